This is an optimization exercise on Yosys and OpenROAD, whose aim is small area and a short achievable clock period, not a production implementation.
At most, simulation tests tie the RTL to the original design; equivalence was not proved.
Runs are listed by start time; runs that overlapped did not see each other's results, and the first one shown may already differ from the original design.
Not every run is shown, and edits may drop behaviour that the tests do not exercise.
Only the layout flow was run in runs 2 to 14, 17, 21 to 24, 36, 38, 46 and 49; the RTL was not checked for function there.

===== flow/design.v =====
module alu (
    input               i_clk,
    input               i_rst_n,
    input               i_valid,
    input signed [11:0] i_data_a,
    input signed [11:0] i_data_b,
    input        [2:0]  i_inst,
    output              o_valid,
    output       [11:0] o_data,
    output              o_overflow
);
reg  [11:0] o_data_w, o_data_r;
reg         o_valid_w, o_valid_r;
reg         o_overflow_w, o_overflow_r;
reg  [19:0] data_old;
reg         overflow_old;
wire [12:0] data_add, data_sub, data_mean;
wire [23:0] data_mul;
wire [19:0] data_mul_round;
wire [20:0] data_mac;
wire [11:0] data_a_abs, data_b_abs;
assign o_valid = o_valid_r;
assign o_data = o_data_r;
assign o_overflow = o_overflow_r;
assign data_add = {i_data_a[11], i_data_a} + {i_data_b[11], i_data_b};
assign data_sub = {i_data_a[11], i_data_a} - {i_data_b[11], i_data_b};
assign data_mul = {{12{i_data_a[11]}}, i_data_a} * {{12{i_data_b[11]}}, i_data_b};
assign data_mul_round = {data_mul[23], data_mul[23:5]} + {19'd0, data_mul[4]};
assign data_mac = {data_mul_round[19], data_mul_round} + {data_old[19], data_old};
assign data_mean = data_add >> 1;
assign data_a_abs = i_data_a[11]? ~(i_data_a)+12'd1: i_data_a;
assign data_b_abs = i_data_b[11]? ~(i_data_b)+12'd1: i_data_b;
always@(*) begin
  o_data_w = 12'd0;
  o_valid_w = i_valid;
  o_overflow_w = 1'b0;
  case(i_inst)
    3'b000: begin  
      o_overflow_w = ^data_add[12:11];
      o_data_w = data_add[11:0];
    end
    3'b001: begin  
      o_overflow_w = ^data_sub[12:11];
      o_data_w = data_sub[11:0];
    end
    3'b010: begin  
      o_data_w = data_mul_round[11:0];
      o_overflow_w = ~(data_mul_round[19:11] == 9'b1_1111_1111 | data_mul_round[19:11] == 9'b0_0000_0000);
    end
    3'b011: begin  
      o_data_w = data_mac[11:0]; 
      o_overflow_w = ~(data_mac[20:11] == 10'b11_1111_1111 | data_mac[20:11] == 10'b00_0000_0000) | overflow_old;
    end
    3'b100: begin  
      o_data_w = ~(i_data_a ^ i_data_b);
    end
    3'b101: begin  
      o_data_w = ~i_data_a[11]? i_data_a: 12'd0;
    end
    3'b110: begin  
      o_data_w = data_mean[11:0];
    end
    3'b111: begin  
      o_data_w = (data_a_abs >= data_b_abs)? data_a_abs: data_b_abs;
    end
  endcase
end
always@(posedge i_clk or negedge i_rst_n) begin
  if(~i_rst_n) begin
    o_data_r <= 12'd0;
    o_overflow_r <= 1'b0;
    o_valid_r <= 1'b0;
  end 
  else begin
    o_data_r <= o_data_w;
    o_overflow_r <= o_overflow_w;
    o_valid_r <= o_valid_w;
  end
end
always@(posedge i_clk or negedge i_rst_n) begin
  if(~i_rst_n) begin
    data_old <= 20'd0;
    overflow_old <= 1'b0;
  end
  else if(i_valid) begin
    if(i_inst == 3'b011)begin
      data_old <= {{8{o_data_w[11]}}, o_data_w};
      overflow_old <= o_overflow_w;
    end
    else begin
      data_old <= 20'd0;
      overflow_old <= 1'b0;
    end
  end
end
endmodule

===== flow/run.sh =====
#!/bin/bash
# synth_recipe.tcl (not shown) runs the flow's synth.tcl, then flattens the netlist and writes it again
# the make line also repeats each setting of config.mk as NAME=value (left out here)
make -C /OpenROAD-flow-scripts/flow DESIGN_CONFIG=/design/flow/config.mk WORK_HOME=/design/flow/orfs CLKGATE_MAP_FILE= SYNTH_SCRIPT=/design/flow/synth_recipe.tcl finish

===== flow/config.mk =====
export PLATFORM = sky130hd
export DESIGN_NAME = alu
export DESIGN_NICKNAME = alu
export VERILOG_FILES = /design/flow/design.v
export SDC_FILE = /design/flow/constraint.sdc
export NUM_CORES = 4
export LEC_CHECK = 0
export CAP_MARGIN = 20
export CORE_MARGIN = 2
export CORE_UTILIZATION = 40
export SLEW_MARGIN = 20

===== flow/constraint.sdc =====
create_clock -name core_clock -period 10.0 [get_ports {i_clk}]
set_input_delay 2.0000 -clock core_clock [delete_from_list [all_inputs] [get_ports {i_clk}]]
set_output_delay 2.0000 -clock core_clock [all_outputs]
set_load 0.01 [all_outputs]

==> results.cfg, run 1 <==
[global_routing]
grt_max_degree = 30
grt_util_all_layers = 0.234
antenna_found_initial = 0
grt_pass1_vias = 10200
grt_overflow = 0
grt_first_pass_wirelength_mm = 52.6

[floorplan]
ioPinCount = 44
coreArea_um2 = 25900
rows = 59
dieHeight_um = 166
start_util = 0.404
design.die.area_um2 = 27500
die-width_um = 166

[finish]
diodes = 0
drive_gt1_frac = 0.169
design.final.nets = 1787
area.growth.synth_to_final_pct = 24.1
fillers = 2486

[timing]
slew_violations = 0
fin_crit_sh = 0.970
min_period_ps = 9700
finClkSkew_ps = 4.20
worst_slew_pin_slew_ps = 1030
timing.hold.ws_ps = 523
slew_headroom = 0.310
setup_viol = 0
fmax_mhz = 103
finalHoldViolations = 0

[detailed_routing]
avgViaCountPerCell = 5.33
final_antenna_net_count = 0
drt_iter0_drc = 610
routed_wl_mm = 31.3
vias = 9809
wl_per_cell_um = 17.0
drtPass1Iterations = 7
drc_errors = 0

[worst_setup_path]
crit_path_start_kind = input pin
critPathRequiredTime_ps = 10110
slowest_delay_ps = 640
ff2ff_path_depth = 15
critPathCaptureType = flip-flop
crit_type = input pin to flip-flop
crit_arrival_ps = 9810
critical_path.max_fanout = 9
worst_path_max_delay_cell = clkdlybuf4s50_1
path_common_cell = ha_1

[cts]
cts_made_buffers = 3
tritoncts = built
clk_pin_slew_ps = 70
clock_latency_ps = 260
cts-root-buf = clkbuf_16
htree_levels = 1
cts.sinks = 27
clk_path_buf_depth = 2

[logic_synthesis]
postSynthAreaPerCell_um2 = 7.98
yosysMostFrequentCell = inv_1
netlist_area_um2 = 10500
synthTopCellsByArea = fa_1, ha_1, inv_1
synthCells = 1312
synth_common_cells = inv_1, fa_1, nand2_1
synth-seq-area-share = 0.0645
ys_dominant_reg_cell = dfrtp_1
yosysUniqueCellTypes = 73
synth_seq_cells = 27
ys_async_sr_fraction = 1.00
syn-num-nets = 1591
synth.top_cell.area_share = 0.270
ys_warn_count = 1
yosysTopAreaCell = fa_1
synth_edf_count = 0

[run]
maxCapViolCount = 0

[placement]
post-dp-hpwl_mm = 26.8
portBuffers = 43
routabilityCongestion = 0.904

[status]
status = finished clean

[hold_path]
hold_depth = 1
hold_path.class = flip-flop to flip-flop
final cells by class:
class	count	area, µm²	share of cell area
multi-input combinational	1012	8930	0.687
sequential	27	676	0.0520
inverter	219	826	0.0636
tap	335	419	0.0323
clock buffer	4	78.8	0.00607
timing repair buffer	245	2060	0.159
worst max-delay path, delay by kind of cell:
family | cells | cell delay (ps)
AO/OA/AOI/OAI | 8 | 1620
XOR/XNOR | 2 | 430
adder cells (fa/ha/maj) | 7 | 2760
buffers and inverters | 5 | 1130
AND/OR/NAND/NOR | 9 | 1850
state kept, by name, summed over array words and instances, names as in the netlist:
| signal | count |
|---|---|
| o_overflow_r | 1 |
| overflow_old | 1 |
| o_valid_r | 1 |
| o_data_r | 12 |
| data_old | 12 |
cell families after synthesis:
logic type,after synthesis,synth area share
simple gates,408,0.190
mux,14,0.0145
buf+inv,273,0.0980
compound gates,255,0.162
fa+ha+maj,249,0.399
xor+xnor,86,0.0726
flops,27,0.0645
placed cells by master (no fill, tap or decap), types with 23 or more instances in the layout:
cell type and count:
nor3_1 28, inv_1 217, nor2_1 84, buf_4 192
nand2_1 135, fa_1 139, ha_1 104, o21ai_0 39
and2_1 34, a21oi_1 71, xnor2_1 55, nand3_1 28
xor2_1 23, dfrtp_1 27, clkdlybuf4s50_1 30
final timing paths:
check	slack, ps	from	to
min	520	data_old[5]	data_old[5]
max in group asynchronous	7620	i_rst_n	data_old[6]
max	300	i_data_b[1]	overflow_old
min reg2reg	520	data_old[5]	data_old[5]
max reg2reg	6470	data_old[0]	overflow_old
min in group asynchronous	2110	i_rst_n	o_data_r[3]
layer usage:
layer / wire length [µm] / global-route usage / up-vias
met2: 15500 / 0.420 / 261
met4: 1050 / 0.0692 / 0
met1: 13600 / 0.304 / 4771
li1: - / - / 4716
met3: 1150 / 0.0138 / 61
met5: 0 / 0 / -
per-stage QoR:
step                instance area (µm²)  utilization  std cells  TNS (ps)  setup slack (ps)
CTS                               12700        0.491       1834         0              49.3
finish                            13000        0.501       1842         0               302
global route                      13000        0.501       1842     -41.9             -22.8
detailed placement                12600        0.488       1830      -321              -195
floorplan                         10500            -       1312         0              13.2
global placement                  12600        0.488       1830     -56.9             -56.9
timing repair:
item / 4_1_cts / 5_1_grt
resized for setup: 0 / 46
setup buffers: 0 / 8
hold buffers: 0 / 0
endpoints found under the setup margin: 0 / 3
Power of run 1 is not shown: default switching activity piles up to over one toggle a cycle in this logic, so the estimate is an artifact.
==> run 2, diff against run 1 <==
==> flow/design.v (replaced) <==
module alu (
    input               i_clk,
    input               i_rst_n,
    input               i_valid,
    input signed [11:0] i_data_a,
    input signed [11:0] i_data_b,
    input        [2:0]  i_inst,
    output              o_valid,
    output       [11:0] o_data,
    output              o_overflow
);
reg  [11:0] o_data_r;
reg         o_valid_r, o_overflow_r, mac_r;
reg  [11:0] res;
reg         ovf;
assign o_valid    = o_valid_r;
assign o_data     = o_data_r;
assign o_overflow = o_overflow_r;
wire        is_mac = (i_inst == 3'b011);
wire        acc_en = mac_r & is_mac;
wire [11:0] acc    = o_data_r & {12{acc_en}};
wire        acc_ov = o_overflow_r & acc_en;
wire signed [23:0] prod = i_data_a * i_data_b;
wire [23:0] macc = prod + {{7{acc[11]}}, acc, 5'b10000};
wire [18:0] m    = macc[23:5];
wire        m_ov = ~(&m[18:11] | ~|m[18:11]);
wire [12:0] sum  = {i_data_a[11], i_data_a} + {i_data_b[11], i_data_b};
wire [12:0] dif  = {i_data_a[11], i_data_a} - {i_data_b[11], i_data_b};
wire        a_ge = ~(sum[12] ^ dif[12]);
wire [11:0] x    = a_ge ? i_data_a : i_data_b;
wire [11:0] xabs = x[11] ? (~x + 12'd1) : x;
always @(*) begin
  ovf = 1'b0;
  case (i_inst)
    3'b000: begin res = sum[11:0]; ovf = sum[12] ^ sum[11]; end
    3'b001: begin res = dif[11:0]; ovf = dif[12] ^ dif[11]; end
    3'b010: begin res = m[11:0];   ovf = m_ov; end
    3'b011: begin res = m[11:0];   ovf = m_ov | acc_ov; end
    3'b100: res = ~(i_data_a ^ i_data_b);
    3'b101: res = i_data_a[11] ? 12'd0 : i_data_a;
    3'b110: res = sum[12:1];
    default: res = xabs;
  endcase
end
always @(posedge i_clk or negedge i_rst_n) begin
  if (~i_rst_n) begin
    o_valid_r    <= 1'b0;
    o_data_r     <= 12'd0;
    o_overflow_r <= 1'b0;
    mac_r        <= 1'b0;
  end else begin
    o_valid_r <= i_valid;
    if (i_valid) begin
      o_data_r     <= res;
      o_overflow_r <= ovf;
      mac_r        <= is_mac;
    end
  end
end
endmodule
==> results.cfg, run 2 <==
[cts]
clock_latency_ps = 260
cts.sinks = 15
htree_levels = 1
clk_pin_slew_ps = 60
clk_path_buf_depth = 2
hold_buffers = 0
tritoncts = built
cts_setup_buffers = 0
cts-root-buf = clkbuf_16
ctsResizeCount = 0
cts_made_buffers = 3

[logic_synthesis]
ys_dominant_reg_cell = dfrtp_1
synthCells = 1013
postSynthAreaPerCell_um2 = 8.43
synth_common_cells = inv_1, fa_1, nand2_1
synth.top_cell.area_share = 0.356
synth_edf_count = 0
yosysMostFrequentCell = inv_1
synthTopCellsByArea = fa_1, ha_1, inv_1
synth_seq_cells = 15
syn-num-nets = 1274
yosysTopAreaCell = fa_1
synth-seq-area-share = 0.0440
ys_warn_count = 1
netlist_area_um2 = 8540
yosysUniqueCellTypes = 67
ys_async_sr_fraction = 1.00

[hold_path]
min_to = o_data_r[0]
min_from = o_data_r[0]
hold_path.class = flip-flop to flip-flop
hold_depth = 1

[worst_setup_path]
crit_path_start_kind = input pin
reg2reg_from = mac_r
critPathCaptureType = flip-flop
critPathRequiredTime_ps = 10110
regToRegSetupSlack_ps = 3420
crit_type = input pin to flip-flop
ff2ff_path_depth = 20
crit_arrival_ps = 9090
r2r_end = o_overflow_r
critical_path.max_fanout = 15

[global_routing]
antenna_found_initial = 0
grt_util_all_layers = 0.235
grt_max_degree = 33
grt_pass1_vias = 7648
grt_overflow = 0
grt_first_pass_wirelength_mm = 41.1

[finish]
area.growth.synth_to_final_pct = 9.93
drive_gt1_frac = 0.0444
final_common_cell = inv_1
regMostFlops = o_data_r
diodes = 0
final_cell_mix = inv_1, fa_1, nand2_1
largest_reg_flops = 12
design.final.nets = 1297

[timing]
finalHoldViolations = 0
slew_headroom = 0.411
min_period_ps = 8980
setup_viol = 0
worst_slew_pin_slew_ps = 881
fmax_mhz = 111
setup_tns_ps = 0
fin_crit_sh = 0.898
rsz0062_at_grt = no
slew_violations = 0
finClkSkew_ps = 5.84

[floorplan]
coreArea_um2 = 21000
start_util = 0.408
die-width_um = 150
dieHeight_um = 150
design.die.area_um2 = 22500
rows = 53
ioPinCount = 44

[detailed_routing]
drt_iter0_drc = 508
wl_per_cell_um = 18.8
drc_errors = 0
vias = 7219
avgViaCountPerCell = 5.51
final_antenna_net_count = 0
drtPass1Iterations = 6
routed_wl_mm = 24.7

[placement]
post-dp-hpwl_mm = 20.2
portBuffers = 43
routabilityCongestion = 0.955

[status]
status = finished clean

[run]
maxCapViolCount = 0
## run 2: cell types whose count changed after synthesis, moves of 13 or more
cell	delta
nor2_1	-31
nand3_1	-15
xor2_1	-13
inv_1	-44
a21oi_1	-34
ha_1	-29
xnor2_1	-16
## run 2: cell families after synthesis
kind of cell	synth area share
compound gates	0.137
xor+xnor	0.0574
fa+ha+maj	0.472
buf+inv	0.100
flops	0.0440
mux	0.0180
simple gates	0.171
## run 2: layout make-up
cell class / instances / area, µm²
Clock buffer: 4 / 78.8
Tap cell: 275 / 344
Sequential cell: 15 / 375
Fill cell: 2113 / 11600
Inverter: 173 / 649
Timing Repair Buffer: 67 / 611
Multi-Input combinational cell: 776 / 7330
## run 2: how the worst max path moves through the flow
| stage | from | depth (start not counted) | slack [ps] | endpoint |
|---|---|---|---|---|
| after floorplan | i_inst[0] | 23 | 1890 | o_overflow_r |
| final | i_inst[1] | 24 | 1020 | o_overflow_r |
| after detailed placement | i_inst[2] | 23 | 810 | o_overflow_r |
| after global routing | i_inst[1] | 24 | 590 | o_overflow_r |
| after global placement | i_inst[1] | 24 | 970 | o_overflow_r |
| after CTS | i_inst[2] | 23 | 1070 | o_overflow_r |
## run 2: per-stage QoR
step / std cells / setup slack (ps) / instance area (µm²) / util / hold WS (ps)
6_report: 1310 / 1020 / 9390 / 0.448 / 547
5_1_grt: 1310 / 592 / 9390 / 0.448 / 590
4_1_cts: 1310 / 1070 / 9380 / 0.448 / 550
3_5_place_dp: 1306 / 805 / 9300 / 0.444 / 538
3_3_place_gp: 1306 / 972 / 9300 / 0.444 / 550
2_1_floorplan: 1013 / 1890 / 8540 / - / 506
## run 2: per-layer routing
layer	GRT usage	wire length, µm	vias to the layer above
met5	0	0	-
met4	0.0642	737	0
met3	0.0203	1480	46
met2	0.411	12000	266
met1	0.313	10400	3603
li1	-	-	3304
## run 2: critical path, stage by stage
cell	delay, ps
clkdlybuf4s50_1	450
buf_4	200
nor2b_1	150
buf_4	200
and3_1	560
nand2_1	160
fa_1	550
inv_1	50
fa_1	500
inv_1	60
fa_1	530
inv_1	50
fa_1	360
ha_1	300
ha_1	340
and3_1	200
a211oi_1	560
a211o_1	260
nand3_1	100
xor2_1	160
or4_1	490
or4_1	400
mux2i_1	270
a41oi_1	160
Power of run 2 is not shown: the default activity estimate is doubtful for this run.
==> run 3: too many edits to list; what changed since run 2 <==
flow/design.v: 60 -> 549 lines; modules unchanged: 0
  alu: edited, 60 -> 549 lines, shown in part
==> module alu, changes in run 3, first 95 of 498 lines <==
@@ -21,6 +21,495 @@
 wire [11:0] acc    = o_data_r & {12{acc_en}};
 wire        acc_ov = o_overflow_r & acc_en;
-wire signed [23:0] prod = i_data_a * i_data_b;
-wire [23:0] macc = prod + {{7{acc[11]}}, acc, 5'b10000};
+wire one1;
+wire two2;
+wire neg3;
+wire pp4;
+wire pp5;
+wire pp6;
+wire pp7;
+wire pp8;
+wire pp9;
+wire pp10;
+wire pp11;
+wire pp12;
+wire pp13;
+wire pp14;
+wire pp15;
+wire pp16;
+wire one17;
+wire two18;
+wire neg19;
+wire pp20;
+wire pp21;
+wire pp22;
+wire pp23;
+wire pp24;
+wire pp25;
+wire pp26;
+wire pp27;
+wire pp28;
+wire pp29;
+wire pp30;
+wire pp31;
+wire pp32;
+wire one33;
+wire two34;
+wire neg35;
+wire pp36;
+wire pp37;
+wire pp38;
+wire pp39;
+wire pp40;
+wire pp41;
+wire pp42;
+wire pp43;
+wire pp44;
+wire pp45;
+wire pp46;
+wire pp47;
+wire pp48;
+wire one49;
+wire two50;
+wire neg51;
+wire pp52;
+wire pp53;
+wire pp54;
+wire pp55;
+wire pp56;
+wire pp57;
+wire pp58;
+wire pp59;
+wire pp60;
+wire pp61;
+wire pp62;
+wire pp63;
+wire pp64;
+wire one65;
+wire two66;
+wire neg67;
+wire pp68;
+wire pp69;
+wire pp70;
+wire pp71;
+wire pp72;
+wire pp73;
+wire pp74;
+wire pp75;
+wire pp76;
+wire pp77;
+wire pp78;
+wire pp79;
+wire pp80;
+wire one81;
+wire two82;
+wire neg83;
+wire pp84;
+wire pp85;
+wire pp86;
+wire pp87;
+wire pp88;
+wire pp89;
+wire pp90;
==> results.cfg, run 3 <==
[status]
status = finished clean

[detailed_routing]
drt_iter0_drc = 529
avgViaCountPerCell = 5.83
final_antenna_net_count = 0
top_layer_used = met4
wl_met1_mm = 9.68
vias = 6514
drc_errors = 0
wl_met3_mm = 1.12
routed_wl_mm = 21.0
drtPass1Iterations = 5
wl_met2_mm = 9.67
wl_per_cell_um = 18.8

[timing]
fin_crit_sh = 0.807
worst_slew_pin_slew_ps = 983
fmax_mhz = 124
setup_tns_ps = 0
timing.hold.ws_ps = 588
min_period_ps = 8070
finClkSkew_ps = 7.15
setup_viol = 0
rsz0062_at_grt = no
slew_headroom = 0.343
finalHoldViolations = 0
slew_violations = 0

[cts]
clock_latency_ps = 260
cts_made_buffers = 3
cts-root-buf = clkbuf_16
clk_pin_slew_ps = 60
cts_setup_buffers = 0
htree_levels = 1
hold_buffers = 0
cts.sinks = 15
ctsResizeCount = 0
clk_path_buf_depth = 2
tritoncts = built

[logic_synthesis]
yosysUniqueCellTypes = 73
synth.top_cell.area_share = 0.165
synth_edf_count = 0
ys_warn_count = 1
synth_seq_cells = 15
netlist_area_um2 = 6910
yosysTopAreaCell = fa_1
ys_async_sr_fraction = 1.00
ys_dominant_reg_cell = dfrtp_1
synthCells = 893
yosysMostFrequentCell = inv_1
synth-seq-area-share = 0.0543
syn-num-nets = 1043
postSynthAreaPerCell_um2 = 7.74
synthTopCellsByArea = fa_1, ha_1, xnor2_1
synth_common_cells = inv_1, nand2_1, xnor2_1

[finish]
largest_reg_flops = 12
final_cell_mix = inv_1, nand2_1, xnor2_1
diodes = 0
area.growth.synth_to_final_pct = 9.88
regMostFlops = o_data_r
drive_gt1_frac = 0.0526
design.final.nets = 1044
final_common_cell = inv_1

[global_routing]
grt_overflow = 0
grt_pass1_vias = 6294
grt_max_degree = 29
grt_first_pass_wirelength_mm = 34.3
grt_util_all_layers = 0.235
antenna_found_initial = 0

[worst_setup_path]
crit_path_start_kind = input pin
reg2reg_from = mac_r
crit_type = input pin to flip-flop
r2r_end = o_overflow_r
regToRegSetupSlack_ps = 4750
critPathCaptureType = flip-flop
ff2ff_path_depth = 18
critical_path.max_fanout = 14
crit_arrival_ps = 8210
critPathRequiredTime_ps = 10140

[floorplan]
start_util = 0.404
dieHeight_um = 135
rows = 48
ioPinCount = 44
design.die.area_um2 = 18300
coreArea_um2 = 17100
die-width_um = 135

[hold_path]
hold_depth = 1
min_to = o_data_r[0]
hold_path.class = flip-flop to flip-flop
min_from = o_data_r[0]

[placement]
routabilityCongestion = 0.914
post-dp-hpwl_mm = 16.5
portBuffers = 43

[run]
maxCapViolCount = 0
==> run 3: final cells by class <==
class	instances	area [µm²]
flip-flops and latches	15	375
repair buffers	67	611
multi-input cells	718	5910
well taps	225	282
fillers	1740	9520
inverters	89	334
clock buffers	3	75.1
clock inverters	1	5.00
==> run 3: stage by stage <==
stage | setup WS (ps) | cells | util | cell area, µm²
2_1_floorplan | 2710 | 893 | - | 6910
3_3_place_gp | 1800 | 1114 | 0.439 | 7510
3_5_place_dp | 1670 | 1114 | 0.439 | 7510
4_1_cts | 1920 | 1118 | 0.444 | 7590
5_1_grt | 1430 | 1118 | 0.444 | 7590
6_report | 1930 | 1118 | 0.444 | 7590
==> run 3: metal layers <==
layer	up-vias	track usage
met3	28	0.0232
met5	-	0
li1	3113	-
met2	208	0.390
met4	0	0.0492
met1	3165	0.334
==> run 3: kinds of logic (layout without fill, tap and decap cells) <==
| kind of cell | after synthesis | count (layout) | synth area share |
|---|---|---|---|
| and+or+nand+nor | 220 | 220 | 0.150 |
| muxes | 13 | 13 | 0.0210 |
| buffers and inverters | 160 | 160 | 0.0902 |
| AOI/OAI and AO/OA | 245 | 245 | 0.253 |
| xor gates and xnor gates | 120 | 120 | 0.152 |
| adders and majority gates | 120 | 120 | 0.279 |
| DFF | 15 | 15 | 0.0543 |
==> run 3: worst max-delay path by stage <==
stage | endpoint | start | slack, ps | cells after the start
global placement | o_overflow_r | i_data_b[3] | 1800 | 20
detailed placement | o_overflow_r | i_data_b[3] | 1670 | 20
global route | o_overflow_r | i_data_b[3] | 1430 | 20
finish | o_overflow_r | i_data_b[3] | 1930 | 20
CTS | o_overflow_r | i_data_b[3] | 1920 | 20
floorplan | o_overflow_r | i_data_b[3] | 2710 | 22
==> run 3: critical path, cell delays in order <==
cell and delay, ps:
clkdlybuf4s50_1 650, ha_1 320, nand2b_1 530, xnor2_1 410, fa_1 470, fa_1 400
fa_1 400, fa_1 510, inv_1 40, ha_1 370, a21o_1 220, nor2_1 210
a31o_2 230, a41oi_4 50, a221o_1 430, nor3_1 190, a31oi_1 60, nor4_1 270
a31oi_1 60, a311o_1 350
Power of run 3 is not shown: the default activity estimate is doubtful for this run.
==> run 4, diff against run 3 <==
--- a/flow/config.mk
+++ b/flow/config.mk
@@ -9,3 +9,4 @@
 export CORE_MARGIN = 2
 export CORE_UTILIZATION = 40
+export SETUP_SLACK_MARGIN = 4
 export SLEW_MARGIN = 20
==> results.cfg, run 4 <==
[status]
status = finished clean

[placement]
dpl_cell_area_um2 = 7640
post-dp-hpwl_mm = 16.6
portBuffers = 43
routabilityCongestion = 0.901
dp_cells = 1104

[logic_synthesis]
synthTopCellsByArea = fa_1, ha_1, xnor2_1
yosysTopAreaCell = fa_1
synth_common_cells = inv_1, nand2_1, xnor2_1
ys_dominant_reg_cell = dfrtp_1
synth-seq-area-share = 0.0543
synth_edf_count = 0
ys_warn_count = 1
ys_async_sr_fraction = 1.00
postSynthAreaPerCell_um2 = 7.74
yosysUniqueCellTypes = 73
synthCells = 893
syn-num-nets = 1043
netlist_area_um2 = 6910
yosysMostFrequentCell = inv_1
synth_seq_cells = 15
synth.top_cell.area_share = 0.165

[timing]
setup_viol = 0
worst_slew_pin_slew_ps = 1010
finalHoldViolations = 0
min_period_ps = 6870
slew_headroom = 0.326
setup_tns_ps = 0
fmax_mhz = 146
finClkSkew_ps = 2.21
rsz0062_at_grt = yes
fin_crit_sh = 0.687
slew_violations = 0

[detailed_routing]
drt_iter0_drc = 427
drc_errors = 0
avgViaCountPerCell = 5.81
routed_wl_mm = 23.3
final_antenna_net_count = 0
drtPass1Iterations = 5
vias = 6875
wl_per_cell_um = 19.7

[worst_setup_path]
crit_path_start_kind = input pin
slowest_delay_ps = 520
critPathRequiredTime_ps = 10130
crit_chain = buf_8, buf_12, ha_4, a22oi_2, xnor2_4, fa_2, fa_2, fa_2, fa_1, inv_2, ha_4, a21o_1, nor2_4, a31o_4, a41oi_4, buf_4, a21oi_2, xnor2_2, nand3b_1, nor4_1, a31oi_1, a311o_1
cp_num_buf_inv = 4
critical_path.max_fanout = 7
path_common_cell = fa_2
critPathCaptureType = flip-flop
crit_type = input pin to flip-flop
path_depth = 22
worst_path_max_delay_cell = fa_1
ff2ff_path_depth = 19
crit_family = adder cells
crit_arrival_ps = 7000

[global_routing]
grt_first_pass_wirelength_mm = 36.7
met1_usage = 0.346
grt_use_met2 = 0.437
grt.met3_usage = 0.0112
grt_util_all_layers = 0.255
grt_pass1_vias = 6641
grt.busiest_layer = met2
grt_max_degree = 30
antenna_found_initial = 0
grt_overflow = 0

[floorplan]
rows = 48
design.die.area_um2 = 18300
dieHeight_um = 135
start_util = 0.404
die-width_um = 135
ioPinCount = 44
coreArea_um2 = 17100

[hold_path]
hold_path.class = flip-flop to flip-flop
hold_depth = 1

[run]
maxCapViolCount = 0

[cts]
cts-root-buf = clkbuf_16
cts_made_buffers = 3
clk_pin_slew_ps = 50
hold_buffers = 0
htree_levels = 1
tritoncts = built
cts.sinks = 15
clk_path_buf_depth = 2
clock_latency_ps = 250

[finish]
final_cell_mix = inv_1, nand2_1, buf_4
drive_gt1_frac = 0.232
regMostFlops = o_data_r
diodes = 0
fin_area_um2 = 8880
design.final.nets = 1109
final_common_cell = inv_1
final_cells = 1183
utilization = 0.519
largest_reg_flops = 12
area.growth.synth_to_final_pct = 28.5
-- run 4: cell counts after synthesis --
Identical to the previous run, type by type.
-- run 4: worst paths after layout --
check                       startpoint      endpoint  slack, ps
hold / removal             o_data_r[0]   o_data_r[0]        560
setup reg to reg                 mac_r  o_overflow_r       4950
max in group asynchronous      i_rst_n     o_valid_r       7330
hold reg to reg            o_data_r[0]   o_data_r[0]        560
min in group asynchronous      i_rst_n   o_data_r[1]       2190
setup / recovery           i_data_b[1]  o_overflow_r       3130
-- run 4: cell type report --
type	count	area (µm²)
clock buffer	4	78.8
fill	1647	8230
inverter	89	360
multi-input combinational	718	6510
sequential	15	375
tap	225	282
timing repair buffer	132	1280
-- run 4: metal layers --
metal,part of all wire,vias up,wire length [µm]
met4,0.028,0,658
met1,0.44,3327,10300
met5,0,-,0
met3,0.050,55,1160
li1,-,3244,-
met2,0.48,249,11200
-- run 4: cell families (layout without fill, tap and decap cells) --
kind of cell               Yosys count  after routing  synth area share
adders and majority gates          120            120             0.279
buffers and inverters              160            225            0.0902
muxes                               13             13            0.0210
AOI/OAI and AO/OA                  245            245             0.253
DFF                                 15             15            0.0543
xor gates and xnor gates           120            120             0.152
and+or+nand+nor                    220            220             0.150
-- run 4: timing repair --
action	in CTS	in global routing
pin swaps	56	40
endpoints found under the setup margin	13	11
resized for setup	184	49
gates cloned	3	0
setup buffers	54	18
-- run 4: stage by stage --
step	hold slack (ps)	setup slack [ps]
3_3_place_gp	550	1950
3_5_place_dp	555	1840
4_1_cts	566	3150
6_report	559	3130
5_1_grt	581	2910
2_1_floorplan	555	3370
Power of run 4 is not shown: the default activity estimate is doubtful for this run.
==> run 5, diff against run 4 <==
--- a/flow/config.mk
+++ b/flow/config.mk
@@ -6,4 +6,5 @@
 export NUM_CORES = 4
 export LEC_CHECK = 0
+export ABC_CLOCK_PERIOD_IN_PS = 4000
 export CAP_MARGIN = 20
 export CORE_MARGIN = 2
==> results.cfg, run 5 <==
[status]
status = finished clean

[hold_path]
hold_path.class = flip-flop to flip-flop
min_to = o_data_r[0]
min_from = o_data_r[0]
hold_depth = 1

[global_routing]
grt_util_all_layers = 0.255
antenna_found_initial = 0
grt_max_degree = 30
met1_usage = 0.346
grt_use_met2 = 0.437
grt_pass1_vias = 6641
grt_first_pass_wirelength_mm = 36.7
grt_overflow = 0
grt.met3_usage = 0.0112
grt.busiest_layer = met2

[floorplan]
design.die.area_um2 = 18300
ioPinCount = 44
coreArea_um2 = 17100
rows = 48
dieHeight_um = 135
start_util = 0.404
die-width_um = 135

[finish]
regMostFlops = o_data_r
drive_gt1_frac = 0.232
largest_reg_flops = 12
fin_area_um2 = 8880
final_cells = 1183
area.growth.synth_to_final_pct = 28.5
fillers = 1647
seqCellArea_um2 = 375
design.final.nets = 1109
multi_input_area_um2 = 6510
final_cell_mix = inv_1, nand2_1, buf_4
final_common_cell = inv_1
diodes = 0

[worst_setup_path]
regToRegSetupSlack_ps = 4950
reg2reg_from = mac_r
critPathRequiredTime_ps = 10130
ff2ff_path_depth = 19
critical_path.max_fanout = 7
r2r_end = o_overflow_r
critPathCaptureType = flip-flop
crit_arrival_ps = 7000
crit_type = input pin to flip-flop
crit_path_start_kind = input pin

[detailed_routing]
drtPass1Iterations = 5
routed_wl_mm = 23.3
avgViaCountPerCell = 5.81
drt_iter0_drc = 427
vias = 6875
drc_errors = 0
final_antenna_net_count = 0
wl_per_cell_um = 19.7

[logic_synthesis]
netlist_area_um2 = 6910
synth.top_cell.area_share = 0.165
ys_dominant_reg_cell = dfrtp_1
yosysMostFrequentCell = inv_1
yosysUniqueCellTypes = 73
synthTopCellsByArea = fa_1, ha_1, xnor2_1
synth_edf_count = 0
yosysTopAreaCell = fa_1
synthCells = 893
synth_common_cells = inv_1, nand2_1, xnor2_1
syn-num-nets = 1043
synth-seq-area-share = 0.0543
synth_seq_cells = 15
ys_async_sr_fraction = 1.00
ys_warn_count = 1
postSynthAreaPerCell_um2 = 7.74

[timing]
finalHoldViolations = 0
setup_viol = 0
timing.hold.ws_ps = 559
slew_headroom = 0.326
min_period_ps = 6870
finClkSkew_ps = 2.21
rsz0062_at_grt = yes
fmax_mhz = 146
setup_tns_ps = 0
worst_slew_pin_slew_ps = 1010
slew_violations = 0
fin_crit_sh = 0.687

[run]
maxCapViolCount = 0

[placement]
post-dp-hpwl_mm = 16.6
portBuffers = 43
routabilityCongestion = 0.901
dp_cells = 1104
dpl_cell_area_um2 = 7640

[cts]
clk_path_buf_depth = 2
cts_made_buffers = 3
tritoncts = built
clock_latency_ps = 250
cts-root-buf = clkbuf_16
clk_pin_slew_ps = 50
cts.sinks = 15
htree_levels = 1
[run 5: area by class of cell]
type	count	share of cell area
multi-input combinational	718	0.733
tap	225	0.0317
inverter	89	0.0406
sequential	15	0.0423
clock buffer	4	0.00887
timing repair buffer	132	0.144
[run 5: routing by layer]
metal  routed length (µm)  part of all wire
met4                  658             0.028
met2                11200              0.48
met5                    0                 0
met3                 1160             0.050
met1                10300              0.44
[run 5: how the worst max path moves through the flow]
stage,cells after the start,startpoint,to
after global placement,19,i_data_b[3],o_overflow_r
after global routing,20,i_data_b[9],o_overflow_r
after CTS,21,i_data_b[1],o_overflow_r
after floorplan,20,i_data_a[5],o_overflow_r
after detailed placement,19,i_data_b[3],o_overflow_r
final,22,i_data_b[1],o_overflow_r
[run 5: timing repair]
action,CTS,global route
hold buffers,0,0
resized for setup,184,49
cloned,3,0
buffers inserted,54,18
pin swaps,56,40
setup endpoints to repair,13,11
[run 5: critical path: stages]
cell,delay (ps)
buf_8,100
buf_12,140
ha_4,280
a22oi_2,270
xnor2_4,160
fa_2,470
fa_2,350
fa_2,350
fa_1,520
inv_2,50
ha_4,290
a21o_1,200
nor2_4,60
a31o_4,230
a41oi_4,250
buf_4,170
a21oi_2,60
xnor2_2,150
nand3b_1,160
nor4_1,260
a31oi_1,130
a311o_1,350
[run 5: kinds of logic (layout without fill, tap and decap cells)]
group	count (synthesis)	after routing	share of synthesized area
AOI/OAI and AO/OA	245	245	0.253
DFF	15	15	0.0543
muxes	13	13	0.0210
buffers and inverters	160	225	0.0902
adders and majority gates	120	120	0.279
xor gates and xnor gates	120	120	0.152
and+or+nand+nor	220	220	0.150
[run 5: per-stage QoR]
stage,setup WS [ps],util
finish,3130,0.519
global route,2910,0.519
CTS,3150,0.505
detailed placement,1840,0.446
global placement,1950,0.446
floorplan,3370,-
Power of run 5 is not shown: the default activity estimate is doubtful for this run.
## Run 6: large edit since run 5, in outline
flow/design.v: 549 -> 572 lines; modules unchanged: 0
  alu: edited, 549 -> 572 lines, shown in part
==> module alu, changes in run 6, first 27 of 480 lines <==
@@ -10,15 +10,34 @@
     output              o_overflow
 );
-reg  [11:0] o_data_r;
-reg         o_valid_r, o_overflow_r, mac_r;
-reg  [11:0] res;
-reg         ovf;
+reg  [18:0] x_r, y_r;
+reg         o_valid_r, ovf_r, mul_r, mac_r;
+wire [18:0] z = x_r + y_r;
+wire        m_ov = ~(&z[18:11] | ~|z[18:11]);
 assign o_valid    = o_valid_r;
-assign o_data     = o_data_r;
-assign o_overflow = o_overflow_r;
+assign o_data     = z[11:0];
+assign o_overflow = (m_ov & mul_r) | ovf_r;
+wire        is_mul = (i_inst[2:1] == 2'b01);
 wire        is_mac = (i_inst == 3'b011);
-wire        acc_en = mac_r & is_mac;
-wire [11:0] acc    = o_data_r & {12{acc_en}};
-wire        acc_ov = o_overflow_r & acc_en;
+wire        mul_en = i_valid & is_mul;
+wire        acc_en = mac_r & (is_mac | ~i_valid);
+wire        oth_en = i_valid & ~is_mul;
+wire        ovf_old = mac_r & (m_ov | ovf_r);
+wire [12:0] sum  = {i_data_a[11], i_data_a} + {i_data_b[11], i_data_b};
+wire [12:0] dif  = {i_data_a[11], i_data_a} - {i_data_b[11], i_data_b};
--- a/flow/config.mk
+++ b/flow/config.mk
@@ -6,8 +6,6 @@
 export NUM_CORES = 4
 export LEC_CHECK = 0
-export ABC_CLOCK_PERIOD_IN_PS = 4000
 export CAP_MARGIN = 20
 export CORE_MARGIN = 2
 export CORE_UTILIZATION = 40
-export SETUP_SLACK_MARGIN = 4
 export SLEW_MARGIN = 20
==> results.cfg, run 6 <==
[status]
status = finished clean

[timing]
setup_tns_ps = 0
post-route-worst-setup-slack_ps = 2230
worst_slew_pin_slew_ps = 1170
fmax_mhz = 129
setup_viol = 0
min_period_ps = 7770
fin_crit_sh = 0.777
slew_headroom = 0.211
slew_violations = 0
finClkSkew_ps = 2.18
finalHoldViolations = 0
rsz0062_at_grt = no

[cts]
tritoncts = built
clk_pin_slew_ps = 60
hold_buffers = 0
cts-root-buf = clkbuf_16
clk_path_buf_depth = 2
cts.sinks = 41
cts_made_buffers = 5
ctsResizeCount = 0
clock_latency_ps = 280
htree_levels = 2
cts_setup_buffers = 0

[finish]
final_cells = 1141
largest_reg_flops = 19
design.final.nets = 1058
utilization = 0.443
regMostFlops = x_r
top_regs = x_r: 19 flops, y_r: 18 flops
final_common_cell = inv_1
fillers = 1868
seqCellArea_um2 = 1030
area.growth.synth_to_final_pct = 8.65
drive_gt1_frac = 0.0474
multi_input_area_um2 = 5900
final_cell_mix = inv_1, xnor2_1, ha_1
diodes = 0

[worst_setup_path]
crit_start = i_data_b[1]
critPathRequiredTime_ps = 10160
reg2reg_from = x_r[6]
regToRegSetupSlack_ps = 6320
ff2ff_path_depth = 11
critical_path.max_fanout = 20
r2r_end = y_r[12]
critPathCaptureType = flip-flop
crit_arrival_ps = 7930
crit_path_start_kind = input pin
crit_type = input pin to flip-flop

[global_routing]
grt_overflow = 0
grt_util_all_layers = 0.222
grt_first_pass_wirelength_mm = 35.2
grt_max_degree = 42
grt_pass1_vias = 6397
antenna_found_initial = 1

[logic_synthesis]
synthTopCellsByArea = fa_1, dfrtp_1, ha_1
ys_dominant_reg_cell = dfrtp_1
netlist_area_um2 = 7620
yosysMostFrequentCell = inv_1
synth-seq-area-share = 0.135
postSynthAreaPerCell_um2 = 8.42
synthCells = 905
yosysUniqueCellTypes = 82
ys_warn_count = 1
synth.top_cell.area_share = 0.152
synth_common_cells = inv_1, xnor2_1, ha_1
synth_edf_count = 0
syn-num-nets = 1057
ys_async_sr_fraction = 1.00
synth_seq_cells = 41
yosysTopAreaCell = fa_1

[hold_path]
hold_path.class = flip-flop to flip-flop
min_from = mac_r
min_to = mac_r
hold_depth = 2

[run]
maxCapViolCount = 0

[detailed_routing]
drt_iter0_drc = 487
final_antenna_net_count = 0
drtPass1Iterations = 6
routed_wl_mm = 22.3
vias = 6639
wl_per_cell_um = 19.5
avgViaCountPerCell = 5.82
drc_errors = 0

[floorplan]
coreArea_um2 = 18700
start_util = 0.407
ioPinCount = 44
rows = 50
die-width_um = 142
dieHeight_um = 142
design.die.area_um2 = 20200

[placement]
dp_cells = 1133
dp_slack_ps = 1880
routabilityCongestion = 0.890
post-dp-hpwl_mm = 17.3
portBuffers = 43
run 6: changes by cell type after synthesis, sizes merged, moves of 6 or more:
cell	before	now
a31oi	12	5
a32o	0	7
buf	16	10
clkbuf	55	49
dfrtp	15	41
inv	88	101
nand2	76	53
nand3	12	18
o211ai	11	4
o31ai	12	1
xor2	53	64
run 6: worst max-delay path by stage:
stage	end	slack [ps]	cells after the start
3_3_place_gp	y_r[7]	2010	17
2_1_floorplan	y_r[9]	3830	18
3_5_place_dp	y_r[7]	1880	17
6_report	y_r[7]	2230	17
4_1_cts	y_r[7]	2190	17
5_1_grt	y_r[7]	1880	17
run 6: critical path, stage by stage:
cell and delay, ps:
clkdlybuf4s50_1 1090, clkinv_1 510, fa_1 580, o21bai_1 260
a2111o_1 240, o221ai_2 120, a21oi_2 210, o41ai_4 90
xor2_2 800, mux2i_1 280, nand2_1 70, a32o_1 270
fa_1 480, inv_1 50, fa_1 360, inv_1 90
fa_1 420
run 6: area by class of cell:
class,instances,area share
Clock buffer,6,0.0168
Tap cell,234,0.0354
Multi-Input combinational cell,702,0.712
Timing Repair Buffer,53,0.0605
Inverter,103,0.0467
Sequential cell,41,0.124
Clock inverter,2,0.00453
run 6: kinds of logic (layout without fill, tap and decap cells):
logic type                 count (synthesis)  count (layout)  synth area share
buffers and inverters                    162             164            0.0934
AOI/OAI and AO/OA                        233             233             0.218
muxes                                     16              16            0.0212
other                                      1               1          0.000492
and+or+nand+nor                          201             201             0.126
adders and majority gates                122             122             0.257
DFF                                       41              41             0.135
xor gates and xnor gates                 129             129             0.149
run 6: metrics by stage:
stage               instance area (µm²)  hold slack (ps)
detailed placement                 8100              525
finish                             8280              534
global placement                   8100              512
floorplan                          7620              491
CTS                                8280              534
global route                       8280              562
run 6: per-layer routing:
metal	track usage	vias up	routed length, µm
met4	0.0726	0	504
met5	0	-	0
met1	0.316	3230	10300
li1	-	3111	-
met3	0.0273	35	1580
met2	0.352	263	9870
Power of run 6 is not shown: the default activity estimate is doubtful for this run.
--- run 7: outline of the changes from run 6 ---
flow/design.v: 572 -> 573 lines; modules unchanged: 0
  alu: edited, 572 -> 573 lines, shown in part
==> module alu, changes in run 7, first 31 of 155 lines <==
@@ -26,5 +26,6 @@
 wire [12:0] dif  = {i_data_a[11], i_data_a} - {i_data_b[11], i_data_b};
 wire        a_ge = ~(sum[12] ^ dif[12]);
-wire [11:0] x    = a_ge ? i_data_a : i_data_b;
+wire [11:0] ra   = i_data_a ^ {12{i_data_a[11]}};    
+wire [11:0] rb   = i_data_b ^ {12{i_data_b[11]}};
 reg  [11:0] oth;
 always @(*) begin
@@ -35,9 +36,9 @@
     3'b101:  oth = i_data_a[11] ? 12'd0 : i_data_a;
     3'b110:  oth = sum[12:1];
-    default: oth = x ^ {12{x[11]}};    
+    default: oth = a_ge ? ra : rb;
   endcase
 end
 wire [11:0] row   = acc_en ? o_data : (oth & {12{oth_en}});
-wire        row_c = oth_en & (i_inst == 3'b111) & x[11];
+wire        row_c = oth_en & (i_inst == 3'b111) & (a_ge ? i_data_a[11] : i_data_b[11]);
 wire one1;
 wire two2;
@@ -394,6 +395,6 @@
 assign s101 = neg19 ^ pp20 ^ pp6;
 assign c102 = (neg19 & pp20) | (pp6 & (neg19 ^ pp20));
-assign s103 = c100 ^ s101;
-assign c104 = c100 & s101;
+assign s103 = s101 ^ c100;
+assign c104 = s101 & c100;
 assign s105 = pp21 ^ pp7 ^ c102;
 assign c106 = (pp21 & pp7) | (c102 & (pp21 ^ pp7));
@@ -408,14 +409,14 @@
 assign s115 = pp23 ^ pp37 ^ pp9;
--- a/flow/config.mk
+++ b/flow/config.mk
@@ -9,3 +9,4 @@
 export CORE_MARGIN = 2
 export CORE_UTILIZATION = 40
+export SETUP_SLACK_MARGIN = 4
 export SLEW_MARGIN = 20
==> results.cfg, run 7 <==
[timing]
finalHoldViolations = 0
min_period_ps = 5870
setup_viol = 0
slew_violations = 0
finClkSkew_ps = 7.93
worst_slew_pin_slew_ps = 949
rsz0062_at_grt = yes
fin_crit_sh = 0.587
fmax_mhz = 170
slew_headroom = 0.367
post-route-worst-setup-slack_ps = 4130
setup_tns_ps = 0

[logic_synthesis]
synth_edf_count = 0
synthTopCellsByArea = fa_1, dfrtp_1, ha_1
yosysTopAreaCell = fa_1
postSynthAreaPerCell_um2 = 8.31
ys_async_sr_fraction = 1.00
ys_dominant_reg_cell = dfrtp_1
synth-seq-area-share = 0.134
synth_seq_cells = 41
netlist_area_um2 = 7680
synthCells = 925
synth_common_cells = inv_1, ha_1, a22oi_1
syn-num-nets = 1090
ys_warn_count = 1
synth.top_cell.area_share = 0.151
yosysUniqueCellTypes = 74
yosysMostFrequentCell = inv_1

[finish]
drive_gt1_frac = 0.131
final_cell_mix = inv_1, ha_1, a22oi_1
utilization = 0.469
final_common_cell = inv_1
area.growth.synth_to_final_pct = 14.5
largest_reg_flops = 19
diodes = 0
design.final.nets = 1108
top_regs = x_r: 19 flops, y_r: 18 flops
regMostFlops = x_r

[global_routing]
grt_max_degree = 42
antenna_found_initial = 1
grt_util_all_layers = 0.235
grt_overflow = 0
grt_first_pass_wirelength_mm = 37.3
grt_pass1_vias = 6456

[placement]
portBuffers = 43
post-dp-hpwl_mm = 18.0
dp_slack_ps = 1910
routabilityCongestion = 1.02

[cts]
htree_levels = 2
clk_path_buf_depth = 2
cts.sinks = 41
clk_pin_slew_ps = 60
clock_latency_ps = 290
cts-root-buf = clkbuf_16
tritoncts = built
cts_made_buffers = 5

[detailed_routing]
avgViaCountPerCell = 5.88
drc_errors = 0
drt_iter0_drc = 601
final_antenna_net_count = 0
routed_wl_mm = 23.6
drtPass1Iterations = 5
vias = 6930
wl_per_cell_um = 20.0

[floorplan]
dieHeight_um = 143
design.die.area_um2 = 20300
die-width_um = 143
start_util = 0.409
coreArea_um2 = 18800
rows = 50
ioPinCount = 44

[worst_setup_path]
reg2reg_from = x_r[0]
crit_start = i_valid
crit_type = input pin to flip-flop
crit_arrival_ps = 6030
crit_path_start_kind = input pin
critical_path.max_fanout = 19
critPathRequiredTime_ps = 10160
critPathCaptureType = flip-flop

[status]
status = finished clean

[run]
maxCapViolCount = 0

[hold_path]
hold_path.class = flip-flop to flip-flop
min_from = ovf_r
[run 7: changes by cell type in the layout (fill, tap and decap cells not counted), moves of 7 or more]
cell	before	now
clkdlybuf4s50_1	42	17
buf_4	10	27
xnor2_1	65	53
inv_1	100	89
mux2i_1	15	5
o21ai_1	2	12
nor3_1	21	13
a32o_1	7	0
buf_2	1	8
[run 7: final timing paths]
path | cells past startpoint | slack [ps] | endpoint
hold reg to reg | 2 | 540 | ovf_r
min in group asynchronous | 1 | 1830 | x_r[0]
setup / recovery | 14 | 4130 | y_r[6]
hold / removal | 2 | 540 | ovf_r
setup reg to reg | 13 | 6090 | y_r[12]
max in group asynchronous | 1 | 7620 | x_r[16]
[run 7: cells by family (layout without fill, tap and decap cells)]
| group | count (synthesis) | in the layout | synth area share |
|---|---|---|---|
| compound gates | 265 | 265 | 0.237 |
| xor+xnor | 111 | 111 | 0.127 |
| fa+ha+maj | 135 | 135 | 0.277 |
| buf+inv | 156 | 173 | 0.0800 |
| flops | 41 | 41 | 0.134 |
| mux | 11 | 13 | 0.0160 |
| other cells | 1 | 1 | 0.000488 |
| simple gates | 205 | 205 | 0.130 |
[run 7: timing repair]
action / 4_1_cts / 5_1_grt
pin swaps: 8 / 11
endpoints found under the setup margin: 33 / 21
setup buffers: 14 / 6
gates resized for setup: 109 / 48
endpoints found under the hold margin: 0 / 0
hold buffers: 0 / 0
cloned: 2 / 0
[run 7: critical path, cell delays in order]
cell           delay, ps
dlygate4sd2_1        760
nand2_4              350
nor3_4               340
clkinvlp_4           140
buf_4                170
xnor2_1              140
fa_1                 420
fa_1                 430
inv_1                100
fa_1                 400
inv_1                 70
fa_1                 400
inv_1                 70
ha_1                 220
[run 7: layer usage]
metal	routed length, µm	global-route usage
met2	10400	0.355
met5	0	0
met1	11100	0.359
met3	1740	0.0246
met4	382	0.0573
[run 7: final cells by class]
type | instances | area (µm²)
fill | 1822 | 9970
multi-input combinational | 730 | 6340
sequential | 41 | 1030
timing repair buffer | 71 | 602
inverter | 94 | 362
tap | 234 | 293
clock buffer | 5 | 125
clock inverter | 3 | 46.3
[run 7: metrics by stage]
stage	std cells	instance area, µm²	hold WS [ps]
floorplan	925	7690	468
global placement	1148	8210	521
detailed placement	1148	8210	534
CTS	1172	8700	548
global route	1178	8800	585
finish	1178	8800	537
Power of run 7 is not shown: the default activity estimate is doubtful for this run.
==> run 8, diff against run 7 <==
--- a/flow/config.mk
+++ b/flow/config.mk
@@ -9,4 +9,3 @@
 export CORE_MARGIN = 2
 export CORE_UTILIZATION = 40
-export SETUP_SLACK_MARGIN = 4
 export SLEW_MARGIN = 20
==> results.cfg, run 8 <==
[status]
status = finished clean

[timing]
min_period_ps = 7980
finClkSkew_ps = 5.65
worst_slew_pin_slew_ps = 934
rsz0062_at_grt = no
slew_violations = 0
slew_headroom = 0.378
setup_viol = 0
finalHoldViolations = 0
fin_crit_sh = 0.798
fmax_mhz = 125
setup_tns_ps = 0

[finish]
area.growth.synth_to_final_pct = 9.35
design.final.nets = 1088
final_cell_mix = inv_1, ha_1, a22oi_1
largest_reg_flops = 19
top_regs = x_r: 19 flops, y_r: 18 flops
regMostFlops = x_r
final_common_cell = inv_1
diodes = 0
fillers = 1865
drive_gt1_frac = 0.0509

[cts]
tritoncts = built
cts_made_buffers = 5
ctsResizeCount = 0
cts.sinks = 41
cts-root-buf = clkbuf_16
cts_setup_buffers = 0
clk_path_buf_depth = 2
hold_buffers = 0
htree_levels = 2
clock_latency_ps = 280
clk_pin_slew_ps = 60

[detailed_routing]
routed_wl_mm = 22.8
drt_iter0_drc = 692
vias = 6829
final_antenna_net_count = 0
avgViaCountPerCell = 5.90
wl_per_cell_um = 19.7
drc_errors = 0
drtPass1Iterations = 6

[worst_setup_path]
critical_path.max_fanout = 20
critPathRequiredTime_ps = 10160
crit_arrival_ps = 8140
crit_path_start_kind = input pin
critPathCaptureType = flip-flop
crit_type = input pin to flip-flop

[logic_synthesis]
synthTopCellsByArea = fa_1, dfrtp_1, ha_1
synthCells = 925
postSynthAreaPerCell_um2 = 8.31
syn-num-nets = 1090
synth.top_cell.area_share = 0.151
yosysUniqueCellTypes = 74
ys_warn_count = 1
ys_dominant_reg_cell = dfrtp_1
synth_common_cells = inv_1, ha_1, a22oi_1
synth_edf_count = 0
netlist_area_um2 = 7680
ys_async_sr_fraction = 1.00
synth_seq_cells = 41
yosysMostFrequentCell = inv_1
synth-seq-area-share = 0.134
yosysTopAreaCell = fa_1

[placement]
portBuffers = 43
routabilityCongestion = 1.03
post-dp-hpwl_mm = 18.1

[floorplan]
die-width_um = 143
start_util = 0.409
design.die.area_um2 = 20300
rows = 50
ioPinCount = 44
coreArea_um2 = 18800
dieHeight_um = 143

[global_routing]
grt_first_pass_wirelength_mm = 36.9
grt_overflow = 0
grt_pass1_vias = 6650
grt_util_all_layers = 0.231
antenna_found_initial = 0
grt_max_degree = 42

[hold_path]
hold_path.class = flip-flop to flip-flop

[run]
maxCapViolCount = 0
[run 8: cell counts after synthesis]
No cell type changed its count.
[run 8: kinds of logic (layout without fill, tap and decap cells)]
kind of cell             count (synthesis)  in the layout  synth area share
XOR/XNOR                               111            111             0.127
other                                    1              1          0.000488
flip-flops                              41             41             0.134
adder cells (fa/ha/maj)                135            135             0.277
AND/OR/NAND/NOR                        205            205             0.130
multiplexers                            11             11            0.0160
AO/OA/AOI/OAI                          265            265             0.237
buffers and inverters                  156            155            0.0800
[run 8: path summary, 6_finish.rpt]
kind | slack [ps] | endpoint | from | cells past startpoint
worst max-delay path | 2020 | y_r[6] | i_inst[1] | 15
worst min-delay path | 530 | ovf_r | ovf_r | 2
worst max register to register | 5890 | y_r[11] | x_r[1] | 13
worst min register to register | 530 | ovf_r | ovf_r | 2
max in group asynchronous | 7630 | y_r[16] | i_rst_n | 1
min in group asynchronous | 1830 | y_r[0] | i_rst_n | 1
[run 8: per-layer routing]
layer,up-vias,track usage,wire length (µm)
met1,3282,0.339,10400
met5,-,0,0
li1,3221,-,-
met2,305,0.356,10000
met3,21,0.0434,2020
met4,0,0.0438,280
[run 8: cell type report]
| type | count | area [µm²] | share of cell area |
|---|---|---|---|
| Inverter | 94 | 353 | 0.0420 |
| Timing Repair Buffer | 53 | 500 | 0.0596 |
| Clock buffer | 6 | 139 | 0.0165 |
| Clock inverter | 2 | 37.5 | 0.00447 |
| Sequential cell | 41 | 1030 | 0.122 |
| Multi-Input combinational cell | 728 | 6050 | 0.720 |
| Tap cell | 234 | 293 | 0.0348 |
[run 8: critical path, cell delays in order]
cell and delay, ps:
clkdlybuf4s50_1 1000, clkinv_1 500, nor2_1 660, nand2_1 560, nor3_1 620, inv_1 430
xnor2_1 260, fa_1 410, fa_1 430, inv_1 90, fa_1 420, inv_1 80
fa_1 400, inv_1 70, ha_1 220
[run 8: per-stage QoR]
stage / hold WS [ps] / utilization / area, µm² / cells / setup WS [ps]
2_1_floorplan: 468 / - / 7680 / 925 / 3920
3_3_place_gp: 520 / 0.438 / 8230 / 1150 / 2060
3_5_place_dp: 529 / 0.438 / 8230 / 1150 / 1870
4_1_cts: 542 / 0.448 / 8400 / 1158 / 2180
5_1_grt: 585 / 0.448 / 8400 / 1158 / 1680
6_report: 534 / 0.448 / 8400 / 1158 / 2020
Power of run 8 is not shown: the default activity estimate is doubtful for this run.
==> run 9, diff against run 8 <==
==> flow/flow/run.sh (new file) <==
#!/bin/bash
# The standard layout, with the port buffers made of buf_4 cells.
set -euo pipefail
export BUFFER_PORTS_ARGS="-buffer_cell sky130_fd_sc_hd__buf_4"
bash standard.sh > standard.log 2>&1
==> flow/standard.sh (new file) <==
#!/bin/bash
# synth_recipe.tcl (not shown) runs the flow's synth.tcl, then flattens the netlist and writes it again
# the make line also repeats each setting of config.mk as NAME=value (left out here)
make -C /OpenROAD-flow-scripts/flow DESIGN_CONFIG=/design/flow/config.mk WORK_HOME=/design/flow/orfs CLKGATE_MAP_FILE= SYNTH_SCRIPT=/design/flow/synth_recipe.tcl "${@:-finish}"
--- a/flow/config.mk
+++ b/flow/config.mk
@@ -9,3 +9,4 @@
 export CORE_MARGIN = 2
 export CORE_UTILIZATION = 40
+export SETUP_SLACK_MARGIN = 4
 export SLEW_MARGIN = 20
removed: flow/run.sh
==> results.cfg, run 9 <==
[status]
status = finished clean

[floorplan]
start_util = 0.409
design.die.area_um2 = 20300
rows = 50
dieHeight_um = 143
ioPinCount = 44
die-width_um = 143
coreArea_um2 = 18800

[timing]
fmax_mhz = 170
rsz0062_at_grt = yes
slew_violations = 0
fin_crit_sh = 0.587
timing.hold.ws_ps = 536
setup_viol = 0
finalHoldViolations = 0
worst_slew_pin_slew_ps = 972
min_period_ps = 5870
finClkSkew_ps = 6.32
slew_headroom = 0.352
setup_tns_ps = 0

[cts]
cts.sinks = 41
clock_latency_ps = 280
clk_pin_slew_ps = 60
htree_levels = 2
tritoncts = built
cts_made_buffers = 5
cts-root-buf = clkbuf_16
clk_path_buf_depth = 2

[hold_path]
hold_depth = 2
min_to = ovf_r
min_from = ovf_r
hold_path.class = flip-flop to flip-flop

[detailed_routing]
drtPass1Iterations = 5
drt_iter0_drc = 620
routed_wl_mm = 23.2
final_antenna_net_count = 0
avgViaCountPerCell = 5.87
vias = 6889
wl_per_cell_um = 19.7
drc_errors = 0

[placement]
dp_cells = 1147
routabilityCongestion = 0.987
post-dp-hpwl_mm = 18.0
portBuffers = 43

[logic_synthesis]
synth_common_cells = inv_1, ha_1, a22oi_1
yosysUniqueCellTypes = 74
synth_edf_count = 0
netlist_area_um2 = 7680
synth-seq-area-share = 0.134
ys_warn_count = 1
ys_async_sr_fraction = 1.00
synth.top_cell.area_share = 0.151
synth_seq_cells = 41
postSynthAreaPerCell_um2 = 8.31
ys_dominant_reg_cell = dfrtp_1
syn-num-nets = 1090
yosysMostFrequentCell = inv_1
synthCells = 925
synthTopCellsByArea = fa_1, dfrtp_1, ha_1
yosysTopAreaCell = fa_1

[global_routing]
grt_max_degree = 42
grt_util_all_layers = 0.233
grt_first_pass_wirelength_mm = 37.1
antenna_found_initial = 0
grt_pass1_vias = 6533
grt_overflow = 0

[finish]
final_common_cell = inv_1
largest_reg_flops = 19
final_cells = 1173
design.final.nets = 1103
final_cell_mix = inv_1, ha_1, buf_4
regMostFlops = x_r
drive_gt1_frac = 0.136
area.growth.synth_to_final_pct = 12.1
top_regs = x_r: 19 flops, y_r: 18 flops
diodes = 0

[worst_setup_path]
critical_path.max_fanout = 14
crit_arrival_ps = 6030
ff2ff_path_depth = 13
reg2reg_from = x_r[1]
critPathCaptureType = flip-flop
crit_path_start_kind = input pin
regToRegSetupSlack_ps = 6090
critPathRequiredTime_ps = 10160
crit_type = input pin to flip-flop
r2r_end = y_r[11]

[run]
maxCapViolCount = 0
==> run 9: cell types whose count changed in the layout (fill, tap and decap cells not counted), moves of 4 or more <==
cell,delta
clkdlybuf4s50_1,-42
ha_1,-4
buf_4,+54
a21oi_1,-4
==> run 9: layout make-up <==
cell class | count | area, µm²
sequential | 41 | 1030
multi-input combinational | 729 | 6240
inverter | 94 | 358
timing repair buffer | 67 | 518
tap | 234 | 293
clock buffer | 6 | 139
fill | 1851 | 10200
clock inverter | 2 | 37.5
==> run 9: what timing repair did <==
action,CTS,global route
hold endpoints to repair,0,0
hold buffers,0,0
pin swaps,1,10
cloned,1,0
setup buffers,6,11
setup endpoints to repair,29,14
resized for setup,25,18
==> run 9: logic make-up (layout without fill, tap and decap cells) <==
kind of cell / after synthesis / count (layout) / synth area share
fa+ha+maj: 135 / 135 / 0.277
flops: 41 / 41 / 0.134
buf+inv: 156 / 169 / 0.0800
other cells: 1 / 1 / 0.000488
simple gates: 205 / 205 / 0.130
compound gates: 265 / 265 / 0.237
mux: 11 / 12 / 0.0160
xor+xnor: 111 / 111 / 0.127
==> run 9: worst max path at each step <==
stage / from / to / cells after the start
final: i_data_a[0] / y_r[9] / 20
after global routing: i_data_b[3] / y_r[7] / 18
after CTS: i_data_b[3] / y_r[7] / 17
after detailed placement: i_inst[1] / y_r[6] / 15
after global placement: i_inst[1] / y_r[6] / 15
after floorplan: i_data_a[0] / y_r[7] / 19
==> run 9: metrics by stage <==
| stage | cell area, µm² | setup slack [ps] | utilization |
|---|---|---|---|
| 2_1_floorplan | 7690 | 4030 | - |
| 3_3_place_gp | 8100 | 2710 | 0.432 |
| 3_5_place_dp | 8100 | 2620 | 0.432 |
| 4_1_cts | 8460 | 4000 | 0.451 |
| 5_1_grt | 8610 | 3930 | 0.459 |
| 6_report | 8610 | 4130 | 0.459 |
==> run 9: metal layers <==
metal / wire length [µm] / global-route usage
met5: 0 / 0
met2: 10200 / 0.358
met4: 349 / 0.0427
met1: 10500 / 0.347
met3: 2090 / 0.0404
==> run 9: worst max-delay path: stages <==
cell,delay (ps)
buf_6,140
inv_1,60
ha_1,220
fa_2,360
nand2b_4,170
a21oi_4,190
o211ai_2,150
o31ai_4,370
a211oi_4,140
mux2i_4,240
buf_4,150
buf_4,110
nand3_1,60
o21ai_1,70
a31oi_1,130
fa_1,560
inv_1,50
fa_1,350
inv_1,80
fa_1,420
Power of run 9 is not shown: the default activity estimate is doubtful for this run.
==> run 10, diff against run 9 <==
==> flow/flow/run.sh (replaced) <==
#!/bin/bash
# The standard layout, with the port buffers made of buf_2 cells.
set -euo pipefail
export BUFFER_PORTS_ARGS="-buffer_cell sky130_fd_sc_hd__buf_2"
bash standard.sh > standard.log 2>&1
==> results.cfg, run 10 <==
[status]
status = finished clean

[global_routing]
grt_first_pass_wirelength_mm = 36.8
grt_util_all_layers = 0.232
antenna_found_initial = 1
grt_overflow = 0
grt_pass1_vias = 6541
grt_max_degree = 42

[finish]
fillers = 1840
diodes = 0
seqCellArea_um2 = 1030
regMostFlops = x_r
top_regs = x_r: 19 flops, y_r: 18 flops
drive_gt1_frac = 0.141
largest_reg_flops = 19
multi_input_area_um2 = 6290
final_cell_mix = inv_1, ha_1, a22oi_1
area.growth.synth_to_final_pct = 11.9
final_common_cell = inv_1
design.final.nets = 1101

[floorplan]
dieHeight_um = 143
coreArea_um2 = 18800
rows = 50
start_util = 0.409
ioPinCount = 44
die-width_um = 143
design.die.area_um2 = 20300

[logic_synthesis]
synthCells = 925
synth_common_cells = inv_1, ha_1, a22oi_1
netlist_area_um2 = 7680
synth_seq_cells = 41
yosysUniqueCellTypes = 74
synth-seq-area-share = 0.134
yosysMostFrequentCell = inv_1
ys_warn_count = 1
synth.top_cell.area_share = 0.151
synthTopCellsByArea = fa_1, dfrtp_1, ha_1
ys_async_sr_fraction = 1.00
postSynthAreaPerCell_um2 = 8.31
syn-num-nets = 1090
yosysTopAreaCell = fa_1
synth_edf_count = 0
ys_dominant_reg_cell = dfrtp_1

[detailed_routing]
final_antenna_net_count = 0
wl_per_cell_um = 19.8
drc_errors = 0
vias = 6851
routed_wl_mm = 23.2
drtPass1Iterations = 5
drt_iter0_drc = 699
avgViaCountPerCell = 5.85

[timing]
rsz0062_at_grt = yes
slew_headroom = 0.285
fin_crit_sh = 0.591
slew_violations = 0
finClkSkew_ps = 5.77
setup_viol = 0
setup_tns_ps = 0
fmax_mhz = 169
worst_slew_pin_slew_ps = 1070
min_period_ps = 5910
finalHoldViolations = 0

[cts]
clock_latency_ps = 280
htree_levels = 2
clk_pin_slew_ps = 60
clk_path_buf_depth = 2
hold_buffers = 0
cts-root-buf = clkbuf_16
tritoncts = built
cts.sinks = 41
cts_made_buffers = 5

[worst_setup_path]
crit_arrival_ps = 6050
critical_path.max_fanout = 15
crit_type = input pin to flip-flop
crit_path_start_kind = input pin
critPathRequiredTime_ps = 10150
ff2ff_path_depth = 13
crit_start = i_data_a[6]
critPathCaptureType = flip-flop
reg2reg_from = x_r[1]

[hold_path]
min_from = ovf_r
hold_path.class = flip-flop to flip-flop
hold_depth = 2

[run]
maxCapViolCount = 0

[placement]
portBuffers = 43
post-dp-hpwl_mm = 17.9
routabilityCongestion = 0.976
-- run 10: cell families (layout without fill, tap and decap cells) --
kind of cell | Yosys count | count (layout) | synth area share
AOI/OAI and AO/OA | 265 | 265 | 0.237
xor gates and xnor gates | 111 | 111 | 0.127
adders and majority gates | 135 | 135 | 0.277
buffers and inverters | 156 | 168 | 0.0800
DFF | 41 | 41 | 0.134
muxes | 11 | 11 | 0.0160
other | 1 | 1 | 0.000488
and+or+nand+nor | 205 | 205 | 0.130
-- run 10: area by class of cell --
class                   instances  area share
inverters                      94      0.0421
multi-input cells             728       0.732
clock inverters                 2     0.00437
well taps                     234      0.0341
repair buffers                 66      0.0523
clock buffers                   6      0.0162
flip-flops and latches         41       0.119
-- run 10: metal layers --
layer	routed length [µm]	up-vias	track usage	part of all wire
met1	10900	3308	0.346	0.47
met4	304	0	0.0433	0.013
met2	10200	275	0.356	0.44
met5	0	-	0	0
li1	-	3245	-	-
met3	1800	23	0.0397	0.078
-- run 10: path summary, 6_finish.rpt --
path / endpoint / slack (ps)
min in group asynchronous: y_r[0] / 1830
max reg2reg: y_r[11] / 6030
min: ovf_r / 540
min reg2reg: ovf_r / 540
max: y_r[7] / 4090
max in group asynchronous: x_r[11] / 7620
-- run 10: metrics by stage --
step	hold slack (ps)	cells	setup WS [ps]	area, µm²	util
floorplan	468	925	4030	7690	-
global placement	527	1146	2770	7990	0.425
detailed placement	531	1146	2630	7990	0.425
CTS	545	1163	4010	8410	0.448
global route	576	1171	3960	8590	0.458
finish	539	1171	4090	8590	0.458
-- run 10: what timing repair did --
action | CTS | global route
setup endpoints to repair | 29 | 17
resized for setup | 39 | 24
pin swaps | 5 | 14
buffers inserted | 9 | 8
-- run 10: critical path: stages --
cell and delay [ps]:
buf_2 220, ha_1 320, or3_1 410, o211ai_2 300, o31ai_4 110, a211oi_4 320
mux2i_4 370, and3_4 220, o21ai_1 70, a22o_1 260, fa_1 500, inv_1 50
fa_1 360, inv_1 100, fa_1 430
Power of run 10 is not shown: the default activity estimate is doubtful for this run.
==> run 11, diff against run 10 <==
--- a/flow/config.mk
+++ b/flow/config.mk
@@ -9,4 +9,4 @@
 export CORE_MARGIN = 2
 export CORE_UTILIZATION = 40
-export SETUP_SLACK_MARGIN = 4
+export SETUP_SLACK_MARGIN = 5
 export SLEW_MARGIN = 20
==> results.cfg, run 11 <==
[cts]
hold_buffers = 0
clk_pin_slew_ps = 60
cts_made_buffers = 5
cts.sinks = 41
cts-root-buf = clkbuf_16
clock_latency_ps = 290
clk_path_buf_depth = 2
htree_levels = 2
tritoncts = built

[finish]
area.growth.synth_to_final_pct = 30.6
design.final.nets = 1175
top_regs = x_r: 19 flops, y_r: 18 flops
largest_reg_flops = 19
regMostFlops = x_r
final_common_cell = buf_4
fillers = 1694
diodes = 0
final_cell_mix = buf_4, inv_1, nand2_1
drive_gt1_frac = 0.302

[global_routing]
grt_util_all_layers = 0.245
grt_first_pass_wirelength_mm = 38.9
grt_max_degree = 42
grt_overflow = 0
antenna_found_initial = 0
grt_pass1_vias = 6870

[worst_setup_path]
critPathCaptureType = flip-flop
worst_path_max_delay_cell = fa_2
critical_path.max_fanout = 7
ff2ff_path_depth = 14
reg2reg_from = x_r[1]
critPathRequiredTime_ps = 10160
crit_type = input pin to flip-flop
regToRegSetupSlack_ps = 6130
r2r_end = y_r[12]
crit_arrival_ps = 5700
path_common_cell = fa_2
crit_chain = buf_12, inv_4, ha_4, fa_2, nand2b_4, a21oi_4, o211ai_4, o31ai_4, a211oi_2, mux2i_1, buf_4, and3_4, o21ai_1, a22o_1, fa_2, inv_2, fa_2, inv_2, fa_1
crit_path_start_kind = input pin
slowest_delay_ps = 530

[logic_synthesis]
postSynthAreaPerCell_um2 = 8.31
synthTopCellsByArea = fa_1, dfrtp_1, ha_1
synth.top_cell.area_share = 0.151
synth_common_cells = inv_1, ha_1, a22oi_1
netlist_area_um2 = 7680
yosysMostFrequentCell = inv_1
ys_async_sr_fraction = 1.00
yosysTopAreaCell = fa_1
synth_edf_count = 0
synth-seq-area-share = 0.134
yosysUniqueCellTypes = 74
syn-num-nets = 1090
synth_seq_cells = 41
synthCells = 925
ys_dominant_reg_cell = dfrtp_1
ys_warn_count = 1

[timing]
setup_tns_ps = 0
setup_viol = 0
finClkSkew_ps = 7.14
min_period_ps = 5550
rsz0062_at_grt = yes
slew_headroom = 0.413
finalHoldViolations = 0
fin_crit_sh = 0.555
fmax_mhz = 180
slew_violations = 0
worst_slew_pin_slew_ps = 880

[floorplan]
die-width_um = 143
ioPinCount = 44
dieHeight_um = 143
start_util = 0.409
design.die.area_um2 = 20300
coreArea_um2 = 18800
rows = 50

[placement]
routabilityCongestion = 0.934
post-dp-hpwl_mm = 17.9
portBuffers = 43

[detailed_routing]
drtPass1Iterations = 5
drc_errors = 0
avgViaCountPerCell = 5.80
routed_wl_mm = 25.1
final_antenna_net_count = 0
vias = 7226
wl_per_cell_um = 20.2
drt_iter0_drc = 689

[hold_path]
hold_path.class = flip-flop to flip-flop
hold_depth = 2
min_from = ovf_r
min_to = ovf_r

[status]
status = finished clean

[run]
maxCapViolCount = 0
[run 11: routing by layer]
metal | track usage | vias to the layer above | part of all wire
li1 | - | 3402 | -
met5 | 0 | - | 0
met3 | 0.0249 | 24 | 0.072
met4 | 0.0532 | 0 | 0.016
met1 | 0.373 | 3489 | 0.48
met2 | 0.376 | 311 | 0.44
[run 11: critical path: cells and delay by family]
kind	cells	cell delay, ps
fa+ha+maj	5	1740
compound gates	6	1030
buf+inv	5	410
simple gates	2	350
mux	1	170
[run 11: cell type report]
cell class                      count  area, µm²  area share
Timing Repair Buffer              139       1320       0.132
Tap cell                          234        293      0.0292
Clock inverter                      3       22.5     0.00224
Clock buffer                        5        125      0.0125
Sequential cell                    41       1030       0.102
Multi-Input combinational cell    729       6840       0.682
Inverter                           94        402      0.0400
[run 11: through the flow]
| stage | hold slack [ps] | setup slack (ps) | instances | utilization | area (µm²) |
|---|---|---|---|---|---|
| 3_3_place_gp | 500 | 2910 | 1148 | 0.434 | 8140 |
| 6_report | 507 | 4450 | 1245 | 0.535 | 10000 |
| 2_1_floorplan | 468 | 4240 | 925 | - | 7890 |
| 5_1_grt | 552 | 4380 | 1245 | 0.535 | 10000 |
| 3_5_place_dp | 506 | 2850 | 1148 | 0.434 | 8140 |
| 4_1_cts | 516 | 4420 | 1217 | 0.507 | 9520 |
[run 11: worst max-delay path by stage]
| stage | start | to | slack [ps] | cells after the start |
|---|---|---|---|---|
| after floorplan | i_data_b[1] | y_r[5] | 4240 | 17 |
| after global placement | i_data_b[0] | y_r[7] | 2910 | 18 |
| after detailed placement | i_data_b[0] | y_r[7] | 2850 | 18 |
| after CTS | i_data_a[0] | y_r[7] | 4420 | 19 |
| after global routing | i_data_a[0] | y_r[7] | 4380 | 19 |
| final | i_data_a[0] | y_r[7] | 4450 | 19 |
[run 11: what timing repair did]
action | 4_1_cts | 5_1_grt
setup endpoints to repair | 32 | 28
endpoints found under the hold margin | 0 | 0
pin swaps | 67 | 73
buffers inserted | 57 | 28
cloned | 4 | 0
gates resized for setup | 151 | 76
[run 11: kinds of logic (layout without fill, tap and decap cells)]
logic type / count (synthesis) / in the layout / synth area share
AO/OA/AOI/OAI: 265 / 265 / 0.237
AND/OR/NAND/NOR: 205 / 206 / 0.130
adder cells (fa/ha/maj): 135 / 135 / 0.277
XOR/XNOR: 111 / 111 / 0.127
buffers and inverters: 156 / 241 / 0.0800
multiplexers: 11 / 11 / 0.0160
other: 1 / 1 / 0.000488
flip-flops: 41 / 41 / 0.134
Power of run 11 is not shown: the default activity estimate is doubtful for this run.
==> run 12, diff against run 11 <==
--- a/flow/config.mk
+++ b/flow/config.mk
@@ -9,4 +9,4 @@
 export CORE_MARGIN = 2
 export CORE_UTILIZATION = 40
-export SETUP_SLACK_MARGIN = 5
+export SETUP_SLACK_MARGIN = 4.5
 export SLEW_MARGIN = 20
==> results.cfg, run 12 <==
[floorplan]
rows = 50
die-width_um = 143
start_util = 0.409
dieHeight_um = 143
design.die.area_um2 = 20300
ioPinCount = 44
coreArea_um2 = 18800

[finish]
final_common_cell = inv_1
final_cells = 1207
fin_area_um2 = 9290
area.growth.synth_to_final_pct = 21.0
final_cell_mix = inv_1, ha_1, nand2_1
multi_input_area_um2 = 6610
top_regs = x_r: 19 flops, y_r: 18 flops
drive_gt1_frac = 0.236
seqCellArea_um2 = 1030
fillers = 1782
regMostFlops = x_r
largest_reg_flops = 19
design.final.nets = 1136

[detailed_routing]
avgViaCountPerCell = 5.89
final_antenna_net_count = 0
wl_per_cell_um = 19.9
drt_iter0_drc = 557
vias = 7114
drc_errors = 0
drtPass1Iterations = 5
routed_wl_mm = 24.1

[logic_synthesis]
ys_async_sr_fraction = 1.00
synth.top_cell.area_share = 0.151
netlist_area_um2 = 7680
synth_seq_cells = 41
syn-num-nets = 1090
synth-seq-area-share = 0.134
synth_common_cells = inv_1, ha_1, a22oi_1
postSynthAreaPerCell_um2 = 8.31
synth_edf_count = 0
ys_dominant_reg_cell = dfrtp_1
ys_warn_count = 1
yosysUniqueCellTypes = 74
yosysMostFrequentCell = inv_1
yosysTopAreaCell = fa_1
synthCells = 925
synthTopCellsByArea = fa_1, dfrtp_1, ha_1

[timing]
setup_viol = 0
min_period_ps = 5590
timing.hold.ws_ps = 518
fmax_mhz = 179
slew_headroom = 0.431
finalHoldViolations = 0
worst_slew_pin_slew_ps = 853
setup_tns_ps = 0
slew_violations = 0
finClkSkew_ps = 5.29
rsz0062_at_grt = yes
fin_crit_sh = 0.559

[global_routing]
grt_first_pass_wirelength_mm = 37.8
met1_usage = 0.356
grt_overflow = 0
grt.busiest_layer = met2
grt_pass1_vias = 6619
antenna_found_initial = 2
grt_use_met2 = 0.359
grt.met3_usage = 0.0303
grt_util_all_layers = 0.239
grt_max_degree = 42

[worst_setup_path]
crit_end = y_r[7]
worst_path_max_delay_cell = fa_2
r2r_end = y_r[11]
crit_arrival_ps = 5740
critPathCaptureType = flip-flop
regToRegSetupSlack_ps = 6140
crit_type = input pin to flip-flop
ff2ff_path_depth = 13
path_common_cell = fa_2
cp_num_buf_inv = 5
reg2reg_from = x_r[7]
crit_chain = buf_16, buf_8, fa_2, nand2b_4, a21oi_4, o211ai_4, o31ai_4, a211oi_4, mux2i_4, buf_6, a21oi_2, o21ai_2, a22o_1, fa_2, inv_2, fa_2, inv_2, fa_1
path_depth = 18
slowest_delay_ps = 530
critPathRequiredTime_ps = 10150
crit_path_start_kind = input pin
crit_family = adder cells
crit_start = i_data_b[1]
critical_path.max_fanout = 4

[placement]
routabilityCongestion = 0.899
dpl_cell_area_um2 = 8110
post-dp-hpwl_mm = 17.9
dp_cells = 1148
portBuffers = 43

[cts]
clock_latency_ps = 280
cts.sinks = 41
htree_levels = 2
tritoncts = built
cts-root-buf = clkbuf_16
hold_buffers = 0
clk_pin_slew_ps = 60
clk_path_buf_depth = 2
cts_made_buffers = 5

[hold_path]
hold_path.class = flip-flop to flip-flop
min_from = ovf_r

[status]
status = finished clean

[run]
maxCapViolCount = 0
-- run 12: cell type report --
| type | count | share of cell area |
|---|---|---|
| clock buffers | 5 | 0.0135 |
| flip-flops and latches | 41 | 0.110 |
| clock inverters | 3 | 0.00242 |
| multi-input cells | 729 | 0.711 |
| inverters | 94 | 0.0398 |
| repair buffers | 100 | 0.0913 |
| well taps | 234 | 0.0315 |
| diodes | 1 | 0.000269 |
-- run 12: per-layer routing --
layer  vias to the layer above  wire length (µm)
li1                       3326                 -
met1                      3492             11300
met2                       261             10600
met3                        35              1680
met4                         0               471
met5                         -                 0
-- run 12: how the worst min path moves through the flow --
stage          slack [ps]  endpoint  depth (start not counted)
2_1_floorplan         470     ovf_r                          2
3_3_place_gp          500     ovf_r                          2
3_5_place_dp          500     ovf_r                          2
4_1_cts               520     ovf_r                          2
5_1_grt               540     ovf_r                          2
6_report              520     ovf_r                          2
-- run 12: timing repair --
action | in CTS | in global routing
setup endpoints to repair | 29 | 21
resized for setup | 116 | 40
gates cloned | 1 | 1
setup buffers | 31 | 17
pin swaps | 31 | 33
-- run 12: cell families after synthesis --
group | Yosys count | share of synthesized area
and+or+nand+nor | 205 | 0.130
other | 1 | 0.000488
adders and majority gates | 135 | 0.277
muxes | 11 | 0.0160
DFF | 41 | 0.134
buffers and inverters | 156 | 0.0800
AOI/OAI and AO/OA | 265 | 0.237
xor gates and xnor gates | 111 | 0.127
-- run 12: worst reg2reg max path: cells and delay by family (launching register included) --
kind	cells	cell delay [ps]
AND/OR/NAND/NOR	1	100
adder cells (fa/ha/maj)	4	1450
XOR/XNOR	1	470
flip-flops	1	360
AO/OA/AOI/OAI	5	1230
buffers and inverters	2	140
-- run 12: per-stage QoR --
| step | util | worst slack (ps) |
|---|---|---|
| floorplan | - | 4240 |
| global placement | 0.432 | 3100 |
| detailed placement | 0.432 | 3060 |
| CTS | 0.480 | 4440 |
| global route | 0.495 | 4340 |
| finish | 0.495 | 4410 |
Power of run 12 is not shown: the default activity estimate is doubtful for this run.
--- run 13: outline of the changes from run 12 ---
flow/design.v: 573 -> 573 lines; modules unchanged: 0
  alu: edited, 573 -> 573 lines, shown in part
==> module alu, changes in run 13, first 27 of 172 lines <==
@@ -395,6 +395,6 @@
 assign s101 = neg19 ^ pp20 ^ pp6;
 assign c102 = (neg19 & pp20) | (pp6 & (neg19 ^ pp20));
-assign s103 = s101 ^ c100;
-assign c104 = s101 & c100;
+assign s103 = c100 ^ s101;
+assign c104 = c100 & s101;
 assign s105 = pp21 ^ pp7 ^ c102;
 assign c106 = (pp21 & pp7) | (c102 & (pp21 ^ pp7));
@@ -409,14 +409,14 @@
 assign s115 = pp23 ^ pp37 ^ pp9;
 assign c116 = (pp23 & pp37) | (pp9 & (pp23 ^ pp37));
-assign s117 = c110 ^ s115 ^ row[0];
-assign c118 = (c110 & s115) | (row[0] & (c110 ^ s115));
-assign s119 = row_c ^ c112 ^ s117;
-assign c120 = (row_c & c112) | (s117 & (row_c ^ c112));
+assign s117 = c110 ^ s115 ^ c112;
+assign c118 = (c110 & s115) | (c112 & (c110 ^ s115));
+assign s119 = row[0] ^ row_c ^ s117;
+assign c120 = (row[0] & row_c) | (s117 & (row[0] ^ row_c));
 assign s121 = neg51 ^ pp10 ^ pp24;
 assign c122 = (neg51 & pp10) | (pp24 & (neg51 ^ pp10));
 assign s123 = pp38 ^ pp52 ^ c116;
 assign c124 = (pp38 & pp52) | (c116 & (pp38 ^ pp52));
-assign s125 = s121 ^ row[1] ^ s123;
-assign c126 = (s121 & row[1]) | (s123 & (s121 ^ row[1]));
+assign s125 = s121 ^ s123 ^ row[1];
--- a/flow/config.mk
+++ b/flow/config.mk
@@ -9,4 +9,4 @@
 export CORE_MARGIN = 2
 export CORE_UTILIZATION = 40
-export SETUP_SLACK_MARGIN = 4.5
+export SETUP_SLACK_MARGIN = 4
 export SLEW_MARGIN = 20
==> results.cfg, run 13 <==
[cts]
htree_levels = 2
clock_latency_ps = 280
tritoncts = built
cts.sinks = 41
clk_pin_slew_ps = 60
cts-root-buf = clkbuf_16
cts_made_buffers = 5
clk_path_buf_depth = 2

[detailed_routing]
drc_errors = 0
routed_wl_mm = 21.9
drtPass1Iterations = 5
vias = 6574
final_antenna_net_count = 0
wl_per_cell_um = 19.0
drt_iter0_drc = 573
avgViaCountPerCell = 5.69

[finish]
top_regs = x_r: 19 flops, y_r: 18 flops
regMostFlops = x_r
area.growth.synth_to_final_pct = 11.2
final_cells = 1156
design.final.nets = 1086
diodes = 0
final_common_cell = inv_1
largest_reg_flops = 19
final_cell_mix = inv_1, ha_1, xnor2_1
drive_gt1_frac = 0.137

[worst_setup_path]
regToRegSetupSlack_ps = 6550
crit_arrival_ps = 6010
r2r_end = y_r[9]
critPathCaptureType = flip-flop
crit_path_start_kind = input pin
cp_num_buf_inv = 6
ff2ff_path_depth = 10
crit_type = input pin to flip-flop
critPathRequiredTime_ps = 10150
critical_path.max_fanout = 20
crit_chain = buf_6, clkinvlp_4, nor2_4, nand2_8, nor3_4, clkinvlp_4, xnor2_1, fa_1, fa_1, inv_1, fa_1, inv_1, fa_1, inv_1, fa_1
reg2reg_from = x_r[1]
crit_family = adder cells
worst_path_max_delay_cell = fa_1
path_common_cell = fa_1
slowest_delay_ps = 510

[timing]
setup_tns_ps = 0
timing.hold.ws_ps = 532
slew_violations = 0
rsz0062_at_grt = no
worst_slew_pin_slew_ps = 1160
fmax_mhz = 171
fin_crit_sh = 0.585
finalHoldViolations = 0
slew_headroom = 0.221
setup_viol = 0
min_period_ps = 5850
finClkSkew_ps = 6.38
post-route-worst-setup-slack_ps = 4150

[hold_path]
hold_depth = 2
min_to = mac_r
min_from = mac_r
hold_path.class = flip-flop to flip-flop

[logic_synthesis]
ys_dominant_reg_cell = dfrtp_1
synth_edf_count = 0
synth_common_cells = inv_1, ha_1, xnor2_1
ys_warn_count = 1
synth.top_cell.area_share = 0.153
synthCells = 901
synthTopCellsByArea = fa_1, dfrtp_1, ha_1
synth-seq-area-share = 0.135
yosysMostFrequentCell = inv_1
synth_seq_cells = 41
yosysUniqueCellTypes = 82
postSynthAreaPerCell_um2 = 8.44
ys_async_sr_fraction = 1.00
yosysTopAreaCell = fa_1
syn-num-nets = 1066
netlist_area_um2 = 7600

[run]
maxCapViolCount = 0

[global_routing]
grt_util_all_layers = 0.221
grt_pass1_vias = 6332
grt_overflow = 0
grt_max_degree = 42
grt_first_pass_wirelength_mm = 35.0
antenna_found_initial = 0

[floorplan]
die-width_um = 142
design.die.area_um2 = 20100
ioPinCount = 44
coreArea_um2 = 18700
rows = 50
start_util = 0.406
dieHeight_um = 142

[placement]
dp_cells = 1124
routabilityCongestion = 0.895
dp_slack_ps = 2490
portBuffers = 43
post-dp-hpwl_mm = 17.1

[status]
status = finished clean
## run 13: logic make-up (layout without fill, tap and decap cells)
group / after synthesis / in the layout / share of synthesized area
buffers and inverters: 167 / 188 / 0.0849
AO/OA/AOI/OAI: 237 / 237 / 0.222
flip-flops: 41 / 41 / 0.135
other: 1 / 1 / 0.000493
XOR/XNOR: 115 / 115 / 0.135
adder cells (fa/ha/maj): 135 / 135 / 0.280
AND/OR/NAND/NOR: 192 / 192 / 0.124
multiplexers: 13 / 13 / 0.0186
## run 13: how the worst max path moves through the flow
stage	from	end	slack, ps	depth (start not counted)
6_report	i_inst[1]	y_r[7]	4150	15
5_1_grt	i_inst[1]	y_r[7]	4000	15
4_1_cts	i_inst[1]	y_r[7]	4010	15
3_5_place_dp	i_inst[1]	y_r[7]	2490	15
3_3_place_gp	i_inst[1]	y_r[7]	2540	15
2_1_floorplan	i_data_b[1]	y_r[7]	4060	16
## run 13: cell type report
type	count	area, µm²
clock inverters	3	46.3
multi-input cells	693	6090
inverters	111	429
flip-flops and latches	41	1030
clock buffers	5	125
repair buffers	69	443
well taps	234	293
fillers	1820	10200
## run 13: worst min-delay path: cells and delay by family, from the launching register on
kind                   cells  cell delay [ps]
AO/OA/AOI/OAI              1              130
buffers and inverters      1               50
flip-flops                 1              320
## run 13: per-stage QoR
step                      utilization  instance area, µm²
after floorplan                     -                7620
after global placement          0.424                7930
after detailed placement        0.424                7930
after CTS                       0.447                8360
after global routing            0.452                8460
final                           0.452                8460
## run 13: what timing repair did
item | 4_1_cts | 5_1_grt
buffers inserted | 19 | 5
endpoints found under the setup margin | 28 | 21
hold buffers | 0 | 0
gates resized for setup | 27 | 15
pin swaps | 4 | 7
hold endpoints to repair | 0 | 0
## run 13: per-layer routing
layer | vias to the layer above | share of wire | global-route usage
li1 | 3169 | - | -
met1 | 3175 | 0.49 | 0.327
met2 | 202 | 0.43 | 0.339
met3 | 28 | 0.062 | 0.0277
met4 | 0 | 0.021 | 0.0605
met5 | - | 0 | 0
Power of run 13 is not shown: the default activity estimate is doubtful for this run.
==> run 14, diff against run 13 <==
--- a/flow/config.mk
+++ b/flow/config.mk
@@ -8,5 +8,6 @@
 export CAP_MARGIN = 20
 export CORE_MARGIN = 2
-export CORE_UTILIZATION = 40
+export CORE_UTILIZATION = 60
+export CTS_BUF_LIST = sky130_fd_sc_hd__clkbuf_4 sky130_fd_sc_hd__clkbuf_8
 export SETUP_SLACK_MARGIN = 4
 export SLEW_MARGIN = 20
==> results.cfg, run 14 <==
[status]
status = finished clean

[global_routing]
grt_overflow = 0
grt_first_pass_wirelength_mm = 35.3
antenna_found_initial = 1
grt_max_degree = 42
grt_pass1_vias = 6432
grt_util_all_layers = 0.340

[placement]
post-dp-hpwl_mm = 17.9
routabilityCongestion = 0.988
portBuffers = 43

[cts]
clock_latency_ps = 300
cts.sinks = 41
htree_levels = 2
clk_path_buf_depth = 2
cts-root-buf = clkbuf_8
clk_pin_slew_ps = 80
cts_made_buffers = 5
tritoncts = built
hold_buffers = 0

[worst_setup_path]
slowest_delay_ps = 550
crit_chain = buf_4, inv_1, ha_1, fa_1, nor2b_2, o31ai_2, a21oi_2, a311oi_2, o21a_2, xor2_4, buf_4, mux2_1, a21oi_1, a22oi_2, fa_1, inv_1, fa_1
critPathCaptureType = flip-flop
crit_family = adder cells
cp_num_buf_inv = 4
regToRegSetupSlack_ps = 6600
critical_path.max_fanout = 14
ff2ff_path_depth = 13
reg2reg_from = x_r[0]
crit_type = input pin to flip-flop
path_common_cell = fa_1
crit_arrival_ps = 6070
r2r_end = y_r[9]
critPathRequiredTime_ps = 10180
worst_path_max_delay_cell = fa_1
crit_path_start_kind = input pin

[timing]
finalHoldViolations = 0
slew_headroom = 0.316
worst_slew_pin_slew_ps = 1030
setup_viol = 0
slew_violations = 0
fmax_mhz = 170
finClkSkew_ps = 7.50
fin_crit_sh = 0.588
rsz0062_at_grt = no
min_period_ps = 5880
setup_tns_ps = 0

[finish]
final_cell_mix = inv_1, ha_1, xnor2_1
utilization = 0.671
area.growth.synth_to_final_pct = 10.6
fillers = 1100
final_common_cell = inv_1
drive_gt1_frac = 0.148
regMostFlops = x_r
top_regs = x_r: 19 flops, y_r: 18 flops
design.final.nets = 1098
largest_reg_flops = 19

[run]
maxCapViolCount = 0

[detailed_routing]
drtPass1Iterations = 6
avgViaCountPerCell = 6.22
vias = 6886
final_antenna_net_count = 0
wl_per_cell_um = 20.8
drc_errors = 0
routed_wl_mm = 23.0
drt_iter0_drc = 745

[hold_path]
min_from = mac_r
hold_depth = 2
hold_path.class = flip-flop to flip-flop
min_to = mac_r

[logic_synthesis]
synth_edf_count = 0
synth_common_cells = inv_1, ha_1, xnor2_1
ys_async_sr_fraction = 1.00
ys_warn_count = 1
synth_seq_cells = 41
yosysTopAreaCell = fa_1
netlist_area_um2 = 7600
ys_dominant_reg_cell = dfrtp_1
synthCells = 901
synth.top_cell.area_share = 0.153
postSynthAreaPerCell_um2 = 8.44
synthTopCellsByArea = fa_1, dfrtp_1, ha_1
yosysMostFrequentCell = inv_1
yosysUniqueCellTypes = 82
syn-num-nets = 1066
synth-seq-area-share = 0.135

[floorplan]
ioPinCount = 44
design.die.area_um2 = 13600
start_util = 0.607
coreArea_um2 = 12500
die-width_um = 117
dieHeight_um = 117
rows = 41
## run 14: cell counts after synthesis
Identical to the previous run, type by type.
## run 14: logic make-up (layout without fill, tap and decap cells)
| family | Yosys count | count (layout) | synth area share |
|---|---|---|---|
| xor gates and xnor gates | 115 | 115 | 0.135 |
| buffers and inverters | 167 | 200 | 0.0849 |
| muxes | 13 | 13 | 0.0186 |
| adders and majority gates | 135 | 135 | 0.280 |
| DFF | 41 | 41 | 0.135 |
| and+or+nand+nor | 192 | 192 | 0.124 |
| other | 1 | 2 | 0.000493 |
| AOI/OAI and AO/OA | 237 | 237 | 0.222 |
## run 14: worst register-to-register path, stage by stage, from the launching register on
cell	delay [ps]
dfrtp_1	340
ha_1	180
inv_1	70
fa_1	400
and2b_1	230
o2111ai_1	180
and4_4	260
a21oi_1	150
xor2_1	260
nand2_1	120
o31a_1	190
fa_1	420
inv_1	70
fa_1	400
## run 14: routing by layer
metal,share of wire,track usage,vias to the layer above
met5,0,0,-
met4,0.027,0.109,0
met3,0.092,0.0317,48
met2,0.44,0.529,350
met1,0.44,0.502,3296
li1,-,-,3192
## run 14: layout make-up
class	instances	area [µm²]	share of cell area
Tap cell	172	215	0.0256
Antenna cell	1	2.50	0.000298
Inverter	111	430	0.0512
Sequential cell	41	1030	0.122
Clock inverter	3	43.8	0.00521
Multi-Input combinational cell	693	6080	0.724
Timing Repair Buffer	81	534	0.0636
Clock buffer	5	68.8	0.00819
## run 14: worst max path at each step
| stage | start | to | depth (start not counted) |
|---|---|---|---|
| after floorplan | i_data_b[1] | y_r[7] | 16 |
| after global placement | i_inst[1] | y_r[7] | 15 |
| after detailed placement | i_inst[1] | y_r[7] | 15 |
| after CTS | i_data_b[1] | y_r[7] | 15 |
| after global routing | i_inst[1] | y_r[7] | 15 |
| final | i_data_a[0] | y_r[9] | 17 |
## run 14: what timing repair did
action,CTS,global route
pin swaps,4,9
gates resized for setup,22,16
setup buffers,17,18
gates cloned,0,0
endpoints found under the setup margin,28,16
## run 14: metrics by stage
step / std cells / worst slack (ps) / cell area [µm²] / hold WS, ps
after floorplan: 901 / 4060 / 7620 / 491
after global placement: 1063 / 2820 / 7860 / 505
after detailed placement: 1063 / 2620 / 7860 / 534
after CTS: 1088 / 4020 / 8190 / 548
after global routing: 1106 / 3980 / 8400 / 581
final: 1107 / 4120 / 8400 / 547
Power of run 14 is not shown: the default activity estimate is doubtful for this run.
==> run 15: too many edits to list; what changed since run 14 <==
flow/design.v: 573 -> 574 lines; modules unchanged: 0
  alu: edited, 573 -> 574 lines, shown in part
==> module alu as of run 15, first 27 of 574 lines <==
module alu (
    input               i_clk,
    input               i_rst_n,
    input               i_valid,
    input signed [11:0] i_data_a,
    input signed [11:0] i_data_b,
    input        [2:0]  i_inst,
    output              o_valid,
    output       [11:0] o_data,
    output              o_overflow
);
reg  [18:0] x_r, y_r;
reg         o_valid_r, ovf_r, mul_r, mac_r;
wire [18:0] z = x_r + y_r;
wire        m_ov = ~(&z[18:11] | ~|z[18:11]);
assign o_valid    = o_valid_r;
assign o_data     = z[11:0];
assign o_overflow = (m_ov & mul_r) | ovf_r;
wire        is_mul = (i_inst[2:1] == 2'b01);
wire        is_mac = (i_inst == 3'b011);
wire        mul_en = i_valid & is_mul;
wire [11:0] ag     = i_data_a & {12{mul_en}};
wire        acc_en = mac_r & (is_mac | ~i_valid);
wire        oth_en = i_valid & ~is_mul;
wire        ovf_old = mac_r & (m_ov | ovf_r);
wire [12:0] sum  = {i_data_a[11], i_data_a} + {i_data_b[11], i_data_b};
wire [12:0] dif  = {i_data_a[11], i_data_a} - {i_data_b[11], i_data_b};
--- a/flow/config.mk
+++ b/flow/config.mk
@@ -8,6 +8,5 @@
 export CAP_MARGIN = 20
 export CORE_MARGIN = 2
-export CORE_UTILIZATION = 60
-export CTS_BUF_LIST = sky130_fd_sc_hd__clkbuf_4 sky130_fd_sc_hd__clkbuf_8
+export CORE_UTILIZATION = 40
 export SETUP_SLACK_MARGIN = 4
 export SLEW_MARGIN = 20
==> results.cfg, run 15 <==
[global_routing]
grt_max_degree = 42
grt_first_pass_wirelength_mm = 35.7
grt_overflow = 0
antenna_found_initial = 0
grt_pass1_vias = 6582
grt_util_all_layers = 0.222

[worst_setup_path]
r2r_end = ovf_r
crit_end = y_r[7]
critPathCaptureType = flip-flop
reg2reg_from = x_r[0]
critical_path.max_fanout = 27
critPathRequiredTime_ps = 10160
crit_arrival_ps = 6030
crit_type = input pin to flip-flop
crit_path_start_kind = input pin
ff2ff_path_depth = 12
crit_start = i_inst[1]
regToRegSetupSlack_ps = 6480

[logic_synthesis]
ys_dominant_reg_cell = dfrtp_1
yosysUniqueCellTypes = 69
synth_common_cells = inv_1, xnor2_1, nand2_1
ys_warn_count = 1
synth_edf_count = 0
syn-num-nets = 1132
postSynthAreaPerCell_um2 = 7.96
synth_seq_cells = 41
netlist_area_um2 = 7700
synth-seq-area-share = 0.133
synthCells = 967
synth.top_cell.area_share = 0.151
ys_async_sr_fraction = 1.00
yosysTopAreaCell = fa_1
synthTopCellsByArea = fa_1, dfrtp_1, ha_1
yosysMostFrequentCell = inv_1

[finish]
top_regs = x_r: 19 flops, y_r: 18 flops
area.growth.synth_to_final_pct = 9.31
design.final.nets = 1138
final_cell_mix = inv_1, xnor2_1, nand2_1
drive_gt1_frac = 0.112
regMostFlops = x_r
final_common_cell = inv_1
diodes = 0
largest_reg_flops = 19

[detailed_routing]
drtPass1Iterations = 5
wl_per_cell_um = 18.2
final_antenna_net_count = 0
avgViaCountPerCell = 5.62
vias = 6791
routed_wl_mm = 22.0
drt_iter0_drc = 518
drc_errors = 0

[placement]
portBuffers = 43
post-dp-hpwl_mm = 17.2
routabilityCongestion = 0.940

[cts]
htree_levels = 2
cts.sinks = 41
clk_path_buf_depth = 2
clock_latency_ps = 290
tritoncts = built
clk_pin_slew_ps = 60
cts_made_buffers = 5
cts-root-buf = clkbuf_16

[floorplan]
die-width_um = 143
design.die.area_um2 = 20400
coreArea_um2 = 18800
start_util = 0.410
rows = 50
ioPinCount = 44
dieHeight_um = 143

[timing]
fin_crit_sh = 0.586
fmax_mhz = 171
finClkSkew_ps = 7.66
worst_slew_pin_slew_ps = 1070
finalHoldViolations = 0
slew_headroom = 0.284
rsz0062_at_grt = yes
min_period_ps = 5860
setup_viol = 0
slew_violations = 0
setup_tns_ps = 0

[hold_path]
hold_depth = 2
hold_path.class = flip-flop to flip-flop

[run]
maxCapViolCount = 0

[status]
status = finished clean
-- run 15: cell count changes in the layout (fill, tap and decap cells not counted), moves of 11 or more --
cell     delta
xor2_1     -44
buf_4      -25
nand3_1    -11
nand2_1    +47
o21ai_0    +43
xnor2_1    +41
a22oi_1    -39
-- run 15: critical path: stages --
cell and delay, ps:
clkbuf_4 310, nor2b_4 270, buf_12 130, and3_1 500, xnor2_1 180, a21oi_1 120, fa_1 470, fa_1 510
inv_1 50, fa_1 470, inv_1 50, fa_1 470, inv_1 50, fa_1 430
-- run 15: per-layer routing --
layer	global-route usage	up-vias	wire [µm]
li1	-	3302	-
met1	0.317	3253	10400
met2	0.365	213	10100
met3	0.0258	23	1180
met4	0.0464	0	341
met5	0	-	0
-- run 15: repair_timing --
| item | in CTS | in global routing |
|---|---|---|
| setup endpoints to repair | 25 | 20 |
| buffers inserted | 7 | 1 |
| hold buffers | 0 | 0 |
| pin swaps | 1 | 4 |
| resized for setup | 11 | 17 |
-- run 15: cell type report --
type | instances | area (µm²)
Fill cell | 1933 | 10400
Multi-Input combinational cell | 759 | 6140
Sequential cell | 41 | 1030
Inverter | 107 | 405
Timing Repair Buffer | 59 | 358
Tap cell | 234 | 293
Clock buffer | 5 | 125
Clock inverter | 3 | 68.8
-- run 15: kinds of logic (layout without fill, tap and decap cells) --
family,after synthesis,after routing,share of synthesized area
multiplexers,18,18,0.0254
other,1,1,0.000487
XOR/XNOR,112,112,0.128
adder cells (fa/ha/maj),135,135,0.276
buffers and inverters,167,174,0.0829
AND/OR/NAND/NOR,241,241,0.148
flip-flops,41,41,0.133
AO/OA/AOI/OAI,252,252,0.205
-- run 15: through the flow --
step	area, µm²	hold slack, ps	utilization	setup slack, ps	std cells
after detailed placement	8030	554	0.428	3110	1192
after global placement	8030	538	0.428	3220	1192
after global routing	8410	585	0.448	3960	1208
after CTS	8340	563	0.444	4000	1207
final	8410	559	0.448	4140	1208
after floorplan	7700	516	-	4010	967
-- run 15: how the worst min path moves through the flow --
stage          startpoint     to  slack [ps]
6_report            mac_r  mac_r         560
2_1_floorplan       mac_r  mac_r         520
4_1_cts             mac_r  mac_r         560
3_3_place_gp        mac_r  mac_r         540
3_5_place_dp        mac_r  mac_r         550
5_1_grt             mac_r  ovf_r         590
Power of run 15 is not shown: the default activity estimate is doubtful for this run.
==> run 16, diff against run 15 <==
==> flow/flow/run.sh (replaced) <==
#!/bin/bash
# The standard layout, with two changes: the port buffers are buf_2 cells, and
# after synthesis flow/fapol.py flips full-adder cells (a full adder is
# self-dual) where that removes inverters between them. Registers are untouched.
set -euo pipefail
export BUFFER_PORTS_ARGS="-buffer_cell sky130_fd_sc_hd__buf_2"
R=orfs/results/sky130hd/alu/base
bash standard.sh synth > synth.log 2>&1
python3 flow/fapol.py $R/1_2_yosys.v > fapol.log 2>&1
rm -f $R/1_synth.odb $R/1_synth.sdc
bash standard.sh > standard.log 2>&1
==> flow/flow/fapol.py (new file) <==
#!/usr/bin/env python3
"""Remove inverters around full-adder cells in a Yosys netlist.

A full adder is self-dual: FA(~a, ~b, ~c) = (~sum, ~cout).  Synthesis maps
adders with arbitrary input and output polarity and leaves inverters between
them.  This pass flips full adders (inverts all three inputs and both outputs)
when that lowers the number of inverters, and rewrites the netlist in place.
It changes no register and no function.
usage: fapol.py netlist.v"""
import re, sys, collections

path = sys.argv[1]
text = open(path).read()
cell_re = re.compile(r'^(\s*)(sky130_fd_sc_hd__\w+)\s+(\S+)\s*\((.*?)\);\n', re.S | re.M)
pin_re = re.compile(r'\.(\w+)\(([^()]*)\)')

cells = {}      # name -> [type, {pin: net}]
order = []
for m in cell_re.finditer(text):
    typ, name, body = m.group(2), m.group(3), m.group(4)
    cells[name] = [typ, {p: n.strip() for p, n in pin_re.findall(body)}]
    order.append(name)

OUT = {'X', 'Y', 'SUM', 'COUT', 'Q', 'Q_N', 'HI', 'LO'}
def is_inv(n): return re.match(r'sky130_fd_sc_hd__(clk)?inv_\d+$', cells[n][0]) is not None
def is_fa(n): return re.match(r'sky130_fd_sc_hd__fa_\d+$', cells[n][0]) is not None

hdr = text[:text.index(');') + 2]
ports = set()
for m in re.finditer(r'^\s*(input|output)\s+(\[\d+:\d+\]\s+)?(\S+);', text, re.M):
    ports.add(m.group(3))
def is_port(net):
    return net.split('[')[0].strip() in ports or net.startswith("1'")

def build():
    drv, loads = {}, collections.defaultdict(list)
    for n, (t, pins) in cells.items():
        for p, net in pins.items():
            if p in OUT: drv[net] = (n, p)
            else: loads[net].append((n, p))
    return drv, loads

newcnt = [0]
def newnet():
    newcnt[0] += 1
    return f'_fapol{newcnt[0]}_'
new_wires = []

def inv_of(net, drv, loads):
    """an existing inverter whose input is net"""
    for (n, p) in loads[net]:
        if is_inv(n) and p == 'A': return n
    return None

def cost_flip(f, drv, loads):
    t, pins = cells[f]
    d = 0
    for p in ('A', 'B', 'CIN'):
        x = pins[p]
        src = drv.get(x)
        if src and is_inv(src[0]):
            d -= 1 if len(loads[x]) == 1 else 0
        elif inv_of(x, drv, loads) is None:
            d += 1
    for p in ('SUM', 'COUT'):
        y = pins[p]
        ls = loads[y]
        invs = [n for n, q in ls if is_inv(n)]
        others = len(ls) - len(invs) + (1 if is_port(y) else 0)
        d -= len(invs)
        if others: d += 1
    return d

def flip(f, drv, loads):
    t, pins = cells[f]
    for p in ('A', 'B', 'CIN'):
        x = pins[p]
        src = drv.get(x)
        if src and is_inv(src[0]):
            pins[p] = cells[src[0]][1]['A']
        else:
            i = inv_of(x, drv, loads)
            if i is None:
                y = newnet(); new_wires.append(y)
                i = f'_fapolinv{newcnt[0]}_'
                cells[i] = ['sky130_fd_sc_hd__inv_1', {'A': x, 'Y': y}]
                order.append(i)
            pins[p] = cells[i][1]['Y']
    for p in ('SUM', 'COUT'):
        y = pins[p]
        ls = list(loads[y])
        y2 = newnet(); new_wires.append(y2)
        pins[p] = y2
        others = False
        for n, q in ls:
            if is_inv(n) and q == 'A':
                # this inverter's output equals y2: move its loads to y2
                z = cells[n][1]['Y']
                if is_port(z):
                    cells[n][1]['A'] = y2     # keep as buffer-free inverter? no: z = ~y = y2
                    # z must equal y2; drive z with a buffer-like pair is not needed:
                    # keep inverter fed by original y instead
                    cells[n][1]['A'] = y
                    others = True
                    continue
                for n2, q2 in loads[z]:
                    cells[n2][1][q2] = y2
                del cells[n]
            else:
                others = True
        if others or is_port(y):
            i = f'_fapolinv{newcnt[0]}_o{p}'
            cells[i] = ['sky130_fd_sc_hd__inv_1', {'A': y2, 'Y': y}]
            order.append(i)

changed = True
passes = 0
nflip = 0
while changed and passes < 50:
    changed = False
    passes += 1
    for f in list(order):
        if f not in cells or not is_fa(f): continue
        drv, loads = build()
        if cost_flip(f, drv, loads) < 0:
            flip(f, drv, loads)
            nflip += 1
            changed = True
    # drop inverters with no loads
    drv, loads = build()
    for n in list(cells):
        if is_inv(n):
            y = cells[n][1]['Y']
            if not loads[y] and not is_port(y):
                del cells[n]

before = sum(1 for l in cell_re.finditer(text) if re.match(r'sky130_fd_sc_hd__(clk)?inv_\d+$', l.group(2)))
after = sum(1 for n in cells if is_inv(n))
sys.stderr.write(f'fapol: {nflip} flips, inverters {before} -> {after}\n')

# rewrite
out = []
pos = 0
first = None
for m in cell_re.finditer(text):
    if first is None: first = m.start()
    last = m.end()
body = text[first:last]
lines = []
for n in order:
    if n not in cells: continue
    t, pins = cells[n]
    conn = ',\n'.join(f'    .{p}({net}' + (' )' if net.startswith('\\') else ')') for p, net in pins.items())
    lines.append(f'  {t} {n} (\n{conn}\n  );\n')
decl = ''.join(f'  wire {w};\n' for w in new_wires)
text2 = text[:first] + decl + ''.join(lines) + text[last:]
open(path, 'w').write(text2)
==> results.cfg, run 16 <==
[finish]
regMostFlops = x_r
multi_input_area_um2 = 6170
area.growth.synth_to_final_pct = 9.54
final_common_cell = xnor2_1
top_regs = x_r: 19 flops, y_r: 18 flops
seqCellArea_um2 = 1030
fillers = 1898
design.final.nets = 1109
largest_reg_flops = 19
diodes = 0
final_cell_mix = xnor2_1, nand2_1, inv_1
drive_gt1_frac = 0.116

[logic_synthesis]
postSynthAreaPerCell_um2 = 8.09
ys_warn_count = 1
netlist_area_um2 = 7590
syn-num-nets = 1104
synthCells = 939

[global_routing]
grt_first_pass_wirelength_mm = 35.5
antenna_found_initial = 0
grt_util_all_layers = 0.224
grt_pass1_vias = 6471
grt_max_degree = 42
grt_overflow = 0

[worst_setup_path]
crit_chain = clkbuf_4, ha_1, fa_1, nor2b_1, o21ai_0, a21oi_2, o211ai_1, a21oi_2, xnor2_4, buf_4, mux2_2, nand2_1, a22oi_1, fa_1, fa_1, inv_1
crit_arrival_ps = 6050
critical_path.max_fanout = 25
regToRegSetupSlack_ps = 6410
crit_path_start_kind = input pin
crit_type = input pin to flip-flop
path_common_cell = fa_1
worst_path_max_delay_cell = fa_1
critPathCaptureType = flip-flop
critPathRequiredTime_ps = 10190
slowest_delay_ps = 520
ff2ff_path_depth = 12

[timing]
min_period_ps = 5860
slew_violations = 0
finalHoldViolations = 0
rsz0062_at_grt = yes
slew_headroom = 0.300
setup_viol = 0
worst_slew_pin_slew_ps = 1050
fmax_mhz = 171
finClkSkew_ps = 9.77
setup_tns_ps = 0
fin_crit_sh = 0.586

[cts]
clock_latency_ps = 290
htree_levels = 2
tritoncts = built
clk_pin_slew_ps = 70
cts-root-buf = clkbuf_16
cts.sinks = 41
hold_buffers = 0
clk_path_buf_depth = 2
cts_made_buffers = 5

[floorplan]
die-width_um = 142
ioPinCount = 44
start_util = 0.407
design.die.area_um2 = 20100
coreArea_um2 = 18600
rows = 50
dieHeight_um = 142

[detailed_routing]
routed_wl_mm = 22.0
avgViaCountPerCell = 5.70
wl_per_cell_um = 18.6
vias = 6721
drtPass1Iterations = 5
drc_errors = 0
drt_iter0_drc = 438
final_antenna_net_count = 0

[placement]
post-dp-hpwl_mm = 17.1
portBuffers = 43
routabilityCongestion = 0.932

[run]
maxCapViolCount = 0

[hold_path]
hold_depth = 2
hold_path.class = flip-flop to flip-flop

[status]
status = finished clean
## run 16: area by class of cell
| class | instances | area share |
|---|---|---|
| clock inverter | 3 | 0.00827 |
| sequential | 41 | 0.123 |
| timing repair buffer | 58 | 0.0403 |
| inverter | 79 | 0.0361 |
| clock buffer | 5 | 0.0150 |
| tap | 234 | 0.0352 |
| multi-input combinational | 759 | 0.742 |
## run 16: critical path: cells and delay by family
kind | cells | cell delay [ps]
compound gates | 5 | 1130
xor+xnor | 1 | 190
fa+ha+maj | 4 | 1710
buf+inv | 3 | 470
mux | 1 | 330
simple gates | 2 | 190
## run 16: final timing paths
check                             from      end
max                        i_data_b[0]   y_r[7]
max in group asynchronous      i_rst_n  x_r[17]
min in group asynchronous      i_rst_n  x_r[18]
min                              mac_r    mac_r
min reg2reg                      mac_r    mac_r
max reg2reg                     x_r[0]    ovf_r
## run 16: repair_timing
item,in CTS,in global routing
setup buffers,4,4
pin swaps,2,4
gates resized for setup,13,19
endpoints found under the setup margin,25,25
## run 16: routing by layer
layer	global-route usage	up-vias	share of wire
li1	-	3234	-
met1	0.315	3221	0.45
met2	0.363	234	0.47
met3	0.0280	32	0.062
met4	0.0668	0	0.024
met5	0	-	0
## run 16: metrics by stage
step / util / hold slack, ps / worst slack, ps / std cells / instance area, µm²
2_1_floorplan: - / 516 / 4090 / 939 / 7590
3_3_place_gp: 0.425 / 546 / 3240 / 1163 / 7920
3_5_place_dp: 0.425 / 547 / 3120 / 1163 / 7920
4_1_cts: 0.440 / 557 / 3940 / 1175 / 8200
5_1_grt: 0.446 / 594 / 3950 / 1179 / 8320
6_report: 0.446 / 558 / 4140 / 1179 / 8320
Power of run 16 is not shown: the default activity estimate is doubtful for this run.
==> run 17: too many edits to list; what changed since run 16 <==
flow/design.v: 574 -> 571 lines; modules unchanged: 0
  alu: edited, 574 -> 571 lines, shown in part
==> module alu, changes in run 17, first 30 of 289 lines <==
@@ -11,35 +11,37 @@
 );
 reg  [18:0] x_r, y_r;
-reg         o_valid_r, ovf_r, mul_r, mac_r;
+reg         o_valid_r, ovf_r, abs_r, mac_r;
 wire [18:0] z = x_r + y_r;
 wire        m_ov = ~(&z[18:11] | ~|z[18:11]);
-assign o_valid    = o_valid_r;
 assign o_data     = z[11:0];
-assign o_overflow = (m_ov & mul_r) | ovf_r;
-wire        is_mul = (i_inst[2:1] == 2'b01);
-wire        is_mac = (i_inst == 3'b011);
-wire        mul_en = i_valid & is_mul;
-wire [11:0] ag     = i_data_a & {12{mul_en}};
-wire        acc_en = mac_r & (is_mac | ~i_valid);
-wire        oth_en = i_valid & ~is_mul;
-wire        ovf_old = mac_r & (m_ov | ovf_r);
-wire [12:0] sum  = {i_data_a[11], i_data_a} + {i_data_b[11], i_data_b};
-wire [12:0] dif  = {i_data_a[11], i_data_a} - {i_data_b[11], i_data_b};
-wire        a_ge = ~(sum[12] ^ dif[12]);
-wire [11:0] ra   = i_data_a ^ {12{i_data_a[11]}};    
-wire [11:0] rb   = i_data_b ^ {12{i_data_b[11]}};
+assign o_valid    = o_valid_r;
+assign o_overflow = (m_ov & ~abs_r) | ovf_r;
+wire        is_mul    = (i_inst[2:1] == 2'b01);
+wire        is_mac    = (i_inst == 3'b011);
+wire        is_abs    = (i_inst == 3'b111);
+wire        mul_en    = i_valid & is_mul;
+wire        addsub_en = i_valid & (i_inst[2:1] == 2'b00);
+wire        mean_en   = i_valid & (i_inst == 3'b110);
==> results.cfg, run 17 <==
[detailed_routing]
drtPass1Iterations = 6
final_antenna_net_count = 0
avgViaCountPerCell = 5.69
vias = 6068
drt_iter0_drc = 492
drc_errors = 0
routed_wl_mm = 19.9
wl_per_cell_um = 18.7

[finish]
diodes = 0
regMostFlops = x_r
final_cell_mix = nand2_1, ha_1, inv_1
drive_gt1_frac = 0.126
design.final.nets = 991
fillers = 1698
top_regs = x_r: 19 flops, y_r: 18 flops
final_common_cell = nand2_1
largest_reg_flops = 19
area.growth.synth_to_final_pct = 9.02
final_cells = 1066

[floorplan]
start_util = 0.407
rows = 48
ioPinCount = 44
design.die.area_um2 = 18500
die-width_um = 136
coreArea_um2 = 17200
dieHeight_um = 136

[cts]
tritoncts = built
clk_path_buf_depth = 2
cts.sinks = 41
clock_latency_ps = 290
htree_levels = 2
clk_pin_slew_ps = 70
cts-root-buf = clkbuf_16
cts_made_buffers = 5

[placement]
portBuffers = 43
dp_cells = 1043
routabilityCongestion = 0.900
post-dp-hpwl_mm = 15.2

[hold_path]
hold_path.class = flip-flop to flip-flop

[status]
status = finished clean

[timing]
slew_headroom = 0.424
finClkSkew_ps = 16.2
rsz0062_at_grt = no
finalHoldViolations = 0
setup_tns_ps = 0
min_period_ps = 5840
slew_violations = 0
worst_slew_pin_slew_ps = 864
fin_crit_sh = 0.584
setup_viol = 0
fmax_mhz = 171

[worst_setup_path]
crit_type = input pin to flip-flop
crit_path_start_kind = input pin
worst_path_max_delay_cell = fa_1
critPathRequiredTime_ps = 10180
path_common_cell = fa_1
crit_chain = buf_2, inv_1, ha_1, mux2i_1, nor2_4, a22oi_1, xor2_1, fa_1, fa_1, fa_1, fa_1, fa_1, inv_1
critPathCaptureType = flip-flop
critical_path.max_fanout = 16
slowest_delay_ps = 510
crit_arrival_ps = 6020

[global_routing]
grt_overflow = 0
grt_max_degree = 42
grt_pass1_vias = 5865
grt_util_all_layers = 0.224
antenna_found_initial = 0
grt_first_pass_wirelength_mm = 32.2

[logic_synthesis]
netlist_area_um2 = 6990
postSynthAreaPerCell_um2 = 8.43
synthCells = 829
ys_warn_count = 1
syn-num-nets = 980

[run]
maxCapViolCount = 0
run 17: worst max-delay path, delay by kind of cell:
| family | cells | cell delay, ps |
|---|---|---|
| fa+ha+maj | 6 | 2570 |
| buf+inv | 3 | 700 |
| mux | 1 | 260 |
| compound gates | 1 | 240 |
| simple gates | 1 | 120 |
| xor+xnor | 1 | 120 |
run 17: metal layers:
layer	vias up	global-route usage	part of all wire
li1	2919	-	-
met1	2930	0.319	0.46
met2	185	0.351	0.45
met3	34	0.0328	0.061
met4	0	0.0660	0.030
met5	-	0	0
run 17: final timing paths:
path	cells after the start	slack [ps]	start	to
worst max-delay path	13	4160	i_data_b[11]	y_r[7]
worst max register to register	13	6490	x_r[0]	y_r[7]
worst min-delay path	2	550	mac_r	mac_r
min in group asynchronous	1	1690	i_rst_n	y_r[2]
max in group asynchronous	1	7910	i_rst_n	abs_r
worst min register to register	2	550	mac_r	mac_r
run 17: repair_timing:
item,in CTS,in global routing
setup endpoints to repair,23,11
hold buffers,0,0
pin swaps,0,1
buffers inserted,3,12
gates resized for setup,13,5
run 17: final cells by class:
cell class	instances	area (µm²)	share of cell area
multi-input cells	663	5530	0.726
repair buffers	66	393	0.0516
well taps	225	282	0.0369
flip-flops and latches	41	1030	0.135
inverters	63	240	0.0315
clock buffers	5	125	0.0164
clock inverters	3	22.5	0.00296
run 17: per-stage QoR:
step | instance area (µm²) | worst slack (ps) | hold WS, ps | util
finish | 7620 | 4160 | 547 | 0.444
global route | 7620 | 3990 | 562 | 0.444
CTS | 7510 | 4010 | 541 | 0.437
detailed placement | 7290 | 2960 | 531 | 0.424
global placement | 7290 | 3120 | 525 | 0.424
floorplan | 6990 | 4190 | 506 | -
Power of run 17 is not shown: the default activity estimate is doubtful for this run.
==> run 18, diff against run 17 <==
--- a/flow/design.v
+++ b/flow/design.v
@@ -12,7 +12,19 @@
 reg  [18:0] x_r, y_r;
 reg         o_valid_r, ovf_r, abs_r, mac_r;
-wire [18:0] z = x_r + y_r;
-wire        m_ov = ~(&z[18:11] | ~|z[18:11]);
-assign o_data     = z[11:0];
+wire [11:0] lo   = {1'b0, x_r[10:0]} + {1'b0, y_r[10:0]};
+wire        c16  = lo[11];
+wire        p11  = x_r[11] ^ y_r[11];
+wire        g11  = x_r[11] & y_r[11];
+wire [6:0]  hx   = x_r[18:12], hy = y_r[18:12];
+wire [6:0]  hp   = hx ^ hy;
+wire [6:0]  ho   = hx | hy;
+wire [6:0]  ha   = hx & hy;
+wire        e0   = ~hp[0] & (&(hp[6:1] ~^ ho[5:0]));                    
+wire        e127 =  hp[0] & (&(hp[6:1] ~^ ~ha[5:0]));                   
+wire        e126 = ~hp[0] & (hp[1] ~^ ~ho[0]) & (&(hp[6:2] ~^ ~ha[5:1]));   
+wire        eq_c0 = g11 ? e127 : (p11 ? e127 : e0);
+wire        eq_c1 = (g11 | p11) ? (p11 ? e127 : e126) : e127;
+wire        m_ov  = ~(c16 ? eq_c1 : eq_c0);
+assign o_data     = {p11 ^ c16, lo[10:0]};
 assign o_valid    = o_valid_r;
 assign o_overflow = (m_ov & ~abs_r) | ovf_r;
==> results.cfg, run 18 <==
[detailed_routing]
wl_met3_um = 736
final_antenna_net_count = 0
vias = 5324
drt_iter0_drc = 384
drtPass1Iterations = 5
routed_wl_mm = 18.0
top_layer_used = met4
avgViaCountPerCell = 5.42
drc_errors = 0
wl_met1_mm = 8.65
wl_met2_mm = 8.33
wl_per_cell_um = 18.3

[worst_setup_path]
critPathRequiredTime_ps = 10190
crit_path_start_kind = input pin
crit_start = i_valid
crit_arrival_ps = 6000
critical_path.max_fanout = 17
crit_type = input pin to flip-flop
critPathCaptureType = flip-flop
reg2reg_from = x_r[0]

[cts]
htree_levels = 2
cts-root-buf = clkbuf_16
cts_made_buffers = 5
clk_pin_slew_ps = 70
hold_buffers = 0
clk_path_buf_depth = 2
tritoncts = built
clock_latency_ps = 290
cts.sinks = 41

[floorplan]
design.die.area_um2 = 17900
die-width_um = 134
coreArea_um2 = 16500
ioPinCount = 44
start_util = 0.408
dieHeight_um = 134
rows = 47

[timing]
rsz0062_at_grt = no
worst_slew_pin_slew_ps = 926
timing.hold.ws_ps = 521
setup_tns_ps = 0
fmax_mhz = 172
setup_viol = 0
min_period_ps = 5810
finalHoldViolations = 0
finClkSkew_ps = 10.6
slew_violations = 0
slew_headroom = 0.383
fin_crit_sh = 0.581

[logic_synthesis]
netlist_area_um2 = 6740
synthCells = 761
postSynthAreaPerCell_um2 = 8.85
ys_warn_count = 1
syn-num-nets = 919

[global_routing]
grt_first_pass_wirelength_mm = 29.3
grt_overflow = 0
antenna_found_initial = 2
grt_max_degree = 45
grt_util_all_layers = 0.210
grt_pass1_vias = 5292

[hold_path]
hold_path.class = flip-flop to flip-flop
min_from = mac_r

[finish]
largest_reg_flops = 19
drive_gt1_frac = 0.112
fillers = 1620
regMostFlops = x_r
area.growth.synth_to_final_pct = 7.84
seqCellArea_um2 = 1030
multi_input_area_um2 = 5200
final_cell_mix = xor2_1, ha_1, inv_1
top_regs = x_r: 19 flops, y_r: 18 flops
final_cells = 982
fin_area_um2 = 7260
final_common_cell = xor2_1
design.final.nets = 917

[placement]
dp_cells = 969
post-dp-hpwl_mm = 13.8
dpl_cell_area_um2 = 6990
routabilityCongestion = 0.858
portBuffers = 43

[status]
status = finished clean

[run]
maxCapViolCount = 0
-- run 18: timing repair --
action / 4_1_cts / 5_1_grt
pin swaps: 1 / 0
endpoints found under the setup margin: 17 / 6
gates resized for setup: 11 / 3
setup buffers: 3 / 0
-- run 18: critical path, stage by stage --
cell,delay [ps]
buf_2,300
nand2_2,160
nor2_4,290
and2_1,450
a22oi_1,170
xor2_1,200
fa_1,460
fa_1,510
fa_1,420
fa_1,470
fa_1,510
inv_1,40
-- run 18: path summary, 6_finish.rpt --
check                           endpoint  slack [ps]  cells past startpoint
worst min register to register     mac_r         520                      2
worst max register to register    y_r[9]        6450                     11
worst min-delay path               mac_r         520                      2
worst max-delay path              y_r[7]        4190                     12
max in group asynchronous         x_r[2]        7570                      1
min in group asynchronous        x_r[18]        1850                      1
-- run 18: area by class of cell --
type,count,area share
Multi-Input combinational cell,587,0.716
Tap cell,220,0.0379
Antenna cell,2,0.000689
Clock inverter,3,0.00947
Clock buffer,5,0.0172
Sequential cell,41,0.141
Inverter,71,0.0367
Timing Repair Buffer,53,0.0403
-- run 18: metal layers --
metal  GRT usage  vias up
met4      0.0544        0
met3      0.0164       14
li1            -     2578
met5           0        -
met2       0.334      138
met1       0.308     2594
-- run 18: metrics by stage --
stage	utilization	setup slack, ps
detailed placement	0.423	3360
finish	0.440	4190
global route	0.440	4040
floorplan	-	4170
global placement	0.423	3430
CTS	0.439	4050
Power of run 18 is not shown: the default activity estimate is doubtful for this run.
==> run 19, diff against run 18 <==
--- a/flow/config.mk
+++ b/flow/config.mk
@@ -9,4 +9,4 @@
 export CORE_MARGIN = 2
 export CORE_UTILIZATION = 40
-export SETUP_SLACK_MARGIN = 4
+export SETUP_SLACK_MARGIN = 4.3
 export SLEW_MARGIN = 20
==> results.cfg, run 19 <==
[logic_synthesis]
syn-num-nets = 919
netlist_area_um2 = 6740
synthCells = 761
postSynthAreaPerCell_um2 = 8.85
ys_warn_count = 1

[timing]
min_period_ps = 5560
finalHoldViolations = 0
slew_violations = 0
timing.hold.ws_ps = 528
worst_slew_pin_slew_ps = 922
setup_viol = 0
setup_tns_ps = 0
fin_crit_sh = 0.556
slew_headroom = 0.386
rsz0062_at_grt = no
finClkSkew_ps = 11.5
fmax_mhz = 180

[placement]
post-dp-hpwl_mm = 13.8
routabilityCongestion = 0.896
portBuffers = 43
dpl_cell_area_um2 = 6990

[global_routing]
grt_util_all_layers = 0.213
grt_max_degree = 45
antenna_found_initial = 2
grt_first_pass_wirelength_mm = 29.6
grt_pass1_vias = 5303
grt_overflow = 0

[floorplan]
design.die.area_um2 = 17900
ioPinCount = 44
coreArea_um2 = 16500
dieHeight_um = 134
start_util = 0.408
rows = 47
die-width_um = 134

[cts]
cts-root-buf = clkbuf_16
clk_path_buf_depth = 2
hold_buffers = 0
cts_made_buffers = 5
cts.sinks = 41
clk_pin_slew_ps = 70
clock_latency_ps = 300
htree_levels = 2
tritoncts = built

[detailed_routing]
vias = 5481
routed_wl_mm = 18.7
wl_per_cell_um = 18.6
final_antenna_net_count = 0
avgViaCountPerCell = 5.46
drt_iter0_drc = 515
drc_errors = 0
drtPass1Iterations = 5

[status]
status = finished clean

[worst_setup_path]
crit_family = adder cells
cp_num_buf_inv = 2
path_common_cell = fa_1
crit_chain = buf_2, or3b_2, a21oi_4, a22oi_1, xor2_1, fa_1, fa_1, fa_1, fa_1, fa_1, inv_1
crit_path_start_kind = input pin
crit_arrival_ps = 5760
crit_type = input pin to flip-flop
slowest_delay_ps = 520
critical_path.max_fanout = 10
critPathCaptureType = flip-flop
critPathRequiredTime_ps = 10200
worst_path_max_delay_cell = fa_1

[finish]
regMostFlops = x_r
top_regs = x_r: 19 flops, y_r: 18 flops
largest_reg_flops = 19
fin_area_um2 = 7510
final_common_cell = xor2_1
design.final.nets = 939
area.growth.synth_to_final_pct = 11.5
final_cell_mix = xor2_1, ha_1, inv_1
drive_gt1_frac = 0.145
fillers = 1626

[hold_path]
hold_path.class = flip-flop to flip-flop

[run]
maxCapViolCount = 0
[run 19: cell type report]
| class | count | area (µm²) | area share |
|---|---|---|---|
| Antenna cell | 2 | 5.00 | 0.000666 |
| Tap cell | 220 | 275 | 0.0367 |
| Clock buffer | 5 | 125 | 0.0167 |
| Clock inverter | 3 | 68.8 | 0.00916 |
| Timing Repair Buffer | 75 | 510 | 0.0680 |
| Multi-Input combinational cell | 587 | 5230 | 0.696 |
| Inverter | 71 | 270 | 0.0360 |
| Sequential cell | 41 | 1030 | 0.137 |
[run 19: metal layers]
metal / part of all wire / track usage / vias to the layer above / routed length, µm
met5: 0 / 0 / - / 0
met4: 0.023 / 0.0609 / 0 / 437
met3: 0.052 / 0.0320 / 28 / 976
met2: 0.46 / 0.339 / 162 / 8630
met1: 0.46 / 0.301 / 2665 / 8610
li1: - / - / 2626 / -
[run 19: path summary, 6_finish.rpt]
check	start	end	slack [ps]	depth (start not counted)
setup / recovery	i_data_b[7]	y_r[7]	4440	11
hold / removal	mac_r	mac_r	530	2
setup reg to reg	x_r[0]	y_r[9]	6420	11
hold reg to reg	mac_r	mac_r	530	2
max in group asynchronous	i_rst_n	y_r[2]	7570	1
min in group asynchronous	i_rst_n	y_r[7]	1850	1
[run 19: stage by stage]
stage | utilization | setup slack (ps) | cells
final | 0.454 | 4440 | 1004
after floorplan | - | 4310 | 761
after global placement | 0.423 | 3420 | 968
after detailed placement | 0.423 | 3320 | 968
after global routing | 0.454 | 4320 | 1004
after CTS | 0.442 | 4370 | 984
[run 19: worst min-delay path, stage by stage (launching register included)]
cell,delay [ps]
dfrtp_1,320
inv_1,50
mux2i_1,110
[run 19: timing repair]
action	CTS	global route
buffers inserted	8	18
hold endpoints to repair	0	0
setup endpoints to repair	26	10
resized for setup	21	11
pin swaps	2	5
Power of run 19 is not shown: the default activity estimate is doubtful for this run.
==> run 20, diff against run 19 <==
--- a/flow/config.mk
+++ b/flow/config.mk
@@ -9,4 +9,4 @@
 export CORE_MARGIN = 2
 export CORE_UTILIZATION = 40
-export SETUP_SLACK_MARGIN = 4.3
+export SETUP_SLACK_MARGIN = 4.6
 export SLEW_MARGIN = 20
==> results.cfg, run 20 <==
[worst_setup_path]
critical_path.max_fanout = 13
regToRegSetupSlack_ps = 6450
critPathRequiredTime_ps = 10190
crit_path_start_kind = input pin
crit_arrival_ps = 5540
r2r_end = y_r[9]
ff2ff_path_depth = 11
crit_type = input pin to flip-flop
critPathCaptureType = flip-flop
reg2reg_from = x_r[0]

[status]
status = finished clean

[cts]
cts-root-buf = clkbuf_16
tritoncts = built
htree_levels = 2
hold_buffers = 0
clock_latency_ps = 290
clk_pin_slew_ps = 70
clk_path_buf_depth = 2
cts_made_buffers = 5
cts.sinks = 41

[logic_synthesis]
netlist_area_um2 = 6740
ys_warn_count = 1
synthCells = 761
postSynthAreaPerCell_um2 = 8.85
syn-num-nets = 919

[hold_path]
hold_path.class = flip-flop to flip-flop
hold_depth = 2
min_to = mac_r
min_from = mac_r

[detailed_routing]
routed_wl_mm = 19.0
drtPass1Iterations = 5
vias = 5475
top_layer_used = met4
wl_met2_mm = 8.85
wl_met3_um = 996
wl_per_cell_um = 18.9
drc_errors = 0
final_antenna_net_count = 0
wl_met1_mm = 8.77
drt_iter0_drc = 403
avgViaCountPerCell = 5.43

[floorplan]
dieHeight_um = 134
start_util = 0.408
die-width_um = 134
coreArea_um2 = 16500
ioPinCount = 44
design.die.area_um2 = 17900
rows = 47

[global_routing]
grt_util_all_layers = 0.216
grt_pass1_vias = 5262
grt_max_degree = 45
grt_first_pass_wirelength_mm = 29.8
grt_overflow = 0
antenna_found_initial = 0

[placement]
portBuffers = 43
routabilityCongestion = 0.907
post-dp-hpwl_mm = 14.1

[finish]
final_common_cell = xor2_1
regMostFlops = x_r
drive_gt1_frac = 0.177
top_regs = x_r: 19 flops, y_r: 18 flops
design.final.nets = 944
area.growth.synth_to_final_pct = 14.5
largest_reg_flops = 19
final_cell_mix = xor2_1, ha_1, inv_1

[timing]
min_period_ps = 5340
fin_crit_sh = 0.534
fmax_mhz = 187
worst_slew_pin_slew_ps = 949
slew_headroom = 0.367
setup_viol = 0
setup_tns_ps = 0
slew_violations = 0
rsz0062_at_grt = yes
finClkSkew_ps = 9.65
finalHoldViolations = 0

[run]
maxCapViolCount = 0
==> run 20: worst max path at each step <==
| stage | start | end | cells past startpoint |
|---|---|---|---|
| after detailed placement | i_inst[1] | y_r[7] | 12 |
| after global routing | i_data_b[3] | y_r[7] | 13 |
| after CTS | i_inst[1] | y_r[7] | 12 |
| after global placement | i_inst[1] | y_r[7] | 12 |
| after floorplan | i_inst[1] | y_r[7] | 13 |
| final | i_data_b[3] | y_r[7] | 13 |
==> run 20: area by class of cell <==
type | instances | area (µm²)
Multi-Input combinational cell | 588 | 5340
Clock buffer | 5 | 125
Tap cell | 220 | 275
Sequential cell | 41 | 1030
Clock inverter | 3 | 68.8
Inverter | 71 | 270
Antenna cell | 1 | 2.50
Timing Repair Buffer | 79 | 602
Fill cell | 1585 | 8810
==> run 20: routing by layer <==
metal  global-route usage  up-vias
met4               0.0550        0
met5                    0        -
met1                0.310     2671
li1                     -     2634
met2                0.344      148
met3               0.0263       22
==> run 20: worst max-delay path, stage by stage <==
cell and delay (ps):
clkbuf_4 170, ha_1 300, o21ai_0 190, nor2_1 80, buf_6 160, a22oi_2 140, xor2_1 210, fa_1 450
fa_1 510, fa_1 430, fa_2 350, fa_1 500, inv_1 40
==> run 20: stage by stage <==
stage / hold WS, ps / instances / setup WS [ps] / instance area (µm²) / utilization
6_report: 521 / 1008 / 4660 / 7710 / 0.467
5_1_grt: 541 / 1007 / 4480 / 7710 / 0.466
4_1_cts: 527 / 996 / 4600 / 7510 / 0.454
3_5_place_dp: 511 / 969 / 3370 / 7040 / 0.426
3_3_place_gp: 500 / 969 / 3420 / 7040 / 0.426
2_1_floorplan: 486 / 761 / 4400 / 6830 / -
==> run 20: what timing repair did <==
| action | 4_1_cts | 5_1_grt |
|---|---|---|
| setup buffers | 19 | 10 |
| cloned | 0 | 1 |
| pin swaps | 6 | 4 |
| hold endpoints to repair | 0 | 0 |
| setup endpoints to repair | 27 | 16 |
| resized for setup | 32 | 30 |
Power of run 20 is not shown: the default activity estimate is doubtful for this run.
==> run 21, diff against run 20 <==
--- a/flow/design.v
+++ b/flow/design.v
@@ -11,5 +11,6 @@
 );
 reg  [18:0] x_r, y_r;
-reg         o_valid_r, ovf_r, abs_r, mac_r;
+reg         o_valid_r, ovf_r, abs_r, mac_r, run_r;
+wire [11:0] o_data_w;
 wire [11:0] lo   = {1'b0, x_r[10:0]} + {1'b0, y_r[10:0]};
 wire        c16  = lo[11];
@@ -26,7 +27,8 @@
 wire        eq_c1 = (g11 | p11) ? (p11 ? e127 : e126) : e127;
 wire        m_ov  = ~(c16 ? eq_c1 : eq_c0);
-assign o_data     = {p11 ^ c16, lo[10:0]};
+assign o_data_w   = {p11 ^ c16, lo[10:0]};
 assign o_valid    = o_valid_r;
-assign o_overflow = (m_ov & ~abs_r) | ovf_r;
+assign o_data     = o_data_w & {12{run_r}};
+assign o_overflow = (m_ov & ~abs_r & run_r) | ovf_r;
 wire        is_mul    = (i_inst[2:1] == 2'b01);
 wire        is_mac    = (i_inst == 3'b011);
@@ -53,5 +55,5 @@
   endcase
 end
-wire [11:0] row   = acc_en ? o_data : (oth & {12{i_valid & ~is_mul}});
+wire [11:0] row   = acc_en ? o_data_w : (oth & {12{i_valid & ~is_mul}});
 wire        row_c = i_valid & ((i_inst == 3'b001) | (is_abs & (a_ge ? sa : sb)));
 wire        rnd   = mean_en ? i_data_b[0] : 1'b1;
@@ -560,9 +562,12 @@
 assign s251 = 1'b1 ^ pp95;
 assign c252 = 1'b1 & pp95;
+always @(posedge i_clk) begin
+  x_r <= {1'b1, pp96, s251, c248, s247, s243, c234, c224, s223, c204, s203, c180, c168, c156, c146, c136, c128, c120, c114};
+  y_r <= {1'b0, c252, c250, s249, c244, c240, s239, s233, c214, s213, c192, s191, s179, s167, s155, s145, s135, s127, s119};
+end
 always @(posedge i_clk or negedge i_rst_n) begin
   if (~i_rst_n) begin
     o_valid_r <= 1'b0;
-    x_r       <= 19'd0;
-    y_r       <= 19'd0;
+    run_r     <= 1'b0;
     ovf_r     <= 1'b0;
     abs_r     <= 1'b0;
@@ -570,6 +575,5 @@
   end else begin
     o_valid_r <= i_valid;
-    x_r       <= {1'b1, pp96, s251, c248, s247, s243, c234, c224, s223, c204, s203, c180, c168, c156, c146, c136, c128, c120, c114};
-    y_r       <= {1'b0, c252, c250, s249, c244, c240, s239, s233, c214, s213, c192, s191, s179, s167, s155, s145, s135, s127, s119};
+    run_r     <= 1'b1;
     abs_r     <= is_abs;
     if (i_valid) begin
--- a/flow/config.mk
+++ b/flow/config.mk
@@ -9,4 +9,4 @@
 export CORE_MARGIN = 2
 export CORE_UTILIZATION = 40
-export SETUP_SLACK_MARGIN = 4.6
+export SETUP_SLACK_MARGIN = 4.3
 export SLEW_MARGIN = 20
==> results.cfg, run 21 <==
[worst_setup_path]
crit_chain = buf_4, inv_1, ha_1, mux2i_1, nor2_4, a22oi_1, xor2_1, fa_1, fa_1, fa_1, fa_1, fa_1, inv_1
critPathCaptureType = flip-flop
crit_type = input pin to flip-flop
crit_arrival_ps = 5740
critical_path.max_fanout = 17
ff2ff_path_depth = 10
crit_path_start_kind = input pin
critPathRequiredTime_ps = 10190
worst_path_max_delay_cell = fa_1
slowest_delay_ps = 510
path_common_cell = fa_1

[detailed_routing]
final_antenna_net_count = 0
avgViaCountPerCell = 5.50
drtPass1Iterations = 5
drt_iter0_drc = 403
vias = 5569
drc_errors = 0
wl_per_cell_um = 18.4
routed_wl_mm = 18.6

[timing]
rsz0062_at_grt = no
fin_crit_sh = 0.555
slew_headroom = 0.592
fmax_mhz = 180
post-route-worst-setup-slack_ps = 4450
finClkSkew_ps = 10.7
setup_viol = 0
finalHoldViolations = 0
slew_violations = 0
worst_slew_pin_slew_ps = 610
min_period_ps = 5550
setup_tns_ps = 0

[global_routing]
grt_first_pass_wirelength_mm = 29.9
grt_util_all_layers = 0.214
antenna_found_initial = 2
grt_pass1_vias = 5419
grt_max_degree = 39
grt_overflow = 0

[logic_synthesis]
synthCells = 767
ys_warn_count = 1
netlist_area_um2 = 6670
postSynthAreaPerCell_um2 = 8.70
syn-num-nets = 925

[hold_path]
hold_depth = 2
hold_path.class = flip-flop to flip-flop

[finish]
final_cell_mix = ha_1, inv_1, xor2_1
drive_gt1_frac = 0.142
design.final.nets = 948
area.growth.synth_to_final_pct = 11.6
top_regs = x_r: 18 flops, y_r: 18 flops
fin_area_um2 = 7450
final_common_cell = ha_1

[status]
status = finished clean

[floorplan]
design.die.area_um2 = 17700
coreArea_um2 = 16500
ioPinCount = 44
die-width_um = 133
start_util = 0.405
rows = 47
dieHeight_um = 133

[run]
maxCapViolCount = 0

[cts]
cts_made_buffers = 5
tritoncts = built
cts-root-buf = clkbuf_16
clk_pin_slew_ps = 60
clock_latency_ps = 290
htree_levels = 2
hold_buffers = 0
clk_path_buf_depth = 2
cts.sinks = 41

[placement]
dp_slack_ps = 3120
post-dp-hpwl_mm = 14.2
dpl_cell_area_um2 = 6870
routabilityCongestion = 0.853
portBuffers = 43
## run 21: cell count changes in the layout (fill, tap and decap cells not counted), moves of 9 or more
cell	before	now
dfrtp_1	41	5
dfxtp_1	0	36
and2_1	2	17
xor2_1	75	61
xnor2_1	46	36
nor2_1	39	30
## run 21: critical path: cells and delay by family
family | cells | cell delay [ps]
adder cells (fa/ha/maj) | 6 | 2510
multiplexers | 1 | 260
AO/OA/AOI/OAI | 1 | 230
AND/OR/NAND/NOR | 1 | 120
buffers and inverters | 3 | 480
XOR/XNOR | 1 | 110
## run 21: per-stage QoR
stage / util / instances / hold WS [ps]
finish: 0.452 / 1012 / 545
global route: 0.452 / 1012 / 587
floorplan: - / 767 / 487
global placement: 0.417 / 972 / 517
CTS: 0.446 / 1002 / 542
detailed placement: 0.417 / 972 / 528
## run 21: what timing repair did
| item | 4_1_cts | 5_1_grt |
|---|---|---|
| gates resized for setup | 17 | 12 |
| pin swaps | 5 | 1 |
| buffers inserted | 22 | 9 |
| setup endpoints to repair | 27 | 14 |
| endpoints found under the hold margin | 0 | 0 |
## run 21: final timing paths
kind                        endpoint  slack (ps)    startpoint
setup / recovery              y_r[7]        4450  i_data_b[11]
hold / removal                 ovf_r         540         ovf_r
setup reg to reg             y_r[11]        6730        x_r[1]
hold reg to reg                ovf_r         540         ovf_r
max in group asynchronous      ovf_r        8310       i_rst_n
min in group asynchronous  o_valid_r        1530       i_rst_n
## run 21: layout make-up
| class | instances | area, µm² |
|---|---|---|
| clock buffers | 6 | 150 |
| diodes | 1 | 2.50 |
| clock inverters | 2 | 38.8 |
| flip-flops and latches | 41 | 846 |
| well taps | 220 | 275 |
| multi-input cells | 596 | 5340 |
| repair buffers | 76 | 523 |
| inverters | 70 | 270 |
| fillers | 1610 | 9020 |
## run 21: layer usage
metal / global-route usage / vias to the layer above / share of wire / wire length, µm
met5: 0 / - / 0 / 0
met1: 0.312 / 2657 / 0.46 / 8550
met2: 0.341 / 195 / 0.46 / 8510
met3: 0.0236 / 21 / 0.062 / 1160
li1: - / 2696 / - / -
met4: 0.0502 / 0 / 0.019 / 361
Power of run 21 is not shown: the default activity estimate is doubtful for this run.
==> run 22, diff against run 21 <==
--- a/flow/design.v
+++ b/flow/design.v
@@ -10,22 +10,15 @@
     output              o_overflow
 );
-reg  [18:0] x_r, y_r;
+reg  [12:0] x_r, y_r;
 reg         o_valid_r, ovf_r, abs_r, mac_r, run_r;
+reg         f_0, f_m1, f_m2;
 wire [11:0] o_data_w;
-wire [11:0] lo   = {1'b0, x_r[10:0]} + {1'b0, y_r[10:0]};
-wire        c16  = lo[11];
-wire        p11  = x_r[11] ^ y_r[11];
-wire        g11  = x_r[11] & y_r[11];
-wire [6:0]  hx   = x_r[18:12], hy = y_r[18:12];
-wire [6:0]  hp   = hx ^ hy;
-wire [6:0]  ho   = hx | hy;
-wire [6:0]  ha   = hx & hy;
-wire        e0   = ~hp[0] & (&(hp[6:1] ~^ ho[5:0]));                    
-wire        e127 =  hp[0] & (&(hp[6:1] ~^ ~ha[5:0]));                   
-wire        e126 = ~hp[0] & (hp[1] ~^ ~ho[0]) & (&(hp[6:2] ~^ ~ha[5:1]));   
-wire        eq_c0 = g11 ? e127 : (p11 ? e127 : e0);
-wire        eq_c1 = (g11 | p11) ? (p11 ? e127 : e126) : e127;
-wire        m_ov  = ~(c16 ? eq_c1 : eq_c0);
-assign o_data_w   = {p11 ^ c16, lo[10:0]};
+wire [13:0] zz  = {1'b0, x_r} + {1'b0, y_r};
+wire        c_top = zz[13];
+wire [1:0]  zm   = zz[12:11];
+wire        hz   = c_top ? f_m1 : f_0;      
+wire        ho1  = c_top ? f_m2 : f_m1;     
+wire        m_ov = ~((hz & ~|zm) | (ho1 & &zm));
+assign o_data_w   = zz[11:0];
 assign o_valid    = o_valid_r;
 assign o_data     = o_data_w & {12{run_r}};
@@ -562,7 +555,16 @@
 assign s251 = 1'b1 ^ pp95;
 assign c252 = 1'b1 & pp95;
+wire [5:0] tx = {1'b1, pp96, s251, c248, s247, s243};
+wire [5:0] ty = {1'b0, c252, c250, s249, c244, c240};
+wire [5:0] tp = tx ^ ty, to = tx | ty, ta = tx & ty;
+wire        f0_d  = ~tp[0] & (&(tp[5:1] ~^ to[4:0]));
+wire        fm1_d =  tp[0] & (&(tp[5:1] ~^ ~ta[4:0]));
+wire        fm2_d = ~tp[0] & (tp[1] ~^ ~to[0]) & (&(tp[5:2] ~^ ~ta[4:1]));
 always @(posedge i_clk) begin
-  x_r <= {1'b1, pp96, s251, c248, s247, s243, c234, c224, s223, c204, s203, c180, c168, c156, c146, c136, c128, c120, c114};
-  y_r <= {1'b0, c252, c250, s249, c244, c240, s239, s233, c214, s213, c192, s191, s179, s167, s155, s145, s135, s127, s119};
+  x_r  <= {c234, c224, s223, c204, s203, c180, c168, c156, c146, c136, c128, c120, c114};
+  y_r  <= {s239, s233, c214, s213, c192, s191, s179, s167, s155, s145, s135, s127, s119};
+  f_0  <= f0_d;
+  f_m1 <= fm1_d;
+  f_m2 <= fm2_d;
 end
 always @(posedge i_clk or negedge i_rst_n) begin
--- a/flow/config.mk
+++ b/flow/config.mk
@@ -9,4 +9,4 @@
 export CORE_MARGIN = 2
 export CORE_UTILIZATION = 40
-export SETUP_SLACK_MARGIN = 4.3
+export SETUP_SLACK_MARGIN = 4.6
 export SLEW_MARGIN = 20
==> results.cfg, run 22 <==
[status]
status = finished clean

[global_routing]
grt_pass1_vias = 5812
antenna_found_initial = 0
grt_max_degree = 41
grt_overflow = 0
grt_first_pass_wirelength_mm = 31.7
grt_util_all_layers = 0.242

[timing]
fmax_mhz = 182
timing.hold.ws_ps = 510
setup_viol = 0
fin_crit_sh = 0.550
min_period_ps = 5500
finalHoldViolations = 0
finClkSkew_ps = 9.50
slew_violations = 0
setup_tns_ps = 0
rsz0062_at_grt = yes
worst_slew_pin_slew_ps = 988
slew_headroom = 0.325

[logic_synthesis]
ys_warn_count = 1
postSynthAreaPerCell_um2 = 8.51
synthCells = 747
syn-num-nets = 903
netlist_area_um2 = 6350

[hold_path]
min_to = mac_r
min_from = mac_r
hold_depth = 1
hold_path.class = flip-flop to flip-flop

[cts]
tritoncts = built
clk_path_buf_depth = 2
cts-root-buf = clkbuf_16
hold_buffers = 0
cts.sinks = 34
cts_made_buffers = 5
clock_latency_ps = 280
clk_pin_slew_ps = 60
htree_levels = 2

[floorplan]
coreArea_um2 = 15700
rows = 46
design.die.area_um2 = 16900
die-width_um = 130
start_util = 0.404
dieHeight_um = 130
ioPinCount = 44

[placement]
routabilityCongestion = 0.918
portBuffers = 43
post-dp-hpwl_mm = 14.5
dp_cells = 954

[finish]
drive_gt1_frac = 0.226
utilization = 0.493
final_cells = 1017
design.final.nets = 956
area.growth.synth_to_final_pct = 21.9
final_cell_mix = ha_1, xor2_1, inv_1
diodes = 0
top_regs = x_r: 13 flops, y_r: 13 flops
final_common_cell = ha_1

[worst_setup_path]
crit_type = input pin to flip-flop
critical_path.max_fanout = 5
r2r_end = f_m2
crit_path_start_kind = input pin
ff2ff_path_depth = 12
reg2reg_from = x_r[3]
regToRegSetupSlack_ps = 6400
critPathRequiredTime_ps = 10170
crit_arrival_ps = 5670
critPathCaptureType = flip-flop

[detailed_routing]
drt_iter0_drc = 424
final_antenna_net_count = 0
drtPass1Iterations = 5
routed_wl_mm = 20.3
avgViaCountPerCell = 5.62
vias = 5718
drc_errors = 0
wl_per_cell_um = 19.9

[run]
maxCapViolCount = 0
-- run 22: timing repair --
action | 4_1_cts | 5_1_grt
cloned | 2 | 0
resized for setup | 84 | 31
pin swaps | 26 | 19
setup buffers | 36 | 17
setup endpoints to repair | 29 | 13
-- run 22: worst max-delay path by stage --
stage,start,end,slack [ps],cells after the start
2_1_floorplan,i_inst[1],f_0,4210,19
3_3_place_gp,i_inst[1],f_0,3300,17
3_5_place_dp,i_inst[1],f_0,3070,17
4_1_cts,i_data_b[6],f_0,4440,16
5_1_grt,i_data_b[5],y_r[7],4420,13
6_report,i_data_b[5],y_r[7],4500,13
-- run 22: critical path, stage by stage --
cell,delay [ps]
buf_12,110
or3b_4,400
a21oi_4,230
buf_4,150
buf_4,120
a22oi_1,70
xor2_1,190
fa_2,390
fa_1,540
fa_1,430
fa_1,460
fa_1,520
inv_1,40
-- run 22: final cells by class --
class | count | area (µm²)
clock buffers | 6 | 139
fillers | 1441 | 7960
well taps | 216 | 270
clock inverters | 2 | 12.5
flip-flops and latches | 34 | 706
multi-input cells | 593 | 5470
repair buffers | 105 | 917
inverters | 61 | 235
-- run 22: through the flow --
stage,setup WS [ps],cell area [µm²]
finish,4500,7750
global route,4420,7750
CTS,4440,7500
detailed placement,3070,6720
global placement,3300,6720
floorplan,4210,6500
-- run 22: metal layers --
layer  track usage  part of all wire  up-vias
li1              -                 -     2678
met1         0.315              0.43     2794
met2         0.396              0.48      208
met3        0.0316             0.050       38
met4         0.124             0.036        0
met5             0                 0        -
Power of run 22 is not shown: the default activity estimate is doubtful for this run.
==> run 23, diff against run 22 <==
--- a/flow/design.v
+++ b/flow/design.v
@@ -10,15 +10,22 @@
     output              o_overflow
 );
-reg  [12:0] x_r, y_r;
+reg  [18:0] x_r, y_r;
 reg         o_valid_r, ovf_r, abs_r, mac_r, run_r;
-reg         f_0, f_m1, f_m2;
 wire [11:0] o_data_w;
-wire [13:0] zz  = {1'b0, x_r} + {1'b0, y_r};
-wire        c_top = zz[13];
-wire [1:0]  zm   = zz[12:11];
-wire        hz   = c_top ? f_m1 : f_0;      
-wire        ho1  = c_top ? f_m2 : f_m1;     
-wire        m_ov = ~((hz & ~|zm) | (ho1 & &zm));
-assign o_data_w   = zz[11:0];
+wire [11:0] lo   = {1'b0, x_r[10:0]} + {1'b0, y_r[10:0]};
+wire        c16  = lo[11];
+wire        p11  = x_r[11] ^ y_r[11];
+wire        g11  = x_r[11] & y_r[11];
+wire [6:0]  hx   = x_r[18:12], hy = y_r[18:12];
+wire [6:0]  hp   = hx ^ hy;
+wire [6:0]  ho   = hx | hy;
+wire [6:0]  ha   = hx & hy;
+wire        e0   = ~hp[0] & (&(hp[6:1] ~^ ho[5:0]));                    
+wire        e127 =  hp[0] & (&(hp[6:1] ~^ ~ha[5:0]));                   
+wire        e126 = ~hp[0] & (hp[1] ~^ ~ho[0]) & (&(hp[6:2] ~^ ~ha[5:1]));   
+wire        eq_c0 = g11 ? e127 : (p11 ? e127 : e0);
+wire        eq_c1 = (g11 | p11) ? (p11 ? e127 : e126) : e127;
+wire        m_ov  = ~(c16 ? eq_c1 : eq_c0);
+assign o_data_w   = {p11 ^ c16, lo[10:0]};
 assign o_valid    = o_valid_r;
 assign o_data     = o_data_w & {12{run_r}};
@@ -555,16 +562,7 @@
 assign s251 = 1'b1 ^ pp95;
 assign c252 = 1'b1 & pp95;
-wire [5:0] tx = {1'b1, pp96, s251, c248, s247, s243};
-wire [5:0] ty = {1'b0, c252, c250, s249, c244, c240};
-wire [5:0] tp = tx ^ ty, to = tx | ty, ta = tx & ty;
-wire        f0_d  = ~tp[0] & (&(tp[5:1] ~^ to[4:0]));
-wire        fm1_d =  tp[0] & (&(tp[5:1] ~^ ~ta[4:0]));
-wire        fm2_d = ~tp[0] & (tp[1] ~^ ~to[0]) & (&(tp[5:2] ~^ ~ta[4:1]));
 always @(posedge i_clk) begin
-  x_r  <= {c234, c224, s223, c204, s203, c180, c168, c156, c146, c136, c128, c120, c114};
-  y_r  <= {s239, s233, c214, s213, c192, s191, s179, s167, s155, s145, s135, s127, s119};
-  f_0  <= f0_d;
-  f_m1 <= fm1_d;
-  f_m2 <= fm2_d;
+  x_r <= {1'b1, pp96, s251, c248, s247, s243, c234, c224, s223, c204, s203, c180, c168, c156, c146, c136, c128, c120, c114};
+  y_r <= {1'b0, c252, c250, s249, c244, c240, s239, s233, c214, s213, c192, s191, s179, s167, s155, s145, s135, s127, s119};
 end
 always @(posedge i_clk or negedge i_rst_n) begin
--- a/flow/config.mk
+++ b/flow/config.mk
@@ -9,4 +9,5 @@
 export CORE_MARGIN = 2
 export CORE_UTILIZATION = 40
-export SETUP_SLACK_MARGIN = 4.6
+export CTS_BUF_LIST = sky130_fd_sc_hd__clkbuf_4 sky130_fd_sc_hd__clkbuf_8
+export SETUP_SLACK_MARGIN = 4.3
 export SLEW_MARGIN = 20
==> results.cfg, run 23 <==
[detailed_routing]
vias = 5551
final_antenna_net_count = 0
wl_per_cell_um = 18.3
drtPass1Iterations = 5
avgViaCountPerCell = 5.49
routed_wl_mm = 18.5
drc_errors = 0
drt_iter0_drc = 409

[finish]
drive_gt1_frac = 0.142
area.growth.synth_to_final_pct = 10.9
fin_area_um2 = 7400
top_regs = x_r: 18 flops, y_r: 18 flops
utilization = 0.449
final_cell_mix = ha_1, inv_1, xor2_1
design.final.nets = 948
final_common_cell = ha_1

[floorplan]
design.die.area_um2 = 17700
coreArea_um2 = 16500
dieHeight_um = 133
start_util = 0.405
die-width_um = 133
ioPinCount = 44
rows = 47

[placement]
routabilityCongestion = 0.853
dpl_cell_area_um2 = 6870
post-dp-hpwl_mm = 14.2
portBuffers = 43

[global_routing]
grt_pass1_vias = 5381
antenna_found_initial = 2
grt_first_pass_wirelength_mm = 29.6
grt_util_all_layers = 0.212
grt_max_degree = 39
grt_overflow = 0

[timing]
slew_violations = 0
min_period_ps = 5560
timing.hold.ws_ps = 550
worst_slew_pin_slew_ps = 605
rsz0062_at_grt = no
slew_headroom = 0.595
fin_crit_sh = 0.556
finalHoldViolations = 0
finClkSkew_ps = 19.2
fmax_mhz = 180
setup_tns_ps = 0
setup_viol = 0

[worst_setup_path]
reg2reg_from = x_r[0]
crit_end = y_r[9]
critPathRequiredTime_ps = 10200
crit_start = i_inst[2]
regToRegSetupSlack_ps = 6720
crit_arrival_ps = 5760
ff2ff_path_depth = 11
critical_path.max_fanout = 34
r2r_end = y_r[9]
crit_path_start_kind = input pin
critPathCaptureType = flip-flop
crit_type = input pin to flip-flop

[cts]
cts_made_buffers = 5
clock_latency_ps = 310
clk_pin_slew_ps = 80
clk_path_buf_depth = 2
cts-root-buf = clkbuf_8
htree_levels = 2
cts.sinks = 41
tritoncts = built

[logic_synthesis]
ys_warn_count = 1
netlist_area_um2 = 6670
synthCells = 767
postSynthAreaPerCell_um2 = 8.70
syn-num-nets = 925

[status]
status = finished clean

[hold_path]
hold_path.class = flip-flop to flip-flop
min_from = ovf_r
hold_depth = 2

[run]
maxCapViolCount = 0
-- run 23: layout make-up --
| class | instances | area (µm²) |
|---|---|---|
| fillers | 1623 | 9070 |
| repair buffers | 76 | 523 |
| inverters | 70 | 270 |
| flip-flops and latches | 41 | 846 |
| diodes | 1 | 2.50 |
| well taps | 220 | 275 |
| clock inverters | 3 | 68.8 |
| clock buffers | 5 | 68.8 |
| multi-input cells | 596 | 5340 |
-- run 23: how the worst min path moves through the flow --
stage	to	slack, ps
after global placement	ovf_r	520
after floorplan	ovf_r	490
after detailed placement	ovf_r	530
after CTS	ovf_r	550
after global routing	ovf_r	590
final	ovf_r	550
-- run 23: stage by stage --
stage,cells,setup WS [ps]
after floorplan,767,4340
after global placement,972,3250
after detailed placement,972,3120
after CTS,1002,4310
after global routing,1012,4310
final,1012,4440
-- run 23: what timing repair did --
item                                    CTS  global route
hold buffers                              0             0
endpoints found under the setup margin   27            16
setup buffers                            22             9
gates resized for setup                  16            13
pin swaps                                 4             1
-- run 23: critical path: stages --
cell and delay [ps]:
clkbuf_4 270, nor2b_4 310, nand2_8 180, nor3b_4 220
buf_6 230, xor2_1 120, fa_1 450, fa_1 580
fa_1 450, fa_1 390, fa_1 490, inv_1 40
-- run 23: routing by layer --
layer | global-route usage | up-vias | share of wire
li1 | - | 2695 | -
met1 | 0.311 | 2656 | 0.46
met2 | 0.339 | 180 | 0.46
met4 | 0.0437 | 0 | 0.017
met5 | 0 | - | 0
met3 | 0.0225 | 20 | 0.062
Power of run 23 is not shown: the default activity estimate is doubtful for this run.
==> run 24, diff against run 23 <==
--- a/flow/config.mk
+++ b/flow/config.mk
@@ -9,5 +9,4 @@
 export CORE_MARGIN = 2
 export CORE_UTILIZATION = 40
-export CTS_BUF_LIST = sky130_fd_sc_hd__clkbuf_4 sky130_fd_sc_hd__clkbuf_8
-export SETUP_SLACK_MARGIN = 4.3
+export SETUP_SLACK_MARGIN = 4.6
 export SLEW_MARGIN = 20
==> results.cfg, run 24 <==
[status]
status = finished clean

[floorplan]
die-width_um = 133
dieHeight_um = 133
rows = 47
ioPinCount = 44
coreArea_um2 = 16500
start_util = 0.405
design.die.area_um2 = 17700

[finish]
area.growth.synth_to_final_pct = 18.6
fin_area_um2 = 7910
final_cell_mix = ha_1, inv_1, xor2_1
final_common_cell = ha_1
drive_gt1_frac = 0.196
utilization = 0.480
top_regs = x_r: 18 flops, y_r: 18 flops
fillers = 1596
design.final.nets = 974

[cts]
cts-root-buf = clkbuf_16
cts_made_buffers = 5
clk_path_buf_depth = 2
cts.sinks = 41
hold_buffers = 0
tritoncts = built
clk_pin_slew_ps = 60
clock_latency_ps = 290
htree_levels = 2

[logic_synthesis]
syn-num-nets = 925
ys_warn_count = 1
synthCells = 767
postSynthAreaPerCell_um2 = 8.70
netlist_area_um2 = 6670

[detailed_routing]
final_antenna_net_count = 0
vias = 5752
routed_wl_mm = 19.8
wl_per_cell_um = 19.1
drtPass1Iterations = 5
drt_iter0_drc = 517
avgViaCountPerCell = 5.54
drc_errors = 0

[worst_setup_path]
crit_path_start_kind = input pin
worst_path_max_delay_cell = fa_1
crit_type = input pin to flip-flop
cp_num_buf_inv = 2
crit_chain = buf_2, or3b_4, a21oi_4, a22oi_2, xor2_1, fa_2, fa_1, fa_1, fa_1, fa_1, inv_1
crit_arrival_ps = 5510
crit_family = adder cells
slowest_delay_ps = 530
critPathRequiredTime_ps = 10180
critPathCaptureType = flip-flop
critical_path.max_fanout = 7
path_common_cell = fa_1

[global_routing]
grt_max_degree = 39
grt_util_all_layers = 0.222
antenna_found_initial = 2
grt_overflow = 0
grt_pass1_vias = 5562
grt_first_pass_wirelength_mm = 30.6

[timing]
finalHoldViolations = 0
worst_slew_pin_slew_ps = 587
fin_crit_sh = 0.533
slew_headroom = 0.606
setup_viol = 0
min_period_ps = 5330
fmax_mhz = 188
rsz0062_at_grt = no
slew_violations = 0
finClkSkew_ps = 12.2
setup_tns_ps = 0

[placement]
dpl_cell_area_um2 = 6920
post-dp-hpwl_mm = 14.3
portBuffers = 43
routabilityCongestion = 0.868

[run]
maxCapViolCount = 0

[hold_path]
hold_path.class = flip-flop to flip-flop
## run 24: cell count changes in the layout (fill, tap and decap cells not counted), sizes merged
cell    delta
diode      +1
nand2      +1
bufinv     -1
clkinv     +1
buf       +25
## run 24: layer usage
| metal | vias up | GRT usage | wire length, µm | share of wire |
|---|---|---|---|---|
| met5 | - | 0 | 0 | 0 |
| met4 | 0 | 0.0851 | 542 | 0.027 |
| met3 | 35 | 0.0213 | 1270 | 0.064 |
| met2 | 203 | 0.358 | 9140 | 0.46 |
| met1 | 2760 | 0.310 | 8900 | 0.45 |
| li1 | 2754 | - | - | - |
## run 24: final timing paths
path / cells past startpoint / endpoint / slack (ps) / start
max: 11 / y_r[7] / 4670 / i_data_b[6]
min: 1 / mac_r / 540 / mac_r
max reg2reg: 10 / y_r[12] / 6680 / x_r[1]
min reg2reg: 1 / mac_r / 540 / mac_r
max in group asynchronous: 1 / ovf_r / 8310 / i_rst_n
min in group asynchronous: 1 / o_valid_r / 1530 / i_rst_n
## run 24: per-stage QoR
step,instances,setup slack (ps),hold slack (ps)
after floorplan,767,4480,487
after global placement,974,3290,520
after detailed placement,974,3180,518
after CTS,1014,4610,537
after global routing,1039,4580,574
final,1039,4670,540
## run 24: area by class of cell
cell class / instances / area [µm²] / area share
antenna: 2 / 5.00 / 0.000633
clock buffer: 5 / 125 / 0.0158
clock inverter: 3 / 46.3 / 0.00585
inverter: 70 / 269 / 0.0340
multi-input combinational: 597 / 5450 / 0.689
sequential: 41 / 846 / 0.107
tap: 220 / 275 / 0.0348
timing repair buffer: 101 / 893 / 0.113
## run 24: timing repair
| item | in CTS | in global routing |
|---|---|---|
| cloned | 1 | 3 |
| setup buffers | 31 | 20 |
| setup endpoints to repair | 29 | 7 |
| resized for setup | 41 | 39 |
| pin swaps | 8 | 21 |
Power of run 24 is not shown: the default activity estimate is doubtful for this run.
==> run 25, diff against run 24 <==
--- a/flow/design.v
+++ b/flow/design.v
@@ -10,22 +10,15 @@
     output              o_overflow
 );
-reg  [18:0] x_r, y_r;
+reg  [13:0] x_r, y_r;
 reg         o_valid_r, ovf_r, abs_r, mac_r, run_r;
+reg         f_0, f_m1, f_m2;
 wire [11:0] o_data_w;
-wire [11:0] lo   = {1'b0, x_r[10:0]} + {1'b0, y_r[10:0]};
-wire        c16  = lo[11];
-wire        p11  = x_r[11] ^ y_r[11];
-wire        g11  = x_r[11] & y_r[11];
-wire [6:0]  hx   = x_r[18:12], hy = y_r[18:12];
-wire [6:0]  hp   = hx ^ hy;
-wire [6:0]  ho   = hx | hy;
-wire [6:0]  ha   = hx & hy;
-wire        e0   = ~hp[0] & (&(hp[6:1] ~^ ho[5:0]));                    
-wire        e127 =  hp[0] & (&(hp[6:1] ~^ ~ha[5:0]));                   
-wire        e126 = ~hp[0] & (hp[1] ~^ ~ho[0]) & (&(hp[6:2] ~^ ~ha[5:1]));   
-wire        eq_c0 = g11 ? e127 : (p11 ? e127 : e0);
-wire        eq_c1 = (g11 | p11) ? (p11 ? e127 : e126) : e127;
-wire        m_ov  = ~(c16 ? eq_c1 : eq_c0);
-assign o_data_w   = {p11 ^ c16, lo[10:0]};
+wire [14:0] zz  = {1'b0, x_r} + {1'b0, y_r};
+wire        c_top = zz[14];
+wire [2:0]  zm   = zz[13:11];
+wire        hz   = c_top ? f_m1 : f_0;      
+wire        ho1  = c_top ? f_m2 : f_m1;     
+wire        m_ov = ~((hz & ~|zm) | (ho1 & &zm));
+assign o_data_w   = zz[11:0];
 assign o_valid    = o_valid_r;
 assign o_data     = o_data_w & {12{run_r}};
@@ -562,7 +555,16 @@
 assign s251 = 1'b1 ^ pp95;
 assign c252 = 1'b1 & pp95;
+wire [4:0] tx = {1'b1, pp96, s251, c248, s247};
+wire [4:0] ty = {1'b0, c252, c250, s249, c244};
+wire [4:0] tp = tx ^ ty, to = tx | ty, ta = tx & ty;
+wire        f0_d  = ~tp[0] & (&(tp[4:1] ~^ to[3:0]));
+wire        fm1_d =  tp[0] & (&(tp[4:1] ~^ ~ta[3:0]));
+wire        fm2_d = ~tp[0] & (tp[1] ~^ ~to[0]) & (&(tp[4:2] ~^ ~ta[3:1]));
 always @(posedge i_clk) begin
-  x_r <= {1'b1, pp96, s251, c248, s247, s243, c234, c224, s223, c204, s203, c180, c168, c156, c146, c136, c128, c120, c114};
-  y_r <= {1'b0, c252, c250, s249, c244, c240, s239, s233, c214, s213, c192, s191, s179, s167, s155, s145, s135, s127, s119};
+  x_r  <= {s243, c234, c224, s223, c204, s203, c180, c168, c156, c146, c136, c128, c120, c114};
+  y_r  <= {c240, s239, s233, c214, s213, c192, s191, s179, s167, s155, s145, s135, s127, s119};
+  f_0  <= f0_d;
+  f_m1 <= fm1_d;
+  f_m2 <= fm2_d;
 end
 always @(posedge i_clk or negedge i_rst_n) begin
==> results.cfg, run 25 <==
[timing]
rsz0062_at_grt = yes
finClkSkew_ps = 2.18
slew_violations = 0
min_period_ps = 5350
finalHoldViolations = 0
setup_tns_ps = 0
fmax_mhz = 187
setup_viol = 0
fin_crit_sh = 0.535
worst_slew_pin_slew_ps = 886
slew_headroom = 0.409

[cts]
hold_buffers = 0
tritoncts = built
cts.sinks = 36
clk_pin_slew_ps = 50
clock_latency_ps = 270
clk_path_buf_depth = 2
htree_levels = 2
cts_made_buffers = 5
cts-root-buf = clkbuf_16

[logic_synthesis]
synthCells = 806
ys_warn_count = 1
netlist_area_um2 = 6530
postSynthAreaPerCell_um2 = 8.10
syn-num-nets = 961

[detailed_routing]
wl_per_cell_um = 18.0
drtPass1Iterations = 5
final_antenna_net_count = 0
routed_wl_mm = 19.3
drc_errors = 0
drt_iter0_drc = 766
avgViaCountPerCell = 5.66
vias = 6053

[placement]
post-dp-hpwl_mm = 14.4
portBuffers = 43
routabilityCongestion = 0.885

[finish]
multi_input_area_um2 = 5460
top_regs = x_r: 14 flops, y_r: 14 flops
drive_gt1_frac = 0.181
final_cell_mix = inv_1, ha_1, a22oi_1, o21ai_0
final_common_cell = inv_1
area.growth.synth_to_final_pct = 17.5
fillers = 1584
design.final.nets = 1008
diodes = 0
seqCellArea_um2 = 746

[floorplan]
dieHeight_um = 132
coreArea_um2 = 15900
start_util = 0.410
design.die.area_um2 = 17400
ioPinCount = 44
rows = 46
die-width_um = 132

[global_routing]
grt_max_degree = 42
antenna_found_initial = 0
grt_pass1_vias = 5573
grt_overflow = 0
grt_util_all_layers = 0.220
grt_first_pass_wirelength_mm = 30.8

[run]
maxCapViolCount = 0

[worst_setup_path]
critical_path.max_fanout = 6
critPathCaptureType = flip-flop
crit_path_start_kind = input pin
critPathRequiredTime_ps = 10170
worst_path_max_delay_cell = fa_1
slowest_delay_ps = 530
path_common_cell = fa_1
crit_type = input pin to flip-flop
crit_chain = clkbuf_4, inv_1, nor3_1, a21oi_1, a21oi_1, buf_4, buf_6, buf_4, a22oi_1, xor2_1, ha_2, fa_1, fa_1, fa_1, fa_1, inv_1
crit_arrival_ps = 5530

[hold_path]
hold_path.class = flip-flop to flip-flop

[status]
status = finished clean
## run 25: cell count changes in the layout (fill, tap and decap cells not counted), sizes merged, moves of 15 or more
cell,previous run,this run
o21ai,30,55
nand3,10,27
a21o,2,18
a21oi,35,50
## run 25: stage by stage
stage / hold slack, ps / instance area [µm²] / setup WS [ps] / instances / utilization
after floorplan: 516 / 6620 / 4460 / 806 / -
after global placement: 545 / 6850 / 3400 / 1010 / 0.430
after detailed placement: 558 / 6850 / 3310 / 1010 / 0.430
after CTS: 565 / 7380 / 4570 / 1050 / 0.463
after global routing: 599 / 7670 / 4530 / 1070 / 0.481
final: 570 / 7670 / 4650 / 1070 / 0.481
## run 25: final timing paths
path | start | to | slack [ps] | depth (start not counted)
setup / recovery | i_data_b[4] | y_r[9] | 4650 | 16
hold / removal | mac_r | mac_r | 570 | 2
setup reg to reg | x_r[0] | x_r[10] | 6590 | 13
hold reg to reg | mac_r | mac_r | 570 | 2
max in group asynchronous | i_rst_n | ovf_r | 8310 | 1
min in group asynchronous | i_rst_n | mac_r | 1540 | 1
## run 25: area by class of cell
type,instances,area share
clock buffers,6,0.0181
multi-input cells,638,0.712
inverters,73,0.0373
clock inverters,2,0.00130
repair buffers,99,0.0993
flip-flops and latches,36,0.0972
well taps,216,0.0352
## run 25: critical path: cells and delay by family
family                     cells  cell delay (ps)
buffers and inverters          6              670
adders and majority gates      5             2190
AOI/OAI and AO/OA              3              300
and+or+nand+nor                1              160
xor gates and xnor gates       1              190
## run 25: what timing repair did
action	in CTS	in global routing
endpoints found under the setup margin	30	21
gates resized for setup	34	38
buffers inserted	32	18
pin swaps	8	18
cloned	0	2
## run 25: layer usage
metal  wire length (µm)  track usage  vias up
met3               1820       0.0204       21
met5                  0            0        -
met2               8470        0.341      264
li1                   -            -     2891
met4                254       0.0386        0
met1               8750        0.336     2877
Power of run 25 is not shown: the default activity estimate is doubtful for this run.
==> run 26, diff against run 25 <==
--- a/flow/config.mk
+++ b/flow/config.mk
@@ -6,7 +6,8 @@
 export NUM_CORES = 4
 export LEC_CHECK = 0
-export CAP_MARGIN = 20
+export CAP_MARGIN = 0
 export CORE_MARGIN = 2
 export CORE_UTILIZATION = 40
+export CTS_BUF_LIST = sky130_fd_sc_hd__clkbuf_4 sky130_fd_sc_hd__clkbuf_8
 export SETUP_SLACK_MARGIN = 4.6
-export SLEW_MARGIN = 20
+export SLEW_MARGIN = 0
==> results.cfg, run 26 <==
[cts]
cts_made_buffers = 5
htree_levels = 2
clk_path_buf_depth = 2
cts-root-buf = clkbuf_8
clock_latency_ps = 280
cts.sinks = 36
hold_buffers = 0
clk_pin_slew_ps = 70
tritoncts = built

[placement]
portBuffers = 43
post-dp-hpwl_mm = 14.4
routabilityCongestion = 0.885

[worst_setup_path]
crit_chain = buf_12, nor2_4, and3_4, a22oi_1, xor2_1, fa_1, fa_1, fa_1, fa_1, fa_1, inv_1
critPathCaptureType = flip-flop
worst_path_max_delay_cell = fa_1
critical_path.max_fanout = 41
crit_type = input pin to flip-flop
critPathRequiredTime_ps = 10190
crit_path_start_kind = input pin
path_common_cell = fa_1
crit_arrival_ps = 5560
slowest_delay_ps = 510

[floorplan]
design.die.area_um2 = 17400
ioPinCount = 44
start_util = 0.410
coreArea_um2 = 15900
dieHeight_um = 132
rows = 46
die-width_um = 132

[detailed_routing]
wl_per_cell_um = 18.0
final_antenna_net_count = 0
drtPass1Iterations = 6
routed_wl_mm = 19.2
drc_errors = 0
avgViaCountPerCell = 5.63
vias = 6000
drt_iter0_drc = 526

[finish]
drive_gt1_frac = 0.172
diodes = 0
final_cell_mix = inv_1, ha_1, a22oi_1
top_regs = x_r: 14 flops, y_r: 14 flops
design.final.nets = 1003
area.growth.synth_to_final_pct = 15.6
final_common_cell = inv_1

[global_routing]
antenna_found_initial = 1
grt_use_met2 = 0.339
grt_util_all_layers = 0.220
met1_usage = 0.333
grt_max_degree = 42
grt_overflow = 0
grt.busiest_layer = met2
grt_first_pass_wirelength_mm = 30.6
grt_pass1_vias = 5574
grt.met3_usage = 0.0235

[timing]
slew_violations = 0
rsz0062_at_grt = yes
slew_headroom = 0.405
finClkSkew_ps = 4.31
setup_viol = 0
setup_tns_ps = 0
min_period_ps = 5370
worst_slew_pin_slew_ps = 893
fmax_mhz = 186
finalHoldViolations = 0
fin_crit_sh = 0.537

[logic_synthesis]
syn-num-nets = 961
synthCells = 806
postSynthAreaPerCell_um2 = 8.10
ys_warn_count = 1
netlist_area_um2 = 6530

[run]
maxCapViolCount = 0

[status]
status = finished clean

[hold_path]
hold_path.class = flip-flop to flip-flop
## run 26: path summary, 6_finish.rpt
kind                            from   endpoint  slack (ps)  cells past startpoint
hold / removal                 mac_r      mac_r         570                      2
setup / recovery           i_inst[2]     y_r[7]        4630                     11
setup reg to reg              x_r[3]     y_r[9]        6580                      9
min in group asynchronous    i_rst_n      run_r        1530                      1
hold reg to reg                mac_r      mac_r         570                      2
max in group asynchronous    i_rst_n  o_valid_r        8330                      1
## run 26: repair_timing
action / 4_1_cts / 5_1_grt
endpoints found under the setup margin: 28 / 21
gates cloned: 0 / 2
setup buffers: 32 / 13
resized for setup: 34 / 30
pin swaps: 8 / 12
## run 26: routing by layer
layer,up-vias,part of all wire
li1,2877,-
met1,2846,0.47
met3,17,0.083
met2,260,0.44
met4,0,0.0093
met5,-,0
## run 26: cell type report
type	instances	area, µm²
clock buffers	6	82.6
clock inverters	2	10.0
fillers	1596	8390
inverters	73	283
multi-input cells	638	5450
flip-flops and latches	36	746
well taps	216	270
repair buffers	94	717
## run 26: metrics by stage
stage	hold WS (ps)	std cells	worst slack (ps)	util	instance area (µm²)
3_3_place_gp	545	1010	3400	0.430	6850
6_report	574	1065	4630	0.474	7550
3_5_place_dp	558	1010	3310	0.430	6850
2_1_floorplan	516	806	4460	-	6620
5_1_grt	602	1065	4480	0.474	7550
4_1_cts	567	1050	4590	0.459	7320
## run 26: critical path, delay by kind of cell
kind	cells	cell delay [ps]
adders and majority gates	5	2370
and+or+nand+nor	2	660
AOI/OAI and AO/OA	1	130
buffers and inverters	2	180
xor gates and xnor gates	1	190
Power of run 26 is not shown: the default activity estimate is doubtful for this run.
==> run 27, diff against run 26 <==
==> flow/flow/run.sh (replaced) <==
#!/bin/bash
# The standard layout, with two changes: the port buffers are buf_1 cells, and
# after synthesis flow/fapol.py flips full-adder cells (a full adder is
# self-dual) where that removes inverters between them. Registers are untouched.
set -euo pipefail
export BUFFER_PORTS_ARGS="-buffer_cell sky130_fd_sc_hd__buf_1"
R=orfs/results/sky130hd/alu/base
bash standard.sh synth > synth.log 2>&1
python3 flow/fapol.py $R/1_2_yosys.v > fapol.log 2>&1
rm -f $R/1_synth.odb $R/1_synth.sdc
bash standard.sh > standard.log 2>&1
--- a/flow/config.mk
+++ b/flow/config.mk
@@ -6,8 +6,8 @@
 export NUM_CORES = 4
 export LEC_CHECK = 0
-export CAP_MARGIN = 0
+export CAP_MARGIN = 20
 export CORE_MARGIN = 2
 export CORE_UTILIZATION = 40
 export CTS_BUF_LIST = sky130_fd_sc_hd__clkbuf_4 sky130_fd_sc_hd__clkbuf_8
 export SETUP_SLACK_MARGIN = 4.6
-export SLEW_MARGIN = 0
+export SLEW_MARGIN = 20
==> results.cfg, run 27 <==
[placement]
dpl_cell_area_um2 = 6870
post-dp-hpwl_mm = 14.5
routabilityCongestion = 0.874
dp_cells = 1020
portBuffers = 43

[floorplan]
start_util = 0.410
rows = 46
dieHeight_um = 132
die-width_um = 132
design.die.area_um2 = 17400
coreArea_um2 = 15900
ioPinCount = 44

[status]
status = finished clean

[worst_setup_path]
critical_path.max_fanout = 15
crit_type = input pin to flip-flop
crit_chain = clkbuf_2, buf_12, ha_1, and3_4, buf_4, o21ai_0, xnor2_1, fa_1, fa_1, fa_1, fa_1, inv_1, fa_1
ff2ff_path_depth = 9
reg2reg_from = x_r[3]
cp_num_buf_inv = 4
crit_path_start_kind = input pin
regToRegSetupSlack_ps = 6520
crit_family = adder cells
critPathRequiredTime_ps = 10170
crit_arrival_ps = 5490
path_common_cell = fa_1
r2r_end = y_r[9]
slowest_delay_ps = 490
worst_path_max_delay_cell = fa_1
critPathCaptureType = flip-flop

[cts]
cts-root-buf = clkbuf_8
clock_latency_ps = 300
clk_pin_slew_ps = 80
clk_path_buf_depth = 2
hold_buffers = 0
cts_made_buffers = 5
tritoncts = built
htree_levels = 2
cts.sinks = 36

[timing]
slew_violations = 0
slew_headroom = 0.399
setup_tns_ps = 0
setup_viol = 0
rsz0062_at_grt = yes
fmax_mhz = 188
finalHoldViolations = 0
fin_crit_sh = 0.532
finClkSkew_ps = 15.0
worst_slew_pin_slew_ps = 901
timing.hold.ws_ps = 554
min_period_ps = 5320

[logic_synthesis]
syn-num-nets = 961
postSynthAreaPerCell_um2 = 8.10
ys_warn_count = 1
netlist_area_um2 = 6530
synthCells = 806

[detailed_routing]
avgViaCountPerCell = 5.63
routed_wl_mm = 19.4
wl_per_cell_um = 18.2
final_antenna_net_count = 0
drt_iter0_drc = 585
drc_errors = 0
vias = 6028
drtPass1Iterations = 5

[finish]
design.final.nets = 1008
final_cell_mix = inv_1, ha_1, o21ai_0
fin_area_um2 = 7660
final_common_cell = inv_1
top_regs = x_r: 14 flops, y_r: 14 flops
drive_gt1_frac = 0.156
final_cells = 1070
diodes = 0
area.growth.synth_to_final_pct = 17.3

[global_routing]
antenna_found_initial = 0
grt.met3_usage = 0.0392
grt_pass1_vias = 5679
grt_first_pass_wirelength_mm = 31.1
grt_overflow = 0
met1_usage = 0.327
grt_util_all_layers = 0.225
grt_max_degree = 43
grt.busiest_layer = met2
grt_use_met2 = 0.341

[run]
maxCapViolCount = 0

[hold_path]
hold_depth = 2
min_from = mac_r
min_to = mac_r
hold_path.class = flip-flop to flip-flop
-- run 27: cell count changes in the layout (fill, tap and decap cells not counted), moves of 3 or more --
| cell | previous run | this run |
|---|---|---|
| buf_1 | 0 | 22 |
| a22oi_2 | 1 | 4 |
| a22oi_1 | 56 | 53 |
| buf_4 | 46 | 41 |
| clkbuf_2 | 0 | 11 |
| fa_1 | 51 | 48 |
| buf_12 | 2 | 7 |
| buf_2 | 34 | 7 |
| fa_2 | 6 | 9 |
-- run 27: repair_timing --
| item | CTS | global route |
|---|---|---|
| pin swaps | 10 | 11 |
| buffers inserted | 31 | 6 |
| cloned | 3 | 2 |
| gates resized for setup | 54 | 41 |
| setup endpoints to repair | 30 | 19 |
-- run 27: cell type report --
| cell class | instances | area [µm²] |
|---|---|---|
| sequential | 36 | 746 |
| multi-input combinational | 639 | 5480 |
| inverter | 73 | 287 |
| tap | 216 | 270 |
| clock buffer | 8 | 97.6 |
| fill | 1562 | 8280 |
| timing repair buffer | 98 | 782 |
-- run 27: worst max-delay path by stage --
stage,from,slack (ps),cells after the start,endpoint
global placement,i_valid,3320,11,y_r[7]
finish,i_data_b[1],4680,13,y_r[12]
CTS,i_inst[1],4610,13,y_r[7]
floorplan,i_data_b[11],4460,14,y_r[7]
global route,i_data_b[3],4560,13,y_r[7]
detailed placement,i_valid,3250,11,y_r[7]
-- run 27: worst register-to-register path: stages, from the launching register on --
cell	delay (ps)
dfxtp_1	310
ha_1	350
o211ai_1	140
o211a_1	250
o41a_1	500
xnor2_1	560
a32oi_2	180
fa_1	540
fa_1	510
inv_1	30
-- run 27: layer usage --
| layer | wire (µm) | up-vias |
|---|---|---|
| met4 | 315 | 0 |
| met1 | 8720 | 2828 |
| met5 | 0 | - |
| li1 | - | 2894 |
| met3 | 1740 | 29 |
| met2 | 8650 | 277 |
-- run 27: per-stage QoR --
stage                     setup slack, ps   util
after global routing                 4560  0.480
after floorplan                      4460      -
after detailed placement             3250  0.431
after CTS                            4610  0.468
after global placement               3320  0.431
final                                4680  0.480
Power of run 27 is not shown: the default activity estimate is doubtful for this run.
==> run 28, diff against run 27 <==
--- a/flow/config.mk
+++ b/flow/config.mk
@@ -6,8 +6,8 @@
 export NUM_CORES = 4
 export LEC_CHECK = 0
-export CAP_MARGIN = 20
+export CAP_MARGIN = 0
 export CORE_MARGIN = 2
 export CORE_UTILIZATION = 40
 export CTS_BUF_LIST = sky130_fd_sc_hd__clkbuf_4 sky130_fd_sc_hd__clkbuf_8
 export SETUP_SLACK_MARGIN = 4.6
-export SLEW_MARGIN = 20
+export SLEW_MARGIN = 0
==> results.cfg, run 28 <==
[floorplan]
coreArea_um2 = 15900
die-width_um = 132
design.die.area_um2 = 17400
rows = 46
dieHeight_um = 132
start_util = 0.410
ioPinCount = 44

[cts]
clk_path_buf_depth = 2
clk_pin_slew_ps = 80
htree_levels = 2
cts-root-buf = clkbuf_8
clock_latency_ps = 300
cts.sinks = 36
tritoncts = built
cts_made_buffers = 5

[timing]
min_period_ps = 5320
setup_viol = 0
slew_headroom = 0.399
slew_violations = 0
finClkSkew_ps = 15.0
timing.hold.ws_ps = 554
fin_crit_sh = 0.532
finalHoldViolations = 0
rsz0062_at_grt = yes
setup_tns_ps = 0
worst_slew_pin_slew_ps = 901
fmax_mhz = 188

[global_routing]
grt_util_all_layers = 0.225
grt.busiest_layer = met2
grt_first_pass_wirelength_mm = 31.1
grt.met3_usage = 0.0392
grt_max_degree = 43
grt_pass1_vias = 5679
met1_usage = 0.327
grt_overflow = 0
antenna_found_initial = 0
grt_use_met2 = 0.341

[detailed_routing]
drc_errors = 0
final_antenna_net_count = 0
wl_per_cell_um = 18.2
routed_wl_mm = 19.4
drt_iter0_drc = 585
drtPass1Iterations = 5
vias = 6028
avgViaCountPerCell = 5.63

[finish]
final_cell_mix = inv_1, ha_1, o21ai_0
top_regs = x_r: 14 flops, y_r: 14 flops
design.final.nets = 1008
fillers = 1562
seqCellArea_um2 = 746
diodes = 0
drive_gt1_frac = 0.156
final_common_cell = inv_1
area.growth.synth_to_final_pct = 17.3
multi_input_area_um2 = 5480

[worst_setup_path]
critPathRequiredTime_ps = 10170
crit_type = input pin to flip-flop
ff2ff_path_depth = 9
critical_path.max_fanout = 15
critPathCaptureType = flip-flop
crit_arrival_ps = 5490
crit_path_start_kind = input pin

[hold_path]
hold_path.class = flip-flop to flip-flop
hold_depth = 2

[logic_synthesis]
ys_warn_count = 1
synthCells = 806
netlist_area_um2 = 6530
syn-num-nets = 961
postSynthAreaPerCell_um2 = 8.10

[placement]
post-dp-hpwl_mm = 14.5
routabilityCongestion = 0.874
portBuffers = 43

[run]
maxCapViolCount = 0

[status]
status = finished clean
==> run 28: cell type report <==
class | instances | area share
inverters | 73 | 0.0374
flip-flops and latches | 36 | 0.0974
multi-input cells | 639 | 0.715
well taps | 216 | 0.0353
repair buffers | 98 | 0.102
clock buffers | 8 | 0.0127
==> run 28: worst max-delay path, stage by stage <==
cell	delay, ps
clkbuf_2	130
buf_12	160
ha_1	280
and3_4	210
buf_4	140
o21ai_0	210
xnor2_1	150
fa_1	450
fa_1	410
fa_1	490
fa_1	360
inv_1	70
fa_1	390
==> run 28: layer usage <==
layer  routed length (µm)  part of all wire  vias to the layer above
met2                 8650              0.45                      277
li1                     -                 -                     2894
met4                  315             0.016                        0
met1                 8720              0.45                     2828
met3                 1740             0.090                       29
met5                    0                 0                        -
==> run 28: worst paths after layout <==
path / start / to / slack (ps)
worst min-delay path: mac_r / mac_r / 550
worst min register to register: mac_r / mac_r / 550
max in group asynchronous: i_rst_n / abs_r / 7990
worst max register to register: x_r[3] / y_r[9] / 6520
worst max-delay path: i_data_b[1] / y_r[12] / 4680
min in group asynchronous: i_rst_n / o_valid_r / 1640
==> run 28: per-stage QoR <==
| stage | instance area, µm² | std cells | worst slack [ps] | util |
|---|---|---|---|---|
| after floorplan | 6620 | 806 | 4460 | - |
| after global placement | 6870 | 1020 | 3320 | 0.431 |
| after detailed placement | 6870 | 1020 | 3250 | 0.431 |
| after CTS | 7450 | 1062 | 4610 | 0.468 |
| after global routing | 7660 | 1070 | 4560 | 0.480 |
| final | 7660 | 1070 | 4680 | 0.480 |
==> run 28: repair_timing <==
item                                    CTS  global route
gates resized for setup                  54            41
endpoints found under the setup margin   30            19
hold buffers                              0             0
pin swaps                                10            11
setup buffers                            31             6
gates cloned                              3             2
Power of run 28 is not shown: the default activity estimate is doubtful for this run.
==> run 29, diff against run 28 <==
==> flow/flow/run.sh (replaced) <==
#!/bin/bash
# The standard layout, with two changes: the port buffers are buf_2 cells, and
# after synthesis flow/fapol.py flips full-adder cells (a full adder is
# self-dual) where that removes inverters between them. Registers are untouched.
set -euo pipefail
export BUFFER_PORTS_ARGS="-buffer_cell sky130_fd_sc_hd__buf_2"
R=orfs/results/sky130hd/alu/base
bash standard.sh synth > synth.log 2>&1
python3 flow/fapol.py $R/1_2_yosys.v > fapol.log 2>&1
rm -f $R/1_synth.odb $R/1_synth.sdc
bash standard.sh > standard.log 2>&1
--- a/flow/config.mk
+++ b/flow/config.mk
@@ -8,5 +8,5 @@
 export CAP_MARGIN = 0
 export CORE_MARGIN = 2
-export CORE_UTILIZATION = 40
+export CORE_UTILIZATION = 55
 export CTS_BUF_LIST = sky130_fd_sc_hd__clkbuf_4 sky130_fd_sc_hd__clkbuf_8
 export SETUP_SLACK_MARGIN = 4.6
==> results.cfg, run 29 <==
[hold_path]
hold_path.class = flip-flop to flip-flop
min_to = mac_r
min_from = mac_r
hold_depth = 2

[worst_setup_path]
r2r_end = y_r[12]
slowest_delay_ps = 510
ff2ff_path_depth = 10
crit_chain = buf_6, ha_1, and3_4, a22oi_1, xor2_2, fa_2, fa_1, fa_1, fa_1, fa_1, inv_1
regToRegSetupSlack_ps = 6560
critical_path.max_fanout = 29
path_common_cell = fa_1
crit_path_start_kind = input pin
cp_num_buf_inv = 2
crit_arrival_ps = 5630
critPathCaptureType = flip-flop
reg2reg_from = x_r[1]
path_depth = 11
crit_type = input pin to flip-flop
critPathRequiredTime_ps = 10190
worst_path_max_delay_cell = fa_1
crit_family = adder cells

[cts]
cts.sinks = 36
htree_levels = 2
cts_made_buffers = 5
cts-root-buf = clkbuf_8
clock_latency_ps = 290
tritoncts = built
clk_pin_slew_ps = 70
clk_path_buf_depth = 2

[detailed_routing]
drt_iter0_drc = 585
routed_wl_mm = 19.5
drtPass1Iterations = 6
final_antenna_net_count = 0
drc_errors = 0
avgViaCountPerCell = 6.23
wl_per_cell_um = 19.9
vias = 6125

[timing]
min_period_ps = 5440
fmax_mhz = 184
slew_violations = 0
setup_tns_ps = 0
timing.hold.ws_ps = 565
worst_slew_pin_slew_ps = 921
slew_headroom = 0.386
finClkSkew_ps = 7.48
setup_viol = 0
finalHoldViolations = 0
fin_crit_sh = 0.544
rsz0062_at_grt = yes

[finish]
drive_gt1_frac = 0.162
design.final.nets = 994
top_regs = x_r: 14 flops, y_r: 14 flops
area.growth.synth_to_final_pct = 12.6
diodes = 0
final_cell_mix = inv_1, ha_1, a22oi_1
final_common_cell = inv_1

[placement]
portBuffers = 43
routabilityCongestion = 0.940
post-dp-hpwl_mm = 14.4

[floorplan]
start_util = 0.567
rows = 39
design.die.area_um2 = 12800
coreArea_um2 = 11500
ioPinCount = 44
dieHeight_um = 113
die-width_um = 113

[run]
maxCapViolCount = 0

[global_routing]
grt_overflow = 0
antenna_found_initial = 0
grt_util_all_layers = 0.305
grt_first_pass_wirelength_mm = 30.5
grt_pass1_vias = 5706
grt_max_degree = 43

[logic_synthesis]
ys_warn_count = 1
synthCells = 806
netlist_area_um2 = 6530
syn-num-nets = 961
postSynthAreaPerCell_um2 = 8.10

[status]
status = finished clean
run 29: worst max-delay path by stage:
stage                       startpoint      to
final                      i_data_b[1]  y_r[7]
after global routing       i_data_b[1]  y_r[7]
after CTS                    i_inst[1]  y_r[7]
after detailed placement     i_inst[1]  y_r[7]
after global placement       i_inst[1]  y_r[7]
after floorplan           i_data_b[11]  y_r[7]
run 29: final cells by class:
class / instances / area, µm²
Clock buffer: 8 / 104
Fill cell: 1022 / 4160
Inverter: 73 / 287
Multi-Input combinational cell: 639 / 5460
Sequential cell: 36 / 746
Tap cell: 143 / 179
Timing Repair Buffer: 84 / 587
run 29: per-stage QoR:
step                utilization  worst slack (ps)  cell area, µm²  instances
detailed placement        0.586              3360            6750        936
global route              0.639              4490            7360        983
finish                    0.639              4560            7360        983
floorplan                     -              4460            6620        806
CTS                       0.625              4620            7200        972
global placement          0.586              3440            6750        936
run 29: repair_timing:
item                                    4_1_cts  5_1_grt
endpoints found under the setup margin       27       14
gates cloned                                  1        1
buffers inserted                             27       10
hold buffers                                  0        0
pin swaps                                     7        2
gates resized for setup                      32       22
run 29: worst register-to-register path, cell delays in order (launching register included):
cell      delay, ps
dfxtp_1         340
ha_1            320
a211oi_1        340
o211a_1         240
o41a_1          320
nor3_1          100
a211oi_2        480
o21ai_0         270
fa_1            450
inv_1            70
fa_1            400
run 29: routing by layer:
metal  GRT usage  share of wire  wire length, µm  vias up
met2       0.481           0.45             8720      325
met5           0              0                0        -
li1            -              -                -     2873
met1       0.436           0.43             8440     2878
met3      0.0407          0.088             1730       49
met4       0.104          0.033              649        0
Power of run 29 is not shown: the default activity estimate is doubtful for this run.
==> run 30, diff against run 29 <==
--- a/flow/config.mk
+++ b/flow/config.mk
@@ -8,6 +8,7 @@
 export CAP_MARGIN = 0
 export CORE_MARGIN = 2
-export CORE_UTILIZATION = 55
+export CORE_UTILIZATION = 40
 export CTS_BUF_LIST = sky130_fd_sc_hd__clkbuf_4 sky130_fd_sc_hd__clkbuf_8
 export SETUP_SLACK_MARGIN = 4.6
 export SLEW_MARGIN = 0
+export TNS_END_PERCENT = 5
==> results.cfg, run 30 <==
[timing]
slew_violations = 0
worst_slew_pin_slew_ps = 901
slew_headroom = 0.400
setup_viol = 0
fmax_mhz = 186
fin_crit_sh = 0.539
rsz0062_at_grt = yes
min_period_ps = 5390
finClkSkew_ps = 4.87
finalHoldViolations = 0
setup_tns_ps = 0

[finish]
drive_gt1_frac = 0.158
diodes = 0
final_cell_mix = inv_1, ha_1, a22oi_1
final_common_cell = inv_1
fillers = 1600
top_regs = x_r: 14 flops, y_r: 14 flops
design.final.nets = 992
area.growth.synth_to_final_pct = 13.9

[floorplan]
die-width_um = 132
dieHeight_um = 132
coreArea_um2 = 15900
start_util = 0.410
rows = 46
design.die.area_um2 = 17400
ioPinCount = 44

[detailed_routing]
vias = 5882
drtPass1Iterations = 5
wl_per_cell_um = 17.7
avgViaCountPerCell = 5.58
routed_wl_mm = 18.7
drt_iter0_drc = 510
drc_errors = 0
final_antenna_net_count = 0

[hold_path]
hold_path.class = flip-flop to flip-flop

[cts]
cts-root-buf = clkbuf_8
htree_levels = 2
clk_path_buf_depth = 2
cts.sinks = 36
clock_latency_ps = 280
tritoncts = built
cts_made_buffers = 5
clk_pin_slew_ps = 70

[logic_synthesis]
postSynthAreaPerCell_um2 = 8.10
netlist_area_um2 = 6530
synthCells = 806
syn-num-nets = 961
ys_warn_count = 1

[worst_setup_path]
crit_arrival_ps = 5570
crit_path_start_kind = input pin
crit_chain = buf_4, clkinvlp_4, ha_1, mux2i_2, nor2_4, a22oi_1, xor2_1, fa_1, fa_1, fa_1, fa_1, fa_1, inv_1
critical_path.max_fanout = 15
critPathRequiredTime_ps = 10180
critPathCaptureType = flip-flop
worst_path_max_delay_cell = fa_1
path_common_cell = fa_1
slowest_delay_ps = 510
crit_type = input pin to flip-flop

[global_routing]
antenna_found_initial = 0
grt_max_degree = 42
grt_first_pass_wirelength_mm = 30.7
grt_util_all_layers = 0.218
grt_overflow = 0
grt_pass1_vias = 5712

[placement]
portBuffers = 43
post-dp-hpwl_mm = 14.3
routabilityCongestion = 0.860

[run]
maxCapViolCount = 0

[status]
status = finished clean
-- run 30: cell count changes in the layout (fill, tap and decap cells not counted), sizes merged --
cell | previous run | this run
nor2 | 42 | 41
clkbuf | 10 | 9
-- run 30: final cells by class --
cell class / count / area, µm² / share of cell area
inverter: 73 / 282 / 0.0378
multi-input combinational: 638 / 5460 / 0.733
tap: 216 / 270 / 0.0363
sequential: 36 / 746 / 0.100
clock buffer: 8 / 104 / 0.0140
timing repair buffer: 83 / 584 / 0.0785
-- run 30: worst paths after layout --
kind	start	endpoint	slack, ps	cells after the start
worst min register to register	mac_r	mac_r	580	2
max in group asynchronous	i_rst_n	o_valid_r	8320	1
worst max-delay path	i_data_b[11]	y_r[7]	4610	13
min in group asynchronous	i_rst_n	run_r	1530	1
worst min-delay path	mac_r	mac_r	580	2
worst max register to register	x_r[4]	y_r[9]	6540	9
-- run 30: metrics by stage --
| stage | hold slack (ps) | cell area (µm²) | worst slack [ps] | utilization | std cells |
|---|---|---|---|---|---|
| 3_3_place_gp | 543 | 6840 | 3380 | 0.429 | 1010 |
| 6_report | 578 | 7440 | 4610 | 0.467 | 1054 |
| 4_1_cts | 574 | 7380 | 4600 | 0.463 | 1053 |
| 5_1_grt | 611 | 7440 | 4490 | 0.467 | 1054 |
| 2_1_floorplan | 516 | 6600 | 4420 | - | 806 |
| 3_5_place_dp | 564 | 6840 | 3280 | 0.429 | 1010 |
-- run 30: repair_timing --
item | in CTS | in global routing
pin swaps | 10 | 5
gates cloned | 1 | 0
hold buffers | 0 | 0
setup buffers | 34 | 1
resized for setup | 39 | 13
setup endpoints to repair | 30 | 18
-- run 30: critical path: cells and delay by family --
kind | cells | cell delay, ps
buf+inv | 3 | 450
fa+ha+maj | 6 | 2510
mux | 1 | 220
xor+xnor | 1 | 140
simple gates | 1 | 70
compound gates | 1 | 170
-- run 30: per-layer routing --
layer	track usage	up-vias	part of all wire
met1	0.317	2789	0.47
met4	0.0465	0	0.015
met5	0	-	0
met3	0.0396	17	0.084
met2	0.339	218	0.43
li1	-	2858	-
Power of run 30 is not shown: the default activity estimate is doubtful for this run.
==> run 31, diff against run 30 <==
--- a/flow/config.mk
+++ b/flow/config.mk
@@ -12,3 +12,3 @@
 export SETUP_SLACK_MARGIN = 4.6
 export SLEW_MARGIN = 0
-export TNS_END_PERCENT = 5
+export TNS_END_PERCENT = 30
==> results.cfg, run 31 <==
[worst_setup_path]
crit_chain = buf_12, nor2_4, and3_4, a22oi_1, xor2_1, fa_1, fa_1, fa_1, fa_1, fa_1, inv_1
slowest_delay_ps = 520
critPathCaptureType = flip-flop
critical_path.max_fanout = 41
crit_family = adder cells
path_common_cell = fa_1
crit_arrival_ps = 5540
crit_type = input pin to flip-flop
crit_path_start_kind = input pin
worst_path_max_delay_cell = fa_1
critPathRequiredTime_ps = 10190
cp_num_buf_inv = 2

[floorplan]
dieHeight_um = 132
design.die.area_um2 = 17400
die-width_um = 132
rows = 46
start_util = 0.410
coreArea_um2 = 15900
ioPinCount = 44

[timing]
finClkSkew_ps = 4.31
rsz0062_at_grt = yes
setup_viol = 0
slew_violations = 0
fmax_mhz = 187
worst_slew_pin_slew_ps = 890
finalHoldViolations = 0
slew_headroom = 0.407
fin_crit_sh = 0.536
setup_tns_ps = 0
timing.hold.ws_ps = 574
min_period_ps = 5360

[detailed_routing]
drtPass1Iterations = 5
vias = 5988
drc_errors = 0
final_antenna_net_count = 0
avgViaCountPerCell = 5.62
wl_per_cell_um = 18.0
drt_iter0_drc = 531
routed_wl_mm = 19.1

[global_routing]
grt_overflow = 0
grt_max_degree = 42
grt.met3_usage = 0.0235
met1_usage = 0.333
grt_pass1_vias = 5574
antenna_found_initial = 1
grt_first_pass_wirelength_mm = 30.6
grt.busiest_layer = met2
grt_util_all_layers = 0.220
grt_use_met2 = 0.339

[finish]
top_regs = x_r: 14 flops, y_r: 14 flops
seqCellArea_um2 = 746
final_common_cell = inv_1
fillers = 1598
final_cells = 1065
area.growth.synth_to_final_pct = 15.6
diodes = 0
multi_input_area_um2 = 5440
design.final.nets = 1003
drive_gt1_frac = 0.171
utilization = 0.474
final_cell_mix = inv_1, ha_1, a22oi_1

[logic_synthesis]
postSynthAreaPerCell_um2 = 8.10
netlist_area_um2 = 6530
syn-num-nets = 961
ys_warn_count = 1
synthCells = 806

[run]
maxCapViolCount = 0

[placement]
dp_cells = 1010
routabilityCongestion = 0.885
portBuffers = 43
post-dp-hpwl_mm = 14.4

[cts]
cts-root-buf = clkbuf_8
htree_levels = 2
hold_buffers = 0
cts_made_buffers = 5
clk_path_buf_depth = 2
tritoncts = built
clock_latency_ps = 280
cts.sinks = 36
clk_pin_slew_ps = 70

[hold_path]
hold_path.class = flip-flop to flip-flop

[status]
status = finished clean
==> run 31: cell type report <==
class                      count  share of cell area
clock buffer                   6              0.0109
multi-input combinational    638               0.721
clock inverter                 2             0.00133
inverter                      73              0.0374
sequential                    36              0.0988
timing repair buffer          94              0.0949
tap                          216              0.0358
==> run 31: path summary, 6_finish.rpt <==
check | to | startpoint | slack, ps | cells past startpoint
max in group asynchronous | o_valid_r | i_rst_n | 8330 | 1
setup reg to reg | y_r[9] | x_r[3] | 6580 | 9
hold / removal | mac_r | mac_r | 570 | 2
hold reg to reg | mac_r | mac_r | 570 | 2
setup / recovery | y_r[7] | i_inst[2] | 4640 | 11
min in group asynchronous | run_r | i_rst_n | 1530 | 1
==> run 31: layer usage <==
layer	wire length [µm]	share of wire
met1	8900	0.47
met2	8410	0.44
met3	1630	0.085
met4	186	0.0097
met5	0	0
==> run 31: stage by stage <==
step	instance area [µm²]	setup slack, ps
finish	7550	4640
global route	7550	4480
CTS	7320	4590
detailed placement	6850	3310
global placement	6850	3400
floorplan	6620	4460
==> run 31: what timing repair did <==
action	CTS	global route
cloned	0	2
gates resized for setup	34	29
endpoints found under the setup margin	28	21
pin swaps	8	11
buffers inserted	32	13
==> run 31: worst register-to-register path, delay by kind of cell, from the launching register on <==
kind | cells | cell delay, ps
DFF | 1 | 310
adders and majority gates | 3 | 1390
buffers and inverters | 1 | 30
xor gates and xnor gates | 1 | 560
AOI/OAI and AO/OA | 4 | 1040
Power of run 31 is not shown: the default activity estimate is doubtful for this run.
==> run 32, diff against run 31 <==
==> flow/flow/run.sh (replaced) <==
#!/bin/bash
# The standard layout, with these changes: the port buffers are buf_2 cells;
# after synthesis flow/fapol.py flips full-adder cells (a full adder is
# self-dual) where that removes inverters between them, and flow/faxor.py
# then builds each full adder from two xor2 gates and a maj3 gate, whose sum
# path is faster than the fa cell's. Registers are untouched.
set -euo pipefail
export BUFFER_PORTS_ARGS="-buffer_cell sky130_fd_sc_hd__buf_2"
R=orfs/results/sky130hd/alu/base
bash standard.sh synth > synth.log 2>&1
python3 flow/fapol.py $R/1_2_yosys.v > fapol.log 2>&1
python3 flow/faxor.py $R/1_2_yosys.v > faxor.log 2>&1
rm -f $R/1_synth.odb $R/1_synth.sdc
bash standard.sh > standard.log 2>&1
==> flow/flow/faxor.py (new file) <==
#!/usr/bin/env python3
"""Replace full-adder cells by two XOR gates and a majority gate.

The sum output of sky130's fa cell is slow; two xor2 gates give the sum
faster, and a maj3 gate gives the carry.  The function is unchanged and no
register is touched.  usage: faxor.py netlist.v"""
import re, sys

path = sys.argv[1]
text = open(path).read()
cell_re = re.compile(r'^(\s*)(sky130_fd_sc_hd__fa_\d+)\s+(\S+)\s*\((.*?)\);\n', re.S | re.M)
pin_re = re.compile(r'\.(\w+)\(([^()]*)\)')
wires = []
n = [0]

def net(x):
    return x + (' ' if x.startswith('\\') else '')

def repl(m):
    ind, typ, name, body = m.groups()
    pins = {p: v.strip() for p, v in pin_re.findall(body)}
    n[0] += 1
    t = f'_faxor{n[0]}_'
    wires.append(t)
    out = ''
    if pins.get('SUM'):
        out += f'{ind}sky130_fd_sc_hd__xor2_1 _faxa{n[0]}_ (.A({net(pins["A"])}), .B({net(pins["B"])}), .X({t}));\n'
        out += f'{ind}sky130_fd_sc_hd__xor2_1 _faxb{n[0]}_ (.A({t}), .B({net(pins["CIN"])}), .X({net(pins["SUM"])}));\n'
    if pins.get('COUT'):
        out += f'{ind}sky130_fd_sc_hd__maj3_1 _faxc{n[0]}_ (.A({net(pins["A"])}), .B({net(pins["B"])}), .C({net(pins["CIN"])}), .X({net(pins["COUT"])}));\n'
    return out

text2 = cell_re.sub(repl, text)
# declare the new wires after the module header's port list
i = text2.index(');', text2.index('module ')) + 2
text2 = text2[:i] + '\n' + ''.join(f'  wire {w};\n' for w in wires) + text2[i:]
open(path, 'w').write(text2)
sys.stderr.write(f'faxor: {n[0]} full adders replaced\n')
--- a/flow/config.mk
+++ b/flow/config.mk
@@ -12,3 +12,3 @@
 export SETUP_SLACK_MARGIN = 4.6
 export SLEW_MARGIN = 0
-export TNS_END_PERCENT = 30
+export TNS_END_PERCENT = 5
==> results.cfg, run 32 <==
[hold_path]
hold_depth = 2
hold_path.class = flip-flop to flip-flop
min_from = mac_r

[floorplan]
rows = 48
start_util = 0.405
ioPinCount = 44
dieHeight_um = 136
coreArea_um2 = 17200
design.die.area_um2 = 18500
die-width_um = 136

[worst_setup_path]
critPathCaptureType = flip-flop
path_depth = 17
reg2reg_from = x_r[1]
path_common_cell = xor2_1
worst_path_max_delay_cell = ha_1
ff2ff_path_depth = 11
crit_arrival_ps = 5520
critPathRequiredTime_ps = 10200
crit_family = compound AO/OA/AOI/OAI gates
critical_path.max_fanout = 14
cp_num_buf_inv = 4
crit_type = input pin to flip-flop
crit_start = i_data_a[11]
slowest_delay_ps = 360
crit_chain = clkbuf_4, clkinvlp_4, ha_1, inv_1, ha_1, a21o_1, a21o_1, a211oi_4, or4_4, nand3_1, a21o_1, a32oi_1, xor2_1, xor2_1, xor2_1, xor2_1, inv_1
crit_path_start_kind = input pin

[detailed_routing]
final_antenna_net_count = 0
avgViaCountPerCell = 5.64
drtPass1Iterations = 5
routed_wl_mm = 20.1
drc_errors = 0
wl_per_cell_um = 17.4
drt_iter0_drc = 450
vias = 6539

[finish]
area.growth.synth_to_final_pct = 9.53
top_regs = x_r: 14 flops, y_r: 14 flops
drive_gt1_frac = 0.110
diodes = 0
final_common_cell = xor2_1
fillers = 1804
design.final.nets = 1032
final_cell_mix = xor2_1, inv_1, ha_1

[timing]
rsz0062_at_grt = yes
min_period_ps = 5320
slew_headroom = 0.473
worst_slew_pin_slew_ps = 790
fmax_mhz = 188
fin_crit_sh = 0.532
setup_viol = 0
slew_violations = 0
finClkSkew_ps = 16.8
finalHoldViolations = 0
setup_tns_ps = 0

[cts]
cts-root-buf = clkbuf_8
clk_pin_slew_ps = 70
clock_latency_ps = 310
clk_path_buf_depth = 2
cts.sinks = 36
tritoncts = built
htree_levels = 2
cts_made_buffers = 5

[run]
maxCapViolCount = 0

[global_routing]
grt_use_met2 = 0.354
grt_pass1_vias = 5978
met1_usage = 0.307
antenna_found_initial = 0
grt_first_pass_wirelength_mm = 31.8
grt.busiest_layer = met2
grt_overflow = 0
grt.met3_usage = 0.0198
grt_max_degree = 42
grt_util_all_layers = 0.219

[placement]
post-dp-hpwl_mm = 15.3
routabilityCongestion = 0.873
portBuffers = 43

[status]
status = finished clean

[logic_synthesis]
postSynthAreaPerCell_um2 = 7.57
ys_warn_count = 1
synthCells = 920
syn-num-nets = 1018
netlist_area_um2 = 6960
-- run 32: what timing repair did --
| item | in CTS | in global routing |
|---|---|---|
| hold buffers | 0 | 0 |
| gates resized for setup | 16 | 11 |
| setup endpoints to repair | 30 | 22 |
| pin swaps | 1 | 1 |
| buffers inserted | 8 | 8 |
-- run 32: layout make-up --
cell class                      instances  area (µm²)  share of cell area
Timing Repair Buffer                   67         413              0.0542
Tap cell                              225         282              0.0369
Sequential cell                        36         746              0.0978
Inverter                               73         278              0.0364
Clock buffer                            5        68.8             0.00903
Clock inverter                          3        42.5             0.00558
Multi-Input combinational cell        751        5790               0.760
-- run 32: path summary, 6_finish.rpt --
| kind | endpoint | slack, ps |
|---|---|---|
| max | y_r[9] | 4680 |
| min in group asynchronous | ovf_r | 1510 |
| max reg2reg | y_r[11] | 6840 |
| max in group asynchronous | mac_r | 8340 |
| min | mac_r | 550 |
| min reg2reg | mac_r | 550 |
-- run 32: worst min-delay path, delay by kind of cell (launching register included) --
family / cells / cell delay (ps)
flops: 1 / 380
buf+inv: 1 / 70
compound gates: 1 / 70
-- run 32: routing by layer --
layer / vias up / part of all wire
met5: - / 0
met4: 0 / 0.022
met3: 34 / 0.052
met2: 208 / 0.47
met1: 3060 / 0.46
li1: 3237 / -
-- run 32: stage by stage --
step                      area [µm²]  hold WS, ps  setup slack [ps]  cells   util
after global placement          7270          548              3700   1136  0.423
after detailed placement        7270          542              3570   1136  0.423
after global routing            7620          571              4500   1160  0.444
after CTS                       7510          555              4510   1152  0.437
after floorplan                 6960          516              4640    920      -
final                           7620          553              4680   1160  0.444
Power of run 32 is not shown: the default activity estimate is doubtful for this run.
==> run 33, diff against run 32 <==
==> flow/flow/run.sh (replaced) <==
#!/bin/bash
# The standard layout, with two changes: the port buffers are buf_2 cells, and
# after synthesis flow/fapol.py flips full-adder cells (a full adder is
# self-dual) where that removes inverters between them. Registers are untouched.
set -euo pipefail
export BUFFER_PORTS_ARGS="-buffer_cell sky130_fd_sc_hd__buf_2"
R=orfs/results/sky130hd/alu/base
bash standard.sh synth > synth.log 2>&1
python3 flow/fapol.py $R/1_2_yosys.v > fapol.log 2>&1
rm -f $R/1_synth.odb $R/1_synth.sdc
bash standard.sh > standard.log 2>&1
--- a/flow/config.mk
+++ b/flow/config.mk
@@ -10,5 +10,5 @@
 export CORE_UTILIZATION = 40
 export CTS_BUF_LIST = sky130_fd_sc_hd__clkbuf_4 sky130_fd_sc_hd__clkbuf_8
-export SETUP_SLACK_MARGIN = 4.6
+export SETUP_SLACK_MARGIN = 5.0
 export SLEW_MARGIN = 0
 export TNS_END_PERCENT = 5
removed: flow/flow/faxor.py
==> results.cfg, run 33 <==
[status]
status = finished clean

[global_routing]
grt_overflow = 0
grt_first_pass_wirelength_mm = 33.5
antenna_found_initial = 0
grt_pass1_vias = 6137
grt_max_degree = 32
grt_util_all_layers = 0.238

[finish]
drive_gt1_frac = 0.255
area.growth.synth_to_final_pct = 27.8
design.final.nets = 1041
final_common_cell = buf_4
top_regs = x_r: 14 flops, y_r: 14 flops
utilization = 0.524
final_cell_mix = buf_4, inv_1, ha_1
diodes = 0

[cts]
tritoncts = built
cts-root-buf = clkbuf_8
htree_levels = 2
clk_pin_slew_ps = 60
cts_made_buffers = 5
clock_latency_ps = 280
clk_path_buf_depth = 2
cts.sinks = 36

[worst_setup_path]
crit_chain = buf_2, clkinvlp_4, nand2_1, and3_1, o21ai_1, fa_2, fa_1, fa_1, fa_2, fa_1, inv_1
cp_num_buf_inv = 3
reg2reg_from = x_r[4]
critPathRequiredTime_ps = 10180
path_common_cell = fa_1
crit_family = adder cells
crit_start = i_data_b[0]
crit_path_start_kind = input pin
crit_arrival_ps = 5390
slowest_delay_ps = 600
crit_type = input pin to flip-flop
critPathCaptureType = flip-flop
critical_path.max_fanout = 15
worst_path_max_delay_cell = fa_2

[floorplan]
design.die.area_um2 = 17400
start_util = 0.410
die-width_um = 132
ioPinCount = 44
coreArea_um2 = 15900
dieHeight_um = 132
rows = 46

[placement]
routabilityCongestion = 0.860
post-dp-hpwl_mm = 14.3
portBuffers = 43

[logic_synthesis]
synthCells = 806
ys_warn_count = 1
postSynthAreaPerCell_um2 = 8.10
syn-num-nets = 961
netlist_area_um2 = 6530

[detailed_routing]
drc_errors = 0
vias = 6364
avgViaCountPerCell = 5.77
drt_iter0_drc = 638
final_antenna_net_count = 0
routed_wl_mm = 21.0
drtPass1Iterations = 6
wl_per_cell_um = 19.0

[timing]
rsz0062_at_grt = yes
fin_crit_sh = 0.521
setup_tns_ps = 0
worst_slew_pin_slew_ps = 954
min_period_ps = 5210
slew_headroom = 0.364
slew_violations = 0
fmax_mhz = 192
finalHoldViolations = 0
finClkSkew_ps = 4.97
timing.hold.ws_ps = 587
setup_viol = 0

[run]
maxCapViolCount = 0

[hold_path]
hold_path.class = flip-flop to flip-flop
min_from = mac_r
[run 33: cell count changes in the layout (fill, tap and decap cells not counted), sizes merged, moves of 2 or more]
cell	before	now
xor2	166	52
inv	72	69
bufbuf	0	3
clkinvlp	2	4
fa	0	57
maj3	57	0
buf	64	126
clkbuf	8	11
[run 33: layout make-up]
| cell class | instances | area, µm² |
|---|---|---|
| timing repair buffer | 132 | 1240 |
| inverter | 73 | 304 |
| tap | 216 | 270 |
| fill | 1466 | 7590 |
| sequential | 36 | 746 |
| clock buffer | 8 | 104 |
| multi-input combinational | 638 | 5690 |
[run 33: worst min-delay path, delay by kind of cell, from the launching register on]
kind	cells	cell delay (ps)
flops	1	390
buf+inv	1	70
compound gates	1	80
[run 33: timing repair]
action,in CTS,in global routing
endpoints found under the setup margin,32,30
buffers inserted,70,11
gates cloned,4,0
resized for setup,103,48
hold endpoints to repair,0,0
pin swaps,39,49
hold buffers,0,0
[run 33: stage by stage]
step	worst slack, ps	std cells	instance area, µm²
finish	4790	1103	8350
global route	4710	1103	8350
CTS	4820	1092	8050
detailed placement	3280	1010	6840
global placement	3380	1010	6840
floorplan	4420	806	6600
[run 33: path summary, 6_finish.rpt]
check / end / slack, ps / cells past startpoint
worst max-delay path: y_r[7] / 4790 / 11
worst min-delay path: mac_r / 590 / 2
worst max register to register: y_r[9] / 6590 / 9
worst min register to register: mac_r / 590 / 2
max in group asynchronous: o_valid_r / 8320 / 1
min in group asynchronous: ovf_r / 1530 / 1
[run 33: routing by layer]
metal	vias up	track usage	wire length (µm)
met5	-	0	0
met4	0	0.0670	669
met3	60	0.0365	2210
met2	367	0.375	9310
met1	2979	0.340	8770
li1	2958	-	-
Power of run 33 is not shown: the default activity estimate is doubtful for this run.
==> run 34, diff against run 33 <==
==> flow/flow/run.sh (replaced) <==
#!/bin/bash
# The standard layout, with these changes: the port buffers are buf_2 cells;
# after synthesis flow/fapol.py flips full-adder cells (a full adder is
# self-dual) where that removes inverters between them, and flow/faxor.py
# then builds each full adder from two xor2 gates and a maj3 gate, whose sum
# path is faster than the fa cell's. Registers are untouched.
set -euo pipefail
export BUFFER_PORTS_ARGS="-buffer_cell sky130_fd_sc_hd__buf_2"
R=orfs/results/sky130hd/alu/base
bash standard.sh synth > synth.log 2>&1
python3 flow/fapol.py $R/1_2_yosys.v > fapol.log 2>&1
python3 flow/faxor.py $R/1_2_yosys.v > faxor.log 2>&1
rm -f $R/1_synth.odb $R/1_synth.sdc
bash standard.sh > standard.log 2>&1
==> flow/flow/faxor.py (new file) <==
#!/usr/bin/env python3
"""Replace full-adder cells by two XOR gates and a majority gate.

The sum output of sky130's fa cell is slow; two xor2 gates give the sum
faster, and a maj3 gate gives the carry.  The function is unchanged and no
register is touched.  usage: faxor.py netlist.v"""
import re, sys

path = sys.argv[1]
text = open(path).read()
cell_re = re.compile(r'^(\s*)(sky130_fd_sc_hd__fa_\d+)\s+(\S+)\s*\((.*?)\);\n', re.S | re.M)
pin_re = re.compile(r'\.(\w+)\(([^()]*)\)')
wires = []
n = [0]

def net(x):
    return x + (' ' if x.startswith('\\') else '')

def repl(m):
    ind, typ, name, body = m.groups()
    pins = {p: v.strip() for p, v in pin_re.findall(body)}
    n[0] += 1
    t = f'_faxor{n[0]}_'
    wires.append(t)
    out = ''
    if pins.get('SUM'):
        out += f'{ind}sky130_fd_sc_hd__xor2_1 _faxa{n[0]}_ (.A({net(pins["A"])}), .B({net(pins["B"])}), .X({t}));\n'
        out += f'{ind}sky130_fd_sc_hd__xor2_1 _faxb{n[0]}_ (.A({t}), .B({net(pins["CIN"])}), .X({net(pins["SUM"])}));\n'
    if pins.get('COUT'):
        out += f'{ind}sky130_fd_sc_hd__maj3_1 _faxc{n[0]}_ (.A({net(pins["A"])}), .B({net(pins["B"])}), .C({net(pins["CIN"])}), .X({net(pins["COUT"])}));\n'
    return out

text2 = cell_re.sub(repl, text)
# declare the new wires after the module header's port list
i = text2.index(');', text2.index('module ')) + 2
text2 = text2[:i] + '\n' + ''.join(f'  wire {w};\n' for w in wires) + text2[i:]
open(path, 'w').write(text2)
sys.stderr.write(f'faxor: {n[0]} full adders replaced\n')
==> results.cfg, run 34 <==
[timing]
setup_tns_ps = 0
timing.hold.ws_ps = 550
rsz0062_at_grt = yes
finalHoldViolations = 0
worst_slew_pin_slew_ps = 812
slew_violations = 0
fmax_mhz = 200
setup_viol = 0
slew_headroom = 0.459
fin_crit_sh = 0.499
min_period_ps = 4990
finClkSkew_ps = 8.19

[detailed_routing]
drt_iter0_drc = 518
wl_per_cell_um = 16.7
drc_errors = 0
avgViaCountPerCell = 5.56
routed_wl_mm = 19.8
vias = 6573
final_antenna_net_count = 0
drtPass1Iterations = 5

[placement]
post-dp-hpwl_mm = 14.8
routabilityCongestion = 0.880
dp_cells = 1132
portBuffers = 43

[finish]
diodes = 0
final_common_cell = xor2_1
multi_input_area_um2 = 5920
utilization = 0.465
drive_gt1_frac = 0.151
final_cell_mix = xor2_1, inv_1, ha_1
area.growth.synth_to_final_pct = 14.7
seqCellArea_um2 = 746
final_cells = 1183
design.final.nets = 1055
top_regs = x_r: 14 flops, y_r: 14 flops
fillers = 1770

[floorplan]
dieHeight_um = 136
start_util = 0.405
design.die.area_um2 = 18500
rows = 48
die-width_um = 136
ioPinCount = 44
coreArea_um2 = 17200

[status]
status = finished clean

[cts]
clock_latency_ps = 290
hold_buffers = 0
htree_levels = 2
clk_path_buf_depth = 2
tritoncts = built
clk_pin_slew_ps = 70
cts.sinks = 36
cts-root-buf = clkbuf_8
cts_made_buffers = 5

[hold_path]
min_from = mac_r
hold_path.class = flip-flop to flip-flop
hold_depth = 2
min_to = mac_r

[worst_setup_path]
critPathRequiredTime_ps = 10170
ff2ff_path_depth = 11
r2r_end = y_r[11]
regToRegSetupSlack_ps = 6860
crit_path_start_kind = input pin
critPathCaptureType = flip-flop
reg2reg_from = x_r[3]
crit_arrival_ps = 5160
critical_path.max_fanout = 15
crit_type = input pin to flip-flop

[logic_synthesis]
synthCells = 920
ys_warn_count = 1
syn-num-nets = 1018
netlist_area_um2 = 6960
postSynthAreaPerCell_um2 = 7.57

[global_routing]
antenna_found_initial = 0
grt_pass1_vias = 5874
grt_overflow = 0
grt_first_pass_wirelength_mm = 31.3
grt_max_degree = 42
grt_util_all_layers = 0.211

[run]
maxCapViolCount = 0
## run 34: cell types whose count changed in the layout (fill, tap and decap cells not counted), sizes merged
| cell | delta |
|---|---|
| bufbuf | -3 |
| buf | -40 |
| maj3 | +57 |
| inv | +2 |
| fa | -57 |
| clkbuf | -3 |
| clkinv | +2 |
| clkinvlp | -1 |
| or4 | +1 |
| xor2 | +114 |
| nand2 | -1 |
## run 34: cell type report
type,instances,share of cell area
clock buffer,6,0.0103
clock inverter,2,0.00125
inverter,73,0.0359
multi-input combinational,752,0.742
sequential,36,0.0934
tap,225,0.0352
timing repair buffer,88,0.0815
timing repair inverter,1,0.000627
## run 34: stage by stage
step                cell area, µm²  worst slack (ps)
floorplan                     7060              4980
global placement              7290              3910
detailed placement            7290              3750
CTS                           7660              4930
global route                  7990              4920
finish                        7990              5010
## run 34: worst max-delay path: stages
cell       delay, ps
buf_2            210
ha_1             380
inv_1             50
ha_1             290
nand3_1          190
or4_2            800
buf_4            190
nand3_1           70
a21oi_1           80
a2bb2oi_1        180
maj3_1           410
inv_1             70
ha_1             220
## run 34: timing repair
item                                    4_1_cts  5_1_grt
endpoints found under the setup margin       32       27
setup buffers                                19       22
pin swaps                                     5       16
gates cloned                                  0        2
endpoints found under the hold margin         0        0
gates resized for setup                      26       30
## run 34: worst max path at each step
stage          endpoint  cells past startpoint    startpoint  slack (ps)
2_1_floorplan   y_r[10]                     15     i_inst[1]        4980
5_1_grt          y_r[9]                     16   i_data_a[5]        4920
6_report         y_r[4]                     13   i_data_a[9]        5010
4_1_cts             f_0                     14  i_data_b[11]        4930
3_5_place_dp    y_r[13]                     14     i_inst[1]        3750
3_3_place_gp    y_r[13]                     14     i_inst[1]        3910
## run 34: layer usage
| layer | vias up | GRT usage | part of all wire |
|---|---|---|---|
| li1 | 3277 | - | - |
| met3 | 15 | 0.0123 | 0.045 |
| met5 | - | 0 | 0 |
| met1 | 3121 | 0.310 | 0.50 |
| met2 | 160 | 0.341 | 0.45 |
| met4 | 0 | 0.0388 | 0.0083 |
Power of run 34 is not shown: the default activity estimate is doubtful for this run.
==> run 35, diff against run 34 <==
--- a/flow/flow/run.sh
+++ b/flow/flow/run.sh
@@ -6,4 +6,5 @@
 # path is faster than the fa cell's. Registers are untouched.
 set -euo pipefail
+export SETUP_SLACK_MARGIN=5.3
 export BUFFER_PORTS_ARGS="-buffer_cell sky130_fd_sc_hd__buf_2"
 R=orfs/results/sky130hd/alu/base
--- a/flow/config.mk
+++ b/flow/config.mk
@@ -10,5 +10,4 @@
 export CORE_UTILIZATION = 40
 export CTS_BUF_LIST = sky130_fd_sc_hd__clkbuf_4 sky130_fd_sc_hd__clkbuf_8
-export SETUP_SLACK_MARGIN = 5.0
 export SLEW_MARGIN = 0
 export TNS_END_PERCENT = 5
==> results.cfg, run 35 <==
[placement]
post-dp-hpwl_mm = 15.7
dpl_cell_area_um2 = 7370
dp_slack_ps = 3980
portBuffers = 43
routabilityCongestion = 0.942

[detailed_routing]
final_antenna_net_count = 0
drtPass1Iterations = 5
avgViaCountPerCell = 5.64
routed_wl_mm = 21.9
vias = 6782
drc_errors = 0
drt_iter0_drc = 649
wl_per_cell_um = 18.2

[timing]
slew_violations = 0
fin_crit_sh = 0.484
slew_headroom = 0.370
setup_tns_ps = 0
worst_slew_pin_slew_ps = 944
min_period_ps = 4840
finClkSkew_ps = 3.97
fmax_mhz = 207
post-route-worst-setup-slack_ps = 5160
rsz0062_at_grt = yes
setup_viol = 0
finalHoldViolations = 0

[finish]
top_regs = x_r: 14 flops, y_r: 14 flops
area.growth.synth_to_final_pct = 23.1
drive_gt1_frac = 0.218
fin_area_um2 = 8570
design.final.nets = 1074
final_common_cell = xor2_1
utilization = 0.499
diodes = 0
final_cell_mix = xor2_1, inv_1, buf_4
fillers = 1732

[worst_setup_path]
crit_type = input pin to flip-flop
crit_start = i_data_a[2]
crit_arrival_ps = 5010
critPathRequiredTime_ps = 10170
crit_chain = buf_2, ha_1, inv_1, ha_1, a211oi_4, buf_4, nor4_4, buf_4, o21ai_0, a21o_1, a32oi_2, xor2_1, xor2_1, inv_1, ha_1
crit_path_start_kind = input pin
reg2reg_from = y_r[3]
slowest_delay_ps = 380
worst_path_max_delay_cell = ha_1
critical_path.max_fanout = 15
path_common_cell = ha_1
critPathCaptureType = flip-flop

[cts]
cts_made_buffers = 5
clk_path_buf_depth = 2
cts.sinks = 36
hold_buffers = 0
clk_pin_slew_ps = 70
cts-root-buf = clkbuf_8
clock_latency_ps = 280
tritoncts = built
htree_levels = 2

[floorplan]
die-width_um = 136
rows = 48
start_util = 0.405
design.die.area_um2 = 18500
ioPinCount = 44
dieHeight_um = 136
coreArea_um2 = 17200

[logic_synthesis]
ys_warn_count = 1
postSynthAreaPerCell_um2 = 7.57
netlist_area_um2 = 6960
synthCells = 920
syn-num-nets = 1018

[global_routing]
antenna_found_initial = 0
grt_pass1_vias = 6459
grt_first_pass_wirelength_mm = 34.9
grt_overflow = 0
grt_util_all_layers = 0.239
grt_max_degree = 42

[hold_path]
min_from = mac_r
hold_path.class = flip-flop to flip-flop

[status]
status = finished clean

[run]
maxCapViolCount = 0
-- run 35: area by class of cell --
type                       instances  area, µm²  area share
clock inverter                     3       42.5     0.00497
tap                              225        282      0.0329
multi-input combinational        752       6240       0.728
timing repair buffer             107        887       0.104
clock buffer                       5       68.8     0.00803
timing repair inverter             1       8.76     0.00102
inverter                          73        293      0.0342
sequential                        36        746      0.0871
-- run 35: per-layer routing --
layer | track usage | part of all wire
met1 | 0.333 | 0.45
met2 | 0.387 | 0.45
met3 | 0.0291 | 0.076
met4 | 0.0683 | 0.026
met5 | 0 | 0
-- run 35: timing repair --
action,4_1_cts,5_1_grt
setup endpoints to repair,32,31
gates resized for setup,102,14
cloned,3,0
pin swaps,44,21
buffers inserted,54,5
-- run 35: critical path, delay by kind of cell --
family,cells,cell delay [ps]
fa+ha+maj,3,960
buf+inv,5,690
compound gates,4,650
xor+xnor,2,380
simple gates,1,310
-- run 35: per-stage QoR --
step	hold slack, ps	cells
final	561	1202
after global routing	631	1202
after CTS	563	1197
after detailed placement	553	1132
after global placement	540	1132
after floorplan	516	920
-- run 35: worst paths after layout --
path | endpoint | slack [ps] | cells after the start
max reg2reg | y_r[11] | 6990 | 11
min | mac_r | 560 | 2
min reg2reg | mac_r | 560 | 2
max | y_r[6] | 5160 | 15
max in group asynchronous | mac_r | 8330 | 1
min in group asynchronous | ovf_r | 1520 | 1
Power of run 35 is not shown: the default activity estimate is doubtful for this run.
==> run 36, diff against run 35 <==
--- a/flow/design.v
+++ b/flow/design.v
@@ -405,6 +405,6 @@
 assign s101 = neg19 ^ pp20 ^ pp6;
 assign c102 = (neg19 & pp20) | (pp6 & (neg19 ^ pp20));
-assign s103 = c100 ^ s101;
-assign c104 = c100 & s101;
+assign s103 = s101 ^ c100;
+assign c104 = s101 & c100;
 assign s105 = pp21 ^ pp7 ^ c102;
 assign c106 = (pp21 & pp7) | (c102 & (pp21 ^ pp7));
@@ -421,14 +421,14 @@
 assign s117 = c110 ^ s115 ^ c112;
 assign c118 = (c110 & s115) | (c112 & (c110 ^ s115));
-assign s119 = row[0] ^ row_c ^ s117;
-assign c120 = (row[0] & row_c) | (s117 & (row[0] ^ row_c));
+assign s119 = s117 ^ row[0] ^ row_c;
+assign c120 = (s117 & row[0]) | (row_c & (s117 ^ row[0]));
 assign s121 = neg51 ^ pp10 ^ pp24;
 assign c122 = (neg51 & pp10) | (pp24 & (neg51 ^ pp10));
 assign s123 = pp38 ^ pp52 ^ c116;
 assign c124 = (pp38 & pp52) | (c116 & (pp38 ^ pp52));
-assign s125 = s121 ^ s123 ^ row[1];
-assign c126 = (s121 & s123) | (row[1] & (s121 ^ s123));
-assign s127 = c118 ^ s125;
-assign c128 = c118 & s125;
+assign s125 = s121 ^ s123 ^ c118;
+assign c126 = (s121 & s123) | (c118 & (s121 ^ s123));
+assign s127 = row[1] ^ s125;
+assign c128 = row[1] & s125;
 assign s129 = pp11 ^ pp25 ^ pp39;
 assign c130 = (pp11 & pp25) | (pp39 & (pp11 ^ pp25));
@@ -453,8 +453,8 @@
 assign s149 = pp55 ^ pp69 ^ c138;
 assign c150 = (pp55 & pp69) | (c138 & (pp55 ^ pp69));
-assign s151 = c140 ^ s147 ^ s149;
-assign c152 = (c140 & s147) | (s149 & (c140 ^ s147));
-assign s153 = c142 ^ row[4] ^ s151;
-assign c154 = (c142 & row[4]) | (s151 & (c142 ^ row[4]));
+assign s151 = c140 ^ s147 ^ c142;
+assign c152 = (c140 & s147) | (c142 & (c140 ^ s147));
+assign s153 = s149 ^ s151 ^ row[4];
+assign c154 = (s149 & s151) | (row[4] & (s149 ^ s151));
 assign s155 = c144 ^ s153;
 assign c156 = c144 & s153;
@@ -467,6 +467,6 @@
 assign s163 = s159 ^ c150 ^ s161;
 assign c164 = (s159 & c150) | (s161 & (s159 ^ c150));
-assign s165 = row[5] ^ c152 ^ s163;
-assign c166 = (row[5] & c152) | (s163 & (row[5] ^ c152));
+assign s165 = c152 ^ s163 ^ row[5];
+assign c166 = (c152 & s163) | (row[5] & (c152 ^ s163));
 assign s167 = c154 ^ s165;
 assign c168 = c154 & s165;
@@ -479,6 +479,6 @@
 assign s175 = s171 ^ c162 ^ s173;
 assign c176 = (s171 & c162) | (s173 & (s171 ^ c162));
-assign s177 = row[6] ^ c164 ^ s175;
-assign c178 = (row[6] & c164) | (s175 & (row[6] ^ c164));
+assign s177 = c164 ^ s175 ^ row[6];
+assign c178 = (c164 & s175) | (row[6] & (c164 ^ s175));
 assign s179 = c166 ^ s177;
 assign c180 = c166 & s177;
@@ -489,10 +489,10 @@
 assign s185 = pp86 ^ c170 ^ c172;
 assign c186 = (pp86 & c170) | (c172 & (pp86 ^ c170));
-assign s187 = s181 ^ s183 ^ s185;
-assign c188 = (s181 & s183) | (s185 & (s181 ^ s183));
-assign s189 = c174 ^ row[7] ^ s187;
-assign c190 = (c174 & row[7]) | (s187 & (c174 ^ row[7]));
-assign s191 = c176 ^ s189 ^ c178;
-assign c192 = (c176 & s189) | (c178 & (c176 ^ s189));
+assign s187 = s181 ^ s183 ^ c174;
+assign c188 = (s181 & s183) | (c174 & (s181 ^ s183));
+assign s189 = s185 ^ c176 ^ s187;
+assign c190 = (s185 & c176) | (s187 & (s185 ^ c176));
+assign s191 = row[7] ^ s189 ^ c178;
+assign c192 = (row[7] & s189) | (c178 & (row[7] ^ s189));
 assign s193 = 1'b1 ^ pp31 ^ pp45;
 assign c194 = (1'b1 & pp31) | (pp45 & (1'b1 ^ pp31));
@@ -503,6 +503,6 @@
 assign s199 = s195 ^ c186 ^ s197;
 assign c200 = (s195 & c186) | (s197 & (s195 ^ c186));
-assign s201 = row[8] ^ c188 ^ s199;
-assign c202 = (row[8] & c188) | (s199 & (row[8] ^ c188));
+assign s201 = c188 ^ s199 ^ row[8];
+assign c202 = (c188 & s199) | (row[8] & (c188 ^ s199));
 assign s203 = c190 ^ s201;
 assign c204 = c190 & s201;
@@ -511,10 +511,10 @@
 assign s207 = pp74 ^ pp88 ^ c194;
 assign c208 = (pp74 & pp88) | (c194 & (pp74 ^ pp88));
-assign s209 = c196 ^ s205 ^ s207;
-assign c210 = (c196 & s205) | (s207 & (c196 ^ s205));
-assign s211 = c198 ^ row[9] ^ s209;
-assign c212 = (c198 & row[9]) | (s209 & (c198 ^ row[9]));
-assign s213 = c200 ^ s211 ^ c202;
-assign c214 = (c200 & s211) | (c202 & (c200 ^ s211));
+assign s209 = c196 ^ s205 ^ c198;
+assign c210 = (c196 & s205) | (c198 & (c196 ^ s205));
+assign s211 = s207 ^ c200 ^ s209;
+assign c212 = (s207 & c200) | (s209 & (s207 ^ c200));
+assign s213 = row[9] ^ s211 ^ c202;
+assign c214 = (row[9] & s211) | (c202 & (row[9] ^ s211));
 assign s215 = 1'b1 ^ pp47 ^ pp61;
 assign c216 = (1'b1 & pp47) | (pp61 & (1'b1 ^ pp47));
@@ -523,6 +523,6 @@
 assign s219 = s215 ^ c208 ^ s217;
 assign c220 = (s215 & c208) | (s217 & (s215 ^ c208));
-assign s221 = row[10] ^ c210 ^ s219;
-assign c222 = (row[10] & c210) | (s219 & (row[10] ^ c210));
+assign s221 = c210 ^ s219 ^ row[10];
+assign c222 = (c210 & s219) | (row[10] & (c210 ^ s219));
 assign s223 = c212 ^ s221;
 assign c224 = c212 & s221;
@@ -533,6 +533,6 @@
 assign s229 = s225 ^ c218 ^ s227;
 assign c230 = (s225 & c218) | (s227 & (s225 ^ c218));
-assign s231 = ~row[11] ^ c220 ^ s229;
-assign c232 = (~row[11] & c220) | (s229 & (~row[11] ^ c220));
+assign s231 = c220 ^ s229 ^ ~row[11];
+assign c232 = (c220 & s229) | (~row[11] & (c220 ^ s229));
 assign s233 = c222 ^ s231;
 assign c234 = c222 & s231;
--- a/flow/flow/run.sh
+++ b/flow/flow/run.sh
@@ -6,5 +6,4 @@
 # path is faster than the fa cell's. Registers are untouched.
 set -euo pipefail
-export SETUP_SLACK_MARGIN=5.3
 export BUFFER_PORTS_ARGS="-buffer_cell sky130_fd_sc_hd__buf_2"
 R=orfs/results/sky130hd/alu/base
--- a/flow/config.mk
+++ b/flow/config.mk
@@ -10,4 +10,5 @@
 export CORE_UTILIZATION = 40
 export CTS_BUF_LIST = sky130_fd_sc_hd__clkbuf_4 sky130_fd_sc_hd__clkbuf_8
+export SETUP_SLACK_MARGIN = 5.0
 export SLEW_MARGIN = 0
 export TNS_END_PERCENT = 5
==> results.cfg, run 36 <==
[placement]
portBuffers = 43
dp_cells = 1130
routabilityCongestion = 0.920
dpl_cell_area_um2 = 7370
post-dp-hpwl_mm = 15.4

[global_routing]
grt_overflow = 0
grt_pass1_vias = 5930
grt_util_all_layers = 0.219
grt_first_pass_wirelength_mm = 32.5
grt_max_degree = 43
antenna_found_initial = 0

[cts]
clk_path_buf_depth = 2
tritoncts = built
clk_pin_slew_ps = 70
cts_made_buffers = 5
cts-root-buf = clkbuf_8
htree_levels = 2
clock_latency_ps = 280
hold_buffers = 0
cts.sinks = 36

[logic_synthesis]
postSynthAreaPerCell_um2 = 7.62
syn-num-nets = 1027
synthCells = 929
netlist_area_um2 = 7080
ys_warn_count = 1

[timing]
slew_violations = 0
setup_tns_ps = 0
fmax_mhz = 200
rsz0062_at_grt = yes
min_period_ps = 4990
finClkSkew_ps = 1.54
fin_crit_sh = 0.499
slew_headroom = 0.636
setup_viol = 0
worst_slew_pin_slew_ps = 532
finalHoldViolations = 0

[worst_setup_path]
slowest_delay_ps = 520
critical_path.max_fanout = 15
regToRegSetupSlack_ps = 7000
worst_path_max_delay_cell = or4_4
critPathRequiredTime_ps = 10170
crit_path_start_kind = input pin
critPathCaptureType = flip-flop
crit_chain = buf_12, clkinvlp_4, buf_6, buf_4, ha_4, inv_1, ha_1, a211oi_4, buf_4, or4_4, nand3_1, a21oi_1, a2bb2oi_2, maj3_1, inv_1, ha_1
crit_type = input pin to flip-flop
crit_arrival_ps = 5160

[finish]
fillers = 1670
drive_gt1_frac = 0.230
final_common_cell = xor2_1
area.growth.synth_to_final_pct = 23.2
final_cell_mix = xor2_1, inv_1, a21oi_1
final_cells = 1203
fin_area_um2 = 8720
top_regs = x_r: 14 flops, y_r: 14 flops
design.final.nets = 1075
diodes = 0

[detailed_routing]
final_antenna_net_count = 0
drc_errors = 0
avgViaCountPerCell = 5.60
top_layer_used = met4
drt_iter0_drc = 610
wl_met3_mm = 1.53
vias = 6734
wl_per_cell_um = 18.0
wl_met1_mm = 9.84
routed_wl_mm = 21.6
wl_met2_mm = 9.81
drtPass1Iterations = 5

[run]
maxCapViolCount = 0

[floorplan]
die-width_um = 137
design.die.area_um2 = 18800
dieHeight_um = 137
start_util = 0.409
rows = 48
coreArea_um2 = 17300
ioPinCount = 44

[hold_path]
hold_path.class = flip-flop to flip-flop

[status]
status = finished clean
==> run 36: critical path: cells and delay by family <==
kind            cells  cell delay (ps)
simple gates        2              630
fa+ha+maj           4             1190
buf+inv             7              930
compound gates      3              400
==> run 36: through the flow <==
step                      utilization  worst slack [ps]  hold slack, ps
after floorplan                     -              4970             516
after global placement          0.426              3500             539
after detailed placement        0.426              3430             543
after CTS                       0.458              4970             556
after global routing            0.504              4940             594
final                           0.504              5010             555
==> run 36: area by class of cell <==
| type | count | area [µm²] | area share |
|---|---|---|---|
| multi-input combinational | 747 | 6370 | 0.730 |
| timing repair buffer | 106 | 892 | 0.102 |
| sequential | 36 | 746 | 0.0856 |
| inverter | 81 | 319 | 0.0366 |
| tap | 225 | 282 | 0.0323 |
| clock buffer | 5 | 68.8 | 0.00790 |
| clock inverter | 3 | 42.5 | 0.00488 |
==> run 36: repair_timing <==
| item | in CTS | in global routing |
|---|---|---|
| gates resized for setup | 41 | 94 |
| pin swaps | 9 | 31 |
| endpoints found under the setup margin | 31 | 29 |
| setup buffers | 31 | 30 |
| cloned | 1 | 3 |
==> run 36: path summary, 6_finish.rpt <==
check	startpoint	endpoint	depth (start not counted)
worst max register to register	x_r[0]	y_r[11]	13
worst max-delay path	i_data_a[11]	y_r[3]	16
min in group asynchronous	i_rst_n	run_r	1
worst min register to register	mac_r	mac_r	2
max in group asynchronous	i_rst_n	mac_r	1
worst min-delay path	mac_r	mac_r	2
==> run 36: routing by layer <==
metal	GRT usage	up-vias
li1	-	3310
met1	0.310	3123
met2	0.350	268
met3	0.0311	33
met4	0.0487	0
met5	0	-
Power of run 36 is not shown: the default activity estimate is doubtful for this run.
==> run 37, diff against run 36 <==
==> flow/design.v: back to that of run 25 <==
==> flow/flow/run.sh (replaced) <==
#!/bin/bash
# The standard layout, with these changes: the port buffers are buf_2 cells;
# after synthesis flow/fapol.py flips full-adder cells (a full adder is
# self-dual) where that removes inverters between them, and flow/faxor.py
# then builds each full adder from two xor2 gates and a maj3 gate (and each
# half adder from an xor2 and an and2 gate), whose sum
# path is faster than the fa cell's. Registers are untouched.
set -euo pipefail
export BUFFER_PORTS_ARGS="-buffer_cell sky130_fd_sc_hd__buf_2"
R=orfs/results/sky130hd/alu/base
bash standard.sh synth > synth.log 2>&1
python3 flow/fapol.py $R/1_2_yosys.v > fapol.log 2>&1
python3 flow/faxor.py $R/1_2_yosys.v --ha > faxor.log 2>&1
rm -f $R/1_synth.odb $R/1_synth.sdc
bash standard.sh > standard.log 2>&1
--- a/flow/flow/faxor.py
+++ b/flow/flow/faxor.py
@@ -1,4 +1,5 @@
 #!/usr/bin/env python3
-"""Replace full-adder cells by two XOR gates and a majority gate.
+"""Replace full-adder cells by two XOR gates and a majority gate (and, with
+--ha, half-adder cells by an XOR and an AND gate).
 
 The sum output of sky130's fa cell is slow; two xor2 gates give the sum
@@ -7,5 +8,7 @@
 import re, sys
 
-path = sys.argv[1]
+args = [a for a in sys.argv[1:] if not a.startswith('--')]
+path = args[0]
+do_ha = '--ha' in sys.argv
 text = open(path).read()
 cell_re = re.compile(r'^(\s*)(sky130_fd_sc_hd__fa_\d+)\s+(\S+)\s*\((.*?)\);\n', re.S | re.M)
@@ -32,7 +35,21 @@
 
 text2 = cell_re.sub(repl, text)
+nh = [0]
+def repl_ha(m):
+    ind, typ, name, body = m.groups()
+    pins = {p: v.strip() for p, v in pin_re.findall(body)}
+    nh[0] += 1
+    out = ''
+    if pins.get('SUM'):
+        out += f'{ind}sky130_fd_sc_hd__xor2_1 _haxa{nh[0]}_ (.A({net(pins["A"])}), .B({net(pins["B"])}), .X({net(pins["SUM"])}));\n'
+    if pins.get('COUT'):
+        out += f'{ind}sky130_fd_sc_hd__and2_1 _haxc{nh[0]}_ (.A({net(pins["A"])}), .B({net(pins["B"])}), .X({net(pins["COUT"])}));\n'
+    return out
+if do_ha:
+    ha_re = re.compile(r'^(\s*)(sky130_fd_sc_hd__ha_\d+)\s+(\S+)\s*\((.*?)\);\n', re.S | re.M)
+    text2 = ha_re.sub(repl_ha, text2)
 # declare the new wires after the module header's port list
 i = text2.index(');', text2.index('module ')) + 2
 text2 = text2[:i] + '\n' + ''.join(f'  wire {w};\n' for w in wires) + text2[i:]
 open(path, 'w').write(text2)
-sys.stderr.write(f'faxor: {n[0]} full adders replaced\n')
+sys.stderr.write(f'faxor: {n[0]} full adders replaced' + (f', {nh[0]} half adders' if do_ha else '') + '\n')
==> results.cfg, run 37 <==
[placement]
dp_cells = 1198
dpl_cell_area_um2 = 7450
routabilityCongestion = 0.837
post-dp-hpwl_mm = 15.1
portBuffers = 43

[global_routing]
grt_overflow = 0
antenna_found_initial = 0
grt.busiest_layer = met2
met1_usage = 0.310
grt_max_degree = 42
grt.met3_usage = 0.0211
grt_pass1_vias = 6120
grt_first_pass_wirelength_mm = 32.4
grt_util_all_layers = 0.218
grt_use_met2 = 0.348

[logic_synthesis]
ys_warn_count = 1
postSynthAreaPerCell_um2 = 7.21
syn-num-nets = 1013
synthCells = 983
netlist_area_um2 = 7090

[timing]
slew_violations = 0
finClkSkew_ps = 10.7
fin_crit_sh = 0.489
finalHoldViolations = 0
rsz0062_at_grt = yes
setup_viol = 0
slew_headroom = 0.452
min_period_ps = 4890
fmax_mhz = 204
setup_tns_ps = 0
worst_slew_pin_slew_ps = 822

[floorplan]
start_util = 0.410
dieHeight_um = 137
ioPinCount = 44
die-width_um = 137
coreArea_um2 = 17300
design.die.area_um2 = 18800
rows = 48

[finish]
area.growth.synth_to_final_pct = 15.0
top_regs = x_r: 14 flops, y_r: 14 flops
fin_area_um2 = 8150
design.final.nets = 1053
final_cells = 1249
utilization = 0.471
final_common_cell = xor2_1
drive_gt1_frac = 0.153
diodes = 0
final_cell_mix = xor2_1, and2_1, inv_1

[worst_setup_path]
crit_arrival_ps = 5130
critical_path.max_fanout = 28
critPathCaptureType = flip-flop
crit_path_start_kind = input pin
crit_type = input pin to flip-flop
critPathRequiredTime_ps = 10240

[cts]
clock_latency_ps = 290
clk_pin_slew_ps = 70
clk_path_buf_depth = 2
htree_levels = 2
cts.sinks = 36
cts-root-buf = clkbuf_8
cts_made_buffers = 5
tritoncts = built
hold_buffers = 0

[detailed_routing]
drtPass1Iterations = 7
routed_wl_mm = 20.9
final_antenna_net_count = 0
drt_iter0_drc = 356
avgViaCountPerCell = 5.43
drc_errors = 0
vias = 6784
wl_per_cell_um = 16.7

[run]
maxCapViolCount = 0

[status]
status = finished clean

[hold_path]
hold_path.class = flip-flop to flip-flop
[run 37: metrics by stage]
stage,setup slack [ps],hold slack (ps)
after CTS,4950,569
after global routing,4980,611
after global placement,3860,553
after detailed placement,3800,560
final,5110,572
after floorplan,4970,516
[run 37: final timing paths]
kind / from / depth (start not counted) / slack [ps] / endpoint
min in group asynchronous: i_rst_n / 1 / 1520 / ovf_r
worst max-delay path: i_inst[1] / 16 / 5110 / y_r[10]
worst min register to register: mac_r / 2 / 570 / mac_r
worst min-delay path: mac_r / 2 / 570 / mac_r
max in group asynchronous: i_rst_n / 1 / 8330 / mac_r
worst max register to register: y_r[2] / 10 / 6900 / y_r[13]
[run 37: layer usage]
layer	share of wire	vias up	wire (µm)
met2	0.45	218	9500
met5	0	-	0
met4	0.020	0	423
met1	0.47	3127	9830
li1	-	3399	-
met3	0.055	40	1150
[run 37: layout make-up]
cell class                      count  area (µm²)
Fill cell                        1762        9150
Tap cell                          225         282
Clock buffer                        5        68.8
Inverter                           73         285
Multi-Input combinational cell    815        6070
Sequential cell                    36         746
Timing Repair Buffer               91         672
Clock inverter                      3        18.8
Timing Repair inverter              1        5.00
[run 37: critical path, cell delays in order]
cell and delay (ps):
buf_12 150, inv_2 90, nor2_4 250, nand2_8 120, buf_12 160, nor3_4 220, buf_4 220, xor2_1 120
maj3_1 410, xor2_1 170, xor2_1 160, buf_4 160, xor2_1 160, maj3_2 340, maj3_1 350, inv_1 50
[run 37: repair_timing]
action / 4_1_cts / 5_1_grt
cloned: 1 / 2
buffers inserted: 19 / 21
setup endpoints to repair: 32 / 31
gates resized for setup: 18 / 45
pin swaps: 7 / 19
endpoints found under the hold margin: 0 / 0
Power of run 37 is not shown: the default activity estimate is doubtful for this run.
==> run 38, diff against run 37 <==
--- a/flow/design.v
+++ b/flow/design.v
@@ -35,6 +35,37 @@
 wire [11:0] ra   = i_data_a ^ {12{sa}};
 wire [11:0] rb   = i_data_b ^ {12{sb}};
-wire [12:0] cmp  = {1'b0, ra} + {1'b0, ~rb} + {12'd0, sa & ~sb};
-wire        a_ge = cmp[12];
+wire [11:0] cg = ra & ~rb;
+wire [11:0] ct = ra | ~rb;
+wire        cg0 = cg[0] | (ct[0] & sa & ~sb);
+wire        pg1 = cg[1] | (ct[1] & cg0);
+wire        pg2 = cg[3] | (ct[3] & cg[2]);
+wire        pt2 = ct[3] & ct[2];
+wire        pg3 = cg[5] | (ct[5] & cg[4]);
+wire        pt3 = ct[5] & ct[4];
+wire        pg4 = cg[7] | (ct[7] & cg[6]);
+wire        pt4 = ct[7] & ct[6];
+wire        pg5 = cg[9] | (ct[9] & cg[8]);
+wire        pt5 = ct[9] & ct[8];
+wire        pg6 = cg[11] | (ct[11] & cg[10]);
+wire        pt6 = ct[11] & ct[10];
+wire        pg7 = cg[2] | (ct[2] & pg1);
+wire        pg8 = pg2 | (pt2 & pg1);
+wire        pg9 = cg[6] | (ct[6] & pg3);
+wire        pt9 = ct[6] & pt3;
+wire        pg10 = pg4 | (pt4 & pg3);
+wire        pt10 = pt4 & pt3;
+wire        pg11 = cg[10] | (ct[10] & pg5);
+wire        pt11 = ct[10] & pt5;
+wire        pg12 = pg6 | (pt6 & pg5);
+wire        pt12 = pt6 & pt5;
+wire        pg13 = cg[4] | (ct[4] & pg8);
+wire        pg14 = pg3 | (pt3 & pg8);
+wire        pg15 = pg9 | (pt9 & pg8);
+wire        pg16 = pg10 | (pt10 & pg8);
+wire        pg17 = cg[8] | (ct[8] & pg16);
+wire        pg18 = pg5 | (pt5 & pg16);
+wire        pg19 = pg11 | (pt11 & pg16);
+wire        pg20 = pg12 | (pt12 & pg16);
+wire        a_ge = pg20;
 reg  [11:0] oth;
 always @(*) begin
==> flow/flow/run.sh (replaced) <==
#!/bin/bash
# The standard layout, with these changes: the port buffers are buf_2 cells;
# after synthesis flow/fapol.py flips full-adder cells (a full adder is
# self-dual) where that removes inverters between them, and flow/faxor.py
# then builds each full adder from two xor2 gates and a maj3 gate, whose sum
# path is faster than the fa cell's. Registers are untouched.
set -euo pipefail
export BUFFER_PORTS_ARGS="-buffer_cell sky130_fd_sc_hd__buf_2"
R=orfs/results/sky130hd/alu/base
bash standard.sh synth > synth.log 2>&1
python3 flow/fapol.py $R/1_2_yosys.v > fapol.log 2>&1
python3 flow/faxor.py $R/1_2_yosys.v > faxor.log 2>&1
rm -f $R/1_synth.odb $R/1_synth.sdc
bash standard.sh > standard.log 2>&1
==> flow/flow/faxor.py (replaced) <==
#!/usr/bin/env python3
"""Replace full-adder cells by two XOR gates and a majority gate.

The sum output of sky130's fa cell is slow; two xor2 gates give the sum
faster, and a maj3 gate gives the carry.  The function is unchanged and no
register is touched.  usage: faxor.py netlist.v"""
import re, sys

path = sys.argv[1]
text = open(path).read()
cell_re = re.compile(r'^(\s*)(sky130_fd_sc_hd__fa_\d+)\s+(\S+)\s*\((.*?)\);\n', re.S | re.M)
pin_re = re.compile(r'\.(\w+)\(([^()]*)\)')
wires = []
n = [0]

def net(x):
    return x + (' ' if x.startswith('\\') else '')

def repl(m):
    ind, typ, name, body = m.groups()
    pins = {p: v.strip() for p, v in pin_re.findall(body)}
    n[0] += 1
    t = f'_faxor{n[0]}_'
    wires.append(t)
    out = ''
    if pins.get('SUM'):
        out += f'{ind}sky130_fd_sc_hd__xor2_1 _faxa{n[0]}_ (.A({net(pins["A"])}), .B({net(pins["B"])}), .X({t}));\n'
        out += f'{ind}sky130_fd_sc_hd__xor2_1 _faxb{n[0]}_ (.A({t}), .B({net(pins["CIN"])}), .X({net(pins["SUM"])}));\n'
    if pins.get('COUT'):
        out += f'{ind}sky130_fd_sc_hd__maj3_1 _faxc{n[0]}_ (.A({net(pins["A"])}), .B({net(pins["B"])}), .C({net(pins["CIN"])}), .X({net(pins["COUT"])}));\n'
    return out

text2 = cell_re.sub(repl, text)
# declare the new wires after the module header's port list
i = text2.index(');', text2.index('module ')) + 2
text2 = text2[:i] + '\n' + ''.join(f'  wire {w};\n' for w in wires) + text2[i:]
open(path, 'w').write(text2)
sys.stderr.write(f'faxor: {n[0]} full adders replaced\n')
==> results.cfg, run 38 <==
[status]
status = finished clean

[floorplan]
ioPinCount = 44
start_util = 0.412
rows = 48
dieHeight_um = 138
coreArea_um2 = 17400
die-width_um = 138
design.die.area_um2 = 19000

[timing]
setup_tns_ps = 0
slew_violations = 0
min_period_ps = 5120
worst_slew_pin_slew_ps = 1240
setup_viol = 0
rsz0062_at_grt = yes
slew_headroom = 0.175
fmax_mhz = 195
fin_crit_sh = 0.512
finClkSkew_ps = 7.52
finalHoldViolations = 0
post-route-worst-setup-slack_ps = 4880

[finish]
fin_area_um2 = 8720
area.growth.synth_to_final_pct = 21.7
top_regs = x_r: 14 flops, y_r: 14 flops
final_cell_mix = xor2_1, buf_4, a22oi_1
final_common_cell = xor2_1
diodes = 0
drive_gt1_frac = 0.203
design.final.nets = 1090

[detailed_routing]
avgViaCountPerCell = 5.87
drtPass1Iterations = 6
routed_wl_mm = 22.3
vias = 7216
wl_per_cell_um = 18.1
drc_errors = 0
drt_iter0_drc = 657
final_antenna_net_count = 0

[worst_setup_path]
crit_path_start_kind = input pin
critical_path.max_fanout = 12
crit_type = input pin to flip-flop
crit_arrival_ps = 5300
critPathRequiredTime_ps = 10190
critPathCaptureType = flip-flop

[placement]
dp_slack_ps = 3600
dpl_cell_area_um2 = 7510
post-dp-hpwl_mm = 15.8
routabilityCongestion = 0.893
portBuffers = 43

[cts]
clk_path_buf_depth = 2
clk_pin_slew_ps = 70
htree_levels = 2
hold_buffers = 0
cts_made_buffers = 5
cts-root-buf = clkbuf_8
tritoncts = built
clock_latency_ps = 280
cts.sinks = 36

[logic_synthesis]
netlist_area_um2 = 7170
ys_warn_count = 1
postSynthAreaPerCell_um2 = 7.63
synthCells = 940
syn-num-nets = 1026

[global_routing]
grt_overflow = 0
grt_first_pass_wirelength_mm = 32.9
grt_max_degree = 35
antenna_found_initial = 0
grt_pass1_vias = 6080
grt_util_all_layers = 0.224

[run]
maxCapViolCount = 0

[hold_path]
hold_path.class = flip-flop to flip-flop
-- run 38: worst paths after layout --
path | slack (ps) | endpoint | cells past startpoint | start
hold / removal | 500 | ovf_r | 1 | ovf_r
hold reg to reg | 500 | ovf_r | 1 | ovf_r
setup reg to reg | 6380 | y_r[9] | 14 | x_r[3]
max in group asynchronous | 8340 | ovf_r | 1 | i_rst_n
setup / recovery | 4880 | y_r[7] | 18 | i_inst[1]
min in group asynchronous | 1520 | mac_r | 1 | i_rst_n
-- run 38: area by class of cell --
cell class / instances / area, µm²
well taps: 225 / 282
fillers: 1666 / 8690
repair buffers: 119 / 985
clock buffers: 8 / 97.6
inverters: 65 / 273
multi-input cells: 777 / 6340
flip-flops and latches: 36 / 747
-- run 38: layer usage --
| metal | vias to the layer above | routed length, µm | global-route usage |
|---|---|---|---|
| li1 | 3478 | - | - |
| met1 | 3395 | 9910 | 0.322 |
| met2 | 310 | 9860 | 0.348 |
| met3 | 33 | 2110 | 0.0384 |
| met4 | 0 | 382 | 0.0488 |
| met5 | - | 0 | 0 |
-- run 38: per-stage QoR --
step | instances | utilization | hold WS (ps)
after detailed placement | 1149 | 0.431 | 485
final | 1230 | 0.501 | 496
after CTS | 1188 | 0.462 | 501
after global placement | 1149 | 0.431 | 475
after global routing | 1230 | 0.501 | 516
after floorplan | 940 | - | 465
-- run 38: repair_timing --
action                     CTS  global route
setup endpoints to repair   32            31
gates cloned                 2             1
buffers inserted            29            41
pin swaps                   15            55
gates resized for setup     50            67
-- run 38: critical path: stages --
cell,delay [ps]
buf_16,120
clkinvlp_4,160
nor2_4,210
nand2_4,130
buf_12,160
a21oi_4,170
a22oi_2,80
xor2_1,190
maj3_2,380
xor2_2,190
xor2_1,250
xor2_1,210
xor2_1,230
xor2_1,190
xor2_1,230
xor2_1,190
xor2_1,160
inv_1,50
Power of run 38 is not shown: the default activity estimate is doubtful for this run.
==> run 39, diff against run 38 <==
--- a/flow/design.v
+++ b/flow/design.v
@@ -35,37 +35,6 @@
 wire [11:0] ra   = i_data_a ^ {12{sa}};
 wire [11:0] rb   = i_data_b ^ {12{sb}};
-wire [11:0] cg = ra & ~rb;
-wire [11:0] ct = ra | ~rb;
-wire        cg0 = cg[0] | (ct[0] & sa & ~sb);
-wire        pg1 = cg[1] | (ct[1] & cg0);
-wire        pg2 = cg[3] | (ct[3] & cg[2]);
-wire        pt2 = ct[3] & ct[2];
-wire        pg3 = cg[5] | (ct[5] & cg[4]);
-wire        pt3 = ct[5] & ct[4];
-wire        pg4 = cg[7] | (ct[7] & cg[6]);
-wire        pt4 = ct[7] & ct[6];
-wire        pg5 = cg[9] | (ct[9] & cg[8]);
-wire        pt5 = ct[9] & ct[8];
-wire        pg6 = cg[11] | (ct[11] & cg[10]);
-wire        pt6 = ct[11] & ct[10];
-wire        pg7 = cg[2] | (ct[2] & pg1);
-wire        pg8 = pg2 | (pt2 & pg1);
-wire        pg9 = cg[6] | (ct[6] & pg3);
-wire        pt9 = ct[6] & pt3;
-wire        pg10 = pg4 | (pt4 & pg3);
-wire        pt10 = pt4 & pt3;
-wire        pg11 = cg[10] | (ct[10] & pg5);
-wire        pt11 = ct[10] & pt5;
-wire        pg12 = pg6 | (pt6 & pg5);
-wire        pt12 = pt6 & pt5;
-wire        pg13 = cg[4] | (ct[4] & pg8);
-wire        pg14 = pg3 | (pt3 & pg8);
-wire        pg15 = pg9 | (pt9 & pg8);
-wire        pg16 = pg10 | (pt10 & pg8);
-wire        pg17 = cg[8] | (ct[8] & pg16);
-wire        pg18 = pg5 | (pt5 & pg16);
-wire        pg19 = pg11 | (pt11 & pg16);
-wire        pg20 = pg12 | (pt12 & pg16);
-wire        a_ge = pg20;
+wire [12:0] cmp  = {1'b0, ra} + {1'b0, ~rb} + {12'd0, sa & ~sb};
+wire        a_ge = cmp[12];
 reg  [11:0] oth;
 always @(*) begin
--- a/flow/config.mk
+++ b/flow/config.mk
@@ -8,5 +8,5 @@
 export CAP_MARGIN = 0
 export CORE_MARGIN = 2
-export CORE_UTILIZATION = 40
+export CORE_UTILIZATION = 55
 export CTS_BUF_LIST = sky130_fd_sc_hd__clkbuf_4 sky130_fd_sc_hd__clkbuf_8
 export SETUP_SLACK_MARGIN = 5.0
==> results.cfg, run 39 <==
[status]
status = finished clean

[logic_synthesis]
synthCells = 920
netlist_area_um2 = 6960
syn-num-nets = 1018
postSynthAreaPerCell_um2 = 7.57
ys_warn_count = 1

[cts]
tritoncts = built
cts.sinks = 36
clock_latency_ps = 300
clk_pin_slew_ps = 80
htree_levels = 2
cts-root-buf = clkbuf_8
hold_buffers = 0
clk_path_buf_depth = 2
cts_made_buffers = 5

[finish]
drive_gt1_frac = 0.161
fillers = 1129
top_regs = x_r: 14 flops, y_r: 14 flops
fin_area_um2 = 8040
final_common_cell = xor2_1
diodes = 0
multi_input_area_um2 = 5990
seqCellArea_um2 = 746
design.final.nets = 1059
final_cell_mix = xor2_1, inv_1, ha_1
area.growth.synth_to_final_pct = 15.5

[timing]
min_period_ps = 4990
setup_tns_ps = 0
post-route-worst-setup-slack_ps = 5010
fmax_mhz = 200
rsz0062_at_grt = yes
finalHoldViolations = 0
finClkSkew_ps = 14.1
slew_headroom = 0.405
setup_viol = 0
fin_crit_sh = 0.499
worst_slew_pin_slew_ps = 893
slew_violations = 0

[detailed_routing]
drc_errors = 0
routed_wl_mm = 21.2
drtPass1Iterations = 5
wl_per_cell_um = 18.7
avgViaCountPerCell = 6.02
final_antenna_net_count = 0
drt_iter0_drc = 475
vias = 6827

[floorplan]
dieHeight_um = 116
ioPinCount = 44
design.die.area_um2 = 13600
rows = 41
start_util = 0.558
coreArea_um2 = 12500
die-width_um = 116

[worst_setup_path]
critPathRequiredTime_ps = 10240
critical_path.max_fanout = 7
crit_type = input pin to flip-flop
crit_arrival_ps = 5240
r2r_end = y_r[10]
crit_family = adder cells
crit_path_start_kind = input pin
worst_path_max_delay_cell = maj3_1
slowest_delay_ps = 420
critPathCaptureType = flip-flop
crit_chain = clkbuf_4, inv_2, nor3_1, a21oi_1, a21oi_2, buf_6, buf_4, a22oi_1, xor2_1, maj3_1, maj3_1, xor2_1, xor2_1, buf_4, buf_4, maj3_1, inv_1
ff2ff_path_depth = 13
cp_num_buf_inv = 7
reg2reg_from = x_r[2]
regToRegSetupSlack_ps = 6850

[hold_path]
min_from = mac_r
min_to = mac_r
hold_path.class = flip-flop to flip-flop
hold_depth = 2

[placement]
post-dp-hpwl_mm = 15.8
routabilityCongestion = 0.913
dp_slack_ps = 3780
dpl_cell_area_um2 = 7240
portBuffers = 43

[global_routing]
antenna_found_initial = 0
grt_max_degree = 42
grt_first_pass_wirelength_mm = 32.2
grt_overflow = 0
grt_util_all_layers = 0.305
grt_pass1_vias = 6201

[run]
maxCapViolCount = 0
==> run 39: worst max-delay path by stage <==
| stage | startpoint | end | slack, ps | cells after the start |
|---|---|---|---|---|
| after floorplan | i_inst[1] | y_r[10] | 4980 | 15 |
| after global placement | i_inst[1] | y_r[13] | 3920 | 14 |
| after detailed placement | i_inst[1] | f_0 | 3780 | 15 |
| after CTS | i_inst[1] | f_0 | 4990 | 15 |
| after global routing | i_data_b[3] | y_r[9] | 4920 | 16 |
| final | i_data_b[3] | y_r[10] | 5010 | 17 |
==> run 39: final cells by class <==
class,instances,area share
well taps,172,0.0268
flip-flops and latches,36,0.0927
inverters,73,0.0361
clock buffers,7,0.0112
clock inverters,1,0.000933
multi-input cells,752,0.745
repair buffers,93,0.0870
==> run 39: what timing repair did <==
item | in CTS | in global routing
pin swaps | 8 | 22
endpoints found under the setup margin | 32 | 31
setup buffers | 20 | 23
gates resized for setup | 31 | 48
gates cloned | 0 | 2
==> run 39: metal layers <==
layer  track usage  share of wire
met4        0.0968          0.022
met2         0.506           0.47
met1         0.422           0.44
met3        0.0228          0.065
met5             0              0
==> run 39: tightest hold or removal path, stage by stage, from the launching register on <==
cell and delay (ps):
dfrtp_1 390, inv_1 70, o21ai_0 80
==> run 39: stage by stage <==
step	hold WS, ps	utilization	cells
floorplan	516	-	920
global placement	555	0.581	1081
detailed placement	574	0.581	1081
CTS	582	0.612	1109
global route	594	0.645	1134
finish	582	0.645	1134
Power of run 39 is not shown: the default activity estimate is doubtful for this run.
==> run 40, diff against run 39 <==
==> flow/flow/run.sh (replaced) <==
#!/bin/bash
# The standard layout, with these changes: the port buffers are buf_2 cells;
# after synthesis flow/fapol.py flips full-adder cells (a full adder is
# self-dual) where that removes inverters between them, and flow/faxor.py
# then builds each full adder from two xor2 gates and a maj3 gate (and each
# half adder from an xor2 and an and2 gate), whose sum
# path is faster than the fa cell's; flow/invabs.py then absorbs inverters
# into the XOR gates they feed (xor2 of an inverted input is xnor2).
# Registers are untouched.
set -euo pipefail
export BUFFER_PORTS_ARGS="-buffer_cell sky130_fd_sc_hd__buf_2"
R=orfs/results/sky130hd/alu/base
bash standard.sh synth > synth.log 2>&1
python3 flow/fapol.py $R/1_2_yosys.v > fapol.log 2>&1
python3 flow/faxor.py $R/1_2_yosys.v --ha > faxor.log 2>&1
python3 flow/invabs.py $R/1_2_yosys.v > invabs.log 2>&1
rm -f $R/1_synth.odb $R/1_synth.sdc
bash standard.sh > standard.log 2>&1
--- a/flow/flow/faxor.py
+++ b/flow/flow/faxor.py
@@ -1,4 +1,5 @@
 #!/usr/bin/env python3
-"""Replace full-adder cells by two XOR gates and a majority gate.
+"""Replace full-adder cells by two XOR gates and a majority gate (and, with
+--ha, half-adder cells by an XOR and an AND gate).
 
 The sum output of sky130's fa cell is slow; two xor2 gates give the sum
@@ -7,5 +8,7 @@
 import re, sys
 
-path = sys.argv[1]
+args = [a for a in sys.argv[1:] if not a.startswith('--')]
+path = args[0]
+do_ha = '--ha' in sys.argv
 text = open(path).read()
 cell_re = re.compile(r'^(\s*)(sky130_fd_sc_hd__fa_\d+)\s+(\S+)\s*\((.*?)\);\n', re.S | re.M)
@@ -32,7 +35,21 @@
 
 text2 = cell_re.sub(repl, text)
+nh = [0]
+def repl_ha(m):
+    ind, typ, name, body = m.groups()
+    pins = {p: v.strip() for p, v in pin_re.findall(body)}
+    nh[0] += 1
+    out = ''
+    if pins.get('SUM'):
+        out += f'{ind}sky130_fd_sc_hd__xor2_1 _haxa{nh[0]}_ (.A({net(pins["A"])}), .B({net(pins["B"])}), .X({net(pins["SUM"])}));\n'
+    if pins.get('COUT'):
+        out += f'{ind}sky130_fd_sc_hd__and2_1 _haxc{nh[0]}_ (.A({net(pins["A"])}), .B({net(pins["B"])}), .X({net(pins["COUT"])}));\n'
+    return out
+if do_ha:
+    ha_re = re.compile(r'^(\s*)(sky130_fd_sc_hd__ha_\d+)\s+(\S+)\s*\((.*?)\);\n', re.S | re.M)
+    text2 = ha_re.sub(repl_ha, text2)
 # declare the new wires after the module header's port list
 i = text2.index(');', text2.index('module ')) + 2
 text2 = text2[:i] + '\n' + ''.join(f'  wire {w};\n' for w in wires) + text2[i:]
 open(path, 'w').write(text2)
-sys.stderr.write(f'faxor: {n[0]} full adders replaced\n')
+sys.stderr.write(f'faxor: {n[0]} full adders replaced' + (f', {nh[0]} half adders' if do_ha else '') + '\n')
==> flow/flow/invabs.py (new file) <==
#!/usr/bin/env python3
"""Absorb inverters into the XOR/XNOR gates (and two-inverter ANDs) they feed.

xor2(~a, b) = xnor2(a, b), and2(~a, ~b) = nor2(a, b).  An inverter whose
loads are all absorbed is removed.  Function and registers are unchanged.
usage: invabs.py netlist.v"""
import re, sys, collections

path = sys.argv[1]
text = open(path).read()
cell_re = re.compile(r'^(\s*)(sky130_fd_sc_hd__\w+)\s+(\S+)\s*\((.*?)\);\n', re.S | re.M)
pin_re = re.compile(r'\.(\w+)\(([^()]*)\)')
cells, order = {}, []
for m in cell_re.finditer(text):
    cells[m.group(3)] = [m.group(2), {p: v.strip() for p, v in pin_re.findall(m.group(4))}]
    order.append(m.group(3))
OUT = {'X', 'Y', 'SUM', 'COUT', 'Q', 'Q_N', 'HI', 'LO'}
ports = set()
for m in re.finditer(r'^\s*(input|output)\s+(\[\d+:\d+\]\s+)?(\S+);', text, re.M):
    ports.add(m.group(3))
is_port = lambda net: net.split('[')[0].strip() in ports
INV = re.compile(r'sky130_fd_sc_hd__(clk)?inv_\d+$')
XOR = re.compile(r'sky130_fd_sc_hd__(xor2|xnor2)_(\d+)$')
AND = re.compile(r'sky130_fd_sc_hd__and2_(\d+)$')

def build():
    drv, loads = {}, collections.defaultdict(list)
    for n, (t, pins) in cells.items():
        for p, v in pins.items():
            if p in OUT: drv[v] = n
            else: loads[v].append((n, p))
    return drv, loads

drv, loads = build()
inv_in = {}
for n, (t, pins) in cells.items():
    if INV.match(t): inv_in[pins['Y']] = pins['A']
nx = na = 0
for n in list(order):
    t, pins = cells[n]
    m = XOR.match(t)
    if m:
        flips = 0
        for p in ('A', 'B'):
            if pins[p] in inv_in and not is_port(pins[p]):
                pins[p] = inv_in[pins[p]]; flips += 1
        if flips % 2:
            kind = 'xnor2' if m.group(1) == 'xor2' else 'xor2'
            outp = 'Y' if m.group(1) == 'xor2' else 'X'
            out = pins.pop('X' if m.group(1) == 'xor2' else 'Y')
            pins[outp] = out
            cells[n][0] = f'sky130_fd_sc_hd__{kind}_{m.group(2)}'
        nx += flips > 0
        continue
    m = AND.match(t)
    if m and pins['A'] in inv_in and pins['B'] in inv_in and not is_port(pins['A']) and not is_port(pins['B']):
        cells[n] = ['sky130_fd_sc_hd__nor2_1', {'A': inv_in[pins['A']], 'B': inv_in[pins['B']], 'Y': pins['X']}]
        na += 1
drv, loads = build()
before = sum(1 for n in cells if INV.match(cells[n][0]))
for n in [n for n in cells if INV.match(cells[n][0])]:
    y = cells[n][1]['Y']
    if not loads[y] and not is_port(y):
        del cells[n]
after = sum(1 for n in cells if INV.match(cells[n][0]))
sys.stderr.write(f'invabs: {nx} xor gates and {na} and gates absorbed inverters; inverters {before} -> {after}\n')
first = last = None
for m in cell_re.finditer(text):
    if first is None: first = m.start()
    last = m.end()
lines = []
for n in order:
    if n not in cells: continue
    t, pins = cells[n]
    conn = ',\n'.join(f'    .{p}({v}' + (' )' if v.startswith('\\') else ')') for p, v in pins.items())
    nm = n + (' ' if n.startswith('\\') else '')
    lines.append(f'  {t} {nm}(\n{conn}\n  );\n')
open(path, 'w').write(text[:first] + ''.join(lines) + text[last:])
--- a/flow/config.mk
+++ b/flow/config.mk
@@ -8,5 +8,5 @@
 export CAP_MARGIN = 0
 export CORE_MARGIN = 2
-export CORE_UTILIZATION = 55
+export CORE_UTILIZATION = 40
 export CTS_BUF_LIST = sky130_fd_sc_hd__clkbuf_4 sky130_fd_sc_hd__clkbuf_8
 export SETUP_SLACK_MARGIN = 5.0
==> results.cfg, run 40 <==
[worst_setup_path]
crit_arrival_ps = 5130
worst_path_max_delay_cell = maj3_1
critical_path.max_fanout = 28
crit_type = input pin to flip-flop
path_common_cell = xor2_1
slowest_delay_ps = 390
crit_family = adder cells
regToRegSetupSlack_ps = 6870
crit_start = i_inst[1]
critPathCaptureType = flip-flop
crit_path_start_kind = input pin
reg2reg_from = y_r[2]
crit_chain = buf_12, inv_2, nor2_4, buf_4, and3_4, a22oi_1, xor2_1, maj3_2, maj3_1, xor2_1, xor2_1, maj3_2, maj3_1, inv_1
cp_num_buf_inv = 4
critPathRequiredTime_ps = 10230

[floorplan]
dieHeight_um = 136
start_util = 0.407
ioPinCount = 44
rows = 48
die-width_um = 136
design.die.area_um2 = 18500
coreArea_um2 = 17200

[global_routing]
grt_max_degree = 42
grt_pass1_vias = 5903
antenna_found_initial = 1
grt_overflow = 0
grt_first_pass_wirelength_mm = 32.3
grt_util_all_layers = 0.219

[placement]
portBuffers = 43
post-dp-hpwl_mm = 15.3
routabilityCongestion = 0.925

[timing]
fmax_mhz = 204
fin_crit_sh = 0.490
setup_viol = 0
finalHoldViolations = 0
worst_slew_pin_slew_ps = 631
finClkSkew_ps = 11.7
rsz0062_at_grt = yes
slew_violations = 0
slew_headroom = 0.580
min_period_ps = 4900
setup_tns_ps = 0

[finish]
top_regs = x_r: 14 flops, y_r: 14 flops
drive_gt1_frac = 0.156
final_cell_mix = xor2_1, and2_1, xnor2_1
final_common_cell = xor2_1
area.growth.synth_to_final_pct = 16.1
design.final.nets = 1027
diodes = 0
fillers = 1763

[logic_synthesis]
netlist_area_um2 = 6990
ys_warn_count = 1
synthCells = 963
postSynthAreaPerCell_um2 = 7.26
syn-num-nets = 993

[cts]
cts-root-buf = clkbuf_8
htree_levels = 2
tritoncts = built
clock_latency_ps = 290
clk_pin_slew_ps = 70
clk_path_buf_depth = 2
cts_made_buffers = 5
hold_buffers = 0
cts.sinks = 36

[status]
status = finished clean

[detailed_routing]
drc_errors = 0
wl_per_cell_um = 16.7
avgViaCountPerCell = 5.43
vias = 6646
final_antenna_net_count = 0
routed_wl_mm = 20.5
drt_iter0_drc = 509
drtPass1Iterations = 5

[hold_path]
hold_path.class = flip-flop to flip-flop
min_from = mac_r

[run]
maxCapViolCount = 0
-- run 40: per-layer routing --
layer  GRT usage  up-vias  part of all wire
met2       0.346      217              0.45
met5           0        -                 0
met1       0.313     3043              0.47
li1            -     3361                 -
met3      0.0365       25             0.065
met4      0.0451        0             0.013
-- run 40: per-stage QoR --
stage	instance area [µm²]	hold WS [ps]	setup slack [ps]	util	instances
2_1_floorplan	7080	516	4990	-	963
3_3_place_gp	7340	541	4000	0.427	1176
3_5_place_dp	7340	545	3870	0.427	1176
4_1_cts	7660	556	4910	0.446	1201
5_1_grt	8110	628	4950	0.472	1223
6_report	8110	560	5100	0.472	1223
-- run 40: final timing paths --
kind | cells past startpoint | end
max in group asynchronous | 1 | ovf_r
setup reg to reg | 10 | y_r[13]
min in group asynchronous | 1 | o_valid_r
hold reg to reg | 2 | mac_r
setup / recovery | 14 | y_r[10]
hold / removal | 2 | mac_r
-- run 40: timing repair --
| item | 4_1_cts | 5_1_grt |
|---|---|---|
| gates resized for setup | 20 | 52 |
| pin swaps | 5 | 10 |
| setup endpoints to repair | 31 | 26 |
| cloned | 0 | 2 |
| buffers inserted | 17 | 20 |
| endpoints found under the hold margin | 0 | 0 |
-- run 40: final cells by class --
| class | count | area, µm² | share of cell area |
|---|---|---|---|
| Timing Repair Buffer | 86 | 656 | 0.0808 |
| Multi-Input combinational cell | 815 | 6120 | 0.754 |
| Tap cell | 225 | 282 | 0.0347 |
| Inverter | 53 | 206 | 0.0254 |
| Sequential cell | 36 | 746 | 0.0919 |
| Clock buffer | 8 | 104 | 0.0128 |
-- run 40: tightest hold or removal path: stages, from the launching register on --
cell and delay, ps:
dfrtp_1 380, inv_1 70, o21ai_0 70
Power of run 40 is not shown: the default activity estimate is doubtful for this run.
==> run 41, diff against run 40 <==
--- a/flow/flow/run.sh
+++ b/flow/flow/run.sh
@@ -1,4 +1,4 @@
 #!/bin/bash
-# The standard layout, with these changes: the port buffers are buf_2 cells;
+# The standard layout, with these changes: the port buffers are buf_1 cells;
 # after synthesis flow/fapol.py flips full-adder cells (a full adder is
 # self-dual) where that removes inverters between them, and flow/faxor.py
@@ -9,5 +9,5 @@
 # Registers are untouched.
 set -euo pipefail
-export BUFFER_PORTS_ARGS="-buffer_cell sky130_fd_sc_hd__buf_2"
+export BUFFER_PORTS_ARGS="-buffer_cell sky130_fd_sc_hd__buf_1"
 R=orfs/results/sky130hd/alu/base
 bash standard.sh synth > synth.log 2>&1
==> results.cfg, run 41 <==
[detailed_routing]
avgViaCountPerCell = 5.47
drc_errors = 0
vias = 6873
drtPass1Iterations = 6
routed_wl_mm = 20.8
drt_iter0_drc = 607
wl_per_cell_um = 16.6
final_antenna_net_count = 0

[logic_synthesis]
ys_warn_count = 1
postSynthAreaPerCell_um2 = 7.26
syn-num-nets = 993
synthCells = 963
netlist_area_um2 = 6990

[cts]
cts_made_buffers = 5
htree_levels = 2
tritoncts = built
clock_latency_ps = 290
clk_path_buf_depth = 2
cts.sinks = 36
clk_pin_slew_ps = 80
cts-root-buf = clkbuf_8

[floorplan]
dieHeight_um = 136
rows = 48
design.die.area_um2 = 18500
ioPinCount = 44
die-width_um = 136
coreArea_um2 = 17200
start_util = 0.407

[finish]
drive_gt1_frac = 0.163
top_regs = x_r: 14 flops, y_r: 14 flops
diodes = 0
final_common_cell = xor2_1
final_cell_mix = xor2_1, and2_1, xnor2_1
design.final.nets = 1060
area.growth.synth_to_final_pct = 20.0

[timing]
slew_headroom = 0.548
rsz0062_at_grt = yes
fmax_mhz = 202
slew_violations = 0
finClkSkew_ps = 8.11
fin_crit_sh = 0.496
setup_tns_ps = 0
worst_slew_pin_slew_ps = 677
setup_viol = 0
finalHoldViolations = 0
min_period_ps = 4960

[global_routing]
grt_overflow = 0
grt_first_pass_wirelength_mm = 31.7
grt_max_degree = 42
antenna_found_initial = 0
grt_pass1_vias = 6120
grt_util_all_layers = 0.215

[placement]
post-dp-hpwl_mm = 15.1
portBuffers = 43
routabilityCongestion = 0.869

[hold_path]
hold_path.class = flip-flop to flip-flop

[worst_setup_path]
critPathRequiredTime_ps = 10250
crit_path_start_kind = input pin
crit_arrival_ps = 5210
critPathCaptureType = flip-flop
critical_path.max_fanout = 14
crit_type = input pin to flip-flop

[run]
maxCapViolCount = 0

[status]
status = finished clean
## run 41: worst max-delay path: stages
cell,delay [ps]
buf_2,150
buf_12,160
inv_2,70
nor2_4,110
buf_4,150
nand2_8,80
buf_4,170
nor3_4,150
buf_12,160
buf_4,180
xor2_1,110
maj3_1,400
xnor2_2,160
xor2_1,190
xor2_1,210
maj3_2,340
maj3_1,360
inv_1,50
## run 41: per-layer routing
layer	GRT usage	wire, µm	vias up
met5	0	0	-
met2	0.354	9360	229
met3	0.0224	1400	27
met1	0.303	9730	3189
met4	0.0457	354	0
li1	-	-	3428
## run 41: layout make-up
cell class | instances | area (µm²)
clock buffers | 5 | 68.8
clock inverters | 3 | 23.8
fillers | 1731 | 8790
inverters | 53 | 206
multi-input cells | 816 | 6160
flip-flops and latches | 36 | 746
well taps | 225 | 282
repair buffers | 118 | 892
## run 41: what timing repair did
item                       in CTS  in global routing
resized for setup              36                 64
buffers inserted               24                 29
hold buffers                    0                  0
setup endpoints to repair      31                 26
pin swaps                       6                 24
cloned                          2                  3
## run 41: worst paths after layout
kind / from / endpoint / slack [ps] / cells after the start
min: mac_r / mac_r / 580 / 2
max in group asynchronous: i_rst_n / run_r / 8200 / 1
max: i_inst[1] / y_r[8] / 5040 / 18
min reg2reg: mac_r / mac_r / 580 / 2
max reg2reg: y_r[2] / y_r[13] / 6940 / 10
min in group asynchronous: i_rst_n / ovf_r / 1560 / 1
## run 41: metrics by stage
step,utilization,worst slack [ps],instances,hold slack [ps],cell area (µm²)
2_1_floorplan,-,4990,963,516,7080
3_3_place_gp,0.430,4080,1190,543,7390
3_5_place_dp,0.430,4070,1190,556,7390
4_1_cts,0.456,4970,1224,566,7840
5_1_grt,0.488,4930,1256,579,8380
6_report,0.488,5040,1256,577,8380
Power of run 41 is not shown: the default activity estimate is doubtful for this run.
==> run 42, diff against run 41 <==
==> flow/flow/run.sh (replaced) <==
#!/bin/bash
# The standard layout, with these changes: the port buffers are buf_2 cells;
# after synthesis flow/fapol.py flips full-adder cells (a full adder is
# self-dual) where that removes inverters between them, and flow/faxor.py
# then builds each full adder from two xor2 gates and three nand2 gates (and each
# half adder from an xor2 and an and2 gate), whose sum
# path is faster than the fa cell's; flow/invabs.py then absorbs inverters
# into the XOR gates they feed (xor2 of an inverted input is xnor2).
# Registers are untouched.
set -euo pipefail
export BUFFER_PORTS_ARGS="-buffer_cell sky130_fd_sc_hd__buf_2"
R=orfs/results/sky130hd/alu/base
bash standard.sh synth > synth.log 2>&1
python3 flow/fapol.py $R/1_2_yosys.v > fapol.log 2>&1
python3 flow/faxor.py $R/1_2_yosys.v --ha --nandc > faxor.log 2>&1
python3 flow/invabs.py $R/1_2_yosys.v > invabs.log 2>&1
rm -f $R/1_synth.odb $R/1_synth.sdc
bash standard.sh > standard.log 2>&1
--- a/flow/flow/faxor.py
+++ b/flow/flow/faxor.py
@@ -11,4 +11,5 @@
 path = args[0]
 do_ha = '--ha' in sys.argv
+nand_c = '--nandc' in sys.argv
 text = open(path).read()
 cell_re = re.compile(r'^(\s*)(sky130_fd_sc_hd__fa_\d+)\s+(\S+)\s*\((.*?)\);\n', re.S | re.M)
@@ -30,5 +31,12 @@
         out += f'{ind}sky130_fd_sc_hd__xor2_1 _faxa{n[0]}_ (.A({net(pins["A"])}), .B({net(pins["B"])}), .X({t}));\n'
         out += f'{ind}sky130_fd_sc_hd__xor2_1 _faxb{n[0]}_ (.A({t}), .B({net(pins["CIN"])}), .X({net(pins["SUM"])}));\n'
-    if pins.get('COUT'):
+    if pins.get('COUT') and nand_c and pins.get('SUM'):
+        # cout = (a & b) | ((a ^ b) & cin) as three nand2 gates, fast from cin
+        u, v = f'_faxu{n[0]}_', f'_faxv{n[0]}_'
+        wires.extend([u, v])
+        out += f'{ind}sky130_fd_sc_hd__nand2_1 _faxd{n[0]}_ (.A({net(pins["A"])}), .B({net(pins["B"])}), .Y({u}));\n'
+        out += f'{ind}sky130_fd_sc_hd__nand2_1 _faxe{n[0]}_ (.A({t}), .B({net(pins["CIN"])}), .Y({v}));\n'
+        out += f'{ind}sky130_fd_sc_hd__nand2_1 _faxc{n[0]}_ (.A({u}), .B({v}), .Y({net(pins["COUT"])}));\n'
+    elif pins.get('COUT'):
         out += f'{ind}sky130_fd_sc_hd__maj3_1 _faxc{n[0]}_ (.A({net(pins["A"])}), .B({net(pins["B"])}), .C({net(pins["CIN"])}), .X({net(pins["COUT"])}));\n'
     return out
==> results.cfg, run 42 <==
[global_routing]
grt_util_all_layers = 0.229
grt_first_pass_wirelength_mm = 33.9
grt_pass1_vias = 6404
grt_overflow = 0
antenna_found_initial = 1
grt_max_degree = 42

[worst_setup_path]
crit_arrival_ps = 2860
crit_type = flip-flop to output pin
crit_path_start_kind = flip-flop
crit_chain = xor2_2, o211ai_1, o211a_1, o41a_1, a211oi_4, nor4_2, a311oi_1, buf_2
regToRegSetupSlack_ps = 6890
critPathCaptureType = output pin
critical_path.max_fanout = 5
slowest_delay_ps = 530
critPathRequiredTime_ps = 8000
worst_path_max_delay_cell = o41a_1

[finish]
drive_gt1_frac = 0.133
final_cell_mix = nand2_1, xor2_1, xnor2_1
area.growth.synth_to_final_pct = 15.5
design.final.nets = 1140
top_regs = x_r: 14 flops, y_r: 14 flops
final_cells = 1337
final_common_cell = nand2_1

[detailed_routing]
drtPass1Iterations = 5
drc_errors = 0
final_antenna_net_count = 0
routed_wl_mm = 21.5
avgViaCountPerCell = 5.34
drt_iter0_drc = 572
vias = 7133
wl_per_cell_um = 16.1

[timing]
slew_headroom = 0.431
finalHoldViolations = 0
finClkSkew_ps = 10.2
rsz0062_at_grt = yes
timing.hold.ws_ps = 556
fmax_mhz = 206
setup_tns_ps = 0
slew_violations = 0
post-route-worst-setup-slack_ps = 5140
min_period_ps = 4860
fin_crit_sh = 0.486
worst_slew_pin_slew_ps = 854
setup_viol = 0

[cts]
tritoncts = built
clock_latency_ps = 300
cts.sinks = 36
cts_made_buffers = 5
clk_pin_slew_ps = 80
htree_levels = 2
hold_buffers = 0
cts-root-buf = clkbuf_8
clk_path_buf_depth = 2

[floorplan]
die-width_um = 137
start_util = 0.408
coreArea_um2 = 17300
ioPinCount = 44
design.die.area_um2 = 18700
dieHeight_um = 137
rows = 48

[logic_synthesis]
netlist_area_um2 = 7060
ys_warn_count = 1
syn-num-nets = 1107
postSynthAreaPerCell_um2 = 6.55
synthCells = 1077

[run]
maxCapViolCount = 0

[placement]
post-dp-hpwl_mm = 15.9
dp_cells = 1291
routabilityCongestion = 0.892
portBuffers = 43
dp_slack_ps = 3710

[status]
status = finished clean

[hold_path]
hold_path.class = flip-flop to flip-flop
run 42: cell type report:
type	instances	area (µm²)
clock buffer	5	68.8
timing repair buffer	85	621
multi-input combinational	929	6210
tap	225	282
sequential	36	746
antenna	1	2.50
inverter	53	203
fill	1822	9140
clock inverter	3	18.8
run 42: final timing paths:
path	start	endpoint	cells past startpoint
worst max-delay path	y_r[2]	o_overflow	8
worst min register to register	mac_r	mac_r	2
worst max register to register	y_r[2]	y_r[9]	11
worst min-delay path	mac_r	mac_r	2
max in group asynchronous	i_rst_n	run_r	1
min in group asynchronous	i_rst_n	mac_r	1
run 42: through the flow:
stage                     cell area, µm²  utilization
after floorplan                     7100            -
after global placement              7380        0.427
after detailed placement            7380        0.427
after CTS                           7650        0.443
after global routing                8160        0.471
final                               8160        0.471
run 42: timing repair:
action	CTS	global route
cloned	0	1
pin swaps	4	22
setup buffers	11	25
resized for setup	22	55
endpoints found under the setup margin	32	31
run 42: layer usage:
layer / global-route usage / share of wire / up-vias
li1: - / - / 3632
met1: 0.323 / 0.47 / 3288
met2: 0.378 / 0.46 / 194
met3: 0.0178 / 0.050 / 19
met4: 0.0578 / 0.017 / 0
met5: 0 / 0 / -
run 42: critical path, delay by kind of cell, from the launching register on:
family	cells	cell delay, ps
flip-flops	1	370
buffers and inverters	1	180
AND/OR/NAND/NOR	1	110
XOR/XNOR	1	240
AO/OA/AOI/OAI	5	1660
Power of run 42 is not shown: the default activity estimate is doubtful for this run.
==> run 43, diff against run 42 <==
--- a/flow/flow/run.sh
+++ b/flow/flow/run.sh
@@ -5,5 +5,6 @@
 # then builds each full adder from two xor2 gates and three nand2 gates (and each
 # half adder from an xor2 and an and2 gate), whose sum
-# path is faster than the fa cell's; flow/invabs.py then absorbs inverters
+# path is faster than the fa cell's (flow/arr.tcl times the netlist so that
+# each adder's latest input takes the fast path); flow/invabs.py then absorbs inverters
 # into the XOR gates they feed (xor2 of an inverted input is xnor2).
 # Registers are untouched.
@@ -13,5 +14,7 @@
 bash standard.sh synth > synth.log 2>&1
 python3 flow/fapol.py $R/1_2_yosys.v > fapol.log 2>&1
-python3 flow/faxor.py $R/1_2_yosys.v --ha --nandc > faxor.log 2>&1
+PLATFORM_DIR=$FLOW_HOME/platforms/sky130hd ARR_NETLIST=$R/1_2_yosys.v ARR_TOP=$FLOW_TOP \
+  ARR_SDC=constraint.sdc ARR_OUT=arr.txt openroad -no_splash -exit flow/arr.tcl > arr.log 2>&1
+python3 flow/faxor.py $R/1_2_yosys.v --ha --nandc --arr=arr.txt > faxor.log 2>&1
 python3 flow/invabs.py $R/1_2_yosys.v > invabs.log 2>&1
 rm -f $R/1_synth.odb $R/1_synth.sdc
==> flow/flow/arr.tcl (new file) <==
# Write the latest arrival time at each input of every full-adder cell of the
# synthesized netlist (no wires yet), for faxor.py to put the latest input last.
read_lef $::env(PLATFORM_DIR)/lef/sky130_fd_sc_hd.tlef
read_lef $::env(PLATFORM_DIR)/lef/sky130_fd_sc_hd_merged.lef
read_liberty $::env(PLATFORM_DIR)/lib/sky130_fd_sc_hd__tt_025C_1v80.lib
read_verilog $::env(ARR_NETLIST)
link_design $::env(ARR_TOP)
read_sdc $::env(ARR_SDC)
set f [open $::env(ARR_OUT) w]
foreach c [get_cells *] {
  if {[string match "*__fa_*" [get_property $c ref_name]]} {
    set out [get_full_name $c]
    foreach p {A B CIN} {
      set pin [get_pins [get_full_name $c]/$p]
      set r [get_property $pin arrival_max_rise]
      set fl [get_property $pin arrival_max_fall]
      lappend out $p [expr {max($r, $fl)}]
    }
    puts $f $out
  }
}
close $f
--- a/flow/flow/faxor.py
+++ b/flow/flow/faxor.py
@@ -12,4 +12,12 @@
 do_ha = '--ha' in sys.argv
 nand_c = '--nandc' in sys.argv
+# optional arrival times: lines "cell A t B t CIN t"; the latest input goes last
+arr = {}
+for a in sys.argv[1:]:
+    if a.startswith('--arr='):
+        for line in open(a[6:]):
+            f = line.split()
+            if len(f) == 7:
+                arr[f[0]] = {f[1]: float(f[2]), f[3]: float(f[4]), f[5]: float(f[6])}
 text = open(path).read()
 cell_re = re.compile(r'^(\s*)(sky130_fd_sc_hd__fa_\d+)\s+(\S+)\s*\((.*?)\);\n', re.S | re.M)
@@ -24,4 +32,10 @@
     ind, typ, name, body = m.groups()
     pins = {p: v.strip() for p, v in pin_re.findall(body)}
+    key = name.lstrip('\\')
+    if key in arr or name in arr:
+        at = arr.get(key) or arr.get(name)
+        order = sorted(('A', 'B', 'CIN'), key=lambda p: at.get(p, 0.0))
+        a, b, c = (pins[p] for p in order)
+        pins['A'], pins['B'], pins['CIN'] = a, b, c
     n[0] += 1
     t = f'_faxor{n[0]}_'
==> results.cfg, run 43 <==
[worst_setup_path]
slowest_delay_ps = 440
crit_chain = buf_2, xnor2_1, xnor2_1, nand3_1, nor4_4, buf_4, o21ai_0, a21o_1, a32oi_1, xor2_1, nand2_1, nand2_1, xor2_2, xor2_1, inv_1
critPathCaptureType = flip-flop
crit_path_start_kind = input pin
crit_type = input pin to flip-flop
critPathRequiredTime_ps = 10190
worst_path_max_delay_cell = nor4_4
cp_num_buf_inv = 3
crit_arrival_ps = 5050
crit_family = XOR/XNOR gates
critical_path.max_fanout = 16

[timing]
setup_tns_ps = 0
rsz0062_at_grt = yes
fmax_mhz = 206
slew_violations = 0
min_period_ps = 4860
slew_headroom = 0.421
finClkSkew_ps = 7.17
finalHoldViolations = 0
setup_viol = 0
worst_slew_pin_slew_ps = 869
fin_crit_sh = 0.486

[detailed_routing]
drt_iter0_drc = 602
avgViaCountPerCell = 5.37
final_antenna_net_count = 0
wl_per_cell_um = 16.3
drc_errors = 0
drtPass1Iterations = 5
vias = 7321
routed_wl_mm = 22.2

[global_routing]
grt_pass1_vias = 6344
grt_overflow = 0
grt_util_all_layers = 0.228
grt_max_degree = 42
antenna_found_initial = 1
grt_first_pass_wirelength_mm = 33.4

[cts]
cts-root-buf = clkbuf_8
cts.sinks = 36
clk_pin_slew_ps = 70
htree_levels = 2
clock_latency_ps = 290
cts_made_buffers = 5
tritoncts = built
hold_buffers = 0
clk_path_buf_depth = 2

[floorplan]
die-width_um = 137
dieHeight_um = 137
rows = 48
coreArea_um2 = 17300
design.die.area_um2 = 18700
start_util = 0.408
ioPinCount = 44

[finish]
top_regs = x_r: 14 flops, y_r: 14 flops
fillers = 1722
seqCellArea_um2 = 746
final_common_cell = nand2_1
design.final.nets = 1166
area.growth.synth_to_final_pct = 20.3
multi_input_area_um2 = 6190
final_cell_mix = nand2_1, xor2_1, xnor2_1
drive_gt1_frac = 0.157

[logic_synthesis]
synthCells = 1077
netlist_area_um2 = 7060
syn-num-nets = 1107
postSynthAreaPerCell_um2 = 6.55
ys_warn_count = 1

[status]
status = finished clean

[placement]
portBuffers = 43
routabilityCongestion = 0.874
post-dp-hpwl_mm = 15.6

[run]
maxCapViolCount = 0

[hold_path]
hold_path.class = flip-flop to flip-flop
==> run 43: final timing paths <==
path	slack (ps)	start	cells past startpoint	endpoint
setup / recovery	5140	i_data_a[10]	15	y_r[7]
hold / removal	550	mac_r	2	mac_r
setup reg to reg	6940	x_r[4]	11	y_r[9]
hold reg to reg	550	mac_r	2	mac_r
max in group asynchronous	8320	i_rst_n	1	mac_r
min in group asynchronous	1520	i_rst_n	1	o_valid_r
==> run 43: final cells by class <==
cell class                 count  area share
sequential                    36      0.0878
inverter                      53      0.0246
tap                          225      0.0332
clock inverter                 3     0.00545
multi-input combinational    929       0.729
clock buffer                   5     0.00810
timing repair buffer         111       0.111
antenna                        1    0.000295
==> run 43: metal layers <==
layer	vias to the layer above	track usage	wire length [µm]
met4	0	0.0682	655
met3	44	0.0167	1320
met1	3331	0.322	10300
met5	-	0	0
li1	3681	-	-
met2	265	0.370	9990
==> run 43: stage by stage <==
stage / utilization / instances / instance area (µm²) / worst slack, ps / hold slack, ps
floorplan: - / 1077 / 7130 / 5000 / 515
global placement: 0.428 / 1292 / 7410 / 3940 / 535
detailed placement: 0.428 / 1292 / 7410 / 3830 / 538
CTS: 0.448 / 1318 / 7750 / 5000 / 551
global route: 0.491 / 1363 / 8490 / 4900 / 558
finish: 0.491 / 1363 / 8490 / 5140 / 551
==> run 43: worst reg2reg max path: stages (launching register included) <==
cell and delay [ps]:
dfxtp_1 340, xor2_1 300, o211ai_1 180, o211a_1 270, o41a_1 450, buf_4 190
xnor2_1 170, a32oi_1 330, xor2_1 330, xor2_2 200, xor2_1 150, inv_1 50
==> run 43: timing repair <==
item | CTS | global route
buffers inserted | 18 | 39
cloned | 0 | 5
pin swaps | 5 | 23
setup endpoints to repair | 29 | 20
resized for setup | 20 | 68
Power of run 43 is not shown: the default activity estimate is doubtful for this run.
==> run 44, diff against run 43 <==
==> flow/flow/run.sh (replaced) <==
#!/bin/bash
# The standard layout, with these changes: the port buffers are buf_2 cells;
# after synthesis flow/fapol.py flips full-adder cells (a full adder is
# self-dual) where that removes inverters between them, and flow/faxor.py
# then builds each full adder from two xor2 gates and three nand2 gates (and each
# half adder from an xor2 and an and2 gate), whose sum
# path is faster than the fa cell's; flow/invabs.py then absorbs inverters
# into the XOR gates they feed (xor2 of an inverted input is xnor2).
# Registers are untouched.
set -euo pipefail
export SETUP_SLACK_MARGIN=5.2
export BUFFER_PORTS_ARGS="-buffer_cell sky130_fd_sc_hd__buf_2"
R=orfs/results/sky130hd/alu/base
bash standard.sh synth > synth.log 2>&1
python3 flow/fapol.py $R/1_2_yosys.v > fapol.log 2>&1
python3 flow/faxor.py $R/1_2_yosys.v --ha --nandc > faxor.log 2>&1
python3 flow/invabs.py $R/1_2_yosys.v > invabs.log 2>&1
rm -f $R/1_synth.odb $R/1_synth.sdc
bash standard.sh > standard.log 2>&1
--- a/flow/flow/faxor.py
+++ b/flow/flow/faxor.py
@@ -12,12 +12,4 @@
 do_ha = '--ha' in sys.argv
 nand_c = '--nandc' in sys.argv
-# optional arrival times: lines "cell A t B t CIN t"; the latest input goes last
-arr = {}
-for a in sys.argv[1:]:
-    if a.startswith('--arr='):
-        for line in open(a[6:]):
-            f = line.split()
-            if len(f) == 7:
-                arr[f[0]] = {f[1]: float(f[2]), f[3]: float(f[4]), f[5]: float(f[6])}
 text = open(path).read()
 cell_re = re.compile(r'^(\s*)(sky130_fd_sc_hd__fa_\d+)\s+(\S+)\s*\((.*?)\);\n', re.S | re.M)
@@ -32,10 +24,4 @@
     ind, typ, name, body = m.groups()
     pins = {p: v.strip() for p, v in pin_re.findall(body)}
-    key = name.lstrip('\\')
-    if key in arr or name in arr:
-        at = arr.get(key) or arr.get(name)
-        order = sorted(('A', 'B', 'CIN'), key=lambda p: at.get(p, 0.0))
-        a, b, c = (pins[p] for p in order)
-        pins['A'], pins['B'], pins['CIN'] = a, b, c
     n[0] += 1
     t = f'_faxor{n[0]}_'
--- a/flow/config.mk
+++ b/flow/config.mk
@@ -10,5 +10,4 @@
 export CORE_UTILIZATION = 40
 export CTS_BUF_LIST = sky130_fd_sc_hd__clkbuf_4 sky130_fd_sc_hd__clkbuf_8
-export SETUP_SLACK_MARGIN = 5.0
 export SLEW_MARGIN = 0
 export TNS_END_PERCENT = 5
removed: flow/flow/arr.tcl
==> results.cfg, run 44 <==
[logic_synthesis]
postSynthAreaPerCell_um2 = 6.55
netlist_area_um2 = 7060
synthCells = 1077
ys_warn_count = 1
syn-num-nets = 1107

[timing]
fin_crit_sh = 0.472
min_period_ps = 4720
slew_headroom = 0.388
setup_viol = 0
finClkSkew_ps = 12.0
setup_tns_ps = 0
worst_slew_pin_slew_ps = 918
slew_violations = 0
finalHoldViolations = 0
fmax_mhz = 212
rsz0062_at_grt = yes

[finish]
final_cell_mix = nand2_1, xor2_1, buf_4
area.growth.synth_to_final_pct = 25.8
fillers = 1740
final_common_cell = nand2_1
fin_area_um2 = 8880
top_regs = x_r: 14 flops, y_r: 14 flops
drive_gt1_frac = 0.201
design.final.nets = 1176

[detailed_routing]
vias = 7392
drtPass1Iterations = 5
routed_wl_mm = 22.5
avgViaCountPerCell = 5.38
drt_iter0_drc = 628
final_antenna_net_count = 0
drc_errors = 0
wl_per_cell_um = 16.4

[worst_setup_path]
crit_path_start_kind = input pin
critPathCaptureType = flip-flop
critPathRequiredTime_ps = 10190
crit_type = input pin to flip-flop
critical_path.max_fanout = 17
crit_arrival_ps = 4910

[cts]
cts.sinks = 36
clk_pin_slew_ps = 80
clock_latency_ps = 300
clk_path_buf_depth = 2
tritoncts = built
cts-root-buf = clkbuf_8
htree_levels = 2
cts_made_buffers = 5
hold_buffers = 0

[status]
status = finished clean

[hold_path]
hold_path.class = flip-flop to flip-flop

[floorplan]
ioPinCount = 44
die-width_um = 137
coreArea_um2 = 17300
dieHeight_um = 137
rows = 48
design.die.area_um2 = 18700
start_util = 0.408

[global_routing]
grt_first_pass_wirelength_mm = 34.8
antenna_found_initial = 1
grt_overflow = 0
grt_pass1_vias = 6654
grt_util_all_layers = 0.236
grt_max_degree = 42

[placement]
portBuffers = 43
routabilityCongestion = 0.905
post-dp-hpwl_mm = 15.8
dpl_cell_area_um2 = 7460

[run]
maxCapViolCount = 0
-- run 44: routing by layer --
layer  track usage  up-vias  wire, µm
met1         0.323     3417     10000
met3        0.0263       36      1370
met2         0.397      256     10600
met5             0        -         0
li1              -     3683         -
met4        0.0538        0       538
-- run 44: area by class of cell --
cell class,instances,area (µm²),area share
multi-input cells,929,6490,0.731
repair buffers,121,1040,0.117
flip-flops and latches,36,761,0.0856
well taps,225,282,0.0317
inverters,53,211,0.0238
clock buffers,7,90.1,0.0101
clock inverters,1,7.51,0.000845
diodes,1,2.50,0.000282
-- run 44: stage by stage --
step | utilization | setup WS, ps | hold slack, ps | instances
global route | 0.514 | 5140 | 637 | 1373
detailed placement | 0.431 | 4080 | 552 | 1291
floorplan | - | 5170 | 516 | 1077
finish | 0.514 | 5280 | 559 | 1373
CTS | 0.459 | 5180 | 563 | 1322
global placement | 0.431 | 4140 | 550 | 1291
-- run 44: path summary, 6_finish.rpt --
path | startpoint | to | slack, ps | cells past startpoint
max in group asynchronous | i_rst_n | mac_r | 8360 | 1
max | i_data_b[11] | y_r[9] | 5280 | 15
min reg2reg | mac_r | mac_r | 560 | 2
min | mac_r | mac_r | 560 | 2
min in group asynchronous | i_rst_n | o_valid_r | 1500 | 1
max reg2reg | y_r[4] | y_r[9] | 6830 | 12
-- run 44: critical path: stages --
cell and delay (ps):
buf_6 210, clkinvlp_4 200, and2_1 190, a21o_1 180, a21o_1 200, a211oi_4 280, or4_4 230, nand3_1 90
a21o_1 190, a32oi_2 270, xor2_2 190, xor2_1 230, xor2_1 230, xor2_1 160, inv_1 40
-- run 44: repair_timing --
item,in CTS,in global routing
gates resized for setup,42,93
cloned,0,5
buffers inserted,23,45
endpoints found under the setup margin,32,32
pin swaps,11,54
Power of run 44 is not shown: the default activity estimate is doubtful for this run.
==> run 45, diff against run 44 <==
==> flow/flow/run.sh (replaced) <==
#!/bin/bash
# The standard layout, with these changes: the port buffers are buf_2 cells;
# after synthesis flow/fapol.py flips full-adder cells (a full adder is
# self-dual) where that removes inverters between them, and flow/faxor.py
# then builds each full adder from two xor2 gates and a maj3 gate (and each
# half adder from an xor2 and an and2 gate), whose sum
# path is faster than the fa cell's; flow/invabs.py then absorbs inverters
# into the XOR gates they feed (xor2 of an inverted input is xnor2).
# Registers are untouched.
set -euo pipefail
export BUFFER_PORTS_ARGS="-buffer_cell sky130_fd_sc_hd__buf_2"
R=orfs/results/sky130hd/alu/base
bash standard.sh synth > synth.log 2>&1
python3 flow/fapol.py $R/1_2_yosys.v > fapol.log 2>&1
python3 flow/faxor.py $R/1_2_yosys.v --ha > faxor.log 2>&1
python3 flow/invabs.py $R/1_2_yosys.v > invabs.log 2>&1
rm -f $R/1_synth.odb $R/1_synth.sdc
bash standard.sh > standard.log 2>&1
--- a/flow/flow/faxor.py
+++ b/flow/flow/faxor.py
@@ -11,5 +11,4 @@
 path = args[0]
 do_ha = '--ha' in sys.argv
-nand_c = '--nandc' in sys.argv
 text = open(path).read()
 cell_re = re.compile(r'^(\s*)(sky130_fd_sc_hd__fa_\d+)\s+(\S+)\s*\((.*?)\);\n', re.S | re.M)
@@ -31,12 +30,5 @@
         out += f'{ind}sky130_fd_sc_hd__xor2_1 _faxa{n[0]}_ (.A({net(pins["A"])}), .B({net(pins["B"])}), .X({t}));\n'
         out += f'{ind}sky130_fd_sc_hd__xor2_1 _faxb{n[0]}_ (.A({t}), .B({net(pins["CIN"])}), .X({net(pins["SUM"])}));\n'
-    if pins.get('COUT') and nand_c and pins.get('SUM'):
-        # cout = (a & b) | ((a ^ b) & cin) as three nand2 gates, fast from cin
-        u, v = f'_faxu{n[0]}_', f'_faxv{n[0]}_'
-        wires.extend([u, v])
-        out += f'{ind}sky130_fd_sc_hd__nand2_1 _faxd{n[0]}_ (.A({net(pins["A"])}), .B({net(pins["B"])}), .Y({u}));\n'
-        out += f'{ind}sky130_fd_sc_hd__nand2_1 _faxe{n[0]}_ (.A({t}), .B({net(pins["CIN"])}), .Y({v}));\n'
-        out += f'{ind}sky130_fd_sc_hd__nand2_1 _faxc{n[0]}_ (.A({u}), .B({v}), .Y({net(pins["COUT"])}));\n'
-    elif pins.get('COUT'):
+    if pins.get('COUT'):
         out += f'{ind}sky130_fd_sc_hd__maj3_1 _faxc{n[0]}_ (.A({net(pins["A"])}), .B({net(pins["B"])}), .C({net(pins["CIN"])}), .X({net(pins["COUT"])}));\n'
     return out
--- a/flow/config.mk
+++ b/flow/config.mk
@@ -10,4 +10,5 @@
 export CORE_UTILIZATION = 40
 export CTS_BUF_LIST = sky130_fd_sc_hd__clkbuf_4 sky130_fd_sc_hd__clkbuf_8
+export SETUP_SLACK_MARGIN = 5.0
 export SLEW_MARGIN = 0
-export TNS_END_PERCENT = 5
+export TNS_END_PERCENT = 1
==> results.cfg, run 45 <==
[status]
status = finished clean

[global_routing]
grt_pass1_vias = 5903
antenna_found_initial = 1
grt_overflow = 0
grt_use_met2 = 0.346
grt_max_degree = 42
grt.busiest_layer = met2
grt.met3_usage = 0.0365
met1_usage = 0.313
grt_first_pass_wirelength_mm = 32.3
grt_util_all_layers = 0.219

[timing]
fin_crit_sh = 0.490
worst_slew_pin_slew_ps = 631
rsz0062_at_grt = yes
fmax_mhz = 204
finClkSkew_ps = 11.7
timing.hold.ws_ps = 560
slew_headroom = 0.580
slew_violations = 0
finalHoldViolations = 0
min_period_ps = 4900
setup_viol = 0
setup_tns_ps = 0

[detailed_routing]
routed_wl_mm = 20.5
drtPass1Iterations = 5
avgViaCountPerCell = 5.43
vias = 6646
drc_errors = 0
drt_iter0_drc = 509
final_antenna_net_count = 0
wl_per_cell_um = 16.7

[cts]
clk_path_buf_depth = 2
htree_levels = 2
cts.sinks = 36
tritoncts = built
cts-root-buf = clkbuf_8
clk_pin_slew_ps = 70
cts_made_buffers = 5
hold_buffers = 0
clock_latency_ps = 290

[finish]
final_common_cell = xor2_1
fin_area_um2 = 8110
fillers = 1763
area.growth.synth_to_final_pct = 16.1
top_regs = x_r: 14 flops, y_r: 14 flops
final_cell_mix = xor2_1, and2_1, xnor2_1
design.final.nets = 1027
diodes = 0
drive_gt1_frac = 0.156

[logic_synthesis]
synthCells = 963
ys_warn_count = 1
syn-num-nets = 993
netlist_area_um2 = 6990
postSynthAreaPerCell_um2 = 7.26

[worst_setup_path]
path_common_cell = xor2_1
crit_type = input pin to flip-flop
worst_path_max_delay_cell = maj3_1
crit_family = adder cells
crit_arrival_ps = 5130
critPathCaptureType = flip-flop
r2r_end = y_r[13]
critPathRequiredTime_ps = 10230
critical_path.max_fanout = 28
crit_chain = buf_12, inv_2, nor2_4, buf_4, and3_4, a22oi_1, xor2_1, maj3_2, maj3_1, xor2_1, xor2_1, maj3_2, maj3_1, inv_1
cp_num_buf_inv = 4
crit_path_start_kind = input pin
slowest_delay_ps = 390
ff2ff_path_depth = 10
regToRegSetupSlack_ps = 6870
reg2reg_from = y_r[2]

[floorplan]
rows = 48
dieHeight_um = 136
start_util = 0.407
coreArea_um2 = 17200
design.die.area_um2 = 18500
ioPinCount = 44
die-width_um = 136

[run]
maxCapViolCount = 0

[placement]
portBuffers = 43
post-dp-hpwl_mm = 15.3
dpl_cell_area_um2 = 7340
routabilityCongestion = 0.925

[hold_path]
hold_path.class = flip-flop to flip-flop
hold_depth = 2
min_from = mac_r
min_to = mac_r
run 45: worst max path at each step:
stage / start / slack [ps] / end / depth (start not counted)
after floorplan: i_inst[1] / 4990 / y_r[10] / 15
after global placement: i_inst[1] / 4000 / y_r[13] / 14
after detailed placement: i_inst[1] / 3870 / y_r[13] / 14
after CTS: i_inst[1] / 4910 / y_r[13] / 14
after global routing: i_inst[1] / 4950 / y_r[13] / 14
final: i_inst[1] / 5100 / y_r[10] / 14
run 45: stage by stage:
stage | util | std cells | worst slack [ps]
2_1_floorplan | - | 963 | 4990
3_3_place_gp | 0.427 | 1176 | 4000
3_5_place_dp | 0.427 | 1176 | 3870
4_1_cts | 0.446 | 1201 | 4910
5_1_grt | 0.472 | 1223 | 4950
6_report | 0.472 | 1223 | 5100
run 45: routing by layer:
metal | routed length (µm) | vias to the layer above
met5 | 0 | -
met4 | 275 | 0
met3 | 1340 | 25
met2 | 9170 | 217
met1 | 9680 | 3043
li1 | - | 3361
run 45: cell type report:
| type | count | area (µm²) | area share |
|---|---|---|---|
| clock buffer | 8 | 104 | 0.0128 |
| tap | 225 | 282 | 0.0347 |
| inverter | 53 | 206 | 0.0254 |
| multi-input combinational | 815 | 6120 | 0.754 |
| timing repair buffer | 86 | 656 | 0.0808 |
| sequential | 36 | 746 | 0.0919 |
run 45: repair_timing:
action | 4_1_cts | 5_1_grt
setup endpoints to repair | 31 | 26
setup buffers | 17 | 20
resized for setup | 20 | 52
cloned | 0 | 2
pin swaps | 5 | 10
run 45: worst register-to-register path, cell delays in order (launching register included):
cell,delay (ps)
dfxtp_1,330
xor2_1,290
o211ai_1,180
o211a_1,250
o41a_1,520
nor3_2,270
a211oi_4,90
o21ai_0,410
maj3_2,300
inv_1,40
maj3_1,340
Power of run 45 is not shown: the default activity estimate is doubtful for this run.
==> run 46, diff against run 45 <==
--- a/flow/design.v
+++ b/flow/design.v
@@ -10,11 +10,11 @@
     output              o_overflow
 );
-reg  [13:0] x_r, y_r;
+reg  [12:0] x_r, y_r;
 reg         o_valid_r, ovf_r, abs_r, mac_r, run_r;
 reg         f_0, f_m1, f_m2;
 wire [11:0] o_data_w;
-wire [14:0] zz  = {1'b0, x_r} + {1'b0, y_r};
-wire        c_top = zz[14];
-wire [2:0]  zm   = zz[13:11];
+wire [13:0] zz  = {1'b0, x_r} + {1'b0, y_r};
+wire        c_top = zz[13];
+wire [1:0]  zm   = zz[12:11];
 wire        hz   = c_top ? f_m1 : f_0;      
 wire        ho1  = c_top ? f_m2 : f_m1;     
@@ -555,13 +555,13 @@
 assign s251 = 1'b1 ^ pp95;
 assign c252 = 1'b1 & pp95;
-wire [4:0] tx = {1'b1, pp96, s251, c248, s247};
-wire [4:0] ty = {1'b0, c252, c250, s249, c244};
-wire [4:0] tp = tx ^ ty, to = tx | ty, ta = tx & ty;
-wire        f0_d  = ~tp[0] & (&(tp[4:1] ~^ to[3:0]));
-wire        fm1_d =  tp[0] & (&(tp[4:1] ~^ ~ta[3:0]));
-wire        fm2_d = ~tp[0] & (tp[1] ~^ ~to[0]) & (&(tp[4:2] ~^ ~ta[3:1]));
+wire [5:0] tx = {1'b1, pp96, s251, c248, s247, s243};
+wire [5:0] ty = {1'b0, c252, c250, s249, c244, c240};
+wire [5:0] tp = tx ^ ty, to = tx | ty, ta = tx & ty;
+wire        f0_d  = ~tp[0] & (&(tp[5:1] ~^ to[4:0]));
+wire        fm1_d =  tp[0] & (&(tp[5:1] ~^ ~ta[4:0]));
+wire        fm2_d = ~tp[0] & (tp[1] ~^ ~to[0]) & (&(tp[5:2] ~^ ~ta[4:1]));
 always @(posedge i_clk) begin
-  x_r  <= {s243, c234, c224, s223, c204, s203, c180, c168, c156, c146, c136, c128, c120, c114};
-  y_r  <= {c240, s239, s233, c214, s213, c192, s191, s179, s167, s155, s145, s135, s127, s119};
+  x_r  <= {c234, c224, s223, c204, s203, c180, c168, c156, c146, c136, c128, c120, c114};
+  y_r  <= {s239, s233, c214, s213, c192, s191, s179, s167, s155, s145, s135, s127, s119};
   f_0  <= f0_d;
   f_m1 <= fm1_d;
--- a/flow/config.mk
+++ b/flow/config.mk
@@ -12,3 +12,3 @@
 export SETUP_SLACK_MARGIN = 5.0
 export SLEW_MARGIN = 0
-export TNS_END_PERCENT = 1
+export TNS_END_PERCENT = 5
==> results.cfg, run 46 <==
[status]
status = finished clean

[finish]
top_regs = x_r: 13 flops, y_r: 13 flops
final_common_cell = xor2_1
diodes = 0
area.growth.synth_to_final_pct = 16.6
final_cell_mix = xor2_1, xnor2_1, and2_1
design.final.nets = 976
drive_gt1_frac = 0.164

[global_routing]
grt_overflow = 0
grt_util_all_layers = 0.216
grt_first_pass_wirelength_mm = 31.0
grt_pass1_vias = 5793
grt_max_degree = 41
antenna_found_initial = 0

[detailed_routing]
drc_errors = 0
drtPass1Iterations = 5
wl_per_cell_um = 16.8
drt_iter0_drc = 383
final_antenna_net_count = 0
routed_wl_mm = 19.6
avgViaCountPerCell = 5.40
vias = 6301

[hold_path]
hold_path.class = flip-flop to flip-flop

[timing]
worst_slew_pin_slew_ps = 1020
slew_headroom = 0.303
finClkSkew_ps = 11.8
finalHoldViolations = 0
fin_crit_sh = 0.507
fmax_mhz = 197
slew_violations = 0
rsz0062_at_grt = yes
setup_tns_ps = 0
min_period_ps = 5070
setup_viol = 0

[cts]
clock_latency_ps = 300
cts-root-buf = clkbuf_8
htree_levels = 2
clk_path_buf_depth = 2
tritoncts = built
cts.sinks = 34
cts_made_buffers = 5
clk_pin_slew_ps = 80

[worst_setup_path]
regToRegSetupSlack_ps = 6680
critPathCaptureType = flip-flop
critPathRequiredTime_ps = 10230
path_common_cell = maj3_2
crit_type = input pin to flip-flop
crit_chain = buf_6, nand2_4, or2_4, buf_6, nor3b_4, buf_6, xnor2_4, maj3_2, maj3_2, xor2_1, xor2_1, maj3_2, maj3_2, nor2_4, xor2_1, nand4_1, nor3_2
slowest_delay_ps = 360
crit_arrival_ps = 5290
crit_path_start_kind = input pin
critical_path.max_fanout = 7
worst_path_max_delay_cell = maj3_2

[logic_synthesis]
netlist_area_um2 = 6810
postSynthAreaPerCell_um2 = 7.52
ys_warn_count = 1
synthCells = 906
syn-num-nets = 936

[floorplan]
die-width_um = 135
rows = 47
dieHeight_um = 135
start_util = 0.409
ioPinCount = 44
design.die.area_um2 = 18100
coreArea_um2 = 16600

[placement]
routabilityCongestion = 0.865
post-dp-hpwl_mm = 14.3
portBuffers = 43

[run]
maxCapViolCount = 0
## run 46: layout make-up
| cell class | count | area (µm²) |
|---|---|---|
| fillers | 1642 | 8700 |
| multi-input cells | 769 | 5920 |
| repair buffers | 93 | 764 |
| flip-flops and latches | 34 | 706 |
| well taps | 220 | 275 |
| inverters | 43 | 169 |
| clock buffers | 7 | 83.8 |
| clock inverters | 1 | 30.0 |
## run 46: worst paths after layout
check / from / endpoint / cells after the start
setup / recovery: i_valid / f_0 / 17
hold / removal: mac_r / mac_r / 1
setup reg to reg: x_r[3] / f_0 / 13
hold reg to reg: mac_r / mac_r / 1
max in group asynchronous: i_rst_n / abs_r / 1
min in group asynchronous: i_rst_n / mac_r / 1
## run 46: worst max-delay path, delay by kind of cell
family	cells	cell delay (ps)
xor gates and xnor gates	4	620
and+or+nand+nor	6	890
buffers and inverters	3	440
adders and majority gates	4	1340
## run 46: layer usage
layer / global-route usage / share of wire / up-vias
met4: 0.0585 / 0.015 / 0
met5: 0 / 0 / -
met3: 0.0206 / 0.048 / 21
met1: 0.296 / 0.46 / 2962
met2: 0.363 / 0.47 / 175
li1: - / - / 3143
## run 46: timing repair
item | CTS | global route
pin swaps | 16 | 7
hold buffers | 0 | 0
cloned | 1 | 0
setup endpoints to repair | 30 | 10
resized for setup | 59 | 19
buffers inserted | 39 | 3
## run 46: metrics by stage
stage                     utilization  setup WS (ps)  std cells  cell area, µm²  hold WS, ps
after global routing            0.477           4760       1167            7940          529
after global placement          0.431           3610       1116            7180          504
after floorplan                     -           4580        906            6940          471
final                           0.477           4930       1167            7940          511
after detailed placement        0.431           3540       1116            7180          494
after CTS                       0.471           4970       1164            7840          511
Power of run 46 is not shown: the default activity estimate is doubtful for this run.
==> run 47, diff against run 46 <==
--- a/flow/design.v
+++ b/flow/design.v
@@ -10,11 +10,11 @@
     output              o_overflow
 );
-reg  [12:0] x_r, y_r;
+reg  [13:0] x_r, y_r;
 reg         o_valid_r, ovf_r, abs_r, mac_r, run_r;
 reg         f_0, f_m1, f_m2;
 wire [11:0] o_data_w;
-wire [13:0] zz  = {1'b0, x_r} + {1'b0, y_r};
-wire        c_top = zz[13];
-wire [1:0]  zm   = zz[12:11];
+wire [14:0] zz  = {1'b0, x_r} + {1'b0, y_r};
+wire        c_top = zz[14];
+wire [2:0]  zm   = zz[13:11];
 wire        hz   = c_top ? f_m1 : f_0;      
 wire        ho1  = c_top ? f_m2 : f_m1;     
@@ -555,13 +555,13 @@
 assign s251 = 1'b1 ^ pp95;
 assign c252 = 1'b1 & pp95;
-wire [5:0] tx = {1'b1, pp96, s251, c248, s247, s243};
-wire [5:0] ty = {1'b0, c252, c250, s249, c244, c240};
-wire [5:0] tp = tx ^ ty, to = tx | ty, ta = tx & ty;
-wire        f0_d  = ~tp[0] & (&(tp[5:1] ~^ to[4:0]));
-wire        fm1_d =  tp[0] & (&(tp[5:1] ~^ ~ta[4:0]));
-wire        fm2_d = ~tp[0] & (tp[1] ~^ ~to[0]) & (&(tp[5:2] ~^ ~ta[4:1]));
+wire [4:0] tx = {1'b1, pp96, s251, c248, s247};
+wire [4:0] ty = {1'b0, c252, c250, s249, c244};
+wire [4:0] tp = tx ^ ty, to = tx | ty, ta = tx & ty;
+wire        f0_d  = ~tp[0] & (&(tp[4:1] ~^ to[3:0]));
+wire        fm1_d =  tp[0] & (&(tp[4:1] ~^ ~ta[3:0]));
+wire        fm2_d = ~tp[0] & (tp[1] ~^ ~to[0]) & (&(tp[4:2] ~^ ~ta[3:1]));
 always @(posedge i_clk) begin
-  x_r  <= {c234, c224, s223, c204, s203, c180, c168, c156, c146, c136, c128, c120, c114};
-  y_r  <= {s239, s233, c214, s213, c192, s191, s179, s167, s155, s145, s135, s127, s119};
+  x_r  <= {s243, c234, c224, s223, c204, s203, c180, c168, c156, c146, c136, c128, c120, c114};
+  y_r  <= {c240, s239, s233, c214, s213, c192, s191, s179, s167, s155, s145, s135, s127, s119};
   f_0  <= f0_d;
   f_m1 <= fm1_d;
--- a/flow/config.mk
+++ b/flow/config.mk
@@ -10,4 +10,5 @@
 export CORE_UTILIZATION = 40
 export CTS_BUF_LIST = sky130_fd_sc_hd__clkbuf_4 sky130_fd_sc_hd__clkbuf_8
+export GPL_ROUTABILITY_DRIVEN = 0
 export SETUP_SLACK_MARGIN = 5.0
 export SLEW_MARGIN = 0
==> results.cfg, run 47 <==
[status]
status = finished clean

[finish]
top_regs = x_r: 14 flops, y_r: 14 flops
seqCellArea_um2 = 746
final_cell_mix = xor2_1, and2_1, xnor2_1
design.final.nets = 1027
diodes = 0
utilization = 0.472
drive_gt1_frac = 0.156
fillers = 1763
multi_input_area_um2 = 6120
final_cells = 1223
area.growth.synth_to_final_pct = 16.1
final_common_cell = xor2_1

[floorplan]
die-width_um = 136
design.die.area_um2 = 18500
coreArea_um2 = 17200
start_util = 0.407
rows = 48
ioPinCount = 44
dieHeight_um = 136

[placement]
dp_cells = 1176
portBuffers = 43
post-dp-hpwl_mm = 15.3

[detailed_routing]
wl_met3_mm = 1.34
drt_iter0_drc = 509
wl_per_cell_um = 16.7
final_antenna_net_count = 0
drc_errors = 0
vias = 6646
routed_wl_mm = 20.5
top_layer_used = met4
drtPass1Iterations = 5
wl_met2_mm = 9.17
wl_met1_mm = 9.68
avgViaCountPerCell = 5.43

[timing]
fin_crit_sh = 0.490
worst_slew_pin_slew_ps = 631
setup_tns_ps = 0
rsz0062_at_grt = yes
slew_violations = 0
fmax_mhz = 204
slew_headroom = 0.580
finalHoldViolations = 0
finClkSkew_ps = 11.7
setup_viol = 0
min_period_ps = 4900

[global_routing]
grt_util_all_layers = 0.219
grt_pass1_vias = 5903
grt_max_degree = 42
grt_first_pass_wirelength_mm = 32.3
antenna_found_initial = 1
grt_overflow = 0

[cts]
cts_made_buffers = 5
clk_pin_slew_ps = 70
clock_latency_ps = 290
hold_buffers = 0
tritoncts = built
clk_path_buf_depth = 2
cts.sinks = 36
cts-root-buf = clkbuf_8
htree_levels = 2

[worst_setup_path]
critPathCaptureType = flip-flop
worst_path_max_delay_cell = maj3_1
crit_type = input pin to flip-flop
path_common_cell = xor2_1
crit_arrival_ps = 5130
critical_path.max_fanout = 28
critPathRequiredTime_ps = 10230
reg2reg_from = y_r[2]
regToRegSetupSlack_ps = 6870
crit_chain = buf_12, inv_2, nor2_4, buf_4, and3_4, a22oi_1, xor2_1, maj3_2, maj3_1, xor2_1, xor2_1, maj3_2, maj3_1, inv_1
crit_path_start_kind = input pin
r2r_end = y_r[13]
ff2ff_path_depth = 10
slowest_delay_ps = 390

[logic_synthesis]
postSynthAreaPerCell_um2 = 7.26
ys_warn_count = 1
synthCells = 963
syn-num-nets = 993
netlist_area_um2 = 6990

[hold_path]
hold_path.class = flip-flop to flip-flop
hold_depth = 2
min_to = mac_r
min_from = mac_r

[run]
maxCapViolCount = 0
-- run 47: stage by stage --
step / setup slack (ps) / hold WS (ps) / area [µm²]
after floorplan: 4990 / 516 / 7080
after global placement: 4000 / 541 / 7340
after detailed placement: 3870 / 545 / 7340
after CTS: 4910 / 556 / 7660
after global routing: 4950 / 628 / 8110
final: 5100 / 560 / 8110
-- run 47: critical path: cells and delay by family --
kind,cells,cell delay (ps)
fa+ha+maj,4,1420
xor+xnor,3,540
compound gates,1,120
buf+inv,4,460
simple gates,2,560
-- run 47: metal layers --
metal / up-vias / global-route usage
met5: - / 0
met4: 0 / 0.0451
met3: 25 / 0.0365
met2: 217 / 0.346
met1: 3043 / 0.313
li1: 3361 / -
-- run 47: worst max path at each step --
stage          cells after the start      start  endpoint
2_1_floorplan                     15  i_inst[1]   y_r[10]
4_1_cts                           14  i_inst[1]   y_r[13]
6_report                          14  i_inst[1]   y_r[10]
5_1_grt                           14  i_inst[1]   y_r[13]
3_3_place_gp                      14  i_inst[1]   y_r[13]
3_5_place_dp                      14  i_inst[1]   y_r[13]
-- run 47: what timing repair did --
item / 4_1_cts / 5_1_grt
endpoints found under the setup margin: 31 / 26
setup buffers: 17 / 20
gates cloned: 0 / 2
resized for setup: 20 / 52
pin swaps: 5 / 10
endpoints found under the hold margin: 0 / 0
-- run 47: layout make-up --
cell class                 instances  area share
inverter                          53      0.0254
multi-input combinational        815       0.754
clock buffer                       8      0.0128
timing repair buffer              86      0.0808
tap                              225      0.0347
sequential                        36      0.0919
Power of run 47 is not shown: the default activity estimate is doubtful for this run.
==> run 48, diff against run 47 <==
--- a/flow/config.mk
+++ b/flow/config.mk
@@ -10,5 +10,5 @@
 export CORE_UTILIZATION = 40
 export CTS_BUF_LIST = sky130_fd_sc_hd__clkbuf_4 sky130_fd_sc_hd__clkbuf_8
-export GPL_ROUTABILITY_DRIVEN = 0
+export PLACE_DENSITY = 0.75
 export SETUP_SLACK_MARGIN = 5.0
 export SLEW_MARGIN = 0
==> results.cfg, run 48 <==
[status]
status = finished clean

[finish]
seqCellArea_um2 = 746
fillers = 1651
multi_input_area_um2 = 6100
final_cells = 1232
drive_gt1_frac = 0.162
final_common_cell = xor2_1
design.final.nets = 1035
area.growth.synth_to_final_pct = 16.0
final_cell_mix = xor2_1, and2_1, xnor2_1
top_regs = x_r: 14 flops, y_r: 14 flops

[detailed_routing]
wl_per_cell_um = 16.6
drc_errors = 0
final_antenna_net_count = 0
avgViaCountPerCell = 5.64
drtPass1Iterations = 5
routed_wl_mm = 20.4
vias = 6948
drt_iter0_drc = 878

[cts]
cts.sinks = 36
cts-root-buf = clkbuf_8
tritoncts = built
cts_made_buffers = 5
clk_path_buf_depth = 2
htree_levels = 2
clock_latency_ps = 280
clk_pin_slew_ps = 70
hold_buffers = 0

[hold_path]
min_from = mac_r
min_to = mac_r
hold_path.class = flip-flop to flip-flop
hold_depth = 2

[timing]
slew_violations = 0
post-route-worst-setup-slack_ps = 5080
min_period_ps = 4920
setup_viol = 0
rsz0062_at_grt = yes
slew_headroom = 0.600
setup_tns_ps = 0
finalHoldViolations = 0
timing.hold.ws_ps = 562
fin_crit_sh = 0.492
fmax_mhz = 203
worst_slew_pin_slew_ps = 600
finClkSkew_ps = 4.46

[logic_synthesis]
synthCells = 963
ys_warn_count = 1
netlist_area_um2 = 6990
postSynthAreaPerCell_um2 = 7.26
syn-num-nets = 993

[worst_setup_path]
crit_type = input pin to flip-flop
slowest_delay_ps = 420
crit_chain = buf_2, nand2b_1, a21oi_2, buf_4, clkdlybuf4s15_2, o21ai_0, xnor2_1, and2_1, inv_1, maj3_1, maj3_1, and2_1, xor2_1, and3_1
critPathRequiredTime_ps = 10180
cp_num_buf_inv = 4
r2r_end = y_r[9]
worst_path_max_delay_cell = buf_2
critPathCaptureType = flip-flop
ff2ff_path_depth = 11
crit_arrival_ps = 5100
crit_path_start_kind = input pin
reg2reg_from = y_r[2]
crit_family = buffers and inverters
crit_start = i_valid
critical_path.max_fanout = 23
regToRegSetupSlack_ps = 6810

[placement]
post-dp-hpwl_mm = 14.5
dp_slack_ps = 3980
portBuffers = 43
routabilityCongestion = 0.942
dp_cells = 1176

[global_routing]
grt_util_all_layers = 0.208
grt_first_pass_wirelength_mm = 30.8
antenna_found_initial = 2
grt_overflow = 0
grt_pass1_vias = 5946
grt_max_degree = 42

[run]
maxCapViolCount = 0

[floorplan]
die-width_um = 136
coreArea_um2 = 17200
design.die.area_um2 = 18500
dieHeight_um = 136
ioPinCount = 44
rows = 48
start_util = 0.407
==> run 48: what timing repair did <==
item,CTS,global route
resized for setup,20,47
setup endpoints to repair,31,21
buffers inserted,23,22
cloned,0,2
pin swaps,4,11
==> run 48: per-layer routing <==
layer	routed length [µm]	global-route usage	vias up
met3	1770	0.0213	34
met2	9580	0.349	327
met5	0	0	-
met1	8580	0.282	3221
met4	510	0.0590	0
li1	-	-	3366
==> run 48: how the worst max path moves through the flow <==
stage,end,slack (ps),cells after the start
2_1_floorplan,y_r[10],4990,15
3_3_place_gp,y_r[10],4050,14
3_5_place_dp,y_r[13],3980,14
4_1_cts,y_r[10],4960,13
5_1_grt,y_r[13],4930,13
6_report,f_m1,5080,14
==> run 48: metrics by stage <==
step / area [µm²] / util
detailed placement: 7340 / 0.427
global placement: 7340 / 0.427
finish: 8100 / 0.472
floorplan: 7080 / -
global route: 8100 / 0.472
CTS: 7690 / 0.448
==> run 48: final cells by class <==
| class | count | share of cell area |
|---|---|---|
| clock buffer | 6 | 0.0102 |
| sequential | 36 | 0.0920 |
| antenna | 1 | 0.000309 |
| clock inverter | 2 | 0.00185 |
| multi-input combinational | 815 | 0.752 |
| tap | 225 | 0.0347 |
| inverter | 53 | 0.0250 |
| timing repair buffer | 94 | 0.0837 |
==> run 48: worst reg2reg max path: stages, from the launching register on <==
cell and delay [ps]:
dfxtp_1 340, xor2_1 310, o211ai_1 170, o211a_1 250, o41a_1 510, xnor2_1 480
a32oi_2 170, xor2_1 210, xor2_1 240, xor2_1 200, xor2_1 160, inv_1 50
Power of run 48 is not shown: the default activity estimate is doubtful for this run.
--- run 49: outline of the changes from run 48 ---
flow/design.v: 589 -> 589 lines; modules unchanged: 0
  alu: edited, 589 -> 589 lines, shown in part
==> module alu, changes in run 49, first 24 of 174 lines <==
@@ -419,22 +419,22 @@
 assign s115 = pp23 ^ pp37 ^ pp9;
 assign c116 = (pp23 & pp37) | (pp9 & (pp23 ^ pp37));
-assign s117 = c110 ^ s115 ^ c112;
-assign c118 = (c110 & s115) | (c112 & (c110 ^ s115));
-assign s119 = row[0] ^ row_c ^ s117;
-assign c120 = (row[0] & row_c) | (s117 & (row[0] ^ row_c));
+assign s117 = c110 ^ row[0] ^ row_c;
+assign c118 = (c110 & row[0]) | (row_c & (c110 ^ row[0]));
+assign s119 = s115 ^ c112 ^ s117;
+assign c120 = (s115 & c112) | (s117 & (s115 ^ c112));
 assign s121 = neg51 ^ pp10 ^ pp24;
 assign c122 = (neg51 & pp10) | (pp24 & (neg51 ^ pp10));
 assign s123 = pp38 ^ pp52 ^ c116;
 assign c124 = (pp38 & pp52) | (c116 & (pp38 ^ pp52));
-assign s125 = s121 ^ s123 ^ row[1];
-assign c126 = (s121 & s123) | (row[1] & (s121 ^ s123));
+assign s125 = row[1] ^ s121 ^ s123;
+assign c126 = (row[1] & s121) | (s123 & (row[1] ^ s121));
 assign s127 = c118 ^ s125;
 assign c128 = c118 & s125;
 assign s129 = pp11 ^ pp25 ^ pp39;
 assign c130 = (pp11 & pp25) | (pp39 & (pp11 ^ pp25));
-assign s131 = pp53 ^ c122 ^ s129;
--- a/flow/config.mk
+++ b/flow/config.mk
@@ -10,5 +10,4 @@
 export CORE_UTILIZATION = 40
 export CTS_BUF_LIST = sky130_fd_sc_hd__clkbuf_4 sky130_fd_sc_hd__clkbuf_8
-export PLACE_DENSITY = 0.75
 export SETUP_SLACK_MARGIN = 5.0
 export SLEW_MARGIN = 0
==> results.cfg, run 49 <==
[status]
status = finished clean

[logic_synthesis]
syn-num-nets = 961
synthCells = 931
ys_warn_count = 1
netlist_area_um2 = 6950
postSynthAreaPerCell_um2 = 7.47

[global_routing]
grt_overflow = 0
antenna_found_initial = 1
grt_pass1_vias = 5690
grt_max_degree = 33
grt_first_pass_wirelength_mm = 31.2
grt_util_all_layers = 0.217

[finish]
multi_input_area_um2 = 6160
final_common_cell = xor2_1
area.growth.synth_to_final_pct = 15.7
drive_gt1_frac = 0.167
diodes = 0
fillers = 1739
design.final.nets = 980
seqCellArea_um2 = 747
final_cell_mix = xor2_1, xnor2_1, and2_1
top_regs = x_r: 14 flops, y_r: 14 flops

[detailed_routing]
drc_errors = 0
drt_iter0_drc = 424
final_antenna_net_count = 0
drtPass1Iterations = 5
avgViaCountPerCell = 5.33
vias = 6268
routed_wl_mm = 19.7
wl_per_cell_um = 16.7

[cts]
hold_buffers = 0
tritoncts = built
cts-root-buf = clkbuf_8
htree_levels = 2
cts_made_buffers = 5
clk_pin_slew_ps = 90
clock_latency_ps = 310
clk_path_buf_depth = 2
cts.sinks = 36

[placement]
post-dp-hpwl_mm = 14.6
portBuffers = 43
routabilityCongestion = 0.884

[worst_setup_path]
regToRegSetupSlack_ps = 6080
crit_type = input pin to flip-flop
critPathCaptureType = flip-flop
critPathRequiredTime_ps = 10240
critical_path.max_fanout = 26
crit_arrival_ps = 5330
crit_path_start_kind = input pin

[floorplan]
start_util = 0.406
dieHeight_um = 136
coreArea_um2 = 17100
ioPinCount = 44
design.die.area_um2 = 18400
die-width_um = 136
rows = 48

[timing]
slew_violations = 0
setup_tns_ps = 0
min_period_ps = 5100
fin_crit_sh = 0.510
rsz0062_at_grt = yes
finalHoldViolations = 0
worst_slew_pin_slew_ps = 884
timing.hold.ws_ps = 532
slew_headroom = 0.395
fmax_mhz = 196
finClkSkew_ps = 22.2
setup_viol = 0

[hold_path]
hold_path.class = flip-flop to flip-flop

[run]
maxCapViolCount = 0
[run 49: final cells by class]
class	instances	share of cell area
multi-input cells	781	0.766
repair inverters	1	0.000622
well taps	225	0.0350
repair buffers	72	0.0663
inverters	53	0.0252
clock buffers	5	0.00855
flip-flops and latches	36	0.0929
clock inverters	3	0.00529
[run 49: timing repair]
action / in CTS / in global routing
gates resized for setup: 62 / 20
setup endpoints to repair: 33 / 26
setup buffers: 22 / 0
cloned: 1 / 0
pin swaps: 14 / 11
hold endpoints to repair: 0 / 0
[run 49: worst paths after layout]
kind,start,end,cells past startpoint
worst max-delay path,i_data_a[11],y_r[8],18
min in group asynchronous,i_rst_n,o_valid_r,1
worst max register to register,y_r[3],y_r[13],15
worst min-delay path,mac_r,mac_r,1
max in group asynchronous,i_rst_n,ovf_r,1
worst min register to register,mac_r,mac_r,1
[run 49: per-layer routing]
metal  global-route usage  wire [µm]
met5                    0         13
met4               0.0625        325
met3               0.0336       1380
met2                0.333       8930
met1                0.312       9040
[run 49: critical path, cell delays in order]
cell	delay (ps)
buf_12	190
xnor2_4	150
inv_1	70
and2_1	160
a21o_1	180
a21o_1	170
a21oi_1	140
o31a_1	200
o21ai_4	110
buf_6	170
mux2_4	310
nand2_2	110
a22oi_2	90
maj3_2	380
xor2_2	170
maj3_2	320
maj3_1	350
inv_1	50
[run 49: metrics by stage]
step | util | cell area, µm² | cells | worst slack [ps]
final | 0.470 | 8040 | 1176 | 4900
after global placement | 0.432 | 7390 | 1145 | 3640
after CTS | 0.464 | 7940 | 1176 | 4930
after global routing | 0.470 | 8040 | 1176 | 4750
after floorplan | - | 7150 | 931 | 4840
after detailed placement | 0.432 | 7390 | 1145 | 3520
Power of run 49 is not shown: the default activity estimate is doubtful for this run.

separate check: timing with driven ports:
In the flow no input, the clock included, has a driving cell. The finished layouts below were timed again as built, in two steps. Step 1, drivers: a clkbuf_16 drives i_clk and a buf_2 each remaining input, both assumed. Step 2 adds t to the input delays and takes it off the output delays; t is the mean of the earliest and latest rising clock arrival at the registers after step 1. Input paths then give back, and output paths get back, about the clock's delay inside the block. Slacks: ideal ports / drivers / drivers and shift; pairs: ideal ports / drivers.
run	t (ns)	setup slack, ns	worst setup path at the end
run 1	0.299	0.302 / 0.303 / 0.004	input to register
run 2	0.291	1.021 / 1.033 / 0.742	input to register
run 3	0.288	1.928 / 1.939 / 1.651	input to register
run 4	0.286	3.133 / 3.122 / 2.836	input to register
run 5	0.286	3.133 / 3.122 / 2.836	input to register
run 6	0.320	2.230 / 2.237 / 1.917	input to register
run 7	0.320	4.130 / 4.128 / 3.809	input to register
run 8	0.314	2.023 / 2.035 / 1.722	input to register
run 9	0.317	4.128 / 4.126 / 3.809	input to register
run 10	0.314	4.093 / 4.096 / 3.782	input to register
run 11	0.319	4.452 / 4.420 / 4.101	input to register
run 12	0.317	4.410 / 4.381 / 4.064	input to register
run 13	0.312	4.148 / 4.135 / 3.823	input to register
run 14	0.328	4.116 / 4.125 / 3.797	input to register
run 15	0.325	4.135 / 4.152 / 3.827	input to register
run 16	0.329	4.139 / 4.099 / 3.825	input to register
run 17	0.324	4.158 / 4.173 / 3.849	input to register
run 18	0.321	4.193 / 4.207 / 3.886	input to register
run 19	0.331	4.436 / 4.420 / 4.089	input to register
run 20	0.328	4.655 / 4.610 / 4.282	input to register
run 21	0.324	4.447 / 4.458 / 4.134	input to register
run 22	0.316	4.504 / 4.448 / 4.133	input to register
run 23	0.337	4.442 / 4.455 / 4.118	input to register
run 24	0.330	4.669 / 4.619 / 4.289	input to register
run 25	0.305	4.648 / 4.549 / 4.244	input to register
run 26	0.312	4.628 / 4.530 / 4.218	input to register
run 27	0.322	4.678 / 4.689 / 4.368	input to register
run 28	0.322	4.678 / 4.689 / 4.368	input to register
run 29	0.315	4.555 / 4.547 / 4.232	input to register
run 30	0.310	4.614 / 4.590 / 4.279	input to register
run 31	0.312	4.642 / 4.544 / 4.231	input to register
run 32	0.338	4.676 / 4.679 / 4.341	input to register
run 33	0.315	4.793 / 4.741 / 4.426	input to register
run 34	0.312	5.011 / 5.011 / 4.699	input to register
run 35	0.310	5.162 / 5.137 / 4.827	input to register
run 36	0.307	5.006 / 4.971 / 4.664	input to register
run 37	0.315	5.107 / 5.074 / 4.759	input to register
run 38	0.313	4.882 / 4.761 / 4.448	input to register
run 39	0.330	5.007 / 5.017 / 4.687	input to register
run 40	0.311	5.100 / 5.071 / 4.760	input to register
run 41	0.318	5.038 / 5.046 / 4.728	input to register
run 42	0.329	5.145 / 5.111 / 4.838	input to register
run 43	0.323	5.139 / 5.066 / 4.744	input to register
run 44	0.330	5.281 / 5.251 / 4.921	input to register
run 45	0.311	5.100 / 5.071 / 4.760	input to register
run 46	0.327	4.932 / 4.869 / 4.542	input to register
run 47	0.311	5.100 / 5.071 / 4.760	input to register
run 48	0.308	5.078 / 5.073 / 4.765	input to register
run 49	0.333	4.904 / 4.874 / 4.541	input to register
After both steps setup and hold are still met in every run listed. The setup slack of run 38, which loses most, moves by -0.121 ns with the drivers and by -0.434 ns with both steps.
